From an optimization exercise on the open Yosys and OpenROAD flow, aimed at small area, a short achievable clock period and few clock cycles per item; shortcuts taken in it are not production practice. At most, simulation tests tie the RTL to the original design; equivalence was not proved. Runs are listed by start time; runs that overlapped did not see each other's results, and the first one shown may already differ from the original design. Some runs may be left out. An edit can pass the tests and still lose a function that they never use. Only the layout flow was run in runs 2, 4, 9 to 11, 18 and 20; the RTL was not checked for function there.

## design/flow/config.mk

```make
export PLATFORM = sky130hd
export DESIGN_NAME = pe_core_v3
export DESIGN_NICKNAME = pe_core_v3
export VERILOG_FILES = /design/flow/design.v
export SDC_FILE = /design/flow/constraint.sdc
export NUM_CORES = 4
export LEC_CHECK = 0
export CAP_MARGIN = 35
export CORE_MARGIN = 2
export CORE_UTILIZATION = 35
export SLEW_MARGIN = 35
```

## design/flow/design.v

```verilog
`timescale 1ns/1ps
module pe_core_v3 (
    input clk,
    input rst_n,
    input [31:0] opcode,       
    input [31:0] op1,
    input [31:0] op2,
    input [31:0] op3,
    input valid_in,
    output reg [31:0] result_out,
    output reg result_valid
);
    reg [31:0] pipeline_opcode;
    reg [31:0] pipeline_op1, pipeline_op2, pipeline_op3;
    reg pipeline_valid;
    localparam OPC_ARITH = 7'b0000001;
    localparam OPC_FPU   = 7'b0000010;
    localparam OPC_COMP  = 7'b0010000;
    always @(posedge clk or negedge rst_n) begin
        if (!rst_n) begin
            pipeline_opcode <= 0;
            pipeline_op1 <= 0;
            pipeline_op2 <= 0;
            pipeline_op3 <= 0;
            pipeline_valid <= 0;
        end else begin
            pipeline_opcode <= opcode;
            pipeline_op1 <= op1;
            pipeline_op2 <= op2;
            pipeline_op3 <= op3;
            pipeline_valid <= valid_in;
        end
    end
    always @(posedge clk or negedge rst_n) begin
        if (!rst_n) begin
            result_valid <= 0;
            result_out <= 0;
        end else begin
            if (pipeline_valid) begin
                result_valid <= 1;
                case (pipeline_opcode[31:25])
                    OPC_ARITH: begin
                        case (pipeline_opcode[24:20])
                            5'b00001: result_out <= pipeline_op1 + pipeline_op2;            
                            5'b00010: result_out <= pipeline_op1 - pipeline_op2;            
                            5'b00011: result_out <= pipeline_op1 * pipeline_op2;            
                            5'b00100: result_out <= (pipeline_op2 == 32'd0) ? 32'hFFFFFFFF : pipeline_op1 / pipeline_op2;   
                            5'b00101: result_out <= pipeline_op1 * pipeline_op2 + pipeline_op3;   
                            5'b00110: result_out <= pipeline_op1 * pipeline_op2 + pipeline_op3;   
                            5'b01001: result_out <= pipeline_op1 & pipeline_op2;            
                            5'b01010: result_out <= pipeline_op1 | pipeline_op2;            
                            5'b01011: result_out <= pipeline_op1 ^ pipeline_op2;            
                            5'b01100: result_out <= pipeline_op1 << pipeline_op2[4:0];     
                            5'b01101: result_out <= pipeline_op1 >> pipeline_op2[4:0];     
                            default:  result_out <= 0;
                        endcase
                    end
                    OPC_FPU: begin
                        case (pipeline_opcode[24:20])
                            5'b00001: result_out <= pipeline_op1 * pipeline_op2 + pipeline_op3;   
                            5'b01011: result_out <= (pipeline_op1[31]) ? 32'd0 : pipeline_op1;   
                            5'b01101: result_out <= (pipeline_op1[31]) ? -pipeline_op1 : pipeline_op1;   
                            5'b01110: result_out <= -pipeline_op1;   
                            5'b10000: result_out <= (pipeline_op1 < pipeline_op2) ? pipeline_op1 : pipeline_op2;   
                            5'b10001: result_out <= (pipeline_op1 > pipeline_op2) ? pipeline_op1 : pipeline_op2;   
                            default:  result_out <= 0;
                        endcase
                    end
                    OPC_COMP: begin
                        case (pipeline_opcode[24:20])
                            5'b00001: result_out <= (pipeline_op1 == pipeline_op2) ? 32'd1 : 32'd0;   
                            5'b00010: result_out <= (pipeline_op1 != pipeline_op2) ? 32'd1 : 32'd0;   
                            5'b00011: result_out <= (pipeline_op1 < pipeline_op2) ? 32'd1 : 32'd0;   
                            5'b00100: result_out <= (pipeline_op1 <= pipeline_op2) ? 32'd1 : 32'd0;   
                            5'b00101: result_out <= (pipeline_op1 > pipeline_op2) ? 32'd1 : 32'd0;   
                            5'b00110: result_out <= (pipeline_op1 >= pipeline_op2) ? 32'd1 : 32'd0;   
                            default:  result_out <= 0;
                        endcase
                    end
                    default: begin
                        result_valid <= 0;
                        result_out <= 0;
                    end
                endcase
            end else begin
                result_valid <= 0;
                result_out <= 0;
            end
        end
    end
endmodule
```

## design/flow/constraint.sdc

```tcl
create_clock -name core_clock -period 65.0 [get_ports {clk}]
set_input_delay 13.0000 -clock core_clock [delete_from_list [all_inputs] [get_ports {clk}]]
set_output_delay 13.0000 -clock core_clock [all_outputs]
set_load 0.01 [all_outputs]
```

## design/flow/run.sh

```bash
#!/bin/bash
# synth_recipe.tcl (not shown) runs the flow's synth.tcl, then flattens the netlist and writes it again
# the make line also repeats each setting of config.mk as NAME=value (left out here)
make -C /OpenROAD-flow-scripts/flow DESIGN_CONFIG=/design/flow/config.mk WORK_HOME=/design/flow/orfs CLKGATE_MAP_FILE= SYNTH_SCRIPT=/design/flow/synth_recipe.tcl finish
```

==> results of run 1 <==
==> final timing paths <==
kind                            slack (ps)         endpoint  cells after the start                start
min in group asynchronous            12450  pipeline_op1[0]                      1                rst_n
worst max-delay path                  1250    result_out[0]                    330     pipeline_op2[29]
worst max register to register        1250    result_out[0]                    330     pipeline_op2[29]
worst min register to register         710    result_out[0]                      3  pipeline_opcode[26]
max in group asynchronous            51400   result_out[13]                      2                rst_n
worst min-delay path                   710    result_out[0]                      3  pipeline_opcode[26]
==> layout make-up <==
type	count	area share, %
sequential	142	4.16
tap	2218	3.24
clock inverter	15	0.225
timing repair buffer	2503	23.1
antenna	15	0.0438
inverter	718	3.16
clock buffer	17	0.497
multi-input combinational	6917	65.6
==> state kept, by name, summed over array words and instances, names as in the netlist <==
signal           flops
pipeline_opcode     12
pipeline_op1        32
result_out          32
pipeline_op2        32
pipeline_op3        32
pipeline_valid       1
result_valid         1
==> per-stage QoR <==
| stage | setup slack (ps) | TNS (ps) | hold slack [ps] |
|---|---|---|---|
| global placement | -4870 | -7660 | 667 |
| finish | 1250 | 0 | 713 |
| detailed placement | -5530 | -9780 | 696 |
| CTS | 3.34 | 0 | 704 |
| floorplan | 15.5 | 0 | 552 |
| global route | -1000 | -1000 | 731 |
==> tightest hold or removal path, delay by kind of cell (launching register included) <==
family	cells	cell delay, ps
simple gates	1	100
compound gates	2	180
flops	1	370
==> repair_timing <==
item,in CTS,in global routing
pin swaps,127,367
endpoints found under the setup margin,3,2
setup buffers,98,166
resized for setup,301,537
cloned,3,6
endpoints found under the hold margin,0,0
==> metal layers <==
metal / up-vias / track usage (%) / wire, µm
li1: 33200 / - / -
met1: 35700 / 46.4 / 131000
met2: 3660 / 55.3 / 140000
met3: 914 / 8.41 / 32900
met4: 20 / 20.5 / 23400
met5: - / 0 / 142
==> logic make-up (layout without fill, tap and decap cells) <==
logic type | count (synthesis) | after routing | synth area share (%)
xor gates and xnor gates | 460 | 460 | 6.73
other | 0 | 15 | 0
DFF | 142 | 142 | 5.94
adders and majority gates | 1195 | 1195 | 30.1
and+or+nand+nor | 2705 | 2705 | 20.3
AOI/OAI and AO/OA | 2362 | 2365 | 26.0
muxes | 192 | 192 | 3.75
buffers and inverters | 1135 | 3253 | 7.15
==> cell usage in the layout, fill, tap and decap left out, types with 59 or more instances in the layout <==
| cell type | synthesis | final |
|---|---|---|
| o211ai_1 | 102 | 102 |
| nor2_1 | 811 | 764 |
| ha_1 | 784 | 702 |
| dfrtp_1 | 142 | 133 |
| xor2_1 | 163 | 162 |
| nand3_1 | 139 | 123 |
| o21bai_1 | 78 | 70 |
| inv_1 | 696 | 676 |
| a21o_1 | 202 | 200 |
| o21ai_0 | 473 | 377 |
| a31oi_1 | 95 | 82 |
| nand4_1 | 68 | 68 |
| o21ai_1 | 12 | 59 |
| mux2i_1 | 110 | 104 |
| a21oi_1 | 608 | 513 |
| nand2_1 | 1011 | 987 |
| fa_1 | 411 | 411 |
| a21oi_2 | 2 | 83 |
| buf_4 | 0 | 2273 |
| clkdlybuf4s50_1 | 0 | 142 |
| xnor2_1 | 297 | 297 |
| nor2b_1 | 69 | 60 |
| nor3_1 | 190 | 161 |
| o21a_1 | 143 | 139 |
| or3_1 | 84 | 69 |
| ha_4 | 0 | 66 |
==> results by group, run 1 <==
Status
  • Status: complete, no violations

Timing
  • Worst-Margin Slew: 1170 ps
  • Final Cycle Share: 98.1%
  • Final Skew: 32.3 ps
  • Setup Viol. Count Final: 0
  • Fmax: 0.0157 GHz
  • Slew Viols, Final: 0
  • Crit path time final: 63750 ps
  • Final hold vios: 0
  • RSZ-0062 raised after global routing: true
  • Normalized max-slew margin: 21.1%

Worst setup path
  • Worst path arrival time: 64160 ps
  • Critical Path Max Stage Delay: 500 ps
  • Top cell by count, worst path: buf_4
  • Crit Path Class: register to register
  • Worst Path Max Fanout: 8
  • Worst Path Required: 65420 ps
  • Critical Path End Type: register
  • CP top delay family: compound AO/OA/AOI/OAI gates
  • Critical Path Start Type: register
  • Slowest CP cell: or3_4
  • Crit path buf inv count: 72

Final layout
  • Fin nets: 11600
  • Layout cells sized above 1: 30.9%
  • Final non-filler cell total: 12500
  • Fillers: 16400
  • Flip-flop and latch area: 3560 µm²
  • Area Overhead vs Synth: 43.1%
  • Post-route cell area: 85600 µm²
  • Core Util, Final: 50.5%
  • Area of the multi-input gates: 56200 µm²

Placed design
  • Final weighted congestion in routability-driven placement: 1.12
  • Post-DP HPWL: 253000 µm
  • DP Area: 78800 µm²
  • Cell Count Post-Placement: 12200
  • Port bufs: 143

Synth
  • Post-Syn Area per Cell: 7.31 µm²
  • Synth area leaders: ha_1, fa_1, nand2_1
  • Dominant cell type by area after synthesis: ha_1
  • Sequential fraction of the synthesis area: 5.94%
  • Mapped Cells: 8191
  • Post-synth ARST share: 100%
  • Synth unique cells: 101
  • Top-count cell post-synth: nand2_1
  • Top FF cell, synth: dfrtp_1
  • Mapped cell area: 59800 µm²
  • EDFF count, synth: 0
  • Synth top area share: 16.4%
  • Synth warn: 1
  • Flops & latches, synth: 142
  • Mapped Nets: 9517
  • Top cells by count, synth: nand2_1, nor2_1, ha_1

Floorplanning
  • Chip Height: 417 µm
  • Die Footprint: 174000 µm²
  • Initial Util: 35.3%
  • Io pins: 164
  • Core Rows: 151
  • CORE AREA: 170000 µm²
  • Die width: 417 µm

Route
  • Initial drt markers: 6926
  • Vias per Instance: 5.86
  • WL per Instance: 26.1 µm
  • Vias: 73600
  • Drc violations: 0
  • Final wirelength: 328000 µm
  • Routed Antenna Nets: 0
  • TritonRoute pass-1 iters: 9

Global routing
  • Global Route Usage Sum: 36.1%
  • Number of global-route vias before repair: 71200
  • Largest net degree at the start of global routing: 79
  • Grt total ovfl: 0
  • Initial antenna violation count: 23
  • Global-route wire length before repair: 468000 µm

Clocking
  • Clock tree buffer depth: 2
  • CTS hold repair buffers: 0
  • CTS root buf: clkbuf_16
  • CTS tree: built
  • Register clock-pin slew on the reported worst setup and hold paths: 70 ps
  • H-tree depth: 4
  • Total clock sinks: 142
  • Cts bufs inserted: 17
  • Clock Latency Late Sink: 530 ps

Run
  • Maxcap violations: 0

Worst hold path
  • Worst min path class: register to register
Testbench counts, summed over its fixed seeds: cycles 160,006, items 160,000.
Power of run 1 is not shown: default switching activity piles up to over one toggle a cycle in this logic, so the estimate is an artifact.
==> inputs of run 2 (changes only) <==
==> design/flow/design.v (replaced) <==
`timescale 1ns/1ps
module pe_divrow #(parameter W = 2) (
    input  [W-2:0] r,
    input          abit,
    input  [31:0]  b,
    output         q,
    output [W-1:0] rn
);
    wire [W-1:0] t = {r, abit};
    wire [W:0] d = {1'b0, t} - {1'b0, b[W-1:0]};
    generate
        if (W == 32) begin : full
            assign q = ~d[W];
        end else begin : part
            assign q = ~d[W] & ~|b[31:W];
        end
    endgenerate
    assign rn = q ? d[W-1:0] : t;
endmodule
module pe_core_v3 (
    input clk,
    input rst_n,
    input [31:0] opcode,
    input [31:0] op1,
    input [31:0] op2,
    input [31:0] op3,
    input valid_in,
    output reg [31:0] result_out,
    output reg result_valid
);
    reg        v0;
    reg [11:0] op0;
    reg [31:0] a0, b0, c0;
    always @(posedge clk or negedge rst_n)
        if (!rst_n) v0 <= 1'b0;
        else        v0 <= valid_in;
    always @(posedge clk) begin
        op0 <= opcode[31:20];
        a0  <= op1;
        b0  <= op2;
        c0  <= op3;
    end
    wire [6:0] cls = op0[11:5];
    wire [4:0] fn  = op0[4:0];
    wire c_ar  = (cls == 7'b0000001);
    wire c_fp  = (cls == 7'b0000010);
    wire c_cmp = (cls == 7'b0010000);
    wire vld1  = v0 & (c_ar | c_fp | c_cmp);
    wire isdiv1 = c_ar & (fn == 5'b00100);
    wire mul_only = c_ar & (fn == 5'b00011);
    wire [31:0] mac = a0 * b0 + (mul_only ? 32'd0 : c0);
    wire [32:0] sb  = {1'b0, a0} - {1'b0, b0};
    wire [31:0] sum = a0 + b0;
    wire [31:0] neg = 32'd0 - a0;
    wire lt = sb[32];
    wire eq = (sb[31:0] == 32'd0);
    reg  [31:0] oth;
    always @* begin
        oth = 32'd0;
        case (1'b1)
            c_ar: case (fn)
                5'b00001: oth = sum;
                5'b00010: oth = sb[31:0];
                5'b00011: oth = mac;    
                5'b00101: oth = mac;
                5'b00110: oth = mac;
                5'b01001: oth = a0 & b0;
                5'b01010: oth = a0 | b0;
                5'b01011: oth = a0 ^ b0;
                5'b01100: oth = a0 << b0[4:0];
                5'b01101: oth = a0 >> b0[4:0];
                default:  oth = 32'd0;
            endcase
            c_fp: case (fn)
                5'b00001: oth = mac;
                5'b01011: oth = a0[31] ? 32'd0 : a0;
                5'b01101: oth = a0[31] ? neg : a0;
                5'b01110: oth = neg;
                5'b10000: oth = lt ? a0 : b0;
                5'b10001: oth = lt ? b0 : a0;
                default:  oth = 32'd0;
            endcase
            c_cmp: case (fn)
                5'b00001: oth = {31'd0, eq};
                5'b00010: oth = {31'd0, ~eq};
                5'b00011: oth = {31'd0, lt};
                5'b00100: oth = {31'd0, lt | eq};
                5'b00101: oth = {31'd0, ~lt & ~eq};
                5'b00110: oth = {31'd0, ~lt};
                default:  oth = 32'd0;
            endcase
            default: oth = 32'd0;
        endcase
    end
    wire q_31; wire [0:0] rn_31;
    assign q_31 = ~|b0[31:1] & (a0[31] | ~b0[0]);
    assign rn_31 = q_31 ? (a0[31] ^ b0[0]) : a0[31];
    wire [31:0] aq_31 = {a0[30:0], q_31};
    wire q_30; wire [1:0] rn_30;
    pe_divrow #(.W(2)) row_30 (.r(rn_31), .abit(aq_31[31]), .b(b0), .q(q_30), .rn(rn_30));
    wire [31:0] aq_30 = {aq_31[30:0], q_30};
    wire q_29; wire [2:0] rn_29;
    pe_divrow #(.W(3)) row_29 (.r(rn_30), .abit(aq_30[31]), .b(b0), .q(q_29), .rn(rn_29));
    wire [31:0] aq_29 = {aq_30[30:0], q_29};
    wire q_28; wire [3:0] rn_28;
    pe_divrow #(.W(4)) row_28 (.r(rn_29), .abit(aq_29[31]), .b(b0), .q(q_28), .rn(rn_28));
    wire [31:0] aq_28 = {aq_29[30:0], q_28};
    wire q_27; wire [4:0] rn_27;
    pe_divrow #(.W(5)) row_27 (.r(rn_28), .abit(aq_28[31]), .b(b0), .q(q_27), .rn(rn_27));
    wire [31:0] aq_27 = {aq_28[30:0], q_27};
    wire q_26; wire [5:0] rn_26;
    pe_divrow #(.W(6)) row_26 (.r(rn_27), .abit(aq_27[31]), .b(b0), .q(q_26), .rn(rn_26));
    wire [31:0] aq_26 = {aq_27[30:0], q_26};
    wire q_25; wire [6:0] rn_25;
    pe_divrow #(.W(7)) row_25 (.r(rn_26), .abit(aq_26[31]), .b(b0), .q(q_25), .rn(rn_25));
    wire [31:0] aq_25 = {aq_26[30:0], q_25};
    wire q_24; wire [7:0] rn_24;
    pe_divrow #(.W(8)) row_24 (.r(rn_25), .abit(aq_25[31]), .b(b0), .q(q_24), .rn(rn_24));
    wire [31:0] aq_24 = {aq_25[30:0], q_24};
    reg [7:0] R1; reg [31:0] AQ1, B1; reg isd1; reg v1;
    always @(posedge clk or negedge rst_n)
        if (!rst_n) v1 <= 1'b0;
        else        v1 <= vld1;
    always @(posedge clk) begin
        R1 <= rn_24;
        AQ1 <= aq_24;
        B1 <= (isdiv1 ? b0 : oth);
        isd1 <= isdiv1;
    end
    wire q_23; wire [8:0] rn_23;
    pe_divrow #(.W(9)) row_23 (.r(R1), .abit(AQ1[31]), .b(B1), .q(q_23), .rn(rn_23));
    wire [31:0] aq_23 = {AQ1[30:0], q_23};
    wire q_22; wire [9:0] rn_22;
    pe_divrow #(.W(10)) row_22 (.r(rn_23), .abit(aq_23[31]), .b(B1), .q(q_22), .rn(rn_22));
    wire [31:0] aq_22 = {aq_23[30:0], q_22};
    wire q_21; wire [10:0] rn_21;
    pe_divrow #(.W(11)) row_21 (.r(rn_22), .abit(aq_22[31]), .b(B1), .q(q_21), .rn(rn_21));
    wire [31:0] aq_21 = {aq_22[30:0], q_21};
    wire q_20; wire [11:0] rn_20;
    pe_divrow #(.W(12)) row_20 (.r(rn_21), .abit(aq_21[31]), .b(B1), .q(q_20), .rn(rn_20));
    wire [31:0] aq_20 = {aq_21[30:0], q_20};
    wire q_19; wire [12:0] rn_19;
    pe_divrow #(.W(13)) row_19 (.r(rn_20), .abit(aq_20[31]), .b(B1), .q(q_19), .rn(rn_19));
    wire [31:0] aq_19 = {aq_20[30:0], q_19};
    wire q_18; wire [13:0] rn_18;
    pe_divrow #(.W(14)) row_18 (.r(rn_19), .abit(aq_19[31]), .b(B1), .q(q_18), .rn(rn_18));
    wire [31:0] aq_18 = {aq_19[30:0], q_18};
    reg [13:0] R2; reg [31:0] AQ2, B2; reg isd2; reg v2;
    always @(posedge clk or negedge rst_n)
        if (!rst_n) v2 <= 1'b0;
        else        v2 <= v1;
    always @(posedge clk) begin
        R2 <= rn_18;
        AQ2 <= aq_18;
        B2 <= B1;
        isd2 <= isd1;
    end
    wire q_17; wire [14:0] rn_17;
    pe_divrow #(.W(15)) row_17 (.r(R2), .abit(AQ2[31]), .b(B2), .q(q_17), .rn(rn_17));
    wire [31:0] aq_17 = {AQ2[30:0], q_17};
    wire q_16; wire [15:0] rn_16;
    pe_divrow #(.W(16)) row_16 (.r(rn_17), .abit(aq_17[31]), .b(B2), .q(q_16), .rn(rn_16));
    wire [31:0] aq_16 = {aq_17[30:0], q_16};
    wire q_15; wire [16:0] rn_15;
    pe_divrow #(.W(17)) row_15 (.r(rn_16), .abit(aq_16[31]), .b(B2), .q(q_15), .rn(rn_15));
    wire [31:0] aq_15 = {aq_16[30:0], q_15};
    wire q_14; wire [17:0] rn_14;
    pe_divrow #(.W(18)) row_14 (.r(rn_15), .abit(aq_15[31]), .b(B2), .q(q_14), .rn(rn_14));
    wire [31:0] aq_14 = {aq_15[30:0], q_14};
    wire q_13; wire [18:0] rn_13;
    pe_divrow #(.W(19)) row_13 (.r(rn_14), .abit(aq_14[31]), .b(B2), .q(q_13), .rn(rn_13));
    wire [31:0] aq_13 = {aq_14[30:0], q_13};
    reg [18:0] R3; reg [31:0] AQ3, B3; reg isd3; reg v3;
    always @(posedge clk or negedge rst_n)
        if (!rst_n) v3 <= 1'b0;
        else        v3 <= v2;
    always @(posedge clk) begin
        R3 <= rn_13;
        AQ3 <= aq_13;
        B3 <= B2;
        isd3 <= isd2;
    end
    wire q_12; wire [19:0] rn_12;
    pe_divrow #(.W(20)) row_12 (.r(R3), .abit(AQ3[31]), .b(B3), .q(q_12), .rn(rn_12));
    wire [31:0] aq_12 = {AQ3[30:0], q_12};
    wire q_11; wire [20:0] rn_11;
    pe_divrow #(.W(21)) row_11 (.r(rn_12), .abit(aq_12[31]), .b(B3), .q(q_11), .rn(rn_11));
    wire [31:0] aq_11 = {aq_12[30:0], q_11};
    wire q_10; wire [21:0] rn_10;
    pe_divrow #(.W(22)) row_10 (.r(rn_11), .abit(aq_11[31]), .b(B3), .q(q_10), .rn(rn_10));
    wire [31:0] aq_10 = {aq_11[30:0], q_10};
    wire q_9; wire [22:0] rn_9;
    pe_divrow #(.W(23)) row_9 (.r(rn_10), .abit(aq_10[31]), .b(B3), .q(q_9), .rn(rn_9));
    wire [31:0] aq_9 = {aq_10[30:0], q_9};
    wire q_8; wire [23:0] rn_8;
    pe_divrow #(.W(24)) row_8 (.r(rn_9), .abit(aq_9[31]), .b(B3), .q(q_8), .rn(rn_8));
    wire [31:0] aq_8 = {aq_9[30:0], q_8};
    reg [23:0] R4; reg [31:0] AQ4, B4; reg isd4; reg v4;
    always @(posedge clk or negedge rst_n)
        if (!rst_n) v4 <= 1'b0;
        else        v4 <= v3;
    always @(posedge clk) begin
        R4 <= rn_8;
        AQ4 <= aq_8;
        B4 <= B3;
        isd4 <= isd3;
    end
    wire q_7; wire [24:0] rn_7;
    pe_divrow #(.W(25)) row_7 (.r(R4), .abit(AQ4[31]), .b(B4), .q(q_7), .rn(rn_7));
    wire [31:0] aq_7 = {AQ4[30:0], q_7};
    wire q_6; wire [25:0] rn_6;
    pe_divrow #(.W(26)) row_6 (.r(rn_7), .abit(aq_7[31]), .b(B4), .q(q_6), .rn(rn_6));
    wire [31:0] aq_6 = {aq_7[30:0], q_6};
    wire q_5; wire [26:0] rn_5;
    pe_divrow #(.W(27)) row_5 (.r(rn_6), .abit(aq_6[31]), .b(B4), .q(q_5), .rn(rn_5));
    wire [31:0] aq_5 = {aq_6[30:0], q_5};
    wire q_4; wire [27:0] rn_4;
    pe_divrow #(.W(28)) row_4 (.r(rn_5), .abit(aq_5[31]), .b(B4), .q(q_4), .rn(rn_4));
    wire [31:0] aq_4 = {aq_5[30:0], q_4};
    reg [27:0] R5; reg [31:0] AQ5, B5; reg isd5; reg v5;
    always @(posedge clk or negedge rst_n)
        if (!rst_n) v5 <= 1'b0;
        else        v5 <= v4;
    always @(posedge clk) begin
        R5 <= rn_4;
        AQ5 <= aq_4;
        B5 <= B4;
        isd5 <= isd4;
    end
    wire q_3; wire [28:0] rn_3;
    pe_divrow #(.W(29)) row_3 (.r(R5), .abit(AQ5[31]), .b(B5), .q(q_3), .rn(rn_3));
    wire [31:0] aq_3 = {AQ5[30:0], q_3};
    wire q_2; wire [29:0] rn_2;
    pe_divrow #(.W(30)) row_2 (.r(rn_3), .abit(aq_3[31]), .b(B5), .q(q_2), .rn(rn_2));
    wire [31:0] aq_2 = {aq_3[30:0], q_2};
    wire q_1; wire [30:0] rn_1;
    pe_divrow #(.W(31)) row_1 (.r(rn_2), .abit(aq_2[31]), .b(B5), .q(q_1), .rn(rn_1));
    wire [31:0] aq_1 = {aq_2[30:0], q_1};
    wire q_0; wire [31:0] rn_0;
    pe_divrow #(.W(32)) row_0 (.r(rn_1), .abit(aq_1[31]), .b(B5), .q(q_0), .rn(rn_0));
    wire [31:0] aq_0 = {aq_1[30:0], q_0};
    always @(posedge clk or negedge rst_n)
        if (!rst_n) result_valid <= 1'b0;
        else        result_valid <= v5;
    always @(posedge clk)
        result_out <= isd5 ? aq_0 : B5;
endmodule
--- a/design/flow/config.mk
+++ b/design/flow/config.mk
@@ -5,7 +5,8 @@
 export SDC_FILE = /design/flow/constraint.sdc
 export NUM_CORES = 4
 export LEC_CHECK = 0
+export ABC_CLOCK_PERIOD_IN_PS = 12000
 export CAP_MARGIN = 35
 export CORE_MARGIN = 2
-export CORE_UTILIZATION = 35
+export CORE_UTILIZATION = 50
 export SLEW_MARGIN = 35
==> run 2 against run 1 <==
Compared with the run above: worst hold slack worse by 410 ps; final cell count decreased by 20%; die area is 22% lower; first-iteration DRC count fell by 29%; core utilization rose by 4.2 points; via count shrank 18%; clock skew grew 28 ps; final area down 15%.
==> results by group, run 2 <==
Worst setup path
  • Critical Path Start Type: register
  • Worst Path Required: 65580 ps
  • Crit Path Class: register to register
  • Slowest CP cell: a221oi_1
  • Critical Path End Type: register
  • Top cell by count, worst path: o21ai_0
  • Worst path arrival time: 18530 ps
  • Critical Path Max Stage Delay: 770 ps
  • Worst Path Max Fanout: 16

Run
  • Maxcap violations: 0

Global routing
  • Largest net degree at the start of global routing: 75
  • Number of global-route vias before repair: 60100
  • Initial antenna violation count: 17
  • Global-route wire length before repair: 370000 µm
  • Grt total ovfl: 0
  • Global Route Usage Sum: 36.0%

Synth
  • Synth area leaders: dfxtp_1, ha_1, fa_1
  • Top-count cell post-synth: inv_1
  • Largest family of logic cells by synthesized area: adder cells
  • Synth warn: 1
  • Dominant cell type by area after synthesis: dfxtp_1
  • Mapped cell area: 66900 µm²
  • Post-Synth Adder-Cell Area: 28.2%
  • Post-Syn Area per Cell: 8.23 µm²
  • Flops & latches, synth: 565
  • Synth top area share: 16.7%
  • Mapped Nets: 9483
  • Mux contribution to synthesized area: 6.90%
  • Post-synth ARST share: 1.24%
  • Post-Synth Simple-Gate Area: 15.2%
  • Compound-Gate Fraction of Synth Area: 19.6%
  • Synth unique cells: 98
  • EDFF count, synth: 0
  • Top FF cell, synth: dfxtp_1
  • Sequential fraction of the synthesis area: 17.0%
  • Top cells by count, synth: inv_1, nand2_1, ha_1
  • Synth Area in XOR/XNOR: 6.19%
  • Mapped Cells: 8124

Timing
  • Final Cycle Share: 27.6%
  • Final Skew: 60.0 ps
  • Normalized max-slew margin: 32.2%
  • Final hold vios: 0
  • Slew Viols, Final: 0
  • Fmax: 0.0557 GHz
  • Setup TNS: 0 ps
  • Setup Viol. Count Final: 0
  • Crit path time final: 17950 ps
  • RSZ-0062 raised after global routing: false
  • Worst-Margin Slew: 1010 ps

Route
  • Initial drt markers: 4908
  • Drc violations: 0
  • Vias per Instance: 6.04
  • Routed Antenna Nets: 0
  • TritonRoute pass-1 iters: 9
  • WL per Instance: 24.9 µm
  • Final wirelength: 248000 µm
  • Vias: 60300

Floorplanning
  • Io pins: 164
  • CORE AREA: 133000 µm²
  • Initial Util: 50.2%
  • Chip Height: 370 µm
  • Die width: 370 µm
  • Core Rows: 134
  • Die Footprint: 137000 µm²

Clocking
  • H-tree depth: 3
  • Clock Latency Late Sink: 740 ps
  • Post_cts resized: 0
  • Cts bufs inserted: 68
  • Postcts setup bufs: 0
  • CTS root buf: clkbuf_16
  • Total clock sinks: 565
  • Register clock-pin slew on the reported worst setup and hold paths: 60 ps
  • Clock tree buffer depth: 3
  • CTS tree: built
  • CTS hold repair buffers: 0

Placed design
  • Post-DP HPWL: 193000 µm
  • Port bufs: 143
  • Final weighted congestion in routability-driven placement: 1.04
  • DP Area: 70400 µm²

Final layout
  • Leading cell type in the layout, fill and taps excluded: inv_1
  • Post-route cell area: 72800 µm²
  • Layout cells sized above 1: 7.87%
  • Area Overhead vs Synth: 8.87%
  • Flip-flop and latch area: 11400 µm²
  • Most frequent cells in the layout: inv_1, nand2_1, ha_1, nor2_1, dfxtp_1
  • Fin nets: 9506
  • Fillers: 12700
  • Area of the multi-input gates: 51100 µm²

Worst hold path
  • Worst min path class: register to register

Status
  • Status: complete, no violations
-- run 2: worst max-delay path, delay by kind of cell, from the launching register on --
kind,cells,cell delay [ps]
AOI/OAI and AO/OA,46,11350
adders and majority gates,6,2220
buffers and inverters,7,1540
and+or+nand+nor,9,1320
muxes,2,720
DFF,1,600
-- run 2: metal layers --
| layer | global-route usage (%) | vias up | routed length (µm) | part of all wire, % |
|---|---|---|---|---|
| met1 | 40.5 | 28700 | 92900 | 37 |
| li1 | - | 28200 | - | - |
| met5 | 0.175 | - | 83 | 0.033 |
| met4 | 26.1 | 14 | 21300 | 8.6 |
| met3 | 7.22 | 908 | 17800 | 7.2 |
| met2 | 60.6 | 2457 | 116000 | 47 |
-- run 2: final timing paths --
| path | depth (start not counted) | endpoint | slack (ps) | startpoint |
|---|---|---|---|---|
| worst max-delay path | 70 | R2[5] | 47050 | B1[1] |
| worst min-delay path | 0 | AQ3[15] | 300 | AQ2[10] |
| worst max register to register | 70 | R2[5] | 47050 | B1[1] |
| worst min register to register | 0 | AQ3[15] | 300 | AQ2[10] |
| max in group asynchronous | 1 | v1 | 52210 | rst_n |
| min in group asynchronous | 1 | v4 | 12560 | rst_n |
-- run 2: through the flow --
stage | util, % | hold WS (ps) | std cells | worst slack, ps
6_report | 54.7 | 305 | 9977 | 47050
5_1_grt | 54.7 | 327 | 9967 | 45300
4_1_cts | 54.7 | 321 | 9965 | 47250
3_5_place_dp | 52.9 | 312 | 9843 | 47410
3_3_place_gp | 52.8 | 310 | 9840 | 47440
2_1_floorplan | - | 310 | 8124 | 50060
-- run 2: final cells by class --
class                           count  share of cell area (%)
Antenna cell                       10                  0.0344
Clock buffer                       87                    2.60
Clock inverter                     35                   0.668
Inverter                          916                    4.72
Multi-Input combinational cell   6332                    70.1
Sequential cell                   565                    15.6
Tap cell                         1768                    3.04
Timing Repair Buffer              264                    3.23
-- run 2: cell families after synthesis --
kind of cell | after synthesis
multiplexers | 408
flip-flops | 565
AO/OA/AOI/OAI | 2005
adder cells (fa/ha/maj) | 1228
buffers and inverters | 1227
AND/OR/NAND/NOR | 2218
XOR/XNOR | 473
Power of run 2 is left out for the same reason.
==> run 3: too many edits to list; what changed since run 2 <==
design/flow/design.v: 247 -> 2658 lines; modules unchanged: 0
  pe_divrow1: new, 4 lines
  pe_divrow2: new, 10 lines
  pe_divrow3: new, 12 lines
  pe_divrow4: new, 16 lines
  pe_divrow5: new, 18 lines
  pe_divrow6: new, 22 lines
  pe_divrow7: new, 26 lines
  pe_divrow8: new, 32 lines
  pe_divrow9: new, 34 lines
  pe_divrow10: new, 38 lines
  pe_divrow11: new, 42 lines
  pe_divrow12: new, 48 lines
  pe_divrow13: new, 52 lines
  pe_divrow14: new, 58 lines
  pe_divrow15: new, 64 lines
  pe_divrow16: new, 72 lines
  pe_divrow17: new, 74 lines
  pe_divrow18: new, 78 lines
  pe_divrow19: new, 82 lines
  pe_divrow20: new, 88 lines, not shown
  pe_divrow21: new, 92 lines, not shown
  pe_divrow22: new, 98 lines, not shown
  pe_divrow23: new, 104 lines, not shown
  pe_divrow24: new, 112 lines, not shown
  pe_divrow25: new, 116 lines, not shown
  pe_divrow26: new, 122 lines, not shown
  pe_divrow27: new, 128 lines, not shown
  pe_divrow28: new, 136 lines, not shown
  pe_divrow29: new, 142 lines, not shown
  pe_divrow30: new, 150 lines, not shown
  pe_core_v3: edited, 228 -> 238 lines, shown in part
  and 3 more new or edited modules, 1 of them shown
  removed: pe_divrow
==> module pe_divrow1 as of run 3 <==
module pe_divrow1 (input r, input abit, input [31:0] b, output q, output rn);
  assign q = ~|b[31:1] & (abit | ~b[0]);
  assign rn = q ? (abit ^ b[0]) : abit;
endmodule
==> module pe_divrow2 as of run 3 <==
module pe_divrow2 (input [0:0] r, input abit, input [31:0] b, output q, output [1:0] rn);
  wire [1:0] t = {r, abit};
  wire [1:0] g0 = ~t & b[1:0];
  wire [1:0] p0 = ~(t ^ b[1:0]);
  wire G0 = g0[1] | (p0[1] & g0[0]);
  wire P0 = p0[1] & p0[0];
  wire [1:0] c = {g0[0], 1'b0};
  assign q = ~G0 & ~|b[31:2];
  assign rn = q ? (t ^ b[1:0] ^ c) : t;
endmodule
==> module pe_divrow3 as of run 3 <==
module pe_divrow3 (input [1:0] r, input abit, input [31:0] b, output q, output [2:0] rn);
  wire [2:0] t = {r, abit};
  wire [2:0] g0 = ~t & b[2:0];
  wire [2:0] p0 = ~(t ^ b[2:0]);
  wire G0 = g0[1] | (p0[1] & g0[0]);
  wire P0 = p0[1] & p0[0];
  wire G1 = g0[2] | (p0[2] & G0);
  wire P1 = p0[2] & P0;
  wire [2:0] c = {G0, g0[0], 1'b0};
  assign q = ~G1 & ~|b[31:3];
  assign rn = q ? (t ^ b[2:0] ^ c) : t;
endmodule
==> module pe_divrow4 as of run 3 <==
module pe_divrow4 (input [2:0] r, input abit, input [31:0] b, output q, output [3:0] rn);
  wire [3:0] t = {r, abit};
  wire [3:0] g0 = ~t & b[3:0];
  wire [3:0] p0 = ~(t ^ b[3:0]);
  wire G0 = g0[1] | (p0[1] & g0[0]);
  wire P0 = p0[1] & p0[0];
  wire G1 = g0[3] | (p0[3] & g0[2]);
  wire P1 = p0[3] & p0[2];
  wire G2 = g0[2] | (p0[2] & G0);
  wire P2 = p0[2] & P0;
  wire G3 = G1 | (P1 & G0);
  wire P3 = P1 & P0;
  wire [3:0] c = {G2, G0, g0[0], 1'b0};
  assign q = ~G3 & ~|b[31:4];
  assign rn = q ? (t ^ b[3:0] ^ c) : t;
endmodule
==> module pe_divrow5 as of run 3 <==
module pe_divrow5 (input [3:0] r, input abit, input [31:0] b, output q, output [4:0] rn);
  wire [4:0] t = {r, abit};
  wire [4:0] g0 = ~t & b[4:0];
  wire [4:0] p0 = ~(t ^ b[4:0]);
  wire G0 = g0[1] | (p0[1] & g0[0]);
  wire P0 = p0[1] & p0[0];
  wire G1 = g0[3] | (p0[3] & g0[2]);
  wire P1 = p0[3] & p0[2];
  wire G2 = g0[2] | (p0[2] & G0);
  wire P2 = p0[2] & P0;
  wire G3 = G1 | (P1 & G0);
  wire P3 = P1 & P0;
  wire G4 = g0[4] | (p0[4] & G3);
  wire P4 = p0[4] & P3;
  wire [4:0] c = {G3, G2, G0, g0[0], 1'b0};
  assign q = ~G4 & ~|b[31:5];
  assign rn = q ? (t ^ b[4:0] ^ c) : t;
endmodule
==> module pe_divrow6 as of run 3 <==
module pe_divrow6 (input [4:0] r, input abit, input [31:0] b, output q, output [5:0] rn);
  wire [5:0] t = {r, abit};
  wire [5:0] g0 = ~t & b[5:0];
  wire [5:0] p0 = ~(t ^ b[5:0]);
  wire G0 = g0[1] | (p0[1] & g0[0]);
  wire P0 = p0[1] & p0[0];
  wire G1 = g0[3] | (p0[3] & g0[2]);
  wire P1 = p0[3] & p0[2];
  wire G2 = g0[5] | (p0[5] & g0[4]);
  wire P2 = p0[5] & p0[4];
  wire G3 = g0[2] | (p0[2] & G0);
  wire P3 = p0[2] & P0;
  wire G4 = G1 | (P1 & G0);
  wire P4 = P1 & P0;
  wire G5 = g0[4] | (p0[4] & G4);
  wire P5 = p0[4] & P4;
  wire G6 = G2 | (P2 & G4);
  wire P6 = P2 & P4;
  wire [5:0] c = {G5, G4, G3, G0, g0[0], 1'b0};
  assign q = ~G6 & ~|b[31:6];
  assign rn = q ? (t ^ b[5:0] ^ c) : t;
endmodule
==> module pe_divrow7 as of run 3 <==
module pe_divrow7 (input [5:0] r, input abit, input [31:0] b, output q, output [6:0] rn);
  wire [6:0] t = {r, abit};
  wire [6:0] g0 = ~t & b[6:0];
  wire [6:0] p0 = ~(t ^ b[6:0]);
  wire G0 = g0[1] | (p0[1] & g0[0]);
  wire P0 = p0[1] & p0[0];
  wire G1 = g0[3] | (p0[3] & g0[2]);
  wire P1 = p0[3] & p0[2];
  wire G2 = g0[5] | (p0[5] & g0[4]);
  wire P2 = p0[5] & p0[4];
  wire G3 = g0[2] | (p0[2] & G0);
  wire P3 = p0[2] & P0;
  wire G4 = G1 | (P1 & G0);
  wire P4 = P1 & P0;
  wire G5 = g0[6] | (p0[6] & G2);
  wire P5 = p0[6] & P2;
  wire G6 = g0[4] | (p0[4] & G4);
  wire P6 = p0[4] & P4;
  wire G7 = G2 | (P2 & G4);
  wire P7 = P2 & P4;
  wire G8 = G5 | (P5 & G4);
  wire P8 = P5 & P4;
  wire [6:0] c = {G7, G6, G4, G3, G0, g0[0], 1'b0};
  assign q = ~G8 & ~|b[31:7];
  assign rn = q ? (t ^ b[6:0] ^ c) : t;
endmodule
==> module pe_divrow8 as of run 3 <==
module pe_divrow8 (input [6:0] r, input abit, input [31:0] b, output q, output [7:0] rn);
  wire [7:0] t = {r, abit};
  wire [7:0] g0 = ~t & b[7:0];
  wire [7:0] p0 = ~(t ^ b[7:0]);
  wire G0 = g0[1] | (p0[1] & g0[0]);
  wire P0 = p0[1] & p0[0];
  wire G1 = g0[3] | (p0[3] & g0[2]);
  wire P1 = p0[3] & p0[2];
  wire G2 = g0[5] | (p0[5] & g0[4]);
  wire P2 = p0[5] & p0[4];
  wire G3 = g0[7] | (p0[7] & g0[6]);
  wire P3 = p0[7] & p0[6];
  wire G4 = g0[2] | (p0[2] & G0);
  wire P4 = p0[2] & P0;
  wire G5 = G1 | (P1 & G0);
  wire P5 = P1 & P0;
  wire G6 = g0[6] | (p0[6] & G2);
  wire P6 = p0[6] & P2;
  wire G7 = G3 | (P3 & G2);
  wire P7 = P3 & P2;
  wire G8 = g0[4] | (p0[4] & G5);
  wire P8 = p0[4] & P5;
  wire G9 = G2 | (P2 & G5);
  wire P9 = P2 & P5;
  wire G10 = G6 | (P6 & G5);
  wire P10 = P6 & P5;
  wire G11 = G7 | (P7 & G5);
  wire P11 = P7 & P5;
  wire [7:0] c = {G10, G9, G8, G5, G4, G0, g0[0], 1'b0};
  assign q = ~G11 & ~|b[31:8];
  assign rn = q ? (t ^ b[7:0] ^ c) : t;
endmodule
==> module pe_divrow9 as of run 3 <==
module pe_divrow9 (input [7:0] r, input abit, input [31:0] b, output q, output [8:0] rn);
  wire [8:0] t = {r, abit};
  wire [8:0] g0 = ~t & b[8:0];
  wire [8:0] p0 = ~(t ^ b[8:0]);
  wire G0 = g0[1] | (p0[1] & g0[0]);
  wire P0 = p0[1] & p0[0];
  wire G1 = g0[3] | (p0[3] & g0[2]);
  wire P1 = p0[3] & p0[2];
  wire G2 = g0[5] | (p0[5] & g0[4]);
  wire P2 = p0[5] & p0[4];
  wire G3 = g0[7] | (p0[7] & g0[6]);
  wire P3 = p0[7] & p0[6];
  wire G4 = g0[2] | (p0[2] & G0);
  wire P4 = p0[2] & P0;
  wire G5 = G1 | (P1 & G0);
  wire P5 = P1 & P0;
  wire G6 = g0[6] | (p0[6] & G2);
  wire P6 = p0[6] & P2;
  wire G7 = G3 | (P3 & G2);
  wire P7 = P3 & P2;
  wire G8 = g0[4] | (p0[4] & G5);
  wire P8 = p0[4] & P5;
  wire G9 = G2 | (P2 & G5);
  wire P9 = P2 & P5;
  wire G10 = G6 | (P6 & G5);
  wire P10 = P6 & P5;
  wire G11 = G7 | (P7 & G5);
  wire P11 = P7 & P5;
  wire G12 = g0[8] | (p0[8] & G11);
  wire P12 = p0[8] & P11;
  wire [8:0] c = {G11, G10, G9, G8, G5, G4, G0, g0[0], 1'b0};
  assign q = ~G12 & ~|b[31:9];
  assign rn = q ? (t ^ b[8:0] ^ c) : t;
endmodule
==> module pe_divrow10 as of run 3 <==
module pe_divrow10 (input [8:0] r, input abit, input [31:0] b, output q, output [9:0] rn);
  wire [9:0] t = {r, abit};
  wire [9:0] g0 = ~t & b[9:0];
  wire [9:0] p0 = ~(t ^ b[9:0]);
  wire G0 = g0[1] | (p0[1] & g0[0]);
  wire P0 = p0[1] & p0[0];
  wire G1 = g0[3] | (p0[3] & g0[2]);
  wire P1 = p0[3] & p0[2];
  wire G2 = g0[5] | (p0[5] & g0[4]);
  wire P2 = p0[5] & p0[4];
  wire G3 = g0[7] | (p0[7] & g0[6]);
  wire P3 = p0[7] & p0[6];
  wire G4 = g0[9] | (p0[9] & g0[8]);
  wire P4 = p0[9] & p0[8];
  wire G5 = g0[2] | (p0[2] & G0);
  wire P5 = p0[2] & P0;
  wire G6 = G1 | (P1 & G0);
  wire P6 = P1 & P0;
  wire G7 = g0[6] | (p0[6] & G2);
  wire P7 = p0[6] & P2;
  wire G8 = G3 | (P3 & G2);
  wire P8 = P3 & P2;
  wire G9 = g0[4] | (p0[4] & G6);
  wire P9 = p0[4] & P6;
  wire G10 = G2 | (P2 & G6);
  wire P10 = P2 & P6;
  wire G11 = G7 | (P7 & G6);
  wire P11 = P7 & P6;
  wire G12 = G8 | (P8 & G6);
  wire P12 = P8 & P6;
  wire G13 = g0[8] | (p0[8] & G12);
  wire P13 = p0[8] & P12;
  wire G14 = G4 | (P4 & G12);
  wire P14 = P4 & P12;
  wire [9:0] c = {G13, G12, G11, G10, G9, G6, G5, G0, g0[0], 1'b0};
  assign q = ~G14 & ~|b[31:10];
  assign rn = q ? (t ^ b[9:0] ^ c) : t;
endmodule
==> module pe_divrow11 as of run 3 <==
module pe_divrow11 (input [9:0] r, input abit, input [31:0] b, output q, output [10:0] rn);
  wire [10:0] t = {r, abit};
  wire [10:0] g0 = ~t & b[10:0];
  wire [10:0] p0 = ~(t ^ b[10:0]);
  wire G0 = g0[1] | (p0[1] & g0[0]);
  wire P0 = p0[1] & p0[0];
  wire G1 = g0[3] | (p0[3] & g0[2]);
  wire P1 = p0[3] & p0[2];
  wire G2 = g0[5] | (p0[5] & g0[4]);
  wire P2 = p0[5] & p0[4];
  wire G3 = g0[7] | (p0[7] & g0[6]);
  wire P3 = p0[7] & p0[6];
  wire G4 = g0[9] | (p0[9] & g0[8]);
  wire P4 = p0[9] & p0[8];
  wire G5 = g0[2] | (p0[2] & G0);
  wire P5 = p0[2] & P0;
  wire G6 = G1 | (P1 & G0);
  wire P6 = P1 & P0;
  wire G7 = g0[6] | (p0[6] & G2);
  wire P7 = p0[6] & P2;
  wire G8 = G3 | (P3 & G2);
  wire P8 = P3 & P2;
  wire G9 = g0[10] | (p0[10] & G4);
  wire P9 = p0[10] & P4;
  wire G10 = g0[4] | (p0[4] & G6);
  wire P10 = p0[4] & P6;
  wire G11 = G2 | (P2 & G6);
  wire P11 = P2 & P6;
  wire G12 = G7 | (P7 & G6);
  wire P12 = P7 & P6;
  wire G13 = G8 | (P8 & G6);
  wire P13 = P8 & P6;
  wire G14 = g0[8] | (p0[8] & G13);
  wire P14 = p0[8] & P13;
  wire G15 = G4 | (P4 & G13);
  wire P15 = P4 & P13;
  wire G16 = G9 | (P9 & G13);
  wire P16 = P9 & P13;
  wire [10:0] c = {G15, G14, G13, G12, G11, G10, G6, G5, G0, g0[0], 1'b0};
  assign q = ~G16 & ~|b[31:11];
  assign rn = q ? (t ^ b[10:0] ^ c) : t;
endmodule
==> module pe_divrow12 as of run 3 <==
module pe_divrow12 (input [10:0] r, input abit, input [31:0] b, output q, output [11:0] rn);
  wire [11:0] t = {r, abit};
  wire [11:0] g0 = ~t & b[11:0];
  wire [11:0] p0 = ~(t ^ b[11:0]);
  wire G0 = g0[1] | (p0[1] & g0[0]);
  wire P0 = p0[1] & p0[0];
  wire G1 = g0[3] | (p0[3] & g0[2]);
  wire P1 = p0[3] & p0[2];
  wire G2 = g0[5] | (p0[5] & g0[4]);
  wire P2 = p0[5] & p0[4];
  wire G3 = g0[7] | (p0[7] & g0[6]);
  wire P3 = p0[7] & p0[6];
  wire G4 = g0[9] | (p0[9] & g0[8]);
  wire P4 = p0[9] & p0[8];
  wire G5 = g0[11] | (p0[11] & g0[10]);
  wire P5 = p0[11] & p0[10];
  wire G6 = g0[2] | (p0[2] & G0);
  wire P6 = p0[2] & P0;
  wire G7 = G1 | (P1 & G0);
  wire P7 = P1 & P0;
  wire G8 = g0[6] | (p0[6] & G2);
  wire P8 = p0[6] & P2;
  wire G9 = G3 | (P3 & G2);
  wire P9 = P3 & P2;
  wire G10 = g0[10] | (p0[10] & G4);
  wire P10 = p0[10] & P4;
  wire G11 = G5 | (P5 & G4);
  wire P11 = P5 & P4;
  wire G12 = g0[4] | (p0[4] & G7);
  wire P12 = p0[4] & P7;
  wire G13 = G2 | (P2 & G7);
  wire P13 = P2 & P7;
  wire G14 = G8 | (P8 & G7);
  wire P14 = P8 & P7;
  wire G15 = G9 | (P9 & G7);
  wire P15 = P9 & P7;
  wire G16 = g0[8] | (p0[8] & G15);
  wire P16 = p0[8] & P15;
  wire G17 = G4 | (P4 & G15);
  wire P17 = P4 & P15;
  wire G18 = G10 | (P10 & G15);
  wire P18 = P10 & P15;
  wire G19 = G11 | (P11 & G15);
  wire P19 = P11 & P15;
  wire [11:0] c = {G18, G17, G16, G15, G14, G13, G12, G7, G6, G0, g0[0], 1'b0};
  assign q = ~G19 & ~|b[31:12];
  assign rn = q ? (t ^ b[11:0] ^ c) : t;
endmodule
==> module pe_divrow13 as of run 3 <==
module pe_divrow13 (input [11:0] r, input abit, input [31:0] b, output q, output [12:0] rn);
  wire [12:0] t = {r, abit};
  wire [12:0] g0 = ~t & b[12:0];
  wire [12:0] p0 = ~(t ^ b[12:0]);
  wire G0 = g0[1] | (p0[1] & g0[0]);
  wire P0 = p0[1] & p0[0];
  wire G1 = g0[3] | (p0[3] & g0[2]);
  wire P1 = p0[3] & p0[2];
  wire G2 = g0[5] | (p0[5] & g0[4]);
  wire P2 = p0[5] & p0[4];
  wire G3 = g0[7] | (p0[7] & g0[6]);
  wire P3 = p0[7] & p0[6];
  wire G4 = g0[9] | (p0[9] & g0[8]);
  wire P4 = p0[9] & p0[8];
  wire G5 = g0[11] | (p0[11] & g0[10]);
  wire P5 = p0[11] & p0[10];
  wire G6 = g0[2] | (p0[2] & G0);
  wire P6 = p0[2] & P0;
  wire G7 = G1 | (P1 & G0);
  wire P7 = P1 & P0;
  wire G8 = g0[6] | (p0[6] & G2);
  wire P8 = p0[6] & P2;
  wire G9 = G3 | (P3 & G2);
  wire P9 = P3 & P2;
  wire G10 = g0[10] | (p0[10] & G4);
  wire P10 = p0[10] & P4;
  wire G11 = G5 | (P5 & G4);
  wire P11 = P5 & P4;
  wire G12 = g0[4] | (p0[4] & G7);
  wire P12 = p0[4] & P7;
  wire G13 = G2 | (P2 & G7);
  wire P13 = P2 & P7;
  wire G14 = G8 | (P8 & G7);
  wire P14 = P8 & P7;
  wire G15 = G9 | (P9 & G7);
  wire P15 = P9 & P7;
  wire G16 = g0[12] | (p0[12] & G11);
  wire P16 = p0[12] & P11;
  wire G17 = g0[8] | (p0[8] & G15);
  wire P17 = p0[8] & P15;
  wire G18 = G4 | (P4 & G15);
  wire P18 = P4 & P15;
  wire G19 = G10 | (P10 & G15);
  wire P19 = P10 & P15;
  wire G20 = G11 | (P11 & G15);
  wire P20 = P11 & P15;
  wire G21 = G16 | (P16 & G15);
  wire P21 = P16 & P15;
  wire [12:0] c = {G20, G19, G18, G17, G15, G14, G13, G12, G7, G6, G0, g0[0], 1'b0};
  assign q = ~G21 & ~|b[31:13];
  assign rn = q ? (t ^ b[12:0] ^ c) : t;
endmodule
==> module pe_divrow14 as of run 3 <==
module pe_divrow14 (input [12:0] r, input abit, input [31:0] b, output q, output [13:0] rn);
  wire [13:0] t = {r, abit};
  wire [13:0] g0 = ~t & b[13:0];
  wire [13:0] p0 = ~(t ^ b[13:0]);
  wire G0 = g0[1] | (p0[1] & g0[0]);
  wire P0 = p0[1] & p0[0];
  wire G1 = g0[3] | (p0[3] & g0[2]);
  wire P1 = p0[3] & p0[2];
  wire G2 = g0[5] | (p0[5] & g0[4]);
  wire P2 = p0[5] & p0[4];
  wire G3 = g0[7] | (p0[7] & g0[6]);
  wire P3 = p0[7] & p0[6];
  wire G4 = g0[9] | (p0[9] & g0[8]);
  wire P4 = p0[9] & p0[8];
  wire G5 = g0[11] | (p0[11] & g0[10]);
  wire P5 = p0[11] & p0[10];
  wire G6 = g0[13] | (p0[13] & g0[12]);
  wire P6 = p0[13] & p0[12];
  wire G7 = g0[2] | (p0[2] & G0);
  wire P7 = p0[2] & P0;
  wire G8 = G1 | (P1 & G0);
  wire P8 = P1 & P0;
  wire G9 = g0[6] | (p0[6] & G2);
  wire P9 = p0[6] & P2;
  wire G10 = G3 | (P3 & G2);
  wire P10 = P3 & P2;
  wire G11 = g0[10] | (p0[10] & G4);
  wire P11 = p0[10] & P4;
  wire G12 = G5 | (P5 & G4);
  wire P12 = P5 & P4;
  wire G13 = g0[4] | (p0[4] & G8);
  wire P13 = p0[4] & P8;
  wire G14 = G2 | (P2 & G8);
  wire P14 = P2 & P8;
  wire G15 = G9 | (P9 & G8);
  wire P15 = P9 & P8;
  wire G16 = G10 | (P10 & G8);
  wire P16 = P10 & P8;
  wire G17 = g0[12] | (p0[12] & G12);
  wire P17 = p0[12] & P12;
  wire G18 = G6 | (P6 & G12);
  wire P18 = P6 & P12;
  wire G19 = g0[8] | (p0[8] & G16);
  wire P19 = p0[8] & P16;
  wire G20 = G4 | (P4 & G16);
  wire P20 = P4 & P16;
  wire G21 = G11 | (P11 & G16);
  wire P21 = P11 & P16;
  wire G22 = G12 | (P12 & G16);
  wire P22 = P12 & P16;
  wire G23 = G17 | (P17 & G16);
  wire P23 = P17 & P16;
  wire G24 = G18 | (P18 & G16);
  wire P24 = P18 & P16;
  wire [13:0] c = {G23, G22, G21, G20, G19, G16, G15, G14, G13, G8, G7, G0, g0[0], 1'b0};
  assign q = ~G24 & ~|b[31:14];
  assign rn = q ? (t ^ b[13:0] ^ c) : t;
endmodule
==> module pe_divrow15 as of run 3 <==
module pe_divrow15 (input [13:0] r, input abit, input [31:0] b, output q, output [14:0] rn);
  wire [14:0] t = {r, abit};
  wire [14:0] g0 = ~t & b[14:0];
  wire [14:0] p0 = ~(t ^ b[14:0]);
  wire G0 = g0[1] | (p0[1] & g0[0]);
  wire P0 = p0[1] & p0[0];
  wire G1 = g0[3] | (p0[3] & g0[2]);
  wire P1 = p0[3] & p0[2];
  wire G2 = g0[5] | (p0[5] & g0[4]);
  wire P2 = p0[5] & p0[4];
  wire G3 = g0[7] | (p0[7] & g0[6]);
  wire P3 = p0[7] & p0[6];
  wire G4 = g0[9] | (p0[9] & g0[8]);
  wire P4 = p0[9] & p0[8];
  wire G5 = g0[11] | (p0[11] & g0[10]);
  wire P5 = p0[11] & p0[10];
  wire G6 = g0[13] | (p0[13] & g0[12]);
  wire P6 = p0[13] & p0[12];
  wire G7 = g0[2] | (p0[2] & G0);
  wire P7 = p0[2] & P0;
  wire G8 = G1 | (P1 & G0);
  wire P8 = P1 & P0;
  wire G9 = g0[6] | (p0[6] & G2);
  wire P9 = p0[6] & P2;
  wire G10 = G3 | (P3 & G2);
  wire P10 = P3 & P2;
  wire G11 = g0[10] | (p0[10] & G4);
  wire P11 = p0[10] & P4;
  wire G12 = G5 | (P5 & G4);
  wire P12 = P5 & P4;
  wire G13 = g0[14] | (p0[14] & G6);
  wire P13 = p0[14] & P6;
  wire G14 = g0[4] | (p0[4] & G8);
  wire P14 = p0[4] & P8;
  wire G15 = G2 | (P2 & G8);
  wire P15 = P2 & P8;
  wire G16 = G9 | (P9 & G8);
  wire P16 = P9 & P8;
  wire G17 = G10 | (P10 & G8);
  wire P17 = P10 & P8;
  wire G18 = g0[12] | (p0[12] & G12);
  wire P18 = p0[12] & P12;
  wire G19 = G6 | (P6 & G12);
  wire P19 = P6 & P12;
  wire G20 = G13 | (P13 & G12);
  wire P20 = P13 & P12;
  wire G21 = g0[8] | (p0[8] & G17);
  wire P21 = p0[8] & P17;
  wire G22 = G4 | (P4 & G17);
  wire P22 = P4 & P17;
  wire G23 = G11 | (P11 & G17);
  wire P23 = P11 & P17;
  wire G24 = G12 | (P12 & G17);
  wire P24 = P12 & P17;
  wire G25 = G18 | (P18 & G17);
  wire P25 = P18 & P17;
  wire G26 = G19 | (P19 & G17);
  wire P26 = P19 & P17;
  wire G27 = G20 | (P20 & G17);
  wire P27 = P20 & P17;
  wire [14:0] c = {G26, G25, G24, G23, G22, G21, G17, G16, G15, G14, G8, G7, G0, g0[0], 1'b0};
  assign q = ~G27 & ~|b[31:15];
  assign rn = q ? (t ^ b[14:0] ^ c) : t;
endmodule
==> module pe_divrow16 as of run 3 <==
module pe_divrow16 (input [14:0] r, input abit, input [31:0] b, output q, output [15:0] rn);
  wire [15:0] t = {r, abit};
  wire [15:0] g0 = ~t & b[15:0];
  wire [15:0] p0 = ~(t ^ b[15:0]);
  wire G0 = g0[1] | (p0[1] & g0[0]);
  wire P0 = p0[1] & p0[0];
  wire G1 = g0[3] | (p0[3] & g0[2]);
  wire P1 = p0[3] & p0[2];
  wire G2 = g0[5] | (p0[5] & g0[4]);
  wire P2 = p0[5] & p0[4];
  wire G3 = g0[7] | (p0[7] & g0[6]);
  wire P3 = p0[7] & p0[6];
  wire G4 = g0[9] | (p0[9] & g0[8]);
  wire P4 = p0[9] & p0[8];
  wire G5 = g0[11] | (p0[11] & g0[10]);
  wire P5 = p0[11] & p0[10];
  wire G6 = g0[13] | (p0[13] & g0[12]);
  wire P6 = p0[13] & p0[12];
  wire G7 = g0[15] | (p0[15] & g0[14]);
  wire P7 = p0[15] & p0[14];
  wire G8 = g0[2] | (p0[2] & G0);
  wire P8 = p0[2] & P0;
  wire G9 = G1 | (P1 & G0);
  wire P9 = P1 & P0;
  wire G10 = g0[6] | (p0[6] & G2);
  wire P10 = p0[6] & P2;
  wire G11 = G3 | (P3 & G2);
  wire P11 = P3 & P2;
  wire G12 = g0[10] | (p0[10] & G4);
  wire P12 = p0[10] & P4;
  wire G13 = G5 | (P5 & G4);
  wire P13 = P5 & P4;
  wire G14 = g0[14] | (p0[14] & G6);
  wire P14 = p0[14] & P6;
  wire G15 = G7 | (P7 & G6);
  wire P15 = P7 & P6;
  wire G16 = g0[4] | (p0[4] & G9);
  wire P16 = p0[4] & P9;
  wire G17 = G2 | (P2 & G9);
  wire P17 = P2 & P9;
  wire G18 = G10 | (P10 & G9);
  wire P18 = P10 & P9;
  wire G19 = G11 | (P11 & G9);
  wire P19 = P11 & P9;
  wire G20 = g0[12] | (p0[12] & G13);
  wire P20 = p0[12] & P13;
  wire G21 = G6 | (P6 & G13);
  wire P21 = P6 & P13;
  wire G22 = G14 | (P14 & G13);
  wire P22 = P14 & P13;
  wire G23 = G15 | (P15 & G13);
  wire P23 = P15 & P13;
  wire G24 = g0[8] | (p0[8] & G19);
  wire P24 = p0[8] & P19;
  wire G25 = G4 | (P4 & G19);
  wire P25 = P4 & P19;
  wire G26 = G12 | (P12 & G19);
  wire P26 = P12 & P19;
  wire G27 = G13 | (P13 & G19);
  wire P27 = P13 & P19;
  wire G28 = G20 | (P20 & G19);
  wire P28 = P20 & P19;
  wire G29 = G21 | (P21 & G19);
  wire P29 = P21 & P19;
  wire G30 = G22 | (P22 & G19);
  wire P30 = P22 & P19;
  wire G31 = G23 | (P23 & G19);
  wire P31 = P23 & P19;
  wire [15:0] c = {G30, G29, G28, G27, G26, G25, G24, G19, G18, G17, G16, G9, G8, G0, g0[0], 1'b0};
  assign q = ~G31 & ~|b[31:16];
  assign rn = q ? (t ^ b[15:0] ^ c) : t;
endmodule
==> module pe_divrow17 as of run 3 <==
module pe_divrow17 (input [15:0] r, input abit, input [31:0] b, output q, output [16:0] rn);
  wire [16:0] t = {r, abit};
  wire [16:0] g0 = ~t & b[16:0];
  wire [16:0] p0 = ~(t ^ b[16:0]);
  wire G0 = g0[1] | (p0[1] & g0[0]);
  wire P0 = p0[1] & p0[0];
  wire G1 = g0[3] | (p0[3] & g0[2]);
  wire P1 = p0[3] & p0[2];
  wire G2 = g0[5] | (p0[5] & g0[4]);
  wire P2 = p0[5] & p0[4];
  wire G3 = g0[7] | (p0[7] & g0[6]);
  wire P3 = p0[7] & p0[6];
  wire G4 = g0[9] | (p0[9] & g0[8]);
  wire P4 = p0[9] & p0[8];
  wire G5 = g0[11] | (p0[11] & g0[10]);
  wire P5 = p0[11] & p0[10];
  wire G6 = g0[13] | (p0[13] & g0[12]);
  wire P6 = p0[13] & p0[12];
  wire G7 = g0[15] | (p0[15] & g0[14]);
  wire P7 = p0[15] & p0[14];
  wire G8 = g0[2] | (p0[2] & G0);
  wire P8 = p0[2] & P0;
  wire G9 = G1 | (P1 & G0);
  wire P9 = P1 & P0;
  wire G10 = g0[6] | (p0[6] & G2);
  wire P10 = p0[6] & P2;
  wire G11 = G3 | (P3 & G2);
  wire P11 = P3 & P2;
  wire G12 = g0[10] | (p0[10] & G4);
  wire P12 = p0[10] & P4;
  wire G13 = G5 | (P5 & G4);
  wire P13 = P5 & P4;
  wire G14 = g0[14] | (p0[14] & G6);
  wire P14 = p0[14] & P6;
  wire G15 = G7 | (P7 & G6);
  wire P15 = P7 & P6;
  wire G16 = g0[4] | (p0[4] & G9);
  wire P16 = p0[4] & P9;
  wire G17 = G2 | (P2 & G9);
  wire P17 = P2 & P9;
  wire G18 = G10 | (P10 & G9);
  wire P18 = P10 & P9;
  wire G19 = G11 | (P11 & G9);
  wire P19 = P11 & P9;
  wire G20 = g0[12] | (p0[12] & G13);
  wire P20 = p0[12] & P13;
  wire G21 = G6 | (P6 & G13);
  wire P21 = P6 & P13;
  wire G22 = G14 | (P14 & G13);
  wire P22 = P14 & P13;
  wire G23 = G15 | (P15 & G13);
  wire P23 = P15 & P13;
  wire G24 = g0[8] | (p0[8] & G19);
  wire P24 = p0[8] & P19;
  wire G25 = G4 | (P4 & G19);
  wire P25 = P4 & P19;
  wire G26 = G12 | (P12 & G19);
  wire P26 = P12 & P19;
  wire G27 = G13 | (P13 & G19);
  wire P27 = P13 & P19;
  wire G28 = G20 | (P20 & G19);
  wire P28 = P20 & P19;
  wire G29 = G21 | (P21 & G19);
  wire P29 = P21 & P19;
  wire G30 = G22 | (P22 & G19);
  wire P30 = P22 & P19;
  wire G31 = G23 | (P23 & G19);
  wire P31 = P23 & P19;
  wire G32 = g0[16] | (p0[16] & G31);
  wire P32 = p0[16] & P31;
  wire [16:0] c = {G31, G30, G29, G28, G27, G26, G25, G24, G19, G18, G17, G16, G9, G8, G0, g0[0], 1'b0};
  assign q = ~G32 & ~|b[31:17];
  assign rn = q ? (t ^ b[16:0] ^ c) : t;
endmodule
==> module pe_divrow18 as of run 3 <==
module pe_divrow18 (input [16:0] r, input abit, input [31:0] b, output q, output [17:0] rn);
  wire [17:0] t = {r, abit};
  wire [17:0] g0 = ~t & b[17:0];
  wire [17:0] p0 = ~(t ^ b[17:0]);
  wire G0 = g0[1] | (p0[1] & g0[0]);
  wire P0 = p0[1] & p0[0];
  wire G1 = g0[3] | (p0[3] & g0[2]);
  wire P1 = p0[3] & p0[2];
  wire G2 = g0[5] | (p0[5] & g0[4]);
  wire P2 = p0[5] & p0[4];
  wire G3 = g0[7] | (p0[7] & g0[6]);
  wire P3 = p0[7] & p0[6];
  wire G4 = g0[9] | (p0[9] & g0[8]);
  wire P4 = p0[9] & p0[8];
  wire G5 = g0[11] | (p0[11] & g0[10]);
  wire P5 = p0[11] & p0[10];
  wire G6 = g0[13] | (p0[13] & g0[12]);
  wire P6 = p0[13] & p0[12];
  wire G7 = g0[15] | (p0[15] & g0[14]);
  wire P7 = p0[15] & p0[14];
  wire G8 = g0[17] | (p0[17] & g0[16]);
  wire P8 = p0[17] & p0[16];
  wire G9 = g0[2] | (p0[2] & G0);
  wire P9 = p0[2] & P0;
  wire G10 = G1 | (P1 & G0);
  wire P10 = P1 & P0;
  wire G11 = g0[6] | (p0[6] & G2);
  wire P11 = p0[6] & P2;
  wire G12 = G3 | (P3 & G2);
  wire P12 = P3 & P2;
  wire G13 = g0[10] | (p0[10] & G4);
  wire P13 = p0[10] & P4;
  wire G14 = G5 | (P5 & G4);
  wire P14 = P5 & P4;
  wire G15 = g0[14] | (p0[14] & G6);
  wire P15 = p0[14] & P6;
  wire G16 = G7 | (P7 & G6);
  wire P16 = P7 & P6;
  wire G17 = g0[4] | (p0[4] & G10);
  wire P17 = p0[4] & P10;
  wire G18 = G2 | (P2 & G10);
  wire P18 = P2 & P10;
  wire G19 = G11 | (P11 & G10);
  wire P19 = P11 & P10;
  wire G20 = G12 | (P12 & G10);
  wire P20 = P12 & P10;
  wire G21 = g0[12] | (p0[12] & G14);
  wire P21 = p0[12] & P14;
  wire G22 = G6 | (P6 & G14);
  wire P22 = P6 & P14;
  wire G23 = G15 | (P15 & G14);
  wire P23 = P15 & P14;
  wire G24 = G16 | (P16 & G14);
  wire P24 = P16 & P14;
  wire G25 = g0[8] | (p0[8] & G20);
  wire P25 = p0[8] & P20;
  wire G26 = G4 | (P4 & G20);
  wire P26 = P4 & P20;
  wire G27 = G13 | (P13 & G20);
  wire P27 = P13 & P20;
  wire G28 = G14 | (P14 & G20);
  wire P28 = P14 & P20;
  wire G29 = G21 | (P21 & G20);
  wire P29 = P21 & P20;
  wire G30 = G22 | (P22 & G20);
  wire P30 = P22 & P20;
  wire G31 = G23 | (P23 & G20);
  wire P31 = P23 & P20;
  wire G32 = G24 | (P24 & G20);
  wire P32 = P24 & P20;
  wire G33 = g0[16] | (p0[16] & G32);
  wire P33 = p0[16] & P32;
  wire G34 = G8 | (P8 & G32);
  wire P34 = P8 & P32;
  wire [17:0] c = {G33, G32, G31, G30, G29, G28, G27, G26, G25, G20, G19, G18, G17, G10, G9, G0, g0[0], 1'b0};
  assign q = ~G34 & ~|b[31:18];
  assign rn = q ? (t ^ b[17:0] ^ c) : t;
endmodule
==> module pe_divrow19 as of run 3 <==
module pe_divrow19 (input [17:0] r, input abit, input [31:0] b, output q, output [18:0] rn);
  wire [18:0] t = {r, abit};
  wire [18:0] g0 = ~t & b[18:0];
  wire [18:0] p0 = ~(t ^ b[18:0]);
  wire G0 = g0[1] | (p0[1] & g0[0]);
  wire P0 = p0[1] & p0[0];
  wire G1 = g0[3] | (p0[3] & g0[2]);
  wire P1 = p0[3] & p0[2];
  wire G2 = g0[5] | (p0[5] & g0[4]);
  wire P2 = p0[5] & p0[4];
  wire G3 = g0[7] | (p0[7] & g0[6]);
  wire P3 = p0[7] & p0[6];
  wire G4 = g0[9] | (p0[9] & g0[8]);
  wire P4 = p0[9] & p0[8];
  wire G5 = g0[11] | (p0[11] & g0[10]);
  wire P5 = p0[11] & p0[10];
  wire G6 = g0[13] | (p0[13] & g0[12]);
  wire P6 = p0[13] & p0[12];
  wire G7 = g0[15] | (p0[15] & g0[14]);
  wire P7 = p0[15] & p0[14];
  wire G8 = g0[17] | (p0[17] & g0[16]);
  wire P8 = p0[17] & p0[16];
  wire G9 = g0[2] | (p0[2] & G0);
  wire P9 = p0[2] & P0;
  wire G10 = G1 | (P1 & G0);
  wire P10 = P1 & P0;
  wire G11 = g0[6] | (p0[6] & G2);
  wire P11 = p0[6] & P2;
  wire G12 = G3 | (P3 & G2);
  wire P12 = P3 & P2;
  wire G13 = g0[10] | (p0[10] & G4);
  wire P13 = p0[10] & P4;
  wire G14 = G5 | (P5 & G4);
  wire P14 = P5 & P4;
  wire G15 = g0[14] | (p0[14] & G6);
  wire P15 = p0[14] & P6;
  wire G16 = G7 | (P7 & G6);
  wire P16 = P7 & P6;
  wire G17 = g0[18] | (p0[18] & G8);
  wire P17 = p0[18] & P8;
  wire G18 = g0[4] | (p0[4] & G10);
  wire P18 = p0[4] & P10;
  wire G19 = G2 | (P2 & G10);
  wire P19 = P2 & P10;
  wire G20 = G11 | (P11 & G10);
  wire P20 = P11 & P10;
  wire G21 = G12 | (P12 & G10);
  wire P21 = P12 & P10;
  wire G22 = g0[12] | (p0[12] & G14);
  wire P22 = p0[12] & P14;
  wire G23 = G6 | (P6 & G14);
  wire P23 = P6 & P14;
  wire G24 = G15 | (P15 & G14);
  wire P24 = P15 & P14;
  wire G25 = G16 | (P16 & G14);
  wire P25 = P16 & P14;
  wire G26 = g0[8] | (p0[8] & G21);
  wire P26 = p0[8] & P21;
  wire G27 = G4 | (P4 & G21);
  wire P27 = P4 & P21;
  wire G28 = G13 | (P13 & G21);
  wire P28 = P13 & P21;
  wire G29 = G14 | (P14 & G21);
  wire P29 = P14 & P21;
  wire G30 = G22 | (P22 & G21);
  wire P30 = P22 & P21;
  wire G31 = G23 | (P23 & G21);
  wire P31 = P23 & P21;
  wire G32 = G24 | (P24 & G21);
  wire P32 = P24 & P21;
  wire G33 = G25 | (P25 & G21);
  wire P33 = P25 & P21;
  wire G34 = g0[16] | (p0[16] & G33);
  wire P34 = p0[16] & P33;
  wire G35 = G8 | (P8 & G33);
  wire P35 = P8 & P33;
  wire G36 = G17 | (P17 & G33);
  wire P36 = P17 & P33;
  wire [18:0] c = {G35, G34, G33, G32, G31, G30, G29, G28, G27, G26, G21, G20, G19, G18, G10, G9, G0, g0[0], 1'b0};
  assign q = ~G36 & ~|b[31:19];
  assign rn = q ? (t ^ b[18:0] ^ c) : t;
endmodule
==> module pe_mac as of run 3 <==
module pe_mac (input [31:0] a, input [31:0] b, input [31:0] c, output [31:0] y);
  wire [32:0] bx = {b, 1'b0};
  wire [32:0] ax = {a, 1'b0};
  wire [31:0] pp [0:15];
  wire [31:0] negv;
  genvar j, k;
  generate for (j = 0; j < 16; j = j + 1) begin : g
    wire b0 = bx[2*j], b1 = bx[2*j+1], b2 = bx[2*j+2];
    wire one = b0 ^ b1;
    wire two = (b2 & ~b1 & ~b0) | (~b2 & b1 & b0);
    wire neg = b2 & ~(b1 & b0);
    wire [31:0] sel;
    for (k = 0; k < 32; k = k + 1) begin : s
      assign sel[k] = ((one & ax[k+1]) | (two & ax[k])) ^ neg;
    end
    assign pp[j] = sel << (2*j);
    assign negv[2*j] = neg;
    assign negv[2*j+1] = 1'b0;
  end endgenerate
  assign y = pp[0] + pp[1] + pp[2] + pp[3] + pp[4] + pp[5] + pp[6] + pp[7]
           + pp[8] + pp[9] + pp[10] + pp[11] + pp[12] + pp[13] + pp[14] + pp[15]
           + negv + c;
endmodule
==> module pe_core_v3, changes in run 3, first 38 of 255 lines <==
@@ -29,7 +29,8 @@
     wire vld1  = v0 & (c_ar | c_fp | c_cmp);
     wire isdiv1 = c_ar & (fn == 5'b00100);
     wire mul_only = c_ar & (fn == 5'b00011);
-    wire [31:0] mac = a0 * b0 + (mul_only ? 32'd0 : c0);
+    wire [31:0] mac;
+    pe_mac u_mac (.a(a0), .b(b0), .c(mul_only ? 32'd0 : c0), .y(mac));
     wire [32:0] sb  = {1'b0, a0} - {1'b0, b0};
     wire [31:0] sum = a0 + b0;
     wire [31:0] neg = 32'd0 - a0;
@@ -42,7 +43,7 @@
             c_ar: case (fn)
                 5'b00001: oth = sum;
                 5'b00010: oth = sb[31:0];
-                5'b00011: oth = mac;    
+                5'b00011: oth = mac;
                 5'b00101: oth = mac;
                 5'b00110: oth = mac;
                 5'b01001: oth = a0 & b0;
@@ -74,29 +75,28 @@
         endcase
     end
     wire q_31; wire [0:0] rn_31;
-    assign q_31 = ~|b0[31:1] & (a0[31] | ~b0[0]);
-    assign rn_31 = q_31 ? (a0[31] ^ b0[0]) : a0[31];
+    pe_divrow1 row_31 (.r(1'b0), .abit(a0[31]), .b(b0), .q(q_31), .rn(rn_31));
     wire [31:0] aq_31 = {a0[30:0], q_31};
     wire q_30; wire [1:0] rn_30;
-    pe_divrow #(.W(2)) row_30 (.r(rn_31), .abit(aq_31[31]), .b(b0), .q(q_30), .rn(rn_30));
+    pe_divrow2 row_30 (.r(rn_31), .abit(aq_31[31]), .b(b0), .q(q_30), .rn(rn_30));
     wire [31:0] aq_30 = {aq_31[30:0], q_30};
     wire q_29; wire [2:0] rn_29;
-    pe_divrow #(.W(3)) row_29 (.r(rn_30), .abit(aq_30[31]), .b(b0), .q(q_29), .rn(rn_29));
+    pe_divrow3 row_29 (.r(rn_30), .abit(aq_30[31]), .b(b0), .q(q_29), .rn(rn_29));
     wire [31:0] aq_29 = {aq_30[30:0], q_29};
     wire q_28; wire [3:0] rn_28;
-    pe_divrow #(.W(4)) row_28 (.r(rn_29), .abit(aq_29[31]), .b(b0), .q(q_28), .rn(rn_28));
+    pe_divrow4 row_28 (.r(rn_29), .abit(aq_29[31]), .b(b0), .q(q_28), .rn(rn_28));
--- a/design/flow/config.mk
+++ b/design/flow/config.mk
@@ -5,7 +5,6 @@
 export SDC_FILE = /design/flow/constraint.sdc
 export NUM_CORES = 4
 export LEC_CHECK = 0
-export ABC_CLOCK_PERIOD_IN_PS = 12000
 export CAP_MARGIN = 35
 export CORE_MARGIN = 2
 export CORE_UTILIZATION = 50
==> run 3 against run 2 <==
Compared with the run above: clock skew shrank 16 ps; flip-flop and latch count is 81 higher; count of clock-buffer cells in the layout increased by 2; highest routed layer unchanged.
==> results by group, run 3 <==
Status
  • Status: complete, no violations

Run
  • Maxcap violations: 0

Global routing
  • Global-route wire length before repair: 314000 µm
  • Number of global-route vias before repair: 51300
  • Grt total ovfl: 0
  • Global Route Usage Sum: 33.5%
  • Largest net degree at the start of global routing: 58
  • Initial antenna violation count: 14

Clocking
  • CTS tree: built
  • CTS root buf: clkbuf_16
  • Total clock sinks: 646
  • Clock Latency Late Sink: 680 ps
  • Cts bufs inserted: 71
  • Register clock-pin slew on the reported worst setup and hold paths: 60 ps
  • CTS hold repair buffers: 0
  • H-tree depth: 3
  • Postcts setup bufs: 0
  • Clock tree buffer depth: 3
  • Post_cts resized: 0

Synth
  • Synth area leaders: dfxtp_1, ha_1, fa_1
  • Mapped Cells: 6902
  • Sequential fraction of the synthesis area: 21.5%
  • Synth top area share: 21.2%
  • Synth unique cells: 89
  • Synth warn: 2
  • Top-count cell post-synth: ha_1
  • Post-synth ARST share: 1.24%
  • Dominant cell type by area after synthesis: dfxtp_1
  • Top cells by count, synth: ha_1, dfxtp_1, inv_1
  • Flops & latches, synth: 646
  • Post-Syn Area per Cell: 8.74 µm²
  • Top FF cell, synth: dfxtp_1
  • EDFF count, synth: 0
  • Mapped cell area: 60300 µm²
  • Mapped Nets: 8116

Worst setup path
  • Worst Path Max Fanout: 48
  • Crit path buf inv count: 9
  • Worst Path Required: 65550 ps
  • Critical Path End Type: register
  • Crit Path Class: register to register
  • Critical Path Max Stage Delay: 600 ps
  • CP top delay family: compound AO/OA/AOI/OAI gates
  • Worst path arrival time: 15820 ps
  • Slowest CP cell: a211oi_1
  • Critical Path Start Type: register

Placed design
  • Final weighted congestion in routability-driven placement: 1.07
  • Post-DP HPWL: 159000 µm
  • Port bufs: 143

Worst hold path
  • Worst min path class: register to register

Timing
  • Worst-Margin Slew: 1010 ps
  • Fmax: 0.0655 GHz
  • RSZ-0062 raised after global routing: false
  • Final Cycle Share: 23.5%
  • Setup Viol. Count Final: 0
  • Normalized max-slew margin: 32.1%
  • Final hold vios: 0
  • Slew Viols, Final: 0
  • Final Skew: 44.0 ps
  • Crit path time final: 15260 ps
  • Setup TNS: 0 ps

Final layout
  • Most frequent cells in the layout: ha_1, dfxtp_1, inv_1, nor2_1, a21oi_1
  • Fin nets: 8122
  • Leading cell type in the layout, fill and taps excluded: ha_1
  • Layout cells sized above 1: 7.46%
  • Area Overhead vs Synth: 9.57%

Floorplanning
  • Die width: 351 µm
  • Initial Util: 50.3%
  • CORE AREA: 120000 µm²
  • Die Footprint: 123000 µm²
  • Core Rows: 127
  • Io pins: 164
  • Chip Height: 351 µm

Route
  • Final wirelength: 208000 µm
  • Vias per Instance: 6.02
  • Routed Antenna Nets: 0
  • WL per Instance: 24.2 µm
  • TritonRoute pass-1 iters: 6
  • Initial drt markers: 4213
  • Drc violations: 0
  • Vias: 51600
run 3: cell types whose count changed in the layout (fill, tap and decap cells not counted), sizes merged, moves of 36 or more:
| cell | previous run | this run |
|---|---|---|
| mux2 | 266 | 178 |
| o21ai | 487 | 421 |
| nand2 | 771 | 406 |
| o211ai | 55 | 19 |
| xor2 | 130 | 269 |
| dfxtp | 558 | 638 |
| nor2 | 655 | 521 |
| a22oi | 50 | 247 |
| inv | 904 | 579 |
| nand3 | 126 | 69 |
| a21oi | 505 | 435 |
| fa | 470 | 355 |
run 3: metal layers:
layer  GRT usage [%]  up-vias  share of wire, %
li1                -    24300                 -
met4            21.1        8               7.3
met1            41.7    24800                41
met2            54.2     2000                45
met5               0        -             0.024
met3            5.09      563               7.0
run 3: kinds of logic after synthesis:
logic type / Yosys count / synth area share, %
flops: 646 / 21.5
mux: 313 / 5.75
fa+ha+maj: 1083 / 26.9
compound gates: 1832 / 19.8
simple gates: 1524 / 11.8
xor+xnor: 586 / 8.51
buf+inv: 918 / 5.74
run 3: path summary, 6_finish.rpt:
check | from | end | slack [ps] | cells past startpoint
max in group asynchronous | rst_n | v6 | 52140 | 1
worst max register to register | AQ5[31] | R6[4] | 49740 | 53
worst min register to register | AQ1[12] | AQ2[16] | 300 | 0
worst min-delay path | AQ1[12] | AQ2[16] | 300 | 0
min in group asynchronous | rst_n | v0 | 12590 | 1
worst max-delay path | AQ5[31] | R6[4] | 49740 | 53
run 3: final cells by class:
cell class | instances | area [µm²]
fill | 11200 | 53700
clock buffer | 89 | 1950
sequential | 646 | 13000
multi-input combinational | 5338 | 44000
antenna | 5 | 12.5
clock inverter | 37 | 529
tap | 1612 | 2020
timing repair buffer | 270 | 2390
inverter | 581 | 2180
run 3: stage by stage:
step / utilization, % / instance area, µm² / cells / hold WS [ps] / setup WS [ps]
after floorplan: - / 60300 / 6902 / 310 / 51620
after global placement: 53.1 / 63600 / 8446 / 310 / 49960
after detailed placement: 53.1 / 63600 / 8446 / 312 / 49840
after CTS: 55.1 / 66100 / 8572 / 290 / 49730
after global routing: 55.2 / 66100 / 8574 / 291 / 48400
final: 55.2 / 66100 / 8578 / 300 / 49740
Testbench counts for the RTL of run 3, summed over its fixed seeds: cycles 160,054, items 160,000.
Power of run 3 is not shown: the default activity estimate is doubtful for this run.
==> inputs of run 4 (changes only) <==
--- a/design/flow/design.v
+++ b/design/flow/design.v
@@ -1,19 +1,19 @@
 `timescale 1ns/1ps
-module pe_divrow1 (input r, input abit, input [31:0] b, output q, output rn);
-  assign q = ~|b[31:1] & (abit | ~b[0]);
+module pe_divrow1 (input r, input abit, input [31:0] b, input hz, output q, output rn);
+  assign q = hz & (abit | ~b[0]);
   assign rn = q ? (abit ^ b[0]) : abit;
 endmodule
-module pe_divrow2 (input [0:0] r, input abit, input [31:0] b, output q, output [1:0] rn);
+module pe_divrow2 (input [0:0] r, input abit, input [31:0] b, input hz, output q, output [1:0] rn);
   wire [1:0] t = {r, abit};
   wire [1:0] g0 = ~t & b[1:0];
   wire [1:0] p0 = ~(t ^ b[1:0]);
   wire G0 = g0[1] | (p0[1] & g0[0]);
   wire P0 = p0[1] & p0[0];
   wire [1:0] c = {g0[0], 1'b0};
-  assign q = ~G0 & ~|b[31:2];
+  assign q = ~G0 & hz;
   assign rn = q ? (t ^ b[1:0] ^ c) : t;
 endmodule
-module pe_divrow3 (input [1:0] r, input abit, input [31:0] b, output q, output [2:0] rn);
+module pe_divrow3 (input [1:0] r, input abit, input [31:0] b, input hz, output q, output [2:0] rn);
   wire [2:0] t = {r, abit};
   wire [2:0] g0 = ~t & b[2:0];
   wire [2:0] p0 = ~(t ^ b[2:0]);
@@ -22,10 +22,10 @@
   wire G1 = g0[2] | (p0[2] & G0);
   wire P1 = p0[2] & P0;
   wire [2:0] c = {G0, g0[0], 1'b0};
-  assign q = ~G1 & ~|b[31:3];
+  assign q = ~G1 & hz;
   assign rn = q ? (t ^ b[2:0] ^ c) : t;
 endmodule
-module pe_divrow4 (input [2:0] r, input abit, input [31:0] b, output q, output [3:0] rn);
+module pe_divrow4 (input [2:0] r, input abit, input [31:0] b, input hz, output q, output [3:0] rn);
   wire [3:0] t = {r, abit};
   wire [3:0] g0 = ~t & b[3:0];
   wire [3:0] p0 = ~(t ^ b[3:0]);
@@ -38,10 +38,10 @@
   wire G3 = G1 | (P1 & G0);
   wire P3 = P1 & P0;
   wire [3:0] c = {G2, G0, g0[0], 1'b0};
-  assign q = ~G3 & ~|b[31:4];
+  assign q = ~G3 & hz;
   assign rn = q ? (t ^ b[3:0] ^ c) : t;
 endmodule
-module pe_divrow5 (input [3:0] r, input abit, input [31:0] b, output q, output [4:0] rn);
+module pe_divrow5 (input [3:0] r, input abit, input [31:0] b, input hz, output q, output [4:0] rn);
   wire [4:0] t = {r, abit};
   wire [4:0] g0 = ~t & b[4:0];
   wire [4:0] p0 = ~(t ^ b[4:0]);
@@ -56,10 +56,10 @@
   wire G4 = g0[4] | (p0[4] & G3);
   wire P4 = p0[4] & P3;
   wire [4:0] c = {G3, G2, G0, g0[0], 1'b0};
-  assign q = ~G4 & ~|b[31:5];
+  assign q = ~G4 & hz;
   assign rn = q ? (t ^ b[4:0] ^ c) : t;
 endmodule
-module pe_divrow6 (input [4:0] r, input abit, input [31:0] b, output q, output [5:0] rn);
+module pe_divrow6 (input [4:0] r, input abit, input [31:0] b, input hz, output q, output [5:0] rn);
   wire [5:0] t = {r, abit};
   wire [5:0] g0 = ~t & b[5:0];
   wire [5:0] p0 = ~(t ^ b[5:0]);
@@ -78,10 +78,10 @@
   wire G6 = G2 | (P2 & G4);
   wire P6 = P2 & P4;
   wire [5:0] c = {G5, G4, G3, G0, g0[0], 1'b0};
-  assign q = ~G6 & ~|b[31:6];
+  assign q = ~G6 & hz;
   assign rn = q ? (t ^ b[5:0] ^ c) : t;
 endmodule
-module pe_divrow7 (input [5:0] r, input abit, input [31:0] b, output q, output [6:0] rn);
+module pe_divrow7 (input [5:0] r, input abit, input [31:0] b, input hz, output q, output [6:0] rn);
   wire [6:0] t = {r, abit};
   wire [6:0] g0 = ~t & b[6:0];
   wire [6:0] p0 = ~(t ^ b[6:0]);
@@ -104,10 +104,10 @@
   wire G8 = G5 | (P5 & G4);
   wire P8 = P5 & P4;
   wire [6:0] c = {G7, G6, G4, G3, G0, g0[0], 1'b0};
-  assign q = ~G8 & ~|b[31:7];
+  assign q = ~G8 & hz;
   assign rn = q ? (t ^ b[6:0] ^ c) : t;
 endmodule
-module pe_divrow8 (input [6:0] r, input abit, input [31:0] b, output q, output [7:0] rn);
+module pe_divrow8 (input [6:0] r, input abit, input [31:0] b, input hz, output q, output [7:0] rn);
   wire [7:0] t = {r, abit};
   wire [7:0] g0 = ~t & b[7:0];
   wire [7:0] p0 = ~(t ^ b[7:0]);
@@ -136,10 +136,10 @@
   wire G11 = G7 | (P7 & G5);
   wire P11 = P7 & P5;
   wire [7:0] c = {G10, G9, G8, G5, G4, G0, g0[0], 1'b0};
-  assign q = ~G11 & ~|b[31:8];
+  assign q = ~G11 & hz;
   assign rn = q ? (t ^ b[7:0] ^ c) : t;
 endmodule
-module pe_divrow9 (input [7:0] r, input abit, input [31:0] b, output q, output [8:0] rn);
+module pe_divrow9 (input [7:0] r, input abit, input [31:0] b, input hz, output q, output [8:0] rn);
   wire [8:0] t = {r, abit};
   wire [8:0] g0 = ~t & b[8:0];
   wire [8:0] p0 = ~(t ^ b[8:0]);
@@ -170,10 +170,10 @@
   wire G12 = g0[8] | (p0[8] & G11);
   wire P12 = p0[8] & P11;
   wire [8:0] c = {G11, G10, G9, G8, G5, G4, G0, g0[0], 1'b0};
-  assign q = ~G12 & ~|b[31:9];
+  assign q = ~G12 & hz;
   assign rn = q ? (t ^ b[8:0] ^ c) : t;
 endmodule
-module pe_divrow10 (input [8:0] r, input abit, input [31:0] b, output q, output [9:0] rn);
+module pe_divrow10 (input [8:0] r, input abit, input [31:0] b, input hz, output q, output [9:0] rn);
   wire [9:0] t = {r, abit};
   wire [9:0] g0 = ~t & b[9:0];
   wire [9:0] p0 = ~(t ^ b[9:0]);
@@ -208,10 +208,10 @@
   wire G14 = G4 | (P4 & G12);
   wire P14 = P4 & P12;
   wire [9:0] c = {G13, G12, G11, G10, G9, G6, G5, G0, g0[0], 1'b0};
-  assign q = ~G14 & ~|b[31:10];
+  assign q = ~G14 & hz;
   assign rn = q ? (t ^ b[9:0] ^ c) : t;
 endmodule
-module pe_divrow11 (input [9:0] r, input abit, input [31:0] b, output q, output [10:0] rn);
+module pe_divrow11 (input [9:0] r, input abit, input [31:0] b, input hz, output q, output [10:0] rn);
   wire [10:0] t = {r, abit};
   wire [10:0] g0 = ~t & b[10:0];
   wire [10:0] p0 = ~(t ^ b[10:0]);
@@ -250,10 +250,10 @@
   wire G16 = G9 | (P9 & G13);
   wire P16 = P9 & P13;
   wire [10:0] c = {G15, G14, G13, G12, G11, G10, G6, G5, G0, g0[0], 1'b0};
-  assign q = ~G16 & ~|b[31:11];
+  assign q = ~G16 & hz;
   assign rn = q ? (t ^ b[10:0] ^ c) : t;
 endmodule
-module pe_divrow12 (input [10:0] r, input abit, input [31:0] b, output q, output [11:0] rn);
+module pe_divrow12 (input [10:0] r, input abit, input [31:0] b, input hz, output q, output [11:0] rn);
   wire [11:0] t = {r, abit};
   wire [11:0] g0 = ~t & b[11:0];
   wire [11:0] p0 = ~(t ^ b[11:0]);
@@ -298,10 +298,10 @@
   wire G19 = G11 | (P11 & G15);
   wire P19 = P11 & P15;
   wire [11:0] c = {G18, G17, G16, G15, G14, G13, G12, G7, G6, G0, g0[0], 1'b0};
-  assign q = ~G19 & ~|b[31:12];
+  assign q = ~G19 & hz;
   assign rn = q ? (t ^ b[11:0] ^ c) : t;
 endmodule
-module pe_divrow13 (input [11:0] r, input abit, input [31:0] b, output q, output [12:0] rn);
+module pe_divrow13 (input [11:0] r, input abit, input [31:0] b, input hz, output q, output [12:0] rn);
   wire [12:0] t = {r, abit};
   wire [12:0] g0 = ~t & b[12:0];
   wire [12:0] p0 = ~(t ^ b[12:0]);
@@ -350,10 +350,10 @@
   wire G21 = G16 | (P16 & G15);
   wire P21 = P16 & P15;
   wire [12:0] c = {G20, G19, G18, G17, G15, G14, G13, G12, G7, G6, G0, g0[0], 1'b0};
-  assign q = ~G21 & ~|b[31:13];
+  assign q = ~G21 & hz;
   assign rn = q ? (t ^ b[12:0] ^ c) : t;
 endmodule
-module pe_divrow14 (input [12:0] r, input abit, input [31:0] b, output q, output [13:0] rn);
+module pe_divrow14 (input [12:0] r, input abit, input [31:0] b, input hz, output q, output [13:0] rn);
   wire [13:0] t = {r, abit};
   wire [13:0] g0 = ~t & b[13:0];
   wire [13:0] p0 = ~(t ^ b[13:0]);
@@ -408,10 +408,10 @@
   wire G24 = G18 | (P18 & G16);
   wire P24 = P18 & P16;
   wire [13:0] c = {G23, G22, G21, G20, G19, G16, G15, G14, G13, G8, G7, G0, g0[0], 1'b0};
-  assign q = ~G24 & ~|b[31:14];
+  assign q = ~G24 & hz;
   assign rn = q ? (t ^ b[13:0] ^ c) : t;
 endmodule
-module pe_divrow15 (input [13:0] r, input abit, input [31:0] b, output q, output [14:0] rn);
+module pe_divrow15 (input [13:0] r, input abit, input [31:0] b, input hz, output q, output [14:0] rn);
   wire [14:0] t = {r, abit};
   wire [14:0] g0 = ~t & b[14:0];
   wire [14:0] p0 = ~(t ^ b[14:0]);
@@ -472,10 +472,10 @@
   wire G27 = G20 | (P20 & G17);
   wire P27 = P20 & P17;
   wire [14:0] c = {G26, G25, G24, G23, G22, G21, G17, G16, G15, G14, G8, G7, G0, g0[0], 1'b0};
-  assign q = ~G27 & ~|b[31:15];
+  assign q = ~G27 & hz;
   assign rn = q ? (t ^ b[14:0] ^ c) : t;
 endmodule
-module pe_divrow16 (input [14:0] r, input abit, input [31:0] b, output q, output [15:0] rn);
+module pe_divrow16 (input [14:0] r, input abit, input [31:0] b, input hz, output q, output [15:0] rn);
   wire [15:0] t = {r, abit};
   wire [15:0] g0 = ~t & b[15:0];
   wire [15:0] p0 = ~(t ^ b[15:0]);
@@ -544,10 +544,10 @@
   wire G31 = G23 | (P23 & G19);
   wire P31 = P23 & P19;
   wire [15:0] c = {G30, G29, G28, G27, G26, G25, G24, G19, G18, G17, G16, G9, G8, G0, g0[0], 1'b0};
-  assign q = ~G31 & ~|b[31:16];
+  assign q = ~G31 & hz;
   assign rn = q ? (t ^ b[15:0] ^ c) : t;
 endmodule
-module pe_divrow17 (input [15:0] r, input abit, input [31:0] b, output q, output [16:0] rn);
+module pe_divrow17 (input [15:0] r, input abit, input [31:0] b, input hz, output q, output [16:0] rn);
   wire [16:0] t = {r, abit};
   wire [16:0] g0 = ~t & b[16:0];
   wire [16:0] p0 = ~(t ^ b[16:0]);
@@ -618,10 +618,10 @@
   wire G32 = g0[16] | (p0[16] & G31);
   wire P32 = p0[16] & P31;
   wire [16:0] c = {G31, G30, G29, G28, G27, G26, G25, G24, G19, G18, G17, G16, G9, G8, G0, g0[0], 1'b0};
-  assign q = ~G32 & ~|b[31:17];
+  assign q = ~G32 & hz;
   assign rn = q ? (t ^ b[16:0] ^ c) : t;
 endmodule
-module pe_divrow18 (input [16:0] r, input abit, input [31:0] b, output q, output [17:0] rn);
+module pe_divrow18 (input [16:0] r, input abit, input [31:0] b, input hz, output q, output [17:0] rn);
   wire [17:0] t = {r, abit};
   wire [17:0] g0 = ~t & b[17:0];
   wire [17:0] p0 = ~(t ^ b[17:0]);
@@ -696,10 +696,10 @@
   wire G34 = G8 | (P8 & G32);
   wire P34 = P8 & P32;
   wire [17:0] c = {G33, G32, G31, G30, G29, G28, G27, G26, G25, G20, G19, G18, G17, G10, G9, G0, g0[0], 1'b0};
-  assign q = ~G34 & ~|b[31:18];
+  assign q = ~G34 & hz;
   assign rn = q ? (t ^ b[17:0] ^ c) : t;
 endmodule
-module pe_divrow19 (input [17:0] r, input abit, input [31:0] b, output q, output [18:0] rn);
+module pe_divrow19 (input [17:0] r, input abit, input [31:0] b, input hz, output q, output [18:0] rn);
   wire [18:0] t = {r, abit};
   wire [18:0] g0 = ~t & b[18:0];
   wire [18:0] p0 = ~(t ^ b[18:0]);
@@ -778,10 +778,10 @@
   wire G36 = G17 | (P17 & G33);
   wire P36 = P17 & P33;
   wire [18:0] c = {G35, G34, G33, G32, G31, G30, G29, G28, G27, G26, G21, G20, G19, G18, G10, G9, G0, g0[0], 1'b0};
-  assign q = ~G36 & ~|b[31:19];
+  assign q = ~G36 & hz;
   assign rn = q ? (t ^ b[18:0] ^ c) : t;
 endmodule
-module pe_divrow20 (input [18:0] r, input abit, input [31:0] b, output q, output [19:0] rn);
+module pe_divrow20 (input [18:0] r, input abit, input [31:0] b, input hz, output q, output [19:0] rn);
   wire [19:0] t = {r, abit};
   wire [19:0] g0 = ~t & b[19:0];
   wire [19:0] p0 = ~(t ^ b[19:0]);
@@ -866,10 +866,10 @@
   wire G39 = G19 | (P19 & G35);
   wire P39 = P19 & P35;
   wire [19:0] c = {G38, G37, G36, G35, G34, G33, G32, G31, G30, G29, G28, G23, G22, G21, G20, G11, G10, G0, g0[0], 1'b0};
-  assign q = ~G39 & ~|b[31:20];
+  assign q = ~G39 & hz;
   assign rn = q ? (t ^ b[19:0] ^ c) : t;
 endmodule
-module pe_divrow21 (input [19:0] r, input abit, input [31:0] b, output q, output [20:0] rn);
+module pe_divrow21 (input [19:0] r, input abit, input [31:0] b, input hz, output q, output [20:0] rn);
   wire [20:0] t = {r, abit};
   wire [20:0] g0 = ~t & b[20:0];
   wire [20:0] p0 = ~(t ^ b[20:0]);
@@ -958,10 +958,10 @@
   wire G41 = G28 | (P28 & G36);
   wire P41 = P28 & P36;
   wire [20:0] c = {G40, G39, G38, G37, G36, G35, G34, G33, G32, G31, G30, G29, G23, G22, G21, G20, G11, G10, G0, g0[0], 1'b0};
-  assign q = ~G41 & ~|b[31:21];
+  assign q = ~G41 & hz;
   assign rn = q ? (t ^ b[20:0] ^ c) : t;
 endmodule
-module pe_divrow22 (input [20:0] r, input abit, input [31:0] b, output q, output [21:0] rn);
+module pe_divrow22 (input [20:0] r, input abit, input [31:0] b, input hz, output q, output [21:0] rn);
   wire [21:0] t = {r, abit};
   wire [21:0] g0 = ~t & b[21:0];
   wire [21:0] p0 = ~(t ^ b[21:0]);
@@ -1056,10 +1056,10 @@
   wire G44 = G30 | (P30 & G38);
   wire P44 = P30 & P38;
   wire [21:0] c = {G43, G42, G41, G40, G39, G38, G37, G36, G35, G34, G33, G32, G31, G24, G23, G22, G21, G12, G11, G0, g0[0], 1'b0};
-  assign q = ~G44 & ~|b[31:22];
+  assign q = ~G44 & hz;
   assign rn = q ? (t ^ b[21:0] ^ c) : t;
 endmodule
-module pe_divrow23 (input [21:0] r, input abit, input [31:0] b, output q, output [22:0] rn);
+module pe_divrow23 (input [21:0] r, input abit, input [31:0] b, input hz, output q, output [22:0] rn);
   wire [22:0] t = {r, abit};
   wire [22:0] g0 = ~t & b[22:0];
   wire [22:0] p0 = ~(t ^ b[22:0]);
@@ -1160,10 +1160,10 @@
   wire G47 = G32 | (P32 & G40);
   wire P47 = P32 & P40;
   wire [22:0] c = {G46, G45, G44, G43, G42, G41, G40, G39, G38, G37, G36, G35, G34, G33, G25, G24, G23, G22, G12, G11, G0, g0[0], 1'b0};
-  assign q = ~G47 & ~|b[31:23];
+  assign q = ~G47 & hz;
   assign rn = q ? (t ^ b[22:0] ^ c) : t;
 endmodule
-module pe_divrow24 (input [22:0] r, input abit, input [31:0] b, output q, output [23:0] rn);
+module pe_divrow24 (input [22:0] r, input abit, input [31:0] b, input hz, output q, output [23:0] rn);
   wire [23:0] t = {r, abit};
   wire [23:0] g0 = ~t & b[23:0];
   wire [23:0] p0 = ~(t ^ b[23:0]);
@@ -1272,10 +1272,10 @@
   wire G51 = G35 | (P35 & G43);
   wire P51 = P35 & P43;
   wire [23:0] c = {G50, G49, G48, G47, G46, G45, G44, G43, G42, G41, G40, G39, G38, G37, G36, G27, G26, G25, G24, G13, G12, G0, g0[0], 1'b0};
-  assign q = ~G51 & ~|b[31:24];
+  assign q = ~G51 & hz;
   assign rn = q ? (t ^ b[23:0] ^ c) : t;
 endmodule
-module pe_divrow25 (input [23:0] r, input abit, input [31:0] b, output q, output [24:0] rn);
+module pe_divrow25 (input [23:0] r, input abit, input [31:0] b, input hz, output q, output [24:0] rn);
   wire [24:0] t = {r, abit};
   wire [24:0] g0 = ~t & b[24:0];
   wire [24:0] p0 = ~(t ^ b[24:0]);
@@ -1388,10 +1388,10 @@
   wire G53 = G44 | (P44 & G43);
   wire P53 = P44 & P43;
   wire [24:0] c = {G52, G51, G50, G49, G48, G47, G46, G45, G43, G42, G41, G40, G39, G38, G37, G36, G27, G26, G25, G24, G13, G12, G0, g0[0], 1'b0};
-  assign q = ~G53 & ~|b[31:25];
+  assign q = ~G53 & hz;
   assign rn = q ? (t ^ b[24:0] ^ c) : t;
 endmodule
-module pe_divrow26 (input [24:0] r, input abit, input [31:0] b, output q, output [25:0] rn);
+module pe_divrow26 (input [24:0] r, input abit, input [31:0] b, input hz, output q, output [25:0] rn);
   wire [25:0] t = {r, abit};
   wire [25:0] g0 = ~t & b[25:0];
   wire [25:0] p0 = ~(t ^ b[25:0]);
@@ -1510,10 +1510,10 @@
   wire G56 = G46 | (P46 & G44);
   wire P56 = P46 & P44;
   wire [25:0] c = {G55, G54, G53, G52, G51, G50, G49, G48, G47, G44, G43, G42, G41, G40, G39, G38, G37, G28, G27, G26, G25, G14, G13, G0, g0[0], 1'b0};
-  assign q = ~G56 & ~|b[31:26];
+  assign q = ~G56 & hz;
   assign rn = q ? (t ^ b[25:0] ^ c) : t;
 endmodule
-module pe_divrow27 (input [25:0] r, input abit, input [31:0] b, output q, output [26:0] rn);
+module pe_divrow27 (input [25:0] r, input abit, input [31:0] b, input hz, output q, output [26:0] rn);
   wire [26:0] t = {r, abit};
   wire [26:0] g0 = ~t & b[26:0];
   wire [26:0] p0 = ~(t ^ b[26:0]);
@@ -1638,10 +1638,10 @@
   wire G59 = G48 | (P48 & G45);
   wire P59 = P48 & P45;
   wire [26:0] c = {G58, G57, G56, G55, G54, G53, G52, G51, G50, G49, G45, G44, G43, G42, G41, G40, G39, G38, G29, G28, G27, G26, G14, G13, G0, g0[0], 1'b0};
-  assign q = ~G59 & ~|b[31:27];
+  assign q = ~G59 & hz;
   assign rn = q ? (t ^ b[26:0] ^ c) : t;
 endmodule
-module pe_divrow28 (input [26:0] r, input abit, input [31:0] b, output q, output [27:0] rn);
+module pe_divrow28 (input [26:0] r, input abit, input [31:0] b, input hz, output q, output [27:0] rn);
   wire [27:0] t = {r, abit};
   wire [27:0] g0 = ~t & b[27:0];
   wire [27:0] p0 = ~(t ^ b[27:0]);
@@ -1774,10 +1774,10 @@
   wire G63 = G51 | (P51 & G47);
   wire P63 = P51 & P47;
   wire [27:0] c = {G62, G61, G60, G59, G58, G57, G56, G55, G54, G53, G52, G47, G46, G45, G44, G43, G42, G41, G40, G31, G30, G29, G28, G15, G14, G0, g0[0], 1'b0};
-  assign q = ~G63 & ~|b[31:28];
+  assign q = ~G63 & hz;
   assign rn = q ? (t ^ b[27:0] ^ c) : t;
 endmodule
-module pe_divrow29 (input [27:0] r, input abit, input [31:0] b, output q, output [28:0] rn);
+module pe_divrow29 (input [27:0] r, input abit, input [31:0] b, input hz, output q, output [28:0] rn);
   wire [28:0] t = {r, abit};
   wire [28:0] g0 = ~t & b[28:0];
   wire [28:0] p0 = ~(t ^ b[28:0]);
@@ -1916,10 +1916,10 @@
   wire G66 = G53 | (P53 & G48);
   wire P66 = P53 & P48;
   wire [28:0] c = {G65, G64, G63, G62, G61, G60, G59, G58, G57, G56, G55, G54, G48, G47, G46, G45, G44, G43, G42, G41, G31, G30, G29, G28, G15, G14, G0, g0[0], 1'b0};
-  assign q = ~G66 & ~|b[31:29];
+  assign q = ~G66 & hz;
   assign rn = q ? (t ^ b[28:0] ^ c) : t;
 endmodule
-module pe_divrow30 (input [28:0] r, input abit, input [31:0] b, output q, output [29:0] rn);
+module pe_divrow30 (input [28:0] r, input abit, input [31:0] b, input hz, output q, output [29:0] rn);
   wire [29:0] t = {r, abit};
   wire [29:0] g0 = ~t & b[29:0];
   wire [29:0] p0 = ~(t ^ b[29:0]);
@@ -2066,10 +2066,10 @@
   wire G70 = G56 | (P56 & G50);
   wire P70 = P56 & P50;
   wire [29:0] c = {G69, G68, G67, G66, G65, G64, G63, G62, G61, G60, G59, G58, G57, G50, G49, G48, G47, G46, G45, G44, G43, G32, G31, G30, G29, G16, G15, G0, g0[0], 1'b0};
-  assign q = ~G70 & ~|b[31:30];
+  assign q = ~G70 & hz;
   assign rn = q ? (t ^ b[29:0] ^ c) : t;
 endmodule
-module pe_divrow31 (input [29:0] r, input abit, input [31:0] b, output q, output [30:0] rn);
+module pe_divrow31 (input [29:0] r, input abit, input [31:0] b, input hz, output q, output [30:0] rn);
   wire [30:0] t = {r, abit};
   wire [30:0] g0 = ~t & b[30:0];
   wire [30:0] p0 = ~(t ^ b[30:0]);
@@ -2224,10 +2224,10 @@
   wire G74 = G59 | (P59 & G52);
   wire P74 = P59 & P52;
   wire [30:0] c = {G73, G72, G71, G70, G69, G68, G67, G66, G65, G64, G63, G62, G61, G60, G52, G51, G50, G49, G48, G47, G46, G45, G33, G32, G31, G30, G16, G15, G0, g0[0], 1'b0};
-  assign q = ~G74 & ~|b[31:31];
+  assign q = ~G74 & hz;
   assign rn = q ? (t ^ b[30:0] ^ c) : t;
 endmodule
-module pe_divrow32 (input [30:0] r, input abit, input [31:0] b, output q, output [31:0] rn);
+module pe_divrow32 (input [30:0] r, input abit, input [31:0] b, input hz, output q, output [31:0] rn);
   wire [31:0] t = {r, abit};
   wire [31:0] g0 = ~t & b[31:0];
   wire [31:0] p0 = ~(t ^ b[31:0]);
@@ -2395,7 +2395,7 @@
   assign q = ~G79 & 1'b1;
   assign rn = q ? (t ^ b[31:0] ^ c) : t;
 endmodule
-module pe_mac (input [31:0] a, input [31:0] b, input [31:0] c, output [31:0] y);
+module pe_mac (input [31:0] a, input [31:0] b, input [31:0] c, input ci, output [31:0] y);
   wire [32:0] bx = {b, 1'b0};
   wire [32:0] ax = {a, 1'b0};
   wire [31:0] pp [0:15];
@@ -2412,11 +2412,15 @@
     end
     assign pp[j] = sel << (2*j);
     assign negv[2*j] = neg;
-    assign negv[2*j+1] = 1'b0;
+    if (j == 0) begin : c0
+      assign negv[1] = 1'b0;
+    end else begin : cn
+      assign negv[2*j+1] = 1'b0;
+    end
   end endgenerate
   assign y = pp[0] + pp[1] + pp[2] + pp[3] + pp[4] + pp[5] + pp[6] + pp[7]
            + pp[8] + pp[9] + pp[10] + pp[11] + pp[12] + pp[13] + pp[14] + pp[15]
-           + negv + c;
+           + negv + c + {31'd0, ci};
 endmodule
 module pe_core_v3 (
     input clk,
@@ -2448,211 +2452,255 @@
     wire c_cmp = (cls == 7'b0010000);
     wire vld1  = v0 & (c_ar | c_fp | c_cmp);
     wire isdiv1 = c_ar & (fn == 5'b00100);
-    wire mul_only = c_ar & (fn == 5'b00011);
+    wire f_add = c_ar & (fn == 5'b00001);
+    wire f_sub = c_ar & (fn == 5'b00010);
+    wire f_mul = c_ar & (fn == 5'b00011);
+    wire f_mad = (c_ar & ((fn == 5'b00101) | (fn == 5'b00110))) | (c_fp & (fn == 5'b00001));
+    wire f_and = c_ar & (fn == 5'b01001);
+    wire f_or  = c_ar & (fn == 5'b01010);
+    wire f_xor = c_ar & (fn == 5'b01011);
+    wire f_shl = c_ar & (fn == 5'b01100);
+    wire f_shr = c_ar & (fn == 5'b01101);
+    wire f_relu = c_fp & (fn == 5'b01011);
+    wire f_abs = c_fp & (fn == 5'b01101);
+    wire f_neg = c_fp & (fn == 5'b01110);
+    wire f_min = c_fp & (fn == 5'b10000);
+    wire f_max = c_fp & (fn == 5'b10001);
+    wire f_eq = c_cmp & (fn == 5'b00001);
+    wire f_ne = c_cmp & (fn == 5'b00010);
+    wire f_lt = c_cmp & (fn == 5'b00011);
+    wire f_le = c_cmp & (fn == 5'b00100);
+    wire f_gt = c_cmp & (fn == 5'b00101);
+    wire f_ge = c_cmp & (fn == 5'b00110);
+    wire [31:0] a_rev;
+    genvar gi;
+    generate for (gi = 0; gi < 32; gi = gi + 1) begin : rv
+        assign a_rev[gi] = a0[31 - gi];
+    end endgenerate
+    wire [31:0] dec = 32'd1 << b0[4:0];
+    wire y_b    = f_mul | f_mad;
+    wire y_dec  = f_shl | f_shr;
+    wire y_one  = f_add | f_sub | (f_abs & ~a0[31]);
+    wire y_ones = f_neg | (f_abs & a0[31]);
+    wire [31:0] mx = f_shr ? a_rev : a0;
+    wire [31:0] my = ({32{y_b}} & b0) | ({32{y_dec}} & dec) | {{31{y_ones}}, y_ones | y_one};
+    wire [31:0] mz = ({32{f_mad}} & c0) | ({32{f_add | f_sub}} & (b0 ^ {32{f_sub}}));
     wire [31:0] mac;
-    pe_mac u_mac (.a(a0), .b(b0), .c(mul_only ? 32'd0 : c0), .y(mac));
-    wire [32:0] sb  = {1'b0, a0} - {1'b0, b0};
-    wire [31:0] sum = a0 + b0;
-    wire [31:0] neg = 32'd0 - a0;
-    wire lt = sb[32];
-    wire eq = (sb[31:0] == 32'd0);
-    reg  [31:0] oth;
-    always @* begin
-        oth = 32'd0;
-        case (1'b1)
-            c_ar: case (fn)
-                5'b00001: oth = sum;
-                5'b00010: oth = sb[31:0];
-                5'b00011: oth = mac;
-                5'b00101: oth = mac;
-                5'b00110: oth = mac;
-                5'b01001: oth = a0 & b0;
-                5'b01010: oth = a0 | b0;
-                5'b01011: oth = a0 ^ b0;
-                5'b01100: oth = a0 << b0[4:0];
-                5'b01101: oth = a0 >> b0[4:0];
-                default:  oth = 32'd0;
-            endcase
-            c_fp: case (fn)
-                5'b00001: oth = mac;
-                5'b01011: oth = a0[31] ? 32'd0 : a0;
-                5'b01101: oth = a0[31] ? neg : a0;
-                5'b01110: oth = neg;
-                5'b10000: oth = lt ? a0 : b0;
-                5'b10001: oth = lt ? b0 : a0;
-                default:  oth = 32'd0;
-            endcase
-            c_cmp: case (fn)
-                5'b00001: oth = {31'd0, eq};
-                5'b00010: oth = {31'd0, ~eq};
-                5'b00011: oth = {31'd0, lt};
-                5'b00100: oth = {31'd0, lt | eq};
-                5'b00101: oth = {31'd0, ~lt & ~eq};
-                5'b00110: oth = {31'd0, ~lt};
-                default:  oth = 32'd0;
-            endcase
-            default: oth = 32'd0;
-        endcase
-    end
+    pe_mac u_mac (.a(mx), .b(my), .c(mz), .ci(f_sub), .y(mac));
+    wire [31:0] mac_rev;
+    generate for (gi = 0; gi < 32; gi = gi + 1) begin : rv2
+        assign mac_rev[gi] = mac[31 - gi];
+    end endgenerate
+    wire lt = a0 < b0;
+    wire eq = a0 == b0;
+    wire cmp = (f_eq & eq) | (f_ne & ~eq) | (f_lt & lt) | (f_le & (lt | eq)) | (f_gt & ~lt & ~eq) | (f_ge & ~lt);
+    wire s_mac = f_add | f_sub | f_mul | f_mad | f_neg | f_abs | f_shl;
+    wire s_a = f_relu & ~a0[31] | f_min & lt | f_max & ~lt;
+    wire s_b = f_min & ~lt | f_max & lt;
+    wire [31:0] oth = ({32{s_mac}} & mac) | ({32{f_shr}} & mac_rev)
+                    | ({32{f_and}} & (a0 & b0)) | ({32{f_or}} & (a0 | b0)) | ({32{f_xor}} & (a0 ^ b0))
+                    | ({32{s_a}} & a0) | ({32{s_b}} & b0) | {31'd0, cmp};
+    wire hz1_7 = ~|b0[31:7];
+    wire hz1_6 = ~|b0[31:6];
+    wire hz1_5 = ~|b0[31:5];
+    wire hz1_4 = ~|b0[31:4];
+    wire hz1_3 = ~|b0[31:3];
+    wire hz1_2 = ~|b0[31:2];
+    wire hz1_1 = ~|b0[31:1];
     wire q_31; wire [0:0] rn_31;
-    pe_divrow1 row_31 (.r(1'b0), .abit(a0[31]), .b(b0), .q(q_31), .rn(rn_31));
+    pe_divrow1 row_31 (.r(1'b0), .abit(a0[31]), .b(b0), .hz(hz1_1), .q(q_31), .rn(rn_31));
     wire [31:0] aq_31 = {a0[30:0], q_31};
     wire q_30; wire [1:0] rn_30;
-    pe_divrow2 row_30 (.r(rn_31), .abit(aq_31[31]), .b(b0), .q(q_30), .rn(rn_30));
+    pe_divrow2 row_30 (.r(rn_31), .abit(aq_31[31]), .b(b0), .hz(hz1_2), .q(q_30), .rn(rn_30));
     wire [31:0] aq_30 = {aq_31[30:0], q_30};
     wire q_29; wire [2:0] rn_29;
-    pe_divrow3 row_29 (.r(rn_30), .abit(aq_30[31]), .b(b0), .q(q_29), .rn(rn_29));
+    pe_divrow3 row_29 (.r(rn_30), .abit(aq_30[31]), .b(b0), .hz(hz1_3), .q(q_29), .rn(rn_29));
     wire [31:0] aq_29 = {aq_30[30:0], q_29};
     wire q_28; wire [3:0] rn_28;
-    pe_divrow4 row_28 (.r(rn_29), .abit(aq_29[31]), .b(b0), .q(q_28), .rn(rn_28));
+    pe_divrow4 row_28 (.r(rn_29), .abit(aq_29[31]), .b(b0), .hz(hz1_4), .q(q_28), .rn(rn_28));
     wire [31:0] aq_28 = {aq_29[30:0], q_28};
     wire q_27; wire [4:0] rn_27;
-    pe_divrow5 row_27 (.r(rn_28), .abit(aq_28[31]), .b(b0), .q(q_27), .rn(rn_27));
+    pe_divrow5 row_27 (.r(rn_28), .abit(aq_28[31]), .b(b0), .hz(hz1_5), .q(q_27), .rn(rn_27));
     wire [31:0] aq_27 = {aq_28[30:0], q_27};
     wire q_26; wire [5:0] rn_26;
-    pe_divrow6 row_26 (.r(rn_27), .abit(aq_27[31]), .b(b0), .q(q_26), .rn(rn_26));
+    pe_divrow6 row_26 (.r(rn_27), .abit(aq_27[31]), .b(b0), .hz(hz1_6), .q(q_26), .rn(rn_26));
     wire [31:0] aq_26 = {aq_27[30:0], q_26};
     wire q_25; wire [6:0] rn_25;
-    pe_divrow7 row_25 (.r(rn_26), .abit(aq_26[31]), .b(b0), .q(q_25), .rn(rn_25));
+    pe_divrow7 row_25 (.r(rn_26), .abit(aq_26[31]), .b(b0), .hz(hz1_7), .q(q_25), .rn(rn_25));
     wire [31:0] aq_25 = {aq_26[30:0], q_25};
-    wire q_24; wire [7:0] rn_24;
-    pe_divrow8 row_24 (.r(rn_25), .abit(aq_25[31]), .b(b0), .q(q_24), .rn(rn_24));
-    wire [31:0] aq_24 = {aq_25[30:0], q_24};
-    reg [7:0] R1; reg [31:0] AQ1, B1; reg isd1; reg v1;
+    reg [6:0] R1; reg [31:0] AQ1, B1; reg isd1; reg v1;
     always @(posedge clk or negedge rst_n)
         if (!rst_n) v1 <= 1'b0;
         else        v1 <= vld1;
     always @(posedge clk) begin
-        R1 <= rn_24;
-        AQ1 <= aq_24;
+        R1 <= rn_25;
+        AQ1 <= aq_25;
         B1 <= (isdiv1 ? b0 : oth);
         isd1 <= isdiv1;
     end
+    wire hz2_11 = ~|B1[31:11];
+    wire hz2_10 = ~|B1[31:10];
+    wire hz2_9 = ~|B1[31:9];
+    wire hz2_8 = ~|B1[31:8];
+    wire q_24; wire [7:0] rn_24;
+    pe_divrow8 row_24 (.r(R1), .abit(AQ1[31]), .b(B1), .hz(hz2_8), .q(q_24), .rn(rn_24));
+    wire [31:0] aq_24 = {AQ1[30:0], q_24};
     wire q_23; wire [8:0] rn_23;
-    pe_divrow9 row_23 (.r(R1), .abit(AQ1[31]), .b(B1), .q(q_23), .rn(rn_23));
-    wire [31:0] aq_23 = {AQ1[30:0], q_23};
+    pe_divrow9 row_23 (.r(rn_24), .abit(aq_24[31]), .b(B1), .hz(hz2_9), .q(q_23), .rn(rn_23));
+    wire [31:0] aq_23 = {aq_24[30:0], q_23};
     wire q_22; wire [9:0] rn_22;
-    pe_divrow10 row_22 (.r(rn_23), .abit(aq_23[31]), .b(B1), .q(q_22), .rn(rn_22));
+    pe_divrow10 row_22 (.r(rn_23), .abit(aq_23[31]), .b(B1), .hz(hz2_10), .q(q_22), .rn(rn_22));
     wire [31:0] aq_22 = {aq_23[30:0], q_22};
     wire q_21; wire [10:0] rn_21;
-    pe_divrow11 row_21 (.r(rn_22), .abit(aq_22[31]), .b(B1), .q(q_21), .rn(rn_21));
+    pe_divrow11 row_21 (.r(rn_22), .abit(aq_22[31]), .b(B1), .hz(hz2_11), .q(q_21), .rn(rn_21));
     wire [31:0] aq_21 = {aq_22[30:0], q_21};
-    wire q_20; wire [11:0] rn_20;
-    pe_divrow12 row_20 (.r(rn_21), .abit(aq_21[31]), .b(B1), .q(q_20), .rn(rn_20));
-    wire [31:0] aq_20 = {aq_21[30:0], q_20};
-    reg [11:0] R2; reg [31:0] AQ2, B2; reg isd2; reg v2;
+    reg [10:0] R2; reg [31:0] AQ2, B2; reg isd2; reg v2;
     always @(posedge clk or negedge rst_n)
         if (!rst_n) v2 <= 1'b0;
         else        v2 <= v1;
     always @(posedge clk) begin
-        R2 <= rn_20;
-        AQ2 <= aq_20;
+        R2 <= rn_21;
+        AQ2 <= aq_21;
         B2 <= B1;
         isd2 <= isd1;
     end
+    wire hz3_15 = ~|B2[31:15];
+    wire hz3_14 = ~|B2[31:14];
+    wire hz3_13 = ~|B2[31:13];
+    wire hz3_12 = ~|B2[31:12];
+    wire q_20; wire [11:0] rn_20;
+    pe_divrow12 row_20 (.r(R2), .abit(AQ2[31]), .b(B2), .hz(hz3_12), .q(q_20), .rn(rn_20));
+    wire [31:0] aq_20 = {AQ2[30:0], q_20};
     wire q_19; wire [12:0] rn_19;
-    pe_divrow13 row_19 (.r(R2), .abit(AQ2[31]), .b(B2), .q(q_19), .rn(rn_19));
-    wire [31:0] aq_19 = {AQ2[30:0], q_19};
+    pe_divrow13 row_19 (.r(rn_20), .abit(aq_20[31]), .b(B2), .hz(hz3_13), .q(q_19), .rn(rn_19));
+    wire [31:0] aq_19 = {aq_20[30:0], q_19};
     wire q_18; wire [13:0] rn_18;
-    pe_divrow14 row_18 (.r(rn_19), .abit(aq_19[31]), .b(B2), .q(q_18), .rn(rn_18));
+    pe_divrow14 row_18 (.r(rn_19), .abit(aq_19[31]), .b(B2), .hz(hz3_14), .q(q_18), .rn(rn_18));
     wire [31:0] aq_18 = {aq_19[30:0], q_18};
     wire q_17; wire [14:0] rn_17;
-    pe_divrow15 row_17 (.r(rn_18), .abit(aq_18[31]), .b(B2), .q(q_17), .rn(rn_17));
+    pe_divrow15 row_17 (.r(rn_18), .abit(aq_18[31]), .b(B2), .hz(hz3_15), .q(q_17), .rn(rn_17));
     wire [31:0] aq_17 = {aq_18[30:0], q_17};
-    wire q_16; wire [15:0] rn_16;
-    pe_divrow16 row_16 (.r(rn_17), .abit(aq_17[31]), .b(B2), .q(q_16), .rn(rn_16));
-    wire [31:0] aq_16 = {aq_17[30:0], q_16};
-    reg [15:0] R3; reg [31:0] AQ3, B3; reg isd3; reg v3;
+    reg [14:0] R3; reg [31:0] AQ3, B3; reg isd3; reg v3;
     always @(posedge clk or negedge rst_n)
         if (!rst_n) v3 <= 1'b0;
         else        v3 <= v2;
     always @(posedge clk) begin
-        R3 <= rn_16;
-        AQ3 <= aq_16;
+        R3 <= rn_17;
+        AQ3 <= aq_17;
         B3 <= B2;
         isd3 <= isd2;
     end
+    wire hz4_19 = ~|B3[31:19];
+    wire hz4_18 = ~|B3[31:18];
+    wire hz4_17 = ~|B3[31:17];
+    wire hz4_16 = ~|B3[31:16];
+    wire q_16; wire [15:0] rn_16;
+    pe_divrow16 row_16 (.r(R3), .abit(AQ3[31]), .b(B3), .hz(hz4_16), .q(q_16), .rn(rn_16));
+    wire [31:0] aq_16 = {AQ3[30:0], q_16};
     wire q_15; wire [16:0] rn_15;
-    pe_divrow17 row_15 (.r(R3), .abit(AQ3[31]), .b(B3), .q(q_15), .rn(rn_15));
-    wire [31:0] aq_15 = {AQ3[30:0], q_15};
+    pe_divrow17 row_15 (.r(rn_16), .abit(aq_16[31]), .b(B3), .hz(hz4_17), .q(q_15), .rn(rn_15));
+    wire [31:0] aq_15 = {aq_16[30:0], q_15};
     wire q_14; wire [17:0] rn_14;
-    pe_divrow18 row_14 (.r(rn_15), .abit(aq_15[31]), .b(B3), .q(q_14), .rn(rn_14));
+    pe_divrow18 row_14 (.r(rn_15), .abit(aq_15[31]), .b(B3), .hz(hz4_18), .q(q_14), .rn(rn_14));
     wire [31:0] aq_14 = {aq_15[30:0], q_14};
     wire q_13; wire [18:0] rn_13;
-    pe_divrow19 row_13 (.r(rn_14), .abit(aq_14[31]), .b(B3), .q(q_13), .rn(rn_13));
+    pe_divrow19 row_13 (.r(rn_14), .abit(aq_14[31]), .b(B3), .hz(hz4_19), .q(q_13), .rn(rn_13));
     wire [31:0] aq_13 = {aq_14[30:0], q_13};
-    wire q_12; wire [19:0] rn_12;
-    pe_divrow20 row_12 (.r(rn_13), .abit(aq_13[31]), .b(B3), .q(q_12), .rn(rn_12));
-    wire [31:0] aq_12 = {aq_13[30:0], q_12};
-    reg [19:0] R4; reg [31:0] AQ4, B4; reg isd4; reg v4;
+    reg [18:0] R4; reg [31:0] AQ4, B4; reg isd4; reg v4;
     always @(posedge clk or negedge rst_n)
         if (!rst_n) v4 <= 1'b0;
         else        v4 <= v3;
     always @(posedge clk) begin
-        R4 <= rn_12;
-        AQ4 <= aq_12;
+        R4 <= rn_13;
+        AQ4 <= aq_13;
         B4 <= B3;
         isd4 <= isd3;
     end
+    wire hz5_23 = ~|B4[31:23];
+    wire hz5_22 = ~|B4[31:22];
+    wire hz5_21 = ~|B4[31:21];
+    wire hz5_20 = ~|B4[31:20];
+    wire q_12; wire [19:0] rn_12;
+    pe_divrow20 row_12 (.r(R4), .abit(AQ4[31]), .b(B4), .hz(hz5_20), .q(q_12), .rn(rn_12));
+    wire [31:0] aq_12 = {AQ4[30:0], q_12};
     wire q_11; wire [20:0] rn_11;
-    pe_divrow21 row_11 (.r(R4), .abit(AQ4[31]), .b(B4), .q(q_11), .rn(rn_11));
-    wire [31:0] aq_11 = {AQ4[30:0], q_11};
+    pe_divrow21 row_11 (.r(rn_12), .abit(aq_12[31]), .b(B4), .hz(hz5_21), .q(q_11), .rn(rn_11));
+    wire [31:0] aq_11 = {aq_12[30:0], q_11};
     wire q_10; wire [21:0] rn_10;
-    pe_divrow22 row_10 (.r(rn_11), .abit(aq_11[31]), .b(B4), .q(q_10), .rn(rn_10));
+    pe_divrow22 row_10 (.r(rn_11), .abit(aq_11[31]), .b(B4), .hz(hz5_22), .q(q_10), .rn(rn_10));
     wire [31:0] aq_10 = {aq_11[30:0], q_10};
     wire q_9; wire [22:0] rn_9;
-    pe_divrow23 row_9 (.r(rn_10), .abit(aq_10[31]), .b(B4), .q(q_9), .rn(rn_9));
+    pe_divrow23 row_9 (.r(rn_10), .abit(aq_10[31]), .b(B4), .hz(hz5_23), .q(q_9), .rn(rn_9));
     wire [31:0] aq_9 = {aq_10[30:0], q_9};
-    wire q_8; wire [23:0] rn_8;
-    pe_divrow24 row_8 (.r(rn_9), .abit(aq_9[31]), .b(B4), .q(q_8), .rn(rn_8));
-    wire [31:0] aq_8 = {aq_9[30:0], q_8};
-    reg [23:0] R5; reg [31:0] AQ5, B5; reg isd5; reg v5;
+    reg [22:0] R5; reg [31:0] AQ5, B5; reg isd5; reg v5;
     always @(posedge clk or negedge rst_n)
         if (!rst_n) v5 <= 1'b0;
         else        v5 <= v4;
     always @(posedge clk) begin
-        R5 <= rn_8;
-        AQ5 <= aq_8;
+        R5 <= rn_9;
+        AQ5 <= aq_9;
         B5 <= B4;
         isd5 <= isd4;
     end
+    wire hz6_26 = ~|B5[31:26];
+    wire hz6_25 = ~|B5[31:25];
+    wire hz6_24 = ~|B5[31:24];
+    wire q_8; wire [23:0] rn_8;
+    pe_divrow24 row_8 (.r(R5), .abit(AQ5[31]), .b(B5), .hz(hz6_24), .q(q_8), .rn(rn_8));
+    wire [31:0] aq_8 = {AQ5[30:0], q_8};
     wire q_7; wire [24:0] rn_7;
-    pe_divrow25 row_7 (.r(R5), .abit(AQ5[31]), .b(B5), .q(q_7), .rn(rn_7));
-    wire [31:0] aq_7 = {AQ5[30:0], q_7};
+    pe_divrow25 row_7 (.r(rn_8), .abit(aq_8[31]), .b(B5), .hz(hz6_25), .q(q_7), .rn(rn_7));
+    wire [31:0] aq_7 = {aq_8[30:0], q_7};
     wire q_6; wire [25:0] rn_6;
-    pe_divrow26 row_6 (.r(rn_7), .abit(aq_7[31]), .b(B5), .q(q_6), .rn(rn_6));
+    pe_divrow26 row_6 (.r(rn_7), .abit(aq_7[31]), .b(B5), .hz(hz6_26), .q(q_6), .rn(rn_6));
     wire [31:0] aq_6 = {aq_7[30:0], q_6};
-    wire q_5; wire [26:0] rn_5;
-    pe_divrow27 row_5 (.r(rn_6), .abit(aq_6[31]), .b(B5), .q(q_5), .rn(rn_5));
-    wire [31:0] aq_5 = {aq_6[30:0], q_5};
-    wire q_4; wire [27:0] rn_4;
-    pe_divrow28 row_4 (.r(rn_5), .abit(aq_5[31]), .b(B5), .q(q_4), .rn(rn_4));
-    wire [31:0] aq_4 = {aq_5[30:0], q_4};
-    reg [27:0] R6; reg [31:0] AQ6, B6; reg isd6; reg v6;
+    reg [25:0] R6; reg [31:0] AQ6, B6; reg isd6; reg v6;
     always @(posedge clk or negedge rst_n)
         if (!rst_n) v6 <= 1'b0;
         else        v6 <= v5;
     always @(posedge clk) begin
-        R6 <= rn_4;
-        AQ6 <= aq_4;
+        R6 <= rn_6;
+        AQ6 <= aq_6;
         B6 <= B5;
         isd6 <= isd5;
     end
+    wire hz7_29 = ~|B6[31:29];
+    wire hz7_28 = ~|B6[31:28];
+    wire hz7_27 = ~|B6[31:27];
+    wire q_5; wire [26:0] rn_5;
+    pe_divrow27 row_5 (.r(R6), .abit(AQ6[31]), .b(B6), .hz(hz7_27), .q(q_5), .rn(rn_5));
+    wire [31:0] aq_5 = {AQ6[30:0], q_5};
+    wire q_4; wire [27:0] rn_4;
+    pe_divrow28 row_4 (.r(rn_5), .abit(aq_5[31]), .b(B6), .hz(hz7_28), .q(q_4), .rn(rn_4));
+    wire [31:0] aq_4 = {aq_5[30:0], q_4};
     wire q_3; wire [28:0] rn_3;
-    pe_divrow29 row_3 (.r(R6), .abit(AQ6[31]), .b(B6), .q(q_3), .rn(rn_3));
-    wire [31:0] aq_3 = {AQ6[30:0], q_3};
+    pe_divrow29 row_3 (.r(rn_4), .abit(aq_4[31]), .b(B6), .hz(hz7_29), .q(q_3), .rn(rn_3));
+    wire [31:0] aq_3 = {aq_4[30:0], q_3};
+    reg [28:0] R7; reg [31:0] AQ7, B7; reg isd7; reg v7;
+    always @(posedge clk or negedge rst_n)
+        if (!rst_n) v7 <= 1'b0;
+        else        v7 <= v6;
+    always @(posedge clk) begin
+        R7 <= rn_3;
+        AQ7 <= aq_3;
+        B7 <= B6;
+        isd7 <= isd6;
+    end
+    wire hz8_32 = 1'b1;
+    wire hz8_31 = ~|B7[31:31];
+    wire hz8_30 = ~|B7[31:30];
     wire q_2; wire [29:0] rn_2;
-    pe_divrow30 row_2 (.r(rn_3), .abit(aq_3[31]), .b(B6), .q(q_2), .rn(rn_2));
-    wire [31:0] aq_2 = {aq_3[30:0], q_2};
+    pe_divrow30 row_2 (.r(R7), .abit(AQ7[31]), .b(B7), .hz(hz8_30), .q(q_2), .rn(rn_2));
+    wire [31:0] aq_2 = {AQ7[30:0], q_2};
     wire q_1; wire [30:0] rn_1;
-    pe_divrow31 row_1 (.r(rn_2), .abit(aq_2[31]), .b(B6), .q(q_1), .rn(rn_1));
+    pe_divrow31 row_1 (.r(rn_2), .abit(aq_2[31]), .b(B7), .hz(hz8_31), .q(q_1), .rn(rn_1));
     wire [31:0] aq_1 = {aq_2[30:0], q_1};
     wire q_0; wire [31:0] rn_0;
-    pe_divrow32 row_0 (.r(rn_1), .abit(aq_1[31]), .b(B6), .q(q_0), .rn(rn_0));
+    pe_divrow32 row_0 (.r(rn_1), .abit(aq_1[31]), .b(B7), .hz(hz8_32), .q(q_0), .rn(rn_0));
     wire [31:0] aq_0 = {aq_1[30:0], q_0};
     always @(posedge clk or negedge rst_n)
         if (!rst_n) result_valid <= 1'b0;
-        else        result_valid <= v6;
+        else        result_valid <= v7;
     always @(posedge clk)
-        result_out <= isd6 ? aq_0 : B6;
+        result_out <= isd7 ? aq_0 : B7;
 endmodule
--- a/design/flow/config.mk
+++ b/design/flow/config.mk
@@ -7,5 +7,5 @@
 export LEC_CHECK = 0
 export CAP_MARGIN = 35
 export CORE_MARGIN = 2
-export CORE_UTILIZATION = 50
+export CORE_UTILIZATION = 55
 export SLEW_MARGIN = 35
==> run 4 against run 3 <==
Compared with the run above: sequential share of layout area up 3.2 points; wire length shrank 11%; highest routed layer unchanged; via count is 9.0% lower; setup slack better by 660 ps; synthesized area is 3.5% lower; die area is 12% lower; worst hold slack barely moved; count of clock-buffer cells in the layout is 16 higher; global-route usage rose by 0.42 points; critical endpoint is now R5[8]; first-iteration DRC count is 17% lower; clock skew fell by 11 ps; maximum frequency rose by 4.5%.
==> results by group, run 4 <==
Route
  • TritonRoute pass-1 iters: 7
  • Vias: 47000
  • Final wirelength: 184000 µm
  • Vias per Instance: 5.86
  • Routed Antenna Nets: 0
  • Initial drt markers: 3504
  • Drc violations: 0
  • WL per Instance: 22.9 µm

Timing
  • Slew Viols, Final: 0
  • Final Cycle Share: 22.5%
  • Final Skew: 32.5 ps
  • Fmax: 0.0685 GHz
  • Setup TNS: 0 ps
  • RSZ-0062 raised after global routing: false
  • Normalized max-slew margin: 29.9%
  • Worst-Margin Slew: 1020 ps
  • Setup Viol. Count Final: 0
  • Final hold vios: 0
  • Crit path time final: 14600 ps

Global routing
  • Number of global-route vias before repair: 46600
  • Largest net degree at the start of global routing: 69
  • Grt total ovfl: 0
  • Global-route wire length before repair: 279000 µm
  • Global Route Usage Sum: 33.9%
  • Initial antenna violation count: 14

Worst setup path
  • Critical Path End Type: register
  • Crit Path Class: register to register
  • Worst Path Max Fanout: 27
  • Critical Path Start Type: register
  • Worst path arrival time: 15180 ps
  • Worst Path Required: 65580 ps
  • Top cell by count, worst path: a21oi_1
  • Critical Path Max Stage Delay: 630 ps
  • Slowest CP cell: o41ai_1

Synth
  • Flops & latches, synth: 734
  • Dominant cell type by area after synthesis: dfxtp_1
  • Synth warn: 2
  • Post-Syn Area per Cell: 9.05 µm²
  • Synth area leaders: dfxtp_1, ha_1, fa_1
  • Mapped cell area: 58200 µm²
  • Synth unique cells: 93
  • Post-synth ARST share: 1.23%
  • Top cells by count, synth: dfxtp_1, ha_1, inv_1
  • EDFF count, synth: 0
  • Mapped Cells: 6433
  • Top FF cell, synth: dfxtp_1
  • Top-count cell post-synth: dfxtp_1
  • Synth top area share: 24.9%
  • Sequential fraction of the synthesis area: 25.3%
  • Mapped Nets: 7624

Clocking
  • Clock Latency Late Sink: 690 ps
  • CTS hold repair buffers: 0
  • H-tree depth: 3
  • Total clock sinks: 734
  • CTS root buf: clkbuf_16
  • Register clock-pin slew on the reported worst setup and hold paths: 60 ps
  • Postcts setup bufs: 0
  • Post_cts resized: 0
  • Clock tree buffer depth: 3
  • Cts bufs inserted: 80
  • CTS tree: built

Final layout
  • Leading cell type in the layout, fill and taps excluded: dfxtp_1
  • Flip-flop and latch area: 14700 µm²
  • Most frequent cells in the layout: dfxtp_1, ha_1, inv_1, nand2_1, o21ai_0
  • Layout cells sized above 1: 7.66%
  • Area of the multi-input gates: 40500 µm²
  • Area Overhead vs Synth: 11.0%
  • Fillers: 9284
  • Fin nets: 7758

Floorplanning
  • Chip Height: 329 µm
  • Die width: 329 µm
  • Die Footprint: 108000 µm²
  • CORE AREA: 105000 µm²
  • Initial Util: 55.4%
  • Io pins: 164
  • Core Rows: 119

Placed design
  • Final weighted congestion in routability-driven placement: 1.06
  • Post-DP HPWL: 146000 µm
  • Port bufs: 143

Status
  • Status: complete, no violations

Run
  • Maxcap violations: 0

Worst hold path
  • Worst min path class: register to register
[run 4: cell families after synthesis]
logic type / synth area share (%)
AOI/OAI and AO/OA: 16.1
xor gates and xnor gates: 9.38
adders and majority gates: 27.3
buffers and inverters: 5.66
DFF: 25.3
muxes: 5.55
and+or+nand+nor: 10.7
[run 4: final timing paths]
kind | start | end | slack [ps] | cells past startpoint
setup / recovery | B4[1] | R5[8] | 50400 | 50
hold / removal | AQ1[8] | AQ2[12] | 300 | 0
setup reg to reg | B4[1] | R5[8] | 50400 | 50
hold reg to reg | AQ1[8] | AQ2[12] | 300 | 0
max in group asynchronous | rst_n | v2 | 52040 | 1
min in group asynchronous | rst_n | v0 | 12650 | 1
[run 4: final cells by class]
class / instances / area share [%]
antenna: 1 / 0.00387
clock buffer: 105 / 3.46
clock inverter: 40 / 0.834
inverter: 642 / 3.73
multi-input combinational: 4824 / 62.6
sequential: 734 / 22.8
tap: 1391 / 2.69
timing repair buffer: 285 / 3.88
[run 4: layer usage]
metal,GRT usage [%],vias to the layer above,part of all wire (%),wire [µm]
li1,-,22400,-,-
met1,40.0,22400,39,72400
met2,57.1,1686,46,85300
met3,5.84,572,6.7,12300
met4,21.5,10,7.5,13800
met5,0,-,0.039,71
[run 4: critical path: cells and delay by family (launching register included)]
kind / cells / cell delay [ps]
and+or+nand+nor: 5 / 810
DFF: 1 / 440
buffers and inverters: 6 / 1780
adders and majority gates: 4 / 1460
AOI/OAI and AO/OA: 32 / 8850
muxes: 3 / 1090
[run 4: metrics by stage]
step           cells  cell area, µm²  hold WS [ps]  setup WS, ps  utilization (%)
2_1_floorplan   6433           58200           310         51620                -
3_3_place_gp    7875           61800           310         50520             58.8
3_5_place_dp    7876           61800           312         50550             58.8
4_1_cts         8021           64600           303         50410             61.5
5_1_grt         8021           64600           317         49230             61.5
6_report        8022           64600           300         50400             61.5
Power of run 4 is not shown: the default activity estimate is doubtful for this run.
==> inputs of run 5 (changes only) <==
--- a/design/flow/design.v
+++ b/design/flow/design.v
@@ -2500,6 +2500,7 @@
     wire [31:0] oth = ({32{s_mac}} & mac) | ({32{f_shr}} & mac_rev)
                     | ({32{f_and}} & (a0 & b0)) | ({32{f_or}} & (a0 | b0)) | ({32{f_xor}} & (a0 ^ b0))
                     | ({32{s_a}} & a0) | ({32{s_b}} & b0) | {31'd0, cmp};
+    wire hz1_8 = ~|b0[31:8];
     wire hz1_7 = ~|b0[31:7];
     wire hz1_6 = ~|b0[31:6];
     wire hz1_5 = ~|b0[31:5];
@@ -2528,104 +2529,103 @@
     wire q_25; wire [6:0] rn_25;
     pe_divrow7 row_25 (.r(rn_26), .abit(aq_26[31]), .b(b0), .hz(hz1_7), .q(q_25), .rn(rn_25));
     wire [31:0] aq_25 = {aq_26[30:0], q_25};
-    reg [6:0] R1; reg [31:0] AQ1, B1; reg isd1; reg v1;
+    wire q_24; wire [7:0] rn_24;
+    pe_divrow8 row_24 (.r(rn_25), .abit(aq_25[31]), .b(b0), .hz(hz1_8), .q(q_24), .rn(rn_24));
+    wire [31:0] aq_24 = {aq_25[30:0], q_24};
+    reg [7:0] R1; reg [31:0] AQ1, B1; reg isd1; reg v1;
     always @(posedge clk or negedge rst_n)
         if (!rst_n) v1 <= 1'b0;
         else        v1 <= vld1;
     always @(posedge clk) begin
-        R1 <= rn_25;
-        AQ1 <= aq_25;
+        R1 <= rn_24;
+        AQ1 <= aq_24;
         B1 <= (isdiv1 ? b0 : oth);
         isd1 <= isdiv1;
     end
+    wire hz2_12 = ~|B1[31:12];
     wire hz2_11 = ~|B1[31:11];
     wire hz2_10 = ~|B1[31:10];
     wire hz2_9 = ~|B1[31:9];
-    wire hz2_8 = ~|B1[31:8];
-    wire q_24; wire [7:0] rn_24;
-    pe_divrow8 row_24 (.r(R1), .abit(AQ1[31]), .b(B1), .hz(hz2_8), .q(q_24), .rn(rn_24));
-    wire [31:0] aq_24 = {AQ1[30:0], q_24};
     wire q_23; wire [8:0] rn_23;
-    pe_divrow9 row_23 (.r(rn_24), .abit(aq_24[31]), .b(B1), .hz(hz2_9), .q(q_23), .rn(rn_23));
-    wire [31:0] aq_23 = {aq_24[30:0], q_23};
+    pe_divrow9 row_23 (.r(R1), .abit(AQ1[31]), .b(B1), .hz(hz2_9), .q(q_23), .rn(rn_23));
+    wire [31:0] aq_23 = {AQ1[30:0], q_23};
     wire q_22; wire [9:0] rn_22;
     pe_divrow10 row_22 (.r(rn_23), .abit(aq_23[31]), .b(B1), .hz(hz2_10), .q(q_22), .rn(rn_22));
     wire [31:0] aq_22 = {aq_23[30:0], q_22};
     wire q_21; wire [10:0] rn_21;
     pe_divrow11 row_21 (.r(rn_22), .abit(aq_22[31]), .b(B1), .hz(hz2_11), .q(q_21), .rn(rn_21));
     wire [31:0] aq_21 = {aq_22[30:0], q_21};
-    reg [10:0] R2; reg [31:0] AQ2, B2; reg isd2; reg v2;
+    wire q_20; wire [11:0] rn_20;
+    pe_divrow12 row_20 (.r(rn_21), .abit(aq_21[31]), .b(B1), .hz(hz2_12), .q(q_20), .rn(rn_20));
+    wire [31:0] aq_20 = {aq_21[30:0], q_20};
+    reg [11:0] R2; reg [31:0] AQ2, B2; reg isd2; reg v2;
     always @(posedge clk or negedge rst_n)
         if (!rst_n) v2 <= 1'b0;
         else        v2 <= v1;
     always @(posedge clk) begin
-        R2 <= rn_21;
-        AQ2 <= aq_21;
+        R2 <= rn_20;
+        AQ2 <= aq_20;
         B2 <= B1;
         isd2 <= isd1;
     end
+    wire hz3_16 = ~|B2[31:16];
     wire hz3_15 = ~|B2[31:15];
     wire hz3_14 = ~|B2[31:14];
     wire hz3_13 = ~|B2[31:13];
-    wire hz3_12 = ~|B2[31:12];
-    wire q_20; wire [11:0] rn_20;
-    pe_divrow12 row_20 (.r(R2), .abit(AQ2[31]), .b(B2), .hz(hz3_12), .q(q_20), .rn(rn_20));
-    wire [31:0] aq_20 = {AQ2[30:0], q_20};
     wire q_19; wire [12:0] rn_19;
-    pe_divrow13 row_19 (.r(rn_20), .abit(aq_20[31]), .b(B2), .hz(hz3_13), .q(q_19), .rn(rn_19));
-    wire [31:0] aq_19 = {aq_20[30:0], q_19};
+    pe_divrow13 row_19 (.r(R2), .abit(AQ2[31]), .b(B2), .hz(hz3_13), .q(q_19), .rn(rn_19));
+    wire [31:0] aq_19 = {AQ2[30:0], q_19};
     wire q_18; wire [13:0] rn_18;
     pe_divrow14 row_18 (.r(rn_19), .abit(aq_19[31]), .b(B2), .hz(hz3_14), .q(q_18), .rn(rn_18));
     wire [31:0] aq_18 = {aq_19[30:0], q_18};
     wire q_17; wire [14:0] rn_17;
     pe_divrow15 row_17 (.r(rn_18), .abit(aq_18[31]), .b(B2), .hz(hz3_15), .q(q_17), .rn(rn_17));
     wire [31:0] aq_17 = {aq_18[30:0], q_17};
-    reg [14:0] R3; reg [31:0] AQ3, B3; reg isd3; reg v3;
+    wire q_16; wire [15:0] rn_16;
+    pe_divrow16 row_16 (.r(rn_17), .abit(aq_17[31]), .b(B2), .hz(hz3_16), .q(q_16), .rn(rn_16));
+    wire [31:0] aq_16 = {aq_17[30:0], q_16};
+    reg [15:0] R3; reg [31:0] AQ3, B3; reg isd3; reg v3;
     always @(posedge clk or negedge rst_n)
         if (!rst_n) v3 <= 1'b0;
         else        v3 <= v2;
     always @(posedge clk) begin
-        R3 <= rn_17;
-        AQ3 <= aq_17;
+        R3 <= rn_16;
+        AQ3 <= aq_16;
         B3 <= B2;
         isd3 <= isd2;
     end
+    wire hz4_20 = ~|B3[31:20];
     wire hz4_19 = ~|B3[31:19];
     wire hz4_18 = ~|B3[31:18];
     wire hz4_17 = ~|B3[31:17];
-    wire hz4_16 = ~|B3[31:16];
-    wire q_16; wire [15:0] rn_16;
-    pe_divrow16 row_16 (.r(R3), .abit(AQ3[31]), .b(B3), .hz(hz4_16), .q(q_16), .rn(rn_16));
-    wire [31:0] aq_16 = {AQ3[30:0], q_16};
     wire q_15; wire [16:0] rn_15;
-    pe_divrow17 row_15 (.r(rn_16), .abit(aq_16[31]), .b(B3), .hz(hz4_17), .q(q_15), .rn(rn_15));
-    wire [31:0] aq_15 = {aq_16[30:0], q_15};
+    pe_divrow17 row_15 (.r(R3), .abit(AQ3[31]), .b(B3), .hz(hz4_17), .q(q_15), .rn(rn_15));
+    wire [31:0] aq_15 = {AQ3[30:0], q_15};
     wire q_14; wire [17:0] rn_14;
     pe_divrow18 row_14 (.r(rn_15), .abit(aq_15[31]), .b(B3), .hz(hz4_18), .q(q_14), .rn(rn_14));
     wire [31:0] aq_14 = {aq_15[30:0], q_14};
     wire q_13; wire [18:0] rn_13;
     pe_divrow19 row_13 (.r(rn_14), .abit(aq_14[31]), .b(B3), .hz(hz4_19), .q(q_13), .rn(rn_13));
     wire [31:0] aq_13 = {aq_14[30:0], q_13};
-    reg [18:0] R4; reg [31:0] AQ4, B4; reg isd4; reg v4;
+    wire q_12; wire [19:0] rn_12;
+    pe_divrow20 row_12 (.r(rn_13), .abit(aq_13[31]), .b(B3), .hz(hz4_20), .q(q_12), .rn(rn_12));
+    wire [31:0] aq_12 = {aq_13[30:0], q_12};
+    reg [19:0] R4; reg [31:0] AQ4, B4; reg isd4; reg v4;
     always @(posedge clk or negedge rst_n)
         if (!rst_n) v4 <= 1'b0;
         else        v4 <= v3;
     always @(posedge clk) begin
-        R4 <= rn_13;
-        AQ4 <= aq_13;
+        R4 <= rn_12;
+        AQ4 <= aq_12;
         B4 <= B3;
         isd4 <= isd3;
     end
     wire hz5_23 = ~|B4[31:23];
     wire hz5_22 = ~|B4[31:22];
     wire hz5_21 = ~|B4[31:21];
-    wire hz5_20 = ~|B4[31:20];
-    wire q_12; wire [19:0] rn_12;
-    pe_divrow20 row_12 (.r(R4), .abit(AQ4[31]), .b(B4), .hz(hz5_20), .q(q_12), .rn(rn_12));
-    wire [31:0] aq_12 = {AQ4[30:0], q_12};
     wire q_11; wire [20:0] rn_11;
-    pe_divrow21 row_11 (.r(rn_12), .abit(aq_12[31]), .b(B4), .hz(hz5_21), .q(q_11), .rn(rn_11));
-    wire [31:0] aq_11 = {aq_12[30:0], q_11};
+    pe_divrow21 row_11 (.r(R4), .abit(AQ4[31]), .b(B4), .hz(hz5_21), .q(q_11), .rn(rn_11));
+    wire [31:0] aq_11 = {AQ4[30:0], q_11};
     wire q_10; wire [21:0] rn_10;
     pe_divrow22 row_10 (.r(rn_11), .abit(aq_11[31]), .b(B4), .hz(hz5_22), .q(q_10), .rn(rn_10));
     wire [31:0] aq_10 = {aq_11[30:0], q_10};
==> run 5 against run 4 <==
Compared with the run above: critical endpoint is now result_valid; sequential share of layout area increased by 0.50 points; via count decreased by 4.1%; flip-flop and latch count increased by 4; highest routed layer unchanged; final area decreased by 1.6%.
==> results by group, run 5 <==
Worst setup path
  • Critical R2R Launch: B3[0]
  • Critical Path End Type: primary output
  • Worst Path Required: 52000 ps
  • Crit path buf inv count: 1
  • R2R depth: 55
  • Worst setup path startpoint: result_valid
  • Slowest CP cell: clkdlybuf4s50_1
  • Crit. path cell count: 1
  • Crit Path Class: register to primary output
  • Critical Path Start Type: register
  • Critical-path cell list: clkdlybuf4s50_1
  • Worst Path Max Fanout: 1
  • Worst path arrival time: 1530 ps
  • Critical Path Max Stage Delay: 540 ps
  • CP top delay family: buffers and inverters

Timing
  • RSZ-0062 raised after global routing: false
  • Final Cycle Share: 22.4%
  • Worst-Margin Slew: 962 ps
  • Setup Viol. Count Final: 0
  • Final setup margin: 50470 ps
  • Normalized max-slew margin: 35.9%
  • Crit path time final: 14530 ps
  • Final hold vios: 0
  • Fmax: 0.0688 GHz
  • Slew Viols, Final: 0
  • Final Skew: 43.2 ps
  • Setup TNS: 0 ps

Global routing
  • Global-route wire length before repair: 266000 µm
  • Initial antenna violation count: 10
  • Largest net degree at the start of global routing: 75
  • Number of global-route vias before repair: 45100
  • Grt total ovfl: 0
  • Global Route Usage Sum: 32.4%

Synth
  • Sequential fraction of the synthesis area: 25.8%
  • Top FF cell, synth: dfxtp_1
  • Top-count cell post-synth: dfxtp_1
  • Synth warn: 2
  • Flops & latches, synth: 738
  • Synth unique cells: 92
  • Mapped Nets: 7385
  • Synth top area share: 25.4%
  • Mapped Cells: 6194
  • Dominant cell type by area after synthesis: dfxtp_1
  • Mapped cell area: 57400 µm²
  • EDFF count, synth: 0
  • Post-Syn Area per Cell: 9.27 µm²
  • Synth area leaders: dfxtp_1, ha_1, fa_1
  • Top cells by count, synth: dfxtp_1, ha_1, inv_1
  • Post-synth ARST share: 1.22%

Clocking
  • Post_cts resized: 0
  • CTS tree: built
  • Clock Latency Late Sink: 680 ps
  • Cts bufs inserted: 81
  • CTS hold repair buffers: 0
  • Clock tree buffer depth: 3
  • CTS root buf: clkbuf_16
  • H-tree depth: 3
  • Postcts setup bufs: 0
  • Total clock sinks: 738
  • Register clock-pin slew on the reported worst setup and hold paths: 60 ps

Run
  • Maxcap violations: 0

Placed design
  • Post-DP HPWL: 135000 µm
  • Final weighted congestion in routability-driven placement: 0.990
  • Port bufs: 143
  • Pre-CTS setup slack: 51150 ps

Final layout
  • Core Util, Final: 61.5%
  • Leading cell type in the layout, fill and taps excluded: dfxtp_1
  • Fillers: 9025
  • Layout cells sized above 1: 7.55%
  • Area Overhead vs Synth: 10.8%
  • Fin nets: 7479
  • Most frequent cells in the layout: dfxtp_1, ha_1, inv_1, xnor2_1

Floorplanning
  • Die width: 327 µm
  • Core Rows: 118
  • Chip Height: 327 µm
  • Io pins: 164
  • CORE AREA: 103000 µm²
  • Die Footprint: 107000 µm²
  • Initial Util: 55.5%

Route
  • Routed Antenna Nets: 0
  • TritonRoute pass-1 iters: 7
  • Vias per Instance: 5.82
  • Vias: 45100
  • Initial drt markers: 3529
  • WL per Instance: 22.3 µm
  • Final wirelength: 173000 µm
  • Drc violations: 0

Worst hold path
  • Worst min path class: register to register
  • HP Start: isd6
  • Worst hold path cell count: 0

Status
  • Status: complete, no violations
-- run 5: cell count changes in the layout (fill, tap and decap cells not counted), sizes merged, moves of 51 or more --
cell,delta
nand2,-180
o21ai,-145
xor2,-51
a21oi,+51
a22oi,+151
nor2,+58
-- run 5: worst paths after layout --
path | to | slack (ps)
worst max-delay path | result_valid | 50470
worst min-delay path | isd7 | 310
worst max register to register | R4[4] | 51280
worst min register to register | isd7 | 310
max in group asynchronous | v0 | 52110
min in group asynchronous | result_valid | 12620
-- run 5: logic make-up (layout without fill, tap and decap cells) --
| family | count (synthesis) | count (layout) | share of synthesized area, % |
|---|---|---|---|
| AOI/OAI and AO/OA | 1503 | 1503 | 17.0 |
| and+or+nand+nor | 1205 | 1205 | 9.93 |
| adders and majority gates | 1060 | 1060 | 27.7 |
| buffers and inverters | 848 | 1008 | 5.66 |
| DFF | 738 | 738 | 25.8 |
| xor gates and xnor gates | 578 | 578 | 8.98 |
| muxes | 262 | 262 | 4.85 |
| other | 0 | 13 | 0 |
-- run 5: through the flow --
stage / hold slack [ps] / std cells / cell area, µm²
final: 313 / 7747 / 63600
after global routing: 326 / 7747 / 63600
after CTS: 317 / 7734 / 63500
after detailed placement: 312 / 7585 / 60600
after global placement: 310 / 7585 / 60600
after floorplan: 310 / 6194 / 57400
-- run 5: cell type report --
class	instances	area, µm²	share of cell area, %
Clock buffer	103	2290	3.60
Clock inverter	46	634	0.997
Antenna cell	13	32.5	0.0511
Tap cell	1380	1730	2.71
Multi-Input combinational cell	4608	39600	62.2
Inverter	606	2270	3.58
Sequential cell	738	14800	23.3
Timing Repair Buffer	253	2260	3.55
-- run 5: per-layer routing --
metal | global-route usage (%) | wire length (µm) | vias up
li1 | - | - | 21700
met1 | 38.3 | 67800 | 21400
met2 | 55.6 | 81500 | 1529
met3 | 4.86 | 11000 | 470
met4 | 19.6 | 12200 | 4
met5 | 0 | 26 | -
Testbench counts for the RTL of run 5, summed over its fixed seeds: cycles 160,062, items 160,000.
Power of run 5 is not shown: the default activity estimate is doubtful for this run.
==> inputs of run 6 (changes only) <==
--- a/design/flow/config.mk
+++ b/design/flow/config.mk
@@ -7,5 +7,6 @@
 export LEC_CHECK = 0
 export CAP_MARGIN = 35
 export CORE_MARGIN = 2
-export CORE_UTILIZATION = 55
+export CORE_UTILIZATION = 70
+export CTS_BUF_LIST = sky130_fd_sc_hd__clkbuf_8
 export SLEW_MARGIN = 35
==> run 6 against run 5 <==
Compared with the run above: non-clock buffer count shrank 18; count of clock-buffer cells in the layout up 41; via count grew 4.0%; register-to-register slack improved by 250 ps; flip-flop and latch count is the same; final area decreased by 1.2%; synthesized cell count did not move; die area is 21% lower; synthesized area unchanged; final cell count decreased by 3.5%; first-iteration DRC count increased by 13%; largest cell class unchanged; highest routed layer unchanged.
==> results by group, run 6 <==
Floorplanning
  • Die width: 290 µm
  • Io pins: 164
  • Initial Util: 70.4%
  • Core Rows: 105
  • CORE AREA: 81600 µm²
  • Die Footprint: 84300 µm²
  • Chip Height: 290 µm

Worst setup path
  • Worst path arrival time: 1680 ps
  • R2r setup slk: 51530 ps
  • Critical Path Max Stage Delay: 550 ps
  • Crit path buf inv count: 1
  • Slowest CP cell: clkdlybuf4s50_1
  • Critical Path Start Type: register
  • Crit Path Class: register to primary output
  • CP top delay family: buffers and inverters
  • Critical Path End Type: primary output
  • Worst Path Max Fanout: 1
  • Worst Path Required: 52000 ps
  • Critical-path cell list: clkdlybuf4s50_1

Clocking
  • H-tree depth: 3
  • Register clock-pin slew on the reported worst setup and hold paths: 70 ps
  • Total clock sinks: 738
  • Postcts setup bufs: 0
  • Clock Latency Late Sink: 860 ps
  • Cts bufs inserted: 113
  • Post_cts resized: 0
  • Clock tree buffer depth: 3
  • CTS root buf: clkbuf_8
  • CTS tree: built
  • CTS hold repair buffers: 0

Status
  • Status: complete, no violations

Synth
  • Top cells by count, synth: dfxtp_1, ha_1, inv_1
  • Synth warn: 2
  • Mapped cell area: 57400 µm²
  • Synth area leaders: dfxtp_1, ha_1, fa_1
  • Mapped Nets: 7385
  • Top-count cell post-synth: dfxtp_1
  • EDFF count, synth: 0
  • Post-synth ARST share: 1.22%
  • Post-Syn Area per Cell: 9.27 µm²
  • Synth unique cells: 92
  • Mapped Cells: 6194
  • Sequential fraction of the synthesis area: 25.8%
  • Dominant cell type by area after synthesis: dfxtp_1
  • Top FF cell, synth: dfxtp_1
  • Synth top area share: 25.4%
  • Flops & latches, synth: 738

Final layout
  • Leading cell type in the layout, fill and taps excluded: dfxtp_1
  • Most frequent cells in the layout: dfxtp_1, ha_1, inv_1, a21oi_1, xnor2_1
  • Area Overhead vs Synth: 9.46%
  • Fillers: 5649
  • Flip-flop and latch area: 14800 µm²
  • Fin nets: 7493
  • Layout cells sized above 1: 7.97%
  • Area of the multi-input gates: 39600 µm²

Route
  • Routed Antenna Nets: 0
  • Final wirelength: 172000 µm
  • Vias: 46900
  • Initial drt markers: 4005
  • Vias per Instance: 6.27
  • Drc violations: 0
  • WL per Instance: 23.0 µm
  • TritonRoute pass-1 iters: 8

Worst hold path
  • Worst min path class: register to register

Timing
  • Final hold vios: 0
  • RSZ-0062 raised after global routing: false
  • Slew Viols, Final: 0
  • Normalized max-slew margin: 32.4%
  • Final Cycle Share: 22.6%
  • Setup TNS: 0 ps
  • Worst-Margin Slew: 1010 ps
  • Setup Viol. Count Final: 0
  • Crit path time final: 14680 ps
  • Fmax: 0.0681 GHz
  • Final Skew: 78.1 ps

Global routing
  • Global-route wire length before repair: 266000 µm
  • Largest net degree at the start of global routing: 69
  • Number of global-route vias before repair: 47600
  • Grt total ovfl: 0
  • Initial antenna violation count: 13
  • Global Route Usage Sum: 40.6%

Placed design
  • Final weighted congestion in routability-driven placement: 1.03
  • Post-DP HPWL: 131000 µm
  • Port bufs: 143

Run
  • Maxcap violations: 0
==> run 6: routing by layer <==
metal | share of wire (%) | vias to the layer above | routed length [µm] | track usage, %
met3 | 7.6 | 789 | 13100 | 7.69
li1 | - | 21700 | - | -
met1 | 37 | 22300 | 62900 | 45.7
met2 | 46 | 2100 | 79000 | 67.1
met4 | 9.8 | 14 | 16800 | 33.7
met5 | 0.052 | - | 89 | 0
==> run 6: worst paths after layout <==
kind,from,end,cells after the start
max,result_out[18],result_out[18],1
min,isd3,isd4,0
max reg2reg,b0[20],R1[5],50
min reg2reg,isd3,isd4,0
max in group asynchronous,rst_n,v6,1
min in group asynchronous,rst_n,result_valid,1
==> run 6: cells by family (layout without fill, tap and decap cells) <==
logic type               count (synthesis)  in the layout  share of synthesized area, %
AND/OR/NAND/NOR                       1205           1205                          9.93
AO/OA/AOI/OAI                         1503           1503                          17.0
adder cells (fa/ha/maj)               1060           1060                          27.7
flip-flops                             738            738                          25.8
buffers and inverters                  848           1054                          5.66
other                                    0              7                             0
multiplexers                           262            262                          4.85
XOR/XNOR                               578            578                          8.98
==> run 6: through the flow <==
step	instances	util, %	setup slack (ps)	hold WS, ps	area (µm²)
6_report	7477	77.0	50320	300	62800
5_1_grt	7475	77.0	50260	325	62800
3_5_place_dp	7257	73.7	51160	312	60100
3_3_place_gp	7257	73.6	51150	310	60100
4_1_cts	7470	77.0	50280	298	62800
2_1_floorplan	6194	-	51620	310	57400
==> run 6: layout make-up <==
cell class,instances,share of cell area [%]
diodes,7,0.0279
clock buffers,144,3.15
clock inverters,69,1.16
inverters,606,3.62
multi-input cells,4608,62.9
flip-flops and latches,738,23.6
well taps,1070,2.13
repair buffers,235,3.38
Power of run 6 is not shown: the default activity estimate is doubtful for this run.
==> inputs of run 7 (changes only) <==
--- a/design/flow/config.mk
+++ b/design/flow/config.mk
@@ -7,6 +7,6 @@
 export LEC_CHECK = 0
 export CAP_MARGIN = 35
 export CORE_MARGIN = 2
-export CORE_UTILIZATION = 70
-export CTS_BUF_LIST = sky130_fd_sc_hd__clkbuf_8
+export CORE_UTILIZATION = 55
+export CTS_BUF_LIST = sky130_fd_sc_hd__clkbuf_4
 export SLEW_MARGIN = 35
==> run 7 against run 6 <==
Compared with the run above: synthesized area stayed put; setup slack got worse by 310 ps; wire length up 0.84%; register-to-register slack lost 190 ps; sequential share of layout area shrank 0.19 points; worst hold slack lost 45 ps; clock skew up 30 ps; critical path type unchanged; die area grew 27%; via count down 2.4%; non-clock buffer count up 18; count of clock-buffer cells in the layout is 115 higher; core utilization down 16 points.
==> results by group, run 7 <==
Route
  • TritonRoute pass-1 iters: 6
  • Initial drt markers: 3284
  • Vias: 45700
  • Routed Antenna Nets: 0
  • WL per Instance: 21.8 µm
  • M1 wire length: 68000 µm
  • Highest routed layer: met5
  • Final wirelength: 173000 µm
  • Wire length on met2: 81300 µm
  • Drc violations: 0
  • Vias per Instance: 5.75
  • Met3 Wirelength: 11000 µm

Final layout
  • Leading cell type in the layout, fill and taps excluded: dfxtp_1
  • Most frequent cells in the layout: dfxtp_1, ha_1, inv_1, xnor2_1
  • Area Overhead vs Synth: 10.3%
  • Layout cells sized above 1: 9.79%
  • Final non-filler cell total: 7948
  • Area of the multi-input gates: 39600 µm²
  • Flip-flop and latch area: 14800 µm²
  • Fin nets: 7588
  • Fillers: 9152

Timing
  • Setup TNS: 0 ps
  • Worst-Margin Slew: 985 ps
  • Crit path time final: 14990 ps
  • RSZ-0062 raised after global routing: false
  • Setup Viol. Count Final: 0
  • Normalized max-slew margin: 34.3%
  • Final Skew: 108 ps
  • Final Cycle Share: 23.1%
  • Final hold vios: 0
  • Slew Viols, Final: 0
  • Fmax: 0.0667 GHz

Synth
  • Top-count cell post-synth: dfxtp_1
  • Mapped Nets: 7385
  • Post-Synth Adder-Cell Area: 27.7%
  • Sequential fraction of the synthesis area: 25.8%
  • Largest family of logic cells by synthesized area: adder cells
  • Post-Syn Area per Cell: 9.27 µm²
  • Dominant cell type by area after synthesis: dfxtp_1
  • Compound-Gate Fraction of Synth Area: 17.0%
  • Synth unique cells: 92
  • Mapped Cells: 6194
  • Mux contribution to synthesized area: 4.85%
  • Mapped cell area: 57400 µm²
  • Post-Synth Simple-Gate Area: 9.93%
  • Synth area leaders: dfxtp_1, ha_1, fa_1
  • Post-synth ARST share: 1.22%
  • Top FF cell, synth: dfxtp_1
  • EDFF count, synth: 0
  • Synth Area in XOR/XNOR: 8.98%
  • Flops & latches, synth: 738
  • Top cells by count, synth: dfxtp_1, ha_1, inv_1
  • Synth warn: 2
  • Synth top area share: 25.4%

Floorplanning
  • Initial Util: 55.5%
  • Die Footprint: 107000 µm²
  • Io pins: 164
  • CORE AREA: 103000 µm²
  • Chip Height: 327 µm
  • Die width: 327 µm
  • Core Rows: 118

Placed design
  • Port bufs: 143
  • Cell Count Post-Placement: 7585
  • Final weighted congestion in routability-driven placement: 0.990
  • Post-DP HPWL: 135000 µm

Clocking
  • Register clock-pin slew on the reported worst setup and hold paths: 70 ps
  • CTS root buf: clkbuf_4
  • Clock Latency Late Sink: 1170 ps
  • CTS hold repair buffers: 0
  • H-tree depth: 4
  • Total clock sinks: 738
  • Postcts setup bufs: 0
  • CTS tree: built
  • Post_cts resized: 0
  • Clock tree buffer depth: 3
  • Cts bufs inserted: 190

Worst setup path
  • Critical Path Max Stage Delay: 540 ps
  • Worst Path Max Fanout: 1
  • Critical Path Start Type: register
  • Critical-path cell list: clkdlybuf4s50_1
  • Crit path buf inv count: 1
  • Slowest CP cell: clkdlybuf4s50_1
  • Worst path arrival time: 1990 ps
  • Crit Path Class: register to primary output
  • CP top delay family: buffers and inverters
  • Worst Path Required: 52000 ps
  • Critical Path End Type: primary output

Worst hold path
  • Worst min path class: register to register

Global routing
  • Grt total ovfl: 0
  • Largest net degree at the start of global routing: 75
  • Number of global-route vias before repair: 46100
  • Initial antenna violation count: 16
  • Global-route wire length before repair: 268000 µm
  • Global Route Usage Sum: 32.7%

Run
  • Maxcap violations: 0

Status
  • Status: complete, no violations
[run 7: cell counts after synthesis]
Identical to the previous run, type by type.
[run 7: cell type report]
| class | instances | area share, % |
|---|---|---|
| clock buffer | 259 | 3.07 |
| clock inverter | 85 | 1.13 |
| multi-input combinational | 4608 | 62.5 |
| antenna | 19 | 0.0751 |
| timing repair buffer | 253 | 3.56 |
| tap | 1380 | 2.73 |
| inverter | 606 | 3.59 |
| sequential | 738 | 23.4 |
[run 7: through the flow]
stage | utilization [%] | setup slack (ps) | hold slack, ps | cell area (µm²)
final | 61.2 | 50010 | 255 | 63300
after global routing | 61.2 | 49890 | 280 | 63300
after CTS | 61.1 | 49890 | 261 | 63300
after detailed placement | 58.6 | 51150 | 312 | 60600
after global placement | 58.5 | 51140 | 310 | 60600
after floorplan | - | 51620 | 310 | 57400
[run 7: per-layer routing]
layer / track usage, % / up-vias
li1: - / 22000
met2: 55.3 / 1598
met4: 21.0 / 14
met1: 38.1 / 21600
met5: 0 / -
met3: 5.91 / 542
[run 7: logic make-up after synthesis]
kind of cell	after synthesis
AOI/OAI and AO/OA	1503
xor gates and xnor gates	578
adders and majority gates	1060
buffers and inverters	848
DFF	738
muxes	262
and+or+nand+nor	1205
[run 7: worst paths after layout]
check                                  to      startpoint  cells past startpoint  slack (ps)
setup / recovery           result_out[10]  result_out[10]                      1       50010
hold / removal                     AQ3[7]          AQ2[3]                      0         260
setup reg to reg                   R4[16]           B3[0]                     55       51340
hold reg to reg                    AQ3[7]          AQ2[3]                      0         260
max in group asynchronous              v0           rst_n                      1       52540
min in group asynchronous    result_valid           rst_n                      1       12190
Power of run 7 is not shown: the default activity estimate is doubtful for this run.
==> inputs of run 8 (changes only) <==
==> design/flow/flow/run.sh (new file) <==
#!/bin/bash
# Own flow: the standard layout (standard.sh), with plain buf_2 cells as the port buffers
# in place of the default delay buffer. Everything else is the standard flow.
set -euo pipefail
bash standard.sh "BUFFER_PORTS_ARGS=-buffer_cell sky130_fd_sc_hd__buf_2" finish > standard_flow.log 2>&1
==> design/flow/standard.sh (new file) <==
#!/bin/bash
# synth_recipe.tcl (not shown) runs the flow's synth.tcl, then flattens the netlist and writes it again
# the make line also repeats each setting of config.mk as NAME=value (left out here)
make -C /OpenROAD-flow-scripts/flow DESIGN_CONFIG=/design/flow/config.mk WORK_HOME=/design/flow/orfs CLKGATE_MAP_FILE= SYNTH_SCRIPT=/design/flow/synth_recipe.tcl "${@:-finish}"
--- a/design/flow/config.mk
+++ b/design/flow/config.mk
@@ -8,5 +8,4 @@
 export CAP_MARGIN = 35
 export CORE_MARGIN = 2
 export CORE_UTILIZATION = 55
-export CTS_BUF_LIST = sky130_fd_sc_hd__clkbuf_4
 export SLEW_MARGIN = 35
removed: design/flow/run.sh
==> run 8 against run 7 <==
Compared with the run above: core utilization decreased by 0.54 points; global-route usage shrank 0.25 points; synthesized cell count unchanged.
==> results by group, run 8 <==
Clocking
  • H-tree depth: 3
  • CTS root buf: clkbuf_16
  • Cts bufs inserted: 79
  • Clock Latency Late Sink: 680 ps
  • Post_cts resized: 0
  • CTS tree: built
  • Total clock sinks: 738
  • CTS hold repair buffers: 0
  • Register clock-pin slew on the reported worst setup and hold paths: 60 ps
  • Postcts setup bufs: 0
  • Clock tree buffer depth: 3

Timing
  • Fmax: 0.0707 GHz
  • Final hold vios: 0
  • RSZ-0062 raised after global routing: false
  • Final Skew: 51.7 ps
  • Slew Viols, Final: 0
  • Setup Viol. Count Final: 0
  • Worst-Margin Slew: 1090 ps
  • Setup TNS: 0 ps
  • Crit path time final: 14150 ps
  • Normalized max-slew margin: 27.3%
  • Final Cycle Share: 21.8%

Global routing
  • Grt total ovfl: 0
  • Largest net degree at the start of global routing: 58
  • Global-route wire length before repair: 266000 µm
  • Initial antenna violation count: 11
  • Number of global-route vias before repair: 45400
  • Global Route Usage Sum: 32.4%

Final layout
  • Area Overhead vs Synth: 9.38%
  • Post-route cell area: 62800 µm²
  • Layout cells sized above 1: 9.77%
  • Fillers: 9097
  • Area of the multi-input gates: 39600 µm²
  • Flip-flop and latch area: 14800 µm²
  • Fin nets: 7483
  • Leading cell type in the layout, fill and taps excluded: dfxtp_1
  • Core Util, Final: 60.7%
  • Most frequent cells in the layout: dfxtp_1, ha_1, inv_1, a21oi_1, xnor2_1

Placed design
  • Port bufs: 143
  • Final weighted congestion in routability-driven placement: 0.976
  • DP Area: 59900 µm²
  • Post-DP HPWL: 136000 µm

Floorplanning
  • CORE AREA: 103000 µm²
  • Die width: 327 µm
  • Chip Height: 327 µm
  • Initial Util: 55.5%
  • Core Rows: 118
  • Die Footprint: 107000 µm²
  • Io pins: 164

Worst setup path
  • Critical R2R Launch: B3[0]
  • Critical Path Max Stage Delay: 360 ps
  • Worst Path Required: 52000 ps
  • Worst setup path startpoint: result_valid
  • R2R depth: 55
  • Worst Path Max Fanout: 1
  • R2r setup slk: 51510 ps
  • Slowest CP cell: dfrtp_1
  • Critical Path End Type: primary output
  • Crit Path Class: register to primary output
  • CP top delay family: flip-flops
  • Worst path arrival time: 1150 ps
  • Critical Path Start Type: register
  • Crit path buf inv count: 1
  • Critical-path cell list: buf_2
  • Crit Reg-Reg Endpoint: R4[16]
  • Crit. path cell count: 1

Worst hold path
  • Worst hold path cell count: 0
  • Hold Path End: AQ5[9]
  • HP Start: AQ4[6]
  • Worst min path class: register to register

Route
  • Initial drt markers: 3136
  • Wire length on met2: 81600 µm
  • Vias: 45000
  • Routed Antenna Nets: 0
  • Final wirelength: 173000 µm
  • WL per Instance: 22.4 µm
  • Vias per Instance: 5.81
  • Drc violations: 0
  • Met3 Wirelength: 9970 µm
  • TritonRoute pass-1 iters: 6
  • Highest routed layer: met5
  • M1 wire length: 69000 µm

Synth
  • Post-synth ARST share: 1.22%
  • Mapped Cells: 6194
  • Synth unique cells: 92
  • Mapped cell area: 57400 µm²
  • Mapped Nets: 7385
  • EDFF count, synth: 0
  • Synth top area share: 25.4%
  • Top-count cell post-synth: dfxtp_1
  • Post-Syn Area per Cell: 9.27 µm²
  • Top cells by count, synth: dfxtp_1, ha_1, inv_1
  • Sequential fraction of the synthesis area: 25.8%
  • Flops & latches, synth: 738
  • Synth warn: 2
  • Top FF cell, synth: dfxtp_1
  • Dominant cell type by area after synthesis: dfxtp_1
  • Synth area leaders: dfxtp_1, ha_1, fa_1

Run
  • Maxcap violations: 0

Status
  • Status: complete, no violations
run 8: cells by family after synthesis:
logic type,count (synthesis),share of synthesized area [%]
mux,262,4.85
compound gates,1503,17.0
flops,738,25.8
xor+xnor,578,8.98
buf+inv,848,5.66
simple gates,1205,9.93
fa+ha+maj,1060,27.7
run 8: routing by layer:
metal	vias to the layer above	global-route usage (%)
met1	21400	38.5
met5	-	0
li1	21700	-
met3	495	4.69
met4	6	20.1
met2	1505	55.3
run 8: worst max-delay path by stage:
stage,to
final,result_valid
after detailed placement,R4[4]
after global routing,R4[16]
after global placement,result_valid
after floorplan,result_valid
after CTS,result_valid
run 8: cell type report:
class / count / share of cell area (%)
clock buffer: 100 / 3.50
tap: 1380 / 2.75
multi-input combinational: 4608 / 63.0
antenna: 15 / 0.0598
sequential: 738 / 23.6
clock inverter: 47 / 0.950
timing repair buffer: 259 / 2.53
inverter: 606 / 3.62
run 8: metrics by stage:
step                hold WS [ps]  instances  setup slack (ps)
global route                 325       7751             50240
CTS                          309       7737             50800
finish                       309       7753             50850
floorplan                    310       6194             51620
global placement             310       7590             51520
detailed placement           312       7590             51510
Power of run 8 is not shown: the default activity estimate is doubtful for this run.
==> inputs of run 9 (changes only) <==
==> design/flow/design.v: back to that of run 4 <==
==> design/flow/flow/run.sh (replaced) <==
#!/bin/bash
set -euo pipefail
bash standard.sh "BUFFER_PORTS_ARGS=-buffer_cell sky130_fd_sc_hd__buf_2" \
  "SETUP_SLACK_MARGIN=50.9" finish > standard_flow.log 2>&1
==> run 9 against run 8 <==
Compared with the run above: critical path type unchanged; synthesized cell count increased by 3.9%; clock skew fell by 1.6 ps; still clean on timing, DRC and antenna; synthesized area up 1.4%.
==> results by group, run 9 <==
Global routing
  • Number of global-route vias before repair: 46600
  • Largest net degree at the start of global routing: 69
  • Busiest layer in global routing: met2
  • Grt total ovfl: 0
  • Routing usage on met1: 40.6%
  • Initial antenna violation count: 13
  • Global-route wire length before repair: 280000 µm
  • Routing usage on met2: 57.4%
  • Global Route Usage Sum: 34.2%
  • Met3 usage: 5.94%

Timing
  • Setup Viol. Count Final: 0
  • Worst-Margin Slew: 989 ps
  • Normalized max-slew margin: 32.2%
  • Final Skew: 50.1 ps
  • Fmax: 0.0705 GHz
  • Crit path time final: 14180 ps
  • Final hold vios: 0
  • Slew Viols, Final: 0
  • RSZ-0062 raised after global routing: true
  • Final Cycle Share: 21.8%
  • Setup TNS: 0 ps

Floorplanning
  • Initial Util: 55.4%
  • Io pins: 164
  • Die width: 329 µm
  • Chip Height: 329 µm
  • Die Footprint: 108000 µm²
  • Core Rows: 119
  • CORE AREA: 105000 µm²

Synth
  • Top-count cell post-synth: dfxtp_1
  • Compound-Gate Fraction of Synth Area: 16.1%
  • Largest family of logic cells by synthesized area: adder cells
  • Post-synth ARST share: 1.23%
  • Mapped cell area: 58200 µm²
  • Flops & latches, synth: 734
  • Synth area leaders: dfxtp_1, ha_1, fa_1
  • Synth unique cells: 93
  • Top cells by count, synth: dfxtp_1, ha_1, inv_1
  • Synth Area in XOR/XNOR: 9.38%
  • Post-Synth Adder-Cell Area: 27.3%
  • Sequential fraction of the synthesis area: 25.3%
  • Mux contribution to synthesized area: 5.55%
  • Synth warn: 2
  • Dominant cell type by area after synthesis: dfxtp_1
  • Post-Syn Area per Cell: 9.05 µm²
  • Synth top area share: 24.9%
  • Post-Synth Simple-Gate Area: 10.7%
  • EDFF count, synth: 0
  • Top FF cell, synth: dfxtp_1
  • Mapped Nets: 7624
  • Mapped Cells: 6433

Final layout
  • Fin nets: 7770
  • Leading cell type in the layout, fill and taps excluded: dfxtp_1
  • Area Overhead vs Synth: 10.4%
  • Most frequent cells in the layout: dfxtp_1, ha_1, inv_1, nand2_1, o21ai_0
  • Layout cells sized above 1: 10.5%
  • Core Util, Final: 61.1%

Worst setup path
  • Critical Path End Type: primary output
  • Worst path arrival time: 1180 ps
  • R2r setup slk: 51910 ps
  • Crit Path Class: register to primary output
  • Critical R2R Launch: B3[0]
  • R2R depth: 56
  • Worst Path Required: 52000 ps
  • Critical Path Start Type: register
  • Worst setup path startpoint: result_valid
  • Crit path buf inv count: 1
  • CP top delay family: flip-flops
  • Slowest CP cell: dfrtp_1
  • Critical-path cell list: buf_6
  • Worst Path Max Fanout: 1
  • Critical Path Max Stage Delay: 390 ps
  • Crit. path cell count: 1

Worst hold path
  • Worst min path class: register to register
  • Worst hold path cell count: 0
  • HP Start: AQ1[23]

Route
  • Vias: 46900
  • Drc violations: 0
  • Vias per Instance: 5.84
  • WL per Instance: 23.1 µm
  • Initial drt markers: 3727
  • Final wirelength: 185000 µm
  • TritonRoute pass-1 iters: 7
  • Routed Antenna Nets: 0

Clocking
  • CTS root buf: clkbuf_16
  • Clock Latency Late Sink: 710 ps
  • Cts bufs inserted: 81
  • CTS tree: built
  • Clock tree buffer depth: 3
  • Register clock-pin slew on the reported worst setup and hold paths: 60 ps
  • CTS hold repair buffers: 0
  • Total clock sinks: 734
  • H-tree depth: 3

Placed design
  • Port bufs: 143
  • Final weighted congestion in routability-driven placement: 1.03
  • Post-DP HPWL: 146000 µm

Run
  • Maxcap violations: 0

Status
  • Status: complete, no violations
-- run 9: cell types whose count changed after synthesis, moves of 37 or more --
cell | previous run | this run
xor2_1 | 169 | 221
a22oi_1 | 211 | 60
a21oi_1 | 410 | 361
o21ai_0 | 319 | 467
nand2_1 | 339 | 519
inv_1 | 594 | 631
mux2i_1 | 131 | 171
nor2_1 | 404 | 348
-- run 9: repair_timing --
item / in CTS / in global routing
buffers inserted: 0 / 10
gates resized for setup: 16 / 25
pin swaps: 1 / 4
gates cloned: 1 / 0
setup endpoints to repair: 56 / 77
-- run 9: kinds of logic after synthesis --
family	Yosys count
AO/OA/AOI/OAI	1493
XOR/XNOR	616
adder cells (fa/ha/maj)	1060
buffers and inverters	875
flip-flops	734
multiplexers	306
AND/OR/NAND/NOR	1349
-- run 9: final timing paths --
check                                     to
worst max-delay path            result_valid
worst min-delay path                 AQ2[27]
worst max register to register        R4[18]
worst min register to register       AQ2[27]
max in group asynchronous                 v0
min in group asynchronous       result_valid
-- run 9: cell type report --
type	count	area [µm²]
repair buffers	295	2010
fillers	9284	40900
clock inverters	55	634
diodes	2	5.00
inverters	642	2410
clock buffers	96	2170
flip-flops and latches	734	14800
well taps	1391	1740
multi-input cells	4825	40500
-- run 9: through the flow --
step           cell area [µm²]  hold WS [ps]  std cells  worst slack, ps
6_report                 64300           298       8040            50820
5_1_grt                  64300           323       8038            50760
4_1_cts                  64000           297       8027            50780
3_5_place_dp             61100           312       7875            50610
3_3_place_gp             61100           310       7874            50820
2_1_floorplan            58200           310       6433            51620
-- run 9: routing by layer --
metal | share of wire [%] | vias up
li1 | - | 22400
met4 | 7.6 | 4
met2 | 46 | 1669
met1 | 39 | 22300
met3 | 6.8 | 546
met5 | 0.016 | -
Power of run 9 is not shown: the default activity estimate is doubtful for this run.
==> inputs of run 10 (changes only) <==
--- a/design/flow/design.v
+++ b/design/flow/design.v
@@ -2398,29 +2398,1028 @@
 module pe_mac (input [31:0] a, input [31:0] b, input [31:0] c, input ci, output [31:0] y);
   wire [32:0] bx = {b, 1'b0};
   wire [32:0] ax = {a, 1'b0};
-  wire [31:0] pp [0:15];
-  wire [31:0] negv;
-  genvar j, k;
-  generate for (j = 0; j < 16; j = j + 1) begin : g
-    wire b0 = bx[2*j], b1 = bx[2*j+1], b2 = bx[2*j+2];
-    wire one = b0 ^ b1;
-    wire two = (b2 & ~b1 & ~b0) | (~b2 & b1 & b0);
-    wire neg = b2 & ~(b1 & b0);
-    wire [31:0] sel;
-    for (k = 0; k < 32; k = k + 1) begin : s
-      assign sel[k] = ((one & ax[k+1]) | (two & ax[k])) ^ neg;
-    end
-    assign pp[j] = sel << (2*j);
-    assign negv[2*j] = neg;
-    if (j == 0) begin : c0
-      assign negv[1] = 1'b0;
-    end else begin : cn
-      assign negv[2*j+1] = 1'b0;
-    end
-  end endgenerate
-  assign y = pp[0] + pp[1] + pp[2] + pp[3] + pp[4] + pp[5] + pp[6] + pp[7]
-           + pp[8] + pp[9] + pp[10] + pp[11] + pp[12] + pp[13] + pp[14] + pp[15]
-           + negv + c + {31'd0, ci};
+  wire one0 = bx[0] ^ bx[1];
+  wire two0 = (bx[2] & ~bx[1] & ~bx[0]) | (~bx[2] & bx[1] & bx[0]);
+  wire neg0 = bx[2] & ~(bx[1] & bx[0]);
+  wire [31:0] pp0;
+  assign pp0[0] = ((one0 & ax[1]) | (two0 & ax[0])) ^ neg0;
+  assign pp0[1] = ((one0 & ax[2]) | (two0 & ax[1])) ^ neg0;
+  assign pp0[2] = ((one0 & ax[3]) | (two0 & ax[2])) ^ neg0;
+  assign pp0[3] = ((one0 & ax[4]) | (two0 & ax[3])) ^ neg0;
+  assign pp0[4] = ((one0 & ax[5]) | (two0 & ax[4])) ^ neg0;
+  assign pp0[5] = ((one0 & ax[6]) | (two0 & ax[5])) ^ neg0;
+  assign pp0[6] = ((one0 & ax[7]) | (two0 & ax[6])) ^ neg0;
+  assign pp0[7] = ((one0 & ax[8]) | (two0 & ax[7])) ^ neg0;
+  assign pp0[8] = ((one0 & ax[9]) | (two0 & ax[8])) ^ neg0;
+  assign pp0[9] = ((one0 & ax[10]) | (two0 & ax[9])) ^ neg0;
+  assign pp0[10] = ((one0 & ax[11]) | (two0 & ax[10])) ^ neg0;
+  assign pp0[11] = ((one0 & ax[12]) | (two0 & ax[11])) ^ neg0;
+  assign pp0[12] = ((one0 & ax[13]) | (two0 & ax[12])) ^ neg0;
+  assign pp0[13] = ((one0 & ax[14]) | (two0 & ax[13])) ^ neg0;
+  assign pp0[14] = ((one0 & ax[15]) | (two0 & ax[14])) ^ neg0;
+  assign pp0[15] = ((one0 & ax[16]) | (two0 & ax[15])) ^ neg0;
+  assign pp0[16] = ((one0 & ax[17]) | (two0 & ax[16])) ^ neg0;
+  assign pp0[17] = ((one0 & ax[18]) | (two0 & ax[17])) ^ neg0;
+  assign pp0[18] = ((one0 & ax[19]) | (two0 & ax[18])) ^ neg0;
+  assign pp0[19] = ((one0 & ax[20]) | (two0 & ax[19])) ^ neg0;
+  assign pp0[20] = ((one0 & ax[21]) | (two0 & ax[20])) ^ neg0;
+  assign pp0[21] = ((one0 & ax[22]) | (two0 & ax[21])) ^ neg0;
+  assign pp0[22] = ((one0 & ax[23]) | (two0 & ax[22])) ^ neg0;
+  assign pp0[23] = ((one0 & ax[24]) | (two0 & ax[23])) ^ neg0;
+  assign pp0[24] = ((one0 & ax[25]) | (two0 & ax[24])) ^ neg0;
+  assign pp0[25] = ((one0 & ax[26]) | (two0 & ax[25])) ^ neg0;
+  assign pp0[26] = ((one0 & ax[27]) | (two0 & ax[26])) ^ neg0;
+  assign pp0[27] = ((one0 & ax[28]) | (two0 & ax[27])) ^ neg0;
+  assign pp0[28] = ((one0 & ax[29]) | (two0 & ax[28])) ^ neg0;
+  assign pp0[29] = ((one0 & ax[30]) | (two0 & ax[29])) ^ neg0;
+  assign pp0[30] = ((one0 & ax[31]) | (two0 & ax[30])) ^ neg0;
+  assign pp0[31] = ((one0 & ax[32]) | (two0 & ax[31])) ^ neg0;
+  wire one1 = bx[2] ^ bx[3];
+  wire two1 = (bx[4] & ~bx[3] & ~bx[2]) | (~bx[4] & bx[3] & bx[2]);
+  wire neg1 = bx[4] & ~(bx[3] & bx[2]);
+  wire [29:0] pp1;
+  assign pp1[0] = ((one1 & ax[1]) | (two1 & ax[0])) ^ neg1;
+  assign pp1[1] = ((one1 & ax[2]) | (two1 & ax[1])) ^ neg1;
+  assign pp1[2] = ((one1 & ax[3]) | (two1 & ax[2])) ^ neg1;
+  assign pp1[3] = ((one1 & ax[4]) | (two1 & ax[3])) ^ neg1;
+  assign pp1[4] = ((one1 & ax[5]) | (two1 & ax[4])) ^ neg1;
+  assign pp1[5] = ((one1 & ax[6]) | (two1 & ax[5])) ^ neg1;
+  assign pp1[6] = ((one1 & ax[7]) | (two1 & ax[6])) ^ neg1;
+  assign pp1[7] = ((one1 & ax[8]) | (two1 & ax[7])) ^ neg1;
+  assign pp1[8] = ((one1 & ax[9]) | (two1 & ax[8])) ^ neg1;
+  assign pp1[9] = ((one1 & ax[10]) | (two1 & ax[9])) ^ neg1;
+  assign pp1[10] = ((one1 & ax[11]) | (two1 & ax[10])) ^ neg1;
+  assign pp1[11] = ((one1 & ax[12]) | (two1 & ax[11])) ^ neg1;
+  assign pp1[12] = ((one1 & ax[13]) | (two1 & ax[12])) ^ neg1;
+  assign pp1[13] = ((one1 & ax[14]) | (two1 & ax[13])) ^ neg1;
+  assign pp1[14] = ((one1 & ax[15]) | (two1 & ax[14])) ^ neg1;
+  assign pp1[15] = ((one1 & ax[16]) | (two1 & ax[15])) ^ neg1;
+  assign pp1[16] = ((one1 & ax[17]) | (two1 & ax[16])) ^ neg1;
+  assign pp1[17] = ((one1 & ax[18]) | (two1 & ax[17])) ^ neg1;
+  assign pp1[18] = ((one1 & ax[19]) | (two1 & ax[18])) ^ neg1;
+  assign pp1[19] = ((one1 & ax[20]) | (two1 & ax[19])) ^ neg1;
+  assign pp1[20] = ((one1 & ax[21]) | (two1 & ax[20])) ^ neg1;
+  assign pp1[21] = ((one1 & ax[22]) | (two1 & ax[21])) ^ neg1;
+  assign pp1[22] = ((one1 & ax[23]) | (two1 & ax[22])) ^ neg1;
+  assign pp1[23] = ((one1 & ax[24]) | (two1 & ax[23])) ^ neg1;
+  assign pp1[24] = ((one1 & ax[25]) | (two1 & ax[24])) ^ neg1;
+  assign pp1[25] = ((one1 & ax[26]) | (two1 & ax[25])) ^ neg1;
+  assign pp1[26] = ((one1 & ax[27]) | (two1 & ax[26])) ^ neg1;
+  assign pp1[27] = ((one1 & ax[28]) | (two1 & ax[27])) ^ neg1;
+  assign pp1[28] = ((one1 & ax[29]) | (two1 & ax[28])) ^ neg1;
+  assign pp1[29] = ((one1 & ax[30]) | (two1 & ax[29])) ^ neg1;
+  wire one2 = bx[4] ^ bx[5];
+  wire two2 = (bx[6] & ~bx[5] & ~bx[4]) | (~bx[6] & bx[5] & bx[4]);
+  wire neg2 = bx[6] & ~(bx[5] & bx[4]);
+  wire [27:0] pp2;
+  assign pp2[0] = ((one2 & ax[1]) | (two2 & ax[0])) ^ neg2;
+  assign pp2[1] = ((one2 & ax[2]) | (two2 & ax[1])) ^ neg2;
+  assign pp2[2] = ((one2 & ax[3]) | (two2 & ax[2])) ^ neg2;
+  assign pp2[3] = ((one2 & ax[4]) | (two2 & ax[3])) ^ neg2;
+  assign pp2[4] = ((one2 & ax[5]) | (two2 & ax[4])) ^ neg2;
+  assign pp2[5] = ((one2 & ax[6]) | (two2 & ax[5])) ^ neg2;
+  assign pp2[6] = ((one2 & ax[7]) | (two2 & ax[6])) ^ neg2;
+  assign pp2[7] = ((one2 & ax[8]) | (two2 & ax[7])) ^ neg2;
+  assign pp2[8] = ((one2 & ax[9]) | (two2 & ax[8])) ^ neg2;
+  assign pp2[9] = ((one2 & ax[10]) | (two2 & ax[9])) ^ neg2;
+  assign pp2[10] = ((one2 & ax[11]) | (two2 & ax[10])) ^ neg2;
+  assign pp2[11] = ((one2 & ax[12]) | (two2 & ax[11])) ^ neg2;
+  assign pp2[12] = ((one2 & ax[13]) | (two2 & ax[12])) ^ neg2;
+  assign pp2[13] = ((one2 & ax[14]) | (two2 & ax[13])) ^ neg2;
+  assign pp2[14] = ((one2 & ax[15]) | (two2 & ax[14])) ^ neg2;
+  assign pp2[15] = ((one2 & ax[16]) | (two2 & ax[15])) ^ neg2;
+  assign pp2[16] = ((one2 & ax[17]) | (two2 & ax[16])) ^ neg2;
+  assign pp2[17] = ((one2 & ax[18]) | (two2 & ax[17])) ^ neg2;
+  assign pp2[18] = ((one2 & ax[19]) | (two2 & ax[18])) ^ neg2;
+  assign pp2[19] = ((one2 & ax[20]) | (two2 & ax[19])) ^ neg2;
+  assign pp2[20] = ((one2 & ax[21]) | (two2 & ax[20])) ^ neg2;
+  assign pp2[21] = ((one2 & ax[22]) | (two2 & ax[21])) ^ neg2;
+  assign pp2[22] = ((one2 & ax[23]) | (two2 & ax[22])) ^ neg2;
+  assign pp2[23] = ((one2 & ax[24]) | (two2 & ax[23])) ^ neg2;
+  assign pp2[24] = ((one2 & ax[25]) | (two2 & ax[24])) ^ neg2;
+  assign pp2[25] = ((one2 & ax[26]) | (two2 & ax[25])) ^ neg2;
+  assign pp2[26] = ((one2 & ax[27]) | (two2 & ax[26])) ^ neg2;
+  assign pp2[27] = ((one2 & ax[28]) | (two2 & ax[27])) ^ neg2;
+  wire one3 = bx[6] ^ bx[7];
+  wire two3 = (bx[8] & ~bx[7] & ~bx[6]) | (~bx[8] & bx[7] & bx[6]);
+  wire neg3 = bx[8] & ~(bx[7] & bx[6]);
+  wire [25:0] pp3;
+  assign pp3[0] = ((one3 & ax[1]) | (two3 & ax[0])) ^ neg3;
+  assign pp3[1] = ((one3 & ax[2]) | (two3 & ax[1])) ^ neg3;
+  assign pp3[2] = ((one3 & ax[3]) | (two3 & ax[2])) ^ neg3;
+  assign pp3[3] = ((one3 & ax[4]) | (two3 & ax[3])) ^ neg3;
+  assign pp3[4] = ((one3 & ax[5]) | (two3 & ax[4])) ^ neg3;
+  assign pp3[5] = ((one3 & ax[6]) | (two3 & ax[5])) ^ neg3;
+  assign pp3[6] = ((one3 & ax[7]) | (two3 & ax[6])) ^ neg3;
+  assign pp3[7] = ((one3 & ax[8]) | (two3 & ax[7])) ^ neg3;
+  assign pp3[8] = ((one3 & ax[9]) | (two3 & ax[8])) ^ neg3;
+  assign pp3[9] = ((one3 & ax[10]) | (two3 & ax[9])) ^ neg3;
+  assign pp3[10] = ((one3 & ax[11]) | (two3 & ax[10])) ^ neg3;
+  assign pp3[11] = ((one3 & ax[12]) | (two3 & ax[11])) ^ neg3;
+  assign pp3[12] = ((one3 & ax[13]) | (two3 & ax[12])) ^ neg3;
+  assign pp3[13] = ((one3 & ax[14]) | (two3 & ax[13])) ^ neg3;
+  assign pp3[14] = ((one3 & ax[15]) | (two3 & ax[14])) ^ neg3;
+  assign pp3[15] = ((one3 & ax[16]) | (two3 & ax[15])) ^ neg3;
+  assign pp3[16] = ((one3 & ax[17]) | (two3 & ax[16])) ^ neg3;
+  assign pp3[17] = ((one3 & ax[18]) | (two3 & ax[17])) ^ neg3;
+  assign pp3[18] = ((one3 & ax[19]) | (two3 & ax[18])) ^ neg3;
+  assign pp3[19] = ((one3 & ax[20]) | (two3 & ax[19])) ^ neg3;
+  assign pp3[20] = ((one3 & ax[21]) | (two3 & ax[20])) ^ neg3;
+  assign pp3[21] = ((one3 & ax[22]) | (two3 & ax[21])) ^ neg3;
+  assign pp3[22] = ((one3 & ax[23]) | (two3 & ax[22])) ^ neg3;
+  assign pp3[23] = ((one3 & ax[24]) | (two3 & ax[23])) ^ neg3;
+  assign pp3[24] = ((one3 & ax[25]) | (two3 & ax[24])) ^ neg3;
+  assign pp3[25] = ((one3 & ax[26]) | (two3 & ax[25])) ^ neg3;
+  wire one4 = bx[8] ^ bx[9];
+  wire two4 = (bx[10] & ~bx[9] & ~bx[8]) | (~bx[10] & bx[9] & bx[8]);
+  wire neg4 = bx[10] & ~(bx[9] & bx[8]);
+  wire [23:0] pp4;
+  assign pp4[0] = ((one4 & ax[1]) | (two4 & ax[0])) ^ neg4;
+  assign pp4[1] = ((one4 & ax[2]) | (two4 & ax[1])) ^ neg4;
+  assign pp4[2] = ((one4 & ax[3]) | (two4 & ax[2])) ^ neg4;
+  assign pp4[3] = ((one4 & ax[4]) | (two4 & ax[3])) ^ neg4;
+  assign pp4[4] = ((one4 & ax[5]) | (two4 & ax[4])) ^ neg4;
+  assign pp4[5] = ((one4 & ax[6]) | (two4 & ax[5])) ^ neg4;
+  assign pp4[6] = ((one4 & ax[7]) | (two4 & ax[6])) ^ neg4;
+  assign pp4[7] = ((one4 & ax[8]) | (two4 & ax[7])) ^ neg4;
+  assign pp4[8] = ((one4 & ax[9]) | (two4 & ax[8])) ^ neg4;
+  assign pp4[9] = ((one4 & ax[10]) | (two4 & ax[9])) ^ neg4;
+  assign pp4[10] = ((one4 & ax[11]) | (two4 & ax[10])) ^ neg4;
+  assign pp4[11] = ((one4 & ax[12]) | (two4 & ax[11])) ^ neg4;
+  assign pp4[12] = ((one4 & ax[13]) | (two4 & ax[12])) ^ neg4;
+  assign pp4[13] = ((one4 & ax[14]) | (two4 & ax[13])) ^ neg4;
+  assign pp4[14] = ((one4 & ax[15]) | (two4 & ax[14])) ^ neg4;
+  assign pp4[15] = ((one4 & ax[16]) | (two4 & ax[15])) ^ neg4;
+  assign pp4[16] = ((one4 & ax[17]) | (two4 & ax[16])) ^ neg4;
+  assign pp4[17] = ((one4 & ax[18]) | (two4 & ax[17])) ^ neg4;
+  assign pp4[18] = ((one4 & ax[19]) | (two4 & ax[18])) ^ neg4;
+  assign pp4[19] = ((one4 & ax[20]) | (two4 & ax[19])) ^ neg4;
+  assign pp4[20] = ((one4 & ax[21]) | (two4 & ax[20])) ^ neg4;
+  assign pp4[21] = ((one4 & ax[22]) | (two4 & ax[21])) ^ neg4;
+  assign pp4[22] = ((one4 & ax[23]) | (two4 & ax[22])) ^ neg4;
+  assign pp4[23] = ((one4 & ax[24]) | (two4 & ax[23])) ^ neg4;
+  wire one5 = bx[10] ^ bx[11];
+  wire two5 = (bx[12] & ~bx[11] & ~bx[10]) | (~bx[12] & bx[11] & bx[10]);
+  wire neg5 = bx[12] & ~(bx[11] & bx[10]);
+  wire [21:0] pp5;
+  assign pp5[0] = ((one5 & ax[1]) | (two5 & ax[0])) ^ neg5;
+  assign pp5[1] = ((one5 & ax[2]) | (two5 & ax[1])) ^ neg5;
+  assign pp5[2] = ((one5 & ax[3]) | (two5 & ax[2])) ^ neg5;
+  assign pp5[3] = ((one5 & ax[4]) | (two5 & ax[3])) ^ neg5;
+  assign pp5[4] = ((one5 & ax[5]) | (two5 & ax[4])) ^ neg5;
+  assign pp5[5] = ((one5 & ax[6]) | (two5 & ax[5])) ^ neg5;
+  assign pp5[6] = ((one5 & ax[7]) | (two5 & ax[6])) ^ neg5;
+  assign pp5[7] = ((one5 & ax[8]) | (two5 & ax[7])) ^ neg5;
+  assign pp5[8] = ((one5 & ax[9]) | (two5 & ax[8])) ^ neg5;
+  assign pp5[9] = ((one5 & ax[10]) | (two5 & ax[9])) ^ neg5;
+  assign pp5[10] = ((one5 & ax[11]) | (two5 & ax[10])) ^ neg5;
+  assign pp5[11] = ((one5 & ax[12]) | (two5 & ax[11])) ^ neg5;
+  assign pp5[12] = ((one5 & ax[13]) | (two5 & ax[12])) ^ neg5;
+  assign pp5[13] = ((one5 & ax[14]) | (two5 & ax[13])) ^ neg5;
+  assign pp5[14] = ((one5 & ax[15]) | (two5 & ax[14])) ^ neg5;
+  assign pp5[15] = ((one5 & ax[16]) | (two5 & ax[15])) ^ neg5;
+  assign pp5[16] = ((one5 & ax[17]) | (two5 & ax[16])) ^ neg5;
+  assign pp5[17] = ((one5 & ax[18]) | (two5 & ax[17])) ^ neg5;
+  assign pp5[18] = ((one5 & ax[19]) | (two5 & ax[18])) ^ neg5;
+  assign pp5[19] = ((one5 & ax[20]) | (two5 & ax[19])) ^ neg5;
+  assign pp5[20] = ((one5 & ax[21]) | (two5 & ax[20])) ^ neg5;
+  assign pp5[21] = ((one5 & ax[22]) | (two5 & ax[21])) ^ neg5;
+  wire one6 = bx[12] ^ bx[13];
+  wire two6 = (bx[14] & ~bx[13] & ~bx[12]) | (~bx[14] & bx[13] & bx[12]);
+  wire neg6 = bx[14] & ~(bx[13] & bx[12]);
+  wire [19:0] pp6;
+  assign pp6[0] = ((one6 & ax[1]) | (two6 & ax[0])) ^ neg6;
+  assign pp6[1] = ((one6 & ax[2]) | (two6 & ax[1])) ^ neg6;
+  assign pp6[2] = ((one6 & ax[3]) | (two6 & ax[2])) ^ neg6;
+  assign pp6[3] = ((one6 & ax[4]) | (two6 & ax[3])) ^ neg6;
+  assign pp6[4] = ((one6 & ax[5]) | (two6 & ax[4])) ^ neg6;
+  assign pp6[5] = ((one6 & ax[6]) | (two6 & ax[5])) ^ neg6;
+  assign pp6[6] = ((one6 & ax[7]) | (two6 & ax[6])) ^ neg6;
+  assign pp6[7] = ((one6 & ax[8]) | (two6 & ax[7])) ^ neg6;
+  assign pp6[8] = ((one6 & ax[9]) | (two6 & ax[8])) ^ neg6;
+  assign pp6[9] = ((one6 & ax[10]) | (two6 & ax[9])) ^ neg6;
+  assign pp6[10] = ((one6 & ax[11]) | (two6 & ax[10])) ^ neg6;
+  assign pp6[11] = ((one6 & ax[12]) | (two6 & ax[11])) ^ neg6;
+  assign pp6[12] = ((one6 & ax[13]) | (two6 & ax[12])) ^ neg6;
+  assign pp6[13] = ((one6 & ax[14]) | (two6 & ax[13])) ^ neg6;
+  assign pp6[14] = ((one6 & ax[15]) | (two6 & ax[14])) ^ neg6;
+  assign pp6[15] = ((one6 & ax[16]) | (two6 & ax[15])) ^ neg6;
+  assign pp6[16] = ((one6 & ax[17]) | (two6 & ax[16])) ^ neg6;
+  assign pp6[17] = ((one6 & ax[18]) | (two6 & ax[17])) ^ neg6;
+  assign pp6[18] = ((one6 & ax[19]) | (two6 & ax[18])) ^ neg6;
+  assign pp6[19] = ((one6 & ax[20]) | (two6 & ax[19])) ^ neg6;
+  wire one7 = bx[14] ^ bx[15];
+  wire two7 = (bx[16] & ~bx[15] & ~bx[14]) | (~bx[16] & bx[15] & bx[14]);
+  wire neg7 = bx[16] & ~(bx[15] & bx[14]);
+  wire [17:0] pp7;
+  assign pp7[0] = ((one7 & ax[1]) | (two7 & ax[0])) ^ neg7;
+  assign pp7[1] = ((one7 & ax[2]) | (two7 & ax[1])) ^ neg7;
+  assign pp7[2] = ((one7 & ax[3]) | (two7 & ax[2])) ^ neg7;
+  assign pp7[3] = ((one7 & ax[4]) | (two7 & ax[3])) ^ neg7;
+  assign pp7[4] = ((one7 & ax[5]) | (two7 & ax[4])) ^ neg7;
+  assign pp7[5] = ((one7 & ax[6]) | (two7 & ax[5])) ^ neg7;
+  assign pp7[6] = ((one7 & ax[7]) | (two7 & ax[6])) ^ neg7;
+  assign pp7[7] = ((one7 & ax[8]) | (two7 & ax[7])) ^ neg7;
+  assign pp7[8] = ((one7 & ax[9]) | (two7 & ax[8])) ^ neg7;
+  assign pp7[9] = ((one7 & ax[10]) | (two7 & ax[9])) ^ neg7;
+  assign pp7[10] = ((one7 & ax[11]) | (two7 & ax[10])) ^ neg7;
+  assign pp7[11] = ((one7 & ax[12]) | (two7 & ax[11])) ^ neg7;
+  assign pp7[12] = ((one7 & ax[13]) | (two7 & ax[12])) ^ neg7;
+  assign pp7[13] = ((one7 & ax[14]) | (two7 & ax[13])) ^ neg7;
+  assign pp7[14] = ((one7 & ax[15]) | (two7 & ax[14])) ^ neg7;
+  assign pp7[15] = ((one7 & ax[16]) | (two7 & ax[15])) ^ neg7;
+  assign pp7[16] = ((one7 & ax[17]) | (two7 & ax[16])) ^ neg7;
+  assign pp7[17] = ((one7 & ax[18]) | (two7 & ax[17])) ^ neg7;
+  wire one8 = bx[16] ^ bx[17];
+  wire two8 = (bx[18] & ~bx[17] & ~bx[16]) | (~bx[18] & bx[17] & bx[16]);
+  wire neg8 = bx[18] & ~(bx[17] & bx[16]);
+  wire [15:0] pp8;
+  assign pp8[0] = ((one8 & ax[1]) | (two8 & ax[0])) ^ neg8;
+  assign pp8[1] = ((one8 & ax[2]) | (two8 & ax[1])) ^ neg8;
+  assign pp8[2] = ((one8 & ax[3]) | (two8 & ax[2])) ^ neg8;
+  assign pp8[3] = ((one8 & ax[4]) | (two8 & ax[3])) ^ neg8;
+  assign pp8[4] = ((one8 & ax[5]) | (two8 & ax[4])) ^ neg8;
+  assign pp8[5] = ((one8 & ax[6]) | (two8 & ax[5])) ^ neg8;
+  assign pp8[6] = ((one8 & ax[7]) | (two8 & ax[6])) ^ neg8;
+  assign pp8[7] = ((one8 & ax[8]) | (two8 & ax[7])) ^ neg8;
+  assign pp8[8] = ((one8 & ax[9]) | (two8 & ax[8])) ^ neg8;
+  assign pp8[9] = ((one8 & ax[10]) | (two8 & ax[9])) ^ neg8;
+  assign pp8[10] = ((one8 & ax[11]) | (two8 & ax[10])) ^ neg8;
+  assign pp8[11] = ((one8 & ax[12]) | (two8 & ax[11])) ^ neg8;
+  assign pp8[12] = ((one8 & ax[13]) | (two8 & ax[12])) ^ neg8;
+  assign pp8[13] = ((one8 & ax[14]) | (two8 & ax[13])) ^ neg8;
+  assign pp8[14] = ((one8 & ax[15]) | (two8 & ax[14])) ^ neg8;
+  assign pp8[15] = ((one8 & ax[16]) | (two8 & ax[15])) ^ neg8;
+  wire one9 = bx[18] ^ bx[19];
+  wire two9 = (bx[20] & ~bx[19] & ~bx[18]) | (~bx[20] & bx[19] & bx[18]);
+  wire neg9 = bx[20] & ~(bx[19] & bx[18]);
+  wire [13:0] pp9;
+  assign pp9[0] = ((one9 & ax[1]) | (two9 & ax[0])) ^ neg9;
+  assign pp9[1] = ((one9 & ax[2]) | (two9 & ax[1])) ^ neg9;
+  assign pp9[2] = ((one9 & ax[3]) | (two9 & ax[2])) ^ neg9;
+  assign pp9[3] = ((one9 & ax[4]) | (two9 & ax[3])) ^ neg9;
+  assign pp9[4] = ((one9 & ax[5]) | (two9 & ax[4])) ^ neg9;
+  assign pp9[5] = ((one9 & ax[6]) | (two9 & ax[5])) ^ neg9;
+  assign pp9[6] = ((one9 & ax[7]) | (two9 & ax[6])) ^ neg9;
+  assign pp9[7] = ((one9 & ax[8]) | (two9 & ax[7])) ^ neg9;
+  assign pp9[8] = ((one9 & ax[9]) | (two9 & ax[8])) ^ neg9;
+  assign pp9[9] = ((one9 & ax[10]) | (two9 & ax[9])) ^ neg9;
+  assign pp9[10] = ((one9 & ax[11]) | (two9 & ax[10])) ^ neg9;
+  assign pp9[11] = ((one9 & ax[12]) | (two9 & ax[11])) ^ neg9;
+  assign pp9[12] = ((one9 & ax[13]) | (two9 & ax[12])) ^ neg9;
+  assign pp9[13] = ((one9 & ax[14]) | (two9 & ax[13])) ^ neg9;
+  wire one10 = bx[20] ^ bx[21];
+  wire two10 = (bx[22] & ~bx[21] & ~bx[20]) | (~bx[22] & bx[21] & bx[20]);
+  wire neg10 = bx[22] & ~(bx[21] & bx[20]);
+  wire [11:0] pp10;
+  assign pp10[0] = ((one10 & ax[1]) | (two10 & ax[0])) ^ neg10;
+  assign pp10[1] = ((one10 & ax[2]) | (two10 & ax[1])) ^ neg10;
+  assign pp10[2] = ((one10 & ax[3]) | (two10 & ax[2])) ^ neg10;
+  assign pp10[3] = ((one10 & ax[4]) | (two10 & ax[3])) ^ neg10;
+  assign pp10[4] = ((one10 & ax[5]) | (two10 & ax[4])) ^ neg10;
+  assign pp10[5] = ((one10 & ax[6]) | (two10 & ax[5])) ^ neg10;
+  assign pp10[6] = ((one10 & ax[7]) | (two10 & ax[6])) ^ neg10;
+  assign pp10[7] = ((one10 & ax[8]) | (two10 & ax[7])) ^ neg10;
+  assign pp10[8] = ((one10 & ax[9]) | (two10 & ax[8])) ^ neg10;
+  assign pp10[9] = ((one10 & ax[10]) | (two10 & ax[9])) ^ neg10;
+  assign pp10[10] = ((one10 & ax[11]) | (two10 & ax[10])) ^ neg10;
+  assign pp10[11] = ((one10 & ax[12]) | (two10 & ax[11])) ^ neg10;
+  wire one11 = bx[22] ^ bx[23];
+  wire two11 = (bx[24] & ~bx[23] & ~bx[22]) | (~bx[24] & bx[23] & bx[22]);
+  wire neg11 = bx[24] & ~(bx[23] & bx[22]);
+  wire [9:0] pp11;
+  assign pp11[0] = ((one11 & ax[1]) | (two11 & ax[0])) ^ neg11;
+  assign pp11[1] = ((one11 & ax[2]) | (two11 & ax[1])) ^ neg11;
+  assign pp11[2] = ((one11 & ax[3]) | (two11 & ax[2])) ^ neg11;
+  assign pp11[3] = ((one11 & ax[4]) | (two11 & ax[3])) ^ neg11;
+  assign pp11[4] = ((one11 & ax[5]) | (two11 & ax[4])) ^ neg11;
+  assign pp11[5] = ((one11 & ax[6]) | (two11 & ax[5])) ^ neg11;
+  assign pp11[6] = ((one11 & ax[7]) | (two11 & ax[6])) ^ neg11;
+  assign pp11[7] = ((one11 & ax[8]) | (two11 & ax[7])) ^ neg11;
+  assign pp11[8] = ((one11 & ax[9]) | (two11 & ax[8])) ^ neg11;
+  assign pp11[9] = ((one11 & ax[10]) | (two11 & ax[9])) ^ neg11;
+  wire one12 = bx[24] ^ bx[25];
+  wire two12 = (bx[26] & ~bx[25] & ~bx[24]) | (~bx[26] & bx[25] & bx[24]);
+  wire neg12 = bx[26] & ~(bx[25] & bx[24]);
+  wire [7:0] pp12;
+  assign pp12[0] = ((one12 & ax[1]) | (two12 & ax[0])) ^ neg12;
+  assign pp12[1] = ((one12 & ax[2]) | (two12 & ax[1])) ^ neg12;
+  assign pp12[2] = ((one12 & ax[3]) | (two12 & ax[2])) ^ neg12;
+  assign pp12[3] = ((one12 & ax[4]) | (two12 & ax[3])) ^ neg12;
+  assign pp12[4] = ((one12 & ax[5]) | (two12 & ax[4])) ^ neg12;
+  assign pp12[5] = ((one12 & ax[6]) | (two12 & ax[5])) ^ neg12;
+  assign pp12[6] = ((one12 & ax[7]) | (two12 & ax[6])) ^ neg12;
+  assign pp12[7] = ((one12 & ax[8]) | (two12 & ax[7])) ^ neg12;
+  wire one13 = bx[26] ^ bx[27];
+  wire two13 = (bx[28] & ~bx[27] & ~bx[26]) | (~bx[28] & bx[27] & bx[26]);
+  wire neg13 = bx[28] & ~(bx[27] & bx[26]);
+  wire [5:0] pp13;
+  assign pp13[0] = ((one13 & ax[1]) | (two13 & ax[0])) ^ neg13;
+  assign pp13[1] = ((one13 & ax[2]) | (two13 & ax[1])) ^ neg13;
+  assign pp13[2] = ((one13 & ax[3]) | (two13 & ax[2])) ^ neg13;
+  assign pp13[3] = ((one13 & ax[4]) | (two13 & ax[3])) ^ neg13;
+  assign pp13[4] = ((one13 & ax[5]) | (two13 & ax[4])) ^ neg13;
+  assign pp13[5] = ((one13 & ax[6]) | (two13 & ax[5])) ^ neg13;
+  wire one14 = bx[28] ^ bx[29];
+  wire two14 = (bx[30] & ~bx[29] & ~bx[28]) | (~bx[30] & bx[29] & bx[28]);
+  wire neg14 = bx[30] & ~(bx[29] & bx[28]);
+  wire [3:0] pp14;
+  assign pp14[0] = ((one14 & ax[1]) | (two14 & ax[0])) ^ neg14;
+  assign pp14[1] = ((one14 & ax[2]) | (two14 & ax[1])) ^ neg14;
+  assign pp14[2] = ((one14 & ax[3]) | (two14 & ax[2])) ^ neg14;
+  assign pp14[3] = ((one14 & ax[4]) | (two14 & ax[3])) ^ neg14;
+  wire one15 = bx[30] ^ bx[31];
+  wire two15 = (bx[32] & ~bx[31] & ~bx[30]) | (~bx[32] & bx[31] & bx[30]);
+  wire neg15 = bx[32] & ~(bx[31] & bx[30]);
+  wire [1:0] pp15;
+  assign pp15[0] = ((one15 & ax[1]) | (two15 & ax[0])) ^ neg15;
+  assign pp15[1] = ((one15 & ax[2]) | (two15 & ax[1])) ^ neg15;
+  wire s0 = pp0[22] ^ pp1[20];
+  wire k0 = pp0[22] & pp1[20];
+  wire s1 = pp0[23] ^ pp1[21];
+  wire k1 = pp0[23] & pp1[21];
+  wire s2 = pp0[24] ^ pp1[22] ^ pp2[20];
+  wire k2 = (pp0[24] & pp1[22]) | (pp0[24] & pp2[20]) | (pp1[22] & pp2[20]);
+  wire s3 = pp3[18] ^ pp4[16];
+  wire k3 = pp3[18] & pp4[16];
+  wire s4 = pp0[25] ^ pp1[23] ^ pp2[21];
+  wire k4 = (pp0[25] & pp1[23]) | (pp0[25] & pp2[21]) | (pp1[23] & pp2[21]);
+  wire s5 = pp3[19] ^ pp4[17];
+  wire k5 = pp3[19] & pp4[17];
+  wire s6 = pp0[26] ^ pp1[24] ^ pp2[22];
+  wire k6 = (pp0[26] & pp1[24]) | (pp0[26] & pp2[22]) | (pp1[24] & pp2[22]);
+  wire s7 = pp3[20] ^ pp4[18] ^ pp5[16];
+  wire k7 = (pp3[20] & pp4[18]) | (pp3[20] & pp5[16]) | (pp4[18] & pp5[16]);
+  wire s8 = pp6[14] ^ pp7[12];
+  wire k8 = pp6[14] & pp7[12];
+  wire s9 = pp0[27] ^ pp1[25] ^ pp2[23];
+  wire k9 = (pp0[27] & pp1[25]) | (pp0[27] & pp2[23]) | (pp1[25] & pp2[23]);
+  wire s10 = pp3[21] ^ pp4[19] ^ pp5[17];
+  wire k10 = (pp3[21] & pp4[19]) | (pp3[21] & pp5[17]) | (pp4[19] & pp5[17]);
+  wire s11 = pp6[15] ^ pp7[13];
+  wire k11 = pp6[15] & pp7[13];
+  wire s12 = pp0[28] ^ pp1[26] ^ pp2[24];
+  wire k12 = (pp0[28] & pp1[26]) | (pp0[28] & pp2[24]) | (pp1[26] & pp2[24]);
+  wire s13 = pp3[22] ^ pp4[20] ^ pp5[18];
+  wire k13 = (pp3[22] & pp4[20]) | (pp3[22] & pp5[18]) | (pp4[20] & pp5[18]);
+  wire s14 = pp6[16] ^ pp7[14] ^ pp8[12];
+  wire k14 = (pp6[16] & pp7[14]) | (pp6[16] & pp8[12]) | (pp7[14] & pp8[12]);
+  wire s15 = pp9[10] ^ pp10[8];
+  wire k15 = pp9[10] & pp10[8];
+  wire s16 = pp0[29] ^ pp1[27] ^ pp2[25];
+  wire k16 = (pp0[29] & pp1[27]) | (pp0[29] & pp2[25]) | (pp1[27] & pp2[25]);
+  wire s17 = pp3[23] ^ pp4[21] ^ pp5[19];
+  wire k17 = (pp3[23] & pp4[21]) | (pp3[23] & pp5[19]) | (pp4[21] & pp5[19]);
+  wire s18 = pp6[17] ^ pp7[15] ^ pp8[13];
+  wire k18 = (pp6[17] & pp7[15]) | (pp6[17] & pp8[13]) | (pp7[15] & pp8[13]);
+  wire s19 = pp9[11] ^ pp10[9];
+  wire k19 = pp9[11] & pp10[9];
+  wire s20 = pp0[30] ^ pp1[28] ^ pp2[26];
+  wire k20 = (pp0[30] & pp1[28]) | (pp0[30] & pp2[26]) | (pp1[28] & pp2[26]);
+  wire s21 = pp3[24] ^ pp4[22] ^ pp5[20];
+  wire k21 = (pp3[24] & pp4[22]) | (pp3[24] & pp5[20]) | (pp4[22] & pp5[20]);
+  wire s22 = pp6[18] ^ pp7[16] ^ pp8[14];
+  wire k22 = (pp6[18] & pp7[16]) | (pp6[18] & pp8[14]) | (pp7[16] & pp8[14]);
+  wire s23 = pp9[12] ^ pp10[10] ^ pp11[8];
+  wire k23 = (pp9[12] & pp10[10]) | (pp9[12] & pp11[8]) | (pp10[10] & pp11[8]);
+  wire s24 = pp12[6] ^ pp13[4];
+  wire k24 = pp12[6] & pp13[4];
+  wire s25 = pp0[31] ^ pp1[29] ^ pp2[27];
+  wire s26 = pp3[25] ^ pp4[23] ^ pp5[21];
+  wire s27 = pp6[19] ^ pp7[17] ^ pp8[15];
+  wire s28 = pp9[13] ^ pp10[11] ^ pp11[9];
+  wire s29 = pp12[7] ^ pp13[5];
+  wire s30 = pp0[14] ^ pp1[12];
+  wire k30 = pp0[14] & pp1[12];
+  wire s31 = pp0[15] ^ pp1[13];
+  wire k31 = pp0[15] & pp1[13];
+  wire s32 = pp0[16] ^ pp1[14] ^ pp2[12];
+  wire k32 = (pp0[16] & pp1[14]) | (pp0[16] & pp2[12]) | (pp1[14] & pp2[12]);
+  wire s33 = pp3[10] ^ pp4[8];
+  wire k33 = pp3[10] & pp4[8];
+  wire s34 = pp0[17] ^ pp1[15] ^ pp2[13];
+  wire k34 = (pp0[17] & pp1[15]) | (pp0[17] & pp2[13]) | (pp1[15] & pp2[13]);
+  wire s35 = pp3[11] ^ pp4[9];
+  wire k35 = pp3[11] & pp4[9];
+  wire s36 = pp0[18] ^ pp1[16] ^ pp2[14];
+  wire k36 = (pp0[18] & pp1[16]) | (pp0[18] & pp2[14]) | (pp1[16] & pp2[14]);
+  wire s37 = pp3[12] ^ pp4[10] ^ pp5[8];
+  wire k37 = (pp3[12] & pp4[10]) | (pp3[12] & pp5[8]) | (pp4[10] & pp5[8]);
+  wire s38 = pp6[6] ^ pp7[4];
+  wire k38 = pp6[6] & pp7[4];
+  wire s39 = pp0[19] ^ pp1[17] ^ pp2[15];
+  wire k39 = (pp0[19] & pp1[17]) | (pp0[19] & pp2[15]) | (pp1[17] & pp2[15]);
+  wire s40 = pp3[13] ^ pp4[11] ^ pp5[9];
+  wire k40 = (pp3[13] & pp4[11]) | (pp3[13] & pp5[9]) | (pp4[11] & pp5[9]);
+  wire s41 = pp6[7] ^ pp7[5];
+  wire k41 = pp6[7] & pp7[5];
+  wire s42 = pp0[20] ^ pp1[18] ^ pp2[16];
+  wire k42 = (pp0[20] & pp1[18]) | (pp0[20] & pp2[16]) | (pp1[18] & pp2[16]);
+  wire s43 = pp3[14] ^ pp4[12] ^ pp5[10];
+  wire k43 = (pp3[14] & pp4[12]) | (pp3[14] & pp5[10]) | (pp4[12] & pp5[10]);
+  wire s44 = pp6[8] ^ pp7[6] ^ pp8[4];
+  wire k44 = (pp6[8] & pp7[6]) | (pp6[8] & pp8[4]) | (pp7[6] & pp8[4]);
+  wire s45 = pp9[2] ^ pp10[0];
+  wire k45 = pp9[2] & pp10[0];
+  wire s46 = pp0[21] ^ pp1[19] ^ pp2[17];
+  wire k46 = (pp0[21] & pp1[19]) | (pp0[21] & pp2[17]) | (pp1[19] & pp2[17]);
+  wire s47 = pp3[15] ^ pp4[13] ^ pp5[11];
+  wire k47 = (pp3[15] & pp4[13]) | (pp3[15] & pp5[11]) | (pp4[13] & pp5[11]);
+  wire s48 = pp6[9] ^ pp7[7] ^ pp8[5];
+  wire k48 = (pp6[9] & pp7[7]) | (pp6[9] & pp8[5]) | (pp7[7] & pp8[5]);
+  wire s49 = pp9[3] ^ pp10[1];
+  wire k49 = pp9[3] & pp10[1];
+  wire s50 = pp2[18] ^ pp3[16] ^ pp4[14];
+  wire k50 = (pp2[18] & pp3[16]) | (pp2[18] & pp4[14]) | (pp3[16] & pp4[14]);
+  wire s51 = pp5[12] ^ pp6[10] ^ pp7[8];
+  wire k51 = (pp5[12] & pp6[10]) | (pp5[12] & pp7[8]) | (pp6[10] & pp7[8]);
+  wire s52 = pp8[6] ^ pp9[4] ^ pp10[2];
+  wire k52 = (pp8[6] & pp9[4]) | (pp8[6] & pp10[2]) | (pp9[4] & pp10[2]);
+  wire s53 = pp11[0] ^ neg11 ^ c[22];
+  wire k53 = (pp11[0] & neg11) | (pp11[0] & c[22]) | (neg11 & c[22]);
+  wire s54 = pp2[19] ^ pp3[17] ^ pp4[15];
+  wire k54 = (pp2[19] & pp3[17]) | (pp2[19] & pp4[15]) | (pp3[17] & pp4[15]);
+  wire s55 = pp5[13] ^ pp6[11] ^ pp7[9];
+  wire k55 = (pp5[13] & pp6[11]) | (pp5[13] & pp7[9]) | (pp6[11] & pp7[9]);
+  wire s56 = pp8[7] ^ pp9[5] ^ pp10[3];
+  wire k56 = (pp8[7] & pp9[5]) | (pp8[7] & pp10[3]) | (pp9[5] & pp10[3]);
+  wire s57 = pp11[1] ^ c[23] ^ k0;
+  wire k57 = (pp11[1] & c[23]) | (pp11[1] & k0) | (c[23] & k0);
+  wire s58 = pp5[14] ^ pp6[12] ^ pp7[10];
+  wire k58 = (pp5[14] & pp6[12]) | (pp5[14] & pp7[10]) | (pp6[12] & pp7[10]);
+  wire s59 = pp8[8] ^ pp9[6] ^ pp10[4];
+  wire k59 = (pp8[8] & pp9[6]) | (pp8[8] & pp10[4]) | (pp9[6] & pp10[4]);
+  wire s60 = pp11[2] ^ pp12[0] ^ neg12;
+  wire k60 = (pp11[2] & pp12[0]) | (pp11[2] & neg12) | (pp12[0] & neg12);
+  wire s61 = c[24] ^ k1 ^ s2;
+  wire k61 = (c[24] & k1) | (c[24] & s2) | (k1 & s2);
+  wire s62 = pp5[15] ^ pp6[13] ^ pp7[11];
+  wire k62 = (pp5[15] & pp6[13]) | (pp5[15] & pp7[11]) | (pp6[13] & pp7[11]);
+  wire s63 = pp8[9] ^ pp9[7] ^ pp10[5];
+  wire k63 = (pp8[9] & pp9[7]) | (pp8[9] & pp10[5]) | (pp9[7] & pp10[5]);
+  wire s64 = pp11[3] ^ pp12[1] ^ c[25];
+  wire k64 = (pp11[3] & pp12[1]) | (pp11[3] & c[25]) | (pp12[1] & c[25]);
+  wire s65 = k2 ^ k3 ^ s4;
+  wire k65 = (k2 & k3) | (k2 & s4) | (k3 & s4);
+  wire s66 = pp8[10] ^ pp9[8] ^ pp10[6];
+  wire k66 = (pp8[10] & pp9[8]) | (pp8[10] & pp10[6]) | (pp9[8] & pp10[6]);
+  wire s67 = pp11[4] ^ pp12[2] ^ pp13[0];
+  wire k67 = (pp11[4] & pp12[2]) | (pp11[4] & pp13[0]) | (pp12[2] & pp13[0]);
+  wire s68 = neg13 ^ c[26] ^ k4;
+  wire k68 = (neg13 & c[26]) | (neg13 & k4) | (c[26] & k4);
+  wire s69 = k5 ^ s6 ^ s7;
+  wire k69 = (k5 & s6) | (k5 & s7) | (s6 & s7);
+  wire s70 = pp8[11] ^ pp9[9] ^ pp10[7];
+  wire k70 = (pp8[11] & pp9[9]) | (pp8[11] & pp10[7]) | (pp9[9] & pp10[7]);
+  wire s71 = pp11[5] ^ pp12[3] ^ pp13[1];
+  wire k71 = (pp11[5] & pp12[3]) | (pp11[5] & pp13[1]) | (pp12[3] & pp13[1]);
+  wire s72 = c[27] ^ k6 ^ k7;
+  wire k72 = (c[27] & k6) | (c[27] & k7) | (k6 & k7);
+  wire s73 = k8 ^ s9 ^ s10;
+  wire k73 = (k8 & s9) | (k8 & s10) | (s9 & s10);
+  wire s74 = pp11[6] ^ pp12[4] ^ pp13[2];
+  wire k74 = (pp11[6] & pp12[4]) | (pp11[6] & pp13[2]) | (pp12[4] & pp13[2]);
+  wire s75 = pp14[0] ^ neg14 ^ c[28];
+  wire k75 = (pp14[0] & neg14) | (pp14[0] & c[28]) | (neg14 & c[28]);
+  wire s76 = k9 ^ k10 ^ k11;
+  wire k76 = (k9 & k10) | (k9 & k11) | (k10 & k11);
+  wire s77 = s12 ^ s13 ^ s14;
+  wire k77 = (s12 & s13) | (s12 & s14) | (s13 & s14);
+  wire s78 = pp11[7] ^ pp12[5] ^ pp13[3];
+  wire k78 = (pp11[7] & pp12[5]) | (pp11[7] & pp13[3]) | (pp12[5] & pp13[3]);
+  wire s79 = pp14[1] ^ c[29] ^ k12;
+  wire k79 = (pp14[1] & c[29]) | (pp14[1] & k12) | (c[29] & k12);
+  wire s80 = k13 ^ k14 ^ k15;
+  wire k80 = (k13 & k14) | (k13 & k15) | (k14 & k15);
+  wire s81 = s16 ^ s17 ^ s18;
+  wire k81 = (s16 & s17) | (s16 & s18) | (s17 & s18);
+  wire s82 = pp14[2] ^ pp15[0] ^ neg15;
+  wire k82 = (pp14[2] & pp15[0]) | (pp14[2] & neg15) | (pp15[0] & neg15);
+  wire s83 = c[30] ^ k16 ^ k17;
+  wire k83 = (c[30] & k16) | (c[30] & k17) | (k16 & k17);
+  wire s84 = k18 ^ k19 ^ s20;
+  wire k84 = (k18 & k19) | (k18 & s20) | (k19 & s20);
+  wire s85 = s21 ^ s22 ^ s23;
+  wire k85 = (s21 & s22) | (s21 & s23) | (s22 & s23);
+  wire s86 = pp14[3] ^ pp15[1] ^ c[31];
+  wire s87 = k20 ^ k21 ^ k22;
+  wire s88 = k23 ^ k24 ^ s25;
+  wire s89 = s26 ^ s27 ^ s28;
+  wire s90 = pp0[8] ^ pp1[6];
+  wire k90 = pp0[8] & pp1[6];
+  wire s91 = pp0[9] ^ pp1[7];
+  wire k91 = pp0[9] & pp1[7];
+  wire s92 = pp0[10] ^ pp1[8] ^ pp2[6];
+  wire k92 = (pp0[10] & pp1[8]) | (pp0[10] & pp2[6]) | (pp1[8] & pp2[6]);
+  wire s93 = pp3[4] ^ pp4[2];
+  wire k93 = pp3[4] & pp4[2];
+  wire s94 = pp0[11] ^ pp1[9] ^ pp2[7];
+  wire k94 = (pp0[11] & pp1[9]) | (pp0[11] & pp2[7]) | (pp1[9] & pp2[7]);
+  wire s95 = pp3[5] ^ pp4[3];
+  wire k95 = pp3[5] & pp4[3];
+  wire s96 = pp0[12] ^ pp1[10] ^ pp2[8];
+  wire k96 = (pp0[12] & pp1[10]) | (pp0[12] & pp2[8]) | (pp1[10] & pp2[8]);
+  wire s97 = pp3[6] ^ pp4[4] ^ pp5[2];
+  wire k97 = (pp3[6] & pp4[4]) | (pp3[6] & pp5[2]) | (pp4[4] & pp5[2]);
+  wire s98 = pp6[0] ^ neg6;
+  wire k98 = pp6[0] & neg6;
+  wire s99 = pp0[13] ^ pp1[11] ^ pp2[9];
+  wire k99 = (pp0[13] & pp1[11]) | (pp0[13] & pp2[9]) | (pp1[11] & pp2[9]);
+  wire s100 = pp3[7] ^ pp4[5] ^ pp5[3];
+  wire k100 = (pp3[7] & pp4[5]) | (pp3[7] & pp5[3]) | (pp4[5] & pp5[3]);
+  wire s101 = pp6[1] ^ c[13];
+  wire k101 = pp6[1] & c[13];
+  wire s102 = pp2[10] ^ pp3[8] ^ pp4[6];
+  wire k102 = (pp2[10] & pp3[8]) | (pp2[10] & pp4[6]) | (pp3[8] & pp4[6]);
+  wire s103 = pp5[4] ^ pp6[2] ^ pp7[0];
+  wire k103 = (pp5[4] & pp6[2]) | (pp5[4] & pp7[0]) | (pp6[2] & pp7[0]);
+  wire s104 = neg7 ^ c[14] ^ s30;
+  wire k104 = (neg7 & c[14]) | (neg7 & s30) | (c[14] & s30);
+  wire s105 = pp2[11] ^ pp3[9] ^ pp4[7];
+  wire k105 = (pp2[11] & pp3[9]) | (pp2[11] & pp4[7]) | (pp3[9] & pp4[7]);
+  wire s106 = pp5[5] ^ pp6[3] ^ pp7[1];
+  wire k106 = (pp5[5] & pp6[3]) | (pp5[5] & pp7[1]) | (pp6[3] & pp7[1]);
+  wire s107 = c[15] ^ k30 ^ s31;
+  wire k107 = (c[15] & k30) | (c[15] & s31) | (k30 & s31);
+  wire s108 = pp5[6] ^ pp6[4] ^ pp7[2];
+  wire k108 = (pp5[6] & pp6[4]) | (pp5[6] & pp7[2]) | (pp6[4] & pp7[2]);
+  wire s109 = pp8[0] ^ neg8 ^ c[16];
+  wire k109 = (pp8[0] & neg8) | (pp8[0] & c[16]) | (neg8 & c[16]);
+  wire s110 = k31 ^ s32 ^ s33;
+  wire k110 = (k31 & s32) | (k31 & s33) | (s32 & s33);
+  wire s111 = pp5[7] ^ pp6[5] ^ pp7[3];
+  wire k111 = (pp5[7] & pp6[5]) | (pp5[7] & pp7[3]) | (pp6[5] & pp7[3]);
+  wire s112 = pp8[1] ^ c[17] ^ k32;
+  wire k112 = (pp8[1] & c[17]) | (pp8[1] & k32) | (c[17] & k32);
+  wire s113 = k33 ^ s34 ^ s35;
+  wire k113 = (k33 & s34) | (k33 & s35) | (s34 & s35);
+  wire s114 = pp8[2] ^ pp9[0] ^ neg9;
+  wire k114 = (pp8[2] & pp9[0]) | (pp8[2] & neg9) | (pp9[0] & neg9);
+  wire s115 = c[18] ^ k34 ^ k35;
+  wire k115 = (c[18] & k34) | (c[18] & k35) | (k34 & k35);
+  wire s116 = s36 ^ s37 ^ s38;
+  wire k116 = (s36 & s37) | (s36 & s38) | (s37 & s38);
+  wire s117 = pp8[3] ^ pp9[1] ^ c[19];
+  wire k117 = (pp8[3] & pp9[1]) | (pp8[3] & c[19]) | (pp9[1] & c[19]);
+  wire s118 = k36 ^ k37 ^ k38;
+  wire k118 = (k36 & k37) | (k36 & k38) | (k37 & k38);
+  wire s119 = s39 ^ s40 ^ s41;
+  wire k119 = (s39 & s40) | (s39 & s41) | (s40 & s41);
+  wire s120 = neg10 ^ c[20] ^ k39;
+  wire k120 = (neg10 & c[20]) | (neg10 & k39) | (c[20] & k39);
+  wire s121 = k40 ^ k41 ^ s42;
+  wire k121 = (k40 & k41) | (k40 & s42) | (k41 & s42);
+  wire s122 = s43 ^ s44 ^ s45;
+  wire k122 = (s43 & s44) | (s43 & s45) | (s44 & s45);
+  wire s123 = c[21] ^ k42 ^ k43;
+  wire k123 = (c[21] & k42) | (c[21] & k43) | (k42 & k43);
+  wire s124 = k44 ^ k45 ^ s46;
+  wire k124 = (k44 & k45) | (k44 & s46) | (k45 & s46);
+  wire s125 = s47 ^ s48 ^ s49;
+  wire k125 = (s47 & s48) | (s47 & s49) | (s48 & s49);
+  wire s126 = k46 ^ k47 ^ k48;
+  wire k126 = (k46 & k47) | (k46 & k48) | (k47 & k48);
+  wire s127 = k49 ^ s50 ^ s51;
+  wire k127 = (k49 & s50) | (k49 & s51) | (s50 & s51);
+  wire s128 = s52 ^ s53 ^ s0;
+  wire k128 = (s52 & s53) | (s52 & s0) | (s53 & s0);
+  wire s129 = k50 ^ k51 ^ k52;
+  wire k129 = (k50 & k51) | (k50 & k52) | (k51 & k52);
+  wire s130 = k53 ^ s54 ^ s55;
+  wire k130 = (k53 & s54) | (k53 & s55) | (s54 & s55);
+  wire s131 = s56 ^ s1 ^ s57;
+  wire k131 = (s56 & s1) | (s56 & s57) | (s1 & s57);
+  wire s132 = k54 ^ k55 ^ k56;
+  wire k132 = (k54 & k55) | (k54 & k56) | (k55 & k56);
+  wire s133 = s58 ^ s59 ^ s60;
+  wire k133 = (s58 & s59) | (s58 & s60) | (s59 & s60);
+  wire s134 = s3 ^ k57 ^ s61;
+  wire k134 = (s3 & k57) | (s3 & s61) | (k57 & s61);
+  wire s135 = k58 ^ k59 ^ k60;
+  wire k135 = (k58 & k59) | (k58 & k60) | (k59 & k60);
+  wire s136 = s62 ^ s63 ^ s64;
+  wire k136 = (s62 & s63) | (s62 & s64) | (s63 & s64);
+  wire s137 = s5 ^ k61 ^ s65;
+  wire k137 = (s5 & k61) | (s5 & s65) | (k61 & s65);
+  wire s138 = k62 ^ k63 ^ k64;
+  wire k138 = (k62 & k63) | (k62 & k64) | (k63 & k64);
+  wire s139 = s66 ^ s67 ^ s8;
+  wire k139 = (s66 & s67) | (s66 & s8) | (s67 & s8);
+  wire s140 = k65 ^ s68 ^ s69;
+  wire k140 = (k65 & s68) | (k65 & s69) | (s68 & s69);
+  wire s141 = k66 ^ k67 ^ s70;
+  wire k141 = (k66 & k67) | (k66 & s70) | (k67 & s70);
+  wire s142 = s71 ^ s11 ^ k68;
+  wire k142 = (s71 & s11) | (s71 & k68) | (s11 & k68);
+  wire s143 = k69 ^ s72 ^ s73;
+  wire k143 = (k69 & s72) | (k69 & s73) | (s72 & s73);
+  wire s144 = k70 ^ k71 ^ s74;
+  wire k144 = (k70 & k71) | (k70 & s74) | (k71 & s74);
+  wire s145 = s75 ^ s15 ^ k72;
+  wire k145 = (s75 & s15) | (s75 & k72) | (s15 & k72);
+  wire s146 = k73 ^ s76 ^ s77;
+  wire k146 = (k73 & s76) | (k73 & s77) | (s76 & s77);
+  wire s147 = k74 ^ k75 ^ s78;
+  wire k147 = (k74 & k75) | (k74 & s78) | (k75 & s78);
+  wire s148 = s19 ^ k76 ^ k77;
+  wire k148 = (s19 & k76) | (s19 & k77) | (k76 & k77);
+  wire s149 = s79 ^ s80 ^ s81;
+  wire k149 = (s79 & s80) | (s79 & s81) | (s80 & s81);
+  wire s150 = k78 ^ s82 ^ s24;
+  wire k150 = (k78 & s82) | (k78 & s24) | (s82 & s24);
+  wire s151 = k79 ^ k80 ^ k81;
+  wire k151 = (k79 & k80) | (k79 & k81) | (k80 & k81);
+  wire s152 = s83 ^ s84 ^ s85;
+  wire k152 = (s83 & s84) | (s83 & s85) | (s84 & s85);
+  wire s153 = k82 ^ s86 ^ s29;
+  wire s154 = k83 ^ k84 ^ k85;
+  wire s155 = s87 ^ s88 ^ s89;
+  wire s156 = pp0[4] ^ pp1[2];
+  wire k156 = pp0[4] & pp1[2];
+  wire s157 = pp0[5] ^ pp1[3];
+  wire k157 = pp0[5] & pp1[3];
+  wire s158 = pp0[6] ^ pp1[4] ^ pp2[2];
+  wire k158 = (pp0[6] & pp1[4]) | (pp0[6] & pp2[2]) | (pp1[4] & pp2[2]);
+  wire s159 = pp3[0] ^ neg3;
+  wire k159 = pp3[0] & neg3;
+  wire s160 = pp0[7] ^ pp1[5] ^ pp2[3];
+  wire k160 = (pp0[7] & pp1[5]) | (pp0[7] & pp2[3]) | (pp1[5] & pp2[3]);
+  wire s161 = pp3[1] ^ c[7];
+  wire k161 = pp3[1] & c[7];
+  wire s162 = pp2[4] ^ pp3[2] ^ pp4[0];
+  wire k162 = (pp2[4] & pp3[2]) | (pp2[4] & pp4[0]) | (pp3[2] & pp4[0]);
+  wire s163 = neg4 ^ c[8] ^ s90;
+  wire k163 = (neg4 & c[8]) | (neg4 & s90) | (c[8] & s90);
+  wire s164 = pp2[5] ^ pp3[3] ^ pp4[1];
+  wire k164 = (pp2[5] & pp3[3]) | (pp2[5] & pp4[1]) | (pp3[3] & pp4[1]);
+  wire s165 = c[9] ^ k90 ^ s91;
+  wire k165 = (c[9] & k90) | (c[9] & s91) | (k90 & s91);
+  wire s166 = pp5[0] ^ neg5 ^ c[10];
+  wire k166 = (pp5[0] & neg5) | (pp5[0] & c[10]) | (neg5 & c[10]);
+  wire s167 = k91 ^ s92 ^ s93;
+  wire k167 = (k91 & s92) | (k91 & s93) | (s92 & s93);
+  wire s168 = pp5[1] ^ c[11] ^ k92;
+  wire k168 = (pp5[1] & c[11]) | (pp5[1] & k92) | (c[11] & k92);
+  wire s169 = k93 ^ s94 ^ s95;
+  wire k169 = (k93 & s94) | (k93 & s95) | (s94 & s95);
+  wire s170 = c[12] ^ k94 ^ k95;
+  wire k170 = (c[12] & k94) | (c[12] & k95) | (k94 & k95);
+  wire s171 = s96 ^ s97 ^ s98;
+  wire k171 = (s96 & s97) | (s96 & s98) | (s97 & s98);
+  wire s172 = k96 ^ k97 ^ k98;
+  wire k172 = (k96 & k97) | (k96 & k98) | (k97 & k98);
+  wire s173 = s99 ^ s100 ^ s101;
+  wire k173 = (s99 & s100) | (s99 & s101) | (s100 & s101);
+  wire s174 = k99 ^ k100 ^ k101;
+  wire k174 = (k99 & k100) | (k99 & k101) | (k100 & k101);
+  wire s175 = s102 ^ s103 ^ s104;
+  wire k175 = (s102 & s103) | (s102 & s104) | (s103 & s104);
+  wire s176 = k102 ^ k103 ^ s105;
+  wire k176 = (k102 & k103) | (k102 & s105) | (k103 & s105);
+  wire s177 = s106 ^ k104 ^ s107;
+  wire k177 = (s106 & k104) | (s106 & s107) | (k104 & s107);
+  wire s178 = k105 ^ k106 ^ s108;
+  wire k178 = (k105 & k106) | (k105 & s108) | (k106 & s108);
+  wire s179 = s109 ^ k107 ^ s110;
+  wire k179 = (s109 & k107) | (s109 & s110) | (k107 & s110);
+  wire s180 = k108 ^ k109 ^ s111;
+  wire k180 = (k108 & k109) | (k108 & s111) | (k109 & s111);
+  wire s181 = k110 ^ s112 ^ s113;
+  wire k181 = (k110 & s112) | (k110 & s113) | (s112 & s113);
+  wire s182 = k111 ^ s114 ^ k112;
+  wire k182 = (k111 & s114) | (k111 & k112) | (s114 & k112);
+  wire s183 = k113 ^ s115 ^ s116;
+  wire k183 = (k113 & s115) | (k113 & s116) | (s115 & s116);
+  wire s184 = k114 ^ s117 ^ k115;
+  wire k184 = (k114 & s117) | (k114 & k115) | (s117 & k115);
+  wire s185 = k116 ^ s118 ^ s119;
+  wire k185 = (k116 & s118) | (k116 & s119) | (s118 & s119);
+  wire s186 = k117 ^ k118 ^ k119;
+  wire k186 = (k117 & k118) | (k117 & k119) | (k118 & k119);
+  wire s187 = s120 ^ s121 ^ s122;
+  wire k187 = (s120 & s121) | (s120 & s122) | (s121 & s122);
+  wire s188 = k120 ^ k121 ^ k122;
+  wire k188 = (k120 & k121) | (k120 & k122) | (k121 & k122);
+  wire s189 = s123 ^ s124 ^ s125;
+  wire k189 = (s123 & s124) | (s123 & s125) | (s124 & s125);
+  wire s190 = k123 ^ k124 ^ k125;
+  wire k190 = (k123 & k124) | (k123 & k125) | (k124 & k125);
+  wire s191 = s126 ^ s127 ^ s128;
+  wire k191 = (s126 & s127) | (s126 & s128) | (s127 & s128);
+  wire s192 = k126 ^ k127 ^ k128;
+  wire k192 = (k126 & k127) | (k126 & k128) | (k127 & k128);
+  wire s193 = s129 ^ s130 ^ s131;
+  wire k193 = (s129 & s130) | (s129 & s131) | (s130 & s131);
+  wire s194 = k129 ^ k130 ^ s132;
+  wire k194 = (k129 & k130) | (k129 & s132) | (k130 & s132);
+  wire s195 = s133 ^ k131 ^ s134;
+  wire k195 = (s133 & k131) | (s133 & s134) | (k131 & s134);
+  wire s196 = k132 ^ k133 ^ s135;
+  wire k196 = (k132 & k133) | (k132 & s135) | (k133 & s135);
+  wire s197 = s136 ^ k134 ^ s137;
+  wire k197 = (s136 & k134) | (s136 & s137) | (k134 & s137);
+  wire s198 = k135 ^ k136 ^ s138;
+  wire k198 = (k135 & k136) | (k135 & s138) | (k136 & s138);
+  wire s199 = s139 ^ k137 ^ s140;
+  wire k199 = (s139 & k137) | (s139 & s140) | (k137 & s140);
+  wire s200 = k138 ^ k139 ^ s141;
+  wire k200 = (k138 & k139) | (k138 & s141) | (k139 & s141);
+  wire s201 = k140 ^ s142 ^ s143;
+  wire k201 = (k140 & s142) | (k140 & s143) | (s142 & s143);
+  wire s202 = k141 ^ s144 ^ k142;
+  wire k202 = (k141 & s144) | (k141 & k142) | (s144 & k142);
+  wire s203 = k143 ^ s145 ^ s146;
+  wire k203 = (k143 & s145) | (k143 & s146) | (s145 & s146);
+  wire s204 = k144 ^ s147 ^ k145;
+  wire k204 = (k144 & s147) | (k144 & k145) | (s147 & k145);
+  wire s205 = k146 ^ s148 ^ s149;
+  wire k205 = (k146 & s148) | (k146 & s149) | (s148 & s149);
+  wire s206 = k147 ^ s150 ^ k148;
+  wire k206 = (k147 & s150) | (k147 & k148) | (s150 & k148);
+  wire s207 = k149 ^ s151 ^ s152;
+  wire k207 = (k149 & s151) | (k149 & s152) | (s151 & s152);
+  wire s208 = k150 ^ s153 ^ k151;
+  wire s209 = k152 ^ s154 ^ s155;
+  wire s210 = pp0[0] ^ neg0;
+  wire k210 = pp0[0] & neg0;
+  wire s211 = pp0[2] ^ pp1[0];
+  wire k211 = pp0[2] & pp1[0];
+  wire s212 = pp0[3] ^ pp1[1];
+  wire k212 = pp0[3] & pp1[1];
+  wire s213 = pp2[0] ^ neg2 ^ c[4];
+  wire k213 = (pp2[0] & neg2) | (pp2[0] & c[4]) | (neg2 & c[4]);
+  wire s214 = pp2[1] ^ c[5] ^ k156;
+  wire k214 = (pp2[1] & c[5]) | (pp2[1] & k156) | (c[5] & k156);
+  wire s215 = c[6] ^ k157 ^ s158;
+  wire k215 = (c[6] & k157) | (c[6] & s158) | (k157 & s158);
+  wire s216 = k158 ^ k159 ^ s160;
+  wire k216 = (k158 & k159) | (k158 & s160) | (k159 & s160);
+  wire s217 = k160 ^ k161 ^ s162;
+  wire k217 = (k160 & k161) | (k160 & s162) | (k161 & s162);
+  wire s218 = k162 ^ s164 ^ k163;
+  wire k218 = (k162 & s164) | (k162 & k163) | (s164 & k163);
+  wire s219 = k164 ^ s166 ^ k165;
+  wire k219 = (k164 & s166) | (k164 & k165) | (s166 & k165);
+  wire s220 = k166 ^ k167 ^ s168;
+  wire k220 = (k166 & k167) | (k166 & s168) | (k167 & s168);
+  wire s221 = k168 ^ k169 ^ s170;
+  wire k221 = (k168 & k169) | (k168 & s170) | (k169 & s170);
+  wire s222 = k170 ^ k171 ^ s172;
+  wire k222 = (k170 & k171) | (k170 & s172) | (k171 & s172);
+  wire s223 = k172 ^ k173 ^ s174;
+  wire k223 = (k172 & k173) | (k172 & s174) | (k173 & s174);
+  wire s224 = k174 ^ s176 ^ k175;
+  wire k224 = (k174 & s176) | (k174 & k175) | (s176 & k175);
+  wire s225 = k176 ^ s178 ^ k177;
+  wire k225 = (k176 & s178) | (k176 & k177) | (s178 & k177);
+  wire s226 = k178 ^ s180 ^ k179;
+  wire k226 = (k178 & s180) | (k178 & k179) | (s180 & k179);
+  wire s227 = k180 ^ k181 ^ s182;
+  wire k227 = (k180 & k181) | (k180 & s182) | (k181 & s182);
+  wire s228 = k182 ^ k183 ^ s184;
+  wire k228 = (k182 & k183) | (k182 & s184) | (k183 & s184);
+  wire s229 = k184 ^ k185 ^ s186;
+  wire k229 = (k184 & k185) | (k184 & s186) | (k185 & s186);
+  wire s230 = k186 ^ k187 ^ s188;
+  wire k230 = (k186 & k187) | (k186 & s188) | (k187 & s188);
+  wire s231 = k188 ^ k189 ^ s190;
+  wire k231 = (k188 & k189) | (k188 & s190) | (k189 & s190);
+  wire s232 = k190 ^ k191 ^ s192;
+  wire k232 = (k190 & k191) | (k190 & s192) | (k191 & s192);
+  wire s233 = k192 ^ s194 ^ k193;
+  wire k233 = (k192 & s194) | (k192 & k193) | (s194 & k193);
+  wire s234 = k194 ^ s196 ^ k195;
+  wire k234 = (k194 & s196) | (k194 & k195) | (s196 & k195);
+  wire s235 = k196 ^ s198 ^ k197;
+  wire k235 = (k196 & s198) | (k196 & k197) | (s198 & k197);
+  wire s236 = k198 ^ s200 ^ k199;
+  wire k236 = (k198 & s200) | (k198 & k199) | (s200 & k199);
+  wire s237 = k200 ^ k201 ^ s202;
+  wire k237 = (k200 & k201) | (k200 & s202) | (k201 & s202);
+  wire s238 = k202 ^ k203 ^ s204;
+  wire k238 = (k202 & k203) | (k202 & s204) | (k203 & s204);
+  wire s239 = k204 ^ k205 ^ s206;
+  wire k239 = (k204 & k205) | (k204 & s206) | (k205 & s206);
+  wire s240 = k206 ^ k207 ^ s208;
+  wire s241 = c[0] ^ ci;
+  wire k241 = c[0] & ci;
+  wire s242 = pp0[1] ^ c[1] ^ k210;
+  wire k242 = (pp0[1] & c[1]) | (pp0[1] & k210) | (c[1] & k210);
+  wire s243 = neg1 ^ c[2] ^ s211;
+  wire k243 = (neg1 & c[2]) | (neg1 & s211) | (c[2] & s211);
+  wire s244 = c[3] ^ k211 ^ s212;
+  wire k244 = (c[3] & k211) | (c[3] & s212) | (k211 & s212);
+  wire s245 = k212 ^ s213 ^ s156;
+  wire k245 = (k212 & s213) | (k212 & s156) | (s213 & s156);
+  wire s246 = k213 ^ s157 ^ s214;
+  wire k246 = (k213 & s157) | (k213 & s214) | (s157 & s214);
+  wire s247 = s159 ^ k214 ^ s215;
+  wire k247 = (s159 & k214) | (s159 & s215) | (k214 & s215);
+  wire s248 = s161 ^ k215 ^ s216;
+  wire k248 = (s161 & k215) | (s161 & s216) | (k215 & s216);
+  wire s249 = k216 ^ s217 ^ s163;
+  wire k249 = (k216 & s217) | (k216 & s163) | (s217 & s163);
+  wire s250 = k217 ^ s165 ^ s218;
+  wire k250 = (k217 & s165) | (k217 & s218) | (s165 & s218);
+  wire s251 = s167 ^ k218 ^ s219;
+  wire k251 = (s167 & k218) | (s167 & s219) | (k218 & s219);
+  wire s252 = s169 ^ k219 ^ s220;
+  wire k252 = (s169 & k219) | (s169 & s220) | (k219 & s220);
+  wire s253 = s171 ^ k220 ^ s221;
+  wire k253 = (s171 & k220) | (s171 & s221) | (k220 & s221);
+  wire s254 = s173 ^ k221 ^ s222;
+  wire k254 = (s173 & k221) | (s173 & s222) | (k221 & s222);
+  wire s255 = k222 ^ s223 ^ s175;
+  wire k255 = (k222 & s223) | (k222 & s175) | (s223 & s175);
+  wire s256 = k223 ^ s177 ^ s224;
+  wire k256 = (k223 & s177) | (k223 & s224) | (s177 & s224);
+  wire s257 = s179 ^ k224 ^ s225;
+  wire k257 = (s179 & k224) | (s179 & s225) | (k224 & s225);
+  wire s258 = s181 ^ k225 ^ s226;
+  wire k258 = (s181 & k225) | (s181 & s226) | (k225 & s226);
+  wire s259 = s183 ^ k226 ^ s227;
+  wire k259 = (s183 & k226) | (s183 & s227) | (k226 & s227);
+  wire s260 = s185 ^ k227 ^ s228;
+  wire k260 = (s185 & k227) | (s185 & s228) | (k227 & s228);
+  wire s261 = s187 ^ k228 ^ s229;
+  wire k261 = (s187 & k228) | (s187 & s229) | (k228 & s229);
+  wire s262 = s189 ^ k229 ^ s230;
+  wire k262 = (s189 & k229) | (s189 & s230) | (k229 & s230);
+  wire s263 = s191 ^ k230 ^ s231;
+  wire k263 = (s191 & k230) | (s191 & s231) | (k230 & s231);
+  wire s264 = k231 ^ s232 ^ s193;
+  wire k264 = (k231 & s232) | (k231 & s193) | (s232 & s193);
+  wire s265 = k232 ^ s195 ^ s233;
+  wire k265 = (k232 & s195) | (k232 & s233) | (s195 & s233);
+  wire s266 = s197 ^ k233 ^ s234;
+  wire k266 = (s197 & k233) | (s197 & s234) | (k233 & s234);
+  wire s267 = s199 ^ k234 ^ s235;
+  wire k267 = (s199 & k234) | (s199 & s235) | (k234 & s235);
+  wire s268 = s201 ^ k235 ^ s236;
+  wire k268 = (s201 & k235) | (s201 & s236) | (k235 & s236);
+  wire s269 = s203 ^ k236 ^ s237;
+  wire k269 = (s203 & k236) | (s203 & s237) | (k236 & s237);
+  wire s270 = s205 ^ k237 ^ s238;
+  wire k270 = (s205 & k237) | (s205 & s238) | (k237 & s238);
+  wire s271 = s207 ^ k238 ^ s239;
+  wire k271 = (s207 & k238) | (s207 & s239) | (k238 & s239);
+  wire s272 = s209 ^ k239 ^ s240;
+  wire [31:0] fa = {k271, k270, k269, k268, k267, k266, k265, k264, k263, k262, k261, k260, k259, k258, k257, k256, k255, k254, k253, k252, k251, k250, k249, k248, k247, k246, k245, k244, k243, k242, k241, s241};
+  wire [31:0] fb = {s272, s271, s270, s269, s268, s267, s266, s265, s264, s263, s262, s261, s260, s259, s258, s257, s256, s255, s254, s253, s252, s251, s250, s249, s248, s247, s246, s245, s244, s243, s242, s210};
+  wire [31:0] g0 = fa & fb;
+  wire [31:0] p0 = fa ^ fb;
+  wire G0 = g0[1] | (p0[1] & g0[0]);
+  wire P0 = p0[1] & p0[0];
+  wire G1 = g0[3] | (p0[3] & g0[2]);
+  wire P1 = p0[3] & p0[2];
+  wire G2 = g0[5] | (p0[5] & g0[4]);
+  wire P2 = p0[5] & p0[4];
+  wire G3 = g0[7] | (p0[7] & g0[6]);
+  wire P3 = p0[7] & p0[6];
+  wire G4 = g0[9] | (p0[9] & g0[8]);
+  wire P4 = p0[9] & p0[8];
+  wire G5 = g0[11] | (p0[11] & g0[10]);
+  wire P5 = p0[11] & p0[10];
+  wire G6 = g0[13] | (p0[13] & g0[12]);
+  wire P6 = p0[13] & p0[12];
+  wire G7 = g0[15] | (p0[15] & g0[14]);
+  wire P7 = p0[15] & p0[14];
+  wire G8 = g0[17] | (p0[17] & g0[16]);
+  wire P8 = p0[17] & p0[16];
+  wire G9 = g0[19] | (p0[19] & g0[18]);
+  wire P9 = p0[19] & p0[18];
+  wire G10 = g0[21] | (p0[21] & g0[20]);
+  wire P10 = p0[21] & p0[20];
+  wire G11 = g0[23] | (p0[23] & g0[22]);
+  wire P11 = p0[23] & p0[22];
+  wire G12 = g0[25] | (p0[25] & g0[24]);
+  wire P12 = p0[25] & p0[24];
+  wire G13 = g0[27] | (p0[27] & g0[26]);
+  wire P13 = p0[27] & p0[26];
+  wire G14 = g0[29] | (p0[29] & g0[28]);
+  wire P14 = p0[29] & p0[28];
+  wire G15 = g0[2] | (p0[2] & G0);
+  wire P15 = p0[2] & P0;
+  wire G16 = G1 | (P1 & G0);
+  wire P16 = P1 & P0;
+  wire G17 = g0[6] | (p0[6] & G2);
+  wire P17 = p0[6] & P2;
+  wire G18 = G3 | (P3 & G2);
+  wire P18 = P3 & P2;
+  wire G19 = g0[10] | (p0[10] & G4);
+  wire P19 = p0[10] & P4;
+  wire G20 = G5 | (P5 & G4);
+  wire P20 = P5 & P4;
+  wire G21 = g0[14] | (p0[14] & G6);
+  wire P21 = p0[14] & P6;
+  wire G22 = G7 | (P7 & G6);
+  wire P22 = P7 & P6;
+  wire G23 = g0[18] | (p0[18] & G8);
+  wire P23 = p0[18] & P8;
+  wire G24 = G9 | (P9 & G8);
+  wire P24 = P9 & P8;
+  wire G25 = g0[22] | (p0[22] & G10);
+  wire P25 = p0[22] & P10;
+  wire G26 = G11 | (P11 & G10);
+  wire P26 = P11 & P10;
+  wire G27 = g0[26] | (p0[26] & G12);
+  wire P27 = p0[26] & P12;
+  wire G28 = G13 | (P13 & G12);
+  wire P28 = P13 & P12;
+  wire G29 = g0[30] | (p0[30] & G14);
+  wire P29 = p0[30] & P14;
+  wire G30 = g0[4] | (p0[4] & G16);
+  wire P30 = p0[4] & P16;
+  wire G31 = G2 | (P2 & G16);
+  wire P31 = P2 & P16;
+  wire G32 = G17 | (P17 & G16);
+  wire P32 = P17 & P16;
+  wire G33 = G18 | (P18 & G16);
+  wire P33 = P18 & P16;
+  wire G34 = g0[12] | (p0[12] & G20);
+  wire P34 = p0[12] & P20;
+  wire G35 = G6 | (P6 & G20);
+  wire P35 = P6 & P20;
+  wire G36 = G21 | (P21 & G20);
+  wire P36 = P21 & P20;
+  wire G37 = G22 | (P22 & G20);
+  wire P37 = P22 & P20;
+  wire G38 = g0[20] | (p0[20] & G24);
+  wire P38 = p0[20] & P24;
+  wire G39 = G10 | (P10 & G24);
+  wire P39 = P10 & P24;
+  wire G40 = G25 | (P25 & G24);
+  wire P40 = P25 & P24;
+  wire G41 = G26 | (P26 & G24);
+  wire P41 = P26 & P24;
+  wire G42 = g0[28] | (p0[28] & G28);
+  wire P42 = p0[28] & P28;
+  wire G43 = G14 | (P14 & G28);
+  wire P43 = P14 & P28;
+  wire G44 = G29 | (P29 & G28);
+  wire P44 = P29 & P28;
+  wire G45 = g0[8] | (p0[8] & G33);
+  wire P45 = p0[8] & P33;
+  wire G46 = G4 | (P4 & G33);
+  wire P46 = P4 & P33;
+  wire G47 = G19 | (P19 & G33);
+  wire P47 = P19 & P33;
+  wire G48 = G20 | (P20 & G33);
+  wire P48 = P20 & P33;
+  wire G49 = G34 | (P34 & G33);
+  wire P49 = P34 & P33;
+  wire G50 = G35 | (P35 & G33);
+  wire P50 = P35 & P33;
+  wire G51 = G36 | (P36 & G33);
+  wire P51 = P36 & P33;
+  wire G52 = G37 | (P37 & G33);
+  wire P52 = P37 & P33;
+  wire G53 = g0[24] | (p0[24] & G41);
+  wire P53 = p0[24] & P41;
+  wire G54 = G12 | (P12 & G41);
+  wire P54 = P12 & P41;
+  wire G55 = G27 | (P27 & G41);
+  wire P55 = P27 & P41;
+  wire G56 = G28 | (P28 & G41);
+  wire P56 = P28 & P41;
+  wire G57 = G42 | (P42 & G41);
+  wire P57 = P42 & P41;
+  wire G58 = G43 | (P43 & G41);
+  wire P58 = P43 & P41;
+  wire G59 = G44 | (P44 & G41);
+  wire P59 = P44 & P41;
+  wire G60 = g0[16] | (p0[16] & G52);
+  wire P60 = p0[16] & P52;
+  wire G61 = G8 | (P8 & G52);
+  wire P61 = P8 & P52;
+  wire G62 = G23 | (P23 & G52);
+  wire P62 = P23 & P52;
+  wire G63 = G24 | (P24 & G52);
+  wire P63 = P24 & P52;
+  wire G64 = G38 | (P38 & G52);
+  wire P64 = P38 & P52;
+  wire G65 = G39 | (P39 & G52);
+  wire P65 = P39 & P52;
+  wire G66 = G40 | (P40 & G52);
+  wire P66 = P40 & P52;
+  wire G67 = G41 | (P41 & G52);
+  wire P67 = P41 & P52;
+  wire G68 = G53 | (P53 & G52);
+  wire P68 = P53 & P52;
+  wire G69 = G54 | (P54 & G52);
+  wire P69 = P54 & P52;
+  wire G70 = G55 | (P55 & G52);
+  wire P70 = P55 & P52;
+  wire G71 = G56 | (P56 & G52);
+  wire P71 = P56 & P52;
+  wire G72 = G57 | (P57 & G52);
+  wire P72 = P57 & P52;
+  wire G73 = G58 | (P58 & G52);
+  wire P73 = P58 & P52;
+  wire G74 = G59 | (P59 & G52);
+  wire P74 = P59 & P52;
+  wire [31:0] cc = {G74, G73, G72, G71, G70, G69, G68, G67, G66, G65, G64, G63, G62, G61, G60, G52, G51, G50, G49, G48, G47, G46, G45, G33, G32, G31, G30, G16, G15, G0, g0[0], 1'b0};
+  assign y = p0 ^ cc;
 endmodule
 module pe_core_v3 (
     input clk,
@@ -2480,19 +3479,21 @@
     wire [31:0] dec = 32'd1 << b0[4:0];
     wire y_b    = f_mul | f_mad;
     wire y_dec  = f_shl | f_shr;
-    wire y_one  = f_add | f_sub | (f_abs & ~a0[31]);
+    wire f_subm = f_sub | c_cmp | f_min | f_max;
+    wire y_one  = f_add | f_subm | (f_abs & ~a0[31]);
     wire y_ones = f_neg | (f_abs & a0[31]);
     wire [31:0] mx = f_shr ? a_rev : a0;
     wire [31:0] my = ({32{y_b}} & b0) | ({32{y_dec}} & dec) | {{31{y_ones}}, y_ones | y_one};
-    wire [31:0] mz = ({32{f_mad}} & c0) | ({32{f_add | f_sub}} & (b0 ^ {32{f_sub}}));
+    wire [31:0] mz = ({32{f_mad}} & c0) | ({32{f_add | f_subm}} & (b0 ^ {32{f_subm}}));
     wire [31:0] mac;
-    pe_mac u_mac (.a(mx), .b(my), .c(mz), .ci(f_sub), .y(mac));
+    pe_mac u_mac (.a(mx), .b(my), .c(mz), .ci(f_subm), .y(mac));
     wire [31:0] mac_rev;
     generate for (gi = 0; gi < 32; gi = gi + 1) begin : rv2
         assign mac_rev[gi] = mac[31 - gi];
     end endgenerate
-    wire lt = a0 < b0;
-    wire eq = a0 == b0;
+    wire c31 = mac[31] ^ a0[31] ^ ~b0[31];
+    wire lt = ~((a0[31] & ~b0[31]) | (a0[31] & c31) | (~b0[31] & c31));
+    wire eq = ~|mac;
     wire cmp = (f_eq & eq) | (f_ne & ~eq) | (f_lt & lt) | (f_le & (lt | eq)) | (f_gt & ~lt & ~eq) | (f_ge & ~lt);
     wire s_mac = f_add | f_sub | f_mul | f_mad | f_neg | f_abs | f_shl;
     wire s_a = f_relu & ~a0[31] | f_min & lt | f_max & ~lt;
@@ -2500,6 +3501,7 @@
     wire [31:0] oth = ({32{s_mac}} & mac) | ({32{f_shr}} & mac_rev)
                     | ({32{f_and}} & (a0 & b0)) | ({32{f_or}} & (a0 | b0)) | ({32{f_xor}} & (a0 ^ b0))
                     | ({32{s_a}} & a0) | ({32{s_b}} & b0) | {31'd0, cmp};
+    wire hz1_8 = ~|b0[31:8];
     wire hz1_7 = ~|b0[31:7];
     wire hz1_6 = ~|b0[31:6];
     wire hz1_5 = ~|b0[31:5];
@@ -2528,104 +3530,103 @@
     wire q_25; wire [6:0] rn_25;
     pe_divrow7 row_25 (.r(rn_26), .abit(aq_26[31]), .b(b0), .hz(hz1_7), .q(q_25), .rn(rn_25));
     wire [31:0] aq_25 = {aq_26[30:0], q_25};
-    reg [6:0] R1; reg [31:0] AQ1, B1; reg isd1; reg v1;
+    wire q_24; wire [7:0] rn_24;
+    pe_divrow8 row_24 (.r(rn_25), .abit(aq_25[31]), .b(b0), .hz(hz1_8), .q(q_24), .rn(rn_24));
+    wire [31:0] aq_24 = {aq_25[30:0], q_24};
+    reg [7:0] R1; reg [31:0] AQ1, B1; reg isd1; reg v1;
     always @(posedge clk or negedge rst_n)
         if (!rst_n) v1 <= 1'b0;
         else        v1 <= vld1;
     always @(posedge clk) begin
-        R1 <= rn_25;
-        AQ1 <= aq_25;
+        R1 <= rn_24;
+        AQ1 <= aq_24;
         B1 <= (isdiv1 ? b0 : oth);
         isd1 <= isdiv1;
     end
+    wire hz2_12 = ~|B1[31:12];
     wire hz2_11 = ~|B1[31:11];
     wire hz2_10 = ~|B1[31:10];
     wire hz2_9 = ~|B1[31:9];
-    wire hz2_8 = ~|B1[31:8];
-    wire q_24; wire [7:0] rn_24;
-    pe_divrow8 row_24 (.r(R1), .abit(AQ1[31]), .b(B1), .hz(hz2_8), .q(q_24), .rn(rn_24));
-    wire [31:0] aq_24 = {AQ1[30:0], q_24};
     wire q_23; wire [8:0] rn_23;
-    pe_divrow9 row_23 (.r(rn_24), .abit(aq_24[31]), .b(B1), .hz(hz2_9), .q(q_23), .rn(rn_23));
-    wire [31:0] aq_23 = {aq_24[30:0], q_23};
+    pe_divrow9 row_23 (.r(R1), .abit(AQ1[31]), .b(B1), .hz(hz2_9), .q(q_23), .rn(rn_23));
+    wire [31:0] aq_23 = {AQ1[30:0], q_23};
     wire q_22; wire [9:0] rn_22;
     pe_divrow10 row_22 (.r(rn_23), .abit(aq_23[31]), .b(B1), .hz(hz2_10), .q(q_22), .rn(rn_22));
     wire [31:0] aq_22 = {aq_23[30:0], q_22};
     wire q_21; wire [10:0] rn_21;
     pe_divrow11 row_21 (.r(rn_22), .abit(aq_22[31]), .b(B1), .hz(hz2_11), .q(q_21), .rn(rn_21));
     wire [31:0] aq_21 = {aq_22[30:0], q_21};
-    reg [10:0] R2; reg [31:0] AQ2, B2; reg isd2; reg v2;
+    wire q_20; wire [11:0] rn_20;
+    pe_divrow12 row_20 (.r(rn_21), .abit(aq_21[31]), .b(B1), .hz(hz2_12), .q(q_20), .rn(rn_20));
+    wire [31:0] aq_20 = {aq_21[30:0], q_20};
+    reg [11:0] R2; reg [31:0] AQ2, B2; reg isd2; reg v2;
     always @(posedge clk or negedge rst_n)
         if (!rst_n) v2 <= 1'b0;
         else        v2 <= v1;
     always @(posedge clk) begin
-        R2 <= rn_21;
-        AQ2 <= aq_21;
+        R2 <= rn_20;
+        AQ2 <= aq_20;
         B2 <= B1;
         isd2 <= isd1;
     end
+    wire hz3_16 = ~|B2[31:16];
     wire hz3_15 = ~|B2[31:15];
     wire hz3_14 = ~|B2[31:14];
     wire hz3_13 = ~|B2[31:13];
-    wire hz3_12 = ~|B2[31:12];
-    wire q_20; wire [11:0] rn_20;
-    pe_divrow12 row_20 (.r(R2), .abit(AQ2[31]), .b(B2), .hz(hz3_12), .q(q_20), .rn(rn_20));
-    wire [31:0] aq_20 = {AQ2[30:0], q_20};
     wire q_19; wire [12:0] rn_19;
-    pe_divrow13 row_19 (.r(rn_20), .abit(aq_20[31]), .b(B2), .hz(hz3_13), .q(q_19), .rn(rn_19));
-    wire [31:0] aq_19 = {aq_20[30:0], q_19};
+    pe_divrow13 row_19 (.r(R2), .abit(AQ2[31]), .b(B2), .hz(hz3_13), .q(q_19), .rn(rn_19));
+    wire [31:0] aq_19 = {AQ2[30:0], q_19};
     wire q_18; wire [13:0] rn_18;
     pe_divrow14 row_18 (.r(rn_19), .abit(aq_19[31]), .b(B2), .hz(hz3_14), .q(q_18), .rn(rn_18));
     wire [31:0] aq_18 = {aq_19[30:0], q_18};
     wire q_17; wire [14:0] rn_17;
     pe_divrow15 row_17 (.r(rn_18), .abit(aq_18[31]), .b(B2), .hz(hz3_15), .q(q_17), .rn(rn_17));
     wire [31:0] aq_17 = {aq_18[30:0], q_17};
-    reg [14:0] R3; reg [31:0] AQ3, B3; reg isd3; reg v3;
+    wire q_16; wire [15:0] rn_16;
+    pe_divrow16 row_16 (.r(rn_17), .abit(aq_17[31]), .b(B2), .hz(hz3_16), .q(q_16), .rn(rn_16));
+    wire [31:0] aq_16 = {aq_17[30:0], q_16};
+    reg [15:0] R3; reg [31:0] AQ3, B3; reg isd3; reg v3;
     always @(posedge clk or negedge rst_n)
         if (!rst_n) v3 <= 1'b0;
         else        v3 <= v2;
     always @(posedge clk) begin
-        R3 <= rn_17;
-        AQ3 <= aq_17;
+        R3 <= rn_16;
+        AQ3 <= aq_16;
         B3 <= B2;
         isd3 <= isd2;
     end
+    wire hz4_20 = ~|B3[31:20];
     wire hz4_19 = ~|B3[31:19];
     wire hz4_18 = ~|B3[31:18];
     wire hz4_17 = ~|B3[31:17];
-    wire hz4_16 = ~|B3[31:16];
-    wire q_16; wire [15:0] rn_16;
-    pe_divrow16 row_16 (.r(R3), .abit(AQ3[31]), .b(B3), .hz(hz4_16), .q(q_16), .rn(rn_16));
-    wire [31:0] aq_16 = {AQ3[30:0], q_16};
     wire q_15; wire [16:0] rn_15;
-    pe_divrow17 row_15 (.r(rn_16), .abit(aq_16[31]), .b(B3), .hz(hz4_17), .q(q_15), .rn(rn_15));
-    wire [31:0] aq_15 = {aq_16[30:0], q_15};
+    pe_divrow17 row_15 (.r(R3), .abit(AQ3[31]), .b(B3), .hz(hz4_17), .q(q_15), .rn(rn_15));
+    wire [31:0] aq_15 = {AQ3[30:0], q_15};
     wire q_14; wire [17:0] rn_14;
     pe_divrow18 row_14 (.r(rn_15), .abit(aq_15[31]), .b(B3), .hz(hz4_18), .q(q_14), .rn(rn_14));
     wire [31:0] aq_14 = {aq_15[30:0], q_14};
     wire q_13; wire [18:0] rn_13;
     pe_divrow19 row_13 (.r(rn_14), .abit(aq_14[31]), .b(B3), .hz(hz4_19), .q(q_13), .rn(rn_13));
     wire [31:0] aq_13 = {aq_14[30:0], q_13};
-    reg [18:0] R4; reg [31:0] AQ4, B4; reg isd4; reg v4;
+    wire q_12; wire [19:0] rn_12;
+    pe_divrow20 row_12 (.r(rn_13), .abit(aq_13[31]), .b(B3), .hz(hz4_20), .q(q_12), .rn(rn_12));
+    wire [31:0] aq_12 = {aq_13[30:0], q_12};
+    reg [19:0] R4; reg [31:0] AQ4, B4; reg isd4; reg v4;
     always @(posedge clk or negedge rst_n)
         if (!rst_n) v4 <= 1'b0;
         else        v4 <= v3;
     always @(posedge clk) begin
-        R4 <= rn_13;
-        AQ4 <= aq_13;
+        R4 <= rn_12;
+        AQ4 <= aq_12;
         B4 <= B3;
         isd4 <= isd3;
     end
     wire hz5_23 = ~|B4[31:23];
     wire hz5_22 = ~|B4[31:22];
     wire hz5_21 = ~|B4[31:21];
-    wire hz5_20 = ~|B4[31:20];
-    wire q_12; wire [19:0] rn_12;
-    pe_divrow20 row_12 (.r(R4), .abit(AQ4[31]), .b(B4), .hz(hz5_20), .q(q_12), .rn(rn_12));
-    wire [31:0] aq_12 = {AQ4[30:0], q_12};
     wire q_11; wire [20:0] rn_11;
-    pe_divrow21 row_11 (.r(rn_12), .abit(aq_12[31]), .b(B4), .hz(hz5_21), .q(q_11), .rn(rn_11));
-    wire [31:0] aq_11 = {aq_12[30:0], q_11};
+    pe_divrow21 row_11 (.r(R4), .abit(AQ4[31]), .b(B4), .hz(hz5_21), .q(q_11), .rn(rn_11));
+    wire [31:0] aq_11 = {AQ4[30:0], q_11};
     wire q_10; wire [21:0] rn_10;
     pe_divrow22 row_10 (.r(rn_11), .abit(aq_11[31]), .b(B4), .hz(hz5_22), .q(q_10), .rn(rn_10));
     wire [31:0] aq_10 = {aq_11[30:0], q_10};
==> run 10 against run 9 <==
Compared with the run above: synthesized cell count is 4.9% lower; highest routed layer unchanged; via count decreased by 3.3%; first-iteration DRC count decreased by 0.83%; sequential share of layout area increased by 0.82 points.
==> results by group, run 10 <==
Route
  • Initial drt markers: 3696
  • Final wirelength: 178000 µm
  • WL per Instance: 23.2 µm
  • Routed Antenna Nets: 0
  • Vias per Instance: 5.93
  • TritonRoute pass-1 iters: 8
  • Vias: 45400
  • Drc violations: 0

Clocking
  • Clock tree buffer depth: 3
  • H-tree depth: 3
  • Register clock-pin slew on the reported worst setup and hold paths: 60 ps
  • Cts bufs inserted: 78
  • CTS tree: built
  • Clock Latency Late Sink: 690 ps
  • CTS hold repair buffers: 0
  • Total clock sinks: 738
  • CTS root buf: clkbuf_16

Placed design
  • Port bufs: 143
  • Post-DP HPWL: 137000 µm
  • Final weighted congestion in routability-driven placement: 0.963

Final layout
  • Most frequent cells in the layout: dfxtp_1, inv_1, ha_1, nand2_1, fa_1
  • Leading cell type in the layout, fill and taps excluded: dfxtp_1
  • Fin nets: 7340
  • Layout cells sized above 1: 10.9%
  • Core Util, Final: 61.3%
  • Area Overhead vs Synth: 10.5%

Timing
  • Normalized max-slew margin: 32.1%
  • Setup Viol. Count Final: 0
  • Final hold vios: 0
  • Worst-Margin Slew: 1020 ps
  • Crit path time final: 14160 ps
  • Setup TNS: 0 ps
  • Final Skew: 48.8 ps
  • Slew Viols, Final: 0
  • Final Cycle Share: 21.8%
  • Fmax: 0.0706 GHz
  • RSZ-0062 raised after global routing: true

Worst setup path
  • Critical Path Max Stage Delay: 360 ps
  • Crit Path Class: register to primary output
  • Crit Reg-Reg Endpoint: R4[11]
  • Critical Path Start Type: register
  • R2R depth: 66
  • Worst Path Max Fanout: 1
  • Worst Path Required: 52000 ps
  • Critical-path cell list: buf_2
  • Critical R2R Launch: B3[0]
  • R2r setup slk: 51730 ps
  • CP top delay family: flip-flops
  • Slowest CP cell: dfrtp_1
  • Worst path arrival time: 1160 ps
  • Critical Path End Type: primary output
  • Crit path buf inv count: 1

Global routing
  • Grt total ovfl: 0
  • Met3 usage: 7.24%
  • Initial antenna violation count: 11
  • Busiest layer in global routing: met2
  • Largest net degree at the start of global routing: 58
  • Number of global-route vias before repair: 44800
  • Global Route Usage Sum: 33.5%
  • Routing usage on met1: 41.7%
  • Routing usage on met2: 53.7%
  • Global-route wire length before repair: 272000 µm

Floorplanning
  • Chip Height: 325 µm
  • Core Rows: 117
  • CORE AREA: 102000 µm²
  • Die Footprint: 105000 µm²
  • Initial Util: 55.5%
  • Io pins: 164
  • Die width: 325 µm

Worst hold path
  • HP Start: AQ1[18]
  • Hold Path End: AQ2[22]
  • Worst min path class: register to register
  • Worst hold path cell count: 0

Synth
  • Dominant cell type by area after synthesis: dfxtp_1
  • Mapped Nets: 7227
  • Flops & latches, synth: 738
  • Synth unique cells: 105
  • Top cells by count, synth: dfxtp_1, inv_1, ha_1
  • Post-Syn Area per Cell: 9.24 µm²
  • Synth warn: 1
  • Post-synth ARST share: 1.22%
  • Mapped Cells: 6117
  • Synth area leaders: dfxtp_1, ha_1, fa_1
  • Synth top area share: 25.8%
  • Top FF cell, synth: dfxtp_1
  • EDFF count, synth: 0
  • Top-count cell post-synth: dfxtp_1
  • Mapped cell area: 56500 µm²
  • Sequential fraction of the synthesis area: 26.2%

Run
  • Maxcap violations: 0

Status
  • Status: complete, no violations
run 10: cell type report:
class	instances	area (µm²)
fill	8952	39400
antenna	1	2.50
clock buffer	97	2150
timing repair inverter	2	12.5
multi-input combinational	4463	38700
inverter	667	2510
timing repair buffer	280	1900
sequential	738	14900
clock inverter	44	618
tap	1368	1710
run 10: timing repair:
| item | CTS | global route |
|---|---|---|
| gates cloned | 2 | 3 |
| resized for setup | 53 | 71 |
| pin swaps | 5 | 11 |
| setup buffers | 4 | 13 |
| endpoints found under the hold margin | 0 | 0 |
| setup endpoints to repair | 66 | 85 |
run 10: per-layer routing:
metal | vias up | share of wire [%]
met3 | 479 | 8.2
met5 | - | 0.0073
met1 | 21600 | 40
met4 | 2 | 7.1
li1 | 21500 | -
met2 | 1811 | 44
run 10: cell families (layout without fill, tap and decap cells):
| group | count (synthesis) | after routing | synth area share (%) |
|---|---|---|---|
| flip-flops | 738 | 738 | 26.2 |
| other | 0 | 1 | 0 |
| multiplexers | 269 | 269 | 5.01 |
| AND/OR/NAND/NOR | 1220 | 1220 | 10.3 |
| AO/OA/AOI/OAI | 1424 | 1426 | 17.0 |
| adder cells (fa/ha/maj) | 980 | 980 | 26.3 |
| XOR/XNOR | 568 | 568 | 9.01 |
| buffers and inverters | 918 | 1090 | 6.19 |
run 10: stage by stage:
step / cells / instance area, µm² / setup slack (ps) / hold slack (ps)
floorplan: 6117 / 56500 / 51150 / 310
global placement: 7493 / 59100 / 49310 / 310
detailed placement: 7496 / 59100 / 49230 / 312
CTS: 7643 / 62100 / 50810 / 296
global route: 7659 / 62500 / 50800 / 306
finish: 7660 / 62500 / 50840 / 306
run 10: worst max path at each step:
stage / from / endpoint / slack (ps) / cells after the start
final: result_valid / result_valid / 50840 / 1
after global routing: result_valid / result_valid / 50800 / 1
after CTS: result_valid / result_valid / 50810 / 1
after detailed placement: B3[0] / R4[11] / 49230 / 64
after global placement: B3[0] / R4[15] / 49310 / 64
after floorplan: B3[0] / R4[11] / 51150 / 66
Power of run 10 is not shown: the default activity estimate is doubtful for this run.
==> inputs of run 11 (changes only) <==
--- a/design/flow/design.v
+++ b/design/flow/design.v
@@ -3543,6 +3543,7 @@
         B1 <= (isdiv1 ? b0 : oth);
         isd1 <= isdiv1;
     end
+    wire hz2_13 = ~|B1[31:13];
     wire hz2_12 = ~|B1[31:12];
     wire hz2_11 = ~|B1[31:11];
     wire hz2_10 = ~|B1[31:10];
@@ -3559,149 +3560,128 @@
     wire q_20; wire [11:0] rn_20;
     pe_divrow12 row_20 (.r(rn_21), .abit(aq_21[31]), .b(B1), .hz(hz2_12), .q(q_20), .rn(rn_20));
     wire [31:0] aq_20 = {aq_21[30:0], q_20};
-    reg [11:0] R2; reg [31:0] AQ2, B2; reg isd2; reg v2;
+    wire q_19; wire [12:0] rn_19;
+    pe_divrow13 row_19 (.r(rn_20), .abit(aq_20[31]), .b(B1), .hz(hz2_13), .q(q_19), .rn(rn_19));
+    wire [31:0] aq_19 = {aq_20[30:0], q_19};
+    reg [12:0] R2; reg [31:0] AQ2, B2; reg isd2; reg v2;
     always @(posedge clk or negedge rst_n)
         if (!rst_n) v2 <= 1'b0;
         else        v2 <= v1;
     always @(posedge clk) begin
-        R2 <= rn_20;
-        AQ2 <= aq_20;
+        R2 <= rn_19;
+        AQ2 <= aq_19;
         B2 <= B1;
         isd2 <= isd1;
     end
+    wire hz3_18 = ~|B2[31:18];
+    wire hz3_17 = ~|B2[31:17];
     wire hz3_16 = ~|B2[31:16];
     wire hz3_15 = ~|B2[31:15];
     wire hz3_14 = ~|B2[31:14];
-    wire hz3_13 = ~|B2[31:13];
-    wire q_19; wire [12:0] rn_19;
-    pe_divrow13 row_19 (.r(R2), .abit(AQ2[31]), .b(B2), .hz(hz3_13), .q(q_19), .rn(rn_19));
-    wire [31:0] aq_19 = {AQ2[30:0], q_19};
     wire q_18; wire [13:0] rn_18;
-    pe_divrow14 row_18 (.r(rn_19), .abit(aq_19[31]), .b(B2), .hz(hz3_14), .q(q_18), .rn(rn_18));
-    wire [31:0] aq_18 = {aq_19[30:0], q_18};
+    pe_divrow14 row_18 (.r(R2), .abit(AQ2[31]), .b(B2), .hz(hz3_14), .q(q_18), .rn(rn_18));
+    wire [31:0] aq_18 = {AQ2[30:0], q_18};
     wire q_17; wire [14:0] rn_17;
     pe_divrow15 row_17 (.r(rn_18), .abit(aq_18[31]), .b(B2), .hz(hz3_15), .q(q_17), .rn(rn_17));
     wire [31:0] aq_17 = {aq_18[30:0], q_17};
     wire q_16; wire [15:0] rn_16;
     pe_divrow16 row_16 (.r(rn_17), .abit(aq_17[31]), .b(B2), .hz(hz3_16), .q(q_16), .rn(rn_16));
     wire [31:0] aq_16 = {aq_17[30:0], q_16};
-    reg [15:0] R3; reg [31:0] AQ3, B3; reg isd3; reg v3;
+    wire q_15; wire [16:0] rn_15;
+    pe_divrow17 row_15 (.r(rn_16), .abit(aq_16[31]), .b(B2), .hz(hz3_17), .q(q_15), .rn(rn_15));
+    wire [31:0] aq_15 = {aq_16[30:0], q_15};
+    wire q_14; wire [17:0] rn_14;
+    pe_divrow18 row_14 (.r(rn_15), .abit(aq_15[31]), .b(B2), .hz(hz3_18), .q(q_14), .rn(rn_14));
+    wire [31:0] aq_14 = {aq_15[30:0], q_14};
+    reg [17:0] R3; reg [31:0] AQ3, B3; reg isd3; reg v3;
     always @(posedge clk or negedge rst_n)
         if (!rst_n) v3 <= 1'b0;
         else        v3 <= v2;
     always @(posedge clk) begin
-        R3 <= rn_16;
-        AQ3 <= aq_16;
+        R3 <= rn_14;
+        AQ3 <= aq_14;
         B3 <= B2;
         isd3 <= isd2;
     end
+    wire hz4_23 = ~|B3[31:23];
+    wire hz4_22 = ~|B3[31:22];
+    wire hz4_21 = ~|B3[31:21];
     wire hz4_20 = ~|B3[31:20];
     wire hz4_19 = ~|B3[31:19];
-    wire hz4_18 = ~|B3[31:18];
-    wire hz4_17 = ~|B3[31:17];
-    wire q_15; wire [16:0] rn_15;
-    pe_divrow17 row_15 (.r(R3), .abit(AQ3[31]), .b(B3), .hz(hz4_17), .q(q_15), .rn(rn_15));
-    wire [31:0] aq_15 = {AQ3[30:0], q_15};
-    wire q_14; wire [17:0] rn_14;
-    pe_divrow18 row_14 (.r(rn_15), .abit(aq_15[31]), .b(B3), .hz(hz4_18), .q(q_14), .rn(rn_14));
-    wire [31:0] aq_14 = {aq_15[30:0], q_14};
     wire q_13; wire [18:0] rn_13;
-    pe_divrow19 row_13 (.r(rn_14), .abit(aq_14[31]), .b(B3), .hz(hz4_19), .q(q_13), .rn(rn_13));
-    wire [31:0] aq_13 = {aq_14[30:0], q_13};
+    pe_divrow19 row_13 (.r(R3), .abit(AQ3[31]), .b(B3), .hz(hz4_19), .q(q_13), .rn(rn_13));
+    wire [31:0] aq_13 = {AQ3[30:0], q_13};
     wire q_12; wire [19:0] rn_12;
     pe_divrow20 row_12 (.r(rn_13), .abit(aq_13[31]), .b(B3), .hz(hz4_20), .q(q_12), .rn(rn_12));
     wire [31:0] aq_12 = {aq_13[30:0], q_12};
-    reg [19:0] R4; reg [31:0] AQ4, B4; reg isd4; reg v4;
-    always @(posedge clk or negedge rst_n)
-        if (!rst_n) v4 <= 1'b0;
-        else        v4 <= v3;
-    always @(posedge clk) begin
-        R4 <= rn_12;
-        AQ4 <= aq_12;
-        B4 <= B3;
-        isd4 <= isd3;
-    end
-    wire hz5_23 = ~|B4[31:23];
-    wire hz5_22 = ~|B4[31:22];
-    wire hz5_21 = ~|B4[31:21];
     wire q_11; wire [20:0] rn_11;
-    pe_divrow21 row_11 (.r(R4), .abit(AQ4[31]), .b(B4), .hz(hz5_21), .q(q_11), .rn(rn_11));
-    wire [31:0] aq_11 = {AQ4[30:0], q_11};
+    pe_divrow21 row_11 (.r(rn_12), .abit(aq_12[31]), .b(B3), .hz(hz4_21), .q(q_11), .rn(rn_11));
+    wire [31:0] aq_11 = {aq_12[30:0], q_11};
     wire q_10; wire [21:0] rn_10;
-    pe_divrow22 row_10 (.r(rn_11), .abit(aq_11[31]), .b(B4), .hz(hz5_22), .q(q_10), .rn(rn_10));
+    pe_divrow22 row_10 (.r(rn_11), .abit(aq_11[31]), .b(B3), .hz(hz4_22), .q(q_10), .rn(rn_10));
     wire [31:0] aq_10 = {aq_11[30:0], q_10};
     wire q_9; wire [22:0] rn_9;
-    pe_divrow23 row_9 (.r(rn_10), .abit(aq_10[31]), .b(B4), .hz(hz5_23), .q(q_9), .rn(rn_9));
+    pe_divrow23 row_9 (.r(rn_10), .abit(aq_10[31]), .b(B3), .hz(hz4_23), .q(q_9), .rn(rn_9));
     wire [31:0] aq_9 = {aq_10[30:0], q_9};
-    reg [22:0] R5; reg [31:0] AQ5, B5; reg isd5; reg v5;
+    reg [22:0] R4; reg [31:0] AQ4, B4; reg isd4; reg v4;
     always @(posedge clk or negedge rst_n)
-        if (!rst_n) v5 <= 1'b0;
-        else        v5 <= v4;
+        if (!rst_n) v4 <= 1'b0;
+        else        v4 <= v3;
     always @(posedge clk) begin
-        R5 <= rn_9;
-        AQ5 <= aq_9;
-        B5 <= B4;
-        isd5 <= isd4;
+        R4 <= rn_9;
+        AQ4 <= aq_9;
+        B4 <= B3;
+        isd4 <= isd3;
     end
-    wire hz6_26 = ~|B5[31:26];
-    wire hz6_25 = ~|B5[31:25];
-    wire hz6_24 = ~|B5[31:24];
+    wire hz5_28 = ~|B4[31:28];
+    wire hz5_27 = ~|B4[31:27];
+    wire hz5_26 = ~|B4[31:26];
+    wire hz5_25 = ~|B4[31:25];
+    wire hz5_24 = ~|B4[31:24];
     wire q_8; wire [23:0] rn_8;
-    pe_divrow24 row_8 (.r(R5), .abit(AQ5[31]), .b(B5), .hz(hz6_24), .q(q_8), .rn(rn_8));
-    wire [31:0] aq_8 = {AQ5[30:0], q_8};
+    pe_divrow24 row_8 (.r(R4), .abit(AQ4[31]), .b(B4), .hz(hz5_24), .q(q_8), .rn(rn_8));
+    wire [31:0] aq_8 = {AQ4[30:0], q_8};
     wire q_7; wire [24:0] rn_7;
-    pe_divrow25 row_7 (.r(rn_8), .abit(aq_8[31]), .b(B5), .hz(hz6_25), .q(q_7), .rn(rn_7));
+    pe_divrow25 row_7 (.r(rn_8), .abit(aq_8[31]), .b(B4), .hz(hz5_25), .q(q_7), .rn(rn_7));
     wire [31:0] aq_7 = {aq_8[30:0], q_7};
     wire q_6; wire [25:0] rn_6;
-    pe_divrow26 row_6 (.r(rn_7), .abit(aq_7[31]), .b(B5), .hz(hz6_26), .q(q_6), .rn(rn_6));
+    pe_divrow26 row_6 (.r(rn_7), .abit(aq_7[31]), .b(B4), .hz(hz5_26), .q(q_6), .rn(rn_6));
     wire [31:0] aq_6 = {aq_7[30:0], q_6};
-    reg [25:0] R6; reg [31:0] AQ6, B6; reg isd6; reg v6;
-    always @(posedge clk or negedge rst_n)
-        if (!rst_n) v6 <= 1'b0;
-        else        v6 <= v5;
-    always @(posedge clk) begin
-        R6 <= rn_6;
-        AQ6 <= aq_6;
-        B6 <= B5;
-        isd6 <= isd5;
-    end
-    wire hz7_29 = ~|B6[31:29];
-    wire hz7_28 = ~|B6[31:28];
-    wire hz7_27 = ~|B6[31:27];
     wire q_5; wire [26:0] rn_5;
-    pe_divrow27 row_5 (.r(R6), .abit(AQ6[31]), .b(B6), .hz(hz7_27), .q(q_5), .rn(rn_5));
-    wire [31:0] aq_5 = {AQ6[30:0], q_5};
+    pe_divrow27 row_5 (.r(rn_6), .abit(aq_6[31]), .b(B4), .hz(hz5_27), .q(q_5), .rn(rn_5));
+    wire [31:0] aq_5 = {aq_6[30:0], q_5};
     wire q_4; wire [27:0] rn_4;
-    pe_divrow28 row_4 (.r(rn_5), .abit(aq_5[31]), .b(B6), .hz(hz7_28), .q(q_4), .rn(rn_4));
+    pe_divrow28 row_4 (.r(rn_5), .abit(aq_5[31]), .b(B4), .hz(hz5_28), .q(q_4), .rn(rn_4));
     wire [31:0] aq_4 = {aq_5[30:0], q_4};
-    wire q_3; wire [28:0] rn_3;
-    pe_divrow29 row_3 (.r(rn_4), .abit(aq_4[31]), .b(B6), .hz(hz7_29), .q(q_3), .rn(rn_3));
-    wire [31:0] aq_3 = {aq_4[30:0], q_3};
-    reg [28:0] R7; reg [31:0] AQ7, B7; reg isd7; reg v7;
+    reg [27:0] R5; reg [31:0] AQ5, B5; reg isd5; reg v5;
     always @(posedge clk or negedge rst_n)
-        if (!rst_n) v7 <= 1'b0;
-        else        v7 <= v6;
+        if (!rst_n) v5 <= 1'b0;
+        else        v5 <= v4;
     always @(posedge clk) begin
-        R7 <= rn_3;
-        AQ7 <= aq_3;
-        B7 <= B6;
-        isd7 <= isd6;
+        R5 <= rn_4;
+        AQ5 <= aq_4;
+        B5 <= B4;
+        isd5 <= isd4;
     end
-    wire hz8_32 = 1'b1;
-    wire hz8_31 = ~|B7[31:31];
-    wire hz8_30 = ~|B7[31:30];
+    wire hz6_32 = 1'b1;
+    wire hz6_31 = ~|B5[31:31];
+    wire hz6_30 = ~|B5[31:30];
+    wire hz6_29 = ~|B5[31:29];
+    wire q_3; wire [28:0] rn_3;
+    pe_divrow29 row_3 (.r(R5), .abit(AQ5[31]), .b(B5), .hz(hz6_29), .q(q_3), .rn(rn_3));
+    wire [31:0] aq_3 = {AQ5[30:0], q_3};
     wire q_2; wire [29:0] rn_2;
-    pe_divrow30 row_2 (.r(R7), .abit(AQ7[31]), .b(B7), .hz(hz8_30), .q(q_2), .rn(rn_2));
-    wire [31:0] aq_2 = {AQ7[30:0], q_2};
+    pe_divrow30 row_2 (.r(rn_3), .abit(aq_3[31]), .b(B5), .hz(hz6_30), .q(q_2), .rn(rn_2));
+    wire [31:0] aq_2 = {aq_3[30:0], q_2};
     wire q_1; wire [30:0] rn_1;
-    pe_divrow31 row_1 (.r(rn_2), .abit(aq_2[31]), .b(B7), .hz(hz8_31), .q(q_1), .rn(rn_1));
+    pe_divrow31 row_1 (.r(rn_2), .abit(aq_2[31]), .b(B5), .hz(hz6_31), .q(q_1), .rn(rn_1));
     wire [31:0] aq_1 = {aq_2[30:0], q_1};
     wire q_0; wire [31:0] rn_0;
-    pe_divrow32 row_0 (.r(rn_1), .abit(aq_1[31]), .b(B7), .hz(hz8_32), .q(q_0), .rn(rn_0));
+    pe_divrow32 row_0 (.r(rn_1), .abit(aq_1[31]), .b(B5), .hz(hz6_32), .q(q_0), .rn(rn_0));
     wire [31:0] aq_0 = {aq_1[30:0], q_0};
     always @(posedge clk or negedge rst_n)
         if (!rst_n) result_valid <= 1'b0;
-        else        result_valid <= v7;
+        else        result_valid <= v5;
     always @(posedge clk)
-        result_out <= isd7 ? aq_0 : B7;
+        result_out <= isd5 ? aq_0 : B5;
 endmodule
==> run 11 against run 10 <==
Compared with the run above: global-route usage rose by 2.4 points; flip-flop and latch count fell by 176; clock skew fell by 32 ps; synthesized cell count rose by 0.20%; die area fell by 5.1%; count of clock-buffer cells in the layout fell by 31.
==> results by group, run 11 <==
Placed design
  • DP Area: 56100 µm²
  • Post-DP HPWL: 138000 µm
  • Final weighted congestion in routability-driven placement: 1.02
  • Port bufs: 143
  • Cell Count Post-Placement: 7397

Clocking
  • Register clock-pin slew on the reported worst setup and hold paths: 70 ps
  • CTS tree: built
  • Clock Latency Late Sink: 690 ps
  • Total clock sinks: 562
  • Clock tree buffer depth: 3
  • CTS hold repair buffers: 0
  • H-tree depth: 2
  • Cts bufs inserted: 59
  • CTS root buf: clkbuf_16

Run
  • Maxcap violations: 0

Timing
  • RSZ-0062 raised after global routing: true
  • Setup Viol. Count Final: 0
  • Fmax: 0.0705 GHz
  • Normalized max-slew margin: 27.3%
  • Final Skew: 16.8 ps
  • Final Cycle Share: 21.8%
  • Final hold vios: 0
  • Setup TNS: 0 ps
  • Worst-Margin Slew: 1080 ps
  • Slew Viols, Final: 0
  • Crit path time final: 14190 ps

Floorplanning
  • Core Rows: 114
  • Die Footprint: 100000 µm²
  • Die width: 316 µm
  • Chip Height: 316 µm
  • CORE AREA: 96700 µm²
  • Initial Util: 55.5%
  • Io pins: 164

Synth
  • Synth unique cells: 100
  • Top cells by count, synth: ha_1, inv_1, dfxtp_1
  • Synth top area share: 20.7%
  • Mapped cell area: 53600 µm²
  • EDFF count, synth: 0
  • Post-synth ARST share: 1.25%
  • Synth Area in XOR/XNOR: 8.96%
  • Post-Syn Area per Cell: 8.75 µm²
  • Top FF cell, synth: dfxtp_1
  • Post-Synth Simple-Gate Area: 11.9%
  • Top-count cell post-synth: ha_1
  • Post-Synth Adder-Cell Area: 27.6%
  • Mapped Cells: 6129
  • Synth warn: 1
  • Dominant cell type by area after synthesis: dfxtp_1
  • Largest family of logic cells by synthesized area: adder cells
  • Flops & latches, synth: 562
  • Mux contribution to synthesized area: 6.49%
  • Compound-Gate Fraction of Synth Area: 18.0%
  • Mapped Nets: 7237
  • Sequential fraction of the synthesis area: 21.0%
  • Synth area leaders: dfxtp_1, ha_1, fa_1

Final layout
  • Layout cells sized above 1: 16.0%
  • Final non-filler cell total: 7710
  • Fillers: 8328
  • Most frequent cells in the layout: ha_1, inv_1, nand2_1, dfxtp_1, o21ai_0
  • Area Overhead vs Synth: 14.4%
  • Leading cell type in the layout, fill and taps excluded: ha_1
  • Area of the multi-input gates: 40700 µm²
  • Flip-flop and latch area: 11300 µm²
  • Post-route cell area: 61400 µm²
  • Fin nets: 7489

Route
  • Routed Antenna Nets: 0
  • Vias per Instance: 6.00
  • WL per Instance: 23.7 µm
  • Initial drt markers: 4274
  • TritonRoute pass-1 iters: 9
  • Final wirelength: 183000 µm
  • Vias: 46200
  • Drc violations: 0

Worst setup path
  • Worst Path Max Fanout: 6
  • Critical Path Max Stage Delay: 420 ps
  • Critical Path Start Type: register
  • Top cell by count, worst path: buf_4
  • Worst path arrival time: 14760 ps
  • Crit Path Class: register to register
  • Critical Path End Type: register
  • Worst Path Required: 65570 ps
  • Slowest CP cell: fa_2

Global routing
  • Global-route wire length before repair: 273000 µm
  • Number of global-route vias before repair: 45000
  • Global Route Usage Sum: 36.0%
  • Initial antenna violation count: 14
  • Grt total ovfl: 0
  • Largest net degree at the start of global routing: 75

Worst hold path
  • Worst min path class: register to register

Status
  • Status: complete, no violations
[run 11: cell families after synthesis]
family,Yosys count
compound gates,1490
mux,328
xor+xnor,539
buf+inv,850
simple gates,1382
fa+ha+maj,978
flops,562
[run 11: final cells by class]
type / count / area share (%)
antenna: 4 / 0.0163
tap: 1276 / 2.60
clock inverter: 44 / 0.921
sequential: 562 / 18.5
multi-input combinational: 4724 / 66.4
clock buffer: 66 / 2.56
timing repair buffer: 439 / 5.36
inverter: 595 / 3.71
[run 11: what timing repair did]
item	in CTS	in global routing
setup buffers	114	72
gates cloned	9	2
endpoints found under the setup margin	128	129
pin swaps	53	76
gates resized for setup	183	189
[run 11: final timing paths]
| kind | startpoint | end | slack [ps] | depth (start not counted) |
|---|---|---|---|---|
| worst max-delay path | AQ2[31] | R3[16] | 50810 | 84 |
| worst min register to register | AQ1[19] | AQ2[24] | 320 | 0 |
| min in group asynchronous | rst_n | v1 | 12130 | 1 |
| worst min-delay path | AQ1[19] | AQ2[24] | 320 | 0 |
| max in group asynchronous | rst_n | v5 | 52720 | 1 |
| worst max register to register | AQ2[31] | R3[16] | 50810 | 84 |
[run 11: per-layer routing]
metal / track usage [%] / routed length (µm) / vias to the layer above
li1: - / - / 21800
met1: 45.8 / 74200 / 22000
met2: 58.6 / 82400 / 1900
met3: 5.73 / 14100 / 538
met4: 19.3 / 11800 / 6
met5: 0 / 43 / -
[run 11: per-stage QoR]
step	hold WS, ps	setup WS, ps	utilization (%)
after floorplan	310	50840	-
final	316	50810	63.5
after detailed placement	312	47910	58.1
after global placement	310	47880	57.9
after global routing	319	50040	63.5
after CTS	314	50770	62.0
[run 11: critical path: cells and delay by family (launching register included)]
kind,cells,cell delay [ps]
mux,5,1330
flops,1,340
compound gates,40,6580
buf+inv,21,2460
simple gates,9,1040
fa+ha+maj,8,2190
xor+xnor,1,90
Power of run 11 is not shown: the default activity estimate is doubtful for this run.
==> inputs of run 12 (changes only) <==
--- a/design/flow/design.v
+++ b/design/flow/design.v
@@ -3543,7 +3543,6 @@
         B1 <= (isdiv1 ? b0 : oth);
         isd1 <= isdiv1;
     end
-    wire hz2_13 = ~|B1[31:13];
     wire hz2_12 = ~|B1[31:12];
     wire hz2_11 = ~|B1[31:11];
     wire hz2_10 = ~|B1[31:10];
@@ -3560,128 +3559,139 @@
     wire q_20; wire [11:0] rn_20;
     pe_divrow12 row_20 (.r(rn_21), .abit(aq_21[31]), .b(B1), .hz(hz2_12), .q(q_20), .rn(rn_20));
     wire [31:0] aq_20 = {aq_21[30:0], q_20};
-    wire q_19; wire [12:0] rn_19;
-    pe_divrow13 row_19 (.r(rn_20), .abit(aq_20[31]), .b(B1), .hz(hz2_13), .q(q_19), .rn(rn_19));
-    wire [31:0] aq_19 = {aq_20[30:0], q_19};
-    reg [12:0] R2; reg [31:0] AQ2, B2; reg isd2; reg v2;
+    reg [11:0] R2; reg [31:0] AQ2, B2; reg isd2; reg v2;
     always @(posedge clk or negedge rst_n)
         if (!rst_n) v2 <= 1'b0;
         else        v2 <= v1;
     always @(posedge clk) begin
-        R2 <= rn_19;
-        AQ2 <= aq_19;
+        R2 <= rn_20;
+        AQ2 <= aq_20;
         B2 <= B1;
         isd2 <= isd1;
     end
-    wire hz3_18 = ~|B2[31:18];
-    wire hz3_17 = ~|B2[31:17];
     wire hz3_16 = ~|B2[31:16];
     wire hz3_15 = ~|B2[31:15];
     wire hz3_14 = ~|B2[31:14];
+    wire hz3_13 = ~|B2[31:13];
+    wire q_19; wire [12:0] rn_19;
+    pe_divrow13 row_19 (.r(R2), .abit(AQ2[31]), .b(B2), .hz(hz3_13), .q(q_19), .rn(rn_19));
+    wire [31:0] aq_19 = {AQ2[30:0], q_19};
     wire q_18; wire [13:0] rn_18;
-    pe_divrow14 row_18 (.r(R2), .abit(AQ2[31]), .b(B2), .hz(hz3_14), .q(q_18), .rn(rn_18));
-    wire [31:0] aq_18 = {AQ2[30:0], q_18};
+    pe_divrow14 row_18 (.r(rn_19), .abit(aq_19[31]), .b(B2), .hz(hz3_14), .q(q_18), .rn(rn_18));
+    wire [31:0] aq_18 = {aq_19[30:0], q_18};
     wire q_17; wire [14:0] rn_17;
     pe_divrow15 row_17 (.r(rn_18), .abit(aq_18[31]), .b(B2), .hz(hz3_15), .q(q_17), .rn(rn_17));
     wire [31:0] aq_17 = {aq_18[30:0], q_17};
     wire q_16; wire [15:0] rn_16;
     pe_divrow16 row_16 (.r(rn_17), .abit(aq_17[31]), .b(B2), .hz(hz3_16), .q(q_16), .rn(rn_16));
     wire [31:0] aq_16 = {aq_17[30:0], q_16};
-    wire q_15; wire [16:0] rn_15;
-    pe_divrow17 row_15 (.r(rn_16), .abit(aq_16[31]), .b(B2), .hz(hz3_17), .q(q_15), .rn(rn_15));
-    wire [31:0] aq_15 = {aq_16[30:0], q_15};
-    wire q_14; wire [17:0] rn_14;
-    pe_divrow18 row_14 (.r(rn_15), .abit(aq_15[31]), .b(B2), .hz(hz3_18), .q(q_14), .rn(rn_14));
-    wire [31:0] aq_14 = {aq_15[30:0], q_14};
-    reg [17:0] R3; reg [31:0] AQ3, B3; reg isd3; reg v3;
+    reg [15:0] R3; reg [31:0] AQ3, B3; reg isd3; reg v3;
     always @(posedge clk or negedge rst_n)
         if (!rst_n) v3 <= 1'b0;
         else        v3 <= v2;
     always @(posedge clk) begin
-        R3 <= rn_14;
-        AQ3 <= aq_14;
+        R3 <= rn_16;
+        AQ3 <= aq_16;
         B3 <= B2;
         isd3 <= isd2;
     end
-    wire hz4_23 = ~|B3[31:23];
-    wire hz4_22 = ~|B3[31:22];
-    wire hz4_21 = ~|B3[31:21];
     wire hz4_20 = ~|B3[31:20];
     wire hz4_19 = ~|B3[31:19];
+    wire hz4_18 = ~|B3[31:18];
+    wire hz4_17 = ~|B3[31:17];
+    wire q_15; wire [16:0] rn_15;
+    pe_divrow17 row_15 (.r(R3), .abit(AQ3[31]), .b(B3), .hz(hz4_17), .q(q_15), .rn(rn_15));
+    wire [31:0] aq_15 = {AQ3[30:0], q_15};
+    wire q_14; wire [17:0] rn_14;
+    pe_divrow18 row_14 (.r(rn_15), .abit(aq_15[31]), .b(B3), .hz(hz4_18), .q(q_14), .rn(rn_14));
+    wire [31:0] aq_14 = {aq_15[30:0], q_14};
     wire q_13; wire [18:0] rn_13;
-    pe_divrow19 row_13 (.r(R3), .abit(AQ3[31]), .b(B3), .hz(hz4_19), .q(q_13), .rn(rn_13));
-    wire [31:0] aq_13 = {AQ3[30:0], q_13};
+    pe_divrow19 row_13 (.r(rn_14), .abit(aq_14[31]), .b(B3), .hz(hz4_19), .q(q_13), .rn(rn_13));
+    wire [31:0] aq_13 = {aq_14[30:0], q_13};
     wire q_12; wire [19:0] rn_12;
     pe_divrow20 row_12 (.r(rn_13), .abit(aq_13[31]), .b(B3), .hz(hz4_20), .q(q_12), .rn(rn_12));
     wire [31:0] aq_12 = {aq_13[30:0], q_12};
-    wire q_11; wire [20:0] rn_11;
-    pe_divrow21 row_11 (.r(rn_12), .abit(aq_12[31]), .b(B3), .hz(hz4_21), .q(q_11), .rn(rn_11));
-    wire [31:0] aq_11 = {aq_12[30:0], q_11};
-    wire q_10; wire [21:0] rn_10;
-    pe_divrow22 row_10 (.r(rn_11), .abit(aq_11[31]), .b(B3), .hz(hz4_22), .q(q_10), .rn(rn_10));
-    wire [31:0] aq_10 = {aq_11[30:0], q_10};
-    wire q_9; wire [22:0] rn_9;
-    pe_divrow23 row_9 (.r(rn_10), .abit(aq_10[31]), .b(B3), .hz(hz4_23), .q(q_9), .rn(rn_9));
-    wire [31:0] aq_9 = {aq_10[30:0], q_9};
-    reg [22:0] R4; reg [31:0] AQ4, B4; reg isd4; reg v4;
+    reg [19:0] R4; reg [31:0] AQ4, B4; reg isd4; reg v4;
     always @(posedge clk or negedge rst_n)
         if (!rst_n) v4 <= 1'b0;
         else        v4 <= v3;
     always @(posedge clk) begin
-        R4 <= rn_9;
-        AQ4 <= aq_9;
+        R4 <= rn_12;
+        AQ4 <= aq_12;
         B4 <= B3;
         isd4 <= isd3;
     end
-    wire hz5_28 = ~|B4[31:28];
-    wire hz5_27 = ~|B4[31:27];
-    wire hz5_26 = ~|B4[31:26];
-    wire hz5_25 = ~|B4[31:25];
     wire hz5_24 = ~|B4[31:24];
+    wire hz5_23 = ~|B4[31:23];
+    wire hz5_22 = ~|B4[31:22];
+    wire hz5_21 = ~|B4[31:21];
+    wire q_11; wire [20:0] rn_11;
+    pe_divrow21 row_11 (.r(R4), .abit(AQ4[31]), .b(B4), .hz(hz5_21), .q(q_11), .rn(rn_11));
+    wire [31:0] aq_11 = {AQ4[30:0], q_11};
+    wire q_10; wire [21:0] rn_10;
+    pe_divrow22 row_10 (.r(rn_11), .abit(aq_11[31]), .b(B4), .hz(hz5_22), .q(q_10), .rn(rn_10));
+    wire [31:0] aq_10 = {aq_11[30:0], q_10};
+    wire q_9; wire [22:0] rn_9;
+    pe_divrow23 row_9 (.r(rn_10), .abit(aq_10[31]), .b(B4), .hz(hz5_23), .q(q_9), .rn(rn_9));
+    wire [31:0] aq_9 = {aq_10[30:0], q_9};
     wire q_8; wire [23:0] rn_8;
-    pe_divrow24 row_8 (.r(R4), .abit(AQ4[31]), .b(B4), .hz(hz5_24), .q(q_8), .rn(rn_8));
-    wire [31:0] aq_8 = {AQ4[30:0], q_8};
+    pe_divrow24 row_8 (.r(rn_9), .abit(aq_9[31]), .b(B4), .hz(hz5_24), .q(q_8), .rn(rn_8));
+    wire [31:0] aq_8 = {aq_9[30:0], q_8};
+    reg [23:0] R5; reg [31:0] AQ5, B5; reg isd5; reg v5;
+    always @(posedge clk or negedge rst_n)
+        if (!rst_n) v5 <= 1'b0;
+        else        v5 <= v4;
+    always @(posedge clk) begin
+        R5 <= rn_8;
+        AQ5 <= aq_8;
+        B5 <= B4;
+        isd5 <= isd4;
+    end
+    wire hz6_28 = ~|B5[31:28];
+    wire hz6_27 = ~|B5[31:27];
+    wire hz6_26 = ~|B5[31:26];
+    wire hz6_25 = ~|B5[31:25];
     wire q_7; wire [24:0] rn_7;
-    pe_divrow25 row_7 (.r(rn_8), .abit(aq_8[31]), .b(B4), .hz(hz5_25), .q(q_7), .rn(rn_7));
-    wire [31:0] aq_7 = {aq_8[30:0], q_7};
+    pe_divrow25 row_7 (.r(R5), .abit(AQ5[31]), .b(B5), .hz(hz6_25), .q(q_7), .rn(rn_7));
+    wire [31:0] aq_7 = {AQ5[30:0], q_7};
     wire q_6; wire [25:0] rn_6;
-    pe_divrow26 row_6 (.r(rn_7), .abit(aq_7[31]), .b(B4), .hz(hz5_26), .q(q_6), .rn(rn_6));
+    pe_divrow26 row_6 (.r(rn_7), .abit(aq_7[31]), .b(B5), .hz(hz6_26), .q(q_6), .rn(rn_6));
     wire [31:0] aq_6 = {aq_7[30:0], q_6};
     wire q_5; wire [26:0] rn_5;
-    pe_divrow27 row_5 (.r(rn_6), .abit(aq_6[31]), .b(B4), .hz(hz5_27), .q(q_5), .rn(rn_5));
+    pe_divrow27 row_5 (.r(rn_6), .abit(aq_6[31]), .b(B5), .hz(hz6_27), .q(q_5), .rn(rn_5));
     wire [31:0] aq_5 = {aq_6[30:0], q_5};
     wire q_4; wire [27:0] rn_4;
-    pe_divrow28 row_4 (.r(rn_5), .abit(aq_5[31]), .b(B4), .hz(hz5_28), .q(q_4), .rn(rn_4));
+    pe_divrow28 row_4 (.r(rn_5), .abit(aq_5[31]), .b(B5), .hz(hz6_28), .q(q_4), .rn(rn_4));
     wire [31:0] aq_4 = {aq_5[30:0], q_4};
-    reg [27:0] R5; reg [31:0] AQ5, B5; reg isd5; reg v5;
+    reg [27:0] R6; reg [31:0] AQ6, B6; reg isd6; reg v6;
     always @(posedge clk or negedge rst_n)
-        if (!rst_n) v5 <= 1'b0;
-        else        v5 <= v4;
+        if (!rst_n) v6 <= 1'b0;
+        else        v6 <= v5;
     always @(posedge clk) begin
-        R5 <= rn_4;
-        AQ5 <= aq_4;
-        B5 <= B4;
-        isd5 <= isd4;
+        R6 <= rn_4;
+        AQ6 <= aq_4;
+        B6 <= B5;
+        isd6 <= isd5;
     end
-    wire hz6_32 = 1'b1;
-    wire hz6_31 = ~|B5[31:31];
-    wire hz6_30 = ~|B5[31:30];
-    wire hz6_29 = ~|B5[31:29];
+    wire hz7_32 = 1'b1;
+    wire hz7_31 = ~|B6[31:31];
+    wire hz7_30 = ~|B6[31:30];
+    wire hz7_29 = ~|B6[31:29];
     wire q_3; wire [28:0] rn_3;
-    pe_divrow29 row_3 (.r(R5), .abit(AQ5[31]), .b(B5), .hz(hz6_29), .q(q_3), .rn(rn_3));
-    wire [31:0] aq_3 = {AQ5[30:0], q_3};
+    pe_divrow29 row_3 (.r(R6), .abit(AQ6[31]), .b(B6), .hz(hz7_29), .q(q_3), .rn(rn_3));
+    wire [31:0] aq_3 = {AQ6[30:0], q_3};
     wire q_2; wire [29:0] rn_2;
-    pe_divrow30 row_2 (.r(rn_3), .abit(aq_3[31]), .b(B5), .hz(hz6_30), .q(q_2), .rn(rn_2));
+    pe_divrow30 row_2 (.r(rn_3), .abit(aq_3[31]), .b(B6), .hz(hz7_30), .q(q_2), .rn(rn_2));
     wire [31:0] aq_2 = {aq_3[30:0], q_2};
     wire q_1; wire [30:0] rn_1;
-    pe_divrow31 row_1 (.r(rn_2), .abit(aq_2[31]), .b(B5), .hz(hz6_31), .q(q_1), .rn(rn_1));
+    pe_divrow31 row_1 (.r(rn_2), .abit(aq_2[31]), .b(B6), .hz(hz7_31), .q(q_1), .rn(rn_1));
     wire [31:0] aq_1 = {aq_2[30:0], q_1};
     wire q_0; wire [31:0] rn_0;
-    pe_divrow32 row_0 (.r(rn_1), .abit(aq_1[31]), .b(B5), .hz(hz6_32), .q(q_0), .rn(rn_0));
+    pe_divrow32 row_0 (.r(rn_1), .abit(aq_1[31]), .b(B6), .hz(hz7_32), .q(q_0), .rn(rn_0));
     wire [31:0] aq_0 = {aq_1[30:0], q_0};
     always @(posedge clk or negedge rst_n)
         if (!rst_n) result_valid <= 1'b0;
-        else        result_valid <= v5;
+        else        result_valid <= v6;
     always @(posedge clk)
-        result_out <= isd5 ? aq_0 : B5;
+        result_out <= isd6 ? aq_0 : B6;
 endmodule
==> run 12 against run 11 <==
Compared with the run above: final area shrank 2.2%; flip-flop and latch count rose by 84; sequential share of layout area up 3.1 points; synthesized cell count decreased by 2.5%; critical path depth decreased by 83; critical endpoint is now result_valid; highest routed layer unchanged.
==> results by group, run 12 <==
Placed design
  • Post-DP HPWL: 132000 µm
  • DP Area: 56500 µm²
  • Port bufs: 143
  • Final weighted congestion in routability-driven placement: 1.01

Timing
  • Final Cycle Share: 21.8%
  • Slew Viols, Final: 0
  • Final hold vios: 0
  • Setup TNS: 0 ps
  • Fmax: 0.0707 GHz
  • Setup Viol. Count Final: 0
  • Final Skew: 32.9 ps
  • RSZ-0062 raised after global routing: true
  • Worst-Margin Slew: 1030 ps
  • Crit path time final: 14150 ps
  • Normalized max-slew margin: 31.0%

Synth
  • Dominant cell type by area after synthesis: dfxtp_1
  • Synth unique cells: 104
  • EDFF count, synth: 0
  • Synth top area share: 23.6%
  • Flops & latches, synth: 646
  • Mapped Cells: 5976
  • Post-Syn Area per Cell: 9.07 µm²
  • Sequential fraction of the synthesis area: 23.9%
  • Top-count cell post-synth: dfxtp_1
  • Synth area leaders: dfxtp_1, ha_1, fa_1
  • Mapped cell area: 54200 µm²
  • Top FF cell, synth: dfxtp_1
  • Synth warn: 1
  • Mapped Nets: 7086
  • Top cells by count, synth: dfxtp_1, ha_1, inv_1
  • Post-synth ARST share: 1.24%

Worst hold path
  • HP Start: AQ3[14]
  • Worst min path class: register to register

Clocking
  • CTS root buf: clkbuf_16
  • Clock Latency Late Sink: 660 ps
  • Register clock-pin slew on the reported worst setup and hold paths: 60 ps
  • H-tree depth: 3
  • CTS tree: built
  • Cts bufs inserted: 74
  • CTS hold repair buffers: 0
  • Clock tree buffer depth: 3
  • Total clock sinks: 646

Final layout
  • Most frequent cells in the layout: ha_1, inv_1, dfxtp_1, nand2_1, o21ai_0
  • Fillers: 8679
  • Fin nets: 7196
  • Layout cells sized above 1: 12.1%
  • Leading cell type in the layout, fill and taps excluded: ha_1
  • Area Overhead vs Synth: 10.7%
  • Post-route cell area: 60000 µm²

Global routing
  • Global Route Usage Sum: 32.8%
  • Grt total ovfl: 0
  • Number of global-route vias before repair: 43300
  • Largest net degree at the start of global routing: 81
  • Global-route wire length before repair: 254000 µm
  • Initial antenna violation count: 13

Floorplanning
  • Initial Util: 55.3%
  • Io pins: 164
  • CORE AREA: 98000 µm²
  • Core Rows: 115
  • Chip Height: 318 µm
  • Die Footprint: 101000 µm²
  • Die width: 318 µm

Worst setup path
  • CP top delay family: flip-flops
  • Worst path arrival time: 1150 ps
  • Crit Path Class: register to primary output
  • Critical Path Start Type: register
  • Critical Path End Type: primary output
  • Critical R2R Launch: B4[0]
  • Critical Path Max Stage Delay: 360 ps
  • Critical-path cell list: buf_2
  • Worst Path Required: 52000 ps
  • Crit path buf inv count: 1
  • Worst Path Max Fanout: 1
  • Worst setup path startpoint: result_valid
  • Slowest CP cell: dfrtp_1

Route
  • Vias: 43700
  • WL per Instance: 22.5 µm
  • Initial drt markers: 3340
  • TritonRoute pass-1 iters: 6
  • Final wirelength: 167000 µm
  • Routed Antenna Nets: 0
  • Drc violations: 0
  • Vias per Instance: 5.87

Run
  • Maxcap violations: 0

Status
  • Status: complete, no violations
==> run 12: cell types whose count changed after synthesis, sizes merged, moves of 39 or more <==
cell    delta
nand2    -169
a22oi     +94
dfxtp     +83
o21ai     -64
inv       +41
clkbuf    -39
==> run 12: layout make-up <==
class / count / area [µm²] / share of cell area [%]
Multi-Input combinational cell: 4464 / 38700 / 64.5
Sequential cell: 646 / 13000 / 21.6
Inverter: 638 / 2400 / 4.00
Clock buffer: 86 / 1980 / 3.30
Timing Repair Buffer: 261 / 1770 / 2.95
Tap cell: 1287 / 1610 / 2.68
Clock inverter: 48 / 568 / 0.946
Antenna cell: 6 / 15.0 / 0.0250
Timing Repair inverter: 1 / 5.00 / 0.00834
==> run 12: worst reg2reg max path, delay by kind of cell, from the launching register on <==
kind | cells | cell delay, ps
multiplexers | 4 | 1170
AND/OR/NAND/NOR | 5 | 810
flip-flops | 1 | 380
adder cells (fa/ha/maj) | 5 | 1520
AO/OA/AOI/OAI | 41 | 8460
buffers and inverters | 5 | 880
==> run 12: what timing repair did <==
item	CTS	global route
gates resized for setup	77	109
hold endpoints to repair	0	0
gates cloned	2	1
setup buffers	10	24
setup endpoints to repair	109	134
pin swaps	6	25
==> run 12: per-layer routing <==
metal	vias up	track usage (%)	wire length, µm
met5	-	0	28
met4	4	18.2	11000
li1	20900	-	-
met1	20800	40.0	67700
met2	1548	55.6	78000
met3	466	4.95	10300
==> run 12: kinds of logic after synthesis <==
logic type               count (synthesis)  synth area share [%]
AO/OA/AOI/OAI                         1419                  16.7
XOR/XNOR                               528                  8.75
adder cells (fa/ha/maj)                980                  27.4
buffers and inverters                  866                  6.12
flip-flops                             646                  23.9
multiplexers                           340                  6.68
AND/OR/NAND/NOR                       1197                  10.4
==> run 12: path summary, 6_finish.rpt <==
kind	end	slack, ps	cells after the start
max in group asynchronous	v4	52660	1
max reg2reg	R5[8]	51610	60
min in group asynchronous	v5	12180	1
min reg2reg	AQ4[18]	310	0
min	AQ4[18]	310	0
max	result_valid	50850	1
==> run 12: per-stage QoR <==
step | util [%] | std cells | hold WS, ps | setup slack, ps
2_1_floorplan | - | 5976 | 310 | 50910
3_3_place_gp | 57.5 | 7258 | 309 | 48950
3_5_place_dp | 57.6 | 7259 | 312 | 48960
4_1_cts | 60.6 | 7405 | 315 | 50810
5_1_grt | 61.3 | 7432 | 328 | 50800
6_report | 61.3 | 7437 | 312 | 50850
Testbench counts for the RTL of run 12, summed over its fixed seeds: cycles 160,054, items 160,000.
Power of run 12 is not shown: the default activity estimate is doubtful for this run.
==> inputs of run 13 (changes only) <==
--- a/design/flow/config.mk
+++ b/design/flow/config.mk
@@ -8,4 +8,6 @@
 export CAP_MARGIN = 35
 export CORE_MARGIN = 2
 export CORE_UTILIZATION = 55
+export CTS_CLUSTER_DIAMETER = 120
+export CTS_CLUSTER_SIZE = 30
 export SLEW_MARGIN = 35
==> run 13 against run 12 <==
Compared with the run above: register-to-register slack gained 50 ps; die area did not move; count of clock-buffer cells in the layout down 54; synthesized cell count is the same; critical path type unchanged.
==> results by group, run 13 <==
Worst hold path
  • Worst min path class: register to register
  • Worst hold path cell count: 0

Route
  • Met3 Wirelength: 9800 µm
  • M1 wire length: 67500 µm
  • Drc violations: 0
  • WL per Instance: 22.5 µm
  • Initial drt markers: 3127
  • Wire length on met2: 77300 µm
  • Vias: 43300
  • Routed Antenna Nets: 0
  • Vias per Instance: 5.88
  • Highest routed layer: met4
  • Final wirelength: 165000 µm
  • TritonRoute pass-1 iters: 6

Global routing
  • Global-route wire length before repair: 252000 µm
  • Largest net degree at the start of global routing: 81
  • Global Route Usage Sum: 32.2%
  • Initial antenna violation count: 11
  • Grt total ovfl: 0
  • Number of global-route vias before repair: 42700

Worst setup path
  • Worst Path Max Fanout: 1
  • Critical-path cell list: buf_2
  • Critical Path Start Type: register
  • Worst Path Required: 52000 ps
  • Crit. path cell count: 1
  • CP top delay family: flip-flops
  • Critical Path End Type: primary output
  • Crit path buf inv count: 1
  • Critical Path Max Stage Delay: 370 ps
  • Slowest CP cell: dfrtp_1
  • R2R depth: 60
  • Worst path arrival time: 1170 ps
  • Crit Path Class: register to primary output

Final layout
  • Layout cells sized above 1: 11.0%
  • Leading cell type in the layout, fill and taps excluded: ha_1
  • Core Util, Final: 59.7%
  • Fillers: 8824
  • Most frequent cells in the layout: ha_1, inv_1, dfxtp_1, nand2_1, o21ai_0
  • Final non-filler cell total: 7351
  • Fin nets: 7155
  • Area Overhead vs Synth: 7.91%

Synth
  • Synth top area share: 23.6%
  • Mapped Cells: 5976
  • Flops & latches, synth: 646
  • Synth unique cells: 104
  • Sequential fraction of the synthesis area: 23.9%
  • Post-synth ARST share: 1.24%
  • EDFF count, synth: 0
  • Mapped cell area: 54200 µm²
  • Mapped Nets: 7086
  • Synth area leaders: dfxtp_1, ha_1, fa_1
  • Synth warn: 1
  • Top cells by count, synth: dfxtp_1, ha_1, inv_1
  • Top FF cell, synth: dfxtp_1
  • Top-count cell post-synth: dfxtp_1
  • Dominant cell type by area after synthesis: dfxtp_1
  • Post-Syn Area per Cell: 9.07 µm²

Clocking
  • Clock Latency Late Sink: 680 ps
  • H-tree depth: 1
  • Clock tree buffer depth: 3
  • CTS tree: built
  • CTS root buf: clkbuf_16
  • Total clock sinks: 646
  • Cts bufs inserted: 30
  • Register clock-pin slew on the reported worst setup and hold paths: 100 ps

Timing
  • Fmax: 0.0706 GHz
  • Setup Viol. Count Final: 0
  • Final hold vios: 0
  • Slew Viols, Final: 0
  • Crit path time final: 14170 ps
  • Setup TNS: 0 ps
  • Worst-Margin Slew: 1010 ps
  • Final Skew: 26.6 ps
  • Normalized max-slew margin: 31.7%
  • Final Cycle Share: 21.8%
  • RSZ-0062 raised after global routing: true

Placed design
  • Final weighted congestion in routability-driven placement: 1.01
  • Port bufs: 143
  • Post-DP HPWL: 132000 µm
  • Cell Count Post-Placement: 7259

Floorplanning
  • Core Rows: 115
  • Chip Height: 318 µm
  • CORE AREA: 98000 µm²
  • Die Footprint: 101000 µm²
  • Io pins: 164
  • Die width: 318 µm
  • Initial Util: 55.3%

Run
  • Maxcap violations: 0

Status
  • Status: complete, no violations
run 13: repair_timing:
| action | in CTS | in global routing |
|---|---|---|
| setup buffers | 11 | 26 |
| resized for setup | 77 | 107 |
| setup endpoints to repair | 109 | 135 |
| pin swaps | 6 | 24 |
| gates cloned | 2 | 1 |
| hold buffers | 0 | 0 |
run 13: area by class of cell:
class	instances	area (µm²)	share of cell area [%]
antenna	7	17.5	0.0299
clock buffer	32	790	1.35
clock inverter	12	205	0.351
inverter	638	2400	4.11
multi-input combinational	4464	38700	66.1
sequential	646	13000	22.2
tap	1287	1610	2.75
timing repair buffer	264	1800	3.07
timing repair inverter	1	5.00	0.00855
run 13: cells by family after synthesis:
kind of cell    count (synthesis)  share of synthesized area (%)
compound gates               1419                           16.7
simple gates                 1197                           10.4
fa+ha+maj                     980                           27.4
buf+inv                       866                           6.12
flops                         646                           23.9
xor+xnor                      528                           8.75
mux                           340                           6.68
run 13: stage by stage:
stage / instance area, µm² / hold WS [ps] / setup WS [ps]
2_1_floorplan: 54200 / 310 / 50910
3_3_place_gp: 56400 / 309 / 48950
3_5_place_dp: 56500 / 312 / 48960
4_1_cts: 57800 / 313 / 50780
5_1_grt: 58500 / 309 / 50780
6_report: 58500 / 310 / 50830
run 13: final timing paths:
| kind | startpoint | end | slack, ps |
|---|---|---|---|
| min in group asynchronous | rst_n | v0 | 12150 |
| hold reg to reg | AQ1[18] | AQ2[22] | 310 |
| setup reg to reg | B4[0] | R5[8] | 51660 |
| hold / removal | AQ1[18] | AQ2[22] | 310 |
| max in group asynchronous | rst_n | v3 | 52680 |
| setup / recovery | result_valid | result_valid | 50830 |
run 13: routing by layer:
layer	GRT usage, %	vias up
li1	-	20700
met2	54.9	1451
met3	3.74	416
met4	17.4	0
met1	40.0	20600
met5	0	-
Power of run 13 is not shown: the default activity estimate is doubtful for this run.
==> inputs of run 14 (changes only) <==
--- a/design/flow/config.mk
+++ b/design/flow/config.mk
@@ -8,6 +8,6 @@
 export CAP_MARGIN = 35
 export CORE_MARGIN = 2
 export CORE_UTILIZATION = 55
-export CTS_CLUSTER_DIAMETER = 120
-export CTS_CLUSTER_SIZE = 30
+export CTS_CLUSTER_DIAMETER = 200
+export CTS_CLUSTER_SIZE = 22
 export SLEW_MARGIN = 35
==> run 14 against run 13 <==
Compared with the run above: final cell count down 0.12%; maximum frequency increased by 0.45%; first-iteration DRC count unchanged; final area fell by 0.24%; die area unchanged; critical path depth did not move; largest cell class unchanged.
==> results by group, run 14 <==
Floorplanning
  • Io pins: 164
  • Core Rows: 115
  • CORE AREA: 98000 µm²
  • Die width: 318 µm
  • Die Footprint: 101000 µm²
  • Chip Height: 318 µm
  • Initial Util: 55.3%

Synth
  • Synth unique cells: 104
  • Dominant cell type by area after synthesis: dfxtp_1
  • Flops & latches, synth: 646
  • Top cells by count, synth: dfxtp_1, ha_1, inv_1
  • Mux contribution to synthesized area: 6.68%
  • Mapped Cells: 5976
  • Post-Synth Simple-Gate Area: 10.4%
  • Top-count cell post-synth: dfxtp_1
  • EDFF count, synth: 0
  • Synth top area share: 23.6%
  • Synth Area in XOR/XNOR: 8.75%
  • Mapped Nets: 7086
  • Synth area leaders: dfxtp_1, ha_1, fa_1
  • Post-synth ARST share: 1.24%
  • Largest family of logic cells by synthesized area: adder cells
  • Post-Syn Area per Cell: 9.07 µm²
  • Sequential fraction of the synthesis area: 23.9%
  • Synth warn: 1
  • Compound-Gate Fraction of Synth Area: 16.7%
  • Post-Synth Adder-Cell Area: 27.4%
  • Top FF cell, synth: dfxtp_1
  • Mapped cell area: 54200 µm²

Placed design
  • Final weighted congestion in routability-driven placement: 1.01
  • Port bufs: 143
  • Post-DP HPWL: 132000 µm

Timing
  • Final Skew: 62.2 ps
  • Setup TNS: 0 ps
  • Final hold vios: 0
  • Worst-Margin Slew: 1070 ps
  • RSZ-0062 raised after global routing: true
  • Fmax: 0.0709 GHz
  • Crit path time final: 14100 ps
  • Final Cycle Share: 21.7%
  • Slew Viols, Final: 0
  • Normalized max-slew margin: 28.7%
  • Setup Viol. Count Final: 0

Clocking
  • CTS hold repair buffers: 0
  • CTS root buf: clkbuf_16
  • CTS tree: built
  • Clock tree buffer depth: 3
  • Register clock-pin slew on the reported worst setup and hold paths: 90 ps
  • Cts bufs inserted: 35
  • Total clock sinks: 646
  • Clock Latency Late Sink: 660 ps
  • H-tree depth: 2

Status
  • Status: complete, no violations

Worst setup path
  • Slowest CP cell: dfrtp_1
  • Critical Path Max Stage Delay: 370 ps
  • Worst Path Required: 52000 ps
  • R2R depth: 60
  • Crit path buf inv count: 1
  • Crit. path cell count: 1
  • Critical Path End Type: primary output
  • Critical-path cell list: buf_2
  • Worst setup path startpoint: result_valid
  • Worst Path Max Fanout: 1
  • R2r setup slk: 51590 ps
  • CP top delay family: flip-flops
  • Worst path arrival time: 1100 ps
  • Crit Path Class: register to primary output
  • Crit path to: result_valid
  • Crit Reg-Reg Endpoint: R5[8]
  • Critical Path Start Type: register
  • Critical R2R Launch: B4[0]

Route
  • Drc violations: 0
  • WL per Instance: 22.6 µm
  • Vias per Instance: 5.90
  • Vias: 43300
  • Routed Antenna Nets: 0
  • Initial drt markers: 3127
  • Final wirelength: 166000 µm
  • TritonRoute pass-1 iters: 9

Global routing
  • Number of global-route vias before repair: 42700
  • Largest net degree at the start of global routing: 81
  • Grt total ovfl: 0
  • Global Route Usage Sum: 32.4%
  • Initial antenna violation count: 12
  • Global-route wire length before repair: 252000 µm

Run
  • Maxcap violations: 0

Final layout
  • Area Overhead vs Synth: 7.65%
  • Fin nets: 7157
  • Most frequent cells in the layout: dfxtp_1, ha_1, inv_1, nand2_1, o21ai_0
  • Layout cells sized above 1: 10.8%

Worst hold path
  • HP Start: AQ3[14]
  • Worst min path class: register to register
run 14: kinds of logic after synthesis:
kind of cell,Yosys count
compound gates,1419
simple gates,1197
fa+ha+maj,980
buf+inv,866
flops,646
xor+xnor,528
mux,340
run 14: final cells by class:
class / instances / area, µm²
fill: 8857 / 39600
tap: 1287 / 1610
sequential: 646 / 13000
clock buffer: 37 / 905
timing repair inverter: 1 / 5.00
clock inverter: 3 / 41.3
antenna: 5 / 12.5
multi-input combinational: 4464 / 38700
inverter: 638 / 2400
timing repair buffer: 261 / 1720
run 14: worst min path at each step:
stage	end	slack [ps]	cells after the start
finish	AQ4[18]	310	0
global route	AQ2[30]	320	0
CTS	AQ6[31]	300	0
detailed placement	AQ3[12]	310	0
global placement	AQ3[16]	310	0
floorplan	AQ2[10]	310	0
run 14: repair_timing:
item	in CTS	in global routing
cloned	2	1
buffers inserted	10	25
pin swaps	6	25
resized for setup	72	102
endpoints found under the setup margin	79	105
run 14: metrics by stage:
step	worst slack (ps)	hold slack [ps]	cells	instance area [µm²]	utilization (%)
after floorplan	50910	310	5976	54200	-
after global placement	48950	309	7258	56400	57.5
after detailed placement	48960	312	7259	56500	57.6
after CTS	50840	303	7311	57700	58.9
after global routing	50740	321	7337	58400	59.6
final	50900	310	7342	58400	59.6
run 14: metal layers:
metal	part of all wire, %	GRT usage [%]
met2	47	54.9
met5	0	0
met3	6.0	4.18
met4	6.6	18.0
met1	41	40.1
Power of run 14 is not shown: the default activity estimate is doubtful for this run.
==> inputs of run 15 (changes only) <==
--- a/design/flow/config.mk
+++ b/design/flow/config.mk
@@ -7,7 +7,7 @@
 export LEC_CHECK = 0
 export CAP_MARGIN = 35
 export CORE_MARGIN = 2
-export CORE_UTILIZATION = 55
+export CORE_UTILIZATION = 65
 export CTS_CLUSTER_DIAMETER = 200
 export CTS_CLUSTER_SIZE = 22
 export SLEW_MARGIN = 35
==> run 15 against run 14 <==
Compared with the run above: wire length rose by 1.4%; first-iteration DRC count increased by 25%; final area decreased by 0.46%; maximum frequency down 0.35%; die area decreased by 15%; final cell count fell by 2.9%; synthesized area stayed put; largest cell class unchanged; still clean on timing, DRC and antenna; synthesized cell count unchanged; via count rose by 2.6%; clock skew decreased by 33 ps; register-to-register slack improved by 60 ps; worst hold slack improved by 21 ps.
==> results by group, run 15 <==
Final layout
  • Fillers: 6485
  • Layout cells sized above 1: 10.8%
  • Leading cell type in the layout, fill and taps excluded: ha_1
  • Flip-flop and latch area: 13000 µm²
  • Most frequent cells in the layout: ha_1, dfxtp_1, inv_1, nand2_1, o21ai_0
  • Fin nets: 7161
  • Area of the multi-input gates: 38700 µm²
  • Area Overhead vs Synth: 7.16%

Synth
  • Mapped cell area: 54200 µm²
  • Post-Synth Adder-Cell Area: 27.4%
  • Post-Synth Simple-Gate Area: 10.4%
  • Top-count cell post-synth: dfxtp_1
  • Top cells by count, synth: dfxtp_1, ha_1, inv_1
  • Synth unique cells: 104
  • Post-synth ARST share: 1.24%
  • Mapped Nets: 7086
  • Compound-Gate Fraction of Synth Area: 16.7%
  • Post-Syn Area per Cell: 9.07 µm²
  • Mux contribution to synthesized area: 6.68%
  • Sequential fraction of the synthesis area: 23.9%
  • Synth area leaders: dfxtp_1, ha_1, fa_1
  • Top FF cell, synth: dfxtp_1
  • EDFF count, synth: 0
  • Mapped Cells: 5976
  • Synth Area in XOR/XNOR: 8.75%
  • Synth warn: 1
  • Dominant cell type by area after synthesis: dfxtp_1
  • Synth top area share: 23.6%
  • Flops & latches, synth: 646
  • Largest family of logic cells by synthesized area: adder cells

Worst setup path
  • Critical-path cell list: buf_6
  • Crit path buf inv count: 1
  • R2r setup slk: 51650 ps
  • Critical Path End Type: primary output
  • Worst Path Required: 52000 ps
  • Worst path arrival time: 1150 ps
  • Critical Path Max Stage Delay: 430 ps
  • Crit Path Class: register to primary output
  • Slowest CP cell: dfxtp_4
  • CP top delay family: flip-flops
  • Worst Path Max Fanout: 1
  • Critical Path Start Type: register

Clocking
  • Total clock sinks: 646
  • Clock Latency Late Sink: 620 ps
  • CTS root buf: clkbuf_16
  • H-tree depth: 2
  • CTS tree: built
  • Register clock-pin slew on the reported worst setup and hold paths: 100 ps
  • Clock tree buffer depth: 3
  • Cts bufs inserted: 35

Timing
  • Final Skew: 29.7 ps
  • RSZ-0062 raised after global routing: true
  • Worst-Margin Slew: 1060 ps
  • Crit path time final: 14150 ps
  • Fmax: 0.0707 GHz
  • Final Cycle Share: 21.8%
  • Normalized max-slew margin: 29.6%
  • Slew Viols, Final: 0
  • Final hold vios: 0
  • Setup Viol. Count Final: 0
  • Setup TNS: 0 ps

Worst hold path
  • Worst min path class: register to register

Floorplanning
  • Chip Height: 293 µm
  • Core Rows: 105
  • CORE AREA: 82400 µm²
  • Initial Util: 65.8%
  • Io pins: 164
  • Die width: 293 µm
  • Die Footprint: 85700 µm²

Placed design
  • Final weighted congestion in routability-driven placement: 1.02
  • Port bufs: 143
  • Post-DP HPWL: 129000 µm

Route
  • Routed Antenna Nets: 0
  • Vias: 44400
  • Initial drt markers: 3901
  • Vias per Instance: 6.23
  • WL per Instance: 23.6 µm
  • Drc violations: 0
  • TritonRoute pass-1 iters: 7
  • Final wirelength: 168000 µm

Global routing
  • Global-route wire length before repair: 256000 µm
  • Initial antenna violation count: 13
  • Largest net degree at the start of global routing: 81
  • Global Route Usage Sum: 39.0%
  • Number of global-route vias before repair: 44300
  • Grt total ovfl: 0

Run
  • Maxcap violations: 0

Status
  • Status: complete, no violations
[run 15: cell counts after synthesis]
No cell type changed its count.
[run 15: what timing repair did]
item	CTS	global route
pin swaps	6	23
setup endpoints to repair	80	103
gates cloned	2	1
hold buffers	0	0
endpoints found under the hold margin	0	0
buffers inserted	6	24
gates resized for setup	68	106
[run 15: logic make-up (layout without fill, tap and decap cells)]
group | after synthesis | after routing
muxes | 340 | 340
AOI/OAI and AO/OA | 1419 | 1419
other | 0 | 6
DFF | 646 | 646
adders and majority gates | 980 | 980
xor gates and xnor gates | 528 | 528
buffers and inverters | 866 | 945
and+or+nand+nor | 1197 | 1197
[run 15: per-stage QoR]
stage | instances | setup slack, ps | cell area [µm²] | hold WS [ps] | utilization, %
after CTS | 7098 | 50850 | 57400 | 327 | 69.7
after detailed placement | 7049 | 48980 | 56200 | 312 | 68.2
after global routing | 7126 | 50790 | 58100 | 323 | 70.5
after global placement | 7049 | 49100 | 56200 | 310 | 68.2
after floorplan | 5976 | 50910 | 54200 | 310 | -
final | 7131 | 50850 | 58100 | 330 | 70.5
[run 15: final timing paths]
check	start	end	depth (start not counted)
setup / recovery	result_out[21]	result_out[21]	1
hold / removal	AQ2[25]	AQ3[29]	0
setup reg to reg	b0[11]	R1[5]	52
hold reg to reg	AQ2[25]	AQ3[29]	0
max in group asynchronous	rst_n	v4	1
min in group asynchronous	rst_n	v5	1
[run 15: worst reg2reg max path: cells and delay by family, from the launching register on]
| family | cells | cell delay, ps |
|---|---|---|
| adders and majority gates | 9 | 3020 |
| xor gates and xnor gates | 1 | 110 |
| buffers and inverters | 4 | 570 |
| muxes | 5 | 1510 |
| DFF | 1 | 540 |
| AOI/OAI and AO/OA | 15 | 3430 |
| and+or+nand+nor | 18 | 4090 |
[run 15: layer usage]
layer | vias up | GRT usage, % | routed length (µm)
met2 | 2003 | 63.4 | 75800
li1 | 20700 | - | -
met3 | 629 | 8.69 | 15300
met4 | 6 | 27.8 | 14000
met1 | 21100 | 45.7 | 63100
met5 | - | 0 | 45
[run 15: area by class of cell]
class,count,area share (%)
Multi-Input combinational cell,4464,66.5
Antenna cell,6,0.0258
Clock buffer,36,1.51
Timing Repair inverter,1,0.00861
Inverter,638,4.13
Clock inverter,5,0.0754
Tap cell,1070,2.30
Timing Repair Buffer,265,3.07
Sequential cell,646,22.3
Power of run 15 is not shown: the default activity estimate is doubtful for this run.
==> inputs of run 16 (changes only) <==
--- a/design/flow/config.mk
+++ b/design/flow/config.mk
@@ -7,7 +7,7 @@
 export LEC_CHECK = 0
 export CAP_MARGIN = 35
 export CORE_MARGIN = 2
-export CORE_UTILIZATION = 65
-export CTS_CLUSTER_DIAMETER = 200
-export CTS_CLUSTER_SIZE = 22
+export CORE_UTILIZATION = 55
+export CTS_CLUSTER_DIAMETER = 160
+export CTS_CLUSTER_SIZE = 26
 export SLEW_MARGIN = 35
==> run 16 against run 15 <==
Compared with the run above: critical endpoint is now result_valid; synthesized cell count is the same; largest cell class unchanged; synthesized area is the same; non-clock buffer count shrank 2; final area grew 0.36%; critical path depth is the same; via count shrank 2.5%; count of clock-buffer cells in the layout shrank 6; first-iteration DRC count shrank 20%.
==> results by group, run 16 <==
Synth
  • Synth top area share: 23.6%
  • Flops & latches, synth: 646
  • Mapped Cells: 5976
  • Synth area leaders: dfxtp_1, ha_1, fa_1
  • Mapped Nets: 7086
  • Sequential fraction of the synthesis area: 23.9%
  • Post-Syn Area per Cell: 9.07 µm²
  • Top FF cell, synth: dfxtp_1
  • EDFF count, synth: 0
  • Dominant cell type by area after synthesis: dfxtp_1
  • Mapped cell area: 54200 µm²
  • Synth warn: 1
  • Synth unique cells: 104
  • Post-synth ARST share: 1.24%
  • Top cells by count, synth: dfxtp_1, ha_1, inv_1
  • Top-count cell post-synth: dfxtp_1

Worst setup path
  • Worst Path Required: 52000 ps
  • Worst path arrival time: 1180 ps
  • Critical Path Start Type: register
  • Critical Path Max Stage Delay: 380 ps
  • Critical R2R Launch: B4[0]
  • Crit Path Class: register to primary output
  • CP top delay family: flip-flops
  • Crit path buf inv count: 1
  • R2R depth: 60
  • R2r setup slk: 51590 ps
  • Critical-path cell list: buf_2
  • Critical Path End Type: primary output
  • Crit Reg-Reg Endpoint: R5[8]
  • Worst Path Max Fanout: 1
  • Slowest CP cell: dfrtp_1

Status
  • Status: complete, no violations

Placed design
  • Port bufs: 143
  • Post-DP HPWL: 132000 µm
  • Pre-CTS setup slack: 48960 ps
  • DP Area: 56500 µm²
  • Final weighted congestion in routability-driven placement: 1.01
  • Cell Count Post-Placement: 7259

Timing
  • RSZ-0062 raised after global routing: true
  • Final Cycle Share: 21.8%
  • Crit path time final: 14180 ps
  • Normalized max-slew margin: 31.0%
  • Final Skew: 44.4 ps
  • Fmax: 0.0705 GHz
  • Final hold vios: 0
  • Setup Viol. Count Final: 0
  • Setup TNS: 0 ps
  • Final setup margin: 50820 ps
  • Worst-Margin Slew: 1030 ps
  • Slew Viols, Final: 0

Worst hold path
  • HP Start: AQ2[7]
  • Hold Path End: AQ3[11]
  • Worst hold path cell count: 0
  • Worst min path class: register to register

Floorplanning
  • Initial Util: 55.3%
  • Die width: 318 µm
  • Io pins: 164
  • Chip Height: 318 µm
  • Core Rows: 115
  • Die Footprint: 101000 µm²
  • CORE AREA: 98000 µm²

Clocking
  • Total clock sinks: 646
  • H-tree depth: 1
  • CTS root buf: clkbuf_16
  • Clock tree buffer depth: 3
  • Clock Latency Late Sink: 670 ps
  • CTS tree: built
  • Cts bufs inserted: 29
  • Register clock-pin slew on the reported worst setup and hold paths: 100 ps

Route
  • TritonRoute pass-1 iters: 6
  • Initial drt markers: 3125
  • Drc violations: 0
  • WL per Instance: 22.5 µm
  • Routed Antenna Nets: 0
  • Final wirelength: 165000 µm
  • Vias per Instance: 5.90
  • Vias: 43300

Final layout
  • Post-route cell area: 58300 µm²
  • Most frequent cells in the layout: ha_1, inv_1, dfxtp_1, nand2_1, o21ai_0
  • Area Overhead vs Synth: 7.54%
  • Leading cell type in the layout, fill and taps excluded: ha_1
  • Final non-filler cell total: 7341
  • Layout cells sized above 1: 10.8%
  • Fin nets: 7153

Global routing
  • Initial antenna violation count: 10
  • Number of global-route vias before repair: 42600
  • Grt total ovfl: 0
  • Global-route wire length before repair: 251000 µm
  • Largest net degree at the start of global routing: 81
  • Global Route Usage Sum: 32.2%

Run
  • Maxcap violations: 0
run 16: cell counts after synthesis:
No cell type changed its count.
run 16: worst register-to-register path, delay by kind of cell, from the launching register on:
kind	cells	cell delay (ps)
simple gates	5	800
buf+inv	5	890
compound gates	41	8500
mux	4	1160
flops	1	390
fa+ha+maj	5	1520
run 16: how the worst max path moves through the flow:
stage                     depth (start not counted)  slack (ps)            to          from
after floorplan                                  69       50910        R4[16]         B3[0]
after global placement                           66       48950         R4[2]         B3[0]
after detailed placement                         66       48960         R4[2]         B3[0]
after CTS                                         1       50770  result_valid  result_valid
after global routing                             57       50730         R5[8]         B4[0]
final                                             1       50820  result_valid  result_valid
run 16: repair_timing:
action                     CTS  global route
hold endpoints to repair     0             0
setup endpoints to repair  109           132
gates resized for setup     79           108
setup buffers               10            25
hold buffers                 0             0
pin swaps                    6            24
gates cloned                 2             2
run 16: kinds of logic (layout without fill, tap and decap cells):
kind of cell / Yosys count / count (layout) / share of synthesized area (%)
fa+ha+maj: 980 / 980 / 27.4
buf+inv: 866 / 936 / 6.12
flops: 646 / 646 / 23.9
other cells: 0 / 8 / 0
mux: 340 / 340 / 6.68
compound gates: 1419 / 1419 / 16.7
simple gates: 1197 / 1197 / 10.4
xor+xnor: 528 / 528 / 8.75
run 16: cell type report:
cell class / instances / area (µm²)
Timing Repair Buffer: 263 / 1810
Timing Repair inverter: 1 / 5.00
Sequential cell: 646 / 13000
Fill cell: 8862 / 39700
Multi-Input combinational cell: 4464 / 38700
Tap cell: 1287 / 1610
Clock inverter: 4 / 36.3
Clock buffer: 30 / 729
Antenna cell: 8 / 20.0
Inverter: 638 / 2400
run 16: per-layer routing:
metal	global-route usage (%)	vias to the layer above	part of all wire, %
met2	54.8	1461	46
met4	17.3	0	6.6
met3	3.85	437	6.0
li1	-	20700	-
met1	39.9	20700	41
met5	0	-	0
run 16: per-stage QoR:
step           hold slack [ps]  util [%]
2_1_floorplan              310         -
3_3_place_gp               309      57.5
3_5_place_dp               312      57.6
4_1_cts                    321      58.8
5_1_grt                    326      59.5
6_report                   322      59.5
Power of run 16 is not shown: the default activity estimate is doubtful for this run.
==> inputs of run 17 (changes only) <==
--- a/design/flow/config.mk
+++ b/design/flow/config.mk
@@ -8,6 +8,7 @@
 export CAP_MARGIN = 35
 export CORE_MARGIN = 2
 export CORE_UTILIZATION = 55
-export CTS_CLUSTER_DIAMETER = 160
-export CTS_CLUSTER_SIZE = 26
+export CTS_BUF_LIST = sky130_fd_sc_hd__clkbuf_16 sky130_fd_sc_hd__clkbuf_8 sky130_fd_sc_hd__clkbuf_4
+export CTS_CLUSTER_DIAMETER = 200
+export CTS_CLUSTER_SIZE = 22
 export SLEW_MARGIN = 35
==> run 17 against run 16 <==
Compared with the run above: still clean on timing, DRC and antenna; synthesized area is the same; global-route usage grew 0.24 points; final area grew 0.11%; non-clock buffer count shrank 2; first-iteration DRC count is essentially flat; core utilization grew 0.063 points; count of clock-buffer cells in the layout grew 7; critical path depth is the same; flip-flop and latch count is the same; worst hold slack lost 12 ps; critical path type unchanged.
==> results by group, run 17 <==
Status
  • Status: complete, no violations

Floorplanning
  • Chip Height: 318 µm
  • CORE AREA: 98000 µm²
  • Core Rows: 115
  • Die Footprint: 101000 µm²
  • Io pins: 164
  • Initial Util: 55.3%
  • Die width: 318 µm

Final layout
  • Area Overhead vs Synth: 7.65%
  • Most frequent cells in the layout: dfxtp_1, ha_1, inv_1, nand2_1, o21ai_0
  • Layout cells sized above 1: 10.8%
  • Post-route cell area: 58400 µm²
  • Final non-filler cell total: 7342
  • Fillers: 8855
  • Fin nets: 7157

Timing
  • Final Cycle Share: 21.7%
  • Worst hold margin: 310 ps
  • Final hold vios: 0
  • RSZ-0062 raised after global routing: true
  • Setup Viol. Count Final: 0
  • Setup TNS: 0 ps
  • Worst-Margin Slew: 1070 ps
  • Fmax: 0.0709 GHz
  • Slew Viols, Final: 0
  • Final Skew: 62.3 ps
  • Crit path time final: 14100 ps
  • Normalized max-slew margin: 28.7%

Global routing
  • Global Route Usage Sum: 32.4%
  • Largest net degree at the start of global routing: 81
  • Initial antenna violation count: 12
  • Global-route wire length before repair: 252000 µm
  • Grt total ovfl: 0
  • Number of global-route vias before repair: 42700

Worst setup path
  • Critical Path End Type: primary output
  • Worst Path Max Fanout: 1
  • Critical Path Max Stage Delay: 370 ps
  • Crit. path cell count: 1
  • Crit path to: result_valid
  • Crit path buf inv count: 1
  • Slowest CP cell: dfrtp_1
  • Worst setup path startpoint: result_valid
  • Critical R2R Launch: B4[0]
  • Worst Path Required: 52000 ps
  • Worst path arrival time: 1100 ps
  • Critical-path cell list: buf_2
  • Crit Path Class: register to primary output
  • Crit Reg-Reg Endpoint: R5[8]
  • Critical Path Start Type: register
  • R2r setup slk: 51590 ps
  • CP top delay family: flip-flops
  • R2R depth: 60

Run
  • Maxcap violations: 0

Synth
  • Mapped cell area: 54200 µm²
  • Synth unique cells: 104
  • Flops & latches, synth: 646
  • Top FF cell, synth: dfxtp_1
  • Post-synth ARST share: 1.24%
  • Mapped Cells: 5976
  • Top-count cell post-synth: dfxtp_1
  • Synth top area share: 23.6%
  • Sequential fraction of the synthesis area: 23.9%
  • Mapped Nets: 7086
  • Synth warn: 1
  • Post-Syn Area per Cell: 9.07 µm²
  • Dominant cell type by area after synthesis: dfxtp_1
  • EDFF count, synth: 0
  • Synth area leaders: dfxtp_1, ha_1, fa_1
  • Top cells by count, synth: dfxtp_1, ha_1, inv_1

Route
  • WL per Instance: 22.6 µm
  • TritonRoute pass-1 iters: 9
  • Routed Antenna Nets: 0
  • Final wirelength: 166000 µm
  • Vias: 43300
  • Drc violations: 0
  • Initial drt markers: 3127
  • Vias per Instance: 5.90

Worst hold path
  • Worst min path class: register to register

Clocking
  • Clock tree buffer depth: 3
  • CTS hold repair buffers: 0
  • Register clock-pin slew on the reported worst setup and hold paths: 90 ps
  • Clock Latency Late Sink: 660 ps
  • CTS tree: built
  • Cts bufs inserted: 35
  • Total clock sinks: 646
  • CTS root buf: clkbuf_16
  • H-tree depth: 2

Placed design
  • Port bufs: 143
  • Final weighted congestion in routability-driven placement: 1.01
  • Post-DP HPWL: 132000 µm
  • Cell Count Post-Placement: 7259
  • DP Area: 56500 µm²
## run 17: how the worst min path moves through the flow
stage | slack [ps] | cells after the start | endpoint | start
3_5_place_dp | 310 | 0 | AQ3[12] | AQ2[8]
5_1_grt | 320 | 0 | AQ2[30] | AQ1[26]
2_1_floorplan | 310 | 0 | AQ2[10] | AQ1[6]
4_1_cts | 300 | 0 | AQ6[31] | AQ5[27]
3_3_place_gp | 310 | 0 | AQ3[16] | AQ2[12]
6_report | 310 | 0 | AQ4[18] | AQ3[14]
## run 17: metrics by stage
| step | setup slack, ps | utilization [%] |
|---|---|---|
| 3_3_place_gp | 48950 | 57.5 |
| 4_1_cts | 50840 | 58.9 |
| 2_1_floorplan | 50910 | - |
| 3_5_place_dp | 48960 | 57.6 |
| 6_report | 50900 | 59.6 |
| 5_1_grt | 50740 | 59.6 |
## run 17: cell families after synthesis
kind of cell    synth area share, %
mux                            6.68
xor+xnor                       8.75
fa+ha+maj                      27.4
compound gates                 16.7
buf+inv                        6.12
flops                          23.9
simple gates                   10.4
## run 17: layout make-up
| class | count | area, µm² | area share (%) |
|---|---|---|---|
| timing repair inverter | 1 | 5.00 | 0.00857 |
| timing repair buffer | 261 | 1720 | 2.94 |
| inverter | 638 | 2400 | 4.12 |
| multi-input combinational | 4464 | 38700 | 66.3 |
| antenna | 5 | 12.5 | 0.0214 |
| clock inverter | 3 | 41.3 | 0.0707 |
| clock buffer | 37 | 908 | 1.56 |
| tap | 1287 | 1610 | 2.76 |
| sequential | 646 | 13000 | 22.2 |
## run 17: what timing repair did
action / 4_1_cts / 5_1_grt
pin swaps: 6 / 25
cloned: 2 / 1
buffers inserted: 10 / 25
endpoints found under the setup margin: 79 / 105
gates resized for setup: 72 / 102
## run 17: routing by layer
metal  vias to the layer above  part of all wire, %  global-route usage (%)
met5                         -                    0                       0
met4                         0                  6.6                    18.0
met3                       440                  6.0                    4.18
met2                      1547                   47                    54.9
met1                     20600                   41                    40.1
li1                      20700                    -                       -
Power of run 17 is not shown: the default activity estimate is doubtful for this run.
==> inputs of run 18 (changes only) <==
==> design/flow/design.v: back to that of run 11 <==
==> design/flow/config.mk (replaced) <==
export PLATFORM = sky130hd
export DESIGN_NAME = pe_core_v3
export DESIGN_NICKNAME = pe_core_v3
export VERILOG_FILES = /design/flow/design.v
export SDC_FILE = /design/flow/constraint.sdc
export NUM_CORES = 4
export LEC_CHECK = 0
export ABC_AREA = 1
export CAP_MARGIN = 35
export CORE_MARGIN = 2
export CORE_UTILIZATION = 55
export CTS_CLUSTER_DIAMETER = 200
export CTS_CLUSTER_SIZE = 22
export SLEW_MARGIN = 35
==> run 18 against run 17 <==
Compared with the run above: still clean; die area up 0.17%; maximum frequency down 0.34%; worst hold slack better by 3.2 ps; setup slack lost 47 ps; synthesized cell count up 22%; critical path type unchanged; largest cell class unchanged.
==> results by group, run 18 <==
Status
  • Status: complete, no violations

Final layout
  • Area Overhead vs Synth: 8.32%
  • Leading cell type in the layout, fill and taps excluded: nand2_1
  • Most frequent cells in the layout: nand2_1, inv_1, ha_1, dfxtp_1, o21ai_0
  • Fin nets: 8488
  • Layout cells sized above 1: 8.81%
  • Post-route cell area: 58800 µm²

Worst setup path
  • Worst Path Required: 52000 ps
  • Critical Path End Type: primary output
  • Crit path buf inv count: 1
  • Slowest CP cell: dfrtp_1
  • Critical-path cell list: buf_2
  • Critical Path Start Type: register
  • Worst path arrival time: 1150 ps
  • Critical Path Max Stage Delay: 370 ps
  • CP top delay family: flip-flops
  • Crit Path Class: register to primary output
  • Worst Path Max Fanout: 1

Timing
  • RSZ-0062 raised after global routing: true
  • Setup Viol. Count Final: 0
  • Fmax: 0.0707 GHz
  • Worst-Margin Slew: 1030 ps
  • Final Skew: 28.6 ps
  • Final Cycle Share: 21.8%
  • Setup TNS: 0 ps
  • Normalized max-slew margin: 31.6%
  • Final hold vios: 0
  • Slew Viols, Final: 0
  • Crit path time final: 14150 ps

Clocking
  • Cts bufs inserted: 29
  • H-tree depth: 1
  • CTS tree: built
  • CTS hold repair buffers: 0
  • Clock Latency Late Sink: 670 ps
  • Register clock-pin slew on the reported worst setup and hold paths: 100 ps
  • CTS root buf: clkbuf_16
  • Total clock sinks: 562
  • Clock tree buffer depth: 3

Synth
  • Mapped cell area: 54300 µm²
  • Sequential fraction of the synthesis area: 20.8%
  • Synth area leaders: dfxtp_1, ha_1, fa_1
  • Dominant cell type by area after synthesis: dfxtp_1
  • Mapped Nets: 8373
  • Top cells by count, synth: nand2_1, inv_1, ha_1
  • Synth unique cells: 65
  • Flops & latches, synth: 562
  • Top-count cell post-synth: nand2_1
  • Post-synth ARST share: 1.25%
  • Mapped Cells: 7265
  • Synth top area share: 20.5%
  • Top FF cell, synth: dfxtp_1
  • Post-Syn Area per Cell: 7.48 µm²
  • Synth warn: 1
  • EDFF count, synth: 0

Placed design
  • Final weighted congestion in routability-driven placement: 1.02
  • Post-DP HPWL: 150000 µm
  • DP Area: 56300 µm²
  • Port bufs: 143

Route
  • Vias per Instance: 5.72
  • TritonRoute pass-1 iters: 6
  • WL per Instance: 21.6 µm
  • Initial drt markers: 3912
  • Final wirelength: 188000 µm
  • Routed Antenna Nets: 0
  • Vias: 49600
  • Drc violations: 0

Floorplanning
  • Initial Util: 55.3%
  • Die width: 318 µm
  • Io pins: 164
  • Core Rows: 115
  • Chip Height: 318 µm
  • Die Footprint: 101000 µm²
  • CORE AREA: 98100 µm²

Worst hold path
  • Worst min path class: register to register

Global routing
  • Grt total ovfl: 0
  • Global-route wire length before repair: 280000 µm
  • Largest net degree at the start of global routing: 64
  • Initial antenna violation count: 11
  • Global Route Usage Sum: 36.1%
  • Number of global-route vias before repair: 47000

Run
  • Maxcap violations: 0
==> run 18: cell count changes after synthesis, sizes merged, moves of 78 or more <==
cell,delta
nand2,+1324
inv,+427
nand3,+258
mux2,-176
o22ai,+173
mux2i,-149
xnor2,-139
xor2,+138
a22oi,-125
dfxtp,-83
a21o,-78
==> run 18: metrics by stage <==
stage | hold slack [ps] | setup WS [ps] | std cells | util [%]
global placement | 310 | 47800 | 8535 | 57.3
detailed placement | 312 | 47510 | 8537 | 57.4
finish | 313 | 50850 | 8674 | 60.0
floorplan | 310 | 51620 | 7265 | -
CTS | 313 | 50810 | 8597 | 58.8
global route | 322 | 50700 | 8668 | 59.9
==> run 18: timing repair <==
item                                    CTS  global route
hold endpoints to repair                  0             0
pin swaps                                 3            40
gates resized for setup                 122           152
cloned                                    9             5
setup buffers                            19            64
endpoints found under the setup margin  105           129
==> run 18: logic make-up after synthesis <==
logic type | after synthesis | share of synthesized area, %
XOR/XNOR | 520 | 8.41
adder cells (fa/ha/maj) | 977 | 27.3
flip-flops | 562 | 20.8
buffers and inverters | 1302 | 9.18
AO/OA/AOI/OAI | 1293 | 14.1
AND/OR/NAND/NOR | 2596 | 20.0
multiplexers | 15 | 0.276
==> run 18: layer usage <==
| layer | up-vias | share of wire, % | GRT usage, % |
|---|---|---|---|
| li1 | 23900 | - | - |
| met1 | 23300 | 39 | 44.1 |
| met2 | 1946 | 46 | 59.9 |
| met3 | 476 | 7.0 | 4.24 |
| met4 | 0 | 7.9 | 24.0 |
| met5 | - | 0 | 0 |
==> run 18: area by class of cell <==
cell class | count | area [µm²]
Inverter | 1087 | 4160
Fill cell | 9117 | 39300
Timing Repair Buffer | 286 | 1990
Clock buffer | 29 | 726
Clock inverter | 3 | 58.8
Timing Repair inverter | 7 | 51.3
Tap cell | 1287 | 1610
Antenna cell | 6 | 15.0
Multi-Input combinational cell | 5407 | 38900
Sequential cell | 562 | 11300
==> run 18: final timing paths <==
| kind | startpoint | endpoint | slack [ps] | cells after the start |
|---|---|---|---|---|
| max in group asynchronous | rst_n | v1 | 52700 | 1 |
| worst min register to register | AQ3[18] | AQ4[23] | 310 | 0 |
| worst max-delay path | result_valid | result_valid | 50850 | 1 |
| worst max register to register | AQ2[31] | R3[2] | 51350 | 86 |
| worst min-delay path | AQ3[18] | AQ4[23] | 310 | 0 |
| min in group asynchronous | rst_n | result_valid | 12160 | 1 |
Power of run 18 is not shown: the default activity estimate is doubtful for this run.
==> inputs of run 19 (changes only) <==
==> design/flow/design.v: back to that of run 12 <==
==> run 19 against run 18 <==
Compared with the run above: highest routed layer unchanged; final cell count down 1.7%; final area up 0.42%; worst hold slack better by 4.9 ps; largest cell class unchanged; die area up 1.4%; still clean on timing, DRC and antenna; flip-flop and latch count up 84.
==> results by group, run 19 <==
Worst hold path
  • Worst min path class: register to register

Worst setup path
  • Worst Path Required: 52000 ps
  • Crit path buf inv count: 1
  • Critical Path End Type: primary output
  • Slowest CP cell: dfrtp_1
  • Worst Path Max Fanout: 1
  • Crit Path Class: register to primary output
  • Critical-path cell list: buf_2
  • Worst path arrival time: 1100 ps
  • Critical Path Start Type: register
  • R2r setup slk: 52050 ps
  • Critical Path Max Stage Delay: 360 ps
  • CP top delay family: flip-flops

Synth
  • Flops & latches, synth: 646
  • Top-count cell post-synth: nand2_1
  • Synth warn: 1
  • Synth unique cells: 72
  • Mapped Nets: 8255
  • Mapped Cells: 7145
  • Mapped cell area: 55100 µm²
  • Post-Syn Area per Cell: 7.71 µm²
  • Sequential fraction of the synthesis area: 23.6%
  • Post-synth ARST share: 1.24%
  • Top FF cell, synth: dfxtp_1
  • Dominant cell type by area after synthesis: dfxtp_1
  • Synth top area share: 23.2%
  • EDFF count, synth: 0
  • Top cells by count, synth: nand2_1, inv_1, dfxtp_1
  • Synth area leaders: dfxtp_1, ha_1, fa_1

Global routing
  • Routing usage on met1: 39.4%
  • Largest net degree at the start of global routing: 57
  • Routing usage on met2: 60.8%
  • Busiest layer in global routing: met2
  • Global-route wire length before repair: 273000 µm
  • Initial antenna violation count: 3
  • Number of global-route vias before repair: 46900
  • Grt total ovfl: 0
  • Met3 usage: 4.43%
  • Global Route Usage Sum: 34.9%

Clocking
  • CTS root buf: clkbuf_16
  • Clock tree buffer depth: 3
  • Register clock-pin slew on the reported worst setup and hold paths: 90 ps
  • Cts bufs inserted: 35
  • Total clock sinks: 646
  • H-tree depth: 2
  • Clock Latency Late Sink: 630 ps
  • CTS tree: built

Route
  • WL per Instance: 21.2 µm
  • Final wirelength: 181000 µm
  • Routed Antenna Nets: 0
  • Initial drt markers: 3439
  • Vias: 48100
  • TritonRoute pass-1 iters: 6
  • Vias per Instance: 5.64
  • Drc violations: 0

Final layout
  • Layout cells sized above 1: 7.65%
  • Fin nets: 8332
  • Most frequent cells in the layout: nand2_1, inv_1, ha_1, dfxtp_1, o21ai_0
  • Area Overhead vs Synth: 7.28%
  • Flip-flop and latch area: 13000 µm²
  • Area of the multi-input gates: 37500 µm²
  • Antenna diode count: 0
  • Fillers: 9315
  • Leading cell type in the layout, fill and taps excluded: nand2_1

Floorplanning
  • Die Footprint: 103000 µm²
  • CORE AREA: 99700 µm²
  • Initial Util: 55.2%
  • Core Rows: 116
  • Io pins: 164
  • Chip Height: 320 µm
  • Die width: 320 µm

Timing
  • RSZ-0062 raised after global routing: true
  • Final Cycle Share: 21.7%
  • Worst-Margin Slew: 1050 ps
  • Slew Viols, Final: 0
  • Crit path time final: 14100 ps
  • Final Skew: 42.1 ps
  • Final hold vios: 0
  • Setup Viol. Count Final: 0
  • Fmax: 0.0709 GHz
  • Setup TNS: 0 ps
  • Normalized max-slew margin: 29.1%

Status
  • Status: complete, no violations

Placed design
  • Post-DP HPWL: 144000 µm
  • Port bufs: 143
  • Final weighted congestion in routability-driven placement: 1.02

Run
  • Maxcap violations: 0
[run 19: worst reg2reg max path: cells and delay by family (launching register included)]
family / cells / cell delay (ps)
buffers and inverters: 3 / 440
multiplexers: 1 / 380
flip-flops: 1 / 470
XOR/XNOR: 1 / 150
AND/OR/NAND/NOR: 34 / 4720
adder cells (fa/ha/maj): 9 / 2890
AO/OA/AOI/OAI: 15 / 3800
[run 19: repair_timing]
action | in CTS | in global routing
hold buffers | 0 | 0
gates cloned | 1 | 9
buffers inserted | 12 | 29
endpoints found under the setup margin | 89 | 112
pin swaps | 6 | 20
resized for setup | 43 | 155
[run 19: path summary, 6_finish.rpt]
path                            cells past startpoint           end          from
worst max-delay path                                1  result_valid  result_valid
worst min-delay path                                0       AQ5[26]       AQ4[22]
worst max register to register                     63         R1[0]        b0[13]
worst min register to register                      0       AQ5[26]       AQ4[22]
max in group asynchronous                           1            v4         rst_n
min in group asynchronous                           1  result_valid         rst_n
[run 19: cell type report]
| type | count | area share (%) |
|---|---|---|
| clock buffers | 37 | 1.50 |
| flip-flops and latches | 646 | 22.0 |
| inverters | 1065 | 6.88 |
| well taps | 1298 | 2.75 |
| clock inverters | 4 | 0.0720 |
| repair inverters | 3 | 0.0402 |
| repair buffers | 256 | 3.24 |
| multi-input cells | 5215 | 63.5 |
[run 19: cells by family (layout without fill, tap and decap cells)]
| kind of cell | Yosys count | count (layout) | synth area share [%] |
|---|---|---|---|
| DFF | 646 | 646 | 23.6 |
| and+or+nand+nor | 2523 | 2523 | 19.3 |
| buffers and inverters | 1284 | 1365 | 8.99 |
| adders and majority gates | 979 | 979 | 27.0 |
| AOI/OAI and AO/OA | 1168 | 1168 | 12.5 |
| xor gates and xnor gates | 530 | 530 | 8.43 |
| muxes | 15 | 15 | 0.273 |
[run 19: metrics by stage]
step	utilization (%)	setup slack [ps]	std cells	hold slack, ps	instance area (µm²)
detailed placement	57.2	49170	8431	312	57000
floorplan	-	51620	7145	310	55100
CTS	58.4	50870	8485	318	58200
global route	59.3	50720	8524	328	59100
finish	59.3	50900	8524	318	59100
global placement	57.1	49420	8424	310	56900
[run 19: layer usage]
layer  vias up  routed length, µm  share of wire [%]
li1      23300                  -                  -
met1     22600              68200                 38
met2      1625              86800                 48
met3       578              10600                5.9
met4         0              15300                8.5
met5         -                  0                  0
Testbench counts for the RTL of run 19, summed over its fixed seeds: cycles 160,054, items 160,000.
Power of run 19 is not shown: the default activity estimate is doubtful for this run.
==> inputs of run 20 (changes only) <==
--- a/design/flow/design.v
+++ b/design/flow/design.v
@@ -3501,7 +3501,6 @@
     wire [31:0] oth = ({32{s_mac}} & mac) | ({32{f_shr}} & mac_rev)
                     | ({32{f_and}} & (a0 & b0)) | ({32{f_or}} & (a0 | b0)) | ({32{f_xor}} & (a0 ^ b0))
                     | ({32{s_a}} & a0) | ({32{s_b}} & b0) | {31'd0, cmp};
-    wire hz1_8 = ~|b0[31:8];
     wire hz1_7 = ~|b0[31:7];
     wire hz1_6 = ~|b0[31:6];
     wire hz1_5 = ~|b0[31:5];
@@ -3530,16 +3529,13 @@
     wire q_25; wire [6:0] rn_25;
     pe_divrow7 row_25 (.r(rn_26), .abit(aq_26[31]), .b(b0), .hz(hz1_7), .q(q_25), .rn(rn_25));
     wire [31:0] aq_25 = {aq_26[30:0], q_25};
-    wire q_24; wire [7:0] rn_24;
-    pe_divrow8 row_24 (.r(rn_25), .abit(aq_25[31]), .b(b0), .hz(hz1_8), .q(q_24), .rn(rn_24));
-    wire [31:0] aq_24 = {aq_25[30:0], q_24};
-    reg [7:0] R1; reg [31:0] AQ1, B1; reg isd1; reg v1;
+    reg [6:0] R1; reg [31:0] AQ1, B1; reg isd1; reg v1;
     always @(posedge clk or negedge rst_n)
         if (!rst_n) v1 <= 1'b0;
         else        v1 <= vld1;
     always @(posedge clk) begin
-        R1 <= rn_24;
-        AQ1 <= aq_24;
+        R1 <= rn_25;
+        AQ1 <= aq_25;
         B1 <= (isdiv1 ? b0 : oth);
         isd1 <= isdiv1;
     end
@@ -3547,9 +3543,13 @@
     wire hz2_11 = ~|B1[31:11];
     wire hz2_10 = ~|B1[31:10];
     wire hz2_9 = ~|B1[31:9];
+    wire hz2_8 = ~|B1[31:8];
+    wire q_24; wire [7:0] rn_24;
+    pe_divrow8 row_24 (.r(R1), .abit(AQ1[31]), .b(B1), .hz(hz2_8), .q(q_24), .rn(rn_24));
+    wire [31:0] aq_24 = {AQ1[30:0], q_24};
     wire q_23; wire [8:0] rn_23;
-    pe_divrow9 row_23 (.r(R1), .abit(AQ1[31]), .b(B1), .hz(hz2_9), .q(q_23), .rn(rn_23));
-    wire [31:0] aq_23 = {AQ1[30:0], q_23};
+    pe_divrow9 row_23 (.r(rn_24), .abit(aq_24[31]), .b(B1), .hz(hz2_9), .q(q_23), .rn(rn_23));
+    wire [31:0] aq_23 = {aq_24[30:0], q_23};
     wire q_22; wire [9:0] rn_22;
     pe_divrow10 row_22 (.r(rn_23), .abit(aq_23[31]), .b(B1), .hz(hz2_10), .q(q_22), .rn(rn_22));
     wire [31:0] aq_22 = {aq_23[30:0], q_22};
@@ -3569,6 +3569,7 @@
         B2 <= B1;
         isd2 <= isd1;
     end
+    wire hz3_17 = ~|B2[31:17];
     wire hz3_16 = ~|B2[31:16];
     wire hz3_15 = ~|B2[31:15];
     wire hz3_14 = ~|B2[31:14];
@@ -3585,113 +3586,102 @@
     wire q_16; wire [15:0] rn_16;
     pe_divrow16 row_16 (.r(rn_17), .abit(aq_17[31]), .b(B2), .hz(hz3_16), .q(q_16), .rn(rn_16));
     wire [31:0] aq_16 = {aq_17[30:0], q_16};
-    reg [15:0] R3; reg [31:0] AQ3, B3; reg isd3; reg v3;
+    wire q_15; wire [16:0] rn_15;
+    pe_divrow17 row_15 (.r(rn_16), .abit(aq_16[31]), .b(B2), .hz(hz3_17), .q(q_15), .rn(rn_15));
+    wire [31:0] aq_15 = {aq_16[30:0], q_15};
+    reg [16:0] R3; reg [31:0] AQ3, B3; reg isd3; reg v3;
     always @(posedge clk or negedge rst_n)
         if (!rst_n) v3 <= 1'b0;
         else        v3 <= v2;
     always @(posedge clk) begin
-        R3 <= rn_16;
-        AQ3 <= aq_16;
+        R3 <= rn_15;
+        AQ3 <= aq_15;
         B3 <= B2;
         isd3 <= isd2;
     end
+    wire hz4_22 = ~|B3[31:22];
+    wire hz4_21 = ~|B3[31:21];
     wire hz4_20 = ~|B3[31:20];
     wire hz4_19 = ~|B3[31:19];
     wire hz4_18 = ~|B3[31:18];
-    wire hz4_17 = ~|B3[31:17];
-    wire q_15; wire [16:0] rn_15;
-    pe_divrow17 row_15 (.r(R3), .abit(AQ3[31]), .b(B3), .hz(hz4_17), .q(q_15), .rn(rn_15));
-    wire [31:0] aq_15 = {AQ3[30:0], q_15};
     wire q_14; wire [17:0] rn_14;
-    pe_divrow18 row_14 (.r(rn_15), .abit(aq_15[31]), .b(B3), .hz(hz4_18), .q(q_14), .rn(rn_14));
-    wire [31:0] aq_14 = {aq_15[30:0], q_14};
+    pe_divrow18 row_14 (.r(R3), .abit(AQ3[31]), .b(B3), .hz(hz4_18), .q(q_14), .rn(rn_14));
+    wire [31:0] aq_14 = {AQ3[30:0], q_14};
     wire q_13; wire [18:0] rn_13;
     pe_divrow19 row_13 (.r(rn_14), .abit(aq_14[31]), .b(B3), .hz(hz4_19), .q(q_13), .rn(rn_13));
     wire [31:0] aq_13 = {aq_14[30:0], q_13};
     wire q_12; wire [19:0] rn_12;
     pe_divrow20 row_12 (.r(rn_13), .abit(aq_13[31]), .b(B3), .hz(hz4_20), .q(q_12), .rn(rn_12));
     wire [31:0] aq_12 = {aq_13[30:0], q_12};
-    reg [19:0] R4; reg [31:0] AQ4, B4; reg isd4; reg v4;
+    wire q_11; wire [20:0] rn_11;
+    pe_divrow21 row_11 (.r(rn_12), .abit(aq_12[31]), .b(B3), .hz(hz4_21), .q(q_11), .rn(rn_11));
+    wire [31:0] aq_11 = {aq_12[30:0], q_11};
+    wire q_10; wire [21:0] rn_10;
+    pe_divrow22 row_10 (.r(rn_11), .abit(aq_11[31]), .b(B3), .hz(hz4_22), .q(q_10), .rn(rn_10));
+    wire [31:0] aq_10 = {aq_11[30:0], q_10};
+    reg [21:0] R4; reg [31:0] AQ4, B4; reg isd4; reg v4;
     always @(posedge clk or negedge rst_n)
         if (!rst_n) v4 <= 1'b0;
         else        v4 <= v3;
     always @(posedge clk) begin
-        R4 <= rn_12;
-        AQ4 <= aq_12;
+        R4 <= rn_10;
+        AQ4 <= aq_10;
         B4 <= B3;
         isd4 <= isd3;
     end
+    wire hz5_27 = ~|B4[31:27];
+    wire hz5_26 = ~|B4[31:26];
+    wire hz5_25 = ~|B4[31:25];
     wire hz5_24 = ~|B4[31:24];
     wire hz5_23 = ~|B4[31:23];
-    wire hz5_22 = ~|B4[31:22];
-    wire hz5_21 = ~|B4[31:21];
-    wire q_11; wire [20:0] rn_11;
-    pe_divrow21 row_11 (.r(R4), .abit(AQ4[31]), .b(B4), .hz(hz5_21), .q(q_11), .rn(rn_11));
-    wire [31:0] aq_11 = {AQ4[30:0], q_11};
-    wire q_10; wire [21:0] rn_10;
-    pe_divrow22 row_10 (.r(rn_11), .abit(aq_11[31]), .b(B4), .hz(hz5_22), .q(q_10), .rn(rn_10));
-    wire [31:0] aq_10 = {aq_11[30:0], q_10};
     wire q_9; wire [22:0] rn_9;
-    pe_divrow23 row_9 (.r(rn_10), .abit(aq_10[31]), .b(B4), .hz(hz5_23), .q(q_9), .rn(rn_9));
-    wire [31:0] aq_9 = {aq_10[30:0], q_9};
+    pe_divrow23 row_9 (.r(R4), .abit(AQ4[31]), .b(B4), .hz(hz5_23), .q(q_9), .rn(rn_9));
+    wire [31:0] aq_9 = {AQ4[30:0], q_9};
     wire q_8; wire [23:0] rn_8;
     pe_divrow24 row_8 (.r(rn_9), .abit(aq_9[31]), .b(B4), .hz(hz5_24), .q(q_8), .rn(rn_8));
     wire [31:0] aq_8 = {aq_9[30:0], q_8};
-    reg [23:0] R5; reg [31:0] AQ5, B5; reg isd5; reg v5;
+    wire q_7; wire [24:0] rn_7;
+    pe_divrow25 row_7 (.r(rn_8), .abit(aq_8[31]), .b(B4), .hz(hz5_25), .q(q_7), .rn(rn_7));
+    wire [31:0] aq_7 = {aq_8[30:0], q_7};
+    wire q_6; wire [25:0] rn_6;
+    pe_divrow26 row_6 (.r(rn_7), .abit(aq_7[31]), .b(B4), .hz(hz5_26), .q(q_6), .rn(rn_6));
+    wire [31:0] aq_6 = {aq_7[30:0], q_6};
+    wire q_5; wire [26:0] rn_5;
+    pe_divrow27 row_5 (.r(rn_6), .abit(aq_6[31]), .b(B4), .hz(hz5_27), .q(q_5), .rn(rn_5));
+    wire [31:0] aq_5 = {aq_6[30:0], q_5};
+    reg [26:0] R5; reg [31:0] AQ5, B5; reg isd5; reg v5;
     always @(posedge clk or negedge rst_n)
         if (!rst_n) v5 <= 1'b0;
         else        v5 <= v4;
     always @(posedge clk) begin
-        R5 <= rn_8;
-        AQ5 <= aq_8;
+        R5 <= rn_5;
+        AQ5 <= aq_5;
         B5 <= B4;
         isd5 <= isd4;
     end
+    wire hz6_32 = 1'b1;
+    wire hz6_31 = ~|B5[31:31];
+    wire hz6_30 = ~|B5[31:30];
+    wire hz6_29 = ~|B5[31:29];
     wire hz6_28 = ~|B5[31:28];
-    wire hz6_27 = ~|B5[31:27];
-    wire hz6_26 = ~|B5[31:26];
-    wire hz6_25 = ~|B5[31:25];
-    wire q_7; wire [24:0] rn_7;
-    pe_divrow25 row_7 (.r(R5), .abit(AQ5[31]), .b(B5), .hz(hz6_25), .q(q_7), .rn(rn_7));
-    wire [31:0] aq_7 = {AQ5[30:0], q_7};
-    wire q_6; wire [25:0] rn_6;
-    pe_divrow26 row_6 (.r(rn_7), .abit(aq_7[31]), .b(B5), .hz(hz6_26), .q(q_6), .rn(rn_6));
-    wire [31:0] aq_6 = {aq_7[30:0], q_6};
-    wire q_5; wire [26:0] rn_5;
-    pe_divrow27 row_5 (.r(rn_6), .abit(aq_6[31]), .b(B5), .hz(hz6_27), .q(q_5), .rn(rn_5));
-    wire [31:0] aq_5 = {aq_6[30:0], q_5};
     wire q_4; wire [27:0] rn_4;
-    pe_divrow28 row_4 (.r(rn_5), .abit(aq_5[31]), .b(B5), .hz(hz6_28), .q(q_4), .rn(rn_4));
-    wire [31:0] aq_4 = {aq_5[30:0], q_4};
-    reg [27:0] R6; reg [31:0] AQ6, B6; reg isd6; reg v6;
-    always @(posedge clk or negedge rst_n)
-        if (!rst_n) v6 <= 1'b0;
-        else        v6 <= v5;
-    always @(posedge clk) begin
-        R6 <= rn_4;
-        AQ6 <= aq_4;
-        B6 <= B5;
-        isd6 <= isd5;
-    end
-    wire hz7_32 = 1'b1;
-    wire hz7_31 = ~|B6[31:31];
-    wire hz7_30 = ~|B6[31:30];
-    wire hz7_29 = ~|B6[31:29];
+    pe_divrow28 row_4 (.r(R5), .abit(AQ5[31]), .b(B5), .hz(hz6_28), .q(q_4), .rn(rn_4));
+    wire [31:0] aq_4 = {AQ5[30:0], q_4};
     wire q_3; wire [28:0] rn_3;
-    pe_divrow29 row_3 (.r(R6), .abit(AQ6[31]), .b(B6), .hz(hz7_29), .q(q_3), .rn(rn_3));
-    wire [31:0] aq_3 = {AQ6[30:0], q_3};
+    pe_divrow29 row_3 (.r(rn_4), .abit(aq_4[31]), .b(B5), .hz(hz6_29), .q(q_3), .rn(rn_3));
+    wire [31:0] aq_3 = {aq_4[30:0], q_3};
     wire q_2; wire [29:0] rn_2;
-    pe_divrow30 row_2 (.r(rn_3), .abit(aq_3[31]), .b(B6), .hz(hz7_30), .q(q_2), .rn(rn_2));
+    pe_divrow30 row_2 (.r(rn_3), .abit(aq_3[31]), .b(B5), .hz(hz6_30), .q(q_2), .rn(rn_2));
     wire [31:0] aq_2 = {aq_3[30:0], q_2};
     wire q_1; wire [30:0] rn_1;
-    pe_divrow31 row_1 (.r(rn_2), .abit(aq_2[31]), .b(B6), .hz(hz7_31), .q(q_1), .rn(rn_1));
+    pe_divrow31 row_1 (.r(rn_2), .abit(aq_2[31]), .b(B5), .hz(hz6_31), .q(q_1), .rn(rn_1));
     wire [31:0] aq_1 = {aq_2[30:0], q_1};
     wire q_0; wire [31:0] rn_0;
-    pe_divrow32 row_0 (.r(rn_1), .abit(aq_1[31]), .b(B6), .hz(hz7_32), .q(q_0), .rn(rn_0));
+    pe_divrow32 row_0 (.r(rn_1), .abit(aq_1[31]), .b(B5), .hz(hz6_32), .q(q_0), .rn(rn_0));
     wire [31:0] aq_0 = {aq_1[30:0], q_0};
     always @(posedge clk or negedge rst_n)
         if (!rst_n) result_valid <= 1'b0;
-        else        result_valid <= v6;
+        else        result_valid <= v5;
     always @(posedge clk)
-        result_out <= isd6 ? aq_0 : B6;
+        result_out <= isd5 ? aq_0 : B5;
 endmodule
==> run 20 against run 19 <==
Compared with the run above: count of clock-buffer cells in the layout fell by 5; critical path type unchanged; still clean; first-iteration DRC count rose by 17%; critical path depth did not move.
==> results by group, run 20 <==
Worst setup path
  • CP top delay family: flip-flops
  • Critical Path Max Stage Delay: 340 ps
  • Worst path arrival time: 1140 ps
  • Slowest CP cell: dfxtp_1
  • Worst Path Required: 52000 ps
  • Critical Path Start Type: register
  • Worst Path Max Fanout: 1
  • Critical Path End Type: primary output
  • Crit Path Class: register to primary output
  • Critical-path cell list: buf_2
  • Crit path buf inv count: 1

Synth
  • Top FF cell, synth: dfxtp_1
  • Mapped Nets: 8319
  • Synth unique cells: 65
  • Mapped Cells: 7210
  • Mapped cell area: 54000 µm²
  • EDFF count, synth: 0
  • Post-synth ARST share: 1.26%
  • Post-Syn Area per Cell: 7.49 µm²
  • Synth warn: 1
  • Sequential fraction of the synthesis area: 20.7%
  • Flops & latches, synth: 557
  • Top-count cell post-synth: nand2_1
  • Synth top area share: 20.4%
  • Dominant cell type by area after synthesis: dfxtp_1
  • Synth area leaders: dfxtp_1, ha_1, fa_1
  • Top cells by count, synth: nand2_1, inv_1, ha_1

Global routing
  • Number of global-route vias before repair: 46400
  • Global Route Usage Sum: 35.9%
  • Global-route wire length before repair: 273000 µm
  • Largest net degree at the start of global routing: 39
  • Initial antenna violation count: 15
  • Grt total ovfl: 0

Clocking
  • Clock Latency Late Sink: 670 ps
  • CTS hold repair buffers: 0
  • CTS root buf: clkbuf_16
  • H-tree depth: 1
  • Cts bufs inserted: 29
  • CTS tree: built
  • Total clock sinks: 557
  • Register clock-pin slew on the reported worst setup and hold paths: 120 ps
  • Clock tree buffer depth: 3

Route
  • Initial drt markers: 4018
  • Routed Antenna Nets: 0
  • TritonRoute pass-1 iters: 7
  • Vias per Instance: 5.70
  • Vias: 49200
  • WL per Instance: 21.5 µm
  • Drc violations: 0
  • Final wirelength: 186000 µm

Floorplanning
  • Chip Height: 317 µm
  • Core Rows: 114
  • CORE AREA: 97000 µm²
  • Initial Util: 55.7%
  • Die Footprint: 101000 µm²
  • Io pins: 164
  • Die width: 317 µm

Final layout
  • Fin nets: 8464
  • Area Overhead vs Synth: 8.69%
  • Fillers: 9159
  • Most frequent cells in the layout: nand2_1, inv_1, ha_1, dfxtp_1, o21ai_0
  • Leading cell type in the layout, fill and taps excluded: nand2_1
  • Layout cells sized above 1: 9.02%

Timing
  • Worst-Margin Slew: 961 ps
  • Fmax: 0.0707 GHz
  • RSZ-0062 raised after global routing: true
  • Crit path time final: 14140 ps
  • Setup Viol. Count Final: 0
  • Final Skew: 39.6 ps
  • Slew Viols, Final: 0
  • Final hold vios: 0
  • Setup TNS: 0 ps
  • Normalized max-slew margin: 36.0%
  • Final Cycle Share: 21.8%

Status
  • Status: complete, no violations

Worst hold path
  • Worst min path class: register to register

Placed design
  • Port bufs: 143
  • Final weighted congestion in routability-driven placement: 1.02
  • Post-DP HPWL: 144000 µm

Run
  • Maxcap violations: 0
run 20: cell count changes in the layout (fill, tap and decap cells not counted), moves of 16 or more:
| cell | delta |
|---|---|
| dfxtp_1 | -99 |
| or2_2 | -16 |
| xor2_1 | -19 |
| a21oi_1 | +25 |
| buf_4 | +59 |
| a21oi_2 | +19 |
| nand2_1 | +38 |
| nand3_1 | -62 |
| inv_1 | +31 |
| a22oi_1 | -26 |
| nand4_1 | +20 |
run 20: path summary, 6_finish.rpt:
| check | from | end | slack, ps | depth (start not counted) |
|---|---|---|---|---|
| worst max-delay path | result_out[31] | result_out[31] | 50860 | 1 |
| worst min-delay path | v4 | v5 | 320 | 0 |
| worst max register to register | B5[0] | result_out[0] | 51810 | 93 |
| worst min register to register | v4 | v5 | 320 | 0 |
| max in group asynchronous | rst_n | v1 | 52680 | 1 |
| min in group asynchronous | rst_n | v5 | 12130 | 1 |
run 20: area by class of cell:
cell class              instances  area, µm²  share of cell area (%)
well taps                    1276       1600                    2.72
clock inverters                 2       36.3                  0.0618
inverters                    1116       4290                    7.32
clock buffers                  32        737                    1.26
multi-input cells            5332      38400                    65.4
repair buffers                314       2370                    4.05
flip-flops and latches        557      11200                    19.1
repair inverters                5       27.5                  0.0469
diodes                          4       10.0                  0.0171
run 20: through the flow:
stage	area (µm²)	setup slack (ps)	util, %	hold WS (ps)	std cells
floorplan	54000	51620	-	310	7210
global placement	55900	47270	57.6	310	8480
detailed placement	56000	47000	57.7	312	8486
CTS	57300	50830	59.1	316	8545
global route	58700	50780	60.5	328	8635
finish	58700	50860	60.5	318	8638
run 20: timing repair:
item | 4_1_cts | 5_1_grt
pin swaps | 13 | 38
setup buffers | 18 | 71
cloned | 7 | 15
setup endpoints to repair | 104 | 112
resized for setup | 103 | 178
run 20: cells by family (layout without fill, tap and decap cells):
group / count (synthesis) / after routing / synth area share [%]
muxes: 17 / 17 / 0.315
xor gates and xnor gates: 517 / 517 / 8.39
buffers and inverters: 1330 / 1469 / 9.45
other: 0 / 4 / 0
adders and majority gates: 978 / 978 / 27.5
AOI/OAI and AO/OA: 1280 / 1280 / 14.0
DFF: 557 / 557 / 20.7
and+or+nand+nor: 2531 / 2540 / 19.7
run 20: routing by layer:
| layer | share of wire [%] | vias up | GRT usage [%] |
|---|---|---|---|
| li1 | - | 23700 | - |
| met1 | 39 | 23000 | 42.8 |
| met5 | 0.036 | - | 0 |
| met4 | 7.6 | 10 | 23.0 |
| met3 | 7.3 | 575 | 5.17 |
| met2 | 46 | 1979 | 60.7 |
Power of run 20 is not shown: the default activity estimate is doubtful for this run.
==> inputs of run 21 (changes only) <==
==> design/flow/design.v: back to that of run 12 <==
==> design/flow/flow/run.sh (replaced) <==
#!/bin/bash
set -euo pipefail
bash standard.sh "BUFFER_PORTS_ARGS=-buffer_cell sky130_fd_sc_hd__buf_2" \
  "SETUP_SLACK_MARGIN=50.75" finish > standard_flow.log 2>&1
--- a/design/flow/config.mk
+++ b/design/flow/config.mk
@@ -5,7 +5,6 @@
 export SDC_FILE = /design/flow/constraint.sdc
 export NUM_CORES = 4
 export LEC_CHECK = 0
-export ABC_AREA = 1
 export CAP_MARGIN = 35
 export CORE_MARGIN = 2
 export CORE_UTILIZATION = 55
==> run 21 against run 20 <==
Compared with the run above: still clean on timing, DRC and antenna; first-iteration DRC count shrank 17%; sequential share of layout area increased by 3.2 points; critical path depth did not move; register-to-register slack worse by 350 ps; die area is 0.44% higher; final cell count fell by 15%; critical path type unchanged; critical endpoint is now result_valid.
==> results by group, run 21 <==
Final layout
  • Leading cell type in the layout, fill and taps excluded: dfxtp_1
  • Fin nets: 7142
  • Most frequent cells in the layout: dfxtp_1, ha_1, inv_1, o21ai_0, nand2_1
  • Layout cells sized above 1: 10.3%
  • Fillers: 8860
  • Area Overhead vs Synth: 7.30%

Timing
  • Worst-Margin Slew: 1060 ps
  • Fmax: 0.0709 GHz
  • Setup TNS: 0 ps
  • Slew Viols, Final: 0
  • Final Cycle Share: 21.7%
  • Setup Viol. Count Final: 0
  • Crit path time final: 14110 ps
  • Normalized max-slew margin: 29.5%
  • Final Skew: 61.3 ps
  • RSZ-0062 raised after global routing: false
  • Final hold vios: 0

Global routing
  • Largest net degree at the start of global routing: 81
  • Initial antenna violation count: 12
  • Number of global-route vias before repair: 42700
  • Grt total ovfl: 0
  • Global Route Usage Sum: 32.4%
  • Global-route wire length before repair: 252000 µm

Synth
  • Flops & latches, synth: 646
  • Mapped Nets: 7086
  • Post-synth ARST share: 1.24%
  • EDFF count, synth: 0
  • Post-Synth Simple-Gate Area: 10.4%
  • Synth warn: 1
  • Compound-Gate Fraction of Synth Area: 16.7%
  • Synth area leaders: dfxtp_1, ha_1, fa_1
  • Mapped Cells: 5976
  • Largest family of logic cells by synthesized area: adder cells
  • Dominant cell type by area after synthesis: dfxtp_1
  • Post-Synth Adder-Cell Area: 27.4%
  • Top FF cell, synth: dfxtp_1
  • Top cells by count, synth: dfxtp_1, ha_1, inv_1
  • Synth unique cells: 104
  • Synth top area share: 23.6%
  • Mux contribution to synthesized area: 6.68%
  • Mapped cell area: 54200 µm²
  • Sequential fraction of the synthesis area: 23.9%
  • Top-count cell post-synth: dfxtp_1
  • Post-Syn Area per Cell: 9.07 µm²
  • Synth Area in XOR/XNOR: 8.75%

Worst setup path
  • Worst Path Max Fanout: 1
  • Crit Path Class: register to primary output
  • CP top delay family: flip-flops
  • Crit path buf inv count: 1
  • Critical Path Max Stage Delay: 370 ps
  • Critical Path End Type: primary output
  • Slowest CP cell: dfrtp_1
  • Worst path arrival time: 1110 ps
  • Critical-path cell list: buf_2
  • Worst Path Required: 52000 ps
  • Critical Path Start Type: register

Route
  • M1 wire length: 67700 µm
  • Final wirelength: 165000 µm
  • WL per Instance: 22.6 µm
  • TritonRoute pass-1 iters: 6
  • Initial drt markers: 3346
  • Wire length on met2: 77000 µm
  • Drc violations: 0
  • Highest routed layer: met4
  • Met3 Wirelength: 9930 µm
  • Vias per Instance: 5.90
  • Routed Antenna Nets: 0
  • Vias: 43200

Clocking
  • Register clock-pin slew on the reported worst setup and hold paths: 90 ps
  • CTS root buf: clkbuf_16
  • Cts bufs inserted: 35
  • CTS hold repair buffers: 0
  • H-tree depth: 2
  • Clock Latency Late Sink: 660 ps
  • Total clock sinks: 646
  • CTS tree: built
  • Clock tree buffer depth: 3

Floorplanning
  • Io pins: 164
  • Initial Util: 55.3%
  • Chip Height: 318 µm
  • Die Footprint: 101000 µm²
  • CORE AREA: 98000 µm²
  • Core Rows: 115
  • Die width: 318 µm

Worst hold path
  • Worst min path class: register to register

Status
  • Status: complete, no violations

Placed design
  • Final weighted congestion in routability-driven placement: 1.01
  • Post-DP HPWL: 132000 µm
  • Port bufs: 143

Run
  • Maxcap violations: 0
==> run 21: per-stage QoR <==
stage | instances | setup WS (ps) | utilization (%) | hold WS [ps] | area [µm²]
floorplan | 5976 | 50910 | - | 310 | 54200
global placement | 7258 | 48950 | 57.5 | 309 | 56400
detailed placement | 7259 | 48960 | 57.6 | 312 | 56500
CTS | 7305 | 50760 | 58.8 | 303 | 57700
global route | 7322 | 50600 | 59.4 | 321 | 58200
finish | 7325 | 50890 | 59.4 | 310 | 58200
==> run 21: per-layer routing <==
layer,GRT usage [%],vias to the layer above
met5,0,-
met4,18.0,0
met3,4.17,423
met2,54.8,1491
met1,40.0,20600
li1,-,20700
==> run 21: final cells by class <==
class	instances	area, µm²	area share, %
antenna	3	7.51	0.0129
clock buffer	37	905	1.55
clock inverter	3	41.3	0.0710
inverter	638	2400	4.12
multi-input combinational	4464	38600	66.4
sequential	646	13000	22.3
tap	1287	1610	2.77
timing repair buffer	246	1610	2.76
timing repair inverter	1	5.00	0.00860
==> run 21: timing repair <==
action                                  4_1_cts  5_1_grt
cloned                                        1        1
endpoints found under the setup margin       76       98
gates resized for setup                      60       95
pin swaps                                     6       22
buffers inserted                              5       16
==> run 21: cell families (layout without fill, tap and decap cells) <==
logic type	after synthesis	in the layout
multiplexers	340	340
other	0	3
AND/OR/NAND/NOR	1197	1197
XOR/XNOR	528	528
AO/OA/AOI/OAI	1419	1419
flip-flops	646	646
adder cells (fa/ha/maj)	980	980
buffers and inverters	866	925
==> run 21: final timing paths <==
path | cells after the start | slack (ps) | to | startpoint
setup / recovery | 1 | 50890 | result_valid | result_valid
hold / removal | 0 | 310 | AQ4[12] | AQ3[8]
setup reg to reg | 60 | 51460 | R5[8] | B4[0]
hold reg to reg | 0 | 310 | AQ4[12] | AQ3[8]
max in group asynchronous | 1 | 52620 | v0 | rst_n
min in group asynchronous | 1 | 12220 | v6 | rst_n
==> run 21: worst reg2reg max path, delay by kind of cell (launching register included) <==
| kind | cells | cell delay (ps) |
|---|---|---|
| AO/OA/AOI/OAI | 41 | 8660 |
| adder cells (fa/ha/maj) | 5 | 1520 |
| buffers and inverters | 5 | 880 |
| flip-flops | 1 | 390 |
| multiplexers | 4 | 1180 |
| AND/OR/NAND/NOR | 5 | 800 |
Testbench counts for the RTL of run 21, summed over its fixed seeds: cycles 160,054, items 160,000.
Power of run 21 is not shown: the default activity estimate is doubtful for this run.

-- re-timing with driven ports --
Ports are ideal in the flow. The routed layouts listed here were re-timed in OpenROAD. Step 1: set_driving_cell puts a clkbuf_16 on clk and a buf_2 on each other input, an assumption about the parent block. Step 2 times the ports against the registers' clock, not the clock port: input delays grow and output delays shrink by t, the midpoint of the rising clock arrivals with the driver on. Slacks: no drivers / after step 1 / after step 2; pairs: no drivers / after step 1.
| run | t, ns | setup slack, ns | slew at the worst register clock pin (ns) |
|---|---|---|---|
| run 1 | 0.574 | 1.253 / 1.253 / 1.253 | 0.09 / 0.09 |
| run 2 | 0.795 | 47.055 / 47.055 / 47.055 | 0.08 / 0.08 |
| run 3 | 0.738 | 49.737 / 49.737 / 49.737 | 0.06 / 0.06 |
| run 4 | 0.752 | 50.397 / 50.369 / 50.397 | 0.07 / 0.07 |
| run 5 | 0.738 | 50.466 / 50.384 / 51.122 | 0.07 / 0.07 |
| run 6 | 0.889 | 50.317 / 50.246 / 51.134 | 0.08 / 0.08 |
| run 7 | 1.193 | 50.011 / 49.934 / 51.128 | 0.09 / 0.09 |
| run 8 | 0.736 | 50.846 / 50.766 / 51.501 | 0.09 / 0.09 |
| run 9 | 0.758 | 50.817 / 50.740 / 51.498 | 0.07 / 0.07 |
| run 10 | 0.736 | 50.839 / 50.766 / 51.501 | 0.07 / 0.07 |
| run 11 | 0.748 | 50.809 / 50.749 / 50.809 | 0.08 / 0.08 |
| run 12 | 0.720 | 50.855 / 50.780 / 51.500 | 0.08 / 0.08 |
| run 13 | 0.738 | 50.832 / 50.757 / 51.494 | 0.11 / 0.11 |
| run 14 | 0.707 | 50.895 / 50.817 / 51.524 | 0.11 / 0.11 |
| run 15 | 0.674 | 50.846 / 50.774 / 51.449 | 0.10 / 0.10 |
| run 16 | 0.728 | 50.819 / 50.742 / 51.469 | 0.12 / 0.12 |
| run 17 | 0.707 | 50.895 / 50.817 / 51.524 | 0.11 / 0.11 |
| run 18 | 0.728 | 50.848 / 50.772 / 51.349 | 0.11 / 0.11 |
| run 19 | 0.684 | 50.904 / 50.830 / 51.515 | 0.11 / 0.11 |
| run 20 | 0.728 | 50.858 / 50.783 / 51.511 | 0.12 / 0.12 |
| run 21 | 0.706 | 50.892 / 50.814 / 51.459 | 0.11 / 0.11 |
After both steps setup and hold are still met in every run listed.
